From an optimization exercise on the open Yosys and OpenROAD flow, aimed at small area and a short achievable clock period; shortcuts taken in it are not production practice. Where RTL was checked, it was by simulation tests only, not by an equivalence proof against the original. Order is by start time. A run may have started before the one above it ended, and the first run may already hold edits. Some runs may be left out. An edit can pass the tests and still lose a function that they never use. Function not checked in runs 4 to 7, 10 to 12, 15, 16, 20, 23 and 25: the RTL went through the layout flow alone. Power is estimated from default activity; no workload was simulated.

==> design/flow/design.v <==
module Axi4SharedSdramCtrl (
  input               io_axi_arw_valid,
  output reg          io_axi_arw_ready,
  input      [22:0]   io_axi_arw_payload_addr,
  input      [3:0]    io_axi_arw_payload_id,
  input      [7:0]    io_axi_arw_payload_len,
  input      [2:0]    io_axi_arw_payload_size,
  input      [1:0]    io_axi_arw_payload_burst,
  input               io_axi_arw_payload_write,
  input               io_axi_w_valid,
  output              io_axi_w_ready,
  input      [31:0]   io_axi_w_payload_data,
  input      [3:0]    io_axi_w_payload_strb,
  input               io_axi_w_payload_last,
  output              io_axi_b_valid,
  input               io_axi_b_ready,
  output     [3:0]    io_axi_b_payload_id,
  output     [1:0]    io_axi_b_payload_resp,
  output              io_axi_r_valid,
  input               io_axi_r_ready,
  output     [31:0]   io_axi_r_payload_data,
  output     [3:0]    io_axi_r_payload_id,
  output     [1:0]    io_axi_r_payload_resp,
  output              io_axi_r_payload_last,
  output     [10:0]   io_sdram_ADDR,
  output     [1:0]    io_sdram_BA,
  input      [31:0]   io_sdram_DQ_read,
  output     [31:0]   io_sdram_DQ_write,
  output     [31:0]   io_sdram_DQ_writeEnable,
  output     [3:0]    io_sdram_DQM,
  output              io_sdram_CASn,
  output              io_sdram_CKE,
  output              io_sdram_CSn,
  output              io_sdram_RASn,
  output              io_sdram_WEn,
  input               io_axiClk,
  input               resetCtrl_axiReset
);
  wire       [20:0]   _zz_3;
  reg        [11:0]   _zz_4;
  wire                ctrl_io_bus_cmd_ready;
  wire                ctrl_io_bus_rsp_valid;
  wire       [31:0]   ctrl_io_bus_rsp_payload_data;
  wire       [3:0]    ctrl_io_bus_rsp_payload_context_id;
  wire                ctrl_io_bus_rsp_payload_context_last;
  wire       [10:0]   ctrl_io_sdram_ADDR;
  wire       [1:0]    ctrl_io_sdram_BA;
  wire                ctrl_io_sdram_CASn;
  wire                ctrl_io_sdram_CKE;
  wire                ctrl_io_sdram_CSn;
  wire       [3:0]    ctrl_io_sdram_DQM;
  wire                ctrl_io_sdram_RASn;
  wire                ctrl_io_sdram_WEn;
  wire       [31:0]   ctrl_io_sdram_DQ_write;
  wire       [31:0]   ctrl_io_sdram_DQ_writeEnable;
  wire                _zz_5;
  wire       [1:0]    _zz_6;
  wire       [11:0]   _zz_7;
  wire       [11:0]   _zz_8;
  wire       [11:0]   _zz_9;
  wire       [2:0]    _zz_10;
  wire       [2:0]    _zz_11;
  reg                 unburstify_result_valid;
  wire                unburstify_result_ready;
  reg                 unburstify_result_payload_last;
  reg        [22:0]   unburstify_result_payload_fragment_addr;
  reg        [3:0]    unburstify_result_payload_fragment_id;
  reg        [2:0]    unburstify_result_payload_fragment_size;
  reg        [1:0]    unburstify_result_payload_fragment_burst;
  reg                 unburstify_result_payload_fragment_write;
  wire                unburstify_doResult;
  reg                 unburstify_buffer_valid;
  reg        [7:0]    unburstify_buffer_len;
  reg        [7:0]    unburstify_buffer_beat;
  reg        [22:0]   unburstify_buffer_transaction_addr;
  reg        [3:0]    unburstify_buffer_transaction_id;
  reg        [2:0]    unburstify_buffer_transaction_size;
  reg        [1:0]    unburstify_buffer_transaction_burst;
  reg                 unburstify_buffer_transaction_write;
  wire                unburstify_buffer_last;
  wire       [1:0]    Axi4Incr_validSize;
  reg        [22:0]   Axi4Incr_result;
  wire       [10:0]   Axi4Incr_highCat;
  wire       [2:0]    Axi4Incr_sizeValue;
  wire       [11:0]   Axi4Incr_alignMask;
  wire       [11:0]   Axi4Incr_base;
  wire       [11:0]   Axi4Incr_baseIncr;
  reg        [1:0]    _zz_1;
  wire       [2:0]    Axi4Incr_wrapCase;
  wire                _zz_2;
  wire                bridge_axiCmd_valid;
  wire                bridge_axiCmd_ready;
  wire                bridge_axiCmd_payload_last;
  wire       [22:0]   bridge_axiCmd_payload_fragment_addr;
  wire       [3:0]    bridge_axiCmd_payload_fragment_id;
  wire       [2:0]    bridge_axiCmd_payload_fragment_size;
  wire       [1:0]    bridge_axiCmd_payload_fragment_burst;
  wire                bridge_axiCmd_payload_fragment_write;
  wire                bridge_writeRsp_valid;
  wire                bridge_writeRsp_ready;
  wire       [3:0]    bridge_writeRsp_payload_id;
  wire       [1:0]    bridge_writeRsp_payload_resp;
  wire                bridge_writeRsp_m2sPipe_valid;
  wire                bridge_writeRsp_m2sPipe_ready;
  wire       [3:0]    bridge_writeRsp_m2sPipe_payload_id;
  wire       [1:0]    bridge_writeRsp_m2sPipe_payload_resp;
  reg                 bridge_writeRsp_m2sPipe_rValid;
  reg        [3:0]    bridge_writeRsp_m2sPipe_rData_id;
  reg        [1:0]    bridge_writeRsp_m2sPipe_rData_resp;
  assign _zz_5 = (io_axi_arw_payload_len == 8'h0);
  assign _zz_6 = {(2'b01 < Axi4Incr_validSize),(2'b00 < Axi4Incr_validSize)};
  assign _zz_7 = unburstify_buffer_transaction_addr[11 : 0];
  assign _zz_8 = _zz_7;
  assign _zz_9 = {9'd0, Axi4Incr_sizeValue};
  assign _zz_10 = {1'd0, Axi4Incr_validSize};
  assign _zz_11 = {1'd0, _zz_1};
  SdramCtrl ctrl (
    .io_bus_cmd_valid                   (bridge_axiCmd_valid                      ),  
    .io_bus_cmd_ready                   (ctrl_io_bus_cmd_ready                    ),  
    .io_bus_cmd_payload_address         (_zz_3[20:0]                              ),  
    .io_bus_cmd_payload_write           (bridge_axiCmd_payload_fragment_write     ),  
    .io_bus_cmd_payload_data            (io_axi_w_payload_data[31:0]              ),  
    .io_bus_cmd_payload_mask            (io_axi_w_payload_strb[3:0]               ),  
    .io_bus_cmd_payload_context_id      (bridge_axiCmd_payload_fragment_id[3:0]   ),  
    .io_bus_cmd_payload_context_last    (bridge_axiCmd_payload_last               ),  
    .io_bus_rsp_valid                   (ctrl_io_bus_rsp_valid                    ),  
    .io_bus_rsp_ready                   (io_axi_r_ready                           ),  
    .io_bus_rsp_payload_data            (ctrl_io_bus_rsp_payload_data[31:0]       ),  
    .io_bus_rsp_payload_context_id      (ctrl_io_bus_rsp_payload_context_id[3:0]  ),  
    .io_bus_rsp_payload_context_last    (ctrl_io_bus_rsp_payload_context_last     ),  
    .io_sdram_ADDR                      (ctrl_io_sdram_ADDR[10:0]                 ),  
    .io_sdram_BA                        (ctrl_io_sdram_BA[1:0]                    ),  
    .io_sdram_DQ_read                   (io_sdram_DQ_read[31:0]                   ),  
    .io_sdram_DQ_write                  (ctrl_io_sdram_DQ_write[31:0]             ),  
    .io_sdram_DQ_writeEnable            (ctrl_io_sdram_DQ_writeEnable[31:0]       ),  
    .io_sdram_DQM                       (ctrl_io_sdram_DQM[3:0]                   ),  
    .io_sdram_CASn                      (ctrl_io_sdram_CASn                       ),  
    .io_sdram_CKE                       (ctrl_io_sdram_CKE                        ),  
    .io_sdram_CSn                       (ctrl_io_sdram_CSn                        ),  
    .io_sdram_RASn                      (ctrl_io_sdram_RASn                       ),  
    .io_sdram_WEn                       (ctrl_io_sdram_WEn                        ),  
    .io_axiClk                          (io_axiClk                                ),  
    .resetCtrl_axiReset                 (resetCtrl_axiReset                       )   
  );
  always @(*) begin
    case(Axi4Incr_wrapCase)
      3'b000 : begin
        _zz_4 = {Axi4Incr_base[11 : 1],Axi4Incr_baseIncr[0 : 0]};
      end
      3'b001 : begin
        _zz_4 = {Axi4Incr_base[11 : 2],Axi4Incr_baseIncr[1 : 0]};
      end
      3'b010 : begin
        _zz_4 = {Axi4Incr_base[11 : 3],Axi4Incr_baseIncr[2 : 0]};
      end
      3'b011 : begin
        _zz_4 = {Axi4Incr_base[11 : 4],Axi4Incr_baseIncr[3 : 0]};
      end
      3'b100 : begin
        _zz_4 = {Axi4Incr_base[11 : 5],Axi4Incr_baseIncr[4 : 0]};
      end
      default : begin
        _zz_4 = {Axi4Incr_base[11 : 6],Axi4Incr_baseIncr[5 : 0]};
      end
    endcase
  end
  assign unburstify_buffer_last = (unburstify_buffer_beat == 8'h01);
  assign Axi4Incr_validSize = unburstify_buffer_transaction_size[1 : 0];
  assign Axi4Incr_highCat = unburstify_buffer_transaction_addr[22 : 12];
  assign Axi4Incr_sizeValue = {(2'b10 == Axi4Incr_validSize),{(2'b01 == Axi4Incr_validSize),(2'b00 == Axi4Incr_validSize)}};
  assign Axi4Incr_alignMask = {10'd0, _zz_6};
  assign Axi4Incr_base = (_zz_8 & (~ Axi4Incr_alignMask));
  assign Axi4Incr_baseIncr = (Axi4Incr_base + _zz_9);
  always @ (*) begin
    if((((unburstify_buffer_len & 8'h08) == 8'h08))) begin
        _zz_1 = 2'b11;
    end else if((((unburstify_buffer_len & 8'h04) == 8'h04))) begin
        _zz_1 = 2'b10;
    end else if((((unburstify_buffer_len & 8'h02) == 8'h02))) begin
        _zz_1 = 2'b01;
    end else begin
        _zz_1 = 2'b00;
    end
  end
  assign Axi4Incr_wrapCase = (_zz_10 + _zz_11);
  always @ (*) begin
    case(unburstify_buffer_transaction_burst)
      2'b00 : begin
        Axi4Incr_result = unburstify_buffer_transaction_addr;
      end
      2'b10 : begin
        Axi4Incr_result = {Axi4Incr_highCat,_zz_4};
      end
      default : begin
        Axi4Incr_result = {Axi4Incr_highCat,Axi4Incr_baseIncr};
      end
    endcase
  end
  always @ (*) begin
    io_axi_arw_ready = 1'b0;
    if(! unburstify_buffer_valid) begin
      io_axi_arw_ready = unburstify_result_ready;
    end
  end
  always @ (*) begin
    if(unburstify_buffer_valid)begin
      unburstify_result_valid = 1'b1;
    end else begin
      unburstify_result_valid = io_axi_arw_valid;
    end
  end
  always @ (*) begin
    if(unburstify_buffer_valid)begin
      unburstify_result_payload_last = unburstify_buffer_last;
    end else begin
      if(_zz_5)begin
        unburstify_result_payload_last = 1'b1;
      end else begin
        unburstify_result_payload_last = 1'b0;
      end
    end
  end
  always @ (*) begin
    if(unburstify_buffer_valid)begin
      unburstify_result_payload_fragment_id = unburstify_buffer_transaction_id;
    end else begin
      unburstify_result_payload_fragment_id = io_axi_arw_payload_id;
    end
  end
  always @ (*) begin
    if(unburstify_buffer_valid)begin
      unburstify_result_payload_fragment_size = unburstify_buffer_transaction_size;
    end else begin
      unburstify_result_payload_fragment_size = io_axi_arw_payload_size;
    end
  end
  always @ (*) begin
    if(unburstify_buffer_valid)begin
      unburstify_result_payload_fragment_burst = unburstify_buffer_transaction_burst;
    end else begin
      unburstify_result_payload_fragment_burst = io_axi_arw_payload_burst;
    end
  end
  always @ (*) begin
    if(unburstify_buffer_valid)begin
      unburstify_result_payload_fragment_write = unburstify_buffer_transaction_write;
    end else begin
      unburstify_result_payload_fragment_write = io_axi_arw_payload_write;
    end
  end
  always @ (*) begin
    if(unburstify_buffer_valid)begin
      unburstify_result_payload_fragment_addr = Axi4Incr_result;
    end else begin
      unburstify_result_payload_fragment_addr = io_axi_arw_payload_addr;
    end
  end
  assign _zz_2 = (! (unburstify_result_payload_fragment_write && (! io_axi_w_valid)));
  assign bridge_axiCmd_valid = (unburstify_result_valid && _zz_2);
  assign unburstify_result_ready = (bridge_axiCmd_ready && _zz_2);
  assign bridge_axiCmd_payload_last = unburstify_result_payload_last;
  assign bridge_axiCmd_payload_fragment_addr = unburstify_result_payload_fragment_addr;
  assign bridge_axiCmd_payload_fragment_id = unburstify_result_payload_fragment_id;
  assign bridge_axiCmd_payload_fragment_size = unburstify_result_payload_fragment_size;
  assign bridge_axiCmd_payload_fragment_burst = unburstify_result_payload_fragment_burst;
  assign bridge_axiCmd_payload_fragment_write = unburstify_result_payload_fragment_write;
  assign _zz_3 = bridge_axiCmd_payload_fragment_addr[22 : 2];
  assign bridge_writeRsp_valid = (((bridge_axiCmd_valid && bridge_axiCmd_ready) && bridge_axiCmd_payload_fragment_write) && bridge_axiCmd_payload_last);
  assign bridge_writeRsp_payload_resp = 2'b00;
  assign bridge_writeRsp_payload_id = bridge_axiCmd_payload_fragment_id;
  assign bridge_writeRsp_ready = ((1'b1 && (! bridge_writeRsp_m2sPipe_valid)) || bridge_writeRsp_m2sPipe_ready);
  assign bridge_writeRsp_m2sPipe_valid = bridge_writeRsp_m2sPipe_rValid;
  assign bridge_writeRsp_m2sPipe_payload_id = bridge_writeRsp_m2sPipe_rData_id;
  assign bridge_writeRsp_m2sPipe_payload_resp = bridge_writeRsp_m2sPipe_rData_resp;
  assign io_axi_b_valid = bridge_writeRsp_m2sPipe_valid;
  assign bridge_writeRsp_m2sPipe_ready = io_axi_b_ready;
  assign io_axi_b_payload_id = bridge_writeRsp_m2sPipe_payload_id;
  assign io_axi_b_payload_resp = bridge_writeRsp_m2sPipe_payload_resp;
  assign io_axi_r_valid = ctrl_io_bus_rsp_valid;
  assign io_axi_r_payload_id = ctrl_io_bus_rsp_payload_context_id;
  assign io_axi_r_payload_data = ctrl_io_bus_rsp_payload_data;
  assign io_axi_r_payload_last = ctrl_io_bus_rsp_payload_context_last;
  assign io_axi_r_payload_resp = 2'b00;
  assign io_axi_w_ready = ((unburstify_result_valid && unburstify_result_payload_fragment_write) && bridge_axiCmd_ready);
  assign bridge_axiCmd_ready = (ctrl_io_bus_cmd_ready && (! (bridge_axiCmd_payload_fragment_write && (! bridge_writeRsp_ready))));
  assign io_sdram_ADDR = ctrl_io_sdram_ADDR;
  assign io_sdram_BA = ctrl_io_sdram_BA;
  assign io_sdram_DQ_write = ctrl_io_sdram_DQ_write;
  assign io_sdram_DQ_writeEnable = ctrl_io_sdram_DQ_writeEnable;
  assign io_sdram_DQM = ctrl_io_sdram_DQM;
  assign io_sdram_CASn = ctrl_io_sdram_CASn;
  assign io_sdram_CKE = ctrl_io_sdram_CKE;
  assign io_sdram_CSn = ctrl_io_sdram_CSn;
  assign io_sdram_RASn = ctrl_io_sdram_RASn;
  assign io_sdram_WEn = ctrl_io_sdram_WEn;
  always @ (posedge io_axiClk or posedge resetCtrl_axiReset) begin
    if (resetCtrl_axiReset) begin
      unburstify_buffer_valid <= 1'b0;
      bridge_writeRsp_m2sPipe_rValid <= 1'b0;
    end else begin
      if(unburstify_result_ready)begin
        if(unburstify_buffer_last)begin
          unburstify_buffer_valid <= 1'b0;
        end
      end
      if(! unburstify_buffer_valid) begin
        if(! _zz_5) begin
          if(unburstify_result_ready)begin
            unburstify_buffer_valid <= io_axi_arw_valid;
          end
        end
      end
      if(bridge_writeRsp_ready)begin
        bridge_writeRsp_m2sPipe_rValid <= bridge_writeRsp_valid;
      end
    end
  end
  always @ (posedge io_axiClk) begin
    if(unburstify_result_ready)begin
      unburstify_buffer_beat <= (unburstify_buffer_beat - 8'h01);
      unburstify_buffer_transaction_addr[11 : 0] <= Axi4Incr_result[11 : 0];
    end
    if(! unburstify_buffer_valid) begin
      if(! _zz_5) begin
        if(unburstify_result_ready)begin
          unburstify_buffer_transaction_addr <= io_axi_arw_payload_addr;
          unburstify_buffer_transaction_id <= io_axi_arw_payload_id;
          unburstify_buffer_transaction_size <= io_axi_arw_payload_size;
          unburstify_buffer_transaction_burst <= io_axi_arw_payload_burst;
          unburstify_buffer_transaction_write <= io_axi_arw_payload_write;
          unburstify_buffer_beat <= io_axi_arw_payload_len;
          unburstify_buffer_len <= io_axi_arw_payload_len;
        end
      end
    end
    if(bridge_writeRsp_ready)begin
      bridge_writeRsp_m2sPipe_rData_id <= bridge_writeRsp_payload_id;
      bridge_writeRsp_m2sPipe_rData_resp <= bridge_writeRsp_payload_resp;
    end
  end
endmodule
module SdramCtrl (
  input               io_bus_cmd_valid,
  output reg          io_bus_cmd_ready,
  input      [20:0]   io_bus_cmd_payload_address,
  input               io_bus_cmd_payload_write,
  input      [31:0]   io_bus_cmd_payload_data,
  input      [3:0]    io_bus_cmd_payload_mask,
  input      [3:0]    io_bus_cmd_payload_context_id,
  input               io_bus_cmd_payload_context_last,
  output              io_bus_rsp_valid,
  input               io_bus_rsp_ready,
  output     [31:0]   io_bus_rsp_payload_data,
  output     [3:0]    io_bus_rsp_payload_context_id,
  output              io_bus_rsp_payload_context_last,
  output     [10:0]   io_sdram_ADDR,
  output     [1:0]    io_sdram_BA,
  input      [31:0]   io_sdram_DQ_read,
  output     [31:0]   io_sdram_DQ_write,
  output     [31:0]   io_sdram_DQ_writeEnable,
  output     [3:0]    io_sdram_DQM,
  output              io_sdram_CASn,
  output              io_sdram_CKE,
  output              io_sdram_CSn,
  output              io_sdram_RASn,
  output              io_sdram_WEn,
  input               io_axiClk,
  input               resetCtrl_axiReset
);
  wire                _zz_18;
  reg                 _zz_19;
  reg        [10:0]   _zz_20;
  reg                 _zz_21;
  reg                 _zz_22;
  wire                chip_backupIn_fifo_io_push_ready;
  wire                chip_backupIn_fifo_io_pop_valid;
  wire       [31:0]   chip_backupIn_fifo_io_pop_payload_data;
  wire       [3:0]    chip_backupIn_fifo_io_pop_payload_context_id;
  wire                chip_backupIn_fifo_io_pop_payload_context_last;
  wire       [1:0]    chip_backupIn_fifo_io_occupancy;
  wire                _zz_23;
  wire                _zz_24;
  wire                _zz_25;
  wire       [0:0]    _zz_26;
  wire       [10:0]   _zz_27;
  wire       [0:0]    _zz_28;
  wire       [2:0]    _zz_29;
  wire                refresh_counter_willIncrement;
  wire                refresh_counter_willClear;
  reg        [10:0]   refresh_counter_valueNext;
  reg        [10:0]   refresh_counter_value;
  wire                refresh_counter_willOverflowIfInc;
  wire                refresh_counter_willOverflow;
  reg                 refresh_pending;
  reg        [13:0]   powerup_counter;
  reg                 powerup_done;
  wire       [13:0]   _zz_1;
  reg                 frontend_banks_0_active;
  reg        [10:0]   frontend_banks_0_row;
  reg                 frontend_banks_1_active;
  reg        [10:0]   frontend_banks_1_row;
  reg                 frontend_banks_2_active;
  reg        [10:0]   frontend_banks_2_row;
  reg                 frontend_banks_3_active;
  reg        [10:0]   frontend_banks_3_row;
  wire       [7:0]    frontend_address_column;
  wire       [1:0]    frontend_address_bank;
  wire       [10:0]   frontend_address_row;
  wire       [20:0]   _zz_2;
  reg                 frontend_rsp_valid;
  wire                frontend_rsp_ready;
  reg        [2:0] frontend_rsp_payload_task;
  wire       [1:0]    frontend_rsp_payload_bank;
  reg        [10:0]   frontend_rsp_payload_rowColumn;
  wire       [31:0]   frontend_rsp_payload_data;
  wire       [3:0]    frontend_rsp_payload_mask;
  wire       [3:0]    frontend_rsp_payload_context_id;
  wire                frontend_rsp_payload_context_last;
  reg        [1:0] frontend_state;
  reg                 frontend_bootRefreshCounter_willIncrement;
  wire                frontend_bootRefreshCounter_willClear;
  reg        [2:0]    frontend_bootRefreshCounter_valueNext;
  reg        [2:0]    frontend_bootRefreshCounter_value;
  wire                frontend_bootRefreshCounter_willOverflowIfInc;
  wire                frontend_bootRefreshCounter_willOverflow;
  wire                _zz_3;
  wire       [3:0]    _zz_4;
  wire                _zz_5;
  wire                _zz_6;
  wire                _zz_7;
  wire                _zz_8;
  wire                bubbleInserter_cmd_valid;
  wire                bubbleInserter_cmd_ready;
  wire       [2:0] bubbleInserter_cmd_payload_task;
  wire       [1:0]    bubbleInserter_cmd_payload_bank;
  wire       [10:0]   bubbleInserter_cmd_payload_rowColumn;
  wire       [31:0]   bubbleInserter_cmd_payload_data;
  wire       [3:0]    bubbleInserter_cmd_payload_mask;
  wire       [3:0]    bubbleInserter_cmd_payload_context_id;
  wire                bubbleInserter_cmd_payload_context_last;
  reg                 frontend_rsp_m2sPipe_rValid;
  reg        [2:0] frontend_rsp_m2sPipe_rData_task;
  reg        [1:0]    frontend_rsp_m2sPipe_rData_bank;
  reg        [10:0]   frontend_rsp_m2sPipe_rData_rowColumn;
  reg        [31:0]   frontend_rsp_m2sPipe_rData_data;
  reg        [3:0]    frontend_rsp_m2sPipe_rData_mask;
  reg        [3:0]    frontend_rsp_m2sPipe_rData_context_id;
  reg                 frontend_rsp_m2sPipe_rData_context_last;
  wire                bubbleInserter_rsp_valid;
  wire                bubbleInserter_rsp_ready;
  wire       [2:0] bubbleInserter_rsp_payload_task;
  wire       [1:0]    bubbleInserter_rsp_payload_bank;
  wire       [10:0]   bubbleInserter_rsp_payload_rowColumn;
  wire       [31:0]   bubbleInserter_rsp_payload_data;
  wire       [3:0]    bubbleInserter_rsp_payload_mask;
  wire       [3:0]    bubbleInserter_rsp_payload_context_id;
  wire                bubbleInserter_rsp_payload_context_last;
  reg                 bubbleInserter_insertBubble;
  wire                _zz_9;
  wire       [2:0] _zz_10;
  reg        [0:0]    bubbleInserter_timings_read_counter;
  wire                bubbleInserter_timings_read_busy;
  reg        [2:0]    bubbleInserter_timings_write_counter;
  wire                bubbleInserter_timings_write_busy;
  reg        [2:0]    bubbleInserter_timings_banks_0_precharge_counter;
  wire                bubbleInserter_timings_banks_0_precharge_busy;
  reg        [1:0]    bubbleInserter_timings_banks_0_active_counter;
  wire                bubbleInserter_timings_banks_0_active_busy;
  reg        [2:0]    bubbleInserter_timings_banks_1_precharge_counter;
  wire                bubbleInserter_timings_banks_1_precharge_busy;
  reg        [1:0]    bubbleInserter_timings_banks_1_active_counter;
  wire                bubbleInserter_timings_banks_1_active_busy;
  reg        [2:0]    bubbleInserter_timings_banks_2_precharge_counter;
  wire                bubbleInserter_timings_banks_2_precharge_busy;
  reg        [1:0]    bubbleInserter_timings_banks_2_active_counter;
  wire                bubbleInserter_timings_banks_2_active_busy;
  reg        [2:0]    bubbleInserter_timings_banks_3_precharge_counter;
  wire                bubbleInserter_timings_banks_3_precharge_busy;
  reg        [1:0]    bubbleInserter_timings_banks_3_active_counter;
  wire                bubbleInserter_timings_banks_3_active_busy;
  wire                chip_cmd_valid;
  wire                chip_cmd_ready;
  wire       [2:0] chip_cmd_payload_task;
  wire       [1:0]    chip_cmd_payload_bank;
  wire       [10:0]   chip_cmd_payload_rowColumn;
  wire       [31:0]   chip_cmd_payload_data;
  wire       [3:0]    chip_cmd_payload_mask;
  wire       [3:0]    chip_cmd_payload_context_id;
  wire                chip_cmd_payload_context_last;
  reg        [10:0]   chip_sdram_ADDR;
  reg        [1:0]    chip_sdram_BA;
  reg        [31:0]   chip_sdram_DQ_read;
  reg        [31:0]   chip_sdram_DQ_write;
  reg        [31:0]   chip_sdram_DQ_writeEnable;
  reg        [3:0]    chip_sdram_DQM;
  reg                 chip_sdram_CASn;
  reg                 chip_sdram_CKE;
  reg                 chip_sdram_CSn;
  reg                 chip_sdram_RASn;
  reg                 chip_sdram_WEn;
  wire                chip_remoteCke;
  wire                chip_readHistory_0;
  wire                chip_readHistory_1;
  wire                chip_readHistory_2;
  wire                chip_readHistory_3;
  wire                chip_readHistory_4;
  wire                chip_readHistory_5;
  wire                _zz_11;
  reg                 _zz_12;
  reg                 _zz_13;
  reg                 _zz_14;
  reg                 _zz_15;
  reg                 _zz_16;
  reg        [3:0]    chip_cmd_payload_context_delay_1_id;
  reg                 chip_cmd_payload_context_delay_1_last;
  reg        [3:0]    chip_cmd_payload_context_delay_2_id;
  reg                 chip_cmd_payload_context_delay_2_last;
  reg        [3:0]    chip_cmd_payload_context_delay_3_id;
  reg                 chip_cmd_payload_context_delay_3_last;
  reg        [3:0]    chip_cmd_payload_context_delay_4_id;
  reg                 chip_cmd_payload_context_delay_4_last;
  reg        [3:0]    chip_contextDelayed_id;
  reg                 chip_contextDelayed_last;
  wire                chip_sdramCkeNext;
  reg                 chip_sdramCkeInternal;
  reg                 chip_sdramCkeInternal_regNext;
  wire                _zz_17;
  wire                chip_backupIn_valid;
  wire                chip_backupIn_ready;
  wire       [31:0]   chip_backupIn_payload_data;
  wire       [3:0]    chip_backupIn_payload_context_id;
  wire                chip_backupIn_payload_context_last;
  assign _zz_23 = (((frontend_banks_0_active || frontend_banks_1_active) || frontend_banks_2_active) || frontend_banks_3_active);
  assign _zz_24 = (_zz_3 && (_zz_20 != frontend_address_row));
  assign _zz_25 = (! _zz_3);
  assign _zz_26 = refresh_counter_willIncrement;
  assign _zz_27 = {10'd0, _zz_26};
  assign _zz_28 = frontend_bootRefreshCounter_willIncrement;
  assign _zz_29 = {2'd0, _zz_28};
  StreamFifoLowLatency chip_backupIn_fifo (
    .io_push_valid                   (chip_backupIn_valid                                ),  
    .io_push_ready                   (chip_backupIn_fifo_io_push_ready                   ),  
    .io_push_payload_data            (chip_backupIn_payload_data[31:0]                   ),  
    .io_push_payload_context_id      (chip_backupIn_payload_context_id[3:0]              ),  
    .io_push_payload_context_last    (chip_backupIn_payload_context_last                 ),  
    .io_pop_valid                    (chip_backupIn_fifo_io_pop_valid                    ),  
    .io_pop_ready                    (io_bus_rsp_ready                                   ),  
    .io_pop_payload_data             (chip_backupIn_fifo_io_pop_payload_data[31:0]       ),  
    .io_pop_payload_context_id       (chip_backupIn_fifo_io_pop_payload_context_id[3:0]  ),  
    .io_pop_payload_context_last     (chip_backupIn_fifo_io_pop_payload_context_last     ),  
    .io_flush                        (_zz_18                                             ),  
    .io_occupancy                    (chip_backupIn_fifo_io_occupancy[1:0]               ),  
    .io_axiClk                       (io_axiClk                                          ),  
    .resetCtrl_axiReset              (resetCtrl_axiReset                                 )   
  );
  always @(*) begin
    case(frontend_address_bank)
      2'b00 : begin
        _zz_19 = frontend_banks_0_active;
        _zz_20 = frontend_banks_0_row;
      end
      2'b01 : begin
        _zz_19 = frontend_banks_1_active;
        _zz_20 = frontend_banks_1_row;
      end
      2'b10 : begin
        _zz_19 = frontend_banks_2_active;
        _zz_20 = frontend_banks_2_row;
      end
      default : begin
        _zz_19 = frontend_banks_3_active;
        _zz_20 = frontend_banks_3_row;
      end
    endcase
  end
  always @(*) begin
    case(bubbleInserter_cmd_payload_bank)
      2'b00 : begin
        _zz_21 = bubbleInserter_timings_banks_0_precharge_busy;
        _zz_22 = bubbleInserter_timings_banks_0_active_busy;
      end
      2'b01 : begin
        _zz_21 = bubbleInserter_timings_banks_1_precharge_busy;
        _zz_22 = bubbleInserter_timings_banks_1_active_busy;
      end
      2'b10 : begin
        _zz_21 = bubbleInserter_timings_banks_2_precharge_busy;
        _zz_22 = bubbleInserter_timings_banks_2_active_busy;
      end
      default : begin
        _zz_21 = bubbleInserter_timings_banks_3_precharge_busy;
        _zz_22 = bubbleInserter_timings_banks_3_active_busy;
      end
    endcase
  end
  assign refresh_counter_willClear = 1'b0;
  assign refresh_counter_willOverflowIfInc = (refresh_counter_value == 11'h61a);
  assign refresh_counter_willOverflow = (refresh_counter_willOverflowIfInc && refresh_counter_willIncrement);
  always @ (*) begin
    if(refresh_counter_willOverflow)begin
      refresh_counter_valueNext = 11'h0;
    end else begin
      refresh_counter_valueNext = (refresh_counter_value + _zz_27);
    end
    if(refresh_counter_willClear)begin
      refresh_counter_valueNext = 11'h0;
    end
  end
  assign refresh_counter_willIncrement = 1'b1;
  assign _zz_1[13 : 0] = 14'h3fff;
  assign _zz_2 = io_bus_cmd_payload_address;
  assign frontend_address_column = _zz_2[7 : 0];
  assign frontend_address_bank = _zz_2[9 : 8];
  assign frontend_address_row = _zz_2[20 : 10];
  always @ (*) begin
    frontend_rsp_valid = 1'b0;
    case(frontend_state)
      2'b00 : begin
        if(powerup_done)begin
          frontend_rsp_valid = 1'b1;
        end
      end
      2'b01 : begin
        frontend_rsp_valid = 1'b1;
      end
      2'b10 : begin
        frontend_rsp_valid = 1'b1;
      end
      default : begin
        if(refresh_pending)begin
          frontend_rsp_valid = 1'b1;
        end else begin
          if(io_bus_cmd_valid)begin
            frontend_rsp_valid = 1'b1;
          end
        end
      end
    endcase
  end
  always @ (*) begin
    frontend_rsp_payload_task = 3'b011;
    case(frontend_state)
      2'b00 : begin
        frontend_rsp_payload_task = 3'b001;
      end
      2'b01 : begin
        frontend_rsp_payload_task = 3'b011;
      end
      2'b10 : begin
        frontend_rsp_payload_task = 3'b000;
      end
      default : begin
        if(refresh_pending)begin
          if(_zz_23)begin
            frontend_rsp_payload_task = 3'b001;
          end else begin
            frontend_rsp_payload_task = 3'b011;
          end
        end else begin
          if(io_bus_cmd_valid)begin
            if(_zz_24)begin
              frontend_rsp_payload_task = 3'b010;
            end else begin
              if(_zz_25)begin
                frontend_rsp_payload_task = 3'b100;
              end else begin
                frontend_rsp_payload_task = (io_bus_cmd_payload_write ? 3'b110 : 3'b101);
              end
            end
          end
        end
      end
    endcase
  end
  assign frontend_rsp_payload_bank = frontend_address_bank;
  always @ (*) begin
    frontend_rsp_payload_rowColumn = frontend_address_row;
    case(frontend_state)
      2'b00 : begin
      end
      2'b01 : begin
      end
      2'b10 : begin
      end
      default : begin
        if(! refresh_pending) begin
          if(io_bus_cmd_valid)begin
            if(! _zz_24) begin
              if(! _zz_25) begin
                frontend_rsp_payload_rowColumn = {3'd0, frontend_address_column};
              end
            end
          end
        end
      end
    endcase
  end
  assign frontend_rsp_payload_data = io_bus_cmd_payload_data;
  assign frontend_rsp_payload_mask = io_bus_cmd_payload_mask;
  assign frontend_rsp_payload_context_id = io_bus_cmd_payload_context_id;
  assign frontend_rsp_payload_context_last = io_bus_cmd_payload_context_last;
  always @ (*) begin
    io_bus_cmd_ready = 1'b0;
    case(frontend_state)
      2'b00 : begin
      end
      2'b01 : begin
      end
      2'b10 : begin
      end
      default : begin
        if(! refresh_pending) begin
          if(io_bus_cmd_valid)begin
            if(! _zz_24) begin
              if(! _zz_25) begin
                io_bus_cmd_ready = frontend_rsp_ready;
              end
            end
          end
        end
      end
    endcase
  end
  always @ (*) begin
    frontend_bootRefreshCounter_willIncrement = 1'b0;
    case(frontend_state)
      2'b00 : begin
      end
      2'b01 : begin
        if(frontend_rsp_ready)begin
          frontend_bootRefreshCounter_willIncrement = 1'b1;
        end
      end
      2'b10 : begin
      end
      default : begin
      end
    endcase
  end
  assign frontend_bootRefreshCounter_willClear = 1'b0;
  assign frontend_bootRefreshCounter_willOverflowIfInc = (frontend_bootRefreshCounter_value == 3'b111);
  assign frontend_bootRefreshCounter_willOverflow = (frontend_bootRefreshCounter_willOverflowIfInc && frontend_bootRefreshCounter_willIncrement);
  always @ (*) begin
    frontend_bootRefreshCounter_valueNext = (frontend_bootRefreshCounter_value + _zz_29);
    if(frontend_bootRefreshCounter_willClear)begin
      frontend_bootRefreshCounter_valueNext = 3'b000;
    end
  end
  assign _zz_3 = _zz_19;
  assign _zz_4 = ({3'd0,1'b1} <<< frontend_address_bank);
  assign _zz_5 = _zz_4[0];
  assign _zz_6 = _zz_4[1];
  assign _zz_7 = _zz_4[2];
  assign _zz_8 = _zz_4[3];
  assign frontend_rsp_ready = ((1'b1 && (! bubbleInserter_cmd_valid)) || bubbleInserter_cmd_ready);
  assign bubbleInserter_cmd_valid = frontend_rsp_m2sPipe_rValid;
  assign bubbleInserter_cmd_payload_task = frontend_rsp_m2sPipe_rData_task;
  assign bubbleInserter_cmd_payload_bank = frontend_rsp_m2sPipe_rData_bank;
  assign bubbleInserter_cmd_payload_rowColumn = frontend_rsp_m2sPipe_rData_rowColumn;
  assign bubbleInserter_cmd_payload_data = frontend_rsp_m2sPipe_rData_data;
  assign bubbleInserter_cmd_payload_mask = frontend_rsp_m2sPipe_rData_mask;
  assign bubbleInserter_cmd_payload_context_id = frontend_rsp_m2sPipe_rData_context_id;
  assign bubbleInserter_cmd_payload_context_last = frontend_rsp_m2sPipe_rData_context_last;
  always @ (*) begin
    bubbleInserter_insertBubble = 1'b0;
    if(bubbleInserter_cmd_valid)begin
      case(bubbleInserter_cmd_payload_task)
        3'b000 : begin
          bubbleInserter_insertBubble = bubbleInserter_timings_banks_0_active_busy;
        end
        3'b001 : begin
          bubbleInserter_insertBubble = ({bubbleInserter_timings_banks_3_precharge_busy,{bubbleInserter_timings_banks_2_precharge_busy,{bubbleInserter_timings_banks_1_precharge_busy,bubbleInserter_timings_banks_0_precharge_busy}}} != 4'b0000);
        end
        3'b010 : begin
          bubbleInserter_insertBubble = _zz_21;
        end
        3'b011 : begin
          bubbleInserter_insertBubble = ({bubbleInserter_timings_banks_3_active_busy,{bubbleInserter_timings_banks_2_active_busy,{bubbleInserter_timings_banks_1_active_busy,bubbleInserter_timings_banks_0_active_busy}}} != 4'b0000);
        end
        3'b100 : begin
          bubbleInserter_insertBubble = _zz_22;
        end
        3'b101 : begin
          bubbleInserter_insertBubble = bubbleInserter_timings_read_busy;
        end
        default : begin
          bubbleInserter_insertBubble = bubbleInserter_timings_write_busy;
        end
      endcase
    end
  end
  assign _zz_9 = (! bubbleInserter_insertBubble);
  assign bubbleInserter_cmd_ready = (bubbleInserter_rsp_ready && _zz_9);
  assign _zz_10 = bubbleInserter_cmd_payload_task;
  assign bubbleInserter_rsp_valid = (bubbleInserter_cmd_valid && _zz_9);
  assign bubbleInserter_rsp_payload_task = _zz_10;
  assign bubbleInserter_rsp_payload_bank = bubbleInserter_cmd_payload_bank;
  assign bubbleInserter_rsp_payload_rowColumn = bubbleInserter_cmd_payload_rowColumn;
  assign bubbleInserter_rsp_payload_data = bubbleInserter_cmd_payload_data;
  assign bubbleInserter_rsp_payload_mask = bubbleInserter_cmd_payload_mask;
  assign bubbleInserter_rsp_payload_context_id = bubbleInserter_cmd_payload_context_id;
  assign bubbleInserter_rsp_payload_context_last = bubbleInserter_cmd_payload_context_last;
  assign bubbleInserter_timings_read_busy = (bubbleInserter_timings_read_counter != 1'b0);
  assign bubbleInserter_timings_write_busy = (bubbleInserter_timings_write_counter != 3'b000);
  assign bubbleInserter_timings_banks_0_precharge_busy = (bubbleInserter_timings_banks_0_precharge_counter != 3'b000);
  assign bubbleInserter_timings_banks_0_active_busy = (bubbleInserter_timings_banks_0_active_counter != 2'b00);
  assign bubbleInserter_timings_banks_1_precharge_busy = (bubbleInserter_timings_banks_1_precharge_counter != 3'b000);
  assign bubbleInserter_timings_banks_1_active_busy = (bubbleInserter_timings_banks_1_active_counter != 2'b00);
  assign bubbleInserter_timings_banks_2_precharge_busy = (bubbleInserter_timings_banks_2_precharge_counter != 3'b000);
  assign bubbleInserter_timings_banks_2_active_busy = (bubbleInserter_timings_banks_2_active_counter != 2'b00);
  assign bubbleInserter_timings_banks_3_precharge_busy = (bubbleInserter_timings_banks_3_precharge_counter != 3'b000);
  assign bubbleInserter_timings_banks_3_active_busy = (bubbleInserter_timings_banks_3_active_counter != 2'b00);
  assign chip_cmd_valid = bubbleInserter_rsp_valid;
  assign bubbleInserter_rsp_ready = chip_cmd_ready;
  assign chip_cmd_payload_task = bubbleInserter_rsp_payload_task;
  assign chip_cmd_payload_bank = bubbleInserter_rsp_payload_bank;
  assign chip_cmd_payload_rowColumn = bubbleInserter_rsp_payload_rowColumn;
  assign chip_cmd_payload_data = bubbleInserter_rsp_payload_data;
  assign chip_cmd_payload_mask = bubbleInserter_rsp_payload_mask;
  assign chip_cmd_payload_context_id = bubbleInserter_rsp_payload_context_id;
  assign chip_cmd_payload_context_last = bubbleInserter_rsp_payload_context_last;
  assign io_sdram_ADDR = chip_sdram_ADDR;
  assign io_sdram_BA = chip_sdram_BA;
  assign io_sdram_DQ_write = chip_sdram_DQ_write;
  assign io_sdram_DQ_writeEnable = chip_sdram_DQ_writeEnable;
  assign io_sdram_DQM = chip_sdram_DQM;
  assign io_sdram_CASn = chip_sdram_CASn;
  assign io_sdram_CKE = chip_sdram_CKE;
  assign io_sdram_CSn = chip_sdram_CSn;
  assign io_sdram_RASn = chip_sdram_RASn;
  assign io_sdram_WEn = chip_sdram_WEn;
  assign _zz_11 = (chip_cmd_valid && ((chip_cmd_payload_task == 3'b101) || 1'b0));
  assign chip_readHistory_0 = _zz_11;
  assign chip_readHistory_1 = _zz_12;
  assign chip_readHistory_2 = _zz_13;
  assign chip_readHistory_3 = _zz_14;
  assign chip_readHistory_4 = _zz_15;
  assign chip_readHistory_5 = _zz_16;
  assign chip_sdramCkeNext = (! (({chip_readHistory_5,{chip_readHistory_4,{chip_readHistory_3,{chip_readHistory_2,{chip_readHistory_1,chip_readHistory_0}}}}} != 6'h0) && (! io_bus_rsp_ready)));
  assign chip_remoteCke = chip_sdramCkeInternal_regNext;
  assign _zz_17 = (! chip_readHistory_1);
  assign chip_backupIn_valid = (chip_readHistory_5 && chip_remoteCke);
  assign chip_backupIn_payload_data = chip_sdram_DQ_read;
  assign chip_backupIn_payload_context_id = chip_contextDelayed_id;
  assign chip_backupIn_payload_context_last = chip_contextDelayed_last;
  assign chip_backupIn_ready = chip_backupIn_fifo_io_push_ready;
  assign io_bus_rsp_valid = chip_backupIn_fifo_io_pop_valid;
  assign io_bus_rsp_payload_data = chip_backupIn_fifo_io_pop_payload_data;
  assign io_bus_rsp_payload_context_id = chip_backupIn_fifo_io_pop_payload_context_id;
  assign io_bus_rsp_payload_context_last = chip_backupIn_fifo_io_pop_payload_context_last;
  assign chip_cmd_ready = chip_remoteCke;
  assign _zz_18 = 1'b0;
  always @ (posedge io_axiClk or posedge resetCtrl_axiReset) begin
    if (resetCtrl_axiReset) begin
      refresh_counter_value <= 11'h0;
      refresh_pending <= 1'b0;
      powerup_counter <= 14'h0;
      powerup_done <= 1'b0;
      frontend_banks_0_active <= 1'b0;
      frontend_banks_1_active <= 1'b0;
      frontend_banks_2_active <= 1'b0;
      frontend_banks_3_active <= 1'b0;
      frontend_state <= 2'b00;
      frontend_bootRefreshCounter_value <= 3'b000;
      frontend_rsp_m2sPipe_rValid <= 1'b0;
      bubbleInserter_timings_read_counter <= 1'b0;
      bubbleInserter_timings_write_counter <= 3'b000;
      bubbleInserter_timings_banks_0_precharge_counter <= 3'b000;
      bubbleInserter_timings_banks_0_active_counter <= 2'b00;
      bubbleInserter_timings_banks_1_precharge_counter <= 3'b000;
      bubbleInserter_timings_banks_1_active_counter <= 2'b00;
      bubbleInserter_timings_banks_2_precharge_counter <= 3'b000;
      bubbleInserter_timings_banks_2_active_counter <= 2'b00;
      bubbleInserter_timings_banks_3_precharge_counter <= 3'b000;
      bubbleInserter_timings_banks_3_active_counter <= 2'b00;
      _zz_12 <= 1'b0;
      _zz_13 <= 1'b0;
      _zz_14 <= 1'b0;
      _zz_15 <= 1'b0;
      _zz_16 <= 1'b0;
      chip_sdramCkeInternal <= 1'b1;
      chip_sdramCkeInternal_regNext <= 1'b1;
    end else begin
      refresh_counter_value <= refresh_counter_valueNext;
      if(refresh_counter_willOverflow)begin
        refresh_pending <= 1'b1;
      end
      if((! powerup_done))begin
        powerup_counter <= (powerup_counter + 14'h0001);
        if((powerup_counter == _zz_1))begin
          powerup_done <= 1'b1;
        end
      end
      frontend_bootRefreshCounter_value <= frontend_bootRefreshCounter_valueNext;
      case(frontend_state)
        2'b00 : begin
          if(powerup_done)begin
            if(frontend_rsp_ready)begin
              frontend_state <= 2'b01;
            end
          end
        end
        2'b01 : begin
          if(frontend_rsp_ready)begin
            if(frontend_bootRefreshCounter_willOverflowIfInc)begin
              frontend_state <= 2'b10;
            end
          end
        end
        2'b10 : begin
          if(frontend_rsp_ready)begin
            frontend_state <= 2'b11;
          end
        end
        default : begin
          if(refresh_pending)begin
            if(_zz_23)begin
              if(frontend_rsp_ready)begin
                frontend_banks_0_active <= 1'b0;
                frontend_banks_1_active <= 1'b0;
                frontend_banks_2_active <= 1'b0;
                frontend_banks_3_active <= 1'b0;
              end
            end else begin
              if(frontend_rsp_ready)begin
                refresh_pending <= 1'b0;
              end
            end
          end else begin
            if(io_bus_cmd_valid)begin
              if(_zz_24)begin
                if(frontend_rsp_ready)begin
                  if(_zz_5)begin
                    frontend_banks_0_active <= 1'b0;
                  end
                  if(_zz_6)begin
                    frontend_banks_1_active <= 1'b0;
                  end
                  if(_zz_7)begin
                    frontend_banks_2_active <= 1'b0;
                  end
                  if(_zz_8)begin
                    frontend_banks_3_active <= 1'b0;
                  end
                end
              end else begin
                if(_zz_25)begin
                  if(frontend_rsp_ready)begin
                    if(_zz_5)begin
                      frontend_banks_0_active <= 1'b1;
                    end
                    if(_zz_6)begin
                      frontend_banks_1_active <= 1'b1;
                    end
                    if(_zz_7)begin
                      frontend_banks_2_active <= 1'b1;
                    end
                    if(_zz_8)begin
                      frontend_banks_3_active <= 1'b1;
                    end
                  end
                end
              end
            end
          end
        end
      endcase
      if(frontend_rsp_ready)begin
        frontend_rsp_m2sPipe_rValid <= frontend_rsp_valid;
      end
      if((bubbleInserter_timings_read_busy && bubbleInserter_rsp_ready))begin
        bubbleInserter_timings_read_counter <= (bubbleInserter_timings_read_counter - 1'b1);
      end
      if((bubbleInserter_timings_write_busy && bubbleInserter_rsp_ready))begin
        bubbleInserter_timings_write_counter <= (bubbleInserter_timings_write_counter - 3'b001);
      end
      if((bubbleInserter_timings_banks_0_precharge_busy && bubbleInserter_rsp_ready))begin
        bubbleInserter_timings_banks_0_precharge_counter <= (bubbleInserter_timings_banks_0_precharge_counter - 3'b001);
      end
      if((bubbleInserter_timings_banks_0_active_busy && bubbleInserter_rsp_ready))begin
        bubbleInserter_timings_banks_0_active_counter <= (bubbleInserter_timings_banks_0_active_counter - 2'b01);
      end
      if((bubbleInserter_timings_banks_1_precharge_busy && bubbleInserter_rsp_ready))begin
        bubbleInserter_timings_banks_1_precharge_counter <= (bubbleInserter_timings_banks_1_precharge_counter - 3'b001);
      end
      if((bubbleInserter_timings_banks_1_active_busy && bubbleInserter_rsp_ready))begin
        bubbleInserter_timings_banks_1_active_counter <= (bubbleInserter_timings_banks_1_active_counter - 2'b01);
      end
      if((bubbleInserter_timings_banks_2_precharge_busy && bubbleInserter_rsp_ready))begin
        bubbleInserter_timings_banks_2_precharge_counter <= (bubbleInserter_timings_banks_2_precharge_counter - 3'b001);
      end
      if((bubbleInserter_timings_banks_2_active_busy && bubbleInserter_rsp_ready))begin
        bubbleInserter_timings_banks_2_active_counter <= (bubbleInserter_timings_banks_2_active_counter - 2'b01);
      end
      if((bubbleInserter_timings_banks_3_precharge_busy && bubbleInserter_rsp_ready))begin
        bubbleInserter_timings_banks_3_precharge_counter <= (bubbleInserter_timings_banks_3_precharge_counter - 3'b001);
      end
      if((bubbleInserter_timings_banks_3_active_busy && bubbleInserter_rsp_ready))begin
        bubbleInserter_timings_banks_3_active_counter <= (bubbleInserter_timings_banks_3_active_counter - 2'b01);
      end
      if(bubbleInserter_cmd_valid)begin
        case(bubbleInserter_cmd_payload_task)
          3'b000 : begin
            if(bubbleInserter_cmd_ready)begin
              if((bubbleInserter_timings_banks_0_active_counter <= 2'b10))begin
                bubbleInserter_timings_banks_0_active_counter <= 2'b10;
              end
              if((bubbleInserter_timings_banks_1_active_counter <= 2'b10))begin
                bubbleInserter_timings_banks_1_active_counter <= 2'b10;
              end
              if((bubbleInserter_timings_banks_2_active_counter <= 2'b10))begin
                bubbleInserter_timings_banks_2_active_counter <= 2'b10;
              end
              if((bubbleInserter_timings_banks_3_active_counter <= 2'b10))begin
                bubbleInserter_timings_banks_3_active_counter <= 2'b10;
              end
            end
          end
          3'b001 : begin
            if(bubbleInserter_cmd_ready)begin
              if((bubbleInserter_timings_banks_0_active_counter <= 2'b01))begin
                bubbleInserter_timings_banks_0_active_counter <= 2'b01;
              end
            end
          end
          3'b010 : begin
            if(bubbleInserter_cmd_ready)begin
              if((bubbleInserter_cmd_payload_bank == 2'b00))begin
                if((bubbleInserter_timings_banks_0_active_counter <= 2'b01))begin
                  bubbleInserter_timings_banks_0_active_counter <= 2'b01;
                end
              end
              if((bubbleInserter_cmd_payload_bank == 2'b01))begin
                if((bubbleInserter_timings_banks_1_active_counter <= 2'b01))begin
                  bubbleInserter_timings_banks_1_active_counter <= 2'b01;
                end
              end
              if((bubbleInserter_cmd_payload_bank == 2'b10))begin
                if((bubbleInserter_timings_banks_2_active_counter <= 2'b01))begin
                  bubbleInserter_timings_banks_2_active_counter <= 2'b01;
                end
              end
              if((bubbleInserter_cmd_payload_bank == 2'b11))begin
                if((bubbleInserter_timings_banks_3_active_counter <= 2'b01))begin
                  bubbleInserter_timings_banks_3_active_counter <= 2'b01;
                end
              end
            end
          end
          3'b011 : begin
            if(bubbleInserter_cmd_ready)begin
              if((bubbleInserter_timings_banks_0_active_counter <= 2'b11))begin
                bubbleInserter_timings_banks_0_active_counter <= 2'b11;
              end
              if((bubbleInserter_timings_banks_1_active_counter <= 2'b11))begin
                bubbleInserter_timings_banks_1_active_counter <= 2'b11;
              end
              if((bubbleInserter_timings_banks_2_active_counter <= 2'b11))begin
                bubbleInserter_timings_banks_2_active_counter <= 2'b11;
              end
              if((bubbleInserter_timings_banks_3_active_counter <= 2'b11))begin
                bubbleInserter_timings_banks_3_active_counter <= 2'b11;
              end
            end
          end
          3'b100 : begin
            if(bubbleInserter_cmd_ready)begin
              if((bubbleInserter_timings_write_counter <= 3'b001))begin
                bubbleInserter_timings_write_counter <= 3'b001;
              end
              bubbleInserter_timings_read_counter <= 1'b1;
              if((bubbleInserter_cmd_payload_bank == 2'b00))begin
                if((bubbleInserter_timings_banks_0_precharge_counter <= 3'b010))begin
                  bubbleInserter_timings_banks_0_precharge_counter <= 3'b010;
                end
              end
              if((bubbleInserter_cmd_payload_bank == 2'b01))begin
                if((bubbleInserter_timings_banks_1_precharge_counter <= 3'b010))begin
                  bubbleInserter_timings_banks_1_precharge_counter <= 3'b010;
                end
              end
              if((bubbleInserter_cmd_payload_bank == 2'b10))begin
                if((bubbleInserter_timings_banks_2_precharge_counter <= 3'b010))begin
                  bubbleInserter_timings_banks_2_precharge_counter <= 3'b010;
                end
              end
              if((bubbleInserter_cmd_payload_bank == 2'b11))begin
                if((bubbleInserter_timings_banks_3_precharge_counter <= 3'b010))begin
                  bubbleInserter_timings_banks_3_precharge_counter <= 3'b010;
                end
              end
              if((bubbleInserter_cmd_payload_bank == 2'b00))begin
                if((bubbleInserter_timings_banks_0_active_counter <= 2'b11))begin
                  bubbleInserter_timings_banks_0_active_counter <= 2'b11;
                end
              end
              if((bubbleInserter_cmd_payload_bank == 2'b01))begin
                if((bubbleInserter_timings_banks_1_active_counter <= 2'b11))begin
                  bubbleInserter_timings_banks_1_active_counter <= 2'b11;
                end
              end
              if((bubbleInserter_cmd_payload_bank == 2'b10))begin
                if((bubbleInserter_timings_banks_2_active_counter <= 2'b11))begin
                  bubbleInserter_timings_banks_2_active_counter <= 2'b11;
                end
              end
              if((bubbleInserter_cmd_payload_bank == 2'b11))begin
                if((bubbleInserter_timings_banks_3_active_counter <= 2'b11))begin
                  bubbleInserter_timings_banks_3_active_counter <= 2'b11;
                end
              end
            end
          end
          3'b101 : begin
            if(bubbleInserter_cmd_ready)begin
              if((bubbleInserter_timings_write_counter <= 3'b100))begin
                bubbleInserter_timings_write_counter <= 3'b100;
              end
            end
          end
          default : begin
            if(bubbleInserter_cmd_ready)begin
              if((bubbleInserter_cmd_payload_bank == 2'b00))begin
                if((bubbleInserter_timings_banks_0_precharge_counter <= 3'b101))begin
                  bubbleInserter_timings_banks_0_precharge_counter <= 3'b101;
                end
              end
              if((bubbleInserter_cmd_payload_bank == 2'b01))begin
                if((bubbleInserter_timings_banks_1_precharge_counter <= 3'b101))begin
                  bubbleInserter_timings_banks_1_precharge_counter <= 3'b101;
                end
              end
              if((bubbleInserter_cmd_payload_bank == 2'b10))begin
                if((bubbleInserter_timings_banks_2_precharge_counter <= 3'b101))begin
                  bubbleInserter_timings_banks_2_precharge_counter <= 3'b101;
                end
              end
              if((bubbleInserter_cmd_payload_bank == 2'b11))begin
                if((bubbleInserter_timings_banks_3_precharge_counter <= 3'b101))begin
                  bubbleInserter_timings_banks_3_precharge_counter <= 3'b101;
                end
              end
            end
          end
        endcase
      end
      if(chip_remoteCke)begin
        _zz_12 <= _zz_11;
      end
      if(chip_remoteCke)begin
        _zz_13 <= _zz_12;
      end
      if(chip_remoteCke)begin
        _zz_14 <= _zz_13;
      end
      if(chip_remoteCke)begin
        _zz_15 <= _zz_14;
      end
      if(chip_remoteCke)begin
        _zz_16 <= _zz_15;
      end
      chip_sdramCkeInternal <= chip_sdramCkeNext;
      chip_sdramCkeInternal_regNext <= chip_sdramCkeInternal;
    end
  end
  always @ (posedge io_axiClk) begin
    case(frontend_state)
      2'b00 : begin
      end
      2'b01 : begin
      end
      2'b10 : begin
      end
      default : begin
        if(! refresh_pending) begin
          if(io_bus_cmd_valid)begin
            if(! _zz_24) begin
              if(_zz_25)begin
                if(_zz_5)begin
                  frontend_banks_0_row <= frontend_address_row;
                end
                if(_zz_6)begin
                  frontend_banks_1_row <= frontend_address_row;
                end
                if(_zz_7)begin
                  frontend_banks_2_row <= frontend_address_row;
                end
                if(_zz_8)begin
                  frontend_banks_3_row <= frontend_address_row;
                end
              end
            end
          end
        end
      end
    endcase
    if(frontend_rsp_ready)begin
      frontend_rsp_m2sPipe_rData_task <= frontend_rsp_payload_task;
      frontend_rsp_m2sPipe_rData_bank <= frontend_rsp_payload_bank;
      frontend_rsp_m2sPipe_rData_rowColumn <= frontend_rsp_payload_rowColumn;
      frontend_rsp_m2sPipe_rData_data <= frontend_rsp_payload_data;
      frontend_rsp_m2sPipe_rData_mask <= frontend_rsp_payload_mask;
      frontend_rsp_m2sPipe_rData_context_id <= frontend_rsp_payload_context_id;
      frontend_rsp_m2sPipe_rData_context_last <= frontend_rsp_payload_context_last;
    end
    if(chip_remoteCke)begin
      chip_cmd_payload_context_delay_1_id <= chip_cmd_payload_context_id;
      chip_cmd_payload_context_delay_1_last <= chip_cmd_payload_context_last;
    end
    if(chip_remoteCke)begin
      chip_cmd_payload_context_delay_2_id <= chip_cmd_payload_context_delay_1_id;
      chip_cmd_payload_context_delay_2_last <= chip_cmd_payload_context_delay_1_last;
    end
    if(chip_remoteCke)begin
      chip_cmd_payload_context_delay_3_id <= chip_cmd_payload_context_delay_2_id;
      chip_cmd_payload_context_delay_3_last <= chip_cmd_payload_context_delay_2_last;
    end
    if(chip_remoteCke)begin
      chip_cmd_payload_context_delay_4_id <= chip_cmd_payload_context_delay_3_id;
      chip_cmd_payload_context_delay_4_last <= chip_cmd_payload_context_delay_3_last;
    end
    if(chip_remoteCke)begin
      chip_contextDelayed_id <= chip_cmd_payload_context_delay_4_id;
      chip_contextDelayed_last <= chip_cmd_payload_context_delay_4_last;
    end
    chip_sdram_CKE <= chip_sdramCkeNext;
    if(chip_remoteCke)begin
      chip_sdram_DQ_read <= io_sdram_DQ_read;
      chip_sdram_CSn <= 1'b0;
      chip_sdram_RASn <= 1'b1;
      chip_sdram_CASn <= 1'b1;
      chip_sdram_WEn <= 1'b1;
      chip_sdram_DQ_write <= chip_cmd_payload_data;
      chip_sdram_DQ_writeEnable <= 32'h0;
      chip_sdram_DQM[0] <= _zz_17;
      chip_sdram_DQM[1] <= _zz_17;
      chip_sdram_DQM[2] <= _zz_17;
      chip_sdram_DQM[3] <= _zz_17;
      if(chip_cmd_valid)begin
        case(chip_cmd_payload_task)
          3'b001 : begin
            chip_sdram_ADDR[10] <= 1'b1;
            chip_sdram_CSn <= 1'b0;
            chip_sdram_RASn <= 1'b0;
            chip_sdram_CASn <= 1'b1;
            chip_sdram_WEn <= 1'b0;
          end
          3'b011 : begin
            chip_sdram_CSn <= 1'b0;
            chip_sdram_RASn <= 1'b0;
            chip_sdram_CASn <= 1'b0;
            chip_sdram_WEn <= 1'b1;
          end
          3'b000 : begin
            chip_sdram_ADDR <= 11'h0;
            chip_sdram_ADDR[2 : 0] <= 3'b000;
            chip_sdram_ADDR[3] <= 1'b0;
            chip_sdram_ADDR[6 : 4] <= 3'b011;
            chip_sdram_ADDR[8 : 7] <= 2'b00;
            chip_sdram_ADDR[9] <= 1'b0;
            chip_sdram_BA <= 2'b00;
            chip_sdram_CSn <= 1'b0;
            chip_sdram_RASn <= 1'b0;
            chip_sdram_CASn <= 1'b0;
            chip_sdram_WEn <= 1'b0;
          end
          3'b100 : begin
            chip_sdram_ADDR <= chip_cmd_payload_rowColumn;
            chip_sdram_BA <= chip_cmd_payload_bank;
            chip_sdram_CSn <= 1'b0;
            chip_sdram_RASn <= 1'b0;
            chip_sdram_CASn <= 1'b1;
            chip_sdram_WEn <= 1'b1;
          end
          3'b110 : begin
            chip_sdram_ADDR <= chip_cmd_payload_rowColumn;
            chip_sdram_ADDR[10] <= 1'b0;
            chip_sdram_DQ_writeEnable <= 32'hffffffff;
            chip_sdram_DQ_write <= chip_cmd_payload_data;
            chip_sdram_DQM <= (~ chip_cmd_payload_mask);
            chip_sdram_BA <= chip_cmd_payload_bank;
            chip_sdram_CSn <= 1'b0;
            chip_sdram_RASn <= 1'b1;
            chip_sdram_CASn <= 1'b0;
            chip_sdram_WEn <= 1'b0;
          end
          3'b101 : begin
            chip_sdram_ADDR <= chip_cmd_payload_rowColumn;
            chip_sdram_ADDR[10] <= 1'b0;
            chip_sdram_BA <= chip_cmd_payload_bank;
            chip_sdram_CSn <= 1'b0;
            chip_sdram_RASn <= 1'b1;
            chip_sdram_CASn <= 1'b0;
            chip_sdram_WEn <= 1'b1;
          end
          default : begin
            chip_sdram_BA <= chip_cmd_payload_bank;
            chip_sdram_ADDR[10] <= 1'b0;
            chip_sdram_CSn <= 1'b0;
            chip_sdram_RASn <= 1'b0;
            chip_sdram_CASn <= 1'b1;
            chip_sdram_WEn <= 1'b0;
          end
        endcase
      end
    end
  end
endmodule
module StreamFifoLowLatency (
  input               io_push_valid,
  output              io_push_ready,
  input      [31:0]   io_push_payload_data,
  input      [3:0]    io_push_payload_context_id,
  input               io_push_payload_context_last,
  output reg          io_pop_valid,
  input               io_pop_ready,
  output reg [31:0]   io_pop_payload_data,
  output reg [3:0]    io_pop_payload_context_id,
  output reg          io_pop_payload_context_last,
  input               io_flush,
  output     [1:0]    io_occupancy,
  input               io_axiClk,
  input               resetCtrl_axiReset
);
  wire       [36:0]   _zz_4;
  wire                _zz_5;
  wire       [0:0]    _zz_6;
  wire       [36:0]   _zz_7;
  reg                 _zz_1;
  reg                 pushPtr_willIncrement;
  reg                 pushPtr_willClear;
  reg        [0:0]    pushPtr_valueNext;
  reg        [0:0]    pushPtr_value;
  wire                pushPtr_willOverflowIfInc;
  wire                pushPtr_willOverflow;
  reg                 popPtr_willIncrement;
  reg                 popPtr_willClear;
  reg        [0:0]    popPtr_valueNext;
  reg        [0:0]    popPtr_value;
  wire                popPtr_willOverflowIfInc;
  wire                popPtr_willOverflow;
  wire                ptrMatch;
  reg                 risingOccupancy;
  wire                empty;
  wire                full;
  wire                pushing;
  wire                popping;
  wire       [36:0]   _zz_2;
  wire       [4:0]    _zz_3;
  wire       [0:0]    ptrDif;
  (* ram_style = "distributed" *) reg [36:0] ram [0:1];
  assign _zz_5 = (! empty);
  assign _zz_6 = _zz_3[4 : 4];
  assign _zz_7 = {{io_push_payload_context_last,io_push_payload_context_id},io_push_payload_data};
  assign _zz_4 = ram[popPtr_value];
  always @ (posedge io_axiClk) begin
    if(_zz_1) begin
      ram[pushPtr_value] <= _zz_7;
    end
  end
  always @ (*) begin
    _zz_1 = 1'b0;
    if(pushing)begin
      _zz_1 = 1'b1;
    end
  end
  always @ (*) begin
    pushPtr_willIncrement = 1'b0;
    if(pushing)begin
      pushPtr_willIncrement = 1'b1;
    end
  end
  always @ (*) begin
    pushPtr_willClear = 1'b0;
    if(io_flush)begin
      pushPtr_willClear = 1'b1;
    end
  end
  assign pushPtr_willOverflowIfInc = (pushPtr_value == 1'b1);
  assign pushPtr_willOverflow = (pushPtr_willOverflowIfInc && pushPtr_willIncrement);
  always @ (*) begin
    pushPtr_valueNext = (pushPtr_value + pushPtr_willIncrement);
    if(pushPtr_willClear)begin
      pushPtr_valueNext = 1'b0;
    end
  end
  always @ (*) begin
    popPtr_willIncrement = 1'b0;
    if(popping)begin
      popPtr_willIncrement = 1'b1;
    end
  end
  always @ (*) begin
    popPtr_willClear = 1'b0;
    if(io_flush)begin
      popPtr_willClear = 1'b1;
    end
  end
  assign popPtr_willOverflowIfInc = (popPtr_value == 1'b1);
  assign popPtr_willOverflow = (popPtr_willOverflowIfInc && popPtr_willIncrement);
  always @ (*) begin
    popPtr_valueNext = (popPtr_value + popPtr_willIncrement);
    if(popPtr_willClear)begin
      popPtr_valueNext = 1'b0;
    end
  end
  assign ptrMatch = (pushPtr_value == popPtr_value);
  assign empty = (ptrMatch && (! risingOccupancy));
  assign full = (ptrMatch && risingOccupancy);
  assign pushing = (io_push_valid && io_push_ready);
  assign popping = (io_pop_valid && io_pop_ready);
  assign io_push_ready = (! full);
  always @ (*) begin
    if(_zz_5)begin
      io_pop_valid = 1'b1;
    end else begin
      io_pop_valid = io_push_valid;
    end
  end
  assign _zz_2 = _zz_4;
  assign _zz_3 = _zz_2[36 : 32];
  always @ (*) begin
    if(_zz_5)begin
      io_pop_payload_data = _zz_2[31 : 0];
    end else begin
      io_pop_payload_data = io_push_payload_data;
    end
  end
  always @ (*) begin
    if(_zz_5)begin
      io_pop_payload_context_id = _zz_3[3 : 0];
    end else begin
      io_pop_payload_context_id = io_push_payload_context_id;
    end
  end
  always @ (*) begin
    if(_zz_5)begin
      io_pop_payload_context_last = _zz_6[0];
    end else begin
      io_pop_payload_context_last = io_push_payload_context_last;
    end
  end
  assign ptrDif = (pushPtr_value - popPtr_value);
  assign io_occupancy = {(risingOccupancy && ptrMatch),ptrDif};
  always @ (posedge io_axiClk or posedge resetCtrl_axiReset) begin
    if (resetCtrl_axiReset) begin
      pushPtr_value <= 1'b0;
      popPtr_value <= 1'b0;
      risingOccupancy <= 1'b0;
    end else begin
      pushPtr_value <= pushPtr_valueNext;
      popPtr_value <= popPtr_valueNext;
      if((pushing != popping))begin
        risingOccupancy <= pushing;
      end
      if(io_flush)begin
        risingOccupancy <= 1'b0;
      end
    end
  end
endmodule
==> design/flow/run.sh <==
#!/bin/bash
# synth_recipe.tcl (not shown) runs the flow's synth.tcl, then flattens the netlist and writes it again
# the make line also repeats each setting of config.mk as NAME=value (left out here)
make -C /OpenROAD-flow-scripts/flow DESIGN_CONFIG=/design/flow/config.mk WORK_HOME=/design/flow/orfs CLKGATE_MAP_FILE= SYNTH_SCRIPT=/design/flow/synth_recipe.tcl finish
==> design/flow/config.mk <==
export PLATFORM = sky130hd
export DESIGN_NAME = Axi4SharedSdramCtrl
export DESIGN_NICKNAME = Axi4SharedSdramCtrl
export VERILOG_FILES = /design/flow/design.v
export SDC_FILE = /design/flow/constraint.sdc
export NUM_CORES = 4
export LEC_CHECK = 0
export CAP_MARGIN = 20
export CORE_MARGIN = 2
export CORE_UTILIZATION = 40
export SLEW_MARGIN = 20
==> design/flow/constraint.sdc <==
create_clock -name core_clock -period 10.0 [get_ports {io_axiClk}]
set_input_delay 2.0000 -clock core_clock [delete_from_list [all_inputs] [get_ports {io_axiClk}]]
set_output_delay 2.0000 -clock core_clock [all_outputs]
set_load 0.01 [all_outputs]
==> results.txt, run 1 <==
Layout
The area occupied by multi-input gates is 0.00613 mm^2. The area used by sequential logic in the layout is 0.0117 mm^2. The register with the most flip-flops in the layout has 74 of them. The fraction of layout cells with a size suffix above 1 is 0.0881. Summing all non-filler instances in the final layout gives an area of 0.0228 mm^2. From synthesis to final layout, the design area changed by 23.5%.

Fill cells in the final layout number 4001. The register with the most flip-flops in the final layout is ctrl.chip_backupIn_fifo.ram. The count of nets after finishing is 1814.

Min path
The worst hold path belongs to the class reg2reg. The startpoint identified for the worst hold timing path is ctrl.chip_sdramCkeInternal. The capture endpoint of the worst hold path is ctrl.chip_sdramCkeInternal_regNext. The number of stages on the worst hold path is 0.

Worst setup path
The largest fanout on the critical path is 10. The kind of capture point of the worst setup path is an output port. The worst reg-to-reg path cell count is 12. The kind of critical path is in2out.

The data arrival time of the critical path is 6580 ps. The critical path data required time is 8000 ps. The type of origin of the critical path is an input port. The minimum setup slack among reg-to-reg paths is 4880 ps.

The reg-to-reg startpoint is unburstify_buffer_transaction_size[1].

Drt
The number of vias in the routed layout is 11900. The number of iterations in the first detailed-routing pass is 5. Using the TritonRoute via totals, the vias-per-cell ratio works out to 5.21. Dividing the detail-routed wire length by the instance count gives 18.7 um.

The residual antenna-violating net count after detailed routing is 0. For this run, design rule violations remaining after detail routing come to 0. Summed over all layers, the routed wires come to 42.7 mm.

The number of design-rule violations left by the first detailed-router iteration is 869.

CTS
The TritonCTS clock tree is yes. The total clock buffers created by CTS is 44. The clock passes through at most 3 buffers. The post-cts sizing count is 0. The number of setup buffers added after CTS is 0. The worst-skew pair later-pin latency is 590 ps. After clock tree synthesis, the clock-pin slew on the worst setup and hold paths is 60 ps. The H-tree depth is 2. Buffers inserted to repair hold after CTS numbered 0. The clock drives 406 sinks. The clock root buffer master is sky130_fd_sc_hd__clkbuf_16.

Logic synthesis
By area, the combinational part of the netlist is dominated by simple AND/OR/NAND/NOR gates. The post-synthesis average cell area is 12.9 um^2. The synthesized-area fraction occupied by ao, oa, aoi and oai cells is 0.0901. The async set or reset register ratio after synthesis is 0.180. Counting flops with a built-in enable in the synthesized netlist gives 319.

The synthesized-area fraction occupied by xor and xnor cells is 0.0294. Yosys mapped the design onto 88 distinct sky130hd cell types. In the synthesized netlist, the number of instances is 1432. The post-synthesis instance area is 0.0184 mm^2. The total of warnings raised by yosys is 3. In this run, synthesis produced a sequential element count of 406. After synthesis, the share of cell area in mux cells is 0.0645. The register area share after synthesis is 0.634. The most used flip-flop cell after synthesis is sky130_fd_sc_hd__edfxtp_1. The share of synthesized cell area in and, or, nand and nor gates is 0.106. Of the total synthesized cell area, the portion taken by full adders, half adders and majority gates is 0.0365.

GRT
Entering global routing, the biggest net connects 83 pins. The initial antenna violation count is 1. The wire length of the first global-routing pass is 65.9 mm. The via count of the first global-routing pass is 11700. Summed over all layers, the global routing overflow is 0. In the global route stage, overall resource usage came out at 0.176.

STA
The worst pin sits at a relative slew slack of 0.283. Based on the critical path, the design can be clocked at up to 0.117 GHz. The final-report max-slew violation count came to 0. The final critical-path required period is 8580 ps. The fraction of the cycle the final worst path needs is 0.858. The final setup skew is 27.7 ps. For the pin with the worst max-slew slack, the measured transition is 1080 ps.

After routing, the total negative slack on setup checks comes to 0 ps. Setup violations remaining at the end of the flow were counted as 0. Setup repair after global routing left no endpoint under its margin. The count of endpoints failing hold in the final timing report was 0.

Floorplan
The chip height is 219 um. The core footprint is 0.0455 mm^2. For this configuration, the core starts out at a cell density of 0.406. The floorplan has 78 rows. From left edge to right edge, the die measures 219 um. The full die area is 0.0479 mm^2.

The number of I/O pins is 251.

Placement
The quantity of I/O buffers inserted on ports is 243. The total cell area at the placement stage is 0.0213 mm^2. The weighted congestion at the end of routability-driven global placement is 0.820. The HPWL after detailed placement is 28.7 mm.

Power
The total power density per cell area is 196 mW/mm^2. The static leakage power is 8.63 nW. The maximum VDD drop is 123 uV.

Run
The max-cap violation count is 0.

Status
The run finished with no timing, DRC or antenna violations.
## report_power, final
group / total (mW) / switching, mW / internal (mW)
clock: 1.60 / 0.670 / 0.928
combinational: 0.918 / 0.466 / 0.452
sequential: 1.95 / 0.0596 / 1.89
total: 4.47 / 1.19 / 3.27
## Yosys cell counts (5+ instances only)
cell                          n  area share
sky130_fd_sc_hd__nand3b_1     8      0.0033
sky130_fd_sc_hd__xor2_1      21       0.010
sky130_fd_sc_hd__ha_1        49       0.033
sky130_fd_sc_hd__o21ai_0     93       0.025
sky130_fd_sc_hd__or3_1        7      0.0024
sky130_fd_sc_hd__a21o_1      10      0.0041
sky130_fd_sc_hd__nand2b_1    16      0.0054
sky130_fd_sc_hd__o22ai_1      9      0.0031
sky130_fd_sc_hd__a2111oi_0    6      0.0028
sky130_fd_sc_hd__nand4_1     15      0.0051
sky130_fd_sc_hd__and4_1       5      0.0024
sky130_fd_sc_hd__nor2_1      75       0.015
sky130_fd_sc_hd__mux2i_1     78       0.042
sky130_fd_sc_hd__nand3_1     38       0.010
sky130_fd_sc_hd__a21oi_1     54       0.015
sky130_fd_sc_hd__dfrtp_1     71       0.096
sky130_fd_sc_hd__a31oi_1     11      0.0037
sky130_fd_sc_hd__edfxtp_1   319        0.52
sky130_fd_sc_hd__nor3_1      18      0.0049
sky130_fd_sc_hd__buf_1        6      0.0012
sky130_fd_sc_hd__a211oi_1     5      0.0020
sky130_fd_sc_hd__o21a_1       6      0.0024
sky130_fd_sc_hd__clkbuf_1    41      0.0083
sky130_fd_sc_hd__mux2_2      28       0.017
sky130_fd_sc_hd__o211ai_1     9      0.0037
sky130_fd_sc_hd__nor2b_1      9      0.0031
sky130_fd_sc_hd__xnor2_1     41       0.019
sky130_fd_sc_hd__a22o_1       6      0.0028
sky130_fd_sc_hd__buf_4       38       0.015
sky130_fd_sc_hd__dfxtp_1     14       0.015
sky130_fd_sc_hd__a31o_2       6      0.0028
sky130_fd_sc_hd__nor4_1      18      0.0061
sky130_fd_sc_hd__and3_1      18      0.0061
sky130_fd_sc_hd__inv_1       59       0.012
sky130_fd_sc_hd__nand2_1    131       0.027
sky130_fd_sc_hd__buf_2        6      0.0016
## worst max-delay path, stage by stage
cell,delay [ps]
sky130_fd_sc_hd__clkdlybuf4s50_1,750
sky130_fd_sc_hd__a22o_1,520
sky130_fd_sc_hd__nor2_4,300
sky130_fd_sc_hd__clkinv_1,400
sky130_fd_sc_hd__o41ai_4,540
sky130_fd_sc_hd__nand4_4,290
sky130_fd_sc_hd__or2_1,420
sky130_fd_sc_hd__or3_4,470
sky130_fd_sc_hd__nor2_1,270
sky130_fd_sc_hd__clkdlybuf4s50_1,610
## metrics by stage
step                      hold slack (ps)  cells   util  setup WS [ps]  power [mW]
after CTS                             361   2278  0.501           1490        4.53
after detailed placement              349   2199  0.469           1490        2.91
after global routing                  364   2280  0.501           1230        4.69
final                                 359   2280  0.501           1420        4.47
after global placement                347   2199  0.469           1520        2.89
after floorplan                       345   1436      -           3240        2.53
## metal layers
metal	wire length, um	GRT usage	share of wire
met1	18900	0.238	0.44
met2	20400	0.286	0.48
met3	2570	0.0326	0.060
met4	939	0.0595	0.022
met5	0	0	0
## area by class of cell
type                    instances  area share
clock buffers                  62      0.0548
repair buffers                256       0.111
clock inverters                17     0.00813
flip-flops and latches        406       0.513
inverters                      63      0.0104
diodes                          1    0.000110
well taps                     600      0.0330
multi-input cells             875       0.269
## logic make-up after synthesis
kind of cell,Yosys count
flops,406
simple gates,386
compound gates,259
buf+inv,155
mux,111
xor+xnor,62
fa+ha+maj,52
other cells,1
## worst max path at each step
stage	from	endpoint	slack, ps	cells past startpoint
floorplan	ctrl.chip_sdramCkeInternal_regNext	io_axi_arw_ready	3240	7
global placement	io_axi_arw_payload_addr[11]	io_axi_arw_ready	1520	10
detailed placement	io_axi_arw_payload_addr[11]	io_axi_arw_ready	1490	10
CTS	io_axi_arw_payload_addr[11]	io_axi_arw_ready	1490	10
global route	io_axi_arw_payload_addr[11]	io_axi_arw_ready	1230	10
finish	io_axi_arw_payload_addr[11]	io_axi_arw_ready	1420	10
## layout by cell type, fill, tap and decap left out, types with 38 or more instances in the layout
cell type,count
sky130_fd_sc_hd__mux2i_1,78
sky130_fd_sc_hd__nand2_1,131
sky130_fd_sc_hd__a21oi_1,54
sky130_fd_sc_hd__dfrtp_1,69
sky130_fd_sc_hd__xnor2_1,41
sky130_fd_sc_hd__nor2_1,74
sky130_fd_sc_hd__clkdlybuf4s50_1,243
sky130_fd_sc_hd__o21ai_0,93
sky130_fd_sc_hd__nand3_1,38
sky130_fd_sc_hd__ha_1,47
sky130_fd_sc_hd__edfxtp_1,319
sky130_fd_sc_hd__clkbuf_16,44
sky130_fd_sc_hd__inv_1,58
==> run 2, diff against run 1 <==
--- a/design/flow/config.mk
+++ b/design/flow/config.mk
@@ -9,3 +9,4 @@
 export CORE_MARGIN = 2
 export CORE_UTILIZATION = 40
+export SETUP_SLACK_MARGIN = 5
 export SLEW_MARGIN = 20
==> run 2 against run 1 <==
Still clean. Sequential power about the same. Maximum frequency increased by 29%. Synthesized area unchanged. Critical path depth increased by 3. First-iteration DRC count increased by 5.4%. Utilization increased by 1.3 points. Die area unchanged. Cell area increased by 2.7%. Final cell count increased by 1.6%. Total power increased by 1.3%. Flip-flop and latch count unchanged. Largest power group unchanged.
==> results.txt, run 2 <==
Logic synthesis
The most frequent cell after synthesis is sky130_fd_sc_hd__edfxtp_1. In this run, synthesis inferred 319 flip-flops with an integrated enable. Sorting the synthesized cells by area gives the leading types as sky130_fd_sc_hd__edfxtp_1, sky130_fd_sc_hd__dfrtp_1, sky130_fd_sc_hd__mux2i_1, sky130_fd_sc_hd__ha_1, sky130_fd_sc_hd__nand2_1. For this run, the register share of the synthesized area comes to 0.634. The post-synthesis register bit count is 406. The largest area contributor in the netlist is sky130_fd_sc_hd__edfxtp_1. For this run, the number of Yosys warnings is 3. In the synthesized netlist, the number of instances is 1432. Of the post-synthesis cell area, the dominant cell type holds 0.519.

The commonest register cell after synthesis is sky130_fd_sc_hd__edfxtp_1. Of all flip-flops after synthesis, the portion carrying an async set or reset was 0.180. By count the netlist is led by sky130_fd_sc_hd__edfxtp_1, sky130_fd_sc_hd__nand2_1, sky130_fd_sc_hd__o21ai_0. The post-synthesis instance area is 0.0184 mm^2. The post-synthesis average cell area is 12.9 um^2. The netlist uses 88 different library cells.

Run
The max-cap violation count is 0.

CTS
TritonCTS built the clock tree. The H-tree depth is 2. The clock root buffer master is sky130_fd_sc_hd__clkbuf_16. At the later pin of the worst-skew pair, clock insertion delay measures 590 ps. The clock-pin transition on the worst setup and hold timing paths is 60 ps. The sink count of the clock tree is 406. Counting along the longest clock path gives a buffer depth of 3.

The total clock buffers created by CTS is 45. The number of buffers inserted for hold repair after clock tree synthesis is 0.

Layout
The most flop-heavy register is ctrl.chip_backupIn_fifo.ram. The multi-input combinational cells in the finished layout cover a total of 0.00642 mm^2. The register with the most flip-flops in the layout has 74 of them. The most common library cell in the layout ignoring fill and taps is sky130_fd_sc_hd__edfxtp_1. The fraction of layout cells with a size suffix above 1 is 0.125.

Relative to the synthesized area, the layout overhead comes to 26.8%. Once layout is complete, the cells apart from fillers number 2316. The count of nets after finishing is 1848.

In the layout the commonest cells are sky130_fd_sc_hd__edfxtp_1, sky130_fd_sc_hd__clkdlybuf4s50_1, sky130_fd_sc_hd__nand2_1, sky130_fd_sc_hd__o21ai_0, sky130_fd_sc_hd__nor2_1. The number of fill cells is 3918. Summing all flip-flop and latch instances after layout gives 0.0117 mm^2.

Worst setup path
The kind of capture point of the worst setup path is an output port. The type of origin of the critical path is an input port. The number of buffer and inverter instances along the worst setup path is 4. The signal on the critical path passes through buf_8 > mux2i_4 > mux2_4 > buf_8 > buf_4 > mux2i_4 > xnor2_2 > o41ai_4 > nand4_4 > or2_4 > or3_4 > nor2_4 > buf_6.

The cell type of the slowest stage on the worst timing path is sky130_fd_sc_hd__or3_4. The largest fanout on the critical path is 5. The largest incremental delay on the critical path is 470 ps. The kind of critical path is in2out. For the worst setup path, the data required time is 8000 ps. STA puts the critical path data arrival time at 4650 ps. Broken down by cell family, the worst path's largest delay share belongs to simple AND/OR/NAND/NOR gates.

Floorplan
The die covers 0.0479 mm^2. The number of I/O pins is 251. The initial utilization of the core area, before any placement, comes to 0.406. The core footprint is 0.0455 mm^2. The die is 219 um tall. The die is 219 um wide.

The number of standard-cell rows in the floorplan is 78.

Drt
The number of iterations in the first detailed-routing pass is 5. The number of vias in the routed layout is 12100. In the routed design, unresolved DRC markers number 0.

After detailed routing, the number of vias per cell comes to 5.21. For this block, the initial DRC count from the detailed router was 916. The average detailed-routed wire length per instance is 18.8 um. The post-detailed-routing wire length is 43.6 mm. The residual antenna-violating net count after detailed routing is 0.

STA
The final-report max-slew violation count is 0. Dividing the final minimum period by the clock period gives 0.665. The normalized max-slew margin is 0.275. The count of endpoints failing hold in the final timing report is 0. Based on the critical path, the design can be clocked at up to 0.150 GHz. Setup total negative slack on the finished layout was measured at 0 ps.

The final setup violation count is 0. Setup repair after global routing could not meet its margin everywhere. Across all hold checks on the routed design, the worst slack comes to 357 ps.

The smallest clock period supported by the final layout is computed as 6650 ps. For the final database, setup skew stands at 16.5 ps. Setup slack closes at 3350 ps.

The slew at the pin with the worst max-slew slack is 1090 ps.

Power
The maximum VDD drop is 132 uV. Of the total power, the clock network draws 0.365. For this design the ratio of total power to cell area is 193 mW/mm^2. For this design the static power due to leakage is 8.83 nW. The combinational share of power is 0.204. In this run the power spent charging and discharging nets is 1.21 mW. The total internal power is 3.32 mW. Of the total power, registers draw 0.431. Of the total power, the share spent switching nets is 0.267.

Placement
The number of cells in the design after placement is 2200. The pre-CTS worst setup slack is 1620 ps. The quantity of I/O buffers inserted on ports is 243. The congestion estimate from routability-driven global placement came to 0.828.

After legalization and detailed placement, the total HPWL measured 28.7 mm.

GRT
The via count of the first global-routing pass is 11500. Across every metal layer, demand over resource in global routing totals 0.178. The first global-routing pass estimated 66.0 mm of wire. The initial antenna violation count came to 2. After global routing the overflow that remains totals 0. The largest net degree at the start of global routing is 78.

Min path
The path class of the tightest hold or removal check is reg2reg.

Status
The flow ran to the end and the layout has no timing, DRC or antenna violations.
-- run 2: cells by family after synthesis --
kind of cell / share of synthesized area
and+or+nand+nor: 0.106
xor gates and xnor gates: 0.0294
other: 0.000203
DFF: 0.634
buffers and inverters: 0.0401
adders and majority gates: 0.0365
muxes: 0.0645
AOI/OAI and AO/OA: 0.0901
-- run 2: final timing paths --
check                                                             start                                  to  slack [ps]  cells past startpoint
max in group asynchronous                            resetCtrl_axiReset                           async pin        7260                      3
worst max register to register  ctrl.frontend_rsp_m2sPipe_rData_task[1]                                flop        5310                     10
worst max-delay path                        io_axi_arw_payload_addr[10]                      io_axi_w_ready        3350                     13
min in group asynchronous                            resetCtrl_axiReset       ctrl.refresh_counter_value[7]        2060                      3
worst min register to register               ctrl.chip_sdramCkeInternal  ctrl.chip_sdramCkeInternal_regNext         360                      0
worst min-delay path                         ctrl.chip_sdramCkeInternal  ctrl.chip_sdramCkeInternal_regNext         360                      0
-- run 2: worst register-to-register path: cells and delay by family (launching register included) --
kind | cells | cell delay [ps]
DFF | 1 | 700
and+or+nand+nor | 5 | 2540
xor gates and xnor gates | 1 | 130
AOI/OAI and AO/OA | 3 | 530
buffers and inverters | 1 | 550
-- run 2: metrics by stage --
stage / area (um^2) / total power [mW] / utilization
after global placement: 21400 / 2.88 / 0.470
final: 23400 / 4.52 / 0.514
after global routing: 23400 / 4.76 / 0.514
after floorplan: 18500 / 2.53 / -
after CTS: 23200 / 4.58 / 0.509
after detailed placement: 21400 / 2.91 / 0.470
-- run 2: repair_timing --
action / in CTS / in global routing
pin swaps: 11 / 11
setup endpoints to repair: 67 / 34
gates resized for setup: 58 / 18
hold endpoints to repair: 0 / 0
gates cloned: 1 / 0
buffers inserted: 15 / 16
-- run 2: power groups by stage --
stage	Combinational [mW]	Clock, mW	Sequential (mW)
final	0.921	1.65	1.95
after global routing	1.02	1.78	1.96
after CTS	0.929	1.70	1.95
after detailed placement	0.924	0	1.98
after global placement	0.905	0	1.98
after floorplan	0.557	0	1.97
-- run 2: cell type report --
cell class / count / area share
Multi-Input combinational cell: 876 / 0.274
Clock buffer: 57 / 0.0505
Sequential cell: 406 / 0.500
Inverter: 63 / 0.0104
Antenna cell: 3 / 0.000321
Timing Repair Buffer: 288 / 0.120
Tap cell: 600 / 0.0321
Clock inverter: 23 / 0.0120
-- run 2: layer usage --
layer | vias up | part of all wire | GRT usage
met3 | 66 | 0.063 | 0.0348
li1 | 5760 | - | -
met4 | 0 | 0.023 | 0.0574
met5 | - | 0 | 0
met1 | 5884 | 0.44 | 0.243
met2 | 362 | 0.48 | 0.288
==> run 3, diff against run 2 <==
--- a/design/flow/config.mk
+++ b/design/flow/config.mk
@@ -9,4 +9,4 @@
 export CORE_MARGIN = 2
 export CORE_UTILIZATION = 40
-export SETUP_SLACK_MARGIN = 5
+export SETUP_SLACK_MARGIN = 3
 export SLEW_MARGIN = 20
==> run 3 against run 2 <==
Non-clock buffer count shrank 24. Clock power shrank 3%. Combinational power is essentially flat. Highest routed layer is now met5. Largest power group unchanged. Sequential power is essentially flat. Count of clock-buffer cells in the layout grew 5. Sequential share of layout area grew 0.80 points. Largest cell class unchanged. Cell area shrank 1.6%. Worst setup slack lost 290 ps. Final cell count shrank 1.2%. Clock skew grew 10 ps.
==> results.txt, run 3 <==
Placement
At the placement stage, the worst setup path has a slack of 1490 ps. The weighted congestion at the end of routability-driven global placement is 0.820. The number of cells in the design after placement is 2199. After legalization and detailed placement, the total HPWL measured 28.7 mm. The count of buffers added on input and output ports is 243.

STA
The final setup skew is 26.6 ps. The slew at the pin with the worst max-slew slack is 1080 ps. The count of endpoints failing hold in the final timing report is 0. The final-report max-slew violation count is 0.

The final setup violation count is 0. The fraction of the cycle the final worst path needs is 0.694. The final critical-path required period is 6940 ps. Setup repair after global routing left no endpoint under its margin. The worst pin sits at a relative slew slack of 0.280. In the final timing run, aggregate negative setup slack is 0 ps. The maximum operating frequency is 0.144 GHz. The slack of the critical path is 3060 ps.

Power
The fraction of power consumed by sequential logic is 0.437. Of the total power, the clock network draws 0.358. The share of total power dissipated in combinational logic is 0.206. Power comes to 4.47 mW.

For this design the ratio of total power to cell area is 194 mW/mm^2. The analysis attributes to cell leakage a power of 8.71 nW. The internal portion of the total power is 3.27 mW. The switching fraction of total power is 0.268. In this run the power spent charging and discharging nets is 1.20 mW. The maximum VDD drop is 123 uV.

GRT
The first global-routing pass estimated 66.6 mm of wire. The combined global-route utilization of all metal layers is 0.178. The global-route congestion overflow total is 0. The initial antenna violation count is 2. Entering global routing, the biggest net connects 83 pins. The via count of the first global-routing pass is 11700.

Logic synthesis
The portion of synthesized area spent on multiplexers is 0.0645. The total of warnings raised by yosys is 3. The top-area cell type share of the netlist area is 0.519. After synthesis, the most frequently instantiated cells are sky130_fd_sc_hd__edfxtp_1, sky130_fd_sc_hd__nand2_1, sky130_fd_sc_hd__o21ai_0. Of the total synthesized cell area, the portion taken by XOR and XNOR cells is 0.0294. By area, the combinational part of the netlist is dominated by simple AND/OR/NAND/NOR gates. The most used flip-flop cell after synthesis is sky130_fd_sc_hd__edfxtp_1. Of the total synthesized cell area, the portion taken by full adders, half adders and majority gates is 0.0365. The post-synthesis instance area is 0.0184 mm^2.

The register area share after synthesis is 0.634. The synthesized-area fraction occupied by ao, oa, aoi and oai cells is 0.0901. In this run, synthesis inferred 319 flip-flops with an integrated enable.

Ranked by total cell area, the synthesized netlist is headed by sky130_fd_sc_hd__edfxtp_1, sky130_fd_sc_hd__dfrtp_1, sky130_fd_sc_hd__mux2i_1, sky130_fd_sc_hd__ha_1, sky130_fd_sc_hd__nand2_1. The gate count after technology mapping is 1432. Among all cell types in the netlist, the one instantiated most often is sky130_fd_sc_hd__edfxtp_1.

The async set or reset register ratio after synthesis is 0.180. Each instance of the synthesized netlist takes up on average 12.9 um^2. Of the total synthesized cell area, the portion taken by AND, OR, NAND and NOR gates is 0.106. The post-synthesis register bit count is 406. Of all cell types, the one taking the most synthesized area is sky130_fd_sc_hd__edfxtp_1. The number of unique standard cell types used by synthesis is 88.

Drt
The number of vias per cell is 5.23. The number of design-rule violations left by the first detailed-router iteration is 916. The number of vias in the routed layout is 12000. The average detailed-routed wire length per instance is 18.9 um. Before antenna repair, the detailed router went through 6 iterations.

The routed design has 43.3 mm of wire. The number of remaining DRC errors is 0. The count of nets left with antenna violations once routing finished came out at 0.

Worst setup path
The worst reg-to-reg path cell count is 10. For the worst setup path, the data arrival time is 4940 ps. STA classifies the critical path startpoint as an input port. The kind of capture point of the worst setup path is an output port. The largest fanout on the critical path is 10. The critical path data required time is 8000 ps.

The critical path in this run is classified as in2out.

CTS
The clock tree buffer depth is 3. The total clock buffers created by CTS is 44. For this design, the sink count on the clock tree is 406. The clock-pin transition on the worst setup and hold timing paths is 60 ps. Clock latency on the worst-skew pair, taken at its later pin, is 590 ps. The clock root buffer master is sky130_fd_sc_hd__clkbuf_16.

TritonCTS built the clock tree. The H-tree depth is 2.

Layout
Counting flops per register, the top entry is ctrl.chip_backupIn_fifo.ram. The register with the most flip-flops in the layout has 74 of them. The synthesis-to-layout area growth is 24.8%. The count of nets after finishing is 1823. The fraction of layout cells with a size suffix above 1 is 0.103. Measured on the finished design, the core utilization comes to 0.506. The library cell used most frequently in the layout, excluding fill and tap cells, is sky130_fd_sc_hd__edfxtp_1. Leaving out fill and tap cells, the most frequent cells in the layout are sky130_fd_sc_hd__edfxtp_1, sky130_fd_sc_hd__clkdlybuf4s50_1, sky130_fd_sc_hd__nand2_1, sky130_fd_sc_hd__o21ai_0, sky130_fd_sc_hd__nor2_1.

The filler-free cell count of the finished design is 2289.

Floorplan
From left edge to right edge, the die measures 219 um. The chip height is 219 um. The full die area is 0.0479 mm^2. The number of I/O pins is 251. In this run the core area contains 78 standard-cell rows. The core footprint is 0.0455 mm^2. For this configuration, the core starts out at a cell density of 0.406.

Min path
The tightest min-delay check is of the reg2reg type. The worst hold path passes through 0 cells.

Status
The flow ran to the end and the layout has no timing, DRC or antenna violations.

Run
The max-cap violation count is 0.
-- run 3: area by class of cell --
class	instances	area, um^2
Fill cell	3981	22400
Sequential cell	406	11700
Multi-Input combinational cell	876	6260
Timing Repair Buffer	264	2640
Clock buffer	62	1250
Tap cell	600	751
Inverter	63	243
Clock inverter	17	185
Antenna cell	1	2.50
-- run 3: cells by family (layout without fill, tap and decap cells) --
group / after synthesis / in the layout
and+or+nand+nor: 386 / 386
adders and majority gates: 52 / 52
other: 1 / 6
muxes: 111 / 112
buffers and inverters: 155 / 406
AOI/OAI and AO/OA: 259 / 259
DFF: 406 / 406
xor gates and xnor gates: 62 / 62
-- run 3: critical path, stage by stage --
cell and delay (ps):
sky130_fd_sc_hd__clkdlybuf4s15_2 240, sky130_fd_sc_hd__mux2i_4 210, sky130_fd_sc_hd__mux2_4 230, sky130_fd_sc_hd__buf_12 110, sky130_fd_sc_hd__clkinv_4 110, sky130_fd_sc_hd__mux2i_2 180
sky130_fd_sc_hd__o22a_1 230, sky130_fd_sc_hd__a211oi_2 330, sky130_fd_sc_hd__nand4_4 120, sky130_fd_sc_hd__or2_4 310, sky130_fd_sc_hd__or3_4 410, sky130_fd_sc_hd__nor2_4 150
sky130_fd_sc_hd__dlygate4sd2_1 290
-- run 3: final timing paths --
| path | startpoint | to | slack [ps] |
|---|---|---|---|
| hold reg to reg | ctrl.chip_sdramCkeInternal | ctrl.chip_sdramCkeInternal_regNext | 360 |
| setup / recovery | io_axi_arw_payload_addr[10] | io_axi_arw_ready | 3060 |
| max in group asynchronous | resetCtrl_axiReset | async pin | 7180 |
| hold / removal | ctrl.chip_sdramCkeInternal | ctrl.chip_sdramCkeInternal_regNext | 360 |
| setup reg to reg | ctrl.frontend_rsp_m2sPipe_rData_task[0] | flop | 5100 |
| min in group asynchronous | resetCtrl_axiReset | ctrl.refresh_counter_value[5] | 1620 |
-- run 3: per-layer routing --
| metal | vias to the layer above | global-route usage | wire, um |
|---|---|---|---|
| met5 | - | 0 | 11 |
| met4 | 2 | 0.0608 | 935 |
| met3 | 64 | 0.0327 | 2710 |
| met2 | 372 | 0.291 | 20800 |
| met1 | 5839 | 0.240 | 18900 |
| li1 | 5698 | - | - |
-- run 3: what timing repair did --
item | in CTS | in global routing
gates cloned | 1 | 0
hold buffers | 0 | 0
resized for setup | 32 | 8
setup endpoints to repair | 2 | 2
setup buffers | 7 | 1
pin swaps | 6 | 3
-- run 3: through the flow --
step	hold slack [ps]	area (um^2)
final	359	23000
after global routing	364	23000
after CTS	361	23000
after detailed placement	349	21300
after global placement	347	21300
after floorplan	345	18500
-- run 3: power by group through the flow --
stage	logic [mW]	registers (mW)	clock network, mW
floorplan	0.557	1.97	0
global placement	0.909	1.98	0
detailed placement	0.926	1.98	0
CTS	0.931	1.95	1.65
global route	1.03	1.96	1.71
finish	0.919	1.95	1.60
==> run 4, diff against run 3 <==
==> design/flow/design.v (replaced) <==
module Axi4SharedSdramCtrl (
  input               io_axi_arw_valid,
  output              io_axi_arw_ready,
  input      [22:0]   io_axi_arw_payload_addr,
  input      [3:0]    io_axi_arw_payload_id,
  input      [7:0]    io_axi_arw_payload_len,
  input      [2:0]    io_axi_arw_payload_size,
  input      [1:0]    io_axi_arw_payload_burst,
  input               io_axi_arw_payload_write,
  input               io_axi_w_valid,
  output              io_axi_w_ready,
  input      [31:0]   io_axi_w_payload_data,
  input      [3:0]    io_axi_w_payload_strb,
  input               io_axi_w_payload_last,
  output              io_axi_b_valid,
  input               io_axi_b_ready,
  output     [3:0]    io_axi_b_payload_id,
  output     [1:0]    io_axi_b_payload_resp,
  output              io_axi_r_valid,
  input               io_axi_r_ready,
  output     [31:0]   io_axi_r_payload_data,
  output     [3:0]    io_axi_r_payload_id,
  output     [1:0]    io_axi_r_payload_resp,
  output              io_axi_r_payload_last,
  output     [10:0]   io_sdram_ADDR,
  output     [1:0]    io_sdram_BA,
  input      [31:0]   io_sdram_DQ_read,
  output     [31:0]   io_sdram_DQ_write,
  output     [31:0]   io_sdram_DQ_writeEnable,
  output     [3:0]    io_sdram_DQM,
  output              io_sdram_CASn,
  output              io_sdram_CKE,
  output              io_sdram_CSn,
  output              io_sdram_RASn,
  output              io_sdram_WEn,
  input               io_axiClk,
  input               resetCtrl_axiReset
);
  localparam T_MODE   = 3'b000;
  localparam T_PREALL = 3'b001;
  localparam T_PRESGL = 3'b010;
  localparam T_REFR   = 3'b011;
  localparam T_ACT    = 3'b100;
  localparam T_READ   = 3'b101;
  localparam T_WRITE  = 3'b110;
  localparam S_BOOT_PRE  = 2'b00;
  localparam S_BOOT_REF  = 2'b01;
  localparam S_BOOT_MODE = 2'b10;
  localparam S_RUN       = 2'b11;
  wire clk = io_axiClk;
  wire rst = resetCtrl_axiReset;
  reg         ub_valid;
  reg  [7:0]  ub_beat;
  reg  [22:0] ub_addr;
  reg  [3:0]  ub_id;
  reg  [1:0]  ub_size;
  reg  [2:0]  ub_wrap;
  reg  [1:0]  ub_burst;
  reg         ub_write;
  reg         b_valid;
  reg  [3:0]  b_id;
  reg  [10:0] refresh_value;
  reg         refresh_pending;
  reg  [3:0]  boot_cnt;        
  reg         powerup_done;
  reg  [1:0]  state;
  reg  [3:0]  bank_active;
  reg  [10:0] bank_row0, bank_row1, bank_row2, bank_row3;
  reg         p_valid;
  reg  [2:0]  p_task;
  reg  [1:0]  p_bank;
  reg  [10:0] p_rc;
  reg  [31:0] p_data;
  reg  [3:0]  p_mask;
  reg  [3:0]  p_id;
  reg         p_last;
  reg         t_read;
  reg  [2:0]  t_write;
  reg  [2:0]  t_pre0, t_pre1, t_pre2, t_pre3;
  reg  [1:0]  t_act0, t_act1, t_act2, t_act3;
  reg  [5:1]  hist;
  reg         cke_int;
  reg         rcke;
  reg  [4:0]  ctx1, ctx2, ctx3, ctx4, ctx5;
  reg  [31:0] dq_in;
  reg  [10:0] sd_addr;
  reg  [1:0]  sd_ba;
  reg  [31:0] sd_dqw;
  reg         sd_dqwe;
  reg  [3:0]  sd_dqm;
  reg         sd_rasn, sd_casn, sd_wen;
  reg  [36:0] fifo0, fifo1;
  reg         f_push_ptr, f_pop_ptr, f_rising;
  wire        len0      = (io_axi_arw_payload_len == 8'h00);
  wire [1:0]  in_lencode = io_axi_arw_payload_len[3] ? 2'd3 :
                           io_axi_arw_payload_len[2] ? 2'd2 :
                           io_axi_arw_payload_len[1] ? 2'd1 : 2'd0;
  wire [2:0]  in_wrap   = {1'b0, io_axi_arw_payload_size[1:0]} + {1'b0, in_lencode};
  wire [11:0] s_addr  = ub_valid ? ub_addr[11:0] : io_axi_arw_payload_addr[11:0];
  wire [1:0]  s_size  = ub_valid ? ub_size  : io_axi_arw_payload_size[1:0];
  wire [2:0]  s_wrap  = ub_valid ? ub_wrap  : in_wrap;
  wire [1:0]  s_burst = ub_valid ? ub_burst : io_axi_arw_payload_burst;
  wire [2:0]  inc_val = {s_size == 2'd2, s_size == 2'd1, s_size == 2'd0};
  wire [11:0] inc_base = {s_addr[11:2], s_addr[1] & ~s_size[1], s_addr[0] & (s_size == 2'd0)};
  wire [11:0] inc_sum  = inc_base + {9'd0, inc_val};
  reg  [5:0]  wrap_sel;
  always @(*) begin
    case (s_wrap)
      3'd0:    wrap_sel = 6'b000001;
      3'd1:    wrap_sel = 6'b000011;
      3'd2:    wrap_sel = 6'b000111;
      3'd3:    wrap_sel = 6'b001111;
      3'd4:    wrap_sel = 6'b011111;
      default: wrap_sel = 6'b111111;
    endcase
  end
  wire [11:0] inc_wrap = {inc_base[11:6], (inc_sum[5:0] & wrap_sel) | (inc_base[5:0] & ~wrap_sel)};
  wire [11:0] inc_next = (s_burst == 2'b00) ? s_addr :
                         (s_burst == 2'b10) ? inc_wrap : inc_sum;
  wire [1:0]  in_bank = io_axi_arw_payload_addr[11:10];
  wire [10:0] in_row  = io_axi_arw_payload_addr[22:12];
  wire [1:0]  ub_bank = ub_addr[11:10];
  wire [10:0] ub_row  = ub_addr[22:12];
  wire [3:0]  eq_in = {bank_row3 == in_row, bank_row2 == in_row, bank_row1 == in_row, bank_row0 == in_row};
  wire [3:0]  eq_ub = {bank_row3 == ub_row, bank_row2 == ub_row, bank_row1 == ub_row, bank_row0 == ub_row};
  wire [3:0]  hit_in_v = eq_in & bank_active;
  wire [3:0]  hit_ub_v = eq_ub & bank_active;
  wire        hit_in = hit_in_v[in_bank];
  wire        hit_ub = hit_ub_v[ub_bank];
  wire        act_in = bank_active[in_bank];
  wire        act_ub = bank_active[ub_bank];
  wire        r_bank_hit = ub_valid ? hit_ub : hit_in;       
  wire        r_active   = ub_valid ? act_ub : act_in;
  wire [1:0]  r_bank     = ub_valid ? ub_bank : in_bank;
  wire [10:0] r_row      = ub_valid ? ub_row : in_row;
  wire [7:0]  r_col      = ub_valid ? ub_addr[9:2] : io_axi_arw_payload_addr[9:2];
  wire        r_write    = ub_valid ? ub_write : io_axi_arw_payload_write;
  wire [3:0]  r_id       = ub_valid ? ub_id : io_axi_arw_payload_id;
  wire        ub_last    = (ub_beat == 8'h01);
  wire        r_last     = ub_valid ? ub_last : len0;
  wire        r_valid    = ub_valid | io_axi_arw_valid;
  wire        wrsp_ready = ~b_valid | io_axi_b_ready;
  wire        w_ok       = ~r_write | io_axi_w_valid;
  wire        cmd_valid  = r_valid & w_ok;
  wire        any_active = |bank_active;
  wire        t_bubble;
  wire        frr        = ~p_valid | (rcke & ~t_bubble);       
  wire        run        = (state == S_RUN);
  wire        go         = run & ~refresh_pending & frr;         
  wire        wr_ok      = ~r_write | wrsp_ready;
  wire        fire       = go & cmd_valid & r_bank_hit & wr_ok;   
  assign io_axi_arw_ready = ~ub_valid & go & hit_in & (~io_axi_arw_payload_write | (io_axi_w_valid & wrsp_ready));
  assign io_axi_w_ready   = go & wrsp_ready &
                            (ub_valid ? (ub_write & hit_ub) : (io_axi_arw_valid & io_axi_arw_payload_write & hit_in));
  reg        f_valid;
  reg  [2:0] f_task;
  always @(*) begin
    case (state)
      S_BOOT_PRE:  begin f_valid = powerup_done; f_task = T_PREALL; end
      S_BOOT_REF:  begin f_valid = 1'b1;         f_task = T_REFR;   end
      S_BOOT_MODE: begin f_valid = 1'b1;         f_task = T_MODE;   end
      default: begin
        f_valid = refresh_pending | cmd_valid;
        if (refresh_pending)
          f_task = any_active ? T_PREALL : T_REFR;
        else if (r_active & ~r_bank_hit)
          f_task = T_PRESGL;
        else if (~r_active)
          f_task = T_ACT;
        else
          f_task = r_write ? T_WRITE : T_READ;
      end
    endcase
  end
  wire        f_rw = run & ~refresh_pending & r_bank_hit;
  wire [10:0] f_rc = f_rw ? {3'd0, r_col} : r_row;
  always @(posedge clk or posedge rst) begin
    if (rst) begin
      ub_valid <= 1'b0;
      b_valid  <= 1'b0;
    end else begin
      if (ub_valid) begin
        if (fire & ub_last) ub_valid <= 1'b0;
      end else begin
        if (fire & ~len0) ub_valid <= 1'b1;
      end
      if (wrsp_ready) b_valid <= fire & r_write & r_last;
    end
  end
  always @(posedge clk) begin
    if (~ub_valid) begin
      ub_addr[22:12] <= io_axi_arw_payload_addr[22:12];
      ub_id    <= io_axi_arw_payload_id;
      ub_size  <= io_axi_arw_payload_size[1:0];
      ub_wrap  <= in_wrap;
      ub_burst <= io_axi_arw_payload_burst;
      ub_write <= io_axi_arw_payload_write;
    end
    if (~ub_valid | fire) begin
      ub_addr[11:0] <= inc_next;
      ub_beat <= ub_valid ? ub_beat - 8'h01 : io_axi_arw_payload_len;
    end
    if (wrsp_ready) b_id <= r_id;
  end
  assign io_axi_b_valid        = b_valid;
  assign io_axi_b_payload_id   = b_id;
  assign io_axi_b_payload_resp = 2'b00;
  wire refresh_wrap = (refresh_value == 11'h61a);
  wire [3:0] bank_sel = 4'b0001 << r_bank;
  always @(posedge clk or posedge rst) begin
    if (rst) begin
      refresh_value   <= 11'h000;
      refresh_pending <= 1'b0;
      boot_cnt        <= 4'd10;
      powerup_done    <= 1'b0;
      state           <= S_BOOT_PRE;
      bank_active     <= 4'b0000;
      p_valid         <= 1'b0;
    end else begin
      refresh_value <= refresh_wrap ? 11'h000 : refresh_value + 11'h001;
      if (refresh_wrap) refresh_pending <= 1'b1;
      if (~powerup_done) begin
        if (refresh_wrap) boot_cnt <= boot_cnt - 4'd1;
        if (boot_cnt == 4'd0 && refresh_value == 11'd753) powerup_done <= 1'b1;
      end
      case (state)
        S_BOOT_PRE:  if (powerup_done & frr) state <= S_BOOT_REF;
        S_BOOT_REF:  if (frr) begin
                       boot_cnt <= boot_cnt + 4'd1;
                       if (boot_cnt[2:0] == 3'b111) state <= S_BOOT_MODE;
                     end
        S_BOOT_MODE: if (frr) state <= S_RUN;
        default: begin
          if (frr) begin
            if (refresh_pending) begin
              if (any_active) bank_active <= 4'b0000;
              else            refresh_pending <= 1'b0;
            end else if (cmd_valid) begin
              if (r_active & ~r_bank_hit) bank_active <= bank_active & ~bank_sel;
              else if (~r_active)         bank_active <= bank_active | bank_sel;
            end
          end
        end
      endcase
      if (frr) p_valid <= f_valid;
    end
  end
  always @(posedge clk) begin
    if (~bank_active[0]) bank_row0 <= r_row;
    if (~bank_active[1]) bank_row1 <= r_row;
    if (~bank_active[2]) bank_row2 <= r_row;
    if (~bank_active[3]) bank_row3 <= r_row;
    if (frr) begin
      p_task <= f_task;
      p_bank <= r_bank;
      p_rc   <= f_rc;
      p_data <= io_axi_w_payload_data;
      p_mask <= io_axi_w_payload_strb;
      p_id   <= r_id;
      p_last <= r_last;
    end
  end
  wire b_read  = (t_read != 1'b0);
  wire b_write = (t_write != 3'd0);
  wire [3:0] b_pre = {t_pre3 != 3'd0, t_pre2 != 3'd0, t_pre1 != 3'd0, t_pre0 != 3'd0};
  wire [3:0] b_act = {t_act3 != 2'd0, t_act2 != 2'd0, t_act1 != 2'd0, t_act0 != 2'd0};
  reg bubble;
  always @(*) begin
    case (p_task)
      T_MODE:   bubble = b_act[0];
      T_PREALL: bubble = |b_pre;
      T_PRESGL: bubble = b_pre[p_bank];
      T_REFR:   bubble = |b_act;
      T_ACT:    bubble = b_act[p_bank];
      T_READ:   bubble = b_read;
      default:  bubble = b_write;
    endcase
  end
  assign t_bubble = p_valid & bubble;
  wire c_valid = p_valid & ~bubble;      
  wire c_fire  = c_valid & rcke;
  wire [3:0] p_bank_sel = 4'b0001 << p_bank;
  wire is_mode   = c_fire & (p_task == T_MODE);
  wire is_preall = c_fire & (p_task == T_PREALL);
  wire is_presgl = c_fire & (p_task == T_PRESGL);
  wire is_refr   = c_fire & (p_task == T_REFR);
  wire is_act    = c_fire & (p_task == T_ACT);
  wire is_read   = c_fire & (p_task == T_READ);
  wire is_write  = c_fire & (p_task == T_WRITE);
  wire [3:0] act_set3 = {4{is_refr}} | ({4{is_act}} & p_bank_sel);
  wire [3:0] act_set1 = {3'b000, is_preall} | ({4{is_presgl}} & p_bank_sel);
  wire [3:0] pre_set2 = {4{is_act}} & p_bank_sel;
  wire [3:0] pre_set5 = {4{is_write}} & p_bank_sel;
  function [1:0] act_next(input [1:0] cur, input dec, input s3, input s2, input s1);
    begin
      if (s3) act_next = 2'd3;
      else if (s2 && cur <= 2'd2) act_next = 2'd2;
      else if (s1 && cur <= 2'd1) act_next = 2'd1;
      else if (dec && cur != 2'd0) act_next = cur - 2'd1;
      else act_next = cur;
    end
  endfunction
  function [2:0] pre_next(input [2:0] cur, input dec, input s5, input s2);
    begin
      if (s5 && cur <= 3'd5) pre_next = 3'd5;
      else if (s2 && cur <= 3'd2) pre_next = 3'd2;
      else if (dec && cur != 3'd0) pre_next = cur - 3'd1;
      else pre_next = cur;
    end
  endfunction
  always @(posedge clk or posedge rst) begin
    if (rst) begin
      t_read  <= 1'b0;
      t_write <= 3'd0;
      t_pre0 <= 3'd0; t_pre1 <= 3'd0; t_pre2 <= 3'd0; t_pre3 <= 3'd0;
      t_act0 <= 2'd0; t_act1 <= 2'd0; t_act2 <= 2'd0; t_act3 <= 2'd0;
    end else begin
      if (is_act) t_read <= 1'b1;
      else if (rcke) t_read <= 1'b0;
      if (is_read && t_write <= 3'd4) t_write <= 3'd4;
      else if (is_act && t_write <= 3'd1) t_write <= 3'd1;
      else if (rcke && t_write != 3'd0) t_write <= t_write - 3'd1;
      t_pre0 <= pre_next(t_pre0, rcke, pre_set5[0], pre_set2[0]);
      t_pre1 <= pre_next(t_pre1, rcke, pre_set5[1], pre_set2[1]);
      t_pre2 <= pre_next(t_pre2, rcke, pre_set5[2], pre_set2[2]);
      t_pre3 <= pre_next(t_pre3, rcke, pre_set5[3], pre_set2[3]);
      t_act0 <= act_next(t_act0, rcke, act_set3[0], is_mode, act_set1[0]);
      t_act1 <= act_next(t_act1, rcke, act_set3[1], is_mode, act_set1[1]);
      t_act2 <= act_next(t_act2, rcke, act_set3[2], is_mode, act_set1[2]);
      t_act3 <= act_next(t_act3, rcke, act_set3[3], is_mode, act_set1[3]);
    end
  end
  wire hist0    = c_valid & (p_task == T_READ);
  wire cke_next = ~((hist0 | (|hist)) & ~io_axi_r_ready);
  wire c_write  = c_valid & (p_task == T_WRITE);
  always @(posedge clk or posedge rst) begin
    if (rst) begin
      hist    <= 5'b00000;
      cke_int <= 1'b1;
      rcke    <= 1'b1;
    end else begin
      if (rcke) hist <= {hist[4:1], hist0};
      cke_int <= cke_next;
      rcke    <= cke_int;
    end
  end
  always @(posedge clk) begin
    if (rcke) begin
      ctx1 <= {p_id, p_last};
      ctx2 <= ctx1;
      ctx3 <= ctx2;
      ctx4 <= ctx3;
      ctx5 <= ctx4;
      dq_in <= io_sdram_DQ_read;
      sd_dqw <= p_data;
      sd_dqwe <= c_write;
      sd_dqm <= c_write ? ~p_mask : {4{~hist[1]}};
      if (c_valid) begin
        case (p_task)
          T_PREALL: {sd_rasn, sd_casn, sd_wen} <= 3'b010;
          T_REFR:   {sd_rasn, sd_casn, sd_wen} <= 3'b001;
          T_MODE:   {sd_rasn, sd_casn, sd_wen} <= 3'b000;
          T_ACT:    {sd_rasn, sd_casn, sd_wen} <= 3'b011;
          T_WRITE:  {sd_rasn, sd_casn, sd_wen} <= 3'b100;
          T_READ:   {sd_rasn, sd_casn, sd_wen} <= 3'b101;
          default:  {sd_rasn, sd_casn, sd_wen} <= 3'b010;
        endcase
      end else begin
        {sd_rasn, sd_casn, sd_wen} <= 3'b111;
      end
      sd_addr[9:0] <= (p_task == T_MODE) ? 10'h030 : p_rc[9:0];
      sd_addr[10]  <= (p_task == T_PREALL) | ((p_task == T_ACT) & p_rc[10]);
      sd_ba        <= (p_task == T_MODE) ? 2'b00 : p_bank;
    end
  end
  assign io_sdram_ADDR = sd_addr;
  assign io_sdram_BA = sd_ba;
  assign io_sdram_DQ_write = sd_dqw;
  assign io_sdram_DQ_writeEnable = {32{sd_dqwe}};
  assign io_sdram_DQM = sd_dqm;
  assign io_sdram_CSn = 1'b0;
  assign io_sdram_RASn = sd_rasn;
  assign io_sdram_CASn = sd_casn;
  assign io_sdram_WEn = sd_wen;
  assign io_sdram_CKE = cke_int;
  wire        push_valid = hist[5] & rcke;
  wire        f_match = (f_push_ptr == f_pop_ptr);
  wire        f_empty = f_match & ~f_rising;
  wire        f_full  = f_match & f_rising;
  wire        pushing = push_valid & ~f_full;
  wire        pop_valid = ~f_empty | push_valid;
  wire        popping = pop_valid & io_axi_r_ready;
  wire [36:0] push_data = {ctx5, dq_in};
  wire [36:0] ram_rd = f_pop_ptr ? fifo1 : fifo0;
  wire [36:0] pop_data = f_empty ? push_data : ram_rd;
  always @(posedge clk or posedge rst) begin
    if (rst) begin
      f_push_ptr <= 1'b0;
      f_pop_ptr  <= 1'b0;
      f_rising   <= 1'b0;
    end else begin
      if (pushing) f_push_ptr <= ~f_push_ptr;
      if (popping) f_pop_ptr <= ~f_pop_ptr;
      if (pushing != popping) f_rising <= pushing;
    end
  end
  always @(posedge clk) begin
    if (pushing & ~f_push_ptr) fifo0 <= push_data;
    if (pushing &  f_push_ptr) fifo1 <= push_data;
  end
  assign io_axi_r_valid        = pop_valid;
  assign io_axi_r_payload_data = pop_data[31:0];
  assign io_axi_r_payload_last = pop_data[32];
  assign io_axi_r_payload_id   = pop_data[36:33];
  assign io_axi_r_payload_resp = 2'b00;
endmodule
--- a/design/flow/config.mk
+++ b/design/flow/config.mk
@@ -9,4 +9,4 @@
 export CORE_MARGIN = 2
 export CORE_UTILIZATION = 40
-export SETUP_SLACK_MARGIN = 3
+export SETUP_SLACK_MARGIN = 5
 export SLEW_MARGIN = 20
==> run 4 against run 3 <==
Still clean on timing, DRC and antenna. Clock skew down 3.7 ps. Die area decreased by 4.8%. Register-to-register slack gained 850 ps. Maximum frequency grew 23%.
==> results.txt, run 4 <==
Status
The run finished with no timing, DRC or antenna violations.

Worst setup path
The signal on the critical path passes through clkdlybuf4s50_1 > a311oi_2 > a311oi_1 > buf_4 > a32o_1 > and3_4 > buf_6. Data arrives at the worst endpoint at 3650 ps. The reg-to-reg startpoint is rcke. The kind of capture point of the worst setup path is an output port. The kind of critical path is in2out. Grouping stages by cell kind, the critical path spends the most delay in buffers and inverters. The largest incremental delay on the critical path is 550 ps. For the worst flop-to-flop path, the logic depth is 6.

The minimum setup slack among reg-to-reg paths is 5950 ps. Along the worst path, the maximum fanout reaches 4. The critical path data required time is 8000 ps. The cell type of the slowest stage on the worst timing path is sky130_fd_sc_hd__clkdlybuf4s50_1. The type of origin of the critical path is an input port. Counting both buffers and inverters, the worst setup path holds a total of 3. In this run the critical register-to-register path is captured at ub_beat[0].

Drt
The first routing iteration left 612 violations. In this run the remaining antenna-violating nets after routing total 0. Wires add up to 39.2 mm.

The routed layout has 10700 vias. For this run, design rule violations remaining after detail routing come to 0. The number of iterations in the first detailed-routing pass is 7. The number of vias per cell is 4.96. The average detailed-routed wire length per instance is 18.2 um.

GRT
The largest net degree at the start of global routing is 76. The wire length of the first global-routing pass is 59.6 mm. For this run, the total global-route usage over all layers was measured as 0.169.

The global-route congestion overflow total is 0. The via count of the first global-routing pass was 10600. The initial antenna violation count is 2.

Layout
The count of nets after finishing is 1696. The library cells used most frequently in the layout, excluding fill and tap cells, are sky130_fd_sc_hd__edfxtp_1, sky130_fd_sc_hd__clkdlybuf4s50_1, sky130_fd_sc_hd__nand2_1, sky130_fd_sc_hd__mux2i_1, sky130_fd_sc_hd__xor2_1. The filler-free cell count of the finished design is 2150. The number of diodes added for antenna fixing is 0. Leaving out fill and tap cells, the most frequent cell in the layout is sky130_fd_sc_hd__edfxtp_1. The fraction of layout cells with a size suffix above 1 is 0.119. The largest registers in the layout are fifo0: 37 flops, fifo1: 37 flops.

Compared with the post-synthesis result, the final layout area differs by 26.3%. Counting the fill cells in the layout gives 3721.

Logic synthesis
The synthesized design contains 309 enable-type register cells. Of all cell types, the one taking the most synthesized area is sky130_fd_sc_hd__edfxtp_1. Ranked by total cell area, the synthesized netlist is headed by sky130_fd_sc_hd__edfxtp_1, sky130_fd_sc_hd__dfrtp_1, sky130_fd_sc_hd__xor2_1, sky130_fd_sc_hd__mux2i_1, sky130_fd_sc_hd__ha_1. By count the netlist is led by sky130_fd_sc_hd__edfxtp_1, sky130_fd_sc_hd__nand2_1, sky130_fd_sc_hd__xor2_1.

The number of unique standard cell types used by synthesis is 80. For this run, the number of Yosys warnings is 1. Yosys instantiated no cell more often than sky130_fd_sc_hd__edfxtp_1. The top-area cell type share of the netlist area is 0.529.

The share of the Yosys chip area taken by registers is 0.641. The post-synthesis average cell area is 13.4 um^2. The mapped netlist covers 0.0175 mm^2. In this run, synthesis produced a sequential element count of 392. The async set or reset register ratio after synthesis is 0.153. The commonest register cell after synthesis is sky130_fd_sc_hd__edfxtp_1. In the synthesized netlist, the number of instances is 1314.

Min path
The number of stages on the worst hold path is 0. The capture endpoint of the worst hold path is rcke. The startpoint identified for the worst hold timing path is cke_int. The path class of the tightest hold or removal check is reg2reg.

Power
The total power density per cell area is 181 mW/mm^2. The analysis attributes to cell leakage a power of 8.57 nW. The maximum VDD drop is 124 uV.

Placement
Routability-driven placement finished with a final weighted congestion of 0.833. The number of cells in the design after placement is 2065. The quantity of I/O buffers inserted on ports is 243. The pre-CTS worst setup slack is 3260 ps. The HPWL after detailed placement is 26.1 mm.

Floorplan
The full die area is 0.0455 mm^2. The effective utilization at floorplan is 0.406. The core footprint is 0.0432 mm^2. The chip height is 213 um. In this run the core area contains 76 standard-cell rows. The number of I/O pins is 251.

From left edge to right edge, the die measures 213 um.

STA
The final-report max-slew violation count is 0. The slew at the pin with the worst max-slew slack is 1030 ps. The clock period could shrink to 5650 ps. The worst path meets setup with 4350 ps of slack. In this run the tightest slew margin relative to its limit is 0.316. The fraction of the cycle the final worst path needs is 0.565. Adding up every negative setup slack in the final design gives 0 ps. For the final database, setup skew stands at 22.9 ps. Setup violations remaining at the end of the flow were counted as 0. The maximum operating frequency is 0.177 GHz. The count of endpoints failing hold in the final timing report is 0. Setup repair after global routing could not meet its margin everywhere.

CTS
The sink count of the clock tree is 392. The worst-skew pair later-pin latency is 580 ps. TritonCTS built the clock tree.

The clock root buffer master is sky130_fd_sc_hd__clkbuf_16. TritonCTS created 44 clock buffers. In this run the number of H-tree levels came out at 2.

The clock-pin transition on the worst setup and hold timing paths is 60 ps. The longest clock path from root to sink contains 3 buffers.

Run
The max-cap violation count is 0.
run 4: area by class of cell:
type	instances	area (um^2)	area share
clock buffers	54	1200	0.0542
well taps	585	732	0.0330
multi-input cells	769	5900	0.266
flip-flops and latches	392	11300	0.508
inverters	67	251	0.0113
repair buffers	256	2570	0.116
clock inverters	27	255	0.0115
run 4: how the worst max path moves through the flow:
stage | start | to | slack (ps) | cells past startpoint
detailed placement | io_axi_arw_payload_addr[19] | io_axi_w_ready | 3260 | 9
finish | io_axi_arw_payload_addr[11] | io_axi_w_ready | 4350 | 7
floorplan | io_axi_arw_payload_addr[14] | io_axi_w_ready | 4700 | 7
global placement | io_axi_arw_payload_addr[19] | io_axi_w_ready | 3220 | 9
CTS | io_axi_arw_payload_addr[13] | io_axi_w_ready | 4350 | 9
global route | io_axi_arw_payload_addr[22] | io_axi_w_ready | 4320 | 9
run 4: worst reg2reg max path, cell delays in order (launching register included):
cell	delay (ps)
sky130_fd_sc_hd__dfstp_4	890
sky130_fd_sc_hd__inv_1	290
sky130_fd_sc_hd__or4_1	590
sky130_fd_sc_hd__o21a_1	280
sky130_fd_sc_hd__nor3b_1	480
sky130_fd_sc_hd__and3b_1	320
sky130_fd_sc_hd__nand2b_1	810
run 4: through the flow:
| step | util | area (um^2) | hold WS (ps) | power [mW] |
|---|---|---|---|---|
| finish | 0.513 | 22200 | 366 | 4.02 |
| global route | 0.513 | 22200 | 375 | 4.19 |
| CTS | 0.510 | 22000 | 371 | 4.08 |
| detailed placement | 0.470 | 20300 | 360 | 2.43 |
| global placement | 0.470 | 20300 | 357 | 2.42 |
| floorplan | - | 17600 | 379 | 2.14 |
run 4: per-layer routing:
metal / vias to the layer above / GRT usage / share of wire
li1: 5137 / - / -
met1: 5189 / 0.234 / 0.46
met2: 281 / 0.265 / 0.46
met3: 65 / 0.0397 / 0.063
met4: 2 / 0.0544 / 0.024
met5: - / 0 / 0.00028
run 4: where the power goes:
group,switching (mW),internal (mW),total [mW]
Sequential,0.0224,1.80,1.82
Combinational,0.278,0.290,0.569
Clock,0.666,0.960,1.63
Total,0.967,3.05,4.02
run 4: what timing repair did:
item                                    in CTS  in global routing
pin swaps                                   16                 10
gates resized for setup                    117                 21
hold endpoints to repair                     0                  0
setup buffers                                4                  0
hold buffers                                 0                  0
cloned                                       0                  0
endpoints found under the setup margin      22                  2
run 4: kinds of logic after synthesis:
family	Yosys count	share of synthesized area
other cells	1	0.000214
flops	392	0.641
buf+inv	157	0.0440
fa+ha+maj	50	0.0365
simple gates	329	0.0967
xor+xnor	125	0.0624
compound gates	164	0.0607
mux	96	0.0584
==> run 5, diff against run 4 <==
--- a/design/flow/config.mk
+++ b/design/flow/config.mk
@@ -6,4 +6,5 @@
 export NUM_CORES = 4
 export LEC_CHECK = 0
+export ABC_AREA = 1
 export CAP_MARGIN = 20
 export CORE_MARGIN = 2
==> run 5 against run 4 <==
Non-clock buffer count is 7 higher. First-iteration DRC count is 62% higher. Flip-flop and latch count stayed put. Hold slack better by 4.4 ps. Cell area is 1.6% higher. Clock skew is 3.3 ps lower. Global-route usage is 2.1 points higher. Utilization is 0.43 points lower. Critical endpoint unchanged. Largest cell class unchanged.
==> results.txt, run 5 <==
Logic synthesis
In the synthesized netlist, the cells that appear most often are sky130_fd_sc_hd__nand2_1, sky130_fd_sc_hd__edfxtp_1, sky130_fd_sc_hd__inv_1. The most frequent cell after synthesis is sky130_fd_sc_hd__nand2_1. The number of enable-type register cells in the synthesized netlist is 309. After synthesis, the cell types taking the most area are sky130_fd_sc_hd__edfxtp_1, sky130_fd_sc_hd__nand2_1, sky130_fd_sc_hd__dfrtp_1, sky130_fd_sc_hd__inv_1, sky130_fd_sc_hd__nor2_1. Counting every instance in the synthesized netlist gives 1729. The number of unique standard cell types used by synthesis is 61. The largest area contributor in the netlist is sky130_fd_sc_hd__edfxtp_1.

For this run, asynchronously set or reset flops after synthesis account for 0.153. For this run, the number of Yosys warnings is 1. The post-synthesis instance area is 0.0180 mm^2. The register area share after synthesis is 0.626. The post-synthesis register bit count is 392. In this run the mean area of a mapped cell was 10.4 um^2.

The commonest register cell after synthesis is sky130_fd_sc_hd__edfxtp_1. Of the post-synthesis cell area, the dominant cell type holds 0.517.

Layout
The largest registers in the layout are fifo0: 37 flops, fifo1: 37 flops. The count of nets after finishing is 2138. The synthesis-to-layout area growth is 25.3%.

The post-layout utilization of the core is 0.509. The most common library cell in the layout ignoring fill and taps is sky130_fd_sc_hd__nand2_1. The top cell types in the final layout, fill and taps aside, are sky130_fd_sc_hd__nand2_1, sky130_fd_sc_hd__edfxtp_1, sky130_fd_sc_hd__clkdlybuf4s50_1, sky130_fd_sc_hd__inv_1, sky130_fd_sc_hd__nor2_1. Of the cells placed in the final design, the portion with a size suffix greater than 1 is 0.0963.

Worst setup path
The type of origin of the critical path is an input port. The critical path runs through a total of 13 cells. Counting stages on the worst path, the most repeated cell is sky130_fd_sc_hd__nand2_1. The data arrival time of the critical path is 3520 ps. Along the worst path, the maximum fanout reaches 4.

Counting both buffers and inverters, the worst setup path holds a total of 3. The worst register-to-register path has a depth of 12. Traced cell by cell, the critical path runs through buf_12 > inv_8 > nor2_2 > nor3_2 > nand2_1 > nor2_2 > nand2_1 > nand2_1 > nand2_1 > nand2_2 > nand3_2 > a211oi_4 > buf_2. The launching instance or port of the critical path is io_axi_arw_payload_addr[13]. The reg-to-reg startpoint is ub_valid.

The critical path data required time is 8000 ps. The kind of capture point of the worst setup path is an output port. The kind of cell adding the most delay to the critical path is simple AND/OR/NAND/NOR gates. On the worst path, the slowest cell contributes a delay of 320 ps.

The kind of critical path is in2out. The cell type of the slowest stage on the worst timing path is sky130_fd_sc_hd__a211oi_4.

Power
The fraction of power consumed by sequential logic is 0.431. The maximum VDD drop is 125 uV. For this design the ratio of total power to cell area is 201 mW/mm^2. The part of the total power dissipated in the clock network is 0.342.

In this run the power spent charging and discharging nets is 1.29 mW. The static leakage power is 9.26 nW. The combinational share of power is 0.226. Summing internal, switching and leakage power gives 4.53 mW. The total internal power is 3.24 mW.

The switching fraction of total power is 0.284.

Floorplan
The die is 216 um tall. The floorplan step defined a die boundary enclosing 0.0466 mm^2. The core footprint is 0.0442 mm^2. In this run the core area contains 77 standard-cell rows. The effective utilization at floorplan is 0.406. The overall die width is 216 um.

The number of I/O pins is 251.

CTS
Counting along the longest clock path gives a buffer depth of 3. Clock latency on the worst-skew pair, taken at its later pin, is 580 ps. The clock-pin transition on the worst setup and hold timing paths is 60 ps. The clock root buffer master is sky130_fd_sc_hd__clkbuf_16. The sink count of the clock tree is 392.

TritonCTS built the clock tree. The total clock buffers created by CTS is 42. The number of buffers inserted for hold repair after clock tree synthesis is 0. In this run the number of H-tree levels came out at 2.

STA
At the pin with the least slew margin, the transition time is 1040 ps. The slack of the critical path is 4480 ps. For the finished layout, the period the worst path requires is 5520 ps.

The normalized max-slew margin is 0.310. The clock arrives with 19.7 ps of skew. The maximum operating frequency is 0.181 GHz. The final-report max-slew violation count is 0. The final setup violation count is 0. Setup repair after global routing could not meet its margin everywhere. The sum of negative setup slack is 0 ps.

The fraction of the cycle the final worst path needs is 0.552. The count of endpoints failing hold in the final timing report is 0.

GRT
The global-route congestion overflow total is 0. The combined global-route utilization of all metal layers is 0.190. The largest net degree at the start of global routing is 77.

The initial antenna violation count is 2. The first global-routing pass estimated 69.2 mm of wire. The via count of the first global-routing pass came to 12400.

Status
The run finished with no timing, DRC or antenna violations.

Min path
The min-delay analysis places its worst path in the category reg2reg. The number of stages on the worst hold path is 0. The worst hold path startpoint is cke_int.

Drt
The number of remaining DRC errors is 0. For this block, the initial DRC count from the detailed router was 990. The final layout contains routed wiring with a total length of 44.5 mm. The average detailed-routed wire length per instance is 17.1 um.

The number of vias per cell is 4.89. The number of iterations in the first detailed-routing pass is 5. The residual antenna-violating net count after detailed routing is 0. The number of vias in the routed layout is 12700.

Placement
OpenSTA, run right after detailed placement, puts the worst setup slack at 3330 ps. Routability-driven placement finished with a final weighted congestion of 0.933. The quantity of I/O buffers inserted on ports is 243. The half-perimeter wire length after detailed placement is 30.3 mm.

Run
Across the run, the number of max-cap violations was 0.
run 5: cell count changes after synthesis, moves of 28 or more:
cell	before	now
sky130_fd_sc_hd__nor4_1	34	6
sky130_fd_sc_hd__nand2_1	90	405
sky130_fd_sc_hd__a31oi_1	2	37
sky130_fd_sc_hd__nor2_1	59	189
sky130_fd_sc_hd__inv_1	66	207
sky130_fd_sc_hd__mux2i_1	69	8
sky130_fd_sc_hd__xor2_1	81	28
sky130_fd_sc_hd__xnor2_1	44	13
run 5: worst register-to-register path: cells and delay by family (launching register included):
kind	cells	cell delay (ps)
fa+ha+maj	1	380
buf+inv	4	1280
flops	1	340
simple gates	4	1100
xor+xnor	1	180
compound gates	2	360
run 5: stage by stage:
step,area [um^2],hold WS (ps),instances
2_1_floorplan,18000,379,1733
3_3_place_gp,20800,358,2506
3_5_place_dp,20800,358,2506
4_1_cts,22300,370,2592
5_1_grt,22500,377,2598
6_report,22500,370,2599
run 5: cell families (layout without fill, tap and decap cells):
logic type | count (synthesis) | in the layout | share of synthesized area
AOI/OAI and AO/OA | 205 | 205 | 0.0665
other | 1 | 8 | 0.000209
and+or+nand+nor | 747 | 749 | 0.179
DFF | 392 | 392 | 0.626
adders and majority gates | 50 | 50 | 0.0357
buffers and inverters | 285 | 554 | 0.0681
muxes | 8 | 8 | 0.00446
xor gates and xnor gates | 41 | 41 | 0.0200
run 5: timing repair:
item                                    4_1_cts  5_1_grt
resized for setup                           109       43
endpoints found under the setup margin       39       36
cloned                                        2        0
buffers inserted                              8        4
pin swaps                                    22       29
run 5: metal layers:
| layer | wire, um | up-vias | part of all wire | GRT usage |
|---|---|---|---|---|
| li1 | - | 6238 | - | - |
| met1 | 20900 | 6081 | 0.47 | 0.271 |
| met2 | 20200 | 331 | 0.45 | 0.295 |
| met3 | 2520 | 56 | 0.057 | 0.0368 |
| met4 | 825 | 0 | 0.019 | 0.0549 |
| met5 | 0 | - | 0 | 0 |
run 5: path summary, 6_finish.rpt:
check                           slack [ps]                to
worst max-delay path                  4480    io_axi_w_ready
worst min-delay path                   370              rcke
worst max register to register        6130       ub_addr[10]
worst min register to register         370              rcke
max in group asynchronous             7430          ub_valid
min in group asynchronous             1970  refresh_value[4]
run 5: cell type report:
class                      instances  area, um^2
fill                            3908       21700
sequential                       392       11300
multi-input combinational       1058        5650
timing repair buffer             263        2640
clock buffer                      59        1130
inverter                         215         845
tap                              592         741
clock inverter                    17         238
antenna                            3        7.51
run 5: power groups by stage:
| stage | logic (mW) | registers (mW) | clock network (mW) |
|---|---|---|---|
| global route | 1.15 | 1.96 | 1.67 |
| CTS | 1.02 | 1.95 | 1.60 |
| finish | 1.03 | 1.95 | 1.55 |
| detailed placement | 1.01 | 1.98 | 0 |
| global placement | 0.976 | 1.98 | 0 |
| floorplan | 0.594 | 1.97 | 0 |
==> run 6, diff against run 5 <==
==> design/flow/flow/run.sh (new file) <==
#!/bin/bash
# Standard ORFS layout (standard.sh), with the port buffers inserted
# as the smallest plain buffer instead of the default delay-buffer cell;
# repair_design / repair_timing then size them as the paths need.
set -euo pipefail
bash standard.sh "BUFFER_PORTS_ARGS=-buffer_cell sky130_fd_sc_hd__buf_1" finish > standard_make.log 2>&1
==> design/flow/standard.sh (new file) <==
#!/bin/bash
# synth_recipe.tcl (not shown) runs the flow's synth.tcl, then flattens the netlist and writes it again
# the make line also repeats each setting of config.mk as NAME=value (left out here)
make -C /OpenROAD-flow-scripts/flow DESIGN_CONFIG=/design/flow/config.mk WORK_HOME=/design/flow/orfs CLKGATE_MAP_FILE= SYNTH_SCRIPT=/design/flow/synth_recipe.tcl "${@:-finish}"
--- a/design/flow/config.mk
+++ b/design/flow/config.mk
@@ -6,8 +6,9 @@
 export NUM_CORES = 4
 export LEC_CHECK = 0
-export ABC_AREA = 1
 export CAP_MARGIN = 20
 export CORE_MARGIN = 2
 export CORE_UTILIZATION = 40
+export CTS_BUF_LIST = sky130_fd_sc_hd__clkbuf_8
+export CTS_CLUSTER_SIZE = 20
 export SETUP_SLACK_MARGIN = 5
 export SLEW_MARGIN = 20
removed: design/flow/run.sh
==> run 6 against run 5 <==
Final cell count decreased by 16%. First-iteration DRC count is 33% lower. Wire length shrank 15%. Still clean. Global-route usage is 2.3 points lower. Sequential share of layout area grew 4.4 points. Synthesized cell count fell by 24%. Synthesized area is 2.3% lower. Via count down 15%.
==> results.txt, run 6 <==
Drt
The post-detailed-routing wire length is 37.9 mm. For this block, the initial DRC count from the detailed router was 666. The number of remaining DRC errors is 0.

The average detailed-routed wire length per instance is 17.3 um. The number of vias in the routed layout is 10800. The count of nets left with antenna violations once routing finished came out at 0. The first detailed-routing pass took 5 iterations. Using the TritonRoute via totals, the vias-per-cell ratio works out to 4.93.

Layout
In the layout the commonest cells are sky130_fd_sc_hd__edfxtp_1, sky130_fd_sc_hd__buf_1, sky130_fd_sc_hd__nand2_1, sky130_fd_sc_hd__inv_1, sky130_fd_sc_hd__clkbuf_8. Fill cells in the final layout number 3897. In the final layout, the registers with the most flip-flops are fifo0: 37 flops, fifo1: 37 flops.

For this run, the share of the core covered by cells in the final layout is 0.479. Excluding fillers, the count of instances in the completed layout stands at 2193. The most common library cell in the layout ignoring fill and taps is sky130_fd_sc_hd__edfxtp_1. From synthesis to final layout, the design area changed by 17.9%.

The area occupied by multi-input gates is 0.00589 mm^2. The fraction of layout cells with a size suffix above 1 is 0.133. The count of nets after finishing is 1719. In the final layout, flip-flops and latches occupy 0.0113 mm^2.

Placement
The weighted congestion at the end of routability-driven global placement is 0.870. The quantity of I/O buffers inserted on ports is 243. After detailed placement, the design holds a cell count of 2064. The half-perimeter wire length after detailed placement is 25.3 mm.

STA
The sum of negative setup slack is 0 ps. The maximum operating frequency is 0.179 GHz. Final hold analysis gives a worst-case slack of 346 ps. The clock arrives with 41.8 ps of skew. Setup repair after global routing could not meet its margin everywhere.

The count of endpoints failing hold in the final timing report came to 0. The normalized max-slew margin is 0.273. Of the available clock period, the critical path in the final layout requires 0.559. The final-report max-slew violation count is 0.

The slew at the pin with the worst max-slew slack is 1090 ps. Setup violations remaining at the end of the flow were counted as 0. The final critical-path required period is 5590 ps.

CTS
The clock-pin transition on the worst setup and hold timing paths is 60 ps. The number of buffers inserted for hold repair after clock tree synthesis is 0. CTS saw 392 sinks. Clock tree synthesis inserted a total of 70 buffers. The H-tree was split into 3 levels. The worst-skew pair later-pin latency is 630 ps. The longest clock path from root to sink contains 3 buffers. The clock root buffer master is sky130_fd_sc_hd__clkbuf_8.

TritonCTS built the clock tree.

GRT
The via count of the first global-routing pass is 11000. After global routing the overflow that remains totals 0. For this run, the total global-route usage over all layers was measured as 0.167. The initial antenna violation count is 1.

The largest net degree at the start of global routing is 76. The wire length of the first global-routing pass is 59.0 mm.

Logic synthesis
The post-synthesis register bit count is 392. Counting instances in the post-synthesis netlist gives the leading cell types as sky130_fd_sc_hd__edfxtp_1, sky130_fd_sc_hd__nand2_1, sky130_fd_sc_hd__xor2_1. The number of unique standard cell types used by synthesis is 80. By area the synthesized netlist is led by sky130_fd_sc_hd__edfxtp_1, sky130_fd_sc_hd__dfrtp_1, sky130_fd_sc_hd__xor2_1, sky130_fd_sc_hd__mux2i_1, sky130_fd_sc_hd__ha_1. A synthesized cell averages 13.4 um^2. The largest area contributor in the netlist is sky130_fd_sc_hd__edfxtp_1. Counting flops with an async set or reset pin after synthesis yields a share of 0.153. Counting flops with a built-in enable in the synthesized netlist gives 309. In the post-synthesis netlist, the cell with the most instances is sky130_fd_sc_hd__edfxtp_1. The top-area cell type share of the netlist area is 0.529. The share of the Yosys chip area taken by registers is 0.641. For this run, the number of Yosys warnings is 1. The gate count after technology mapping is 1314.

After synthesis the cells add up to 0.0175 mm^2. The commonest register cell after synthesis is sky130_fd_sc_hd__edfxtp_1.

Status
The flow ran to the end and the layout has no timing, DRC or antenna violations.

Floorplan
The core footprint is 0.0432 mm^2. The overall die width is 213 um. The die covers 0.0455 mm^2. From bottom edge to top edge, the die measures 213 um.

Row generation in the floorplan step produced 76 rows. For this configuration, the core starts out at a cell density of 0.406. The number of I/O pins is 251.

Power
In this run the static leakage power is 8.02 nW. The maximum VDD drop is 115 uV. The design draws 3.78 mW. For this design the ratio of total power to cell area is 183 mW/mm^2.

Worst setup path
Of all nets on the critical path, the largest fanout is 5. The kind of capture point of the worst setup path is an output port. For the worst flop-to-flop path, the logic depth is 8.

The worst setup path is of the in2out kind. Data arrives at the worst endpoint at 3590 ps. The critical path data required time is 8000 ps. The type of origin of the critical path is an input port.

Min path
The number of stages on the worst hold path is 0. The kind of path behind the tightest hold check is reg2reg.

Run
Across the run, the number of max-cap violations was 0.
run 6: cell types whose count changed in the layout (fill, tap and decap cells not counted), sizes merged, moves of 31 or more:
cell and change:
mux2i +61, nor2 -139, clkdlybuf4s50 -229, nand2 -326, xnor2 +31, a31oi -35, o21ai -31, inv -128
buf +219, xor2 +53
run 6: cell type report:
class	instances	area share
multi-input cells	769	0.285
well taps	585	0.0354
clock buffers	75	0.0499
inverters	67	0.0122
repair buffers	253	0.0544
clock inverters	51	0.0190
diodes	1	0.000121
flip-flops and latches	392	0.544
run 6: metrics by stage:
stage | setup WS, ps | instance area (um^2)
floorplan | 4700 | 17600
global placement | 4000 | 18800
detailed placement | 4000 | 18800
CTS | 4390 | 20600
global route | 4360 | 20700
finish | 4410 | 20700
run 6: cell families after synthesis:
logic type,Yosys count,share of synthesized area
adder cells (fa/ha/maj),50,0.0365
buffers and inverters,157,0.0440
XOR/XNOR,125,0.0624
other,1,0.000214
AND/OR/NAND/NOR,329,0.0967
AO/OA/AOI/OAI,164,0.0607
flip-flops,392,0.641
multiplexers,96,0.0584
run 6: final timing paths:
kind	startpoint	to	slack [ps]
worst min register to register	cke_int	rcke	350
max in group asynchronous	resetCtrl_axiReset	ub_valid	7780
worst max-delay path	io_axi_arw_payload_addr[17]	io_axi_w_ready	4410
worst min-delay path	cke_int	rcke	350
min in group asynchronous	resetCtrl_axiReset	f_rising	1610
worst max register to register	rcke	boot_cnt[3]	6300
run 6: critical path, stage by stage:
cell and delay, ps:
sky130_fd_sc_hd__buf_12 120, sky130_fd_sc_hd__xor2_1 180, sky130_fd_sc_hd__nor4_1 280, sky130_fd_sc_hd__nand3_1 140, sky130_fd_sc_hd__a311oi_2 370, sky130_fd_sc_hd__a32o_1 210
sky130_fd_sc_hd__and3_4 180, sky130_fd_sc_hd__buf_6 110
run 6: power by group:
part / leakage [nW] / switching (mW) / total, mW / internal, mW
Combinational: 3.22 / 0.279 / 0.440 / 0.160
Clock: 0.796 / 0.663 / 1.52 / 0.855
Sequential: 4.01 / 0.0233 / 1.83 / 1.80
Total: 8.02 / 0.966 / 3.78 / 2.82
run 6: what timing repair did:
action,4_1_cts,5_1_grt
setup buffers,2,0
pin swaps,19,10
gates resized for setup,74,13
setup endpoints to repair,2,2
run 6: layer usage:
layer,global-route usage,share of wire
met5,0,0
met3,0.0466,0.069
met2,0.266,0.46
met4,0.0532,0.015
met1,0.221,0.45
==> run 7, diff against run 6 <==
==> design/flow/run.sh (new file) <==
#!/bin/bash
# synth_recipe.tcl (not shown) runs the flow's synth.tcl, then flattens the netlist and writes it again
# the make line also repeats each setting of config.mk as NAME=value (left out here)
make -C /OpenROAD-flow-scripts/flow DESIGN_CONFIG=/design/flow/config.mk WORK_HOME=/design/flow/orfs CLKGATE_MAP_FILE= SYNTH_SCRIPT=/design/flow/synth_recipe.tcl finish
removed: design/flow/flow/run.sh
removed: design/flow/standard.sh
==> run 7 against run 6 <==
Total power increased by 1.2%. Critical endpoint unchanged. Flip-flop and latch count unchanged. Global-route usage increased by 0.34 points. Synthesized cell count unchanged.
==> results.txt, run 7 <==
Worst setup path
The kind of critical path is in2out. The worst setup path is launched from an input port. The number of buffer and inverter instances along the worst setup path is 3. On the critical path, the stage with the largest delay is an instance of sky130_fd_sc_hd__clkdlybuf4s50_1. On the worst path, the slowest cell contributes a delay of 540 ps. The signal on the critical path passes through clkdlybuf4s50_1 > a311oi_2 > a311oi_1 > buf_4 > a32o_1 > and3_4 > buf_6. The kind of cell adding the most delay to the critical path is buffers and inverters.

The data arrival time of the critical path is 3650 ps. The largest fanout on the critical path is 4. The critical path data required time is 8000 ps.

The worst setup path is captured at an output port.

GRT
The via count of the first global-routing pass is 10800. Entering global routing, the biggest net connects 76 pins. Across every metal layer, demand over resource in global routing totals 0.170.

The wire length of the first global-routing pass is 59.8 mm. Summed over all layers, the global routing overflow is 0. The initial antenna violation count is 2.

Floorplan
The overall die width is 213 um. The full die area is 0.0455 mm^2. After floorplanning, the core was divided into 76 placement rows.

The core footprint is 0.0432 mm^2. The chip height is 213 um. The effective utilization at floorplan is 0.406.

For this design the top-level I/O count stands at 251.

Drt
In the routed design, unresolved DRC markers number 0. The post-detailed-routing wire length is 39.4 mm. In this run the remaining antenna-violating nets after routing total 0.

The detailed router finished its first iteration with 555 violations. Detailed routing inserted a total of 10800 vias. In the final routed layout, each cell accounts on average for 17.9 um. For this run, the detailed router's first-pass iteration total came to 5.

Using the TritonRoute via totals, the vias-per-cell ratio works out to 4.93.

Power
The total power density per cell area is 173 mW/mm^2. Of the total power, combinational logic draws 0.149. The completed layout was analyzed and its total power is 3.83 mW.

The fraction of power consumed by sequential logic is 0.477. The net load switching power is 962 uW. The total internal power is 2.87 mW.

The static leakage power is 8.67 nW. The switching fraction of total power is 0.251. Across the VDD grid, the largest voltage drop is 93.1 uV. The part of the total power dissipated in the clock network is 0.375.

CTS
TritonCTS created 71 clock buffers. Counting every sink on the clock net gives 392. The clock tree synthesis step divided the H-tree into 3 levels. The TritonCTS clock tree is yes. After clock tree synthesis, the flow added hold-fix buffers numbering 0. Counting along the longest clock path gives a buffer depth of 3. Clock-pin slew was measured on the worst setup and hold paths at 60 ps. The clock root buffer master is sky130_fd_sc_hd__clkbuf_8. The worst-skew pair later-pin latency is 620 ps.

STA
For the pin with the worst max-slew slack, the measured transition is 1030 ps. The final setup violation count is 0. Setup repair after global routing could not meet its margin everywhere. Counting I/O delays and the setup requirement, the final critical path takes 5650 ps. The maximum operating frequency is 0.177 GHz. The final setup skew is 38.0 ps.

The fraction of the cycle the final worst path needs is 0.565. Adding up every negative setup slack in the final design gives 0 ps. The count of endpoints failing hold in the final timing report is 0. The normalized max-slew margin is 0.317. The final-report max-slew violation count is 0.

The slack of the critical path is 4350 ps.

Logic synthesis
Yosys instantiated no cell more often than sky130_fd_sc_hd__edfxtp_1. The top-area cell type share of the netlist area is 0.529. Among all flip-flop cells after synthesis, the most frequent one is sky130_fd_sc_hd__edfxtp_1.

In the synthesized netlist the async set-or-reset flop fraction comes to 0.153. Sorting the synthesized cells by area gives the leading types as sky130_fd_sc_hd__edfxtp_1, sky130_fd_sc_hd__dfrtp_1, sky130_fd_sc_hd__xor2_1, sky130_fd_sc_hd__mux2i_1, sky130_fd_sc_hd__ha_1. The number of enable-type register cells in the synthesized netlist is 309. The largest area contributor in the netlist is sky130_fd_sc_hd__edfxtp_1.

Of the synthesized area, sequential elements account for 0.641. The total of warnings raised by yosys is 1. By count the netlist is led by sky130_fd_sc_hd__edfxtp_1, sky130_fd_sc_hd__nand2_1, sky130_fd_sc_hd__xor2_1.

The synthesized netlist contains 80 unique library cells. The post-synthesis instance area is 0.0175 mm^2. In this run, synthesis produced a sequential element count of 392. The gate count after technology mapping is 1314. A synthesized cell averages 13.4 um^2.

Placement
During placement, the flow inserted port buffers numbering 243. The half-perimeter wire length after detailed placement is 26.1 mm. At the placement stage, the worst setup path has a slack of 3260 ps. At the end of routability-driven placement, the weighted congestion stood at 0.833.

Layout
The area used by sequential logic in the layout is 0.0113 mm^2. The area occupied by multi-input gates is 0.00590 mm^2. The number of diodes added for antenna fixing is 0.

The largest registers in the layout are fifo0: 37 flops, fifo1: 37 flops. The synthesis-to-layout area growth is 25.8%. The most common library cell in the layout ignoring fill and taps is sky130_fd_sc_hd__edfxtp_1. Of the cells placed in the final design, the portion with a size suffix greater than 1 is 0.131. The post-layout utilization of the core is 0.511. Leaving out fill and tap cells, the most frequent cells in the layout are sky130_fd_sc_hd__edfxtp_1, sky130_fd_sc_hd__clkdlybuf4s50_1, sky130_fd_sc_hd__inv_1, sky130_fd_sc_hd__nand2_1, sky130_fd_sc_hd__clkbuf_8. Fill cells in the final layout number 3741. The net count of the finished layout is 1723.

Run
Across the run, the number of max-cap violations was 0.

Min path
The kind of path behind the tightest hold check is reg2reg.

Status
The run finished with no timing, DRC or antenna violations.
-- run 7: cell counts after synthesis --
No cell type changed its count.
-- run 7: routing by layer --
metal	track usage	wire length (um)	vias up
met1	0.229	17800	5273
met2	0.267	18100	311
met3	0.0455	2730	61
li1	-	-	5195
met5	0	13	-
met4	0.0577	775	2
-- run 7: power groups by stage --
stage	logic (mW)	registers [mW]	clock network, mW
final	0.570	1.82	1.43
after global routing	0.619	1.83	1.56
after CTS	0.574	1.82	1.49
after detailed placement	0.568	1.86	0
after global placement	0.565	1.86	0
after floorplan	0.287	1.85	0
-- run 7: worst reg2reg max path: cells and delay by family, from the launching register on --
family	cells	cell delay, ps
and+or+nand+nor	4	1990
DFF	1	900
AOI/OAI and AO/OA	1	280
buffers and inverters	1	290
-- run 7: final cells by class --
cell class,count,area share
Inverter,67,0.0114
Clock inverter,52,0.0130
Sequential cell,392,0.510
Tap cell,585,0.0332
Timing Repair Buffer,256,0.117
Multi-Input combinational cell,769,0.267
Clock buffer,78,0.0486
-- run 7: logic make-up after synthesis --
kind of cell | count (synthesis) | share of synthesized area
other | 1 | 0.000214
XOR/XNOR | 125 | 0.0624
AND/OR/NAND/NOR | 329 | 0.0967
AO/OA/AOI/OAI | 164 | 0.0607
multiplexers | 96 | 0.0584
flip-flops | 392 | 0.641
buffers and inverters | 157 | 0.0440
adder cells (fa/ha/maj) | 50 | 0.0365
-- run 7: what timing repair did --
action / in CTS / in global routing
setup endpoints to repair: 22 / 2
hold endpoints to repair: 0 / 0
gates resized for setup: 117 / 22
pin swaps: 15 / 10
buffers inserted: 4 / 0
-- run 7: path summary, 6_finish.rpt --
path                                              from              to  slack, ps  cells after the start
max in group asynchronous           resetCtrl_axiReset        ub_valid       7420                      3
hold reg to reg                                cke_int            rcke        360                      0
min in group asynchronous           resetCtrl_axiReset      f_push_ptr       1970                      3
hold / removal                                 cke_int            rcke        360                      0
setup / recovery           io_axi_arw_payload_addr[11]  io_axi_w_ready       4350                      7
setup reg to reg                                  rcke     ub_addr[11]       6140                      6
-- run 7: per-stage QoR --
step	cell area, um^2	hold slack (ps)	instances
floorplan	17600	379	1318
global placement	20300	357	2065
detailed placement	20300	360	2065
CTS	21900	364	2199
global route	22100	365	2199
finish	22100	358	2199
==> run 8, diff against run 7 <==
--- a/design/flow/design.v
+++ b/design/flow/design.v
@@ -122,6 +122,7 @@
   wire [1:0]  ub_bank = ub_addr[11:10];
   wire [10:0] ub_row  = ub_addr[22:12];
+  reg  [3:0]  ub_match;
   wire [3:0]  eq_in = {bank_row3 == in_row, bank_row2 == in_row, bank_row1 == in_row, bank_row0 == in_row};
-  wire [3:0]  eq_ub = {bank_row3 == ub_row, bank_row2 == ub_row, bank_row1 == ub_row, bank_row0 == ub_row};
+  wire [3:0]  eq_ub = ub_match;
   wire [3:0]  hit_in_v = eq_in & bank_active;
   wire [3:0]  hit_ub_v = eq_ub & bank_active;
@@ -150,7 +151,10 @@
   wire        wr_ok      = ~r_write | wrsp_ready;
   wire        fire       = go & cmd_valid & r_bank_hit & wr_ok;   
-  assign io_axi_arw_ready = ~ub_valid & go & hit_in & (~io_axi_arw_payload_write | (io_axi_w_valid & wrsp_ready));
-  assign io_axi_w_ready   = go & wrsp_ready &
-                            (ub_valid ? (ub_write & hit_ub) : (io_axi_arw_valid & io_axi_arw_payload_write & hit_in));
+  wire [3:0]  in_dec  = 4'b0001 << in_bank;
+  wire [3:0]  in_q    = bank_active & {4{go & ~ub_valid}};
+  wire        in_go   = |(in_q & in_dec & eq_in);
+  wire        ub_go   = ub_valid & go & ub_write & hit_ub;
+  assign io_axi_arw_ready = in_go & (~io_axi_arw_payload_write | (io_axi_w_valid & wrsp_ready));
+  assign io_axi_w_ready   = wrsp_ready & (ub_go | (in_go & io_axi_arw_valid & io_axi_arw_payload_write));
   reg        f_valid;
   reg  [2:0] f_task;
@@ -247,4 +251,7 @@
   end
   always @(posedge clk) begin
+    ub_match <= ~bank_active | (ub_valid ? ub_match : eq_in);
+  end
+  always @(posedge clk) begin
     if (~bank_active[0]) bank_row0 <= r_row;
     if (~bank_active[1]) bank_row1 <= r_row;
==> design/flow/flow/run.sh (new file) <==
#!/bin/bash
# Standard ORFS layout (standard.sh), with the port buffers inserted
# as the smallest plain buffer instead of the default delay-buffer cell;
# repair_design / repair_timing then size them as the paths need.
set -euo pipefail
bash standard.sh "BUFFER_PORTS_ARGS=-buffer_cell sky130_fd_sc_hd__buf_1" finish > standard_make.log 2>&1
==> design/flow/standard.sh (new file) <==
#!/bin/bash
# synth_recipe.tcl (not shown) runs the flow's synth.tcl, then flattens the netlist and writes it again
# the make line also repeats each setting of config.mk as NAME=value (left out here)
make -C /OpenROAD-flow-scripts/flow DESIGN_CONFIG=/design/flow/config.mk WORK_HOME=/design/flow/orfs CLKGATE_MAP_FILE= SYNTH_SCRIPT=/design/flow/synth_recipe.tcl "${@:-finish}"
--- a/design/flow/config.mk
+++ b/design/flow/config.mk
@@ -8,7 +8,8 @@
 export CAP_MARGIN = 20
 export CORE_MARGIN = 2
-export CORE_UTILIZATION = 40
+export CORE_UTILIZATION = 55
 export CTS_BUF_LIST = sky130_fd_sc_hd__clkbuf_8
-export CTS_CLUSTER_SIZE = 20
+export CTS_CLUSTER_DIAMETER = 80
+export CTS_CLUSTER_SIZE = 15
 export SETUP_SLACK_MARGIN = 5
 export SLEW_MARGIN = 20
removed: design/flow/run.sh
==> run 8 against run 7 <==
Still clean. Utilization grew 11 points. Sequential share of layout area grew 8.7 points. Total power shrank 20%. Cell area shrank 14%. Wire length shrank 15%. Flip-flop and latch count grew 4. Non-clock buffer count grew 4. Clock skew shrank 11 ps. Die area shrank 29%. Clock power shrank 45%. Synthesized cell count shrank 4.5%. Highest routed layer unchanged.
==> results.txt, run 8 <==
Status
The flow ran to the end and the layout has no timing, DRC or antenna violations.

Worst setup path
The largest incremental delay on the critical path is 300 ps. In this run the register-to-register setup slack is 5600 ps. The cell type of the slowest stage on the worst timing path is sky130_fd_sc_hd__nor4_2. The critical path ends at io_axi_w_ready.

The kind of cell adding the most delay to the critical path is simple AND/OR/NAND/NOR gates. The critical path goes through buf_8 > xor2_2 > nor4_2 > buf_4 > nand4_1 > a21oi_2 > or2_4 > nand3_4 > a21oi_4 > buf_6. The worst reg-to-reg path cell count is 6.

For the worst setup path, the data required time is 8000 ps. At the worst endpoint, the arrival time is 3630 ps. The worst setup path is captured at an output port. The worst setup path is of the in2out kind. The critical path crosses 10 cells after its start point. The critical path contains buffers and inverters numbering 3 combined.

The reg-to-reg startpoint is ub_valid. The type of origin of the critical path is an input port. Tracing the worst setup path back leads to its startpoint at io_axi_arw_payload_addr[20].

The largest fanout on the critical path is 5. The worst register-to-register path ends at ub_addr[0].

GRT
In the global route stage, overall resource usage came out at 0.203. The largest net degree at the start of global routing is 76. The initial antenna violation count is 6. Global routing finished with a remaining overflow of 0. The via count of the first global-routing pass is 10100. The first global-routing pass estimated 53.2 mm of wire.

Layout
The library cells used most frequently in the layout, excluding fill and tap cells, are sky130_fd_sc_hd__edfxtp_1, sky130_fd_sc_hd__buf_1, sky130_fd_sc_hd__nand2_1, sky130_fd_sc_hd__inv_1, sky130_fd_sc_hd__o21ai_0. Leaving out fill and tap cells, the most frequent cell in the layout is sky130_fd_sc_hd__edfxtp_1. The number of fill cells is 2401. In the final layout, the registers with the most flip-flops are fifo0: 37 flops, fifo1: 37 flops. The synthesis-to-layout area growth is 11.6%.

After routing the design area is 0.0190 mm^2. Once layout is complete, the utilization of the core stands at 0.623. The count of nets after finishing is 1630. The fraction of layout cells with a size suffix above 1 is 0.0927.

Floorplan
For this design the top-level I/O count stands at 251. The chip height is 180 um. The full die area is 0.0324 mm^2. The number of standard-cell rows in the floorplan is 64. The die is 180 um wide. The effective utilization at floorplan is 0.558. The core footprint is 0.0305 mm^2.

Logic synthesis
The post-synthesis average cell area is 13.6 um^2. In this run, synthesis inferred 309 flip-flops with an integrated enable. By area the synthesized netlist is led by sky130_fd_sc_hd__edfxtp_1, sky130_fd_sc_hd__dfrtp_1, sky130_fd_sc_hd__ha_1, sky130_fd_sc_hd__dfxtp_1, sky130_fd_sc_hd__mux2i_1. In this run the cell area of the synthesized design comes to 0.0170 mm^2.

sky130_fd_sc_hd__edfxtp_1 takes more of the synthesized area than any other cell. The gate count after technology mapping is 1255. In this run, synthesis produced a sequential element count of 396.

The commonest register cell after synthesis is sky130_fd_sc_hd__edfxtp_1. Of all flip-flops after synthesis, the portion carrying an async set or reset was 0.152. The most frequent cell after synthesis is sky130_fd_sc_hd__edfxtp_1. Counting distinct cell types in the post-synthesis netlist gives 74.

For this run, the number of Yosys warnings is 1. By count the netlist is led by sky130_fd_sc_hd__edfxtp_1, sky130_fd_sc_hd__nand2_1, sky130_fd_sc_hd__o21ai_0. The share of synthesized area in the top cell type comes to 0.545. The share of the Yosys chip area taken by registers is 0.665.

STA
In the final timing run, aggregate negative setup slack is 0 ps. The count of endpoints failing hold in the final timing report is 0. The final critical-path required period is 5630 ps. The final setup violation count is 0.

Based on the critical path, the design can be clocked at up to 0.178 GHz. Measured against its own limit, the worst slew margin works out to 0.284. The final-report max-slew violation count came to 0. The tightest hold path in the finished design has a slack of 383 ps.

The final setup skew is 26.6 ps. The slew at the pin with the worst max-slew slack is 1070 ps. Setup repair after global routing could not meet its margin everywhere. The fraction of the cycle the final worst path needs is 0.563.

CTS
TritonCTS built the clock tree. The clock root buffer master is sky130_fd_sc_hd__clkbuf_8. The number of clock buffers added by TritonCTS is 30. In this run the number of H-tree levels came out at 1. The clock-pin transition on the worst setup and hold timing paths is 100 ps. The clock tree buffer depth is 3. The worst-skew pair later-pin latency is 620 ps. The clock net in this run drives a total of 396 sinks.

Power
The share of total power dissipated in combinational logic is 0.141. The switching fraction of total power is 0.260. For this design the static power due to leakage is 7.22 nW. The net load switching power is 793 uW. The total internal power is 2.26 mW.

The share of total power dissipated in the clock network is 0.258. VDD sags by at most 146 uV. The total power density per cell area is 161 mW/mm^2. The share of total power dissipated in sequential elements is 0.601.

Placement
Summed over all nets, the half-perimeter wirelength after detailed placement is 22.3 mm. Port buffering added 243 buffers. The weighted congestion at the end of routability-driven global placement is 0.853.

The total cell area at the placement stage is 0.0181 mm^2.

Run
The max-cap violation count is 0.

Drt
The number of vias per cell is 5.34. The average detailed-routed wire length per instance is 17.8 um. The residual antenna-violating net count after detailed routing is 0.

The number of vias in the routed layout is 10100. The post-detailed-routing wire length is 33.5 mm. The first detailed-routing pass took 4 iterations. For this block, the initial DRC count from the detailed router was 693. The number of remaining DRC errors is 0.

Min path
The path class of the tightest hold or removal check is reg2reg. Counting instances, the worst hold path has a depth of 0.
-- run 8: changes by cell type after synthesis, moves of 9 or more --
cell and change:
sky130_fd_sc_hd__xor2_1 -23, sky130_fd_sc_hd__nand2_1 +11, sky130_fd_sc_hd__nor4_1 -15, sky130_fd_sc_hd__o21ai_0 +13
sky130_fd_sc_hd__mux2i_1 -18, sky130_fd_sc_hd__nor2_1 -11, sky130_fd_sc_hd__and2_1 +10, sky130_fd_sc_hd__o211ai_1 +9
sky130_fd_sc_hd__xnor2_1 -20
-- run 8: worst reg2reg max path, stage by stage (launching register included) --
cell	delay, ps
sky130_fd_sc_hd__dfrtp_2	790
sky130_fd_sc_hd__buf_4	560
sky130_fd_sc_hd__inv_1	230
sky130_fd_sc_hd__a311oi_1	530
sky130_fd_sc_hd__o31a_1	730
sky130_fd_sc_hd__and3_1	330
sky130_fd_sc_hd__nand2b_1	840
-- run 8: how the worst min path moves through the flow --
| stage | start | to | slack (ps) |
|---|---|---|---|
| 6_report | cke_int | rcke | 380 |
| 5_1_grt | cke_int | rcke | 390 |
| 4_1_cts | cke_int | rcke | 390 |
| 3_5_place_dp | cke_int | rcke | 370 |
| 3_3_place_gp | cke_int | rcke | 370 |
| 2_1_floorplan | cke_int | rcke | 380 |
-- run 8: kinds of logic (layout without fill, tap and decap cells) --
family	Yosys count	after routing	synth area share
DFF	396	396	0.665
buffers and inverters	147	376	0.0415
AOI/OAI and AO/OA	190	190	0.0699
other	1	8	0.000220
and+or+nand+nor	305	305	0.0900
xor gates and xnor gates	82	82	0.0422
adders and majority gates	50	50	0.0376
muxes	84	84	0.0533
-- run 8: repair_timing --
item	CTS	global route
endpoints found under the setup margin	31	6
pin swaps	12	23
hold buffers	0	0
endpoints found under the hold margin	0	0
resized for setup	34	41
setup buffers	5	3
cloned	0	0
-- run 8: metrics by stage --
step | instances | setup slack (ps) | total power [mW]
after global routing | 1884 | 4310 | 3.20
after global placement | 1820 | 3960 | 2.29
final | 1887 | 4370 | 3.06
after CTS | 1881 | 4320 | 3.10
after floorplan | 1259 | 4720 | 2.16
after detailed placement | 1820 | 3930 | 2.30
-- run 8: metal layers --
| metal | wire [um] | global-route usage |
|---|---|---|
| met2 | 15700 | 0.336 |
| met3 | 2390 | 0.0504 |
| met5 | 58 | 0 |
| met1 | 14800 | 0.274 |
| met4 | 640 | 0.0449 |
-- run 8: power by group through the flow --
stage | sequential (mW) | clock [mW] | combinational (mW)
detailed placement | 1.87 | 0 | 0.426
global route | 1.84 | 0.879 | 0.480
floorplan | 1.87 | 0 | 0.284
CTS | 1.84 | 0.831 | 0.432
global placement | 1.87 | 0 | 0.422
finish | 1.84 | 0.787 | 0.432
-- run 8: cell type report --
type / count / area [um^2] / area share
Multi-Input combinational cell: 716 / 5250 / 0.276
Antenna cell: 3 / 7.51 / 0.000395
Inverter: 60 / 225 / 0.0119
Tap cell: 396 / 495 / 0.0261
Sequential cell: 396 / 11300 / 0.596
Clock inverter: 26 / 115 / 0.00606
Timing Repair Buffer: 260 / 1160 / 0.0609
Clock buffer: 30 / 413 / 0.0217
==> run 9, diff against run 8 <==
--- a/design/flow/config.mk
+++ b/design/flow/config.mk
@@ -9,7 +9,7 @@
 export CORE_MARGIN = 2
 export CORE_UTILIZATION = 55
-export CTS_BUF_LIST = sky130_fd_sc_hd__clkbuf_8
-export CTS_CLUSTER_DIAMETER = 80
-export CTS_CLUSTER_SIZE = 15
+export CTS_BUF_LIST = sky130_fd_sc_hd__clkbuf_16
+export CTS_CLUSTER_DIAMETER = 100
+export CTS_CLUSTER_SIZE = 30
 export SETUP_SLACK_MARGIN = 5
 export SLEW_MARGIN = 20
==> run 9 against run 8 <==
Still clean on timing, DRC and antenna. Via count is 0.47% lower. Flip-flop and latch count stayed put. Hold slack better by 3.3 ps. Sequential power hardly changed. Non-clock buffer count stayed put. Cell area is 0.36% lower. Critical path depth stayed put. Maximum frequency is 0.20% lower. Sequential share of layout area is 0.22 points higher. Combinational power hardly changed. Critical path type unchanged.
==> results.txt, run 9 <==
Status
The run finished with no timing, DRC or antenna violations.

Floorplan
The die is 180 um wide. The floorplan has 64 rows. During I/O placement, the number of pins put on the boundary was 251.

The core footprint is 0.0305 mm^2. The effective utilization at floorplan is 0.558. The floorplan step defined a die boundary enclosing 0.0324 mm^2. The die is 180 um tall.

Placement
The pre-CTS worst setup slack is 3930 ps. The quantity of I/O buffers inserted on ports is 243. At the end of routability-driven placement, the weighted congestion stood at 0.853. The half-perimeter wire length after detailed placement is 22.3 mm.

In this run, placement finished with an instance count of 1820.

GRT
Entering global routing, the biggest net connects 76 pins. The wire length of the first global-routing pass is 52.7 mm. The via count of the first global-routing pass is 9995.

For this run, the total global-route usage over all layers was measured as 0.201. Summed over all layers, the global routing overflow is 0. The initial antenna violation count is 7.

Logic synthesis
The main combinational cell family by area after synthesis is simple AND/OR/NAND/NOR gates. The largest area contributor in the netlist is sky130_fd_sc_hd__edfxtp_1. The share of synthesized area in the top cell type comes to 0.545. Of the total synthesized cell area, the portion taken by AND, OR, NAND and NOR gates is 0.0900. The post-synthesis register bit count is 396.

The gate count after technology mapping is 1255. The synthesized netlist contains 74 unique library cells. Sorting the synthesized cells by how often they occur yields sky130_fd_sc_hd__edfxtp_1, sky130_fd_sc_hd__nand2_1, sky130_fd_sc_hd__o21ai_0.

The most frequent cell after synthesis is sky130_fd_sc_hd__edfxtp_1. In the synthesized netlist the dominant register cell turns out to be sky130_fd_sc_hd__edfxtp_1. Yosys attributes the largest share of cell area to sky130_fd_sc_hd__edfxtp_1, sky130_fd_sc_hd__dfrtp_1, sky130_fd_sc_hd__ha_1, sky130_fd_sc_hd__dfxtp_1, sky130_fd_sc_hd__mux2i_1. The number of enable-type register cells in the synthesized netlist is 309. Of the synthesized area, sequential elements account for 0.665. Measured against the total synthesized area, the mux share comes to 0.0533.

Of the total synthesized cell area, the portion taken by full adders, half adders and majority gates is 0.0376. The synthesized-area fraction occupied by xor and xnor cells is 0.0422. The post-synthesis average cell area is 13.6 um^2. The post-synthesis instance area is 0.0170 mm^2. The synthesized-area fraction occupied by ao, oa, aoi and oai cells is 0.0699. Counting flops with an async set or reset pin after synthesis yields a share of 0.152. The total of warnings raised by yosys is 1.

STA
Headroom to the max-slew limit came out at 0.412. The clock arrives with 21.8 ps of skew. The final-report max-slew violation count was 0. The count of endpoints failing hold in the final timing report came to 0. Based on the critical path, the design can be clocked at up to 0.177 GHz. Setup repair after global routing could not meet its margin everywhere.

The slew at the pin with the worst max-slew slack is 882 ps. The slack of the critical path is 4360 ps. The tightest hold path in the finished design has a slack of 387 ps. Setup violations remaining at the end of the flow were counted as 0. Setup total negative slack on the finished layout was measured at 0 ps.

The final critical-path required period is 5640 ps. The fraction of the cycle the final worst path needs is 0.564.

Worst setup path
For the worst setup path, the data required time is 8000 ps. The kind of critical path is in2out. The minimum setup slack among reg-to-reg paths is 6010 ps. The worst reg-to-reg path cell count is 6.

In this run the critical register-to-register path is captured at ub_addr[10]. The reg-to-reg startpoint is ub_valid. The largest fanout on the critical path is 5.

STA classifies the critical path startpoint as an input port. Data on the critical path arrives at its endpoint at 3640 ps. The worst setup path is captured at an output port.

Power
VDD sags by at most 148 uV. The analysis attributes to cell leakage a power of 7.12 nW. The total power density per cell area is 163 mW/mm^2. Total power for the finished layout comes to 3.08 mW.

Layout
The number of fill cells is 2372. The fraction of layout cells with a size suffix above 1 is 0.0876. Leaving out filler cells and counting taps, the final layout contains 1861. The count of nets after finishing is 1617. The most common library cell in the layout ignoring fill and taps is sky130_fd_sc_hd__edfxtp_1. The largest registers in the layout are fifo0: 37 flops, fifo1: 37 flops. In the layout the commonest cells are sky130_fd_sc_hd__edfxtp_1, sky130_fd_sc_hd__buf_1, sky130_fd_sc_hd__nand2_1, sky130_fd_sc_hd__o21ai_0, sky130_fd_sc_hd__inv_1.

The synthesis-to-layout area growth is 11.2%. The area used by sequential logic in the layout is 0.0113 mm^2. The area occupied by multi-input gates is 0.00523 mm^2.

Drt
The number of remaining DRC errors is 0. The top layer reached by signal wires is met5. The post-detailed-routing wire length is 33.1 mm. The residual antenna-violating net count after detailed routing is 0.

The met2 routed wirelength is 15.6 mm. The number of vias in the routed layout is 10000. Dividing the detail-routed via count by the number of cells gives 5.39. The average detailed-routed wire length per instance is 17.8 um. Detailed routing placed a total of 1.98 mm of wire on met3.

After detailed routing, the wire length on met1 is 14.8 mm. The first TritonRoute pass finished after 4 iterations. The number of design-rule violations left by the first detailed-router iteration is 586.

CTS
Clock tree synthesis selected as its root buffer the cell sky130_fd_sc_hd__clkbuf_16. The sink count of the clock tree is 396. The longest clock path from root to sink contains 3 buffers. The clock-pin transition on the worst setup and hold timing paths is 110 ps. The TritonCTS clock tree is yes.

Hold repair after CTS inserted 0 buffers. In this run the number of H-tree levels came out at 1. The worst-skew pair later-pin latency is 530 ps. TritonCTS created 17 clock buffers.

Min path
For hold timing, the worst endpoint is rcke. In this run the worst hold path is classified as reg2reg. The worst hold path begins at cke_int. The worst hold path passes through 0 cells.

Run
The max-cap violation count is 0.
==> run 9: cell type report <==
class,count,area share
diodes,3,0.000397
clock inverters,13,0.00383
inverters,60,0.0119
repair buffers,260,0.0601
well taps,396,0.0262
flip-flops and latches,396,0.599
multi-input cells,716,0.276
clock buffers,17,0.0225
==> run 9: worst max-delay path: stages <==
cell	delay, ps
sky130_fd_sc_hd__buf_8	110
sky130_fd_sc_hd__xor2_2	180
sky130_fd_sc_hd__nor4_2	300
sky130_fd_sc_hd__buf_4	190
sky130_fd_sc_hd__nand4_1	90
sky130_fd_sc_hd__a21oi_2	190
sky130_fd_sc_hd__or2_4	170
sky130_fd_sc_hd__nand3_4	60
sky130_fd_sc_hd__a21oi_4	210
sky130_fd_sc_hd__buf_6	130
==> run 9: cells by family (layout without fill, tap and decap cells) <==
group           Yosys count  after routing
flops                   396            396
fa+ha+maj                50             50
buf+inv                 147            350
simple gates            305            305
other cells               1              8
xor+xnor                 82             82
mux                      84             84
compound gates          190            190
==> run 9: what timing repair did <==
action                                  4_1_cts  5_1_grt
hold endpoints to repair                      0        0
endpoints found under the setup margin       22       45
buffers inserted                              6        2
gates resized for setup                      32       38
pin swaps                                    14       24
==> run 9: per-stage QoR <==
stage	util	instance area, um^2
floorplan	-	17100
global placement	0.593	18100
detailed placement	0.593	18100
CTS	0.614	18700
global route	0.620	18900
finish	0.620	18900
==> run 9: power breakdown <==
group / total, mW / switching, mW / internal [mW]
Clock: 0.813 / 0.490 / 0.323
Sequential: 1.84 / 0.0191 / 1.82
Combinational: 0.431 / 0.272 / 0.159
Total: 3.08 / 0.782 / 2.30
==> run 9: layer usage <==
| metal | global-route usage | up-vias |
|---|---|---|
| met5 | 0 | - |
| met4 | 0.0407 | 10 |
| met1 | 0.273 | 4883 |
| met2 | 0.334 | 215 |
| met3 | 0.0482 | 47 |
| li1 | - | 4878 |
==> run 9: how the worst max path moves through the flow <==
stage | cells after the start | endpoint | slack [ps] | startpoint
final | 10 | io_axi_w_ready | 4360 | io_axi_arw_payload_addr[20]
after global routing | 10 | io_axi_w_ready | 4320 | io_axi_arw_payload_addr[20]
after CTS | 9 | io_axi_arw_ready | 4320 | io_axi_arw_payload_addr[12]
after detailed placement | 9 | io_axi_w_ready | 3930 | io_axi_arw_payload_addr[14]
after global placement | 9 | io_axi_w_ready | 3960 | io_axi_arw_payload_addr[14]
after floorplan | 8 | io_axi_w_ready | 4720 | io_axi_arw_payload_addr[20]
==> run 10, diff against run 9 <==
--- a/design/flow/design.v
+++ b/design/flow/design.v
@@ -123,5 +123,5 @@
   wire [10:0] ub_row  = ub_addr[22:12];
   reg  [3:0]  ub_match;
-  wire [3:0]  eq_in = {bank_row3 == in_row, bank_row2 == in_row, bank_row1 == in_row, bank_row0 == in_row};
+  wire [3:0]  eq_in;
   wire [3:0]  eq_ub = ub_match;
   wire [3:0]  hit_in_v = eq_in & bank_active;
@@ -151,10 +151,22 @@
   wire        wr_ok      = ~r_write | wrsp_ready;
   wire        fire       = go & cmd_valid & r_bank_hit & wr_ok;   
-  wire [3:0]  in_dec  = 4'b0001 << in_bank;
-  wire [3:0]  in_q    = bank_active & {4{go & ~ub_valid}};
-  wire        in_go   = |(in_q & in_dec & eq_in);
-  wire        ub_go   = ub_valid & go & ub_write & hit_ub;
-  assign io_axi_arw_ready = in_go & (~io_axi_arw_payload_write | (io_axi_w_valid & wrsp_ready));
-  assign io_axi_w_ready   = wrsp_ready & (ub_go | (in_go & io_axi_arw_valid & io_axi_arw_payload_write));
+  Axi4SharedSdramCtrl_ready ready_logic (
+    .in_row     (in_row),
+    .in_bank    (in_bank),
+    .row0       (bank_row0),
+    .row1       (bank_row1),
+    .row2       (bank_row2),
+    .row3       (bank_row3),
+    .in_q       (bank_active & {4{go & ~ub_valid}}),
+    .ub_go      (ub_valid & go & ub_write & hit_ub),
+    .arw_valid  (io_axi_arw_valid),
+    .arw_write  (io_axi_arw_payload_write),
+    .w_valid    (io_axi_w_valid),
+    .b_valid    (b_valid),
+    .b_ready    (io_axi_b_ready),
+    .eq_in      (eq_in),
+    .arw_ready  (io_axi_arw_ready),
+    .w_ready    (io_axi_w_ready)
+  );
   reg        f_valid;
   reg  [2:0] f_task;
@@ -422,2 +434,27 @@
   assign io_axi_r_payload_resp = 2'b00;
 endmodule
+module Axi4SharedSdramCtrl_ready (
+  input      [10:0] in_row,
+  input      [1:0]  in_bank,
+  input      [10:0] row0,
+  input      [10:0] row1,
+  input      [10:0] row2,
+  input      [10:0] row3,
+  input      [3:0]  in_q,
+  input             ub_go,
+  input             arw_valid,
+  input             arw_write,
+  input             w_valid,
+  input             b_valid,
+  input             b_ready,
+  output     [3:0]  eq_in,
+  output            arw_ready,
+  output            w_ready
+);
+  assign eq_in = {row3 == in_row, row2 == in_row, row1 == in_row, row0 == in_row};
+  wire [3:0] in_dec = 4'b0001 << in_bank;
+  wire       in_go = |(in_q & in_dec & eq_in);
+  wire       wrsp_ready = ~b_valid | b_ready;
+  assign arw_ready = in_go & (~arw_write | (w_valid & wrsp_ready));
+  assign w_ready   = wrsp_ready & (ub_go | (in_go & arw_valid & arw_write));
+endmodule
--- a/design/flow/config.mk
+++ b/design/flow/config.mk
@@ -14,2 +14,4 @@
 export SETUP_SLACK_MARGIN = 5
 export SLEW_MARGIN = 20
+export SYNTH_HIERARCHICAL = 1
+export SYNTH_MINIMUM_KEEP_SIZE = 0
==> run 10 against run 9 <==
Hold slack got worse by 7.7 ps. Sequential power up 5%. Final cell count up 4.2%. Via count up 6.6%. Clock power grew 0.5%. Non-clock buffer count increased by 51. Still clean.
==> results.txt, run 10 <==
Status
The flow ran to the end and the layout has no timing, DRC or antenna violations.

STA
The slew at the pin with the worst max-slew slack is 1010 ps. The count of endpoints failing hold in the final timing report is 0. Setup total negative slack on the finished layout was measured at 0 ps. The fraction of the cycle the final worst path needs is 0.547. The clock arrives with 21.9 ps of skew. Setup repair after global routing could not meet its margin everywhere. The worst path in the final design needs a cycle of 5470 ps, including I/O delays and setup. Headroom to the max-slew limit came out at 0.321.

Setup violations remaining at the end of the flow were counted as 0. For this run, the top clock speed supported by timing is 0.183 GHz. The final-report max-slew violation count is 0.

Floorplan
The effective utilization at floorplan is 0.562. The full die area is 0.0329 mm^2. The die is 181 um wide.

251 I/O pins were placed. After floorplanning, the core was sized to cover 0.0307 mm^2. The die is 181 um tall. The number of standard-cell rows in the floorplan is 64.

Min path
The worst hold path begins at cke_int. The kind of path behind the tightest hold check is reg2reg. The capture endpoint of the worst hold path is rcke.

The number of stages on the worst hold path is 0.

Logic synthesis
The gate count after technology mapping is 1282. The synthesized-area fraction occupied by xor and xnor cells is 0.0410. The number of unique standard cell types used by synthesis is 80. The commonest register cell after synthesis is sky130_fd_sc_hd__edfxtp_1. The commonest cells after synthesis are sky130_fd_sc_hd__edfxtp_1, sky130_fd_sc_hd__nand2_1, sky130_fd_sc_hd__o21ai_0. The share of the Yosys chip area taken by registers is 0.655. The largest area contributor in the netlist is sky130_fd_sc_hd__edfxtp_1. The total of warnings raised by yosys is 7. The post-synthesis mux area share is 0.0578.

After synthesis the cells add up to 0.0173 mm^2. The main combinational cell family by area after synthesis is simple AND/OR/NAND/NOR gates. After synthesis, the share of flip-flops with an asynchronous set or reset is 0.152.

The share of synthesized area in the top cell type comes to 0.537. The synthesized-area fraction occupied by ao, oa, aoi and oai cells is 0.0751. A synthesized cell averages 13.5 um^2. The share of synthesized cell area in and, or, nand and nor gates is 0.0937. The number of enable-type register cells in the synthesized netlist is 309. In the post-synthesis netlist, the biggest area contributors are sky130_fd_sc_hd__edfxtp_1, sky130_fd_sc_hd__dfrtp_1, sky130_fd_sc_hd__ha_1, sky130_fd_sc_hd__xnor2_1, sky130_fd_sc_hd__mux2i_1. Of the total synthesized cell area, the portion taken by full adders, half adders and majority gates is 0.0371. The synthesized design contains 396 register bits. By instance count, the leading cell after synthesis is sky130_fd_sc_hd__edfxtp_1.

GRT
The wire length of the first global-routing pass is 57.5 mm. Global routing finished with a remaining overflow of 0. The initial antenna violation count is 0. The via count of the first global-routing pass is 10600. Entering global routing, the biggest net connects 66 pins. The combined global-route utilization of all metal layers is 0.218.

Power
Overall power consumption after layout is estimated at 3.64 mW. The static leakage power is 7.46 nW. IR analysis of the VDD net gives a maximum drop of 138 uV.

Power spread over the standard cell area amounts to 186 mW/mm^2.

Layout
The most common library cell in the layout ignoring fill and taps is sky130_fd_sc_hd__edfxtp_1. The cell area after layout is 0.0196 mm^2. The synthesis-to-layout area growth is 13.6%. The fraction of layout cells with a size suffix above 1 is 0.133. 0 antenna diodes ended up in the layout. The count of nets after finishing is 1699.

The library cells used most frequently in the layout, excluding fill and tap cells, are sky130_fd_sc_hd__edfxtp_1, sky130_fd_sc_hd__buf_1, sky130_fd_sc_hd__nand2_1, sky130_fd_sc_hd__o21ai_0, sky130_fd_sc_hd__buf_4. In the final layout, the registers with the most flip-flops are fifo0: 37 flops, fifo1: 37 flops.

Worst setup path
The largest incremental delay on the critical path is 550 ps. Measured in cells, the most critical reg-to-reg path has a length of 18. The worst setup path is launched from a flop. The kind of capture point of the worst setup path is an output port. The cell that appears most often on the critical path is sky130_fd_sc_hd__nor4_4. The minimum setup slack among reg-to-reg paths is 6030 ps. In this run the worst setup path begins at p_task[0]. For the worst setup path, the data arrival time is 3470 ps. Along the worst path, the maximum fanout reaches 8. At the worst endpoint, the required time is 8000 ps. The kind of critical path is reg2out. The critical path goes through buf_6 > xor2_2 > o32a_1 > and2_4 > a31oi_4 > bufinv_16 > nand2_4 > nor3_4 > nand3_2 > nor4_4 > nor4_4 > buf_4 > o21ai_2 > buf_2. The startpoint identified for the worst register-to-register timing path is p_task[0]. The slowest stage of the critical path belongs to the cell sky130_fd_sc_hd__edfxtp_1. In this run the critical register-to-register path is captured at sd_dqm[2].

CTS
In this run the number of H-tree levels came out at 1. The clock net in this run drives a total of 396 sinks. The clock tree buffer depth is 3. Buffers inserted during clock tree synthesis total 17. In this run the clock root is driven by a sky130_fd_sc_hd__clkbuf_16. TritonCTS built the clock tree. The clock reaches the later pin of the worst-skew pair after 530 ps.

The clock-pin transition on the worst setup and hold timing paths is 120 ps.

Drt
Across all layers, the routed design uses 10700 vias. The first TritonRoute pass finished after 5 iterations. Once detail routing completed, the nets flagged for antenna violations numbered 0. After detailed routing, the total wire length is 35.9 mm. Dividing the detail-routed wire length by the instance count gives 18.5 um. The number of remaining DRC errors is 0. The number of design-rule violations left by the first detailed-router iteration is 821. Using the TritonRoute via totals, the vias-per-cell ratio works out to 5.51.

Placement
After legalization and detailed placement, the total HPWL measured 22.8 mm. Once placement finished, the instance area stood at 0.0184 mm^2. At the end of routability-driven placement, the weighted congestion stood at 0.859. In this run the tool buffered the top-level ports with 243 buffer cells.

Run
The max-cap violation count is 0.
## run 10: per-layer routing
layer,part of all wire,GRT usage
met1,0.46,0.320
met2,0.47,0.355
met3,0.056,0.0302
met4,0.013,0.0400
met5,0,0
## run 10: final cells by class
cell class	count	area [um^2]
Sequential cell	396	11300
Fill cell	2464	11100
Multi-Input combinational cell	751	5590
Timing Repair Buffer	311	1470
Tap cell	396	495
Clock buffer	17	425
Inverter	54	229
Clock inverter	13	75.1
Timing Repair inverter	2	17.5
## run 10: stage by stage
| step | hold WS [ps] | setup WS, ps | util | instances |
|---|---|---|---|---|
| 2_1_floorplan | 379 | 4970 | - | 1286 |
| 3_3_place_gp | 361 | 3640 | 0.597 | 1848 |
| 3_5_place_dp | 361 | 3610 | 0.597 | 1848 |
| 4_1_cts | 381 | 4590 | 0.636 | 1933 |
| 5_1_grt | 385 | 4400 | 0.639 | 1940 |
| 6_report | 379 | 4530 | 0.639 | 1940 |
## run 10: modules after synthesis, one instance, submodules excluded
| module | cell area, um^2 | cells |
|---|---|---|
| Axi4SharedSdramCtrl | 16700 | 1200 |
| Axi4SharedSdramCtrl_ready | 619 | 82 |
## run 10: timing repair
item                       CTS  global route
setup endpoints to repair   22            22
hold buffers                 0             0
pin swaps                   17             4
gates resized for setup     64             4
cloned                       3             0
buffers inserted            52             7
## run 10: how the worst max path moves through the flow
stage | end | slack, ps | cells past startpoint
2_1_floorplan | io_axi_w_ready | 4970 | 6
3_3_place_gp | ub_addr[1] | 3640 | 10
3_5_place_dp | ub_addr[1] | 3610 | 10
4_1_cts | io_axi_w_ready | 4590 | 15
5_1_grt | io_axi_w_ready | 4400 | 14
6_report | io_axi_w_ready | 4530 | 14
## run 10: kinds of logic after synthesis
| logic type | Yosys count |
|---|---|
| AOI/OAI and AO/OA | 205 |
| other | 1 |
| xor gates and xnor gates | 81 |
| adders and majority gates | 50 |
| DFF | 396 |
| muxes | 90 |
| buffers and inverters | 140 |
| and+or+nand+nor | 319 |
## run 10: worst max-delay path, delay by kind of cell (launching register included)
kind,cells,cell delay [ps]
buf+inv,4,760
simple gates,6,750
compound gates,3,720
flops,1,550
xor+xnor,1,160
## run 10: power by group
part	switching (mW)	internal (mW)	leakage [nW]
clock network	0.494	0.323	0.274
logic	0.509	0.374	3.18
registers	0.0600	1.88	4.00
==> run 11, diff against run 10 <==
--- a/design/flow/design.v
+++ b/design/flow/design.v
@@ -60,5 +60,5 @@
   reg         b_valid;
   reg  [3:0]  b_id;
-  reg  [10:0] refresh_value;
+  reg  [10:0] refresh_value;    
   reg         refresh_pending;
   reg  [3:0]  boot_cnt;        
@@ -123,5 +123,5 @@
   wire [10:0] ub_row  = ub_addr[22:12];
   reg  [3:0]  ub_match;
-  wire [3:0]  eq_in;
+  wire [3:0]  eq_in = {bank_row3 == in_row, bank_row2 == in_row, bank_row1 == in_row, bank_row0 == in_row};
   wire [3:0]  eq_ub = ub_match;
   wire [3:0]  hit_in_v = eq_in & bank_active;
@@ -148,25 +148,13 @@
   wire        frr        = ~p_valid | (rcke & ~t_bubble);       
   wire        run        = (state == S_RUN);
-  wire        go         = run & ~refresh_pending & frr;         
+  reg         go;
   wire        wr_ok      = ~r_write | wrsp_ready;
   wire        fire       = go & cmd_valid & r_bank_hit & wr_ok;   
-  Axi4SharedSdramCtrl_ready ready_logic (
-    .in_row     (in_row),
-    .in_bank    (in_bank),
-    .row0       (bank_row0),
-    .row1       (bank_row1),
-    .row2       (bank_row2),
-    .row3       (bank_row3),
-    .in_q       (bank_active & {4{go & ~ub_valid}}),
-    .ub_go      (ub_valid & go & ub_write & hit_ub),
-    .arw_valid  (io_axi_arw_valid),
-    .arw_write  (io_axi_arw_payload_write),
-    .w_valid    (io_axi_w_valid),
-    .b_valid    (b_valid),
-    .b_ready    (io_axi_b_ready),
-    .eq_in      (eq_in),
-    .arw_ready  (io_axi_arw_ready),
-    .w_ready    (io_axi_w_ready)
-  );
+  wire [3:0]  in_dec  = 4'b0001 << in_bank;
+  wire [3:0]  in_q    = bank_active & {4{go & ~ub_valid}};
+  wire        in_go   = |(in_q & in_dec & eq_in);
+  wire        ub_go   = ub_valid & go & ub_write & hit_ub;
+  assign io_axi_arw_ready = in_go & (~io_axi_arw_payload_write | (io_axi_w_valid & wrsp_ready));
+  assign io_axi_w_ready   = wrsp_ready & (ub_go | (in_go & io_axi_arw_valid & io_axi_arw_payload_write));
   reg        f_valid;
   reg  [2:0] f_task;
@@ -222,9 +210,9 @@
   assign io_axi_b_payload_id   = b_id;
   assign io_axi_b_payload_resp = 2'b00;
-  wire refresh_wrap = (refresh_value == 11'h61a);
+  wire refresh_wrap = (refresh_value == 11'h742);
   wire [3:0] bank_sel = 4'b0001 << r_bank;
   always @(posedge clk or posedge rst) begin
     if (rst) begin
-      refresh_value   <= 11'h000;
+      refresh_value   <= 11'h001;
       refresh_pending <= 1'b0;
       boot_cnt        <= 4'd10;
@@ -234,9 +222,9 @@
       p_valid         <= 1'b0;
     end else begin
-      refresh_value <= refresh_wrap ? 11'h000 : refresh_value + 11'h001;
+      refresh_value <= refresh_wrap ? 11'h001 : {refresh_value[9:0], refresh_value[10] ^ refresh_value[8]};
       if (refresh_wrap) refresh_pending <= 1'b1;
       if (~powerup_done) begin
         if (refresh_wrap) boot_cnt <= boot_cnt - 4'd1;
-        if (boot_cnt == 4'd0 && refresh_value == 11'd753) powerup_done <= 1'b1;
+        if (boot_cnt == 4'd0 && refresh_value == 11'h063) powerup_done <= 1'b1;
       end
       case (state)
@@ -280,20 +268,22 @@
     end
   end
+  function bubble_fn(input [2:0] tsk, input [1:0] bank, input br, input bw, input [3:0] bp, input [3:0] ba);
+    begin
+      case (tsk)
+        T_MODE:   bubble_fn = ba[0];
+        T_PREALL: bubble_fn = |bp;
+        T_PRESGL: bubble_fn = bp[bank];
+        T_REFR:   bubble_fn = |ba;
+        T_ACT:    bubble_fn = ba[bank];
+        T_READ:   bubble_fn = br;
+        default:  bubble_fn = bw;
+      endcase
+    end
+  endfunction
   wire b_read  = (t_read != 1'b0);
   wire b_write = (t_write != 3'd0);
   wire [3:0] b_pre = {t_pre3 != 3'd0, t_pre2 != 3'd0, t_pre1 != 3'd0, t_pre0 != 3'd0};
   wire [3:0] b_act = {t_act3 != 2'd0, t_act2 != 2'd0, t_act1 != 2'd0, t_act0 != 2'd0};
-  reg bubble;
-  always @(*) begin
-    case (p_task)
-      T_MODE:   bubble = b_act[0];
-      T_PREALL: bubble = |b_pre;
-      T_PRESGL: bubble = b_pre[p_bank];
-      T_REFR:   bubble = |b_act;
-      T_ACT:    bubble = b_act[p_bank];
-      T_READ:   bubble = b_read;
-      default:  bubble = b_write;
-    endcase
-  end
+  wire bubble = bubble_fn(p_task, p_bank, b_read, b_write, b_pre, b_act);
   assign t_bubble = p_valid & bubble;
   wire c_valid = p_valid & ~bubble;      
@@ -328,4 +318,16 @@
     end
   endfunction
+  wire       t_read_n  = is_act ? 1'b1 : (rcke ? 1'b0 : t_read);
+  wire [2:0] t_write_n = (is_read && t_write <= 3'd4) ? 3'd4 :
+                         (is_act && t_write <= 3'd1) ? 3'd1 :
+                         (rcke && t_write != 3'd0) ? t_write - 3'd1 : t_write;
+  wire [2:0] t_pre0_n = pre_next(t_pre0, rcke, pre_set5[0], pre_set2[0]);
+  wire [2:0] t_pre1_n = pre_next(t_pre1, rcke, pre_set5[1], pre_set2[1]);
+  wire [2:0] t_pre2_n = pre_next(t_pre2, rcke, pre_set5[2], pre_set2[2]);
+  wire [2:0] t_pre3_n = pre_next(t_pre3, rcke, pre_set5[3], pre_set2[3]);
+  wire [1:0] t_act0_n = act_next(t_act0, rcke, act_set3[0], is_mode, act_set1[0]);
+  wire [1:0] t_act1_n = act_next(t_act1, rcke, act_set3[1], is_mode, act_set1[1]);
+  wire [1:0] t_act2_n = act_next(t_act2, rcke, act_set3[2], is_mode, act_set1[2]);
+  wire [1:0] t_act3_n = act_next(t_act3, rcke, act_set3[3], is_mode, act_set1[3]);
   always @(posedge clk or posedge rst) begin
     if (rst) begin
@@ -335,18 +337,23 @@
       t_act0 <= 2'd0; t_act1 <= 2'd0; t_act2 <= 2'd0; t_act3 <= 2'd0;
     end else begin
-      if (is_act) t_read <= 1'b1;
-      else if (rcke) t_read <= 1'b0;
-      if (is_read && t_write <= 3'd4) t_write <= 3'd4;
-      else if (is_act && t_write <= 3'd1) t_write <= 3'd1;
-      else if (rcke && t_write != 3'd0) t_write <= t_write - 3'd1;
-      t_pre0 <= pre_next(t_pre0, rcke, pre_set5[0], pre_set2[0]);
-      t_pre1 <= pre_next(t_pre1, rcke, pre_set5[1], pre_set2[1]);
-      t_pre2 <= pre_next(t_pre2, rcke, pre_set5[2], pre_set2[2]);
-      t_pre3 <= pre_next(t_pre3, rcke, pre_set5[3], pre_set2[3]);
-      t_act0 <= act_next(t_act0, rcke, act_set3[0], is_mode, act_set1[0]);
-      t_act1 <= act_next(t_act1, rcke, act_set3[1], is_mode, act_set1[1]);
-      t_act2 <= act_next(t_act2, rcke, act_set3[2], is_mode, act_set1[2]);
-      t_act3 <= act_next(t_act3, rcke, act_set3[3], is_mode, act_set1[3]);
-    end
+      t_read  <= t_read_n;
+      t_write <= t_write_n;
+      t_pre0 <= t_pre0_n; t_pre1 <= t_pre1_n; t_pre2 <= t_pre2_n; t_pre3 <= t_pre3_n;
+      t_act0 <= t_act0_n; t_act1 <= t_act1_n; t_act2 <= t_act2_n; t_act3 <= t_act3_n;
+    end
+  end
+  wire       run_n     = (state == S_RUN) | (state == S_BOOT_MODE & frr);
+  wire       pending_n = (refresh_pending | refresh_wrap) &
+                         ~(run & frr & refresh_pending & ~any_active);
+  wire       p_valid_n = frr ? f_valid : p_valid;
+  wire [2:0] p_task_n  = frr ? f_task : p_task;
+  wire [1:0] p_bank_n  = frr ? r_bank : p_bank;
+  wire       bubble_n  = bubble_fn(p_task_n, p_bank_n, t_read_n != 1'b0, t_write_n != 3'd0,
+                                   {t_pre3_n != 3'd0, t_pre2_n != 3'd0, t_pre1_n != 3'd0, t_pre0_n != 3'd0},
+                                   {t_act3_n != 2'd0, t_act2_n != 2'd0, t_act1_n != 2'd0, t_act0_n != 2'd0});
+  wire       go_n      = run_n & ~pending_n & (~p_valid_n | (cke_int & ~bubble_n));
+  always @(posedge clk or posedge rst) begin
+    if (rst) go <= 1'b0;
+    else     go <= go_n;
   end
   wire hist0    = c_valid & (p_task == T_READ);
@@ -434,27 +441,2 @@
   assign io_axi_r_payload_resp = 2'b00;
 endmodule
-module Axi4SharedSdramCtrl_ready (
-  input      [10:0] in_row,
-  input      [1:0]  in_bank,
-  input      [10:0] row0,
-  input      [10:0] row1,
-  input      [10:0] row2,
-  input      [10:0] row3,
-  input      [3:0]  in_q,
-  input             ub_go,
-  input             arw_valid,
-  input             arw_write,
-  input             w_valid,
-  input             b_valid,
-  input             b_ready,
-  output     [3:0]  eq_in,
-  output            arw_ready,
-  output            w_ready
-);
-  assign eq_in = {row3 == in_row, row2 == in_row, row1 == in_row, row0 == in_row};
-  wire [3:0] in_dec = 4'b0001 << in_bank;
-  wire       in_go = |(in_q & in_dec & eq_in);
-  wire       wrsp_ready = ~b_valid | b_ready;
-  assign arw_ready = in_go & (~arw_write | (w_valid & wrsp_ready));
-  assign w_ready   = wrsp_ready & (ub_go | (in_go & arw_valid & arw_write));
-endmodule
--- a/design/flow/config.mk
+++ b/design/flow/config.mk
@@ -14,4 +14,2 @@
 export SETUP_SLACK_MARGIN = 5
 export SLEW_MARGIN = 20
-export SYNTH_HIERARCHICAL = 1
-export SYNTH_MINIMUM_KEEP_SIZE = 0
==> run 11 against run 10 <==
Still clean. Non-clock buffer count decreased by 46. Hold slack improved by 1.7 ps. Sequential share of layout area increased by 0.48 points. Global-route usage decreased by 0.54 points. Flip-flop and latch count increased by 1. Maximum frequency decreased by 0.19%. Count of clock-buffer cells in the layout unchanged. First-iteration DRC count decreased by 29%. Utilization decreased by 2.1 points. Via count increased by 0.23%. Clock power decreased by 1%. Sequential power decreased by 3%. Largest power group unchanged.
==> results.txt, run 11 <==
Status
The flow ran to the end and the layout has no timing, DRC or antenna violations.

Logic synthesis
In this run the cell area of the synthesized design comes to 0.0176 mm^2. For this run, the number of Yosys warnings is 1. The post-synthesis average cell area is 13.1 um^2.

Of the post-synthesis cell area, the dominant cell type holds 0.519. The largest area contributor in the netlist is sky130_fd_sc_hd__edfxtp_1. Yosys attributes the largest share of cell area to sky130_fd_sc_hd__edfxtp_1, sky130_fd_sc_hd__dfrtp_1, sky130_fd_sc_hd__dfxtp_1, sky130_fd_sc_hd__mux2i_1, sky130_fd_sc_hd__ha_1. Synthesis handed over a netlist of 1344 instances. The number of unique standard cell types used by synthesis is 87.

For this run, the register share of the synthesized area comes to 0.643. The most common cell in the synthesized netlist is sky130_fd_sc_hd__edfxtp_1. The post-synthesis register bit count is 397. By count the netlist is led by sky130_fd_sc_hd__edfxtp_1, sky130_fd_sc_hd__nand2_1, sky130_fd_sc_hd__o21ai_0. After synthesis, the share of flip-flops with an asynchronous set or reset is 0.154.

In the synthesized netlist the dominant register cell turns out to be sky130_fd_sc_hd__edfxtp_1. The synthesized design contains 304 enable-type register cells.

GRT
The global routing usage on met2 is 0.352. The initial antenna violation count is 4. In this run the most used layer during global routing was met2. The met3 usage is 0.0435. For met1 alone, demand over resource in global routing was 0.292. The largest net degree at the start of global routing is 76. Across every metal layer, demand over resource in global routing totals 0.213. The wire length of the first global-routing pass is 56.1 mm. The global-route congestion overflow total is 0. The via count of the first global-routing pass is 10500.

Placement
The total cell area at the placement stage is 0.0186 mm^2. The quantity of I/O buffers inserted on ports is 243. Routability-driven placement finished with a final weighted congestion of 0.866.

The number of cells in the design after placement is 1909. The half-perimeter wire length after detailed placement is 25.0 mm.

CTS
The worst-skew pair later-pin latency is 530 ps. CTS built an H-tree with a depth of 1. CTS placed an instance of sky130_fd_sc_hd__clkbuf_16 at the clock tree root. The clock drives 397 sinks. The clock tree buffer depth is 3. TritonCTS built the clock tree. The number of buffers inserted for hold repair after clock tree synthesis is 0. The clock-pin transition on the worst setup and hold timing paths is 110 ps. The total clock buffers created by CTS is 17.

Drt
Dividing the detail-routed via count by the number of cells gives 5.50. The number of vias in the routed layout is 10700. The number of remaining DRC errors is 0. The number of iterations in the first detailed-routing pass is 5. The final layout contains routed wiring with a total length of 36.2 mm.

The average detailed-routed wire length per instance is 18.6 um. In this run the remaining antenna-violating nets after routing total 0. The detailed router finished its first iteration with 586 violations.

STA
The final critical-path required period is 5480 ps. The count of endpoints failing hold in the final timing report is 0. Setup repair after global routing could not meet its margin everywhere. The final-report max-slew violation count is 0. The normalized max-slew margin is 0.335. Based on the critical path, the design can be clocked at up to 0.183 GHz.

The final setup skew is 31.7 ps. Dividing the final minimum period by the clock period gives 0.548. At the pin with the least slew margin, the transition time is 995 ps. The sum of negative setup slack is 0 ps. The final setup violation count is 0.

Worst setup path
The data arrival time of the critical path is 3480 ps. The number of buffers and inverters on the critical path is 2. The largest fanout on the critical path is 5. The critical path data required time is 8000 ps. The cell type of the slowest stage on the worst timing path is sky130_fd_sc_hd__nor4_4.

Walking the worst path, the cells encountered are buf_12 > xor2_4 > nor4_4 > nand3_2 > o22ai_4 > o21ai_2 > o22ai_1 > and2_4 > buf_6. STA classifies the critical path endpoint as an output port. In this design, the stage delay of the slowest critical-path cell is 350 ps. The worst setup path is of the in2out kind.

Among cell families on the critical path, the largest total delay comes from simple AND/OR/NAND/NOR gates. STA classifies the critical path startpoint as an input port.

Floorplan
The effective utilization at floorplan is 0.558. The chip height is 183 um. The core region is 0.0315 mm^2.

The die is 183 um wide. The die covers 0.0334 mm^2. The number of standard-cell rows in the floorplan is 65. The number of I/O pins is 251.

Layout
The fraction of layout cells with a size suffix above 1 is 0.0917. The most common library cell in the layout ignoring fill and taps is sky130_fd_sc_hd__edfxtp_1. After filler insertion, the fill cell instance count of the layout stands at 2582.

For this run, the post-layout net count is 1701. The multi-input combinational cells in the finished layout cover a total of 0.00573 mm^2. Once layout is complete, the cells apart from fillers number 1950. The area used by sequential logic in the layout is 0.0113 mm^2. The area growth from synthesis to layout is 10.6%.

In the final layout, the registers with the most flip-flops are fifo0: 37 flops, fifo1: 37 flops. The number of antenna diodes in the final layout is 0. The cell area after layout is 0.0194 mm^2. The library cells used most frequently in the layout, excluding fill and tap cells, are sky130_fd_sc_hd__edfxtp_1, sky130_fd_sc_hd__buf_1, sky130_fd_sc_hd__nand2_1, sky130_fd_sc_hd__o21ai_0, sky130_fd_sc_hd__nor2_1.

Run
Max-cap violations in this run came to 0.

Power
In this run the power density over the cells is 170 mW/mm^2. The static leakage power is 7.29 nW. The worst-case IR drop observed on VDD is 142 uV. The design draws 3.30 mW.

Min path
The kind of path behind the tightest hold check is reg2reg.
[run 11: changes by cell type in the layout (fill, tap and decap cells not counted), moves of 11 or more]
| cell | previous run | this run |
|---|---|---|
| sky130_fd_sc_hd__o21ai_0 | 77 | 88 |
| sky130_fd_sc_hd__xor2_1 | 14 | 48 |
| sky130_fd_sc_hd__buf_4 | 67 | 23 |
| sky130_fd_sc_hd__o211ai_1 | 5 | 18 |
| sky130_fd_sc_hd__inv_1 | 49 | 65 |
| sky130_fd_sc_hd__nor2_1 | 50 | 69 |
| sky130_fd_sc_hd__xnor2_1 | 65 | 20 |
[run 11: worst paths after layout]
| kind | startpoint | end | slack [ps] | cells past startpoint |
|---|---|---|---|---|
| worst max register to register | p_task[1] | go | 6250 | 10 |
| worst max-delay path | io_axi_arw_payload_addr[20] | io_axi_w_ready | 4520 | 9 |
| worst min-delay path | refresh_value[2] | refresh_value[3] | 380 | 0 |
| min in group asynchronous | resetCtrl_axiReset | bank_active[3] | 1660 | 3 |
| max in group asynchronous | resetCtrl_axiReset | f_pop_ptr | 7690 | 3 |
| worst min register to register | refresh_value[2] | refresh_value[3] | 380 | 0 |
[run 11: cell families after synthesis]
kind of cell	share of synthesized area
AOI/OAI and AO/OA	0.0884
xor gates and xnor gates	0.0364
adders and majority gates	0.0350
buffers and inverters	0.0436
DFF	0.643
muxes	0.0582
other	0.000213
and+or+nand+nor	0.0950
[run 11: layer usage]
metal  part of all wire  routed length, um  vias to the layer above
met3              0.059               2150                       53
met4              0.021                769                        8
met2               0.48              17300                      245
met5             0.0013                 46                        -
met1               0.44              16000                     5204
li1                   -                  -                     5206
[run 11: what timing repair did]
| item | in CTS | in global routing |
|---|---|---|
| pin swaps | 16 | 9 |
| endpoints found under the hold margin | 0 | 0 |
| endpoints found under the setup margin | 2 | 2 |
| resized for setup | 46 | 13 |
| buffers inserted | 7 | 4 |
[run 11: through the flow]
stage	hold slack [ps]	util	setup WS (ps)
after floorplan	388	-	4740
after global placement	355	0.591	3860
after detailed placement	365	0.591	3850
after CTS	382	0.614	4540
after global routing	387	0.618	4460
final	381	0.618	4520
[run 11: worst reg2reg max path: stages, from the launching register on]
cell	delay [ps]
sky130_fd_sc_hd__dfxtp_1	790
sky130_fd_sc_hd__or3_1	570
sky130_fd_sc_hd__a21o_1	220
sky130_fd_sc_hd__o211ai_1	100
sky130_fd_sc_hd__o21ai_2	260
sky130_fd_sc_hd__nand2_1	390
sky130_fd_sc_hd__o21ai_0	550
sky130_fd_sc_hd__o211ai_1	140
sky130_fd_sc_hd__o21a_1	120
sky130_fd_sc_hd__nor4bb_1	380
sky130_fd_sc_hd__o41ai_2	120
[run 11: power by group]
part           total (mW)  switching [mW]  internal (mW)
logic               0.598           0.370          0.228
clock network       0.807           0.484          0.323
registers            1.89          0.0437           1.85
total                3.30           0.898           2.40
[run 11: area by class of cell]
cell class	count	share of cell area
Timing Repair Buffer	265	0.0601
Clock buffer	17	0.0219
Inverter	60	0.0120
Clock inverter	13	0.00367
Multi-Input combinational cell	796	0.295
Tap cell	402	0.0259
Sequential cell	397	0.582
==> run 12, diff against run 11 <==
==> design/flow/flow/run.sh (replaced) <==
#!/bin/bash
# Standard ORFS layout (standard.sh) with two changes:
#  - port buffers are inserted as the smallest plain buffer instead of the
#    default delay-buffer cell; repair_design / repair_timing then size them;
#  - clock tree synthesis without dummy load cells.
set -euo pipefail
bash standard.sh \
  "BUFFER_PORTS_ARGS=-buffer_cell sky130_fd_sc_hd__buf_1" \
  "CTS_ARGS=-sink_clustering_enable -repair_clock_nets -sink_clustering_size 30 -sink_clustering_max_diameter 100 -buf_list sky130_fd_sc_hd__clkbuf_16 -dont_use_dummy_load" \
  finish > standard_make.log 2>&1
==> run 12 against run 11 <==
Clock skew increased by 32 ps. Final cell count down 0.67%. Largest power group unchanged. Sequential power hardly changed. Global-route usage hardly changed. Synthesized cell count did not move. Still clean. Largest cell class unchanged. Critical endpoint unchanged. Non-clock buffer count unchanged. Highest routed layer unchanged. Clock power shrank 4.7%. Flip-flop and latch count unchanged. Count of clock-buffer cells in the layout unchanged. Total power down 1.1%.
==> results.txt, run 12 <==
CTS
The clock root buffer master is sky130_fd_sc_hd__clkbuf_16. The sink count of the clock tree is 397. TritonCTS built the clock tree. The clock-pin transition on the worst setup and hold timing paths is 110 ps.

After clock tree synthesis, the flow added hold-fix buffers numbering 0. The later pin in the worst-skew pair is clocked with a latency of 530 ps. The clock passes through at most 3 buffers. CTS built an H-tree with a depth of 1. The total clock buffers created by CTS is 17.

Floorplan
For this design the top-level I/O count stands at 251. The die covers 0.0334 mm^2. The region available for standard cell placement spans 0.0315 mm^2.

The number of standard-cell rows in the floorplan is 65. The chip height is 183 um. The effective utilization at floorplan is 0.558. The die is 183 um wide.

Drt
The residual antenna-violating net count after detailed routing is 0. The number of vias in the routed layout is 10700. For this run, design rule violations remaining after detail routing come to 0. The final layout contains routed wiring with a total length of 36.3 mm. The first routing iteration left 573 violations. The number of vias per cell is 5.50. The number of iterations in the first detailed-routing pass is 5. The average detailed-routed wire length per instance is 18.7 um.

Layout
The number of fill cells is 2576. The repair_antennas step left the layout with diodes totalling 0. The synthesis-to-layout area growth is 10.2%.

The net count of the finished layout is 1701. The cell area after layout is 0.0194 mm^2. In the layout the commonest cells are sky130_fd_sc_hd__edfxtp_1, sky130_fd_sc_hd__buf_1, sky130_fd_sc_hd__nand2_1, sky130_fd_sc_hd__o21ai_0, sky130_fd_sc_hd__nor2_1. The most common library cell in the layout ignoring fill and taps is sky130_fd_sc_hd__edfxtp_1. The fraction of layout cells with a size suffix above 1 is 0.0906. In the final layout, the registers with the most flip-flops are fifo0: 37 flops, fifo1: 37 flops.

GRT
For this run, global-route usage on met3 was measured as 0.0441. The global-route congestion overflow total is 0. The global routing usage on met2 is 0.352. The first global-routing pass estimated 56.2 mm of wire. met2 is the most crowded layer. The initial antenna violation count is 4. The largest net degree at the start of global routing is 76. The met1 track demand over resource is 0.293. The combined global-route utilization of all metal layers is 0.213. The via count of the first global-routing pass is 10500.

STA
After routing, the total negative slack on setup checks comes to 0 ps. The worst hold margin is 375 ps. The final setup violation count is 0. The final-report max-slew violation count was 0.

The fraction of the cycle the final worst path needs is 0.548. The final setup skew is 63.6 ps. The count of endpoints failing hold in the final timing report came to 0. Static timing analysis puts the maximum clock frequency at 0.182 GHz. The slew at the pin with the worst max-slew slack is 1010 ps.

The final critical-path required period is 5480 ps. Headroom to the max-slew limit came out at 0.324. Setup repair after global routing could not meet its margin everywhere.

Worst setup path
The endpoint of the worst-slack reg-to-reg timing path is go. The critical path data required time is 8000 ps. The reg-to-reg startpoint is p_task[1]. The kind of capture point of the worst setup path is an output port. The type of origin of the critical path is an input port. The largest fanout on the critical path is 5. The worst reg-to-reg path cell count is 10. For flop-to-flop paths, the worst setup slack is 6230 ps. The data arrival time of the critical path is 3480 ps. The kind of critical path is in2out.

Placement
The half-perimeter wire length after detailed placement is 25.0 mm. During placement, the flow inserted port buffers numbering 243. Routability-driven placement finished with a final weighted congestion of 0.866. The total cell area at the placement stage is 0.0186 mm^2.

Logic synthesis
After technology mapping, the gate count stands at 1344. The register area share after synthesis is 0.643. Yosys mapped the design onto 87 distinct sky130hd cell types. The top-area cell type share of the netlist area is 0.519.

The async set or reset register ratio after synthesis is 0.154. After synthesis, the cell types taking the most area are sky130_fd_sc_hd__edfxtp_1, sky130_fd_sc_hd__dfrtp_1, sky130_fd_sc_hd__dfxtp_1, sky130_fd_sc_hd__mux2i_1, sky130_fd_sc_hd__ha_1. The post-synthesis instance area is 0.0176 mm^2. The post-synthesis average cell area is 13.1 um^2. Yosys mapped a number of flops with a built-in enable equal to 304. Ranked by instance count, the synthesized netlist is headed by sky130_fd_sc_hd__edfxtp_1, sky130_fd_sc_hd__nand2_1, sky130_fd_sc_hd__o21ai_0.

The post-synthesis register bit count is 397. For this run, the number of Yosys warnings is 1. The most common cell in the synthesized netlist is sky130_fd_sc_hd__edfxtp_1. Among all flip-flop cells after synthesis, the most frequent one is sky130_fd_sc_hd__edfxtp_1. The largest area contributor in the netlist is sky130_fd_sc_hd__edfxtp_1.

Min path
The min-delay analysis places its worst path in the category reg2reg. For hold timing, the worst endpoint is refresh_value[5]. Counting instances, the worst hold path has a depth of 0. The worst hold path startpoint is refresh_value[4].

Status
The flow ran to the end and the layout has no timing, DRC or antenna violations.

Run
The max-cap violation count is 0.

Power
Power spread over the standard cell area amounts to 168 mW/mm^2. The static leakage power is 7.23 nW. The overall power is 3.26 mW. The maximum VDD drop is 140 uV.
run 12: cells by family after synthesis:
logic type / Yosys count / synth area share
and+or+nand+nor: 336 / 0.0950
DFF: 397 / 0.643
xor gates and xnor gates: 73 / 0.0364
buffers and inverters: 155 / 0.0436
adders and majority gates: 48 / 0.0350
muxes: 94 / 0.0582
AOI/OAI and AO/OA: 240 / 0.0884
other: 1 / 0.000213
run 12: area by class of cell:
| cell class | instances | area, um^2 | share of cell area |
|---|---|---|---|
| sequential | 397 | 11300 | 0.584 |
| multi-input combinational | 796 | 5730 | 0.296 |
| tap | 402 | 503 | 0.0260 |
| timing repair buffer | 265 | 1170 | 0.0603 |
| inverter | 60 | 233 | 0.0120 |
| clock buffer | 17 | 425 | 0.0220 |
run 12: stage by stage:
step	cells	util	setup WS (ps)
3_5_place_dp	1909	0.591	3850
4_1_cts	1933	0.612	4540
5_1_grt	1937	0.615	4460
6_report	1937	0.615	4520
2_1_floorplan	1348	-	4740
3_3_place_gp	1909	0.591	3860
run 12: worst max-delay path by stage:
stage	start	to	slack (ps)	cells past startpoint
floorplan	io_axi_arw_payload_addr[16]	io_axi_w_ready	4740	8
detailed placement	io_axi_arw_payload_addr[15]	io_axi_w_ready	3850	9
global route	io_axi_arw_payload_addr[18]	io_axi_w_ready	4460	9
finish	io_axi_arw_payload_addr[20]	io_axi_w_ready	4520	9
CTS	io_axi_arw_payload_addr[20]	io_axi_w_ready	4540	9
global placement	io_axi_arw_payload_addr[15]	io_axi_w_ready	3860	9
run 12: power by group:
group | switching (mW) | internal (mW)
sequential | 0.0439 | 1.85
combinational | 0.369 | 0.228
clock | 0.461 | 0.309
run 12: critical path: stages:
cell and delay [ps]:
sky130_fd_sc_hd__buf_12 110, sky130_fd_sc_hd__xor2_4 150, sky130_fd_sc_hd__nor4_4 350, sky130_fd_sc_hd__nand3_2 180, sky130_fd_sc_hd__o22ai_4 190, sky130_fd_sc_hd__o21ai_2 100
sky130_fd_sc_hd__o22ai_1 140, sky130_fd_sc_hd__and2_4 160, sky130_fd_sc_hd__buf_6 90
run 12: per-layer routing:
layer / up-vias / share of wire
li1: 5197 / -
met1: 5160 / 0.44
met2: 239 / 0.48
met3: 54 / 0.058
met4: 8 / 0.022
met5: - / 0.0013
run 12: timing repair:
item,in CTS,in global routing
buffers inserted,7,4
pin swaps,16,9
resized for setup,46,13
setup endpoints to repair,2,2
==> run 13, diff against run 12 <==
==> design/flow/design.v: back to that of run 8 <==
--- a/design/flow/config.mk
+++ b/design/flow/config.mk
@@ -12,4 +12,3 @@
 export CTS_CLUSTER_DIAMETER = 100
 export CTS_CLUSTER_SIZE = 30
-export SETUP_SLACK_MARGIN = 5
 export SLEW_MARGIN = 20
==> run 13 against run 12 <==
Count of clock-buffer cells in the layout unchanged. Critical path type unchanged. First-iteration DRC count shrank 1.6%. Die area decreased by 3.1%. Synthesized cell count fell by 6.6%. Maximum frequency fell by 9.6%. Still clean. Wire length down 10%. Cell area decreased by 4.6%. Non-clock buffer count decreased by 14. Combinational power shrank about 30%. Sequential power decreased by 3%. Hold slack gained 11 ps. Critical path depth unchanged.
==> results.txt, run 13 <==
Layout
The largest registers in the layout are fifo0: 37 flops, fifo1: 37 flops. The most common library cell in the layout ignoring fill and taps is sky130_fd_sc_hd__edfxtp_1. The fraction of layout cells with a size suffix above 1 is 0.0542.

After routing the design area is 0.0185 mm^2. In the layout the commonest cells are sky130_fd_sc_hd__edfxtp_1, sky130_fd_sc_hd__buf_1, sky130_fd_sc_hd__nand2_1, sky130_fd_sc_hd__o21ai_0. The count of nets after finishing is 1608.

Compared with the post-synthesis result, the final layout area differs by 8.59%. For this run, the number of standard cells in the final layout without fillers is 1837.

Floorplan
The floorplan step set the die height to 180 um. The number of I/O pins is 251. The overall die width is 180 um. The effective utilization at floorplan is 0.558. The full die area is 0.0324 mm^2.

In this run the core area contains 64 standard-cell rows. The region available for standard cell placement spans 0.0305 mm^2.

Drt
The number of vias in the routed layout is 9931. The met2 routed wirelength is 15.4 mm. The post-detailed-routing wire length is 32.7 mm.

Dividing the detail-routed wire length by the instance count gives 17.8 um. The top layer reached by signal wires is met5. The number of remaining DRC errors is 0. The count of nets left with antenna violations once routing finished came out at 0. The number of design-rule violations left by the first detailed-router iteration is 564. The number of iterations in the first detailed-routing pass is 5.

The routed design uses 1.88 mm of met3 wire. After detailed routing, the wire length on met1 is 15.0 mm. The number of vias per cell is 5.41.

Logic synthesis
The post-synthesis register bit count is 396. Synthesis produced a netlist whose cell count is 1255. The cell area that synthesis handed to floorplanning was 0.0170 mm^2. sky130_fd_sc_hd__edfxtp_1 takes more of the synthesized area than any other cell.

The top-area cell type share of the netlist area is 0.545. By count the netlist is led by sky130_fd_sc_hd__edfxtp_1, sky130_fd_sc_hd__nand2_1, sky130_fd_sc_hd__o21ai_0. The register area share after synthesis is 0.665. The most frequent cell after synthesis is sky130_fd_sc_hd__edfxtp_1. In the post-synthesis netlist, the biggest area contributors are sky130_fd_sc_hd__edfxtp_1, sky130_fd_sc_hd__dfrtp_1, sky130_fd_sc_hd__ha_1, sky130_fd_sc_hd__dfxtp_1, sky130_fd_sc_hd__mux2i_1. The commonest register cell after synthesis is sky130_fd_sc_hd__edfxtp_1. A synthesized cell averages 13.6 um^2. The number of unique standard cell types used by synthesis is 74. The total of warnings raised by yosys is 1. The async set or reset register ratio after synthesis is 0.152. The number of enable-type register cells in the synthesized netlist is 309.

Worst setup path
STA classifies the critical path startpoint as an input port. The critical path data required time is 8000 ps. The worst setup path is of the in2out kind.

The launching instance or port of the critical path is io_axi_arw_payload_addr[13]. The last element of the critical path is io_axi_w_ready. The largest fanout on the critical path is 5.

The minimum setup slack among reg-to-reg paths is 5930 ps. The worst reg-to-reg path cell count is 6. The endpoint of the worst-slack reg-to-reg timing path is ub_addr[9]. Data arrives at the worst endpoint at 4060 ps. STA classifies the critical path endpoint as an output port. The startpoint identified for the worst register-to-register timing path is ub_valid.

CTS
The clock drives 396 sinks. Counting the buffers created by CTS gives 17. The number of buffers inserted for hold repair after clock tree synthesis is 0. The TritonCTS clock tree is yes. The tree is rooted in a sky130_fd_sc_hd__clkbuf_16.

The H-tree depth is 1. Clock-pin slew was measured on the worst setup and hold paths at 100 ps. The worst-skew pair later-pin latency is 520 ps. The clock passes through at most 3 buffers. After clock tree synthesis, the repair step resized 0 gates. The buffer count from post-CTS setup fixing is 0.

Run
The max-cap violation count is 0.

STA
The final setup skew is 49.1 ps. Static timing analysis puts the maximum clock frequency at 0.165 GHz. The final-report max-slew violation count is 0.

The final critical-path required period is 6060 ps. Setup repair after global routing left no endpoint under its margin. For the pin with the worst max-slew slack, the measured transition is 1030 ps.

Of the available clock period, the critical path in the final layout requires 0.606. Summed over all failing endpoints, the final setup total negative slack is 0 ps. Measured against its own limit, the worst slew margin works out to 0.311. Setup violations remaining at the end of the flow were counted as 0. The count of endpoints failing hold in the final timing report is 0.

Placement
The total cell area at the placement stage is 0.0181 mm^2. At the end of routability-driven placement, the weighted congestion stood at 0.859. The quantity of I/O buffers inserted on ports is 243. Counting tap cells, the placed design contains a total of 1819 instances.

The half-perimeter wire length after detailed placement is 21.8 mm.

GRT
The wire length of the first global-routing pass is 52.1 mm. The initial antenna violation count came to 3. For this run, the total global-route usage over all layers was measured as 0.199. After global routing the overflow that remains totals 0. The via count of the first global-routing pass is 9762. The largest net degree at the start of global routing is 76.

Power
VDD sags by at most 196 uV. The total power density per cell area is 164 mW/mm^2. After layout, the design draws a total of 3.03 mW.

In this run the static leakage power is 6.93 nW.

Status
The flow ran to the end and the layout has no timing, DRC or antenna violations.

Min path
The kind of path behind the tightest hold check is reg2reg.
run 13: worst min-delay path by stage:
stage | startpoint | to | depth (start not counted)
after CTS | cke_int | rcke | 0
after floorplan | cke_int | rcke | 0
after global routing | cke_int | rcke | 0
final | cke_int | rcke | 0
after global placement | cke_int | rcke | 0
after detailed placement | cke_int | rcke | 0
run 13: power breakdown:
part / internal, mW / switching (mW) / leakage, nW
clock: 0.309 / 0.467 / 0.209
combinational: 0.153 / 0.267 / 2.64
sequential: 1.82 / 0.0177 / 4.08
run 13: logic make-up (layout without fill, tap and decap cells):
| logic type | after synthesis | after routing | share of synthesized area |
|---|---|---|---|
| xor+xnor | 82 | 82 | 0.0422 |
| buf+inv | 147 | 328 | 0.0415 |
| other cells | 1 | 6 | 0.000220 |
| compound gates | 190 | 190 | 0.0699 |
| simple gates | 305 | 305 | 0.0900 |
| flops | 396 | 396 | 0.665 |
| fa+ha+maj | 50 | 50 | 0.0376 |
| mux | 84 | 84 | 0.0533 |
run 13: final cells by class:
cell class,instances,area [um^2]
Antenna cell,1,2.50
Clock buffer,17,425
Fill cell,2483,12000
Inverter,60,225
Multi-Input combinational cell,716,5030
Sequential cell,396,11300
Tap cell,396,495
Timing Repair Buffer,251,972
run 13: per-stage QoR:
stage | setup WS, ps | hold WS [ps] | util
finish | 3940 | 386 | 0.606
global route | 3620 | 394 | 0.606
CTS | 3910 | 387 | 0.606
detailed placement | 3920 | 372 | 0.592
global placement | 3940 | 366 | 0.592
floorplan | 3390 | 377 | -
run 13: worst max-delay path, stage by stage:
cell and delay [ps]:
sky130_fd_sc_hd__buf_1 290, sky130_fd_sc_hd__xor2_1 120, sky130_fd_sc_hd__nor4_1 550, sky130_fd_sc_hd__nand4_1 170, sky130_fd_sc_hd__a21oi_1 280, sky130_fd_sc_hd__or2_2 190
sky130_fd_sc_hd__nand3_1 70, sky130_fd_sc_hd__a21oi_1 170, sky130_fd_sc_hd__buf_1 220
run 13: routing by layer:
layer | global-route usage | vias to the layer above
met4 | 0.0296 | 4
met5 | 0 | -
met2 | 0.326 | 205
met1 | 0.282 | 4836
met3 | 0.0421 | 30
li1 | - | 4856
==> run 14, diff against run 13 <==
--- a/design/flow/config.mk
+++ b/design/flow/config.mk
@@ -6,4 +6,5 @@
 export NUM_CORES = 4
 export LEC_CHECK = 0
+export ABC_AREA = 1
 export CAP_MARGIN = 20
 export CORE_MARGIN = 2
@@ -12,3 +13,4 @@
 export CTS_CLUSTER_DIAMETER = 100
 export CTS_CLUSTER_SIZE = 30
+export SETUP_SLACK_MARGIN = 5
 export SLEW_MARGIN = 20
==> run 14 against run 13 <==
Clock skew down 17 ps. Critical endpoint unchanged. Largest power group unchanged. Synthesized cell count up 23%. First-iteration DRC count up 27%. Sequential share of layout area down 2.5 points.
==> results.txt, run 14 <==
Power
Summed over all nets, the switching power comes to 1.10 mW. The combinational share of power is 0.237. The share of total power dissipated in sequential elements is 0.549.

The worst-case IR drop observed on VDD is 149 uV. Of the total power, the clock network draws 0.214. The total internal power is 2.52 mW. In this run the static leakage power is 7.77 nW. The total power density per cell area is 188 mW/mm^2. Of the total power, the share spent switching nets is 0.303.

The design draws 3.62 mW.

Logic synthesis
For this run, the register share of the synthesized area comes to 0.655. The post-synthesis average cell area is 11.2 um^2. After synthesis, the cell types taking the most area are sky130_fd_sc_hd__edfxtp_1, sky130_fd_sc_hd__dfrtp_1, sky130_fd_sc_hd__nand2_1, sky130_fd_sc_hd__nor2_1, sky130_fd_sc_hd__ha_1. The number of unique standard cell types used by synthesis is 52. The largest area contributor in the netlist is sky130_fd_sc_hd__edfxtp_1. The gate count after technology mapping is 1538.

Among all cell types in the netlist, the one instantiated most often is sky130_fd_sc_hd__nand2_1. For this run, asynchronously set or reset flops after synthesis account for 0.152. The top-area cell type share of the netlist area is 0.537.

Counting flops with a built-in enable in the synthesized netlist gives 309. The total of warnings raised by yosys is 1. In the synthesized netlist the dominant register cell turns out to be sky130_fd_sc_hd__edfxtp_1. The mapped netlist covers 0.0173 mm^2. By count the netlist is led by sky130_fd_sc_hd__nand2_1, sky130_fd_sc_hd__edfxtp_1, sky130_fd_sc_hd__nor2_1. Synthesis inferred 396 register bits.

Drt
Detailed routing inserted a total of 11200 vias. The residual antenna-violating net count after detailed routing is 0. The number of vias per cell is 5.22. After detailed routing, the number of remaining DRC violations is 0. The first detailed-routing pass ran for 4 iterations. For this block, the initial DRC count from the detailed router was 714.

The average detailed-routed wire length per instance is 16.3 um. The post-detailed-routing wire length is 35.1 mm.

Worst setup path
For this run, the slowest stage of the critical path takes 230 ps. The type of origin of the critical path is an input port. The last element of the critical path is io_axi_w_ready.

The most repeated library cell on the critical path is sky130_fd_sc_hd__nand2_2. In this run the register-to-register setup slack is 6120 ps. The worst setup path is captured at an output port. The cell type of the slowest stage on the worst timing path is sky130_fd_sc_hd__nor3_4. At the worst endpoint, the required time is 8000 ps.

The launching instance or port of the critical path is io_axi_arw_payload_addr[14]. STA puts the critical path data arrival time at 3440 ps. Traced cell by cell, the critical path runs through buf_12 > xnor2_4 > nand2_2 > nor3_4 > nand3_1 > nand2_1 > nand2_2 > nand2_2 > nand4_1 > a21oi_2 > buf_2. The worst reg-to-reg path cell count is 24. The kind of cell adding the most delay to the critical path is simple AND/OR/NAND/NOR gates. The reg-to-reg startpoint is bank_row2[2]. Together, buffers and inverters on the worst path number 2.

The total number of cells along the worst setup path is 11. The largest fanout on the critical path is 5. The kind of critical path is in2out. The endpoint of the worst-slack reg-to-reg timing path is ub_beat[3].

GRT
The most heavily used metal layer in global routing is met2. The via count of the first global-routing pass was 10700. For met3 alone, demand over resource in global routing was 0.0375.

For met2 alone, demand over resource in global routing was 0.337. For met1 alone, demand over resource in global routing was 0.303. Entering global routing, the biggest net connects 76 pins. The combined global-route utilization of all metal layers is 0.210. The global-route congestion overflow total is 0.

The initial antenna violation count is 0. The first global-routing pass estimated 55.5 mm of wire.

Layout
The library cells used most frequently in the layout, excluding fill and tap cells, are sky130_fd_sc_hd__nand2_1, sky130_fd_sc_hd__edfxtp_1, sky130_fd_sc_hd__buf_1, sky130_fd_sc_hd__nor2_1, sky130_fd_sc_hd__inv_1. Of the cells placed in the final design, the portion with a size suffix greater than 1 is 0.0871. The most common library cell in the layout ignoring fill and taps is sky130_fd_sc_hd__nand2_1. Once layout is complete, the utilization of the core stands at 0.627. The area growth from synthesis to layout is 11.5%. The repair_antennas step left the layout with diodes totalling 0. In the final design database the tool counted 1925 nets. In the final layout, the registers with the most flip-flops are fifo0: 37 flops, fifo1: 37 flops.

CTS
No sink is reached through more buffers than the 3 on the longest clock path. The number of buffers inserted for hold repair after clock tree synthesis is 0. Clock latency on the worst-skew pair, taken at its later pin, is 530 ps. TritonCTS built the clock tree. The sink count of the clock tree is 396. The clock root buffer master is sky130_fd_sc_hd__clkbuf_16. The H-tree depth is 1. Clock tree synthesis inserted a total of 17 buffers. Clock-pin slew was measured on the worst setup and hold paths at 110 ps.

Floorplan
The number of standard-cell rows in the floorplan is 64. The core footprint is 0.0307 mm^2. 251 I/O pins were placed. The effective utilization at floorplan is 0.562.

The die covers 0.0329 mm^2. The overall die width is 181 um. The chip height is 181 um.

Placement
The pre-CTS worst setup slack is 4270 ps. The quantity of I/O buffers inserted on ports is 243. The weighted congestion at the end of routability-driven global placement is 0.839. After legalization and detailed placement, the total HPWL measured 22.7 mm.

STA
Based on the critical path, the design can be clocked at up to 0.184 GHz. The slew at the pin with the worst max-slew slack is 949 ps. The routed design could run at a clock period as short as 5440 ps. The sum of negative setup slack is 0 ps.

Setup violations remaining at the end of the flow were counted as 0. The normalized max-slew margin is 0.367. Once routing completed, OpenROAD measured the worst setup slack at 4560 ps. The count of endpoints failing hold in the final timing report came to 0.

The final setup skew is 32.5 ps. Setup repair after global routing could not meet its margin everywhere. The final-report max-slew violation count is 0. In the finished design, the share of the clock period the worst path needs comes to 0.544. The worst hold margin is 376 ps.

Status
The run finished with no timing, DRC or antenna violations.

Min path
The path class of the tightest hold or removal check is reg2reg.

Run
The max-cap violation count is 0.
## run 14: cell count changes after synthesis, sizes merged, moves of 14 or more
cell,change
mux2,-30
clkbuf,-17
nand2,+225
a31oi,+36
inv,+79
nand2b,-15
mux2i,-42
and2,-16
nand3,+46
nor2,+126
nor2b,-14
xor2,-22
## run 14: metal layers
metal,wire (um),share of wire
met1,16300,0.46
met2,16100,0.46
met3,2150,0.061
met4,491,0.014
met5,0,0
## run 14: per-stage QoR
stage          instances  instance area (um^2)
2_1_floorplan       1542                 17400
3_3_place_gp        2110                 18300
3_5_place_dp        2110                 18300
4_1_cts             2144                 19000
5_1_grt             2153                 19300
6_report            2153                 19300
## run 14: worst min-delay path by stage
stage | start | endpoint | slack, ps | cells after the start
detailed placement | cke_int | rcke | 360 | 0
finish | cke_int | rcke | 380 | 0
floorplan | cke_int | rcke | 380 | 0
global placement | cke_int | rcke | 360 | 0
global route | cke_int | rcke | 390 | 0
CTS | cke_int | rcke | 380 | 0
## run 14: what timing repair did
item,4_1_cts,5_1_grt
resized for setup,37,39
setup buffers,17,5
setup endpoints to repair,2,56
gates cloned,0,4
pin swaps,19,29
## run 14: power by group through the flow
stage	sequential (mW)	clock [mW]	combinational [mW]
2_1_floorplan	2.01	0	0.605
3_3_place_gp	2.02	0	0.824
3_5_place_dp	2.02	0	0.846
4_1_cts	1.99	0.803	0.856
5_1_grt	2.00	0.852	0.990
6_report	1.99	0.776	0.858
## run 14: kinds of logic after synthesis
kind of cell	Yosys count	share of synthesized area
simple gates	622	0.152
mux	10	0.00579
flops	396	0.655
xor+xnor	69	0.0350
compound gates	171	0.0575
buf+inv	219	0.0575
fa+ha+maj	50	0.0371
other cells	1	0.000217
## run 14: cell type report
type                            instances  area [um^2]
Fill cell                            2460        11500
Sequential cell                       396        11300
Multi-Input combinational cell        931         5270
Timing Repair Buffer                  274         1230
Inverter                              139          524
Tap cell                              396          495
Clock buffer                           17          425
## run 14: worst register-to-register path: stages (launching register included)
cell and delay, ps:
sky130_fd_sc_hd__edfxtp_1 480, sky130_fd_sc_hd__xnor2_4 180, sky130_fd_sc_hd__nand2_2 80, sky130_fd_sc_hd__nor3_4 230, sky130_fd_sc_hd__nand3_1 110, sky130_fd_sc_hd__nand2_1 100
sky130_fd_sc_hd__nand2_2 70, sky130_fd_sc_hd__buf_4 130, sky130_fd_sc_hd__buf_4 120, sky130_fd_sc_hd__buf_4 120, sky130_fd_sc_hd__buf_4 120, sky130_fd_sc_hd__buf_4 120
sky130_fd_sc_hd__buf_4 120, sky130_fd_sc_hd__buf_4 120, sky130_fd_sc_hd__buf_4 120, sky130_fd_sc_hd__buf_4 120, sky130_fd_sc_hd__buf_4 120, sky130_fd_sc_hd__buf_4 120
sky130_fd_sc_hd__buf_4 120, sky130_fd_sc_hd__buf_4 120, sky130_fd_sc_hd__buf_4 120, sky130_fd_sc_hd__buf_4 140, sky130_fd_sc_hd__nand3_4 110, sky130_fd_sc_hd__nand3_4 210
sky130_fd_sc_hd__nand2_4 180
==> run 15, diff against run 14 <==
--- a/design/flow/design.v
+++ b/design/flow/design.v
@@ -89,5 +89,5 @@
   reg         sd_dqwe;
   reg  [3:0]  sd_dqm;
-  reg         sd_rasn, sd_casn, sd_wen;
+  reg         sd_rasn, sd_casn, sd_wen, sd_csn, sd_cke;
   reg  [36:0] fifo0, fifo1;
   reg         f_push_ptr, f_pop_ptr, f_rising;
@@ -353,5 +353,7 @@
   end
   always @(posedge clk) begin
+    sd_cke <= cke_next;
     if (rcke) begin
+      sd_csn <= 1'b0;
       ctx1 <= {p_id, p_last};
       ctx2 <= ctx1;
@@ -386,9 +388,9 @@
   assign io_sdram_DQ_writeEnable = {32{sd_dqwe}};
   assign io_sdram_DQM = sd_dqm;
-  assign io_sdram_CSn = 1'b0;
+  assign io_sdram_CSn = sd_csn;
   assign io_sdram_RASn = sd_rasn;
   assign io_sdram_CASn = sd_casn;
   assign io_sdram_WEn = sd_wen;
-  assign io_sdram_CKE = cke_int;
+  assign io_sdram_CKE = sd_cke;
   wire        push_valid = hist[5] & rcke;
   wire        f_match = (f_push_ptr == f_pop_ptr);
--- a/design/flow/config.mk
+++ b/design/flow/config.mk
@@ -9,5 +9,5 @@
 export CAP_MARGIN = 20
 export CORE_MARGIN = 2
-export CORE_UTILIZATION = 55
+export CORE_UTILIZATION = 65
 export CTS_BUF_LIST = sky130_fd_sc_hd__clkbuf_16
 export CTS_CLUSTER_DIAMETER = 100
==> run 15 against run 14 <==
First-iteration DRC count up 9.2%. Die area shrank 14%. Wire length is 3.8% lower. Sequential power hardly changed. Synthesized cell count increased by 0.52%. Non-clock buffer count shrank 13. Clock skew is 8.3 ps higher. Final cell count down 3.1%.
==> results.txt, run 15 <==
Status
The flow ran to the end and the layout has no timing, DRC or antenna violations.

STA
On the final layout, the worst clock skew is 40.8 ps. Setup violations remaining at the end of the flow were counted as 0. The sum of negative setup slack is 0 ps. For the pin with the worst max-slew slack, the measured transition is 1010 ps.

The worst path in the final design needs a cycle of 5470 ps, including I/O delays and setup. Setup repair after global routing could not meet its margin everywhere. The fraction of the cycle the final worst path needs is 0.547.

The count of endpoints failing hold in the final timing report is 0. The maximum operating frequency is 0.183 GHz. In this run the tightest slew margin relative to its limit is 0.324. The final-report max-slew violation count is 0.

Worst setup path
The type of origin of the critical path is an input port. In this run the worst setup path begins at io_axi_arw_payload_addr[18]. Along the worst path, the maximum fanout reaches 5. The kind of capture point of the worst setup path is an output port.

The worst setup path is of the in2out kind. STA puts the critical path data required time at 8000 ps. The reg-to-reg startpoint is ub_valid. For the worst setup path, the data arrival time is 3470 ps.

Drt
The detail route stage leaves a number of antenna-violating nets equal to 0. After the first detailed-routing iteration, the DRC count stood at 780. After detailed routing, the number of remaining DRC violations is 0. The number of iterations in the first detailed-routing pass is 5. The number of vias in the routed layout is 11300.

The number of vias per cell is 5.42. The post-detailed-routing wire length is 33.7 mm. The average detailed-routed wire length per instance is 16.2 um.

CTS
After clock tree synthesis, the clock-pin slew on the worst setup and hold paths is 100 ps. The clock tree buffer depth is 3. The number of buffers inserted for hold repair after clock tree synthesis is 0. TritonCTS created 17 clock buffers.

The sink count of the clock tree is 397. The H-tree depth is 1. TritonCTS built the clock tree. Clock latency on the worst-skew pair, taken at its later pin, is 520 ps. The cell sitting at the root of the clock tree is a sky130_fd_sc_hd__clkbuf_16.

Logic synthesis
The post-synthesis instance area is 0.0174 mm^2. The most frequent cell after synthesis is sky130_fd_sc_hd__edfxtp_1. The commonest register cell after synthesis is sky130_fd_sc_hd__edfxtp_1.

The number of unique standard cell types used by synthesis is 59. The top-area cell type share of the netlist area is 0.532. For this run, the number of Yosys warnings is 1. The register area share after synthesis is 0.650.

The average instance in the mapped netlist occupies 11.3 um^2. The async set or reset register ratio after synthesis is 0.151. The commonest cells after synthesis are sky130_fd_sc_hd__edfxtp_1, sky130_fd_sc_hd__nand2_1, sky130_fd_sc_hd__nor2_1. In this run, synthesis produced a sequential element count of 397. Yosys attributes the largest share of cell area to sky130_fd_sc_hd__edfxtp_1, sky130_fd_sc_hd__dfrtp_1, sky130_fd_sc_hd__nand2_1, sky130_fd_sc_hd__ha_1, sky130_fd_sc_hd__nor2_1. The number of enable-type register cells in the synthesized netlist is 309. The largest area contributor in the netlist is sky130_fd_sc_hd__edfxtp_1. The gate count after technology mapping is 1546.

Layout
Summing all non-filler instances in the final layout gives an area of 0.0192 mm^2. The count of nets after finishing is 1920. The area used by sequential logic in the layout is 0.0114 mm^2. The number of diodes added for antenna fixing is 0.

The library cells used most frequently in the layout, excluding fill and tap cells, are sky130_fd_sc_hd__edfxtp_1, sky130_fd_sc_hd__nand2_1, sky130_fd_sc_hd__buf_1, sky130_fd_sc_hd__nor2_1, sky130_fd_sc_hd__inv_1. The area occupied by multi-input gates is 0.00535 mm^2. Compared with the post-synthesis result, the final layout area differs by 10.2%. The largest registers in the layout are fifo0: 37 flops, fifo1: 37 flops. Counting the fill cells in the layout gives 1808. Once layout is complete, the utilization of the core stands at 0.734.

In the final layout, the share of cells above drive strength 1 is 0.0873. The most common library cell in the layout ignoring fill and taps is sky130_fd_sc_hd__edfxtp_1.

Placement
The placed instances occupy a cell area of 0.0185 mm^2. Summed over all nets, the half-perimeter wirelength after detailed placement is 22.2 mm. The quantity of I/O buffers inserted on ports is 243.

The weighted congestion at the end of routability-driven global placement is 0.890.

Floorplan
The chip height is 168 um. The number of I/O pins is 251. In this run the core area contains 59 standard-cell rows.

After floorplanning, the core was sized to cover 0.0262 mm^2. The floorplan step defined a die boundary enclosing 0.0282 mm^2. The overall die width is 168 um. The initial utilization of the core area, before any placement, comes to 0.666.

Power
The maximum VDD drop is 162 uV. The static leakage power is 7.76 nW. The total power density per cell area is 185 mW/mm^2.

Min path
In this run the most critical hold path is launched from cke_int. The kind of path behind the tightest hold check is reg2reg.

GRT
The largest net degree at the start of global routing is 81. The via count of the first global-routing pass is 10900. For this run the aggregate overflow at the end of global routing stands at 0. In the global route stage, overall resource usage came out at 0.233. The initial antenna violation count is 0. The first global-routing pass estimated 53.3 mm of wire.

Run
Across the run, the number of max-cap violations was 0.
## run 15: cell types whose count changed after synthesis, moves of 6 or more
| cell | change |
|---|---|
| sky130_fd_sc_hd__nand2_2 | +6 |
| sky130_fd_sc_hd__nand3_1 | -6 |
| sky130_fd_sc_hd__inv_1 | +9 |
| sky130_fd_sc_hd__nor2_2 | +7 |
| sky130_fd_sc_hd__nand2_1 | -12 |
| sky130_fd_sc_hd__nand4_1 | +18 |
| sky130_fd_sc_hd__nor2_1 | -12 |
| sky130_fd_sc_hd__nor3_1 | -7 |
## run 15: per-layer routing
| metal | global-route usage | part of all wire | vias to the layer above | routed length (um) |
|---|---|---|---|---|
| met5 | 0 | 0 | - | 0 |
| met4 | 0.0609 | 0.021 | 0 | 717 |
| met3 | 0.0360 | 0.066 | 48 | 2220 |
| met2 | 0.389 | 0.47 | 359 | 15900 |
| met1 | 0.327 | 0.44 | 5327 | 14900 |
| li1 | - | - | 5578 | - |
## run 15: layout make-up
type	instances	area share
Sequential cell	397	0.590
Multi-Input combinational cell	928	0.278
Timing Repair Buffer	261	0.0587
Inverter	149	0.0291
Clock buffer	17	0.0221
Tap cell	335	0.0218
## run 15: repair_timing
item / 4_1_cts / 5_1_grt
resized for setup: 43 / 8
setup endpoints to repair: 2 / 17
buffers inserted: 4 / 5
pin swaps: 18 / 9
gates cloned: 0 / 2
## run 15: stage by stage
stage	total power, mW	setup WS, ps	instances	hold slack, ps
5_1_grt	3.78	4430	2087	371
3_3_place_gp	2.79	4260	2058	348
4_1_cts	3.59	4540	2079	368
2_1_floorplan	2.59	4890	1550	346
3_5_place_dp	2.83	4250	2058	352
6_report	3.57	4530	2087	364
## run 15: worst paths after layout
kind / endpoint / slack [ps] / cells after the start
max reg2reg: ub_addr[4] / 6270 / 13
max in group asynchronous: ub_valid / 7770 / 3
min reg2reg: rcke / 360 / 0
min in group asynchronous: hist[5] / 1700 / 3
min: rcke / 360 / 0
max: io_axi_arw_ready / 4530 / 10
## run 15: where the power goes
group	internal, mW	switching (mW)
clock	0.308	0.453
combinational	0.297	0.541
sequential	1.90	0.0698
total	2.50	1.06
## run 15: kinds of logic (layout without fill, tap and decap cells)
logic type	after synthesis	after routing	synth area share
other	1	5	0.000215
AOI/OAI and AO/OA	167	167	0.0561
xor gates and xnor gates	70	70	0.0351
and+or+nand+nor	625	627	0.157
adders and majority gates	50	50	0.0367
DFF	397	397	0.650
buffers and inverters	227	427	0.0590
muxes	9	9	0.00524
## run 15: worst max-delay path: stages
cell	delay, ps
sky130_fd_sc_hd__buf_4	140
sky130_fd_sc_hd__xnor2_2	120
sky130_fd_sc_hd__nand4_1	150
sky130_fd_sc_hd__nor2_2	220
sky130_fd_sc_hd__nand3_1	100
sky130_fd_sc_hd__nand3b_1	140
sky130_fd_sc_hd__nand2_4	80
sky130_fd_sc_hd__buf_4	140
sky130_fd_sc_hd__a211oi_4	190
sky130_fd_sc_hd__buf_2	180
==> run 16, diff against run 15 <==
==> design/flow/design.v: back to that of run 11 <==
--- a/design/flow/config.mk
+++ b/design/flow/config.mk
@@ -9,5 +9,5 @@
 export CAP_MARGIN = 20
 export CORE_MARGIN = 2
-export CORE_UTILIZATION = 65
+export CORE_UTILIZATION = 55
 export CTS_BUF_LIST = sky130_fd_sc_hd__clkbuf_16
 export CTS_CLUSTER_DIAMETER = 100
==> run 16 against run 15 <==
Still clean. Register-to-register slack got worse by 170 ps. Critical path depth unchanged. Cell area increased by 1.1%. Global-route usage decreased by 2.3 points. Via count increased by 2.4%. Combinational power decreased by 37%. Critical path type unchanged. Largest cell class unchanged. Largest power group unchanged.
==> results.txt, run 16 <==
CTS
The total clock buffers created by CTS is 17. The clock tree buffer depth is 3. The clock-pin transition on the worst setup and hold timing paths is 110 ps.

Buffers inserted to repair hold after CTS numbered 0. The clock drives 397 sinks. The TritonCTS clock tree is yes.

The worst-skew pair later-pin latency is 530 ps. CTS built an H-tree with a depth of 1. CTS placed an instance of sky130_fd_sc_hd__clkbuf_16 at the clock tree root.

GRT
The first global-routing pass estimated 56.0 mm of wire. In the global route stage, overall resource usage came out at 0.210. The initial antenna violation count is 2. In the global route stage, met3 resource usage came out at 0.0381.

After global routing, the most crowded layer is met2. The largest net degree at the start of global routing is 75. The via count of the first global-routing pass is 11100.

For this run, global-route usage on met1 was measured as 0.296. The global routing usage on met2 is 0.346. The global-route congestion overflow total is 0.

STA
The normalized max-slew margin is 0.347. The final setup skew is 63.4 ps. The fraction of the cycle the final worst path needs is 0.528. Setup violations remaining at the end of the flow were counted as 0. The sum of negative setup slack is 0 ps. Setup repair after global routing could not meet its margin everywhere. The count of endpoints failing hold in the final timing report came to 0. The final-report max-slew violation count is 0. The slew at the pin with the worst max-slew slack is 977 ps. The final critical-path required period is 5280 ps.

Static timing analysis puts the maximum clock frequency at 0.189 GHz.

Min path
The path class of the tightest hold or removal check is reg2reg. In this run the most critical hold path is launched from cke_int.

Drt
The residual antenna-violating net count after detailed routing is 0. The first TritonRoute pass finished after 5 iterations. In this run, the number of DRC markers left after iteration 0 of detailed routing was 679. Dividing the detail-routed wire length by the instance count gives 15.8 um.

Summed over all layers, the routed wires come to 35.4 mm. The number of vias per cell is 5.17. For this run, design rule violations remaining after detail routing come to 0. Detailed routing inserted a total of 11600 vias.

Layout
Relative to the synthesized area, the layout overhead comes to 11.1%. Once layout is complete, the cells apart from fillers number 2238. The largest registers in the layout are fifo0: 37 flops, fifo1: 37 flops. The count of nets after finishing is 2001. The fraction of layout cells with a size suffix above 1 is 0.0937.

Leaving out fill and tap cells, the most frequent cell in the layout is sky130_fd_sc_hd__nand2_1. The top cell types in the final layout, fill and taps aside, are sky130_fd_sc_hd__nand2_1, sky130_fd_sc_hd__edfxtp_1, sky130_fd_sc_hd__buf_1, sky130_fd_sc_hd__inv_1, sky130_fd_sc_hd__nor2_1.

Worst setup path
The reg-to-reg startpoint is ub_valid. The worst setup path is captured at an output port. The data arrival time of the critical path is 3280 ps.

The launching instance or port of the critical path is io_axi_arw_payload_addr[18]. The critical path data required time is 8000 ps. The largest fanout on the critical path is 5.

STA classifies the critical path startpoint as an input port. For flop-to-flop paths, the worst setup slack is 6100 ps. The kind of critical path is in2out.

Logic synthesis
The top-area cell type share of the netlist area is 0.522. The gate count after technology mapping is 1616. Sorting the synthesized cells by how often they occur yields sky130_fd_sc_hd__nand2_1, sky130_fd_sc_hd__edfxtp_1, sky130_fd_sc_hd__inv_1. The async set or reset register ratio after synthesis is 0.154. Sorting the synthesized cells by area gives the leading types as sky130_fd_sc_hd__edfxtp_1, sky130_fd_sc_hd__dfrtp_1, sky130_fd_sc_hd__nand2_1, sky130_fd_sc_hd__inv_1, sky130_fd_sc_hd__dfxtp_1. The largest area contributor in the netlist is sky130_fd_sc_hd__edfxtp_1.

For this run, the number of Yosys warnings is 1. The number of unique standard cell types used by synthesis is 59. For this run, the register share of the synthesized area comes to 0.646. The most used flip-flop cell after synthesis is sky130_fd_sc_hd__edfxtp_1. Among all cell types in the netlist, the one instantiated most often is sky130_fd_sc_hd__nand2_1. Counting flops and latches in the post-synthesis netlist gives 397. The number of enable-type register cells in the synthesized netlist is 304.

Averaged over all synthesized cells, the footprint is 10.8 um^2. The mapped netlist covers 0.0175 mm^2.

Power
The static leakage power is 8.13 nW. Power spread over the standard cell area amounts to 164 mW/mm^2. The overall power is 3.19 mW. The maximum VDD drop is 136 uV.

Floorplan
The number of I/O pins is 251. After floorplanning, the core was sized to cover 0.0315 mm^2. The full die area is 0.0333 mm^2. The number of standard-cell rows in the floorplan is 65.

The overall die width is 182 um. The chip height is 182 um. For this configuration, the core starts out at a cell density of 0.556.

Placement
The weighted congestion at the end of routability-driven global placement is 0.899. After legalization and detailed placement, the total HPWL measured 23.7 mm. The quantity of I/O buffers inserted on ports is 243. Once placement completed, the tool counted placed cells totaling 2195.

Run
Across the run, the number of max-cap violations was 0.

Status
The run finished with no timing, DRC or antenna violations.
## run 16: worst paths after layout
path	end	depth (start not counted)
min in group asynchronous	p_valid	3
setup / recovery	io_axi_w_ready	10
max in group asynchronous	ub_valid	3
setup reg to reg	ub_addr[10]	15
hold / removal	rcke	0
hold reg to reg	rcke	0
## run 16: power by group
part / internal, mW / switching (mW) / leakage, nW
registers: 1.86 / 0.0299 / 4.20
clock network: 0.308 / 0.463 / 0.209
logic: 0.170 / 0.362 / 3.72
total: 2.34 / 0.855 / 8.13
## run 16: kinds of logic (layout without fill, tap and decap cells)
logic type,after synthesis,count (layout),synth area share
AND/OR/NAND/NOR,658,658,0.162
AO/OA/AOI/OAI,186,186,0.0622
buffers and inverters,270,485,0.0661
multiplexers,10,10,0.00579
adder cells (fa/ha/maj),48,48,0.0352
flip-flops,397,397,0.646
other,1,6,0.000214
XOR/XNOR,46,46,0.0230
## run 16: routing by layer
metal  vias to the layer above  share of wire
met5                         -        0.00034
met1                      5478           0.46
met2                       281           0.46
met4                         2          0.017
li1                       5777              -
met3                        42          0.057
## run 16: through the flow
stage | setup WS [ps] | hold slack, ps | utilization | cell area, um^2
final | 4720 | 364 | 0.618 | 19400
after global routing | 4620 | 363 | 0.618 | 19400
after CTS | 4740 | 365 | 0.614 | 19300
after detailed placement | 4470 | 362 | 0.590 | 18600
after global placement | 4490 | 360 | 0.590 | 18600
after floorplan | 5040 | 383 | - | 17500
## run 16: cell type report
class | instances | area [um^2]
sequential | 397 | 11300
clock buffer | 17 | 425
timing repair buffer | 277 | 1250
antenna | 1 | 2.50
fill | 2629 | 12000
multi-input combinational | 953 | 5210
tap | 402 | 503
inverter | 191 | 737
## run 16: worst max-delay path, stage by stage
cell                       delay (ps)
sky130_fd_sc_hd__clkbuf_4         160
sky130_fd_sc_hd__xnor2_2          160
sky130_fd_sc_hd__nand2_2          100
sky130_fd_sc_hd__nor2_2           130
sky130_fd_sc_hd__nand4_1          120
sky130_fd_sc_hd__nand3_2          130
sky130_fd_sc_hd__nand3_2           80
sky130_fd_sc_hd__nor2_1            90
sky130_fd_sc_hd__o21a_1           170
sky130_fd_sc_hd__buf_2            150
## run 16: timing repair
action	CTS	global route
pin swaps	28	27
resized for setup	56	32
setup buffers	23	2
setup endpoints to repair	2	3
==> run 17, diff against run 16 <==
--- a/design/flow/design.v
+++ b/design/flow/design.v
@@ -60,5 +60,5 @@
   reg         b_valid;
   reg  [3:0]  b_id;
-  reg  [10:0] refresh_value;    
+  reg  [10:0] refresh_value;
   reg         refresh_pending;
   reg  [3:0]  boot_cnt;        
@@ -89,5 +89,5 @@
   reg         sd_dqwe;
   reg  [3:0]  sd_dqm;
-  reg         sd_rasn, sd_casn, sd_wen;
+  reg         sd_rasn, sd_casn, sd_wen, sd_csn, sd_cke;
   reg  [36:0] fifo0, fifo1;
   reg         f_push_ptr, f_pop_ptr, f_rising;
@@ -210,9 +210,9 @@
   assign io_axi_b_payload_id   = b_id;
   assign io_axi_b_payload_resp = 2'b00;
-  wire refresh_wrap = (refresh_value == 11'h742);
+  wire refresh_wrap = (refresh_value == 11'h61a);
   wire [3:0] bank_sel = 4'b0001 << r_bank;
   always @(posedge clk or posedge rst) begin
     if (rst) begin
-      refresh_value   <= 11'h001;
+      refresh_value   <= 11'h000;
       refresh_pending <= 1'b0;
       boot_cnt        <= 4'd10;
@@ -222,9 +222,9 @@
       p_valid         <= 1'b0;
     end else begin
-      refresh_value <= refresh_wrap ? 11'h001 : {refresh_value[9:0], refresh_value[10] ^ refresh_value[8]};
+      refresh_value <= refresh_wrap ? 11'h000 : refresh_value + 11'h001;
       if (refresh_wrap) refresh_pending <= 1'b1;
       if (~powerup_done) begin
         if (refresh_wrap) boot_cnt <= boot_cnt - 4'd1;
-        if (boot_cnt == 4'd0 && refresh_value == 11'h063) powerup_done <= 1'b1;
+        if (boot_cnt == 4'd0 && refresh_value == 11'd753) powerup_done <= 1'b1;
       end
       case (state)
@@ -372,5 +372,7 @@
   end
   always @(posedge clk) begin
+    sd_cke <= cke_next;
     if (rcke) begin
+      sd_csn <= 1'b0;
       ctx1 <= {p_id, p_last};
       ctx2 <= ctx1;
@@ -405,9 +407,9 @@
   assign io_sdram_DQ_writeEnable = {32{sd_dqwe}};
   assign io_sdram_DQM = sd_dqm;
-  assign io_sdram_CSn = 1'b0;
+  assign io_sdram_CSn = sd_csn;
   assign io_sdram_RASn = sd_rasn;
   assign io_sdram_CASn = sd_casn;
   assign io_sdram_WEn = sd_wen;
-  assign io_sdram_CKE = cke_int;
+  assign io_sdram_CKE = sd_cke;
   wire        push_valid = hist[5] & rcke;
   wire        f_match = (f_push_ptr == f_pop_ptr);
==> run 17 against run 16 <==
Still clean. Worst setup slack got worse by 25 ps. Flip-flop and latch count increased by 1. Combinational power decreased by 7.1%. Maximum frequency decreased by 0.47%. Count of clock-buffer cells in the layout unchanged. Largest power group unchanged.
==> results.txt, run 17 <==
Logic synthesis
The synthesized-area fraction occupied by ao, oa, aoi and oai cells is 0.0595. Sorting the synthesized cells by how often they occur yields sky130_fd_sc_hd__nand2_1, sky130_fd_sc_hd__edfxtp_1, sky130_fd_sc_hd__inv_1. The post-synthesis instance area is 0.0176 mm^2.

After synthesis, the netlist uses 52 different library cells. By instance count, the leading cell after synthesis is sky130_fd_sc_hd__nand2_1. Among all flip-flop cells after synthesis, the most frequent one is sky130_fd_sc_hd__edfxtp_1.

The number of enable-type register cells in the synthesized netlist is 304. The async set or reset register ratio after synthesis is 0.153. The share of synthesized area in the top cell type comes to 0.519.

Sorting the synthesized cells by area gives the leading types as sky130_fd_sc_hd__edfxtp_1, sky130_fd_sc_hd__nand2_1, sky130_fd_sc_hd__dfrtp_1, sky130_fd_sc_hd__inv_1, sky130_fd_sc_hd__dfxtp_1. The share of synthesized cell area in and, or, nand and nor gates is 0.165. The total of warnings raised by yosys is 1. Synthesis handed over a netlist of 1651 instances. For this run, the register share of the synthesized area comes to 0.644. The post-synthesis mux area share is 0.00406. The fraction of the mapped netlist area in adder cells is 0.0364. The main combinational cell family by area after synthesis is simple AND/OR/NAND/NOR gates. Dividing the synthesized area by the synthesized cell count gives 10.7 um^2. Synthesis inferred 398 register bits. The synthesized-area fraction occupied by xor and xnor cells is 0.0249.

The largest area contributor in the netlist is sky130_fd_sc_hd__edfxtp_1.

CTS
TritonCTS created 17 clock buffers. For the worst-skew pair, the clock arrives at the later sink with an insertion delay of 530 ps. The clock root buffer master is sky130_fd_sc_hd__clkbuf_16. The clock-pin transition on the worst setup and hold timing paths is 90 ps. In this run the number of H-tree levels came out at 1. The sink count of the clock tree is 398.

The clock passes through at most 3 buffers. TritonCTS built the clock tree.

Worst setup path
The worst register-to-register path ends at go. The type of origin of the critical path is an input port. The data arrival time of the critical path is 3310 ps. The signal on the critical path passes through buf_12 > inv_8 > nand2_4 > nand2_2 > nor2_1 > nand2_1 > nor2_2 > nand3_1 > nand2_1 > nand2_2 > nand2_2 > nand2_2 > nor2_1 > o21a_1 > buf_2.

The most repeated library cell on the critical path is sky130_fd_sc_hd__nand2_2. The largest fanout on the critical path is 5. The minimum setup slack among reg-to-reg paths is 5590 ps.

The critical path is of the in2out type. The worst register-to-register path begins at ub_valid. The worst register-to-register path has a depth of 32. The cell type of the slowest stage on the worst timing path is sky130_fd_sc_hd__nor2_2. For this run, the slowest stage of the critical path takes 130 ps. The kind of capture point of the worst setup path is an output port. For the worst setup path, the data required time is 8000 ps.

STA
The slew at the pin with the worst max-slew slack is 997 ps. The final critical-path required period is 5310 ps. The fraction of the cycle the final worst path needs is 0.531.

The final-report max-slew violation count is 0. The count of endpoints failing hold in the final timing report came to 0. Setup violations remaining at the end of the flow were counted as 0. Setup repair after global routing could not meet its margin everywhere. The normalized max-slew margin is 0.336.

The clock arrives with 42.6 ps of skew. The sum of negative setup slack is 0 ps. The maximum operating frequency is 0.188 GHz.

Min path
The worst hold path belongs to the class reg2reg. The capture endpoint of the worst hold path is rcke. The number of stages on the worst hold path is 0. The worst hold path startpoint is cke_int.

Layout
The fraction of layout cells with a size suffix above 1 is 0.0867. Compared with the post-synthesis result, the final layout area differs by 11.4%. The library cell used most frequently in the layout, excluding fill and tap cells, is sky130_fd_sc_hd__nand2_1. In the final design database the tool counted 2048 nets. The top cell types in the final layout, fill and taps aside, are sky130_fd_sc_hd__nand2_1, sky130_fd_sc_hd__edfxtp_1, sky130_fd_sc_hd__buf_1, sky130_fd_sc_hd__inv_1, sky130_fd_sc_hd__nor2_1.

The largest registers in the layout are fifo0: 37 flops, fifo1: 37 flops. The filler cells instantiated in the layout total 2641. The number of diodes added for antenna fixing is 0.

The cell area after layout is 0.0196 mm^2.

GRT
The most heavily used metal layer in global routing is met2. The largest net degree at the start of global routing is 77. The met3 usage is 0.0415.

The met1 track demand over resource is 0.301. The initial antenna violation count is 1. The combined global-route utilization of all metal layers is 0.212.

The first global-routing pass estimated 56.5 mm of wire. The via count of the first global-routing pass is 11200. The global routing usage on met2 is 0.344. After global routing the overflow that remains totals 0.

Power
For this design the ratio of total power to cell area is 160 mW/mm^2. After layout, the design draws a total of 3.14 mW. The analysis attributes to cell leakage a power of 8.20 nW. VDD sags by at most 159 uV.

Drt
In the routed design, unresolved DRC markers number 0. The number of design-rule violations left by the first detailed-router iteration is 850. Before antenna repair, the detailed router went through 6 iterations. For this block, the routed nets add up to 36.2 mm of wire. The detailed router placed 11700 vias in this run. The average detailed-routed wire length per instance is 15.8 um. The detail route stage leaves a number of antenna-violating nets equal to 0. The number of vias per cell is 5.15.

Floorplan
The effective utilization at floorplan is 0.557. The total area inside the core boundary comes to 0.0316 mm^2. The floorplan has 65 rows.

The number of I/O pins is 251. The full die area is 0.0334 mm^2. The floorplan step set the die width to 183 um.

The chip height is 183 um.

Placement
The half-perimeter wire length after detailed placement is 24.1 mm. The total cell area at the placement stage is 0.0187 mm^2. The quantity of I/O buffers inserted on ports is 243. The weighted congestion at the end of routability-driven global placement is 0.889.

Status
The flow ran to the end and the layout has no timing, DRC or antenna violations.

Run
The tool flagged a number of max-cap violations equal to 0.
run 17: repair_timing:
item | CTS | global route
setup buffers | 22 | 5
endpoints found under the setup margin | 2 | 37
gates resized for setup | 55 | 38
pin swaps | 21 | 19
hold buffers | 0 | 0
gates cloned | 0 | 0
run 17: power breakdown:
part           total [mW]  switching, mW  internal (mW)  leakage, nW
Clock               0.778          0.469          0.309        0.209
Combinational       0.494          0.343          0.151         3.88
Sequential           1.87         0.0224           1.84         4.10
run 17: layer usage:
layer	routed length, um	vias to the layer above
li1	-	5903
met1	16500	5486
met2	16700	313
met3	2390	40
met4	561	2
met5	16	-
run 17: layout make-up:
cell class | count | area (um^2) | area share
Sequential cell | 398 | 11300 | 0.578
Multi-Input combinational cell | 985 | 5300 | 0.270
Timing Repair Buffer | 280 | 1270 | 0.0647
Inverter | 200 | 777 | 0.0396
Tap cell | 402 | 503 | 0.0257
Clock buffer | 17 | 425 | 0.0217
run 17: worst max-delay path: cells and delay by family:
| kind | cells | cell delay, ps |
|---|---|---|
| buf+inv | 3 | 280 |
| simple gates | 11 | 900 |
| compound gates | 1 | 130 |
run 17: how the worst max path moves through the flow:
stage / start / end / slack [ps] / depth (start not counted)
6_report: io_axi_arw_payload_addr[16] / io_axi_w_ready / 4690 / 15
5_1_grt: io_axi_arw_payload_addr[13] / io_axi_w_ready / 4610 / 15
4_1_cts: io_axi_arw_payload_addr[17] / io_axi_w_ready / 4740 / 15
3_5_place_dp: io_axi_arw_payload_addr[12] / io_axi_w_ready / 4420 / 15
3_3_place_gp: io_axi_arw_payload_addr[16] / io_axi_w_ready / 4460 / 15
2_1_floorplan: io_axi_arw_payload_addr[22] / io_axi_w_ready / 5000 / 10
run 17: logic make-up (layout without fill, tap and decap cells):
| kind of cell | Yosys count | in the layout |
|---|---|---|
| AOI/OAI and AO/OA | 183 | 183 |
| xor gates and xnor gates | 50 | 50 |
| adders and majority gates | 50 | 50 |
| buffers and inverters | 272 | 497 |
| DFF | 398 | 398 |
| muxes | 7 | 7 |
| other | 1 | 5 |
| and+or+nand+nor | 690 | 690 |
run 17: metrics by stage:
step	hold slack (ps)	utilization	setup slack (ps)	std cells
finish	376	0.621	4690	2282
global route	384	0.621	4610	2282
CTS	375	0.615	4740	2277
detailed placement	360	0.592	4420	2238
global placement	360	0.592	4460	2238
floorplan	354	-	5000	1655
==> run 18, diff against run 17 <==
--- a/design/flow/design.v
+++ b/design/flow/design.v
@@ -123,5 +123,5 @@
   wire [10:0] ub_row  = ub_addr[22:12];
   reg  [3:0]  ub_match;
-  wire [3:0]  eq_in = {bank_row3 == in_row, bank_row2 == in_row, bank_row1 == in_row, bank_row0 == in_row};
+  wire [3:0]  eq_in;
   wire [3:0]  eq_ub = ub_match;
   wire [3:0]  hit_in_v = eq_in & bank_active;
@@ -151,10 +151,22 @@
   wire        wr_ok      = ~r_write | wrsp_ready;
   wire        fire       = go & cmd_valid & r_bank_hit & wr_ok;   
-  wire [3:0]  in_dec  = 4'b0001 << in_bank;
-  wire [3:0]  in_q    = bank_active & {4{go & ~ub_valid}};
-  wire        in_go   = |(in_q & in_dec & eq_in);
-  wire        ub_go   = ub_valid & go & ub_write & hit_ub;
-  assign io_axi_arw_ready = in_go & (~io_axi_arw_payload_write | (io_axi_w_valid & wrsp_ready));
-  assign io_axi_w_ready   = wrsp_ready & (ub_go | (in_go & io_axi_arw_valid & io_axi_arw_payload_write));
+  Axi4SharedSdramCtrl_ready ready_logic (
+    .in_row     (in_row),
+    .in_bank    (in_bank),
+    .row0       (bank_row0),
+    .row1       (bank_row1),
+    .row2       (bank_row2),
+    .row3       (bank_row3),
+    .in_q       (bank_active & {4{go & ~ub_valid}}),
+    .ub_go      (ub_valid & go & ub_write & hit_ub),
+    .arw_valid  (io_axi_arw_valid),
+    .arw_write  (io_axi_arw_payload_write),
+    .w_valid    (io_axi_w_valid),
+    .b_valid    (b_valid),
+    .b_ready    (io_axi_b_ready),
+    .eq_in      (eq_in),
+    .arw_ready  (io_axi_arw_ready),
+    .w_ready    (io_axi_w_ready)
+  );
   reg        f_valid;
   reg  [2:0] f_task;
@@ -443,2 +455,27 @@
   assign io_axi_r_payload_resp = 2'b00;
 endmodule
+module Axi4SharedSdramCtrl_ready (
+  input      [10:0] in_row,
+  input      [1:0]  in_bank,
+  input      [10:0] row0,
+  input      [10:0] row1,
+  input      [10:0] row2,
+  input      [10:0] row3,
+  input      [3:0]  in_q,
+  input             ub_go,
+  input             arw_valid,
+  input             arw_write,
+  input             w_valid,
+  input             b_valid,
+  input             b_ready,
+  output     [3:0]  eq_in,
+  output            arw_ready,
+  output            w_ready
+);
+  assign eq_in = {row3 == in_row, row2 == in_row, row1 == in_row, row0 == in_row};
+  wire [3:0] in_dec = 4'b0001 << in_bank;
+  wire       in_go = |(in_q & in_dec & eq_in);
+  wire       wrsp_ready = ~b_valid | b_ready;
+  assign arw_ready = in_go & (~arw_write | (w_valid & wrsp_ready));
+  assign w_ready   = wrsp_ready & (ub_go | (in_go & arw_valid & arw_write));
+endmodule
--- a/design/flow/config.mk
+++ b/design/flow/config.mk
@@ -15,2 +15,4 @@
 export SETUP_SLACK_MARGIN = 5
 export SLEW_MARGIN = 20
+export SYNTH_HIERARCHICAL = 1
+export SYNTH_MINIMUM_KEEP_SIZE = 0
==> run 18 against run 17 <==
Non-clock buffer count increased by 9. Critical path depth decreased by 6. Wire length increased by 0.16%. Worst setup slack improved by 120 ps. Final cell count decreased by 0.18%. Synthesized cell count decreased by 0.73%. Maximum frequency increased by 2.3%. Die area increased by 0.73%. Cell area increased by 1.8%. Register-to-register slack improved by 630 ps. Largest cell class unchanged. Largest power group unchanged. Highest routed layer is now met4.
==> results.txt, run 18 <==
Power
The analysis attributes to cell leakage a power of 8.23 nW. The total power density per cell area is 181 mW/mm^2. VDD sags by at most 128 uV.

Logic synthesis
The mapped netlist covers 0.0177 mm^2. The commonest register cell after synthesis is sky130_fd_sc_hd__edfxtp_1. The register area share after synthesis is 0.639. The post-synthesis average cell area is 10.8 um^2. By area the synthesized netlist is led by sky130_fd_sc_hd__edfxtp_1, sky130_fd_sc_hd__nand2_1, sky130_fd_sc_hd__dfrtp_1, sky130_fd_sc_hd__dfxtp_1, sky130_fd_sc_hd__nor2_1. For this run, the number of Yosys warnings is 7.

Of the post-synthesis cell area, the dominant cell type holds 0.515. After synthesis, the most frequently instantiated cells are sky130_fd_sc_hd__nand2_1, sky130_fd_sc_hd__edfxtp_1, sky130_fd_sc_hd__nor2_1. Synthesis produced 1639 cells.

In the post-synthesis netlist, the cell with the most instances is sky130_fd_sc_hd__nand2_1. The largest area contributor in the netlist is sky130_fd_sc_hd__edfxtp_1. The number of enable-type register cells in the synthesized netlist is 304. Yosys mapped the design onto 65 distinct sky130hd cell types. The post-synthesis register bit count is 398. After synthesis, the share of flip-flops with an asynchronous set or reset is 0.153.

Placement
The HPWL after detailed placement is 24.3 mm. The number of cells in the design after placement is 2225. At the end of routability-driven placement, the weighted congestion stood at 0.831. Input and output buffers added on the ports amount to 243.

CTS
The total clock buffers created by CTS is 17. The TritonCTS clock tree is yes. The clock root buffer master is sky130_fd_sc_hd__clkbuf_16. After clock tree synthesis, the clock-pin slew on the worst setup and hold paths is 100 ps. For this design, the CTS-stage hold fixing added 0 buffers. In this run the number of H-tree levels came out at 1. The later pin in the worst-skew pair is clocked with a latency of 540 ps. The tree built by TritonCTS fans out to 398 sinks. The clock tree buffer depth is 3.

Worst setup path
The largest incremental delay on the critical path is 170 ps. The critical path data required time is 8000 ps. The reg-to-reg startpoint is ub_valid. The data arrival time of the critical path is 3190 ps.

The total number of cells along the worst setup path is 9. The cell type of the slowest stage on the worst timing path is sky130_fd_sc_hd__a21oi_2. Together, buffers and inverters on the worst path number 2. Traced cell by cell, the critical path runs through buf_4 > xnor2_2 > nand3_2 > nor2_1 > nand3_1 > nand2_2 > nor2_1 > a21oi_2 > buf_2.

The most repeated library cell on the critical path is sky130_fd_sc_hd__nor2_1. The type of origin of the critical path is an input port. In this run the critical register-to-register path is captured at ub_addr[10]. The kind of cell adding the most delay to the critical path is simple AND/OR/NAND/NOR gates. The worst reg-to-reg path cell count is 15. The largest fanout on the critical path is 5.

The kind of critical path is in2out. The worst setup path is captured at an output port. The minimum setup slack among reg-to-reg paths is 6220 ps.

Layout
The number of fill cells is 2637. Measured on the finished design, the core utilization comes to 0.630. Once layout is complete, the cells apart from fillers number 2278. The fraction of layout cells with a size suffix above 1 is 0.121.

The largest registers in the layout are fifo0: 37 flops, fifo1: 37 flops. The library cell used most frequently in the layout, excluding fill and tap cells, is sky130_fd_sc_hd__nand2_1. The count of nets after finishing is 2042.

Leaving out fill and tap cells, the most frequent cells in the layout are sky130_fd_sc_hd__nand2_1, sky130_fd_sc_hd__edfxtp_1, sky130_fd_sc_hd__buf_1, sky130_fd_sc_hd__nor2_1, sky130_fd_sc_hd__inv_1. The synthesis-to-layout area growth is 12.6%.

Min path
The min-delay analysis places its worst path in the category reg2reg. The worst hold path was traced through 0 stages. The startpoint identified for the worst hold timing path is cke_int. The path with the worst hold slack has its endpoint at rcke.

Drt
The average detailed-routed wire length per instance is 15.9 um. For this run, design rule violations remaining after detail routing come to 0. The residual antenna-violating net count after detailed routing is 0.

The routed layout has 11800 vias. Using the TritonRoute via totals, the vias-per-cell ratio works out to 5.20. The routed design has 36.2 mm of wire. The number of iterations in the first detailed-routing pass is 5.

The number of design-rule violations left by the first detailed-router iteration is 660.

STA
The final critical-path required period is 5190 ps. The final-report max-slew violation count was 0. At the pin with the least slew margin, the transition time is 927 ps.

The maximum operating frequency is 0.193 GHz. The final setup skew is 48.2 ps. The worst hold margin is 402 ps. The sum of negative setup slack is 0 ps. The final setup violation count is 0.

In the finished design, the share of the clock period the worst path needs comes to 0.519. The normalized max-slew margin is 0.381. Setup repair after global routing could not meet its margin everywhere.

The count of endpoints failing hold in the final timing report is 0.

Floorplan
The region available for standard cell placement spans 0.0316 mm^2. The chip height is 183 um. The die is 183 um wide. The number of standard-cell rows in the floorplan is 65.

The full die area is 0.0337 mm^2. For this configuration, the core starts out at a cell density of 0.560. The number of I/O pins is 251.

GRT
The via count of the first global-routing pass was 11400. The first global-routing pass estimated 56.3 mm of wire. Across every metal layer, demand over resource in global routing totals 0.210.

The initial antenna violation count is 0. Entering global routing, the biggest net connects 65 pins. The global-route congestion overflow total is 0.

Run
The tool flagged a number of max-cap violations equal to 0.

Status
The flow ran to the end and the layout has no timing, DRC or antenna violations.
[run 18: changes by cell type in the layout (fill, tap and decap cells not counted), sizes merged, moves of 5 or more]
cell / before / now
nand3: 46 / 74
inv: 199 / 174
nor3: 27 / 12
xnor2: 20 / 31
nand4: 21 / 11
o21ai: 83 / 75
a21oi: 32 / 26
buf: 278 / 284
or2: 21 / 16
[run 18: worst max path at each step]
stage,startpoint,to
CTS,io_axi_arw_payload_addr[20],io_axi_w_ready
global placement,io_axi_arw_payload_addr[17],io_axi_w_ready
floorplan,io_axi_arw_payload_addr[13],io_axi_w_ready
finish,io_axi_arw_payload_addr[13],io_axi_arw_ready
detailed placement,io_axi_arw_payload_addr[20],io_axi_w_ready
global route,io_axi_arw_payload_addr[13],io_axi_w_ready
[run 18: Yosys stat by module, one instance, submodules excluded]
module                     area [um^2]  flip-flops and latches  cells
Axi4SharedSdramCtrl              16900                     398   1466
Axi4SharedSdramCtrl_ready          838                       0    173
[run 18: stage by stage]
stage	total power, mW	setup slack, ps	instance area [um^2]
2_1_floorplan	2.59	5150	17700
3_3_place_gp	2.82	4660	18800
3_5_place_dp	2.84	4630	18800
4_1_cts	3.63	4850	19500
5_1_grt	3.82	4730	19900
6_report	3.60	4810	19900
[run 18: area by class of cell]
class,instances,area (um^2),area share
repair buffers,289,1370,0.0688
well taps,402,503,0.0252
clock buffers,17,425,0.0213
diodes,1,2.50,0.000125
flip-flops and latches,398,11300,0.568
inverters,176,673,0.0337
multi-input cells,995,5640,0.283
[run 18: cells by family (layout without fill, tap and decap cells)]
kind of cell | Yosys count | count (layout) | share of synthesized area
flops | 398 | 398 | 0.639
fa+ha+maj | 49 | 49 | 0.0354
simple gates | 702 | 702 | 0.172
mux | 9 | 9 | 0.00515
buf+inv | 250 | 482 | 0.0622
other cells | 1 | 6 | 0.000212
compound gates | 171 | 171 | 0.0572
xor+xnor | 59 | 59 | 0.0292
[run 18: per-layer routing]
layer | global-route usage | share of wire | vias to the layer above
met5 | 0 | 0 | -
met4 | 0.0406 | 0.014 | 0
met3 | 0.0370 | 0.058 | 35
met2 | 0.365 | 0.48 | 289
met1 | 0.279 | 0.44 | 5619
li1 | - | - | 5895
[run 18: power by group]
group	switching [mW]	leakage (nW)	total, mW	internal, mW
Combinational	0.578	3.98	0.884	0.306
Clock	0.467	0.209	0.776	0.309
Sequential	0.0660	4.04	1.94	1.88
[run 18: what timing repair did]
item                       4_1_cts  5_1_grt
resized for setup               35       80
hold endpoints to repair         0        0
pin swaps                       18       39
setup endpoints to repair        3       57
buffers inserted                27        8
[run 18: worst register-to-register path, stage by stage, from the launching register on]
cell	delay [ps]
sky130_fd_sc_hd__dfrtp_2	360
sky130_fd_sc_hd__buf_4	500
sky130_fd_sc_hd__inv_2	100
sky130_fd_sc_hd__buf_6	230
sky130_fd_sc_hd__or2_1	280
sky130_fd_sc_hd__o21ai_1	160
sky130_fd_sc_hd__inv_2	100
sky130_fd_sc_hd__nor2_1	230
sky130_fd_sc_hd__fa_1	280
sky130_fd_sc_hd__a21oi_1	110
sky130_fd_sc_hd__nor4_1	310
sky130_fd_sc_hd__nand2_1	130
sky130_fd_sc_hd__or3_1	360
sky130_fd_sc_hd__nor3_1	200
sky130_fd_sc_hd__xor2_1	170
sky130_fd_sc_hd__inv_1	50
==> run 19, diff against run 18 <==
--- a/design/flow/config.mk
+++ b/design/flow/config.mk
@@ -6,5 +6,4 @@
 export NUM_CORES = 4
 export LEC_CHECK = 0
-export ABC_AREA = 1
 export CAP_MARGIN = 20
 export CORE_MARGIN = 2
==> run 19 against run 18 <==
Global-route usage fell by 0.32 points. Register-to-register slack got worse by 280 ps. Maximum frequency fell by 1.1%. Die area rose by 0.51%. Non-clock buffer count fell by 29. Via count fell by 9.8%. Combinational power fell by 54%. Clock skew rose by 3.2 ps. Highest routed layer unchanged.
==> results.txt, run 19 <==
Logic synthesis
The average instance in the mapped netlist occupies 13.1 um^2. In the synthesized netlist, the number of instances is 1356. The async set or reset register ratio after synthesis is 0.153. The post-synthesis register bit count is 398.

The most frequent cell after synthesis is sky130_fd_sc_hd__edfxtp_1. The total of warnings raised by yosys is 7. The top-area cell type share of the netlist area is 0.513. The number of enable-type register cells in the synthesized netlist is 304.

The register area share after synthesis is 0.636. In the synthesized netlist the dominant register cell turns out to be sky130_fd_sc_hd__edfxtp_1. Yosys attributes the largest share of cell area to sky130_fd_sc_hd__edfxtp_1, sky130_fd_sc_hd__dfrtp_1, sky130_fd_sc_hd__mux2i_1, sky130_fd_sc_hd__dfxtp_1, sky130_fd_sc_hd__ha_1. The largest area contributor in the netlist is sky130_fd_sc_hd__edfxtp_1. The number of different library cells used by synthesis comes to 85.

The commonest cells after synthesis are sky130_fd_sc_hd__edfxtp_1, sky130_fd_sc_hd__nand2_1, sky130_fd_sc_hd__mux2i_1. In this run the cell area of the synthesized design comes to 0.0178 mm^2.

GRT
For this run, the total global-route usage over all layers was measured as 0.207. The via count of the first global-routing pass is 10200. The largest net degree at the start of global routing is 71. The wire length of the first global-routing pass is 55.2 mm. After global routing the overflow that remains totals 0. The initial antenna violation count is 0.

Drt
The met2 routed wirelength is 16.6 mm. The number of vias per cell is 5.47. The post-detailed-routing wire length is 35.2 mm. After detailed routing, the number of remaining DRC violations is 0. The top layer reached by signal wires is met4. In the final routing, the length of wire on met1 measures 16.2 mm. Summed over all nets, wire length on met3 after detailed routing comes to 2.01 mm.

The detailed router finished its first iteration with 754 violations. The residual antenna-violating net count after detailed routing is 0. The number of vias in the routed layout is 10700. The average detailed-routed wire length per instance is 18.0 um.

The number of iterations in the first detailed-routing pass is 5.

Floorplan
The number of standard-cell rows in the floorplan is 65. From bottom edge to top edge, the die measures 184 um. The effective utilization at floorplan is 0.562. The die covers 0.0338 mm^2. 251 I/O pins were placed. The core footprint is 0.0317 mm^2. In this run the horizontal extent of the chip is 184 um.

Worst setup path
The kind of critical path is in2out. The critical path goes through buf_12 > xor2_2 > nor4_2 > buf_4 > and4bb_1 > nor4_4 > o21ai_1 > buf_2. The kind of capture point of the worst setup path is an output port. The cell type of the slowest stage on the worst timing path is sky130_fd_sc_hd__nor4_2. The worst register-to-register path ends at go. For the worst setup path, the data arrival time is 3250 ps. STA classifies the critical path startpoint as an input port.

In this run the critical register-to-register path is launched from t_pre2[0]. The minimum setup slack among reg-to-reg paths is 5940 ps. In this design, the stage delay of the slowest critical-path cell is 260 ps. The worst reg-to-reg path cell count is 12.

In this run the worst path has a maximum fanout of 5. STA puts the critical path data required time at 8000 ps.

CTS
The cell sitting at the root of the clock tree is a sky130_fd_sc_hd__clkbuf_16. The total clock buffers created by CTS is 17. The TritonCTS clock tree is yes.

The clock tree buffer depth is 3. After clock tree synthesis, the clock-pin slew on the worst setup and hold paths is 100 ps. For the worst-skew pair, the clock arrives at the later sink with an insertion delay of 530 ps. CTS built an H-tree with a depth of 1. CTS saw 398 sinks.

Power
The combinational share of power is 0.136. After layout, the design draws a total of 3.03 mW. In this run the static leakage power is 7.18 nW. The total power density per cell area is 156 mW/mm^2. The part of the total power dissipated in the clock network is 0.254. Of the total power, the share spent switching nets is 0.245. The total internal power is 2.29 mW. The share of total power dissipated in sequential elements is 0.610. The net load switching power is 744 uW. The worst-case IR drop observed on VDD is 116 uV.

STA
The count of endpoints failing hold in the final timing report was 0. For the finished layout, the period the worst path requires is 5250 ps. After layout, the worst setup slack is 4750 ps. Setup violations remaining at the end of the flow were counted as 0. Derived from the worst setup path, the maximum achievable clock frequency is 0.191 GHz. The final-report max-slew violation count was 0. For the pin with the worst max-slew slack, the measured transition is 974 ps.

The sum of negative setup slack is 0 ps. Setup repair after global routing could not meet its margin everywhere. In this run the tightest slew margin relative to its limit is 0.350. The worst hold margin is 417 ps. The final setup skew is 51.4 ps. The fraction of the cycle the final worst path needs is 0.525.

Placement
Detailed placement finished with a half-perimeter wire length of 24.5 mm. At the end of routability-driven placement, the weighted congestion stood at 0.867. The number of cells in the design after placement is 1927. The pre-CTS worst setup slack is 4420 ps.

Input and output buffers added on the ports amount to 243.

Status
The run finished with no timing, DRC or antenna violations.

Layout
The synthesis-to-layout area growth is 9.28%. Leaving out filler cells and counting taps, the final layout contains 1951. The number of diodes added for antenna fixing is 0. In the final layout, the registers with the most flip-flops are fifo0: 37 flops, fifo1: 37 flops.

Leaving out fill and tap cells, the most frequent cell in the layout is sky130_fd_sc_hd__edfxtp_1. In the final layout, the share of cells above drive strength 1 is 0.0813. At the end of the flow, the number of nets in the layout was 1716. The number of fill cells is 2582. In the layout the commonest cells are sky130_fd_sc_hd__edfxtp_1, sky130_fd_sc_hd__buf_1, sky130_fd_sc_hd__nand2_1, sky130_fd_sc_hd__mux2i_1, sky130_fd_sc_hd__o21ai_0.

Min path
The capture endpoint of the worst hold path is ctx5[0]. The worst hold path startpoint is ctx4[0]. Counting instances, the worst hold path has a depth of 0.

The kind of path behind the tightest hold check is reg2reg.

Run
The max-cap violation count is 0.
[run 19: worst max-delay path by stage]
| stage | start | end | slack (ps) | depth (start not counted) |
|---|---|---|---|---|
| after floorplan | io_axi_arw_payload_addr[12] | io_axi_arw_ready | 5010 | 6 |
| after global placement | io_axi_arw_payload_addr[18] | io_axi_w_ready | 4430 | 7 |
| after detailed placement | io_axi_arw_payload_addr[18] | io_axi_w_ready | 4420 | 7 |
| after CTS | io_axi_arw_payload_addr[16] | io_axi_arw_ready | 4760 | 8 |
| after global routing | io_axi_arw_payload_addr[16] | io_axi_w_ready | 4650 | 8 |
| final | io_axi_arw_payload_addr[16] | io_axi_w_ready | 4750 | 8 |
[run 19: through the flow]
step	instance area, um^2	util
finish	19500	0.614
global route	19500	0.614
CTS	19400	0.613
detailed placement	18900	0.595
global placement	18900	0.595
floorplan	17800	-
[run 19: critical path, delay by kind of cell]
| family | cells | cell delay [ps] |
|---|---|---|
| and+or+nand+nor | 3 | 580 |
| buffers and inverters | 3 | 410 |
| xor gates and xnor gates | 1 | 140 |
| AOI/OAI and AO/OA | 1 | 120 |
[run 19: area by class of cell]
class                           count  area [um^2]  share of cell area
Tap cell                          402          503              0.0258
Timing Repair Buffer              260         1090              0.0559
Inverter                           64          243              0.0125
Multi-Input combinational cell    810         5880               0.302
Sequential cell                   398        11300               0.582
Clock buffer                       17          425              0.0219
[run 19: cell families after synthesis]
kind of cell | synth area share
buffers and inverters | 0.0421
xor gates and xnor gates | 0.0413
DFF | 0.636
muxes | 0.0649
and+or+nand+nor | 0.105
other | 0.000211
adders and majority gates | 0.0353
AOI/OAI and AO/OA | 0.0758
[run 19: power by group through the flow]
stage,combinational [mW],clock [mW],sequential [mW]
finish,0.411,0.770,1.85
global route,0.459,0.860,1.86
CTS,0.418,0.806,1.85
detailed placement,0.412,0,1.89
global placement,0.408,0,1.89
floorplan,0.272,0,1.89
[run 19: layer usage]
layer	track usage	up-vias
met2	0.340	267
met5	0	-
li1	-	5236
met3	0.0287	25
met1	0.299	5150
met4	0.0352	0
[run 19: timing repair]
action | CTS | global route
setup endpoints to repair | 2 | 2
pin swaps | 17 | 3
cloned | 0 | 0
buffers inserted | 6 | 1
hold buffers | 0 | 0
gates resized for setup | 32 | 2
[run 19: per-module statistics from Yosys (local to each module, per instance)]
module	cell area, um^2	flip-flops and latches
Axi4SharedSdramCtrl	17200	398
Axi4SharedSdramCtrl_ready	619	0
==> run 20, diff against run 19 <==
--- a/design/flow/design.v
+++ b/design/flow/design.v
@@ -473,9 +473,23 @@
   output            w_ready
 );
-  assign eq_in = {row3 == in_row, row2 == in_row, row1 == in_row, row0 == in_row};
   wire [3:0] in_dec = 4'b0001 << in_bank;
-  wire       in_go = |(in_q & in_dec & eq_in);
+  wire [3:0] t;
+  Axi4SharedSdramCtrl_bankhit bank0 (.row(row0), .in_row(in_row), .qd(in_q[0] & in_dec[0]), .eq(eq_in[0]), .t(t[0]));
+  Axi4SharedSdramCtrl_bankhit bank1 (.row(row1), .in_row(in_row), .qd(in_q[1] & in_dec[1]), .eq(eq_in[1]), .t(t[1]));
+  Axi4SharedSdramCtrl_bankhit bank2 (.row(row2), .in_row(in_row), .qd(in_q[2] & in_dec[2]), .eq(eq_in[2]), .t(t[2]));
+  Axi4SharedSdramCtrl_bankhit bank3 (.row(row3), .in_row(in_row), .qd(in_q[3] & in_dec[3]), .eq(eq_in[3]), .t(t[3]));
+  wire       in_go = |t;
   wire       wrsp_ready = ~b_valid | b_ready;
   assign arw_ready = in_go & (~arw_write | (w_valid & wrsp_ready));
   assign w_ready   = wrsp_ready & (ub_go | (in_go & arw_valid & arw_write));
 endmodule
+module Axi4SharedSdramCtrl_bankhit (
+  input      [10:0] row,
+  input      [10:0] in_row,
+  input             qd,
+  output            eq,
+  output            t
+);
+  assign eq = (row == in_row);
+  assign t  = qd & eq;
+endmodule
==> run 20 against run 19 <==
Total power grew 0.36%. Flip-flop and latch count unchanged. Die area is essentially flat. Sequential power barely moved. Count of clock-buffer cells in the layout is the same. Worst setup slack got worse by 150 ps. Sequential share of layout area decreased by 0.29 points. Hold slack about the same. Largest power group unchanged. Critical path depth stayed put. Cell area is 0.50% higher.
==> results.txt, run 20 <==
GRT
Entering global routing, the biggest net connects 76 pins. The initial antenna violation count came to 1. The first global-routing pass estimated 55.7 mm of wire. The combined global-route utilization of all metal layers is 0.209. The global-route congestion overflow total is 0.

The via count of the first global-routing pass is 10300.

STA
The final-report max-slew violation count came to 0. The normalized max-slew margin is 0.384. Setup repair after global routing could not meet its margin everywhere. The sum of negative setup slack is 0 ps. The maximum operating frequency is 0.185 GHz. After layout, the minimum clock period comes to 5400 ps. The final setup skew is 38.2 ps. At the pin with the least slew margin, the transition time is 924 ps. The count of endpoints failing hold in the final timing report is 0. The fraction of the cycle the final worst path needs is 0.540.

Setup violations remaining at the end of the flow were counted as 0.

Logic synthesis
The synthesized design spends more area on one cell type than any other, namely sky130_fd_sc_hd__edfxtp_1. By count the netlist is led by sky130_fd_sc_hd__edfxtp_1, sky130_fd_sc_hd__nand2_1, sky130_fd_sc_hd__xnor2_1. The number of unique standard cell types used by synthesis is 83. The top-area cell type share of the netlist area is 0.513. The total of warnings raised by yosys is 7. The most common cell in the synthesized netlist is sky130_fd_sc_hd__edfxtp_1.

Yosys attributes the largest share of cell area to sky130_fd_sc_hd__edfxtp_1, sky130_fd_sc_hd__dfrtp_1, sky130_fd_sc_hd__mux2i_1, sky130_fd_sc_hd__dfxtp_1, sky130_fd_sc_hd__xnor2_1. The post-synthesis average cell area is 13.2 um^2. The gate count after technology mapping is 1354. The commonest register cell after synthesis is sky130_fd_sc_hd__edfxtp_1. After synthesis the netlist holds a flip-flop and latch count of 398. The async set or reset register ratio after synthesis is 0.153. The post-synthesis instance area is 0.0178 mm^2.

The register area share after synthesis is 0.636. The number of enable-type register cells in the synthesized netlist is 304.

Drt
The number of design-rule violations left by the first detailed-router iteration is 677. Using the TritonRoute via totals, the vias-per-cell ratio works out to 5.51. The number of vias in the routed layout is 10700.

In the routed design, unresolved DRC markers number 0. After detailed routing, the average wire length per cell comes to 18.4 um. The residual antenna-violating net count after detailed routing is 0. For this block, the routed nets add up to 35.8 mm of wire. The first detailed-routing pass took 5 iterations.

CTS
TritonCTS built the clock tree. Clock tree synthesis selected as its root buffer the cell sky130_fd_sc_hd__clkbuf_16. The sink count of the clock tree is 398. Counting along the longest clock path gives a buffer depth of 3.

At the later pin of the worst-skew pair, clock insertion delay measures 520 ps. TritonCTS created 17 clock buffers. The H-tree depth is 1. After clock tree synthesis, the clock-pin slew on the worst setup and hold paths is 110 ps.

Worst setup path
The type of origin of the critical path is an input port. The critical path goes through buf_12 > xnor2_2 > nand4_1 > nor4_4 > nor4_4 > nor2_1 > o22a_1 > buf_2. The most repeated library cell on the critical path is sky130_fd_sc_hd__nor4_4. The worst setup path is of the in2out kind. The largest incremental delay on the critical path is 410 ps. STA puts the critical path data required time at 8000 ps. The worst setup path is captured at an output port. The worst reg-to-reg path cell count is 12. The slowest stage of the critical path is the sky130_fd_sc_hd__nor4_4 cell. The data arrival time of the critical path is 3400 ps. The largest fanout on the critical path is 5.

Power
The total power density per cell area is 156 mW/mm^2. VDD sags by at most 115 uV. The analysis attributes to cell leakage a power of 7.23 nW.

Layout
The most common library cell in the layout ignoring fill and taps is sky130_fd_sc_hd__edfxtp_1. The fraction of layout cells with a size suffix above 1 is 0.0834. The synthesis-to-layout area growth is 9.87%. The finished layout holds 1950 standard cells, fillers aside. The largest registers in the layout are fifo0: 37 flops, fifo1: 37 flops. The top cell types in the final layout, fill and taps aside, are sky130_fd_sc_hd__edfxtp_1, sky130_fd_sc_hd__buf_1, sky130_fd_sc_hd__nand2_1, sky130_fd_sc_hd__o21ai_0, sky130_fd_sc_hd__mux2i_1.

The final layout contains 1714 nets.

Floorplan
Row generation in the floorplan step produced 65 rows. The initial utilization of the core area, before any placement, comes to 0.561. In this run the vertical extent of the chip is 184 um. After floorplanning, the core was sized to cover 0.0317 mm^2. The die is 184 um wide.

The number of I/O pins is 251. The floorplan step defined a die boundary enclosing 0.0338 mm^2.

Placement
The quantity of I/O buffers inserted on ports is 243. At the end of routability-driven placement, the weighted congestion stood at 0.811. Counting tap cells, the placed design contains a total of 1930 instances. The half-perimeter wire length after detailed placement is 24.0 mm.

Min path
The worst hold path passes through 0 cells. The path class of the tightest hold or removal check is reg2reg.

Status
The run finished with no timing, DRC or antenna violations.

Run
The max-cap violation count is 0.
-- run 20: changes by cell type after synthesis, sizes merged, moves of 2 or more --
cell / change
clkbuf: -7
inv: +5
xnor2: +4
xor2: -4
nand3: -2
nand3b: -2
-- run 20: what timing repair did --
item / CTS / global route
resized for setup: 48 / 3
setup endpoints to repair: 3 / 2
hold endpoints to repair: 0 / 0
pin swaps: 25 / 7
hold buffers: 0 / 0
buffers inserted: 2 / 0
-- run 20: critical path, delay by kind of cell --
family	cells	cell delay (ps)
compound gates	1	120
xor+xnor	1	140
simple gates	4	890
buf+inv	2	240
-- run 20: area by class of cell --
class / instances / area (um^2)
inverters: 69 / 262
multi-input cells: 810 / 5970
well taps: 402 / 503
diodes: 1 / 2.50
fillers: 2552 / 12200
flip-flops and latches: 398 / 11300
clock buffers: 17 / 425
repair buffers: 253 / 1070
-- run 20: final timing paths --
path                                             start              to  slack, ps
max                        io_axi_arw_payload_addr[13]  io_axi_w_ready       4600
min reg2reg                                    cke_int            rcke        420
max reg2reg                                  t_pre1[0]              go       5640
min in group asynchronous           resetCtrl_axiReset         b_valid       1680
min                                            cke_int            rcke        420
max in group asynchronous           resetCtrl_axiReset       f_pop_ptr       7710
-- run 20: kinds of logic (layout without fill, tap and decap cells) --
logic type / Yosys count / in the layout / synth area share
buffers and inverters: 150 / 339 / 0.0412
other: 1 / 6 / 0.000211
AO/OA/AOI/OAI: 211 / 211 / 0.0763
XOR/XNOR: 84 / 84 / 0.0413
adder cells (fa/ha/maj): 49 / 49 / 0.0353
AND/OR/NAND/NOR: 357 / 357 / 0.105
flip-flops: 398 / 398 / 0.636
multiplexers: 104 / 104 / 0.0649
-- run 20: Yosys stat by module, one instance, submodules excluded --
module | copies in the design | flip-flops and latches | cell area, um^2 | cells
Axi4SharedSdramCtrl | 1 | 398 | 17200 | 1274
Axi4SharedSdramCtrl_bankhit | 4 | 0 | 135 | 17
Axi4SharedSdramCtrl_ready | 1 | 0 | 72.6 | 12
-- run 20: layer usage --
layer,share of wire,vias to the layer above,track usage
met1,0.47,5211,0.302
li1,-,5232,-
met3,0.052,30,0.0307
met2,0.47,267,0.339
met4,0.013,0,0.0410
met5,0,-,0
-- run 20: metrics by stage --
stage	setup WS [ps]	hold WS [ps]	area (um^2)	util	power, mW
after floorplan	5110	361	17800	-	2.16
after global placement	4400	399	18900	0.595	2.29
after detailed placement	4370	395	18900	0.595	2.30
after CTS	4650	401	19500	0.616	3.08
after global routing	4530	414	19600	0.617	3.18
final	4600	417	19600	0.617	3.04
-- run 20: report_power, final --
part | total, mW | internal, mW | switching (mW)
logic | 0.414 | 0.153 | 0.261
registers | 1.85 | 1.83 | 0.0226
clock network | 0.778 | 0.309 | 0.469
total | 3.04 | 2.29 | 0.752
==> run 21, diff against run 20 <==
--- a/design/flow/design.v
+++ b/design/flow/design.v
@@ -473,23 +473,9 @@
   output            w_ready
 );
+  assign eq_in = {row3 == in_row, row2 == in_row, row1 == in_row, row0 == in_row};
   wire [3:0] in_dec = 4'b0001 << in_bank;
-  wire [3:0] t;
-  Axi4SharedSdramCtrl_bankhit bank0 (.row(row0), .in_row(in_row), .qd(in_q[0] & in_dec[0]), .eq(eq_in[0]), .t(t[0]));
-  Axi4SharedSdramCtrl_bankhit bank1 (.row(row1), .in_row(in_row), .qd(in_q[1] & in_dec[1]), .eq(eq_in[1]), .t(t[1]));
-  Axi4SharedSdramCtrl_bankhit bank2 (.row(row2), .in_row(in_row), .qd(in_q[2] & in_dec[2]), .eq(eq_in[2]), .t(t[2]));
-  Axi4SharedSdramCtrl_bankhit bank3 (.row(row3), .in_row(in_row), .qd(in_q[3] & in_dec[3]), .eq(eq_in[3]), .t(t[3]));
-  wire       in_go = |t;
+  wire       in_go = |(in_q & in_dec & eq_in);
   wire       wrsp_ready = ~b_valid | b_ready;
   assign arw_ready = in_go & (~arw_write | (w_valid & wrsp_ready));
   assign w_ready   = wrsp_ready & (ub_go | (in_go & arw_valid & arw_write));
 endmodule
-module Axi4SharedSdramCtrl_bankhit (
-  input      [10:0] row,
-  input      [10:0] in_row,
-  input             qd,
-  output            eq,
-  output            t
-);
-  assign eq = (row == in_row);
-  assign t  = qd & eq;
-endmodule
--- a/design/flow/config.mk
+++ b/design/flow/config.mk
@@ -8,5 +8,5 @@
 export CAP_MARGIN = 20
 export CORE_MARGIN = 2
-export CORE_UTILIZATION = 55
+export CORE_UTILIZATION = 65
 export CTS_BUF_LIST = sky130_fd_sc_hd__clkbuf_16
 export CTS_CLUSTER_DIAMETER = 100
==> run 21 against run 20 <==
Via count up 1.4%. Sequential power about the same. Highest routed layer unchanged. Final cell count is 3.2% lower. Critical path depth decreased by 1. Wire length is 2.8% lower. Largest cell class unchanged. Largest power group unchanged. Utilization grew 11 points. Hold slack better by 3.3 ps.
==> results.txt, run 21 <==
STA
Based on the critical path, the design can be clocked at up to 0.191 GHz. The count of endpoints failing hold in the final timing report is 0. The final setup skew is 56.0 ps.

The fraction of the cycle the final worst path needs is 0.525. The slew at the pin with the worst max-slew slack is 961 ps. The final setup violation count is 0.

The sum of negative setup slack is 0 ps. The final-report max-slew violation count is 0. Setup repair after global routing could not meet its margin everywhere. The normalized max-slew margin is 0.357. The final critical-path required period is 5250 ps.

Layout
Summing all non-filler instances in the final layout gives an area of 0.0196 mm^2. In the final layout, the registers with the most flip-flops are fifo0: 37 flops, fifo1: 37 flops. In the layout the commonest cells are sky130_fd_sc_hd__edfxtp_1, sky130_fd_sc_hd__buf_1, sky130_fd_sc_hd__nand2_1, sky130_fd_sc_hd__mux2i_1, sky130_fd_sc_hd__o21ai_0. The count of nets after finishing is 1711. The area occupied by multi-input gates is 0.00606 mm^2.

The synthesis-to-layout area growth is 9.98%. In the final layout, the share of cells above drive strength 1 is 0.0907. Registers take 0.0113 mm^2. Leaving out fill and tap cells, the most frequent cell in the layout is sky130_fd_sc_hd__edfxtp_1. Fill cells in the final layout number 1872.

Worst setup path
The worst setup path is of the in2out kind. The largest fanout on the critical path is 5. STA puts the critical path data arrival time at 3250 ps. The worst reg-to-reg path cell count is 12. The worst setup path is captured at an output port.

STA classifies the critical path startpoint as an input port. The critical path data required time is 8000 ps.

Drt
The residual antenna-violating net count after detailed routing is 0. The average detailed-routed wire length per instance is 18.5 um. In this run, the number of DRC markers left after iteration 0 of detailed routing was 753. The number of vias in the routed layout is 10900. In the routed design, unresolved DRC markers number 0. Before antenna repair, the detailed router went through 5 iterations. The number of vias per cell is 5.77. Summed over all layers, the routed wires come to 34.8 mm.

Floorplan
The number of standard-cell rows in the floorplan is 60. The floorplan step defined a core boundary enclosing 0.0270 mm^2. The die covers 0.0287 mm^2. The number of I/O pins is 251. The overall die width is 170 um.

The effective utilization at floorplan is 0.661. From bottom edge to top edge, the die measures 170 um.

Logic synthesis
The post-synthesis instance area is 0.0178 mm^2. The most common cell in the synthesized netlist is sky130_fd_sc_hd__edfxtp_1. The post-synthesis register bit count is 398. The top-area cell type share of the netlist area is 0.513. Among all flip-flop cells after synthesis, the most frequent one is sky130_fd_sc_hd__edfxtp_1. Yosys attributes the largest share of cell area to sky130_fd_sc_hd__edfxtp_1, sky130_fd_sc_hd__dfrtp_1, sky130_fd_sc_hd__mux2i_1, sky130_fd_sc_hd__dfxtp_1, sky130_fd_sc_hd__ha_1. The number of unique standard cell types used by synthesis is 85. The register area share after synthesis is 0.636. After synthesis, the mean cell area works out to 13.1 um^2. The commonest cells after synthesis are sky130_fd_sc_hd__edfxtp_1, sky130_fd_sc_hd__nand2_1, sky130_fd_sc_hd__mux2i_1.

The largest area contributor in the netlist is sky130_fd_sc_hd__edfxtp_1. The async set or reset register ratio after synthesis is 0.153. Counting every instance in the synthesized netlist gives 1356. The Yosys step of the flow raised 7 warnings.

The synthesized design contains 304 enable-type register cells.

CTS
The number of buffers inserted for hold repair after clock tree synthesis is 0. The clock tree buffer depth is 3. The H-tree depth is 1. The worst-skew pair later-pin latency is 540 ps.

The clock root buffer master is sky130_fd_sc_hd__clkbuf_16. The TritonCTS clock tree is yes. Counting every sink on the clock net gives 398. The total clock buffers created by CTS is 17.

Clock-pin slew was measured on the worst setup and hold paths at 110 ps.

Min path
The number of stages on the worst hold path is 0. The path class of the tightest hold or removal check is reg2reg.

GRT
The first global-routing pass estimated 54.6 mm of wire. The via count of the first global-routing pass came to 10500. The combined global-route utilization of all metal layers is 0.240.

After global routing the overflow that remains totals 0. The initial antenna violation count is 2. The largest net degree at the start of global routing is 78.

Status
The flow ran to the end and the layout has no timing, DRC or antenna violations.

Power
The completed layout was analyzed and its total power is 3.04 mW. Power spread over the standard cell area amounts to 155 mW/mm^2. Across the VDD grid, the largest voltage drop is 121 uV.

For this design the static power due to leakage is 7.28 nW.

Placement
Detailed placement ended at an HPWL of 23.7 mm. The total cell area at the placement stage is 0.0188 mm^2. The count of buffers added on input and output ports is 243. The weighted congestion at the end of routability-driven global placement is 0.853.

Run
The max-cap violation count is 0.
==> run 21: cell count changes in the layout (fill, tap and decap cells not counted), moves of 2 or more <==
cell	delta
sky130_fd_sc_hd__xnor2_4	-2
sky130_fd_sc_hd__nand3b_1	+2
sky130_fd_sc_hd__buf_4	+5
sky130_fd_sc_hd__o21ai_0	-2
sky130_fd_sc_hd__xor2_4	+3
sky130_fd_sc_hd__nand3_2	+4
sky130_fd_sc_hd__buf_2	-6
sky130_fd_sc_hd__nand3_1	-2
sky130_fd_sc_hd__buf_6	+3
sky130_fd_sc_hd__inv_1	-5
sky130_fd_sc_hd__xnor2_1	-6
sky130_fd_sc_hd__xnor2_2	+4
==> run 21: worst paths after layout <==
check,start,to,slack (ps)
setup / recovery,io_axi_arw_payload_addr[15],io_axi_w_ready,4750
hold / removal,ctx4[4],ctx5[4],420
setup reg to reg,t_pre1[0],go,5590
hold reg to reg,ctx4[4],ctx5[4],420
max in group asynchronous,resetCtrl_axiReset,f_pop_ptr,7700
min in group asynchronous,resetCtrl_axiReset,refresh_pending,1680
==> run 21: metal layers <==
metal,track usage,up-vias,part of all wire
li1,-,5235,-
met2,0.415,347,0.50
met5,0,-,0
met1,0.327,5267,0.43
met3,0.0310,40,0.057
met4,0.0606,0,0.020
==> run 21: worst max-delay path, cell delays in order <==
cell and delay [ps]:
sky130_fd_sc_hd__buf_4 150, sky130_fd_sc_hd__xnor2_2 150, sky130_fd_sc_hd__nand4_1 240, sky130_fd_sc_hd__nor4_4 340, sky130_fd_sc_hd__nor4_4 110, sky130_fd_sc_hd__o21ai_1 120, sky130_fd_sc_hd__buf_2 140
==> run 21: layout make-up <==
type / instances / area share
diodes: 2 / 0.000255
clock buffers: 17 / 0.0217
inverters: 64 / 0.0124
multi-input cells: 810 / 0.309
flip-flops and latches: 398 / 0.578
well taps: 341 / 0.0218
repair buffers: 255 / 0.0563
==> run 21: kinds of logic (layout without fill, tap and decap cells) <==
family / after synthesis / count (layout) / share of synthesized area
AO/OA/AOI/OAI: 210 / 210 / 0.0758
XOR/XNOR: 84 / 84 / 0.0413
adder cells (fa/ha/maj): 49 / 49 / 0.0353
buffers and inverters: 152 / 336 / 0.0421
flip-flops: 398 / 398 / 0.636
multiplexers: 104 / 104 / 0.0649
other: 1 / 7 / 0.000211
AND/OR/NAND/NOR: 358 / 358 / 0.105
==> run 21: report_power, final <==
group,internal [mW],switching [mW]
registers,1.83,0.0228
clock network,0.308,0.459
logic,0.155,0.268
total,2.29,0.749
==> run 21: Yosys stat by module, one instance, submodules excluded <==
module,times used,area (um^2),flops+latches
Axi4SharedSdramCtrl_ready,1,619,0
Axi4SharedSdramCtrl,1,17200,398
==> run 21: repair_timing <==
| action | CTS | global route |
|---|---|---|
| endpoints found under the setup margin | 3 | 2 |
| pin swaps | 8 | 20 |
| setup buffers | 1 | 3 |
| resized for setup | 37 | 42 |
==> run 21: through the flow <==
step	hold WS, ps	setup WS [ps]	utilization	instances
finish	420	4750	0.727	1887
global route	426	4660	0.727	1887
CTS	416	4730	0.719	1882
detailed placement	396	4410	0.696	1864
global placement	400	4410	0.696	1864
floorplan	361	5010	-	1360
==> run 22, diff against run 21 <==
--- a/design/flow/config.mk
+++ b/design/flow/config.mk
@@ -8,5 +8,5 @@
 export CAP_MARGIN = 20
 export CORE_MARGIN = 2
-export CORE_UTILIZATION = 65
+export CORE_UTILIZATION = 45
 export CTS_BUF_LIST = sky130_fd_sc_hd__clkbuf_16
 export CTS_CLUSTER_DIAMETER = 100
==> run 22 against run 21 <==
Largest power group unchanged. Combinational power hardly changed. Largest cell class unchanged. Sequential power about the same. Worst setup slack lost 36 ps. Highest routed layer unchanged. Register-to-register slack lost 90 ps. Synthesized cell count unchanged.
==> results.txt, run 22 <==
STA
Measured against its own limit, the worst slew margin works out to 0.328. The final setup violation count is 0. The final-report max-slew violation count is 0. The slew at the pin with the worst max-slew slack is 1010 ps.

The clock period could shrink to 5280 ps. The fraction of the cycle the final worst path needs is 0.528. The sum of negative setup slack is 0 ps. For the final database, setup skew stands at 64.5 ps. Setup repair after global routing could not meet its margin everywhere. The count of endpoints failing hold in the final timing report is 0. Static timing analysis puts the maximum clock frequency at 0.189 GHz. Setup slack closes at 4720 ps.

Layout
In the final design database the tool counted 1714 nets. The number of fill cells is 3450. The area used by sequential logic in the layout is 0.0113 mm^2. The largest registers in the layout are fifo0: 37 flops, fifo1: 37 flops.

The number of diodes added for antenna fixing is 0. In the final layout, the share of cells above drive strength 1 is 0.0873. In the layout the commonest cells are sky130_fd_sc_hd__edfxtp_1, sky130_fd_sc_hd__buf_1, sky130_fd_sc_hd__nand2_1, sky130_fd_sc_hd__mux2i_1, sky130_fd_sc_hd__o21ai_0. The most common library cell in the layout ignoring fill and taps is sky130_fd_sc_hd__edfxtp_1. The area occupied by multi-input gates is 0.00598 mm^2. The filler-free cell count of the finished design is 2065. The area growth from synthesis to layout is 10.7%.

Worst setup path
The setup path with the least slack is of type in2out. The worst setup path is captured at an output port. The largest fanout on the critical path is 5. The worst setup path is launched from an input port. At the worst endpoint, the required time is 8000 ps. Data arrives at the worst endpoint at 3280 ps.

Logic synthesis
In this run, synthesis inferred 304 flip-flops with an integrated enable. The Yosys step of the flow raised 7 warnings. The largest area contributor in the netlist is sky130_fd_sc_hd__edfxtp_1. By count the netlist is led by sky130_fd_sc_hd__edfxtp_1, sky130_fd_sc_hd__nand2_1, sky130_fd_sc_hd__mux2i_1. Synthesis produced a netlist whose cell count is 1356. The synthesized design contains 398 register bits. The top-area cell type share of the netlist area is 0.513.

A synthesized cell averages 13.1 um^2. In this run the cell area of the synthesized design comes to 0.0178 mm^2. For this run, the leading register cell type out of synthesis is sky130_fd_sc_hd__edfxtp_1. By area the synthesized netlist is led by sky130_fd_sc_hd__edfxtp_1, sky130_fd_sc_hd__dfrtp_1, sky130_fd_sc_hd__mux2i_1, sky130_fd_sc_hd__dfxtp_1, sky130_fd_sc_hd__ha_1. The most frequent cell after synthesis is sky130_fd_sc_hd__edfxtp_1.

The number of unique standard cell types used by synthesis is 85. The register area share after synthesis is 0.636. The async set or reset register ratio after synthesis is 0.153.

Placement
Input and output buffers added on the ports amount to 243. At the end of routability-driven placement, the weighted congestion stood at 0.794. After legalization and detailed placement, the total HPWL measured 24.9 mm. The number of cells in the design after placement is 2042. The pre-CTS worst setup slack is 4330 ps.

GRT
In the global route stage, overall resource usage came out at 0.173. The wire length of the first global-routing pass is 57.0 mm. The via count of the first global-routing pass was 10600. Entering global routing, the biggest net connects 76 pins. The global-route congestion overflow total is 0. The initial antenna violation count is 0.

Power
The maximum VDD drop is 99.0 uV. The total power density per cell area is 155 mW/mm^2. Summed over all cells, the static leakage comes to 7.24 nW.

CTS
The clock root buffer master is sky130_fd_sc_hd__clkbuf_16. The worst-skew pair later-pin latency is 540 ps. Counting along the longest clock path gives a buffer depth of 3. The TritonCTS clock tree is yes. The sink count of the clock tree is 398. The number of clock buffers added by TritonCTS is 17.

CTS built an H-tree with a depth of 1. For this design, the CTS-stage hold fixing added 0 buffers. Clock-pin slew was measured on the worst setup and hold paths at 120 ps.

Floorplan
The die is 203 um tall. The overall die width is 203 um. The die covers 0.0412 mm^2.

The core region is 0.0388 mm^2. The number of standard-cell rows in the floorplan is 72. 251 I/O pins were placed. The effective utilization at floorplan is 0.459.

Drt
The number of design-rule violations left by the first detailed-router iteration is 842. The post-detailed-routing wire length is 36.3 mm. The number of iterations in the first detailed-routing pass is 5. Dividing the detail-routed via count by the number of cells gives 5.22. Dividing the detail-routed wire length by the instance count gives 17.6 um.

The number of vias in the routed layout is 10800. The residual antenna-violating net count after detailed routing is 0. After detailed routing, the number of remaining DRC violations is 0.

Run
Across the run, the number of max-cap violations was 0.

Min path
In this run the worst hold path is classified as reg2reg.

Status
The flow ran to the end and the layout has no timing, DRC or antenna violations.
## run 22: cell counts after synthesis
No cell type changed its count.
## run 22: Yosys stat by module (local to each module, per instance)
module | times used | cell area [um^2] | flip-flops and latches
Axi4SharedSdramCtrl_ready | 1 | 619 | 0
Axi4SharedSdramCtrl | 1 | 17200 | 398
## run 22: layer usage
metal  vias up  wire length (um)  global-route usage
met5         -                 0                   0
met1      5257             16800               0.249
met2       260             17100               0.282
met4         0               502              0.0381
met3        30              1880              0.0210
li1       5234                 -                   -
## run 22: cell families after synthesis
kind of cell / Yosys count / synth area share
DFF: 398 / 0.636
and+or+nand+nor: 358 / 0.105
AOI/OAI and AO/OA: 210 / 0.0758
buffers and inverters: 152 / 0.0421
muxes: 104 / 0.0649
xor gates and xnor gates: 84 / 0.0413
adders and majority gates: 49 / 0.0353
other: 1 / 0.000211
## run 22: repair_timing
item,in CTS,in global routing
endpoints found under the setup margin,2,2
endpoints found under the hold margin,0,0
gates resized for setup,33,23
buffers inserted,4,2
pin swaps,14,10
## run 22: report_power, final
| part | switching (mW) | leakage, nW | internal [mW] | total (mW) |
|---|---|---|---|---|
| registers | 0.0227 | 4.15 | 1.83 | 1.85 |
| clock network | 0.473 | 0.209 | 0.309 | 0.782 |
| logic | 0.269 | 2.88 | 0.154 | 0.423 |
## run 22: worst max-delay path: stages
cell and delay [ps]:
sky130_fd_sc_hd__clkbuf_4 170, sky130_fd_sc_hd__xnor2_1 140, sky130_fd_sc_hd__nand3_1 130, sky130_fd_sc_hd__and4bb_1 260, sky130_fd_sc_hd__nor4_4 340, sky130_fd_sc_hd__o21ai_1 100
sky130_fd_sc_hd__buf_1 140
## run 22: through the flow
step | hold slack, ps | util | area (um^2) | total power [mW]
floorplan | 361 | - | 17800 | 2.16
global placement | 396 | 0.489 | 19000 | 2.30
detailed placement | 397 | 0.489 | 19000 | 2.31
CTS | 392 | 0.505 | 19600 | 3.10
global route | 408 | 0.508 | 19700 | 3.19
finish | 387 | 0.508 | 19700 | 3.06
## run 22: cell type report
cell class / instances / area share
Multi-Input combinational cell: 810 / 0.303
Clock buffer: 17 / 0.0216
Inverter: 64 / 0.0123
Sequential cell: 398 / 0.575
Timing Repair Buffer: 258 / 0.0552
Tap cell: 518 / 0.0329
## run 22: path summary, 6_finish.rpt
| check | from | to | slack [ps] | cells after the start |
|---|---|---|---|---|
| setup / recovery | io_axi_arw_payload_addr[21] | io_axi_w_ready | 4720 | 7 |
| hold / removal | p_data[20] | sd_dqw[20] | 390 | 0 |
| setup reg to reg | t_pre1[0] | go | 5500 | 12 |
| hold reg to reg | p_data[20] | sd_dqw[20] | 390 | 0 |
| max in group asynchronous | resetCtrl_axiReset | f_pop_ptr | 7700 | 3 |
| min in group asynchronous | resetCtrl_axiReset | bank_active[2] | 1690 | 3 |
==> run 23, diff against run 22 <==
--- a/design/flow/design.v
+++ b/design/flow/design.v
@@ -83,8 +83,7 @@
   reg         rcke;
   reg  [4:0]  ctx1, ctx2, ctx3, ctx4, ctx5;
-  reg  [31:0] dq_in;
+  reg  [31:0] dq_reg;
   reg  [10:0] sd_addr;
   reg  [1:0]  sd_ba;
-  reg  [31:0] sd_dqw;
   reg         sd_dqwe;
   reg  [3:0]  sd_dqm;
@@ -392,6 +391,5 @@
       ctx4 <= ctx3;
       ctx5 <= ctx4;
-      dq_in <= io_sdram_DQ_read;
-      sd_dqw <= p_data;
+      dq_reg <= c_write ? p_data : io_sdram_DQ_read;
       sd_dqwe <= c_write;
       sd_dqm <= c_write ? ~p_mask : {4{~hist[1]}};
@@ -416,5 +414,5 @@
   assign io_sdram_ADDR = sd_addr;
   assign io_sdram_BA = sd_ba;
-  assign io_sdram_DQ_write = sd_dqw;
+  assign io_sdram_DQ_write = dq_reg;
   assign io_sdram_DQ_writeEnable = {32{sd_dqwe}};
   assign io_sdram_DQM = sd_dqm;
@@ -431,5 +429,5 @@
   wire        pop_valid = ~f_empty | push_valid;
   wire        popping = pop_valid & io_axi_r_ready;
-  wire [36:0] push_data = {ctx5, dq_in};
+  wire [36:0] push_data = {ctx5, dq_reg};
   wire [36:0] ram_rd = f_pop_ptr ? fifo1 : fifo0;
   wire [36:0] pop_data = f_empty ? push_data : ram_rd;
--- a/design/flow/config.mk
+++ b/design/flow/config.mk
@@ -8,5 +8,5 @@
 export CAP_MARGIN = 20
 export CORE_MARGIN = 2
-export CORE_UTILIZATION = 45
+export CORE_UTILIZATION = 55
 export CTS_BUF_LIST = sky130_fd_sc_hd__clkbuf_16
 export CTS_CLUSTER_DIAMETER = 100
==> run 23 against run 22 <==
Hold slack gained 9.7 ps. Total power fell by 6.5%. Sequential power down 8%. Critical path type unchanged.
==> results.txt, run 23 <==
Min path
The capture endpoint of the worst hold path is rcke. The number of stages on the worst hold path is 0. The worst hold path startpoint is cke_int.

In this run the worst hold path is classified as reg2reg.

Worst setup path
The critical path data required time is 8000 ps. The worst setup path is captured at an output port. At the worst endpoint, the arrival time is 3330 ps.

The most repeated library cell on the critical path is sky130_fd_sc_hd__nor4_4. In this run the worst path has a maximum fanout of 5. In this run the register-to-register setup slack is 5970 ps. The number of buffer and inverter instances along the worst setup path is 2. For this design, the slowest cell found on the critical path is sky130_fd_sc_hd__nor4_4. The kind of critical path is in2out. The endpoint of the worst-slack reg-to-reg timing path is go. The reg-to-reg startpoint is p_bank[0]. Broken down by cell family, the worst path's largest delay share belongs to simple AND/OR/NAND/NOR gates. Walking the worst path, the cells encountered are buf_12 > xor2_4 > nor4_4 > and4bb_1 > nor4_4 > a21oi_2 > buf_2. The number of cells on the worst reg-to-reg path is 10.

STA classifies the critical path startpoint as an input port. On the worst path, the slowest cell contributes a delay of 340 ps.

Logic synthesis
The share of synthesized area in the top cell type comes to 0.474. Yosys mapped a number of flops with a built-in enable equal to 272. The total of warnings raised by yosys is 7. Summing every instance area after synthesis gives 0.0172 mm^2. Sorting the synthesized cells by area gives the leading types as sky130_fd_sc_hd__edfxtp_1, sky130_fd_sc_hd__dfrtp_1, sky130_fd_sc_hd__mux2_2, sky130_fd_sc_hd__dfxtp_1, sky130_fd_sc_hd__ha_1.

After synthesis, the netlist uses 88 different library cells. The largest area contributor in the netlist is sky130_fd_sc_hd__edfxtp_1. Sorting the synthesized cells by how often they occur yields sky130_fd_sc_hd__edfxtp_1, sky130_fd_sc_hd__nand2_1, sky130_fd_sc_hd__nor2_1. The most frequent cell after synthesis is sky130_fd_sc_hd__edfxtp_1.

The commonest register cell after synthesis is sky130_fd_sc_hd__edfxtp_1. The register area share after synthesis is 0.601. The async set or reset register ratio after synthesis is 0.167.

Synthesis produced 1379 cells. The post-synthesis register bit count is 366. The post-synthesis average cell area is 12.5 um^2.

STA
The final setup violation count is 0. Setup repair after global routing could not meet its margin everywhere. Timing would allow up to 0.187 GHz. The sum of negative setup slack is 0 ps. The final-report max-slew violation count is 0. The final setup skew is 41.8 ps. At the pin with the least slew margin, the transition time is 999 ps. The final critical-path required period is 5330 ps. The normalized max-slew margin is 0.328. In the finished design, the share of the clock period the worst path needs comes to 0.533. The count of endpoints failing hold in the final timing report was 0. The worst hold margin is 396 ps.

CTS
Clock latency on the worst-skew pair, taken at its later pin, is 520 ps. In this run the clock root is driven by a sky130_fd_sc_hd__clkbuf_16. After clock tree synthesis, the clock-pin slew on the worst setup and hold paths is 100 ps. Clock tree synthesis found a total of 366 sinks.

After clock tree synthesis, the flow added hold-fix buffers numbering 0. The clock tree buffer depth is 3. The total clock buffers created by CTS is 16.

The TritonCTS clock tree is yes. CTS built an H-tree with a depth of 1.

Power
For this design the static power due to leakage is 7.02 nW. The maximum VDD drop is 162 uV. The overall power is 2.86 mW. In this run the power density over the cells is 150 mW/mm^2.

GRT
The initial antenna violation count is 2. The combined global-route utilization of all metal layers is 0.217. The wire length of the first global-routing pass is 56.4 mm.

The via count of the first global-routing pass is 10400. Entering global routing, the biggest net connects 74 pins. The global-route congestion overflow total is 0.

Layout
Relative to the synthesized area, the layout overhead comes to 10.3%. The top cell types in the final layout, fill and taps aside, are sky130_fd_sc_hd__edfxtp_1, sky130_fd_sc_hd__buf_1, sky130_fd_sc_hd__nand2_1, sky130_fd_sc_hd__nor2_1, sky130_fd_sc_hd__o21ai_0. The area used by sequential logic in the layout is 0.0104 mm^2. The number of fill cells is 2538.

The area occupied by multi-input gates is 0.00640 mm^2. The largest registers in the layout are fifo0: 37 flops, fifo1: 37 flops. In the final design database the tool counted 1734 nets. The fraction of layout cells with a size suffix above 1 is 0.108. The library cell used most frequently in the layout, excluding fill and tap cells, is sky130_fd_sc_hd__edfxtp_1.

The filler-free cell count of the finished design is 1963. For this run, the share of the core covered by cells in the final layout is 0.618.

Drt
The number of iterations in the first detailed-routing pass is 5. The number of remaining DRC errors is 0. In the routed layout, each cell is associated on average with a via count of 5.56. The number of vias in the routed layout is 10900. The detailed router finished its first iteration with 733 violations.

The residual antenna-violating net count after detailed routing is 0. The post-detailed-routing wire length is 36.5 mm. After detailed routing, the average wire length per cell comes to 18.6 um.

Floorplan
The core footprint is 0.0307 mm^2. The overall die width is 181 um. Measured along the y axis, the die boundary spans 181 um. The number of standard-cell rows in the floorplan is 64. For this design the top-level I/O count stands at 251.

The die covers 0.0328 mm^2. For this configuration, the core starts out at a cell density of 0.560.

Placement
The weighted congestion at the end of routability-driven global placement is 0.866. The half-perimeter wire length after detailed placement is 25.4 mm. The number of cells in the design after placement is 1942. The quantity of I/O buffers inserted on ports is 243.

Status
The flow ran to the end and the layout has no timing, DRC or antenna violations.

Run
Across the run, the number of max-cap violations was 0.
run 23: cell count changes in the layout (fill, tap and decap cells not counted), sizes merged, moves of 6 or more:
cell    previous run  this run
mux2              29        66
edfxtp           304       272
nor2              61        89
nand2            117       104
o21a              13         1
and2              24        13
mux2i             72        62
a21oi             49        56
nor3              24        31
a211oi            11         5
o21ai             70        76
run 23: layer usage:
metal	routed length, um	track usage	vias to the layer above
met5	0	0	-
met4	720	0.0537	0
met3	1960	0.0341	40
met2	16700	0.349	279
met1	17100	0.313	5265
li1	-	-	5324
run 23: logic make-up after synthesis:
kind of cell,Yosys count,synth area share
and+or+nand+nor,379,0.110
DFF,366,0.601
AOI/OAI and AO/OA,213,0.0793
buffers and inverters,153,0.0433
other,1,0.000218
adders and majority gates,51,0.0379
muxes,131,0.0843
xor gates and xnor gates,85,0.0432
run 23: worst max path at each step:
stage / startpoint / endpoint / depth (start not counted)
final: io_axi_arw_payload_addr[16] / io_axi_arw_ready / 7
after global routing: io_axi_arw_payload_addr[14] / io_axi_arw_ready / 7
after CTS: io_axi_arw_payload_addr[18] / io_axi_arw_ready / 7
after detailed placement: io_axi_arw_payload_addr[17] / io_axi_arw_ready / 7
after global placement: io_axi_arw_payload_addr[17] / io_axi_arw_ready / 7
after floorplan: io_axi_arw_payload_addr[12] / io_axi_arw_ready / 6
run 23: what timing repair did:
action,in CTS,in global routing
gates cloned,0,0
pin swaps,13,11
buffers inserted,1,2
endpoints found under the setup margin,2,2
gates resized for setup,48,17
hold endpoints to repair,0,0
run 23: Yosys stat by module (local to each module, per instance):
module / cell area [um^2] / cells inside / flops+latches
Axi4SharedSdramCtrl: 16600 / 1297 / 366
Axi4SharedSdramCtrl_ready: 619 / 82 / 0
run 23: final cells by class:
cell class | count | share of cell area
flip-flops and latches | 366 | 0.546
multi-input cells | 864 | 0.337
repair buffers | 258 | 0.0578
well taps | 396 | 0.0261
clock buffers | 16 | 0.0211
inverters | 61 | 0.0123
diodes | 2 | 0.000263
run 23: through the flow:
stage	setup WS (ps)	cell area [um^2]
3_5_place_dp	4300	18300
6_report	4670	19000
2_1_floorplan	5010	17300
5_1_grt	4610	19000
4_1_cts	4700	18900
3_3_place_gp	4320	18300
run 23: where the power goes:
group,total [mW],switching [mW],internal [mW]
logic,0.434,0.273,0.161
clock network,0.721,0.431,0.291
registers,1.70,0.0248,1.68
==> run 24, diff against run 23 <==
--- a/design/flow/design.v
+++ b/design/flow/design.v
@@ -71,8 +71,6 @@
   reg  [1:0]  p_bank;
   reg  [10:0] p_rc;
-  reg  [31:0] p_data;
+  reg  [31:0] p_data;    
   reg  [3:0]  p_mask;
-  reg  [3:0]  p_id;
-  reg         p_last;
   reg         t_read;
   reg  [2:0]  t_write;
@@ -273,8 +271,6 @@
       p_bank <= r_bank;
       p_rc   <= f_rc;
-      p_data <= io_axi_w_payload_data;
+      p_data <= {io_axi_w_payload_data[31:5], r_write ? io_axi_w_payload_data[4:0] : {r_id, r_last}};
       p_mask <= io_axi_w_payload_strb;
-      p_id   <= r_id;
-      p_last <= r_last;
     end
   end
@@ -386,5 +382,5 @@
     if (rcke) begin
       sd_csn <= 1'b0;
-      ctx1 <= {p_id, p_last};
+      ctx1 <= p_data[4:0];
       ctx2 <= ctx1;
       ctx3 <= ctx2;
==> run 24 against run 23 <==
Worst setup slack better by 57 ps. Largest cell class unchanged. Critical path depth stayed put. Still clean on timing, DRC and antenna. Synthesized area is 0.45% lower. Global-route usage is 0.24 points higher. Utilization is 0.25 points lower. Clock power hardly changed. Register-to-register slack worse by 60 ps. Clock skew is 6.3 ps lower. Via count is 1.3% lower. Sequential share of layout area is 0.43 points lower.
==> results.txt, run 24 <==
Status
The flow ran to the end and the layout has no timing, DRC or antenna violations.

Logic synthesis
Yosys printed 7 warnings. The post-synthesis average cell area is 12.6 um^2. By count the netlist is led by sky130_fd_sc_hd__edfxtp_1, sky130_fd_sc_hd__nand2_1, sky130_fd_sc_hd__o21ai_0. For this run, the leading register cell type out of synthesis is sky130_fd_sc_hd__edfxtp_1. The post-synthesis register bit count is 361.

sky130_fd_sc_hd__edfxtp_1 is the most common cell in the netlist. sky130_fd_sc_hd__edfxtp_1 takes more of the synthesized area than any other cell. The async set or reset register ratio after synthesis is 0.169. Counting distinct cell types in the post-synthesis netlist gives 93. By area the synthesized netlist is led by sky130_fd_sc_hd__edfxtp_1, sky130_fd_sc_hd__dfrtp_1, sky130_fd_sc_hd__dfxtp_1, sky130_fd_sc_hd__mux2_2, sky130_fd_sc_hd__mux2i_1.

Yosys mapped a number of flops with a built-in enable equal to 267. Of the post-synthesis cell area, the dominant cell type holds 0.468. The synthesized netlist occupies a cell area of 0.0171 mm^2. The register area share after synthesis is 0.595. The gate count after technology mapping is 1364.

Min path
The tightest min-delay check is of the reg2reg type.

GRT
The initial antenna violation count is 1. The largest net degree at the start of global routing is 80. The global-route congestion overflow total is 0. The first global-routing pass estimated 57.7 mm of wire.

Across every metal layer, demand over resource in global routing totals 0.220. The via count of the first global-routing pass is 10400.

Drt
In the routed design, unresolved DRC markers number 0. The post-detailed-routing wire length is 36.4 mm. The number of vias per cell is 5.52. The detail route stage leaves a number of antenna-violating nets equal to 0. The number of design-rule violations left by the first detailed-router iteration is 764. For this block, the via count after detailed routing is 10800. The average detailed-routed wire length per instance is 18.7 um. The number of iterations in the first detailed-routing pass is 7.

Floorplan
The number of standard-cell rows in the floorplan is 64. The number of I/O pins is 251. For this configuration, the core starts out at a cell density of 0.559. The die covers 0.0326 mm^2. The overall die width is 181 um. The core region is 0.0307 mm^2. In this run the vertical extent of the chip is 181 um.

Worst setup path
Data on the critical path arrives at its endpoint at 3280 ps. The worst setup path is captured at an output port. The largest individual stage delay along the critical path comes from the cell sky130_fd_sc_hd__nor4_4. The critical path goes through buf_6 > xnor2_2 > nand4_1 > nor4_4 > nor4_4 > o21ai_2 > buf_2. In this run the worst path has a maximum fanout of 5. On the worst path, the slowest cell contributes a delay of 400 ps.

Data on the critical path is required at its endpoint by 8000 ps. The critical path is of the in2out type. In this design, the critical path's most frequently occurring cell is sky130_fd_sc_hd__nor4_4. The type of origin of the critical path is an input port.

STA
The final-report max-slew violation count is 0. The fraction of the cycle the final worst path needs is 0.528. The final setup violation count is 0. The maximum operating frequency is 0.190 GHz. The final setup skew is 35.4 ps. The worst pin sits at a relative slew slack of 0.295.

The count of endpoints failing hold in the final timing report is 0. The worst path needs 5280 ps of the cycle, external delays included. Setup repair after global routing could not meet its margin everywhere.

The sum of negative setup slack is 0 ps. At the pin with the least slew margin, the transition time is 1060 ps. Setup slack on the critical path of the routed design comes to 4720 ps.

Layout
The area growth from synthesis to layout is 10.1%. Across the whole layout, storage elements account for 0.0102 mm^2. The largest registers in the layout are fifo0: 37 flops, fifo1: 37 flops. In the final layout, the share of cells above drive strength 1 is 0.115. The number of diodes added for antenna fixing is 0. In the layout the commonest cells are sky130_fd_sc_hd__edfxtp_1, sky130_fd_sc_hd__buf_1, sky130_fd_sc_hd__nand2_1, sky130_fd_sc_hd__o21ai_0, sky130_fd_sc_hd__nor2_1. The count of nets after finishing is 1721. The most common library cell in the layout ignoring fill and taps is sky130_fd_sc_hd__edfxtp_1. The area occupied by multi-input gates is 0.00641 mm^2. The number of fill cells is 2499.

Placement
The weighted congestion at the end of routability-driven global placement is 0.892. During placement, the flow inserted port buffers numbering 243. The HPWL after detailed placement is 25.3 mm. Prior to clock tree synthesis, the placed netlist has a worst setup slack of 4170 ps.

CTS
The clock tree buffer depth is 3. The tree built by TritonCTS fans out to 361 sinks. The H-tree depth is 1. Clock latency on the worst-skew pair, taken at its later pin, is 510 ps.

The clock-pin transition on the worst setup and hold timing paths is 110 ps. The total clock buffers created by CTS is 16. The root buffer cell chosen for the clock tree is sky130_fd_sc_hd__clkbuf_16. The TritonCTS clock tree is yes.

Power
Dividing total power by cell area gives a power density of 151 mW/mm^2. The maximum VDD drop is 199 uV. For this design the static power due to leakage is 7.00 nW.

The design draws 2.84 mW.

Run
Across the run, the number of max-cap violations was 0.
-- run 24: stage by stage --
step | instances | util | hold slack, ps | instance area (um^2)
after floorplan | 1368 | - | 361 | 17200
after global placement | 1928 | 0.591 | 390 | 18100
after detailed placement | 1928 | 0.591 | 386 | 18100
after CTS | 1946 | 0.611 | 406 | 18700
after global routing | 1950 | 0.615 | 414 | 18900
final | 1950 | 0.615 | 406 | 18900
-- run 24: modules after synthesis, one instance, submodules excluded --
module	cells	flip-flops and latches
Axi4SharedSdramCtrl	1282	361
Axi4SharedSdramCtrl_ready	82	0
-- run 24: final timing paths --
kind / start / endpoint / cells past startpoint / slack (ps)
worst max-delay path: io_axi_arw_payload_addr[12] / io_axi_w_ready / 7 / 4720
worst min-delay path: cke_int / rcke / 0 / 410
worst max register to register: ub_valid / go / 9 / 5910
worst min register to register: cke_int / rcke / 0 / 410
max in group asynchronous: resetCtrl_axiReset / f_pop_ptr / 3 / 7700
min in group asynchronous: resetCtrl_axiReset / refresh_value[6] / 3 / 1700
-- run 24: area by class of cell --
class | instances | share of cell area
inverters | 62 | 0.0123
repair buffers | 259 | 0.0594
flip-flops and latches | 361 | 0.541
multi-input cells | 856 | 0.339
clock buffers | 16 | 0.0212
well taps | 396 | 0.0263
-- run 24: repair_timing --
| action | 4_1_cts | 5_1_grt |
|---|---|---|
| endpoints found under the hold margin | 0 | 0 |
| buffers inserted | 2 | 4 |
| resized for setup | 43 | 22 |
| pin swaps | 17 | 11 |
| endpoints found under the setup margin | 24 | 3 |
| hold buffers | 0 | 0 |
-- run 24: per-layer routing --
metal / track usage / vias up / wire length [um]
li1: - / 5257 / -
met1: 0.328 / 5208 / 17200
met2: 0.355 / 275 / 17000
met3: 0.0283 / 26 / 1770
met4: 0.0306 / 2 / 449
met5: 0 / - / 14
-- run 24: cells by family (layout without fill, tap and decap cells) --
group / Yosys count / count (layout) / synth area share
other cells: 1 / 5 / 0.000219
buf+inv: 151 / 337 / 0.0479
fa+ha+maj: 49 / 49 / 0.0366
mux: 128 / 128 / 0.0834
compound gates: 219 / 219 / 0.0846
simple gates: 367 / 367 / 0.107
xor+xnor: 88 / 88 / 0.0449
flops: 361 / 361 / 0.595
-- run 24: report_power, final --
group / total [mW] / switching, mW / internal [mW] / leakage (nW)
logic: 0.439 / 0.278 / 0.160 / 3.05
clock network: 0.723 / 0.432 / 0.291 / 0.197
registers: 1.68 / 0.0253 / 1.66 / 3.75
total: 2.84 / 0.736 / 2.11 / 7.00
-- run 24: worst max-delay path: cells and delay by family --
kind | cells | cell delay, ps
and+or+nand+nor | 3 | 720
buffers and inverters | 2 | 270
AOI/OAI and AO/OA | 1 | 150
xor gates and xnor gates | 1 | 130
==> run 25, diff against run 24 <==
--- a/design/flow/design.v
+++ b/design/flow/design.v
@@ -120,5 +120,5 @@
   wire [10:0] ub_row  = ub_addr[22:12];
   reg  [3:0]  ub_match;
-  wire [3:0]  eq_in;
+  wire [3:0]  eq_in = {bank_row3 == in_row, bank_row2 == in_row, bank_row1 == in_row, bank_row0 == in_row};
   wire [3:0]  eq_ub = ub_match;
   wire [3:0]  hit_in_v = eq_in & bank_active;
@@ -162,5 +162,4 @@
     .b_valid    (b_valid),
     .b_ready    (io_axi_b_ready),
-    .eq_in      (eq_in),
     .arw_ready  (io_axi_arw_ready),
     .w_ready    (io_axi_w_ready)
@@ -463,9 +462,8 @@
   input             b_valid,
   input             b_ready,
-  output     [3:0]  eq_in,
   output            arw_ready,
   output            w_ready
 );
-  assign eq_in = {row3 == in_row, row2 == in_row, row1 == in_row, row0 == in_row};
+  wire [3:0] eq_in = {row3 == in_row, row2 == in_row, row1 == in_row, row0 == in_row};
   wire [3:0] in_dec = 4'b0001 << in_bank;
   wire       in_go = |(in_q & in_dec & eq_in);
==> run 25 against run 24 <==
Non-clock buffer count did not move. Highest routed layer unchanged. Synthesized cell count rose by 5.9%. Largest power group unchanged. Maximum frequency rose by 0.17%. Critical path type unchanged.
==> results.txt, run 25 <==
STA
Setup repair after global routing could not meet its margin everywhere. The final critical-path required period is 5270 ps. The final setup skew is 48.2 ps. The slew at the pin with the worst max-slew slack is 966 ps. In this run the tightest slew margin relative to its limit is 0.354. The fraction of the cycle the final worst path needs is 0.527. For this run, the top clock speed supported by timing is 0.190 GHz. The count of endpoints failing hold in the final timing report is 0.

The final-report max-slew violation count is 0. The sum of negative setup slack is 0 ps. The final setup violation count is 0.

Logic synthesis
The register area share after synthesis is 0.583. Ranked by total cell area, the synthesized netlist is headed by sky130_fd_sc_hd__edfxtp_1, sky130_fd_sc_hd__dfrtp_1, sky130_fd_sc_hd__mux2_2, sky130_fd_sc_hd__mux2i_1, sky130_fd_sc_hd__xnor2_1. sky130_fd_sc_hd__edfxtp_1 takes more of the synthesized area than any other cell. The async set or reset register ratio after synthesis is 0.169. The most used flip-flop cell after synthesis is sky130_fd_sc_hd__edfxtp_1.

The post-synthesis register bit count is 361. The share of synthesized area in the top cell type comes to 0.458. The number of unique standard cell types used by synthesis is 78.

sky130_fd_sc_hd__edfxtp_1 is the most common cell in the netlist. The post-synthesis instance area is 0.0175 mm^2. The number of enable-type register cells in the synthesized netlist is 267. Dividing the synthesized area by the synthesized cell count gives 12.1 um^2. The gate count after technology mapping is 1444. The total of warnings raised by yosys is 7. Counting instances in the post-synthesis netlist gives the leading cell types as sky130_fd_sc_hd__edfxtp_1, sky130_fd_sc_hd__nand2_1, sky130_fd_sc_hd__xnor2_1.

Power
The maximum VDD drop is 126 uV. The static leakage power is 7.18 nW. The design draws 3.23 mW.

Dividing total power by cell area gives a power density of 169 mW/mm^2.

CTS
The sink count of the clock tree is 361. TritonCTS built the clock tree. The worst-skew pair later-pin latency is 530 ps. The number of buffers inserted for hold repair after clock tree synthesis is 0. The clock-pin transition on the worst setup and hold timing paths is 110 ps.

The buffer count from post-CTS setup fixing is 0. CTS built an H-tree with a depth of 1. The clock root buffer master is sky130_fd_sc_hd__clkbuf_16.

TritonCTS created 16 clock buffers. The clock tree buffer depth is 3.

Worst setup path
The reg-to-reg startpoint is rcke. The worst setup path is of the in2out kind. For the worst setup path, the data required time is 8000 ps. The data arrival time of the critical path is 3270 ps.

The largest incremental delay on the critical path is 340 ps. The minimum setup slack among reg-to-reg paths is 5630 ps. Among the stages of the critical path, the cell type that occurs most often is sky130_fd_sc_hd__nor4_2. The number of buffer and inverter instances along the worst setup path is 2. The kind of capture point of the worst setup path is an output port.

The endpoint of the worst-slack reg-to-reg timing path is go. The total number of cells along the worst setup path is 7. The last element of the critical path is io_axi_w_ready. The largest fanout on the critical path is 9.

The cell type of the slowest stage on the worst timing path is sky130_fd_sc_hd__nor4_2. Broken down by cell family, the worst path's largest delay share belongs to simple AND/OR/NAND/NOR gates. Counting cells, the worst reg-to-reg path comes to 10.

Walking the worst path, the cells encountered are buf_6 > xnor2_1 > nand2_2 > nor4_2 > nor4_2 > o21ai_1 > buf_2. The launching instance or port of the critical path is io_axi_arw_payload_addr[16]. STA classifies the critical path startpoint as an input port.

Drt
After detailed routing, the average wire length per cell comes to 18.8 um. The number of design-rule violations left by the first detailed-router iteration is 741. Once detail routing completed, the nets flagged for antenna violations numbered 0. Summed over all layers, the routed wires come to 38.0 mm.

The first detailed-routing pass took 5 iterations. The detailed router used layers up to and including met5. The routed layout has 11300 vias. The routed length on met1 is 18.0 mm.

The number of remaining DRC errors is 0. Using the TritonRoute via totals, the vias-per-cell ratio works out to 5.60. The routed design uses 1.81 mm of met3 wire.

Wire segments on met2 add up to 17.5 mm in the final route.

GRT
The first global-routing pass estimated 59.1 mm of wire. Across every metal layer, demand over resource in global routing totals 0.225. The via count of the first global-routing pass is 10700. Entering global routing, the biggest net connects 76 pins. The global-route congestion overflow total is 0. The initial antenna violation count came to 3.

Placement
The quantity of I/O buffers inserted on ports is 243. The half-perimeter wire length after detailed placement is 26.6 mm. The weighted congestion at the end of routability-driven global placement is 0.867.

Floorplan
The overall die width is 182 um. The core region is 0.0315 mm^2. For this design the top-level I/O count stands at 251.

The full die area is 0.0333 mm^2. For this configuration, the core starts out at a cell density of 0.557. The number of standard-cell rows in the floorplan is 65. In this run the vertical extent of the chip is 182 um.

Layout
The largest registers in the layout are fifo0: 37 flops, fifo1: 37 flops. The library cell used most frequently in the layout, excluding fill and tap cells, is sky130_fd_sc_hd__edfxtp_1. The count of nets after finishing is 1780. The top cell types in the final layout, fill and taps aside, are sky130_fd_sc_hd__edfxtp_1, sky130_fd_sc_hd__buf_1, sky130_fd_sc_hd__nand2_1, sky130_fd_sc_hd__o21ai_0, sky130_fd_sc_hd__nor2_1. Of the cells placed in the final design, the portion with a size suffix greater than 1 is 0.0973. Relative to the synthesized area, the layout overhead comes to 9.36%.

Run
The max-cap violation count is 0.

Status
The flow ran to the end and the layout has no timing, DRC or antenna violations.

Min path
The kind of path behind the tightest hold check is reg2reg.
==> run 25: changes by cell type after synthesis, sizes merged, moves of 9 or more <==
cell    previous run  this run
nor4              10        19
and2              22        12
clkbuf            36        46
nor2b             11        24
nor2              67        77
xnor2             69        80
buf               53        64
o21a              11         0
xor2              19        48
nand2            140       122
==> run 25: worst min path at each step <==
stage | start | to | slack [ps] | cells after the start
after floorplan | cke_int | rcke | 360 | 0
after global placement | cke_int | rcke | 370 | 0
after detailed placement | cke_int | rcke | 370 | 0
after CTS | cke_int | rcke | 390 | 0
after global routing | cke_int | rcke | 390 | 0
final | cke_int | rcke | 390 | 0
==> run 25: modules after synthesis, one instance, submodules excluded <==
module                     flip-flops and latches  cells  cell area (um^2)
Axi4SharedSdramCtrl                           361   1361             16900
Axi4SharedSdramCtrl_ready                       0     83               613
==> run 25: area by class of cell <==
cell class	instances	area, um^2
well taps	402	503
clock buffers	16	400
multi-input cells	918	6690
repair buffers	259	1120
inverters	59	221
diodes	1	2.50
flip-flops and latches	361	10200
fillers	2585	12300
==> run 25: layer usage <==
| layer | track usage | up-vias |
|---|---|---|
| li1 | - | 5457 |
| met3 | 0.0327 | 50 |
| met4 | 0.0468 | 4 |
| met5 | 0 | - |
| met2 | 0.361 | 320 |
| met1 | 0.329 | 5452 |
==> run 25: repair_timing <==
item	4_1_cts	5_1_grt
gates resized for setup	56	1
setup endpoints to repair	2	2
pin swaps	16	1
==> run 25: per-stage QoR <==
stage | hold WS [ps] | cell area, um^2 | utilization | setup WS (ps) | std cells
after global routing | 395 | 19200 | 0.609 | 4690 | 2016
after global placement | 372 | 18500 | 0.589 | 4290 | 1999
after CTS | 391 | 19200 | 0.609 | 4780 | 2015
after floorplan | 358 | 17500 | - | 5080 | 1448
after detailed placement | 374 | 18500 | 0.589 | 4270 | 1999
final | 387 | 19200 | 0.609 | 4730 | 2016
==> run 25: cells by family (layout without fill, tap and decap cells) <==
kind of cell    after synthesis  count (layout)  synth area share
fa+ha+maj                    49              49            0.0359
mux                         136             136            0.0839
buf+inv                     169             334            0.0471
flops                       361             361             0.583
simple gates                375             375             0.106
other cells                   1               6          0.000214
compound gates              225             225            0.0801
xor+xnor                    128             128            0.0640
==> run 25: where the power goes <==
| part | internal [mW] | leakage, nW | switching, mW |
|---|---|---|---|
| sequential | 1.68 | 3.77 | 0.0539 |
| clock | 0.291 | 0.197 | 0.435 |
| combinational | 0.292 | 3.21 | 0.480 |
| total | 2.26 | 7.18 | 0.969 |
==> run 26, diff against run 25 <==
--- a/design/flow/design.v
+++ b/design/flow/design.v
@@ -120,5 +120,5 @@
   wire [10:0] ub_row  = ub_addr[22:12];
   reg  [3:0]  ub_match;
-  wire [3:0]  eq_in = {bank_row3 == in_row, bank_row2 == in_row, bank_row1 == in_row, bank_row0 == in_row};
+  wire [3:0]  eq_in;
   wire [3:0]  eq_ub = ub_match;
   wire [3:0]  hit_in_v = eq_in & bank_active;
@@ -162,4 +162,5 @@
     .b_valid    (b_valid),
     .b_ready    (io_axi_b_ready),
+    .eq_in      (eq_in),
     .arw_ready  (io_axi_arw_ready),
     .w_ready    (io_axi_w_ready)
@@ -462,8 +463,9 @@
   input             b_valid,
   input             b_ready,
+  output     [3:0]  eq_in,
   output            arw_ready,
   output            w_ready
 );
-  wire [3:0] eq_in = {row3 == in_row, row2 == in_row, row1 == in_row, row0 == in_row};
+  assign eq_in = {row3 == in_row, row2 == in_row, row1 == in_row, row0 == in_row};
   wire [3:0] in_dec = 4'b0001 << in_bank;
   wire       in_go = |(in_q & in_dec & eq_in);
--- a/design/flow/flow/run.sh
+++ b/design/flow/flow/run.sh
@@ -7,4 +7,4 @@
 bash standard.sh \
   "BUFFER_PORTS_ARGS=-buffer_cell sky130_fd_sc_hd__buf_1" \
-  "CTS_ARGS=-sink_clustering_enable -repair_clock_nets -sink_clustering_size 30 -sink_clustering_max_diameter 100 -buf_list sky130_fd_sc_hd__clkbuf_16 -dont_use_dummy_load" \
+  "CTS_ARGS=-sink_clustering_enable -repair_clock_nets -sink_clustering_size 30 -sink_clustering_max_diameter 100 -buf_list {sky130_fd_sc_hd__clkbuf_8 sky130_fd_sc_hd__clkbuf_16} -dont_use_dummy_load" \
   finish > standard_make.log 2>&1
==> run 26 against run 25 <==
Sequential power fell by 3%. Count of clock-buffer cells in the layout unchanged. Combinational power down 43%. Synthesized area is 2.1% lower. Critical path depth unchanged. Clock power about the same. Via count down 4.6%. Clock skew is 13 ps lower. Maximum frequency is 0.17% lower. Cell area decreased by 1.5%.
==> results.txt, run 26 <==
Logic synthesis
In the post-synthesis netlist, the cell with the most instances is sky130_fd_sc_hd__edfxtp_1. The async set or reset register ratio after synthesis is 0.169. The register area share after synthesis is 0.595. The gate count after technology mapping is 1364. In the synthesized netlist, the cells that appear most often are sky130_fd_sc_hd__edfxtp_1, sky130_fd_sc_hd__nand2_1, sky130_fd_sc_hd__o21ai_0. Sorting the synthesized cells by area gives the leading types as sky130_fd_sc_hd__edfxtp_1, sky130_fd_sc_hd__dfrtp_1, sky130_fd_sc_hd__dfxtp_1, sky130_fd_sc_hd__mux2_2, sky130_fd_sc_hd__mux2i_1.

Among all flip-flop cells after synthesis, the most frequent one is sky130_fd_sc_hd__edfxtp_1. The top-area cell type share of the netlist area is 0.468. The post-synthesis register bit count is 361. The post-synthesis average cell area is 12.6 um^2. The cell area that synthesis handed to floorplanning was 0.0171 mm^2. The Yosys step of the flow raised 7 warnings.

The number of different library cells used by synthesis comes to 93. The largest area contributor in the netlist is sky130_fd_sc_hd__edfxtp_1. The number of enable-type register cells in the synthesized netlist is 267.

Floorplan
The initial utilization of the core area, before any placement, comes to 0.559. The number of standard-cell rows in the floorplan is 64. The floorplan step set the die width to 181 um. The die covers 0.0326 mm^2. The core region is 0.0307 mm^2. From bottom edge to top edge, the die measures 181 um. 251 I/O pins were placed.

CTS
In this run the deepest clock path goes through 3 buffers. The worst-skew pair later-pin latency is 510 ps. Hold repair after CTS inserted 0 buffers. The sink count of the clock tree is 361. The clock root buffer master is sky130_fd_sc_hd__clkbuf_16. TritonCTS built the clock tree. Clock-pin slew was measured on the worst setup and hold paths at 110 ps. The total clock buffers created by CTS is 16.

CTS built an H-tree with a depth of 1.

Placement
OpenSTA, run right after detailed placement, puts the worst setup slack at 4170 ps. The half-perimeter wire length after detailed placement is 25.3 mm. The quantity of I/O buffers inserted on ports is 243. After detailed placement, the total cell area comes to 0.0181 mm^2. The weighted congestion at the end of routability-driven global placement is 0.892.

Min path
The capture endpoint of the worst hold path is rcke. The number of stages on the worst hold path is 0. The worst hold path begins at cke_int. The kind of path behind the tightest hold check is reg2reg.

STA
Setup repair after global routing could not meet its margin everywhere. Dividing the final minimum period by the clock period gives 0.528. The count of endpoints failing hold in the final timing report was 0. The worst path meets setup with 4720 ps of slack. For the pin with the worst max-slew slack, the measured transition is 1060 ps. The sum of negative setup slack is 0 ps. Setup violations remaining at the end of the flow were counted as 0. The clock arrives with 35.4 ps of skew. The maximum operating frequency is 0.190 GHz. The normalized max-slew margin is 0.295. The worst path needs 5280 ps of the cycle, external delays included.

The final-report max-slew violation count is 0.

Power
The static leakage power is 7.00 nW. In this run the power density over the cells is 151 mW/mm^2. The maximum VDD drop is 199 uV.

Worst setup path
The type of origin of the critical path is an input port. The startpoint identified for the worst register-to-register timing path is ub_valid. The critical path is of the in2out type. Setup slack on the worst reg-to-reg path comes out at 5910 ps.

For the worst setup path, the data arrival time is 3280 ps. The kind of capture point of the worst setup path is an output port. The largest fanout on the critical path is 5.

In this run the critical register-to-register path is captured at go. Data on the critical path is required at its endpoint by 8000 ps. The number of cells on the worst reg-to-reg path is 9.

Drt
The final route contains 10800 vias. Summed over all layers, the routed wires come to 36.4 mm. In the routed design, unresolved DRC markers number 0. Dividing the detail-routed wire length by the instance count gives 18.7 um.

In this run, the number of DRC markers left after iteration 0 of detailed routing was 764. In the routed layout, each cell is associated on average with a via count of 5.52. The residual antenna-violating net count after detailed routing is 0. The first detailed-routing pass took 7 iterations.

Layout
For this run, the share of the core covered by cells in the final layout is 0.615. The cell area after layout is 0.0189 mm^2. In the final layout, the registers with the most flip-flops are fifo0: 37 flops, fifo1: 37 flops. The library cells used most frequently in the layout, excluding fill and tap cells, are sky130_fd_sc_hd__edfxtp_1, sky130_fd_sc_hd__buf_1, sky130_fd_sc_hd__nand2_1, sky130_fd_sc_hd__o21ai_0, sky130_fd_sc_hd__nor2_1.

For this run, the post-layout net count is 1721. The number of antenna diodes in the final layout is 0. After filler insertion, the fill cell instance count of the layout stands at 2499.

The most common library cell in the layout ignoring fill and taps is sky130_fd_sc_hd__edfxtp_1. The synthesis-to-layout area growth is 10.1%. In the final layout, the share of cells above drive strength 1 is 0.115.

Status
The flow ran to the end and the layout has no timing, DRC or antenna violations.

GRT
The via count of the first global-routing pass is 10400. Entering global routing, the biggest net connects 80 pins. The wire length of the first global-routing pass is 57.7 mm. The global-route congestion overflow total is 0. The initial antenna violation count was 1. The combined global-route utilization of all metal layers is 0.220.

Run
The tool flagged a number of max-cap violations equal to 0.
[run 26: kinds of logic after synthesis]
group | after synthesis | share of synthesized area
AO/OA/AOI/OAI | 219 | 0.0846
XOR/XNOR | 88 | 0.0449
adder cells (fa/ha/maj) | 49 | 0.0366
buffers and inverters | 151 | 0.0479
flip-flops | 361 | 0.595
multiplexers | 128 | 0.0834
other | 1 | 0.000219
AND/OR/NAND/NOR | 367 | 0.107
[run 26: metrics by stage]
stage,power (mW),hold slack (ps),instances
2_1_floorplan,1.99,361,1368
3_5_place_dp,2.15,386,1928
3_3_place_gp,2.14,390,1928
6_report,2.84,406,1950
5_1_grt,2.96,414,1950
4_1_cts,2.87,406,1946
[run 26: cell type report]
class                           instances  area [um^2]  area share
Inverter                               62          233      0.0123
Tap cell                              396          495      0.0263
Timing Repair Buffer                  259         1120      0.0594
Clock buffer                           16          400      0.0212
Multi-Input combinational cell        856         6410       0.339
Sequential cell                       361        10200       0.541
[run 26: metal layers]
layer	vias up	wire length, um	GRT usage
li1	5257	-	-
met1	5208	17200	0.328
met2	275	17000	0.355
met3	26	1770	0.0283
met4	2	449	0.0306
met5	-	14	0
[run 26: how the worst max path moves through the flow]
| stage | startpoint | end | slack (ps) | depth (start not counted) |
|---|---|---|---|---|
| detailed placement | io_axi_arw_payload_addr[17] | go | 4170 | 13 |
| finish | io_axi_arw_payload_addr[12] | io_axi_w_ready | 4720 | 7 |
| floorplan | io_axi_arw_payload_addr[12] | io_axi_arw_ready | 5010 | 6 |
| global placement | io_axi_arw_payload_addr[17] | go | 4200 | 13 |
| global route | io_axi_arw_payload_addr[14] | io_axi_w_ready | 4660 | 7 |
| CTS | io_axi_arw_payload_addr[18] | io_axi_w_ready | 4680 | 7 |
[run 26: critical path: stages]
cell                      delay, ps
sky130_fd_sc_hd__buf_6          120
sky130_fd_sc_hd__xnor2_2        130
sky130_fd_sc_hd__nand4_1        230
sky130_fd_sc_hd__nor4_4         400
sky130_fd_sc_hd__nor4_4          90
sky130_fd_sc_hd__o21ai_2        150
sky130_fd_sc_hd__buf_2          150
[run 26: repair_timing]
item,4_1_cts,5_1_grt
gates cloned,0,0
pin swaps,17,11
gates resized for setup,43,22
setup endpoints to repair,24,3
buffers inserted,2,4
[run 26: report_power, final]
part | internal (mW) | leakage [nW] | switching, mW | total, mW
Sequential | 1.66 | 3.75 | 0.0253 | 1.68
Combinational | 0.160 | 3.05 | 0.278 | 0.439
Clock | 0.291 | 0.197 | 0.432 | 0.723
[run 26: Yosys stat by module (local to each module, per instance)]
| module | copies in the design | flip-flops and latches | cells inside |
|---|---|---|---|
| Axi4SharedSdramCtrl | 1 | 361 | 1282 |
| Axi4SharedSdramCtrl_ready | 1 | 0 | 82 |
==> run 27, diff against run 26 <==
==> design/flow/flow/run.sh (replaced) <==
#!/bin/bash
# Standard ORFS layout (standard.sh) with these changes:
#  - port buffers are inserted as the smallest plain buffer instead of the
#    default delay-buffer cell; repair_design / repair_timing then size them;
#  - clock tree synthesis without dummy load cells;
#  - the slow 4-input NOR cells are not used.
set -euo pipefail
DU=$(make -s -C "$FLOW_HOME" DESIGN_CONFIG="$PWD/config.mk" print-DONT_USE_CELLS 2>/dev/null | sed -n 's/^DONT_USE_CELLS: //p')
bash standard.sh \
  "DONT_USE_CELLS=$DU sky130_fd_sc_hd__nor4_1 sky130_fd_sc_hd__nor4_2 sky130_fd_sc_hd__nor4_4 sky130_fd_sc_hd__nor4b_1 sky130_fd_sc_hd__nor4b_2 sky130_fd_sc_hd__nor4b_4 sky130_fd_sc_hd__nor4bb_1 sky130_fd_sc_hd__nor4bb_2 sky130_fd_sc_hd__nor4bb_4" \
  "BUFFER_PORTS_ARGS=-buffer_cell sky130_fd_sc_hd__buf_1" \
  "CTS_ARGS=-sink_clustering_enable -repair_clock_nets -sink_clustering_size 30 -sink_clustering_max_diameter 100 -buf_list sky130_fd_sc_hd__clkbuf_16 -dont_use_dummy_load" \
  finish > standard_make.log 2>&1
==> run 27 against run 26 <==
Still clean. Total power increased by 10%. Count of clock-buffer cells in the layout unchanged. Maximum frequency decreased by 3.0%. Utilization increased by 0.17 points. Wire length decreased by 0.93%. Flip-flop and latch count unchanged. Via count increased by 0.67%. Largest cell class unchanged.
==> results.txt, run 27 <==
Logic synthesis
The top-area cell type share of the netlist area is 0.467. Yosys printed 7 warnings. Averaged over all synthesized cells, the footprint is 12.5 um^2. The number of enable-type register cells in the synthesized netlist is 267. After synthesis the netlist holds a flip-flop and latch count of 361. In the post-synthesis netlist, the cell with the most instances is sky130_fd_sc_hd__edfxtp_1.

The commonest register cell after synthesis is sky130_fd_sc_hd__edfxtp_1. The gate count after technology mapping is 1371. By area the synthesized netlist is led by sky130_fd_sc_hd__edfxtp_1, sky130_fd_sc_hd__dfrtp_1, sky130_fd_sc_hd__mux2_2, sky130_fd_sc_hd__dfxtp_1, sky130_fd_sc_hd__mux2i_1.

The async set or reset register ratio after synthesis is 0.169. The synthesized design spends more area on one cell type than any other, namely sky130_fd_sc_hd__edfxtp_1. The commonest cells after synthesis are sky130_fd_sc_hd__edfxtp_1, sky130_fd_sc_hd__nand2_1, sky130_fd_sc_hd__nor2_1. The cell area that synthesis handed to floorplanning was 0.0172 mm^2. The register area share after synthesis is 0.594. The number of unique standard cell types used by synthesis is 77.

CTS
The tree is rooted in a sky130_fd_sc_hd__clkbuf_16. The sink count of the clock tree is 361. The TritonCTS clock tree is yes. Buffers inserted during clock tree synthesis total 16. No sink is reached through more buffers than the 3 on the longest clock path.

In this run the number of H-tree levels came out at 1. The clock-pin transition on the worst setup and hold timing paths is 100 ps. After clock tree synthesis, the flow added hold-fix buffers numbering 0. The worst-skew pair later-pin latency is 520 ps.

Drt
Once detail routing completed, the nets flagged for antenna violations numbered 0. The detailed router finished its first iteration with 691 violations. The number of iterations in the first detailed-routing pass is 5.

The final route contains 10800 vias. For this run, design rule violations remaining after detail routing come to 0. In the routed layout, each cell is associated on average with a via count of 5.53. The post-detailed-routing wire length is 36.1 mm. The average detailed-routed wire length per instance is 18.4 um.

STA
The sum of negative setup slack is 0 ps. The final critical-path required period is 5440 ps. The final setup skew is 40.0 ps. The count of endpoints failing hold in the final timing report is 0.

The final-report max-slew violation count was 0. The final setup violation count is 0. Setup repair after global routing could not meet its margin everywhere.

Based on the critical path, the design can be clocked at up to 0.184 GHz. The fraction of the cycle the final worst path needs is 0.544. The slew at the pin with the worst max-slew slack is 964 ps. The normalized max-slew margin is 0.357.

GRT
In the global route stage, overall resource usage came out at 0.216. The initial antenna violation count was 0. The global-route congestion overflow total is 0.

The largest net degree at the start of global routing is 62. The first global-routing pass estimated 56.7 mm of wire. The via count of the first global-routing pass came to 10400.

Floorplan
The chip height is 181 um. The full die area is 0.0327 mm^2. Row generation in the floorplan step produced 64 rows. The floorplan step set the die width to 181 um. The number of I/O pins is 251.

After floorplanning, the core was sized to cover 0.0307 mm^2. For this configuration, the core starts out at a cell density of 0.560.

Layout
The filler-free cell count of the finished design is 1960. The most common library cell in the layout ignoring fill and taps is sky130_fd_sc_hd__edfxtp_1. Of the cells placed in the final design, the portion with a size suffix greater than 1 is 0.120. The number of diodes added for antenna fixing is 0. The top cell types in the final layout, fill and taps aside, are sky130_fd_sc_hd__edfxtp_1, sky130_fd_sc_hd__buf_1, sky130_fd_sc_hd__nand2_1, sky130_fd_sc_hd__nor2_1, sky130_fd_sc_hd__mux2i_1.

Compared with the post-synthesis result, the final layout area differs by 10.1%. Measured on the finished design, the core utilization comes to 0.617. The largest registers in the layout are fifo0: 37 flops, fifo1: 37 flops. At the end of the flow, the number of nets in the layout was 1731.

Power
The maximum VDD drop is 122 uV. For this design the static power due to leakage is 6.96 nW. In this run the power density over the cells is 165 mW/mm^2.

Placement
The number of cells in the design after placement is 1934. The weighted congestion at the end of routability-driven global placement is 0.869. The half-perimeter wire length after detailed placement is 25.0 mm.

Input and output buffers added on the ports amount to 243.

Worst setup path
The number of buffer and inverter instances along the worst setup path is 2. The slowest stage of the critical path belongs to the cell sky130_fd_sc_hd__or4_4. The worst setup path is captured at an output port. The largest fanout on the critical path is 5. Traced cell by cell, the critical path runs through clkbuf_4 > xor2_1 > or4_4 > o2111a_2 > o21ai_2 > buf_2. Data arrives at the worst endpoint at 3440 ps. The largest incremental delay on the critical path is 540 ps. The kind of cell adding the most delay to the critical path is simple AND/OR/NAND/NOR gates. The worst setup path is launched from an input port.

The critical path data required time is 8000 ps. The worst setup path is of the in2out kind.

Status
The flow ran to the end and the layout has no timing, DRC or antenna violations.

Min path
The tightest min-delay check is of the reg2reg type.

Run
Max-cap violations in this run came to 0.
[run 27: cell count changes in the layout (fill, tap and decap cells not counted), moves of 5 or more]
cell / before / now
sky130_fd_sc_hd__nand2_1: 139 / 120
sky130_fd_sc_hd__nor2b_1: 11 / 22
sky130_fd_sc_hd__xnor2_1: 57 / 47
sky130_fd_sc_hd__buf_4: 16 / 25
sky130_fd_sc_hd__nor3_1: 18 / 27
sky130_fd_sc_hd__o21ai_0: 69 / 61
sky130_fd_sc_hd__and2_1: 21 / 14
sky130_fd_sc_hd__and3_1: 5 / 11
sky130_fd_sc_hd__xor2_1: 15 / 21
sky130_fd_sc_hd__a21oi_1: 51 / 56
sky130_fd_sc_hd__nor4_4: 5 / 0
sky130_fd_sc_hd__xnor2_2: 12 / 17
[run 27: power by group]
part | total, mW | leakage [nW] | switching [mW] | internal [mW]
clock | 0.727 | 0.197 | 0.437 | 0.291
combinational | 0.700 | 3.08 | 0.447 | 0.253
sequential | 1.70 | 3.68 | 0.0351 | 1.67
[run 27: worst paths after layout]
path	startpoint	end	slack, ps	cells after the start
setup / recovery	io_axi_arw_payload_addr[20]	io_axi_w_ready	4560	6
setup reg to reg	p_task[1]	go	6020	8
min in group asynchronous	resetCtrl_axiReset	t_write[2]	1690	3
hold / removal	cke_int	rcke	430	0
hold reg to reg	cke_int	rcke	430	0
max in group asynchronous	resetCtrl_axiReset	f_pop_ptr	7700	3
[run 27: stage by stage]
step	setup slack (ps)	hold slack (ps)	area (um^2)	power [mW]
finish	4560	426	18900	3.13
CTS	4550	420	18800	3.16
global route	4520	426	18900	3.29
detailed placement	4240	403	18200	2.43
floorplan	4750	361	17300	2.20
global placement	4260	403	18200	2.42
[run 27: final cells by class]
| cell class | instances | area (um^2) |
|---|---|---|
| Multi-Input combinational cell | 859 | 6420 |
| Clock buffer | 16 | 400 |
| Inverter | 64 | 240 |
| Timing Repair Buffer | 264 | 1150 |
| Fill cell | 2516 | 11700 |
| Sequential cell | 361 | 10200 |
| Tap cell | 396 | 495 |
[run 27: per-layer routing]
metal / up-vias / part of all wire / GRT usage
li1: 5277 / - / -
met1: 5225 / 0.45 / 0.311
met2: 304 / 0.48 / 0.360
met3: 34 / 0.058 / 0.0308
met4: 0 / 0.012 / 0.0316
met5: - / 0 / 0
[run 27: kinds of logic after synthesis]
logic type      Yosys count  synth area share
xor+xnor                 88            0.0466
compound gates          215            0.0810
mux                     134            0.0886
fa+ha+maj                49            0.0365
other cells               1          0.000218
simple gates            368             0.107
flops                   361             0.594
buf+inv                 155            0.0463
[run 27: repair_timing]
item / CTS / global route
setup buffers: 4 / 6
setup endpoints to repair: 23 / 23
pin swaps: 12 / 14
gates resized for setup: 39 / 21
[run 27: Yosys stat by module, one instance, submodules excluded]
| module | flops+latches | cells |
|---|---|---|
| Axi4SharedSdramCtrl | 361 | 1287 |
| Axi4SharedSdramCtrl_ready | 0 | 84 |

re-timing with driven ports:
The results above use ideal ports. As a check the final layouts listed here were re-extracted and re-timed, cells and wires unchanged.
Step 1, drivers: a clkbuf_16 drives io_axiClk and a buf_2 each remaining input, both assumed.
Step 2, shift: input delay + t, output delay - t, t = (earliest + latest rising clock arrival at the registers) / 2. This alone moves slack from input paths to output paths.
Slacks: no drivers / after step 1 / after step 2; pairs: no drivers / after step 1.
run	t (ns)	slack for setup (ns)	worst setup path at the end	latest minus earliest clock arrival (ns)
run 1	0.625	1.418 / 1.379 / 1.379	input to output	0.031 / 0.031
run 2	0.633	3.348 / 3.292 / 3.292	input to output	0.016 / 0.016
run 3	0.625	3.058 / 3.037 / 3.037	input to output	0.029 / 0.029
run 4	0.621	4.350 / 4.326 / 4.326	input to output	0.025 / 0.025
run 5	0.617	4.476 / 4.423 / 4.423	input to output	0.022 / 0.021
run 6	0.652	4.411 / 4.365 / 4.365	input to output	0.047 / 0.048
run 7	0.646	4.351 / 4.327 / 4.327	input to output	0.038 / 0.038
run 8	0.651	4.372 / 4.333 / 4.333	input to output	0.027 / 0.027
run 9	0.572	4.361 / 4.322 / 4.322	input to output	0.023 / 0.023
run 10	0.570	4.534 / 4.483 / 4.520	input to output	0.022 / 0.021
run 11	0.570	4.524 / 4.477 / 4.477	input to output	0.031 / 0.032
run 12	0.553	4.518 / 4.472 / 4.472	input to output	0.063 / 0.064
run 13	0.546	3.938 / 3.909 / 3.909	input to output	0.049 / 0.049
run 14	0.563	4.564 / 4.514 / 4.457	input to register	0.036 / 0.036
run 15	0.550	4.534 / 4.492 / 4.492	input to output	0.041 / 0.041
run 16	0.555	4.716 / 4.677 / 4.677	input to output	0.064 / 0.064
run 17	0.559	4.691 / 4.629 / 4.283	input to register	0.043 / 0.044
run 18	0.562	4.811 / 4.787 / 4.574	input to register	0.049 / 0.049
run 19	0.555	4.751 / 4.703 / 4.703	input to output	0.052 / 0.051
run 20	0.557	4.603 / 4.550 / 4.550	input to output	0.038 / 0.039
run 21	0.566	4.752 / 4.711 / 4.711	input to output	0.059 / 0.058
run 22	0.568	4.716 / 4.663 / 4.663	input to output	0.066 / 0.065
run 23	0.552	4.666 / 4.613 / 4.613	input to output	0.042 / 0.042
run 24	0.547	4.723 / 4.673 / 4.559	input to register	0.036 / 0.036
run 25	0.558	4.733 / 4.686 / 4.686	input to output	0.049 / 0.049
run 26	0.547	4.723 / 4.673 / 4.559	input to register	0.036 / 0.036
run 27	0.555	4.559 / 4.523 / 4.523	input to output	0.041 / 0.040
After both steps setup and hold are still met in every run listed. The setup slack of run 17, which loses most, moves by -0.062 ns with the drivers and by -0.408 ns with both steps.
